Background: an optimization exercise with open tools, aiming at small area. Do not read the settings as production practice.
Only simulation tests tie the RTL to the original design; equivalence was not proved.
Order is by start time. A run may have started before the one above it ended, and the first run may already hold edits.
Some runs may be left out. An edit can pass the tests and still lose a function that they never use.
Power is estimated from default activity; no workload was simulated.

--- design/flow/config.mk ---
export PLATFORM = sky130hd
export DESIGN_NAME = ADPLL
export DESIGN_NICKNAME = ADPLL
export VERILOG_FILES = /design/flow/design.v
export SDC_FILE = /design/flow/constraint.sdc
export NUM_CORES = 4
export LEC_CHECK = 0
export CAP_MARGIN = 20
export CORE_MARGIN = 2
export CORE_UTILIZATION = 40
export SLEW_MARGIN = 20
export SYNTH_MEMORY_MAX_BITS = 16384
--- design/flow/constraint.sdc ---
create_clock -name core_clock -period 10.0 [get_ports {clk}]
set_input_delay 2.0000 -clock core_clock [delete_from_list [all_inputs] [get_ports {clk}]]
set_output_delay 2.0000 -clock core_clock [all_outputs]
set_load 0.01 [all_outputs]
--- design/flow/design.v ---
`timescale 1ns/100ps
`default_nettype none
module Counter #(
    parameter M = 100
)(
    input wire clk, rst, en,
    output logic [$clog2(M) - 1 : 0] cnt,
    output logic co
);
    assign co = en & (cnt == M - 1);
    always_ff@(posedge clk) begin
        if(rst) cnt <= '0;
        else if(en) begin
            if(cnt < M - 1) cnt <= cnt + 1'b1;
            else cnt <= '0;
        end
    end
endmodule
module CicDownSampler2 (
    input wire clk, rst, eno,
    input wire signed [11:0] in,
    output logic signed [11:0] out
);
    localparam DW = 38;
    logic signed [DW-1:0] i1, i2, i3, candi, d, dly1, c1, dly2, c2, dly3;
    logic signed [11:0] fc3;
    always_ff@(posedge clk) begin
        if(rst) begin
            i1 <= '0; i2 <= '0; i3 <= '0; candi <= '0;
        end
        else begin
            i1 <= i1 + in;
            i2 <= i2 + i1;
            i3 <= i3 + i2;
            candi <= i3;
        end
    end
    wire signed [DW-1:0] c3 = c2 - dly3;
    wire signed [49:0] prod = c3 * 50'sd2147;
    always_ff@(posedge clk) begin
        if(rst) begin
            d <= '0; dly1 <= '0; c1 <= '0; dly2 <= '0; c2 <= '0; dly3 <= '0;
            fc3 <= '0; out <= '0;
        end
        else if(eno) begin
            d <= candi;
            dly1 <= d;
            c1 <= d - dly1;
            dly2 <= c1;
            c2 <= c1 - dly2;
            dly3 <= c2;
            fc3 <= prod[48:37];
            out <= fc3;
        end
    end
endmodule
module FIR_Kaiser_13Taps_LP_0d500_CSDMult_p003813791456755
(
    input [11:0] in,
    output [11:0] out
);
    wire [11:0] shiftSign = (in[11] == 1'b0)? 12'b0 : - 12'b1;
    assign out = + {shiftSign[11:4], in[11:8]} - {shiftSign[11:1], in[11:11]};
endmodule
module FIR_Kaiser_13Taps_LP_0d500_CSDMult_p044784569577449
(
    input [11:0] in,
    output [11:0] out
);
    wire [11:0] shiftSign = (in[11] == 1'b0)? 12'b0 : - 12'b1;
    assign out = ({shiftSign[11:8], in[11:4]} - {shiftSign[11:6], in[11:6]}) - ({shiftSign[11:3], in[11:9]} + {shiftSign[11:1], in[11:11]});
endmodule
module FIR_Kaiser_13Taps_LP_0d500_CSDMult_p290749904641556
(
    input [11:0] in,
    output [11:0] out
);
    wire [11:0] shiftSign = (in[11] == 1'b0)? 12'b0 : - 12'b1;
    assign out = ({shiftSign[11:10], in[11:2]} + {shiftSign[11:7], in[11:5]}) + ({shiftSign[11:5], in[11:7]} + {shiftSign[11:3], in[11:9]} - {shiftSign[11:1], in[11:11]});
endmodule
module FIR_Kaiser_13Taps_LP_0d500_CSDMult_p500000000000000
(
    input [11:0] in,
    output [11:0] out
);
    wire [11:0] shiftSign = (in[11] == 1'b0)? 12'b0 : - 12'b1;
    assign out = + {shiftSign[11:11], in[11:1]};
endmodule
module FIR_Kaiser_13Taps_LP_0d500
(
    input Clock,
    input ClkEn,
    input AsyncRst,
    input signed [11:0] In,
    output reg signed [11:0] Out
);
    reg signed [11:0] delay[11:0];
    wire signed [11:0] prod_0p003813791456755;
    wire signed [11:0] prod_0p044784569577449;
    wire signed [11:0] prod_0p290749904641556;
    wire signed [11:0] prod_0p500000000000000;
    FIR_Kaiser_13Taps_LP_0d500_CSDMult_p003813791456755 mult0p003813791456755(In, prod_0p003813791456755);
    FIR_Kaiser_13Taps_LP_0d500_CSDMult_p044784569577449 mult0p044784569577449(In, prod_0p044784569577449);
    FIR_Kaiser_13Taps_LP_0d500_CSDMult_p290749904641556 mult0p290749904641556(In, prod_0p290749904641556);
    FIR_Kaiser_13Taps_LP_0d500_CSDMult_p500000000000000 mult0p500000000000000(In, prod_0p500000000000000);
    always@(posedge Clock or posedge AsyncRst)
    begin
        if(AsyncRst)
        begin
            delay[0] <= 1'b0;
            delay[1] <= 1'b0;
            delay[2] <= 1'b0;
            delay[3] <= 1'b0;
            delay[4] <= 1'b0;
            delay[5] <= 1'b0;
            delay[6] <= 1'b0;
            delay[7] <= 1'b0;
            delay[8] <= 1'b0;
            delay[9] <= 1'b0;
            delay[10] <= 1'b0;
            delay[11] <= 1'b0;
        end
        else if(ClkEn)
        begin
            Out <= delay[0];
            delay[0] <= delay[1] + prod_0p003813791456755;
            delay[1] <= delay[2];
            delay[2] <= delay[3] - prod_0p044784569577449;
            delay[3] <= delay[4];
            delay[4] <= delay[5] + prod_0p290749904641556;
            delay[5] <= delay[6] + prod_0p500000000000000;
            delay[6] <= delay[7] + prod_0p290749904641556;
            delay[7] <= delay[8];
            delay[8] <= delay[9] - prod_0p044784569577449;
            delay[9] <= delay[10];
            delay[10] <= delay[11] + prod_0p003813791456755;
            delay[11] <= 1'b0;
        end
    end
endmodule
module FIR_Kaiser_17Taps_LP_0d500_CSDMult_p001813036673549
(
    input [11:0] in,
    output [11:0] out
);
    wire [11:0] shiftSign = (in[11] == 1'b0)? 12'b0 : - 12'b1;
    assign out = + {shiftSign[11:3], in[11:9]} - {shiftSign[11:1], in[11:11]};
endmodule
module FIR_Kaiser_17Taps_LP_0d500_CSDMult_p015611065194188
(
    input [11:0] in,
    output [11:0] out
);
    wire [11:0] shiftSign = (in[11] == 1'b0)? 12'b0 : - 12'b1;
    assign out = + {shiftSign[11:6], in[11:6]} - {shiftSign[11:1], in[11:11]};
endmodule
module FIR_Kaiser_17Taps_LP_0d500_CSDMult_p066232043062618
(
    input [11:0] in,
    output [11:0] out
);
    wire [11:0] shiftSign = (in[11] == 1'b0)? 12'b0 : - 12'b1;
    assign out = + {shiftSign[11:8], in[11:4]} + {shiftSign[11:4], in[11:8]} - {shiftSign[11:1], in[11:11]};
endmodule
module FIR_Kaiser_17Taps_LP_0d500_CSDMult_p302544388719490
(
    input [11:0] in,
    output [11:0] out
);
    wire [11:0] shiftSign = (in[11] == 1'b0)? 12'b0 : - 12'b1;
    assign out = ({shiftSign[11:10], in[11:2]} + {shiftSign[11:8], in[11:4]}) - ({shiftSign[11:5], in[11:7]} + {shiftSign[11:3], in[11:9]} + {shiftSign[11:1], in[11:11]});
endmodule
module FIR_Kaiser_17Taps_LP_0d500_CSDMult_p500000000000000
(
    input [11:0] in,
    output [11:0] out
);
    wire [11:0] shiftSign = (in[11] == 1'b0)? 12'b0 : - 12'b1;
    assign out = + {shiftSign[11:11], in[11:1]};
endmodule
module FIR_Kaiser_17Taps_LP_0d500
(
    input Clock,
    input ClkEn,
    input AsyncRst,
    input signed [11:0] In,
    output reg signed [11:0] Out
);
    reg signed [11:0] delay[15:0];
    wire signed [11:0] prod_0p001813036673549;
    wire signed [11:0] prod_0p015611065194188;
    wire signed [11:0] prod_0p066232043062618;
    wire signed [11:0] prod_0p302544388719490;
    wire signed [11:0] prod_0p500000000000000;
    FIR_Kaiser_17Taps_LP_0d500_CSDMult_p001813036673549 mult0p001813036673549(In, prod_0p001813036673549);
    FIR_Kaiser_17Taps_LP_0d500_CSDMult_p015611065194188 mult0p015611065194188(In, prod_0p015611065194188);
    FIR_Kaiser_17Taps_LP_0d500_CSDMult_p066232043062618 mult0p066232043062618(In, prod_0p066232043062618);
    FIR_Kaiser_17Taps_LP_0d500_CSDMult_p302544388719490 mult0p302544388719490(In, prod_0p302544388719490);
    FIR_Kaiser_17Taps_LP_0d500_CSDMult_p500000000000000 mult0p500000000000000(In, prod_0p500000000000000);
    always@(posedge Clock or posedge AsyncRst)
    begin
        if(AsyncRst)
        begin
            delay[0] <= 1'b0;
            delay[1] <= 1'b0;
            delay[2] <= 1'b0;
            delay[3] <= 1'b0;
            delay[4] <= 1'b0;
            delay[5] <= 1'b0;
            delay[6] <= 1'b0;
            delay[7] <= 1'b0;
            delay[8] <= 1'b0;
            delay[9] <= 1'b0;
            delay[10] <= 1'b0;
            delay[11] <= 1'b0;
            delay[12] <= 1'b0;
            delay[13] <= 1'b0;
            delay[14] <= 1'b0;
            delay[15] <= 1'b0;
        end
        else if(ClkEn)
        begin
            Out <= delay[0];
            delay[0] <= delay[1] - prod_0p001813036673549;
            delay[1] <= delay[2];
            delay[2] <= delay[3] + prod_0p015611065194188;
            delay[3] <= delay[4];
            delay[4] <= delay[5] - prod_0p066232043062618;
            delay[5] <= delay[6];
            delay[6] <= delay[7] + prod_0p302544388719490;
            delay[7] <= delay[8] + prod_0p500000000000000;
            delay[8] <= delay[9] + prod_0p302544388719490;
            delay[9] <= delay[10];
            delay[10] <= delay[11] - prod_0p066232043062618;
            delay[11] <= delay[12];
            delay[12] <= delay[13] + prod_0p015611065194188;
            delay[13] <= delay[14];
            delay[14] <= delay[15] - prod_0p001813036673549;
            delay[15] <= 1'b0;
        end
    end
endmodule
module FIR_Kaiser_25Taps_LP_0d125_CSDMult_p000157335600574
(
    input [11:0] in,
    output [11:0] out
);
    wire [11:0] shiftSign = (in[11] == 1'b0)? 12'b0 : - 12'b1;
    assign out = 12'b0;
endmodule
module FIR_Kaiser_25Taps_LP_0d125_CSDMult_p000657966241498
(
    input [11:0] in,
    output [11:0] out
);
    wire [11:0] shiftSign = (in[11] == 1'b0)? 12'b0 : - 12'b1;
    assign out = + {shiftSign[11:1], in[11:11]};
endmodule
module FIR_Kaiser_25Taps_LP_0d125_CSDMult_p001348378900551
(
    input [11:0] in,
    output [11:0] out
);
    wire [11:0] shiftSign = (in[11] == 1'b0)? 12'b0 : - 12'b1;
    assign out = + {shiftSign[11:2], in[11:10]};
endmodule
module FIR_Kaiser_25Taps_LP_0d125_CSDMult_p001574013167120
(
    input [11:0] in,
    output [11:0] out
);
    wire [11:0] shiftSign = (in[11] == 1'b0)? 12'b0 : - 12'b1;
    assign out = + {shiftSign[11:3], in[11:9]} - {shiftSign[11:1], in[11:11]};
endmodule
module FIR_Kaiser_25Taps_LP_0d125_CSDMult_p005213441418913
(
    input [11:0] in,
    output [11:0] out
);
    wire [11:0] shiftSign = (in[11] == 1'b0)? 12'b0 : - 12'b1;
    assign out = + {shiftSign[11:4], in[11:8]} + {shiftSign[11:2], in[11:10]};
endmodule
module FIR_Kaiser_25Taps_LP_0d125_CSDMult_p015833736420368
(
    input [11:0] in,
    output [11:0] out
);
    wire [11:0] shiftSign = (in[11] == 1'b0)? 12'b0 : - 12'b1;
    assign out = + {shiftSign[11:6], in[11:6]};
endmodule
module FIR_Kaiser_25Taps_LP_0d125_CSDMult_p032709156492843
(
    input [11:0] in,
    output [11:0] out
);
    wire [11:0] shiftSign = (in[11] == 1'b0)? 12'b0 : - 12'b1;
    assign out = + {shiftSign[11:7], in[11:5]} + {shiftSign[11:2], in[11:10]};
endmodule
module FIR_Kaiser_25Taps_LP_0d125_CSDMult_p054989358624542
(
    input [11:0] in,
    output [11:0] out
);
    wire [11:0] shiftSign = (in[11] == 1'b0)? 12'b0 : - 12'b1;
    assign out = + {shiftSign[11:8], in[11:4]} - {shiftSign[11:5], in[11:7]};
endmodule
module FIR_Kaiser_25Taps_LP_0d125_CSDMult_p079821695477339
(
    input [11:0] in,
    output [11:0] out
);
    wire [11:0] shiftSign = (in[11] == 1'b0)? 12'b0 : - 12'b1;
    assign out = ({shiftSign[11:8], in[11:4]} + {shiftSign[11:6], in[11:6]}) + ({shiftSign[11:3], in[11:9]} - {shiftSign[11:1], in[11:11]});
endmodule
module FIR_Kaiser_25Taps_LP_0d125_CSDMult_p102795614600693
(
    input [11:0] in,
    output [11:0] out
);
    wire [11:0] shiftSign = (in[11] == 1'b0)? 12'b0 : - 12'b1;
    assign out = ({shiftSign[11:9], in[11:3]} - {shiftSign[11:7], in[11:5]}) + ({shiftSign[11:5], in[11:7]} + {shiftSign[11:2], in[11:10]});
endmodule
module FIR_Kaiser_25Taps_LP_0d125_CSDMult_p119098010057580
(
    input [11:0] in,
    output [11:0] out
);
    wire [11:0] shiftSign = (in[11] == 1'b0)? 12'b0 : - 12'b1;
    assign out = ({shiftSign[11:9], in[11:3]} - {shiftSign[11:5], in[11:7]}) + ({shiftSign[11:3], in[11:9]} - {shiftSign[11:1], in[11:11]});
endmodule
module FIR_Kaiser_25Taps_LP_0d125_CSDMult_p125000000000000
(
    input [11:0] in,
    output [11:0] out
);
    wire [11:0] shiftSign = (in[11] == 1'b0)? 12'b0 : - 12'b1;
    assign out = + {shiftSign[11:9], in[11:3]};
endmodule
module FIR_Kaiser_25Taps_LP_0d125
(
    input Clock,
    input ClkEn,
    input AsyncRst,
    input signed [11:0] In,
    output reg signed [11:0] Out
);
    reg signed [11:0] delay[23:0];
    wire signed [11:0] prod_0p000157335600574;
    wire signed [11:0] prod_0p000657966241498;
    wire signed [11:0] prod_0p001348378900551;
    wire signed [11:0] prod_0p001574013167120;
    wire signed [11:0] prod_0p005213441418913;
    wire signed [11:0] prod_0p015833736420368;
    wire signed [11:0] prod_0p032709156492843;
    wire signed [11:0] prod_0p054989358624542;
    wire signed [11:0] prod_0p079821695477339;
    wire signed [11:0] prod_0p102795614600693;
    wire signed [11:0] prod_0p119098010057580;
    wire signed [11:0] prod_0p125000000000000;
    FIR_Kaiser_25Taps_LP_0d125_CSDMult_p000157335600574 mult0p000157335600574(In, prod_0p000157335600574);
    FIR_Kaiser_25Taps_LP_0d125_CSDMult_p000657966241498 mult0p000657966241498(In, prod_0p000657966241498);
    FIR_Kaiser_25Taps_LP_0d125_CSDMult_p001348378900551 mult0p001348378900551(In, prod_0p001348378900551);
    FIR_Kaiser_25Taps_LP_0d125_CSDMult_p001574013167120 mult0p001574013167120(In, prod_0p001574013167120);
    FIR_Kaiser_25Taps_LP_0d125_CSDMult_p005213441418913 mult0p005213441418913(In, prod_0p005213441418913);
    FIR_Kaiser_25Taps_LP_0d125_CSDMult_p015833736420368 mult0p015833736420368(In, prod_0p015833736420368);
    FIR_Kaiser_25Taps_LP_0d125_CSDMult_p032709156492843 mult0p032709156492843(In, prod_0p032709156492843);
    FIR_Kaiser_25Taps_LP_0d125_CSDMult_p054989358624542 mult0p054989358624542(In, prod_0p054989358624542);
    FIR_Kaiser_25Taps_LP_0d125_CSDMult_p079821695477339 mult0p079821695477339(In, prod_0p079821695477339);
    FIR_Kaiser_25Taps_LP_0d125_CSDMult_p102795614600693 mult0p102795614600693(In, prod_0p102795614600693);
    FIR_Kaiser_25Taps_LP_0d125_CSDMult_p119098010057580 mult0p119098010057580(In, prod_0p119098010057580);
    FIR_Kaiser_25Taps_LP_0d125_CSDMult_p125000000000000 mult0p125000000000000(In, prod_0p125000000000000);
    always@(posedge Clock or posedge AsyncRst)
    begin
        if(AsyncRst)
        begin
            Out <= 1'b0;
            delay[0] <= 1'b0;
            delay[1] <= 1'b0;
            delay[2] <= 1'b0;
            delay[3] <= 1'b0;
            delay[4] <= 1'b0;
            delay[5] <= 1'b0;
            delay[6] <= 1'b0;
            delay[7] <= 1'b0;
            delay[8] <= 1'b0;
            delay[9] <= 1'b0;
            delay[10] <= 1'b0;
            delay[11] <= 1'b0;
            delay[12] <= 1'b0;
            delay[13] <= 1'b0;
            delay[14] <= 1'b0;
            delay[15] <= 1'b0;
            delay[16] <= 1'b0;
            delay[17] <= 1'b0;
            delay[18] <= 1'b0;
            delay[19] <= 1'b0;
            delay[20] <= 1'b0;
            delay[21] <= 1'b0;
            delay[22] <= 1'b0;
            delay[23] <= 1'b0;
        end
        else if(ClkEn)
        begin
            Out <= delay[0] - prod_0p000157335600574;
            delay[0] <= delay[1] - prod_0p000657966241498;
            delay[1] <= delay[2] - prod_0p001348378900551;
            delay[2] <= delay[3] - prod_0p001574013167120;
            delay[3] <= delay[4];
            delay[4] <= delay[5] + prod_0p005213441418913;
            delay[5] <= delay[6] + prod_0p015833736420368;
            delay[6] <= delay[7] + prod_0p032709156492843;
            delay[7] <= delay[8] + prod_0p054989358624542;
            delay[8] <= delay[9] + prod_0p079821695477339;
            delay[9] <= delay[10] + prod_0p102795614600693;
            delay[10] <= delay[11] + prod_0p119098010057580;
            delay[11] <= delay[12] + prod_0p125000000000000;
            delay[12] <= delay[13] + prod_0p119098010057580;
            delay[13] <= delay[14] + prod_0p102795614600693;
            delay[14] <= delay[15] + prod_0p079821695477339;
            delay[15] <= delay[16] + prod_0p054989358624542;
            delay[16] <= delay[17] + prod_0p032709156492843;
            delay[17] <= delay[18] + prod_0p015833736420368;
            delay[18] <= delay[19] + prod_0p005213441418913;
            delay[19] <= delay[20];
            delay[20] <= delay[21] - prod_0p001574013167120;
            delay[21] <= delay[22] - prod_0p001348378900551;
            delay[22] <= delay[23] - prod_0p000657966241498;
            delay[23] <=  - prod_0p000157335600574;
        end
    end
endmodule
module OrthDDS (
    input wire clk, rst,
    input wire [31:0] freq,
    output logic signed [11:0] sin, cos
);
    logic [31:0] phaseAcc;
    logic [9:0] phSum;
    always_ff@(posedge clk) begin
        if(rst) phaseAcc <= '0;
        else phaseAcc <= phaseAcc + freq;
    end
    always_ff@(posedge clk) begin
        if(rst) phSum <= '0;
        else phSum <= phaseAcc[31:22];
    end
    wire [1:0] q = phSum[9:8];
    wire [10:0] a, b;            
    QuarterSin0 rom0(phSum[7:0], a);
    QuarterSin1 rom1(~phSum[7:0], b);
    wire signed [11:0] pa = {1'b0, a}, pb = {1'b0, b};
    always_ff@(posedge clk) begin
        if(rst) begin
            sin <= '0;
            cos <= '0;
        end
        else begin
            case(q)
                2'd0: begin sin <= pa;  cos <= pb;  end
                2'd1: begin sin <= pb;  cos <= -pa; end
                2'd2: begin sin <= -pa; cos <= -pb; end
                default: begin sin <= -pb; cos <= pa; end
            endcase
        end
    end
endmodule
module ADPLL #(
    parameter PW=32, DW=12, AW=10
)(
    input wire clk, rst,     
    input wire signed [DW-1:0] in,
    input wire signed [PW-1:0] base_freq,
    output logic signed [DW-1:0] sin, cos,
    output logic signed [PW-1:0] freq
);
    logic signed [DW-1:0] mix, mix_cic, mix_fir1, mix_fir2, mix_fil;
    always_ff@(posedge clk) begin
        mix <= ((2*DW)'(in) * -sin) >>> (DW-1);
    end
    logic en_250k, en_125k, en_62k5;
    Counter #(400) cnt250k(clk, rst, 1'b1, , en_250k);
    Counter #(2) cnt125k(clk, rst, en_250k, , en_125k);
    Counter #(2) cnt62k5(clk, rst, en_125k, , en_62k5);
    CicDownSampler2 cicDs(clk, rst, en_250k, mix, mix_cic);
    FIR_Kaiser_13Taps_LP_0d500 fir1(clk, en_250k, rst, mix_cic, mix_fir1);
    FIR_Kaiser_17Taps_LP_0d500 fir2(clk, en_125k, rst, mix_fir1, mix_fir2);
    FIR_Kaiser_25Taps_LP_0d125 fir3(clk, en_62k5, rst, mix_fir2, mix_fil);
    wire signed [10:0] s = mix_fil[10:0];
    wire signed [24:0] xp_prod = s * 25'sd10737;
    wire signed [17:0] xi_prod = s * 18'sd69;
    wire signed [14:0] xp = xp_prod[24:10];
    wire signed [7:0] xi = xi_prod[17:10];
    logic signed [32:0] xi_acc;
    logic [31:0] pi_out;
    wire signed [33:0] xi_sum = xi_acc + xi;
    always_ff@(posedge clk) begin
        if(rst) xi_acc <= '0;
        else if(en_62k5) begin
            if(xi_sum > 34'sh080000000) xi_acc <= 33'sh080000000;
            else if(xi_sum < -34'sh080000000) xi_acc <= -33'sh080000000;
            else xi_acc <= xi_sum[32:0];
        end
    end
    always_ff@(posedge clk) begin
        if(rst) pi_out <= '0;
        else if(en_62k5) pi_out <= 32'(xp) + xi_acc[31:0];
    end
    always_ff@(posedge clk) begin
        if(rst) freq <= base_freq;
        else freq <= pi_out + base_freq;
    end
    OrthDDS theDds(clk, rst, freq, sin, cos);
endmodule
module QuarterSin0(
    input wire [7:0] a,
    output logic [10:0] y
);
    always_comb begin
        case(a)
            8'd0: y = 11'd0;
            8'd1: y = 11'd13;
            8'd2: y = 11'd25;
            8'd3: y = 11'd38;
            8'd4: y = 11'd50;
            8'd5: y = 11'd63;
            8'd6: y = 11'd75;
            8'd7: y = 11'd88;
            8'd8: y = 11'd100;
            8'd9: y = 11'd113;
            8'd10: y = 11'd126;
            8'd11: y = 11'd138;
            8'd12: y = 11'd151;
            8'd13: y = 11'd163;
            8'd14: y = 11'd176;
            8'd15: y = 11'd188;
            8'd16: y = 11'd201;
            8'd17: y = 11'd213;
            8'd18: y = 11'd226;
            8'd19: y = 11'd238;
            8'd20: y = 11'd251;
            8'd21: y = 11'd263;
            8'd22: y = 11'd275;
            8'd23: y = 11'd288;
            8'd24: y = 11'd300;
            8'd25: y = 11'd313;
            8'd26: y = 11'd325;
            8'd27: y = 11'd338;
            8'd28: y = 11'd350;
            8'd29: y = 11'd362;
            8'd30: y = 11'd375;
            8'd31: y = 11'd387;
            8'd32: y = 11'd399;
            8'd33: y = 11'd412;
            8'd34: y = 11'd424;
            8'd35: y = 11'd436;
            8'd36: y = 11'd449;
            8'd37: y = 11'd461;
            8'd38: y = 11'd473;
            8'd39: y = 11'd485;
            8'd40: y = 11'd497;
            8'd41: y = 11'd510;
            8'd42: y = 11'd522;
            8'd43: y = 11'd534;
            8'd44: y = 11'd546;
            8'd45: y = 11'd558;
            8'd46: y = 11'd570;
            8'd47: y = 11'd582;
            8'd48: y = 11'd594;
            8'd49: y = 11'd606;
            8'd50: y = 11'd618;
            8'd51: y = 11'd630;
            8'd52: y = 11'd642;
            8'd53: y = 11'd654;
            8'd54: y = 11'd666;
            8'd55: y = 11'd678;
            8'd56: y = 11'd690;
            8'd57: y = 11'd701;
            8'd58: y = 11'd713;
            8'd59: y = 11'd725;
            8'd60: y = 11'd737;
            8'd61: y = 11'd748;
            8'd62: y = 11'd760;
            8'd63: y = 11'd772;
            8'd64: y = 11'd783;
            8'd65: y = 11'd795;
            8'd66: y = 11'd807;
            8'd67: y = 11'd818;
            8'd68: y = 11'd830;
            8'd69: y = 11'd841;
            8'd70: y = 11'd852;
            8'd71: y = 11'd864;
            8'd72: y = 11'd875;
            8'd73: y = 11'd887;
            8'd74: y = 11'd898;
            8'd75: y = 11'd909;
            8'd76: y = 11'd920;
            8'd77: y = 11'd932;
            8'd78: y = 11'd943;
            8'd79: y = 11'd954;
            8'd80: y = 11'd965;
            8'd81: y = 11'd976;
            8'd82: y = 11'd987;
            8'd83: y = 11'd998;
            8'd84: y = 11'd1009;
            8'd85: y = 11'd1020;
            8'd86: y = 11'd1031;
            8'd87: y = 11'd1042;
            8'd88: y = 11'd1052;
            8'd89: y = 11'd1063;
            8'd90: y = 11'd1074;
            8'd91: y = 11'd1085;
            8'd92: y = 11'd1095;
            8'd93: y = 11'd1106;
            8'd94: y = 11'd1116;
            8'd95: y = 11'd1127;
            8'd96: y = 11'd1137;
            8'd97: y = 11'd1148;
            8'd98: y = 11'd1158;
            8'd99: y = 11'd1168;
            8'd100: y = 11'd1179;
            8'd101: y = 11'd1189;
            8'd102: y = 11'd1199;
            8'd103: y = 11'd1209;
            8'd104: y = 11'd1219;
            8'd105: y = 11'd1229;
            8'd106: y = 11'd1239;
            8'd107: y = 11'd1249;
            8'd108: y = 11'd1259;
            8'd109: y = 11'd1269;
            8'd110: y = 11'd1279;
            8'd111: y = 11'd1289;
            8'd112: y = 11'd1299;
            8'd113: y = 11'd1308;
            8'd114: y = 11'd1318;
            8'd115: y = 11'd1328;
            8'd116: y = 11'd1337;
            8'd117: y = 11'd1347;
            8'd118: y = 11'd1356;
            8'd119: y = 11'd1365;
            8'd120: y = 11'd1375;
            8'd121: y = 11'd1384;
            8'd122: y = 11'd1393;
            8'd123: y = 11'd1402;
            8'd124: y = 11'd1411;
            8'd125: y = 11'd1421;
            8'd126: y = 11'd1430;
            8'd127: y = 11'd1439;
            8'd128: y = 11'd1447;
            8'd129: y = 11'd1456;
            8'd130: y = 11'd1465;
            8'd131: y = 11'd1474;
            8'd132: y = 11'd1483;
            8'd133: y = 11'd1491;
            8'd134: y = 11'd1500;
            8'd135: y = 11'd1508;
            8'd136: y = 11'd1517;
            8'd137: y = 11'd1525;
            8'd138: y = 11'd1533;
            8'd139: y = 11'd1542;
            8'd140: y = 11'd1550;
            8'd141: y = 11'd1558;
            8'd142: y = 11'd1566;
            8'd143: y = 11'd1574;
            8'd144: y = 11'd1582;
            8'd145: y = 11'd1590;
            8'd146: y = 11'd1598;
            8'd147: y = 11'd1606;
            8'd148: y = 11'd1614;
            8'd149: y = 11'd1621;
            8'd150: y = 11'd1629;
            8'd151: y = 11'd1637;
            8'd152: y = 11'd1644;
            8'd153: y = 11'd1652;
            8'd154: y = 11'd1659;
            8'd155: y = 11'd1666;
            8'd156: y = 11'd1674;
            8'd157: y = 11'd1681;
            8'd158: y = 11'd1688;
            8'd159: y = 11'd1695;
            8'd160: y = 11'd1702;
            8'd161: y = 11'd1709;
            8'd162: y = 11'd1716;
            8'd163: y = 11'd1723;
            8'd164: y = 11'd1729;
            8'd165: y = 11'd1736;
            8'd166: y = 11'd1743;
            8'd167: y = 11'd1749;
            8'd168: y = 11'd1756;
            8'd169: y = 11'd1762;
            8'd170: y = 11'd1769;
            8'd171: y = 11'd1775;
            8'd172: y = 11'd1781;
            8'd173: y = 11'd1787;
            8'd174: y = 11'd1793;
            8'd175: y = 11'd1799;
            8'd176: y = 11'd1805;
            8'd177: y = 11'd1811;
            8'd178: y = 11'd1817;
            8'd179: y = 11'd1823;
            8'd180: y = 11'd1828;
            8'd181: y = 11'd1834;
            8'd182: y = 11'd1840;
            8'd183: y = 11'd1845;
            8'd184: y = 11'd1850;
            8'd185: y = 11'd1856;
            8'd186: y = 11'd1861;
            8'd187: y = 11'd1866;
            8'd188: y = 11'd1871;
            8'd189: y = 11'd1876;
            8'd190: y = 11'd1881;
            8'd191: y = 11'd1886;
            8'd192: y = 11'd1891;
            8'd193: y = 11'd1896;
            8'd194: y = 11'd1901;
            8'd195: y = 11'd1905;
            8'd196: y = 11'd1910;
            8'd197: y = 11'd1914;
            8'd198: y = 11'd1919;
            8'd199: y = 11'd1923;
            8'd200: y = 11'd1927;
            8'd201: y = 11'd1932;
            8'd202: y = 11'd1936;
            8'd203: y = 11'd1940;
            8'd204: y = 11'd1944;
            8'd205: y = 11'd1948;
            8'd206: y = 11'd1951;
            8'd207: y = 11'd1955;
            8'd208: y = 11'd1959;
            8'd209: y = 11'd1962;
            8'd210: y = 11'd1966;
            8'd211: y = 11'd1969;
            8'd212: y = 11'd1973;
            8'd213: y = 11'd1976;
            8'd214: y = 11'd1979;
            8'd215: y = 11'd1983;
            8'd216: y = 11'd1986;
            8'd217: y = 11'd1989;
            8'd218: y = 11'd1992;
            8'd219: y = 11'd1994;
            8'd220: y = 11'd1997;
            8'd221: y = 11'd2000;
            8'd222: y = 11'd2003;
            8'd223: y = 11'd2005;
            8'd224: y = 11'd2008;
            8'd225: y = 11'd2010;
            8'd226: y = 11'd2012;
            8'd227: y = 11'd2015;
            8'd228: y = 11'd2017;
            8'd229: y = 11'd2019;
            8'd230: y = 11'd2021;
            8'd231: y = 11'd2023;
            8'd232: y = 11'd2025;
            8'd233: y = 11'd2027;
            8'd234: y = 11'd2028;
            8'd235: y = 11'd2030;
            8'd236: y = 11'd2032;
            8'd237: y = 11'd2033;
            8'd238: y = 11'd2035;
            8'd239: y = 11'd2036;
            8'd240: y = 11'd2037;
            8'd241: y = 11'd2038;
            8'd242: y = 11'd2039;
            8'd243: y = 11'd2040;
            8'd244: y = 11'd2041;
            8'd245: y = 11'd2042;
            8'd246: y = 11'd2043;
            8'd247: y = 11'd2044;
            8'd248: y = 11'd2045;
            8'd249: y = 11'd2045;
            8'd250: y = 11'd2046;
            8'd251: y = 11'd2046;
            8'd252: y = 11'd2046;
            8'd253: y = 11'd2047;
            8'd254: y = 11'd2047;
            8'd255: y = 11'd2047;
        endcase
    end
endmodule
module QuarterSin1(
    input wire [7:0] a,
    output logic [10:0] y
);
    always_comb begin
        case(a)
            8'd0: y = 11'd13;
            8'd1: y = 11'd25;
            8'd2: y = 11'd38;
            8'd3: y = 11'd50;
            8'd4: y = 11'd63;
            8'd5: y = 11'd75;
            8'd6: y = 11'd88;
            8'd7: y = 11'd100;
            8'd8: y = 11'd113;
            8'd9: y = 11'd126;
            8'd10: y = 11'd138;
            8'd11: y = 11'd151;
            8'd12: y = 11'd163;
            8'd13: y = 11'd176;
            8'd14: y = 11'd188;
            8'd15: y = 11'd201;
            8'd16: y = 11'd213;
            8'd17: y = 11'd226;
            8'd18: y = 11'd238;
            8'd19: y = 11'd251;
            8'd20: y = 11'd263;
            8'd21: y = 11'd275;
            8'd22: y = 11'd288;
            8'd23: y = 11'd300;
            8'd24: y = 11'd313;
            8'd25: y = 11'd325;
            8'd26: y = 11'd338;
            8'd27: y = 11'd350;
            8'd28: y = 11'd362;
            8'd29: y = 11'd375;
            8'd30: y = 11'd387;
            8'd31: y = 11'd399;
            8'd32: y = 11'd412;
            8'd33: y = 11'd424;
            8'd34: y = 11'd436;
            8'd35: y = 11'd449;
            8'd36: y = 11'd461;
            8'd37: y = 11'd473;
            8'd38: y = 11'd485;
            8'd39: y = 11'd497;
            8'd40: y = 11'd510;
            8'd41: y = 11'd522;
            8'd42: y = 11'd534;
            8'd43: y = 11'd546;
            8'd44: y = 11'd558;
            8'd45: y = 11'd570;
            8'd46: y = 11'd582;
            8'd47: y = 11'd594;
            8'd48: y = 11'd606;
            8'd49: y = 11'd618;
            8'd50: y = 11'd630;
            8'd51: y = 11'd642;
            8'd52: y = 11'd654;
            8'd53: y = 11'd666;
            8'd54: y = 11'd678;
            8'd55: y = 11'd690;
            8'd56: y = 11'd701;
            8'd57: y = 11'd713;
            8'd58: y = 11'd725;
            8'd59: y = 11'd737;
            8'd60: y = 11'd748;
            8'd61: y = 11'd760;
            8'd62: y = 11'd772;
            8'd63: y = 11'd783;
            8'd64: y = 11'd795;
            8'd65: y = 11'd807;
            8'd66: y = 11'd818;
            8'd67: y = 11'd830;
            8'd68: y = 11'd841;
            8'd69: y = 11'd852;
            8'd70: y = 11'd864;
            8'd71: y = 11'd875;
            8'd72: y = 11'd887;
            8'd73: y = 11'd898;
            8'd74: y = 11'd909;
            8'd75: y = 11'd920;
            8'd76: y = 11'd932;
            8'd77: y = 11'd943;
            8'd78: y = 11'd954;
            8'd79: y = 11'd965;
            8'd80: y = 11'd976;
            8'd81: y = 11'd987;
            8'd82: y = 11'd998;
            8'd83: y = 11'd1009;
            8'd84: y = 11'd1020;
            8'd85: y = 11'd1031;
            8'd86: y = 11'd1042;
            8'd87: y = 11'd1052;
            8'd88: y = 11'd1063;
            8'd89: y = 11'd1074;
            8'd90: y = 11'd1085;
            8'd91: y = 11'd1095;
            8'd92: y = 11'd1106;
            8'd93: y = 11'd1116;
            8'd94: y = 11'd1127;
            8'd95: y = 11'd1137;
            8'd96: y = 11'd1148;
            8'd97: y = 11'd1158;
            8'd98: y = 11'd1168;
            8'd99: y = 11'd1179;
            8'd100: y = 11'd1189;
            8'd101: y = 11'd1199;
            8'd102: y = 11'd1209;
            8'd103: y = 11'd1219;
            8'd104: y = 11'd1229;
            8'd105: y = 11'd1239;
            8'd106: y = 11'd1249;
            8'd107: y = 11'd1259;
            8'd108: y = 11'd1269;
            8'd109: y = 11'd1279;
            8'd110: y = 11'd1289;
            8'd111: y = 11'd1299;
            8'd112: y = 11'd1308;
            8'd113: y = 11'd1318;
            8'd114: y = 11'd1328;
            8'd115: y = 11'd1337;
            8'd116: y = 11'd1347;
            8'd117: y = 11'd1356;
            8'd118: y = 11'd1365;
            8'd119: y = 11'd1375;
            8'd120: y = 11'd1384;
            8'd121: y = 11'd1393;
            8'd122: y = 11'd1402;
            8'd123: y = 11'd1411;
            8'd124: y = 11'd1421;
            8'd125: y = 11'd1430;
            8'd126: y = 11'd1439;
            8'd127: y = 11'd1447;
            8'd128: y = 11'd1456;
            8'd129: y = 11'd1465;
            8'd130: y = 11'd1474;
            8'd131: y = 11'd1483;
            8'd132: y = 11'd1491;
            8'd133: y = 11'd1500;
            8'd134: y = 11'd1508;
            8'd135: y = 11'd1517;
            8'd136: y = 11'd1525;
            8'd137: y = 11'd1533;
            8'd138: y = 11'd1542;
            8'd139: y = 11'd1550;
            8'd140: y = 11'd1558;
            8'd141: y = 11'd1566;
            8'd142: y = 11'd1574;
            8'd143: y = 11'd1582;
            8'd144: y = 11'd1590;
            8'd145: y = 11'd1598;
            8'd146: y = 11'd1606;
            8'd147: y = 11'd1614;
            8'd148: y = 11'd1621;
            8'd149: y = 11'd1629;
            8'd150: y = 11'd1637;
            8'd151: y = 11'd1644;
            8'd152: y = 11'd1652;
            8'd153: y = 11'd1659;
            8'd154: y = 11'd1666;
            8'd155: y = 11'd1674;
            8'd156: y = 11'd1681;
            8'd157: y = 11'd1688;
            8'd158: y = 11'd1695;
            8'd159: y = 11'd1702;
            8'd160: y = 11'd1709;
            8'd161: y = 11'd1716;
            8'd162: y = 11'd1723;
            8'd163: y = 11'd1729;
            8'd164: y = 11'd1736;
            8'd165: y = 11'd1743;
            8'd166: y = 11'd1749;
            8'd167: y = 11'd1756;
            8'd168: y = 11'd1762;
            8'd169: y = 11'd1769;
            8'd170: y = 11'd1775;
            8'd171: y = 11'd1781;
            8'd172: y = 11'd1787;
            8'd173: y = 11'd1793;
            8'd174: y = 11'd1799;
            8'd175: y = 11'd1805;
            8'd176: y = 11'd1811;
            8'd177: y = 11'd1817;
            8'd178: y = 11'd1823;
            8'd179: y = 11'd1828;
            8'd180: y = 11'd1834;
            8'd181: y = 11'd1840;
            8'd182: y = 11'd1845;
            8'd183: y = 11'd1850;
            8'd184: y = 11'd1856;
            8'd185: y = 11'd1861;
            8'd186: y = 11'd1866;
            8'd187: y = 11'd1871;
            8'd188: y = 11'd1876;
            8'd189: y = 11'd1881;
            8'd190: y = 11'd1886;
            8'd191: y = 11'd1891;
            8'd192: y = 11'd1896;
            8'd193: y = 11'd1901;
            8'd194: y = 11'd1905;
            8'd195: y = 11'd1910;
            8'd196: y = 11'd1914;
            8'd197: y = 11'd1919;
            8'd198: y = 11'd1923;
            8'd199: y = 11'd1927;
            8'd200: y = 11'd1932;
            8'd201: y = 11'd1936;
            8'd202: y = 11'd1940;
            8'd203: y = 11'd1944;
            8'd204: y = 11'd1948;
            8'd205: y = 11'd1951;
            8'd206: y = 11'd1955;
            8'd207: y = 11'd1959;
            8'd208: y = 11'd1962;
            8'd209: y = 11'd1966;
            8'd210: y = 11'd1969;
            8'd211: y = 11'd1973;
            8'd212: y = 11'd1976;
            8'd213: y = 11'd1979;
            8'd214: y = 11'd1983;
            8'd215: y = 11'd1986;
            8'd216: y = 11'd1989;
            8'd217: y = 11'd1992;
            8'd218: y = 11'd1994;
            8'd219: y = 11'd1997;
            8'd220: y = 11'd2000;
            8'd221: y = 11'd2003;
            8'd222: y = 11'd2005;
            8'd223: y = 11'd2008;
            8'd224: y = 11'd2010;
            8'd225: y = 11'd2012;
            8'd226: y = 11'd2015;
            8'd227: y = 11'd2017;
            8'd228: y = 11'd2019;
            8'd229: y = 11'd2021;
            8'd230: y = 11'd2023;
            8'd231: y = 11'd2025;
            8'd232: y = 11'd2027;
            8'd233: y = 11'd2028;
            8'd234: y = 11'd2030;
            8'd235: y = 11'd2032;
            8'd236: y = 11'd2033;
            8'd237: y = 11'd2035;
            8'd238: y = 11'd2036;
            8'd239: y = 11'd2037;
            8'd240: y = 11'd2038;
            8'd241: y = 11'd2039;
            8'd242: y = 11'd2040;
            8'd243: y = 11'd2041;
            8'd244: y = 11'd2042;
            8'd245: y = 11'd2043;
            8'd246: y = 11'd2044;
            8'd247: y = 11'd2045;
            8'd248: y = 11'd2045;
            8'd249: y = 11'd2046;
            8'd250: y = 11'd2046;
            8'd251: y = 11'd2046;
            8'd252: y = 11'd2047;
            8'd253: y = 11'd2047;
            8'd254: y = 11'd2047;
            8'd255: y = 11'd2047;
        endcase
    end
endmodule
--- design/flow/run.sh ---
#!/bin/bash
# synth_recipe.tcl (not shown) runs the flow's synth.tcl, then flattens the netlist and writes it again
# the make line also repeats each setting of config.mk as NAME=value (left out here)
make -C /OpenROAD-flow-scripts/flow DESIGN_CONFIG=/design/flow/config.mk WORK_HOME=/design/flow/orfs CLKGATE_MAP_FILE= SYNTH_SCRIPT=/design/flow/synth_recipe.tcl finish
==> out/qor.csv, run 1 <==
stage,metric,value,unit
worst_setup_path,timing.rr.start,fir3.Out[7],
pwr,finalPower,0.0296,W
sta,fmax,112,MHz
logic_synthesis,synth_cell_types,99,
die,ioPinCount,102,
sta,slew_violations,0,
cells_and_area,fill_cells,22768,
job,maxCapViolCount,0,
drt,vias,72998,
cells_and_area,top_register,fir3.delay,
logic_synthesis,ys_warn_count,13,
worst_setup_path,worst-setup-path-type,register to register,
pwr,peakVddDrop,0.00252,V
cells_and_area,area.growth.synth_to_final,9.54,%
worst_setup_path,worstPathRequired,10710,ps
outcome,status,no timing/DRC/antenna violations,
hold_path,holdPathEnd,cicDs.dly2[21],
worst_setup_path,end_kind,register,
pwr,p_leak,48.7,nW
worst_setup_path,cp_slowest_stage_delay,630,ps
logic_synthesis,synth_ff_type,dfxtp_1,
sta,relSlewSlack,26.0,%
clock_tree,clk-insertion-delay-late,820,ps
clock_tree,cts-root-buf,clkbuf_16,
worst_setup_path,reg2reg_to,pi_out[29],
sta,final.setup.tns,0,ps
logic_synthesis,syn_nets,12545,
cells_and_area,reg_top3,"fir3.delay x240, fir2.delay x165, fir1.delay x117",
drt,drt_pre_antenna_iters,5,
worst_setup_path,crit_cells,31,
sta,skew,75.1,ps
drt,wl_per_cell,15.9,um
hold_path,min_path_type,register to register,
sta,worstMarginPinSlew,1110,ps
die,core,232000,um^2
drt,drcViolationCount,0,
clock_tree,clk_pin_slew,60,ps
worst_setup_path,worstSetupStartpointType,register,
cells_and_area,postLayoutCoreUtil,43.9,%
clock_tree,htreeDepth,4,
clock_tree,cts_buffers,144,
clock_tree,cts_tree,done,
grt,grt_pass1_wl,372000,um
drt,drt-initial-drc-count,3869,
logic_synthesis,synth_edf_count,20,
logic_synthesis,netlist_area,93000,um^2
place,pre_cts_slack,1230,ps
cells_and_area,final_cell_mix,"1645 x nand2_1, 1195 x ha_1, 1066 x inv_1",
drt,vias_per_cell,5.22,
grt,grt-ovfl-total,0,
hold_path,min_from,cicDs.c1[21],
worst_setup_path,r2r_cells,31,
place,place_hpwl,164000,um
cells_and_area,largest_reg_flops,240,
drt,wirelength,223000,um
worst_setup_path,critPathArrivalTime,9600,ps
place,gp_congestion,0.893,
logic_synthesis,yosysSeqAreaShare,27.9,%
worst_setup_path,crit_fanout,18,
sta,hold_viol,0,
clock_tree,holdBufCountCts,0,
grt,grt_usage,18.7,%
clock_tree,cts_resized,0,
logic_synthesis,synthArstFlopShare,46.3,%
clock_tree,clock_path_buffers,3,
clock_tree,cts_sinks,1152,
die,dieArea,236000,um^2
place,io_buffers,101,
worst_setup_path,critPathBufInv,6,
sta,rsz0062_at_grt,no,
worst_setup_path,startpoint,fir3.Out[7],
sta,fin_crit,8890,ps
logic_synthesis,synth_cells,10899,
logic_synthesis,ys_seq_elements,1152,
sta,setup_slack,1110,ps
sta,finalSetupViolations,0,
die,rows,177,
worst_setup_path,cp_slowest_cell,o41ai_1,
worst_setup_path,regToRegSetupSlack,1110,ps
hold_path,hold_path_depth,2,
cells_and_area,nets,12465,
drt,detail-route-antenna-nets,0,
logic_synthesis,synth_area_per_cell,8.54,um^2
worst_setup_path,critPathTopFamily,compound AO/OA/AOI/OAI gates,
sta,fin_crit_sh,88.9,%
clock_tree,post_cts_buffers,0,
grt,grt_start_max_net_pins,237,
die,initial_utilization,40.1,%
cells_and_area,drive_gt1_share,4.84,%
pwr,power_density,291,nW/um^2
grt,grt_pass1_vias,73795,
cells_and_area,mostFrequentLayoutCell,nand2_1,
die,die_h,486,um
grt,antenna_found_initial,2,
die,chipWidth,486,um
routing by layer:
layer / share of wire [%] / up-vias / wire length [um] / track usage (%)
li1: - / 36860 / - / -
met1: 48 / 34603 / 107000 / 25.5
met2: 46 / 1178 / 102000 / 31.1
met3: 3.5 / 357 / 7760 / 2.21
met4: 2.5 / 0 / 5530 / 5.51
met5: 0 / - / 0 / 0
stage by stage:
step | cells | cell area (um^2) | hold WS [ps]
CTS | 13980 | 102000 | 412
global route | 13981 | 102000 | 440
detailed placement | 13716 | 97000 | 425
global placement | 13716 | 97000 | 421
finish | 13982 | 102000 | 421
floorplan | 10899 | 93000 | 417
cell families after synthesis:
| family | Yosys count | synth area share [%] |
|---|---|---|
| compound gates | 2785 | 18.3 |
| xor+xnor | 776 | 7.32 |
| fa+ha+maj | 1600 | 24.8 |
| buf+inv | 1487 | 6.06 |
| flops | 1152 | 27.9 |
| mux | 130 | 1.69 |
| simple gates | 2969 | 14.0 |
power by group:
| part | internal (W) | total [W] | switching, W |
|---|---|---|---|
| Clock | 0.00311 | 0.00534 | 0.00222 |
| Combinational | 0.00826 | 0.0186 | 0.0104 |
| Sequential | 0.00534 | 0.00564 | 0.000296 |
| Total | 0.0167 | 0.0296 | 0.0129 |
how the worst max path moves through the flow:
stage / endpoint / slack, ps
final: pi_out[29] / 1110
after global routing: pi_out[29] / 330
after CTS: pi_out[29] / 1120
after detailed placement: pi_out[29] / 1230
after global placement: pi_out[29] / 1220
after floorplan: pi_out[29] / 1820
worst register-to-register path: cells and delay by family, from the launching register on:
kind	cells	cell delay (ps)
AOI/OAI and AO/OA	12	3330
and+or+nand+nor	5	950
buffers and inverters	6	810
DFF	1	360
xor gates and xnor gates	1	180
adders and majority gates	7	3160
Yosys cell counts (123+ instances only):
cell / number / area share [%]
xor2_1: 215 / 2.0
ha_1: 1195 / 16
a21o_1: 241 / 1.9
o21ai_0: 717 / 3.9
dfrtp_1: 533 / 14
nor2_1: 511 / 2.1
clkbuf_1: 362 / 1.5
o21bai_1: 233 / 1.9
a21oi_1: 973 / 5.2
inv_1: 1066 / 4.3
nor3_1: 123 / 0.66
dfxtp_1: 599 / 13
nand2_1: 1646 / 6.6
fa_1: 405 / 8.7
xnor2_1: 560 / 5.3
area by class of cell:
| class | instances | area, um^2 | share of cell area (%) |
|---|---|---|---|
| clock inverter | 61 | 808 | 0.793 |
| tap | 3043 | 3810 | 3.74 |
| clock buffer | 203 | 4080 | 4.00 |
| antenna | 2 | 5.00 | 0.00491 |
| inverter | 1072 | 4030 | 3.96 |
| sequential | 1152 | 25900 | 25.5 |
| timing repair buffer | 189 | 1710 | 1.68 |
| multi-input combinational | 8260 | 61500 | 60.4 |
==> run 2, diff against run 1 <==
--- a/design/flow/design.v
+++ b/design/flow/design.v
@@ -1,431 +1,245 @@
 `timescale 1ns/100ps
 `default_nettype none
-module Counter #(
-    parameter M = 100
-)(
-    input wire clk, rst, en,
-    output logic [$clog2(M) - 1 : 0] cnt,
-    output logic co
-);
-    assign co = en & (cnt == M - 1);
+module WordRing #(parameter W = 12, L = 6, PB = 3)(
+    input wire clk, clr, arm, shiftp,
+    input wire [W-1:0] term,
+    output wire [W-1:0] head,
+    output logic [PB-1:0] phase,
+    output wire run
+);
+    logic [W-1:0] r [L];
+    logic pending, started;
+    assign head = r[0];
+    assign run = started | (pending & (phase == '0));
+    wire last = (phase == PB'(L - 1));
+    wire [W-1:0] base = shiftp ? (last ? '0 : r[1]) : r[0];
+    wire [W-1:0] tail = clr ? '0 : run ? base + term : r[0];
+    always_ff@(posedge clk) begin
+        for(int j = 0; j < L - 1; j++) r[j] <= r[j+1];
+        r[L-1] <= tail;
+        phase <= (clr | last) ? '0 : phase + 1'b1;
+    end
     always_ff@(posedge clk) begin
-        if(rst) cnt <= '0;
-        else if(en) begin
-            if(cnt < M - 1) cnt <= cnt + 1'b1;
-            else cnt <= '0;
+        if(clr) begin
+            pending <= 1'b0;
+            started <= 1'b0;
+        end
+        else begin
+            if(arm) pending <= 1'b1;
+            else if(run & last) pending <= 1'b0;
+            if(run) started <= ~last;
         end
     end
 endmodule
 module CicDownSampler2 (
-    input wire clk, rst, eno,
+    input wire clk, rst, init,
+    input wire [3:0] hi,
+    input wire [5:0] lo,
     input wire signed [11:0] in,
-    output logic signed [11:0] out
+    output logic [10:0] f
 );
     localparam DW = 38;
-    logic signed [DW-1:0] i1, i2, i3, candi, d, dly1, c1, dly2, c2, dly3;
-    logic signed [11:0] fc3;
+    logic signed [DW-1:0] i1, i2, i3;
     always_ff@(posedge clk) begin
         if(rst) begin
-            i1 <= '0; i2 <= '0; i3 <= '0; candi <= '0;
+            i1 <= '0; i2 <= '0; i3 <= '0;
         end
         else begin
             i1 <= i1 + in;
             i2 <= i2 + i1;
             i3 <= i3 + i2;
-            candi <= i3;
         end
     end
-    wire signed [DW-1:0] c3 = c2 - dly3;
-    wire signed [49:0] prod = c3 * 50'sd2147;
+    logic [39:0] dr, q1, q2, q3;
+    wire load = (hi == 4'd9) && (lo == 6'd38);
+    wire b0 = (hi == 4'd7) && (lo == 6'd39);
+    wire qact = !init && (b0 || (hi == 4'd8 && lo <= 6'd36));
+    wire b37 = (hi == 4'd8) && (lo == 6'd36);
+    wire mact = !init && ((hi == 4'd8 && lo >= 6'd37) || (hi == 4'd9 && lo <= 6'd7));
+    logic dprev, ct, c1, c2, c3, cv, vsign;
+    wire d = dr[0];
+    wire d1 = b0 ? 1'b0 : dprev;
+    wire t = d ^ d1 ^ ct;
+    wire ct_n = (d & d1) | (d & ct) | (d1 & ct);
+    wire nt = ~t;
+    wire n1 = q2[0] ^ nt ^ c1;
+    wire c1_n = (q2[0] & nt) | (q2[0] & c1) | (nt & c1);
+    wire n2 = q3[0] ^ t ^ c2;
+    wire c2_n = (q3[0] & t) | (q3[0] & c2) | (t & c2);
+    wire n3 = ~d ^ c3;
+    wire c3_n = ~d & c3;
+    wire vb = d ^ q1[0] ^ cv;
+    wire cv_n = (d & q1[0]) | (d & cv) | (q1[0] & cv);
     always_ff@(posedge clk) begin
-        if(rst) begin
-            d <= '0; dly1 <= '0; c1 <= '0; dly2 <= '0; c2 <= '0; dly3 <= '0;
-            fc3 <= '0; out <= '0;
+        dprev <= d;
+        if(qact) begin
+            ct <= ct_n; c1 <= c1_n; c2 <= c2_n; c3 <= c3_n; cv <= cv_n;
         end
-        else if(eno) begin
-            d <= candi;
-            dly1 <= d;
-            c1 <= d - dly1;
-            dly2 <= c1;
-            c2 <= c1 - dly2;
-            dly3 <= c2;
-            fc3 <= prod[48:37];
-            out <= fc3;
+        else begin
+            ct <= 1'b0; c1 <= 1'b1; c2 <= 1'b0; c3 <= 1'b1; cv <= 1'b0;
         end
+        if(b37) vsign <= vb;
+    end
+    always_ff@(posedge clk) begin
+        if(load) dr <= {2'b00, i3};
+        else dr <= {dr[0], dr[39:1]};
+        q1 <= {init ? 1'b0 : qact ? n1 : q1[0], q1[39:1]};
+        q2 <= {init ? 1'b0 : qact ? n2 : q2[0], q2[39:1]};
+        q3 <= {init ? 1'b0 : qact ? n3 : q3[0], q3[39:1]};
+    end
+    wire vs = qact ? vb : mact ? vsign : 1'b0;
+    logic [10:0] vd;
+    logic [2:0] pc;
+    wire [3:0] psum = vs + vd[0] + vd[4] + vd[5] + vd[10] + pc;
+    always_ff@(posedge clk) begin
+        vd <= {vd[9:0], vs};
+        pc <= (qact | mact) ? psum[3:1] : 3'd0;
+    end
+    wire fsh = mact;
+    always_ff@(posedge clk) begin
+        if(rst) f <= '0;
+        else if(fsh) f <= {psum[0], f[10:1]};
     end
-endmodule
-module FIR_Kaiser_13Taps_LP_0d500_CSDMult_p003813791456755
-(
-    input [11:0] in,
-    output [11:0] out
-);
-    wire [11:0] shiftSign = (in[11] == 1'b0)? 12'b0 : - 12'b1;
-    assign out = + {shiftSign[11:4], in[11:8]} - {shiftSign[11:1], in[11:11]};
-endmodule
-module FIR_Kaiser_13Taps_LP_0d500_CSDMult_p044784569577449
-(
-    input [11:0] in,
-    output [11:0] out
-);
-    wire [11:0] shiftSign = (in[11] == 1'b0)? 12'b0 : - 12'b1;
-    assign out = ({shiftSign[11:8], in[11:4]} - {shiftSign[11:6], in[11:6]}) - ({shiftSign[11:3], in[11:9]} + {shiftSign[11:1], in[11:11]});
-endmodule
-module FIR_Kaiser_13Taps_LP_0d500_CSDMult_p290749904641556
-(
-    input [11:0] in,
-    output [11:0] out
-);
-    wire [11:0] shiftSign = (in[11] == 1'b0)? 12'b0 : - 12'b1;
-    assign out = ({shiftSign[11:10], in[11:2]} + {shiftSign[11:7], in[11:5]}) + ({shiftSign[11:5], in[11:7]} + {shiftSign[11:3], in[11:9]} - {shiftSign[11:1], in[11:11]});
-endmodule
-module FIR_Kaiser_13Taps_LP_0d500_CSDMult_p500000000000000
-(
-    input [11:0] in,
-    output [11:0] out
-);
-    wire [11:0] shiftSign = (in[11] == 1'b0)? 12'b0 : - 12'b1;
-    assign out = + {shiftSign[11:11], in[11:1]};
 endmodule
 module FIR_Kaiser_13Taps_LP_0d500
 (
-    input Clock,
-    input ClkEn,
-    input AsyncRst,
-    input signed [11:0] In,
-    output reg signed [11:0] Out
-);
-    reg signed [11:0] delay[11:0];
-    wire signed [11:0] prod_0p003813791456755;
-    wire signed [11:0] prod_0p044784569577449;
-    wire signed [11:0] prod_0p290749904641556;
-    wire signed [11:0] prod_0p500000000000000;
-    FIR_Kaiser_13Taps_LP_0d500_CSDMult_p003813791456755 mult0p003813791456755(In, prod_0p003813791456755);
-    FIR_Kaiser_13Taps_LP_0d500_CSDMult_p044784569577449 mult0p044784569577449(In, prod_0p044784569577449);
-    FIR_Kaiser_13Taps_LP_0d500_CSDMult_p290749904641556 mult0p290749904641556(In, prod_0p290749904641556);
-    FIR_Kaiser_13Taps_LP_0d500_CSDMult_p500000000000000 mult0p500000000000000(In, prod_0p500000000000000);
-    always@(posedge Clock or posedge AsyncRst)
-    begin
-        if(AsyncRst)
-        begin
-            delay[0] <= 1'b0;
-            delay[1] <= 1'b0;
-            delay[2] <= 1'b0;
-            delay[3] <= 1'b0;
-            delay[4] <= 1'b0;
-            delay[5] <= 1'b0;
-            delay[6] <= 1'b0;
-            delay[7] <= 1'b0;
-            delay[8] <= 1'b0;
-            delay[9] <= 1'b0;
-            delay[10] <= 1'b0;
-            delay[11] <= 1'b0;
-        end
-        else if(ClkEn)
-        begin
-            Out <= delay[0];
-            delay[0] <= delay[1] + prod_0p003813791456755;
-            delay[1] <= delay[2];
-            delay[2] <= delay[3] - prod_0p044784569577449;
-            delay[3] <= delay[4];
-            delay[4] <= delay[5] + prod_0p290749904641556;
-            delay[5] <= delay[6] + prod_0p500000000000000;
-            delay[6] <= delay[7] + prod_0p290749904641556;
-            delay[7] <= delay[8];
-            delay[8] <= delay[9] - prod_0p044784569577449;
-            delay[9] <= delay[10];
-            delay[10] <= delay[11] + prod_0p003813791456755;
-            delay[11] <= 1'b0;
+    input wire Clock,
+    input wire Clr,
+    input wire Arm,
+    input wire Odd,
+    input wire [10:0] In,          
+    output logic [10:0] Out        
+);
+    wire [11:0] in = {In, 1'b0};
+    wire [11:0] shiftSign = (in[11] == 1'b0)? 12'b0 : - 12'b1;
+    wire [11:0] p0038 = + {shiftSign[11:4], in[11:8]} - {shiftSign[11:1], in[11:11]};
+    wire [11:0] p0448 = ({shiftSign[11:8], in[11:4]} - {shiftSign[11:6], in[11:6]}) - ({shiftSign[11:3], in[11:9]} + {shiftSign[11:1], in[11:11]});
+    wire [11:0] p29 = ({shiftSign[11:10], in[11:2]} + {shiftSign[11:7], in[11:5]}) + ({shiftSign[11:5], in[11:7]} + {shiftSign[11:3], in[11:9]} - {shiftSign[11:1], in[11:11]});
+    wire [11:0] p5 = + {shiftSign[11:11], in[11:1]};
+    wire [11:0] head;
+    wire [2:0] phase;
+    wire run;
+    logic [11:0] p;
+    logic neg;
+    always_comb begin
+        neg = 1'b0;
+        p = '0;
+        if(Odd) begin
+            if(phase == 3'd2) p = p5;
+        end
+        else begin
+            case(phase)
+                3'd0, 3'd5: p = p0038;
+                3'd1, 3'd4: begin p = p0448; neg = 1'b1; end
+                3'd2, 3'd3: p = p29;
+                default: p = '0;
+            endcase
         end
     end
-endmodule
-module FIR_Kaiser_17Taps_LP_0d500_CSDMult_p001813036673549
-(
-    input [11:0] in,
-    output [11:0] out
-);
-    wire [11:0] shiftSign = (in[11] == 1'b0)? 12'b0 : - 12'b1;
-    assign out = + {shiftSign[11:3], in[11:9]} - {shiftSign[11:1], in[11:11]};
-endmodule
-module FIR_Kaiser_17Taps_LP_0d500_CSDMult_p015611065194188
-(
-    input [11:0] in,
-    output [11:0] out
-);
-    wire [11:0] shiftSign = (in[11] == 1'b0)? 12'b0 : - 12'b1;
-    assign out = + {shiftSign[11:6], in[11:6]} - {shiftSign[11:1], in[11:11]};
-endmodule
-module FIR_Kaiser_17Taps_LP_0d500_CSDMult_p066232043062618
-(
-    input [11:0] in,
-    output [11:0] out
-);
-    wire [11:0] shiftSign = (in[11] == 1'b0)? 12'b0 : - 12'b1;
-    assign out = + {shiftSign[11:8], in[11:4]} + {shiftSign[11:4], in[11:8]} - {shiftSign[11:1], in[11:11]};
-endmodule
-module FIR_Kaiser_17Taps_LP_0d500_CSDMult_p302544388719490
-(
-    input [11:0] in,
-    output [11:0] out
-);
-    wire [11:0] shiftSign = (in[11] == 1'b0)? 12'b0 : - 12'b1;
-    assign out = ({shiftSign[11:10], in[11:2]} + {shiftSign[11:8], in[11:4]}) - ({shiftSign[11:5], in[11:7]} + {shiftSign[11:3], in[11:9]} + {shiftSign[11:1], in[11:11]});
-endmodule
-module FIR_Kaiser_17Taps_LP_0d500_CSDMult_p500000000000000
-(
-    input [11:0] in,
-    output [11:0] out
-);
-    wire [11:0] shiftSign = (in[11] == 1'b0)? 12'b0 : - 12'b1;
-    assign out = + {shiftSign[11:11], in[11:1]};
+    wire [11:0] term = neg ? -p : p;
+    WordRing #(12, 6, 3) ring(Clock, Clr, Arm, Odd, term, head, phase, run);
+    always_ff@(posedge Clock) begin
+        if(Clr) Out <= '0;
+        else if(run && Odd && phase == 3'd0) Out <= head[11:1];
+    end
 endmodule
 module FIR_Kaiser_17Taps_LP_0d500
 (
-    input Clock,
-    input ClkEn,
-    input AsyncRst,
-    input signed [11:0] In,
-    output reg signed [11:0] Out
-);
-    reg signed [11:0] delay[15:0];
-    wire signed [11:0] prod_0p001813036673549;
-    wire signed [11:0] prod_0p015611065194188;
-    wire signed [11:0] prod_0p066232043062618;
-    wire signed [11:0] prod_0p302544388719490;
-    wire signed [11:0] prod_0p500000000000000;
-    FIR_Kaiser_17Taps_LP_0d500_CSDMult_p001813036673549 mult0p001813036673549(In, prod_0p001813036673549);
-    FIR_Kaiser_17Taps_LP_0d500_CSDMult_p015611065194188 mult0p015611065194188(In, prod_0p015611065194188);
-    FIR_Kaiser_17Taps_LP_0d500_CSDMult_p066232043062618 mult0p066232043062618(In, prod_0p066232043062618);
-    FIR_Kaiser_17Taps_LP_0d500_CSDMult_p302544388719490 mult0p302544388719490(In, prod_0p302544388719490);
-    FIR_Kaiser_17Taps_LP_0d500_CSDMult_p500000000000000 mult0p500000000000000(In, prod_0p500000000000000);
-    always@(posedge Clock or posedge AsyncRst)
-    begin
-        if(AsyncRst)
-        begin
-            delay[0] <= 1'b0;
-            delay[1] <= 1'b0;
-            delay[2] <= 1'b0;
-            delay[3] <= 1'b0;
-            delay[4] <= 1'b0;
-            delay[5] <= 1'b0;
-            delay[6] <= 1'b0;
-            delay[7] <= 1'b0;
-            delay[8] <= 1'b0;
-            delay[9] <= 1'b0;
-            delay[10] <= 1'b0;
-            delay[11] <= 1'b0;
-            delay[12] <= 1'b0;
-            delay[13] <= 1'b0;
-            delay[14] <= 1'b0;
-            delay[15] <= 1'b0;
-        end
-        else if(ClkEn)
-        begin
-            Out <= delay[0];
-            delay[0] <= delay[1] - prod_0p001813036673549;
-            delay[1] <= delay[2];
-            delay[2] <= delay[3] + prod_0p015611065194188;
-            delay[3] <= delay[4];
-            delay[4] <= delay[5] - prod_0p066232043062618;
-            delay[5] <= delay[6];
-            delay[6] <= delay[7] + prod_0p302544388719490;
-            delay[7] <= delay[8] + prod_0p500000000000000;
-            delay[8] <= delay[9] + prod_0p302544388719490;
-            delay[9] <= delay[10];
-            delay[10] <= delay[11] - prod_0p066232043062618;
-            delay[11] <= delay[12];
-            delay[12] <= delay[13] + prod_0p015611065194188;
-            delay[13] <= delay[14];
-            delay[14] <= delay[15] - prod_0p001813036673549;
-            delay[15] <= 1'b0;
+    input wire Clock,
+    input wire Clr,
+    input wire Arm,
+    input wire Odd,
+    input wire [10:0] In,          
+    output logic [8:0] Out         
+);
+    wire [11:0] in = {In, 1'b0};
+    wire [11:0] shiftSign = (in[11] == 1'b0)? 12'b0 : - 12'b1;
+    wire [11:0] p0018 = + {shiftSign[11:3], in[11:9]} - {shiftSign[11:1], in[11:11]};
+    wire [11:0] p0156 = + {shiftSign[11:6], in[11:6]} - {shiftSign[11:1], in[11:11]};
+    wire [11:0] p066 = + {shiftSign[11:8], in[11:4]} + {shiftSign[11:4], in[11:8]} - {shiftSign[11:1], in[11:11]};
+    wire [11:0] p30 = ({shiftSign[11:10], in[11:2]} + {shiftSign[11:8], in[11:4]}) - ({shiftSign[11:5], in[11:7]} + {shiftSign[11:3], in[11:9]} + {shiftSign[11:1], in[11:11]});
+    wire [11:0] p5 = + {shiftSign[11:11], in[11:1]};
+    wire [11:0] head;
+    wire [2:0] phase;
+    wire run;
+    logic [11:0] p;
+    logic neg;
+    always_comb begin
+        neg = 1'b0;
+        p = '0;
+        if(Odd) begin
+            if(phase == 3'd3) p = p5;
+        end
+        else begin
+            case(phase)
+                3'd0, 3'd7: begin p = p0018; neg = 1'b1; end
+                3'd1, 3'd6: p = p0156;
+                3'd2, 3'd5: begin p = p066; neg = 1'b1; end
+                default: p = p30;
+            endcase
         end
     end
-endmodule
-module FIR_Kaiser_25Taps_LP_0d125_CSDMult_p000157335600574
-(
-    input [11:0] in,
-    output [11:0] out
-);
-    wire [11:0] shiftSign = (in[11] == 1'b0)? 12'b0 : - 12'b1;
-    assign out = 12'b0;
-endmodule
-module FIR_Kaiser_25Taps_LP_0d125_CSDMult_p000657966241498
-(
-    input [11:0] in,
-    output [11:0] out
-);
-    wire [11:0] shiftSign = (in[11] == 1'b0)? 12'b0 : - 12'b1;
-    assign out = + {shiftSign[11:1], in[11:11]};
-endmodule
-module FIR_Kaiser_25Taps_LP_0d125_CSDMult_p001348378900551
-(
-    input [11:0] in,
-    output [11:0] out
-);
-    wire [11:0] shiftSign = (in[11] == 1'b0)? 12'b0 : - 12'b1;
-    assign out = + {shiftSign[11:2], in[11:10]};
-endmodule
-module FIR_Kaiser_25Taps_LP_0d125_CSDMult_p001574013167120
-(
-    input [11:0] in,
-    output [11:0] out
-);
-    wire [11:0] shiftSign = (in[11] == 1'b0)? 12'b0 : - 12'b1;
-    assign out = + {shiftSign[11:3], in[11:9]} - {shiftSign[11:1], in[11:11]};
-endmodule
-module FIR_Kaiser_25Taps_LP_0d125_CSDMult_p005213441418913
-(
-    input [11:0] in,
-    output [11:0] out
-);
-    wire [11:0] shiftSign = (in[11] == 1'b0)? 12'b0 : - 12'b1;
-    assign out = + {shiftSign[11:4], in[11:8]} + {shiftSign[11:2], in[11:10]};
-endmodule
-module FIR_Kaiser_25Taps_LP_0d125_CSDMult_p015833736420368
-(
-    input [11:0] in,
-    output [11:0] out
-);
-    wire [11:0] shiftSign = (in[11] == 1'b0)? 12'b0 : - 12'b1;
-    assign out = + {shiftSign[11:6], in[11:6]};
-endmodule
-module FIR_Kaiser_25Taps_LP_0d125_CSDMult_p032709156492843
-(
-    input [11:0] in,
-    output [11:0] out
-);
-    wire [11:0] shiftSign = (in[11] == 1'b0)? 12'b0 : - 12'b1;
-    assign out = + {shiftSign[11:7], in[11:5]} + {shiftSign[11:2], in[11:10]};
-endmodule
-module FIR_Kaiser_25Taps_LP_0d125_CSDMult_p054989358624542
-(
-    input [11:0] in,
-    output [11:0] out
-);
-    wire [11:0] shiftSign = (in[11] == 1'b0)? 12'b0 : - 12'b1;
-    assign out = + {shiftSign[11:8], in[11:4]} - {shiftSign[11:5], in[11:7]};
-endmodule
-module FIR_Kaiser_25Taps_LP_0d125_CSDMult_p079821695477339
-(
-    input [11:0] in,
-    output [11:0] out
-);
-    wire [11:0] shiftSign = (in[11] == 1'b0)? 12'b0 : - 12'b1;
-    assign out = ({shiftSign[11:8], in[11:4]} + {shiftSign[11:6], in[11:6]}) + ({shiftSign[11:3], in[11:9]} - {shiftSign[11:1], in[11:11]});
-endmodule
-module FIR_Kaiser_25Taps_LP_0d125_CSDMult_p102795614600693
-(
-    input [11:0] in,
-    output [11:0] out
-);
-    wire [11:0] shiftSign = (in[11] == 1'b0)? 12'b0 : - 12'b1;
-    assign out = ({shiftSign[11:9], in[11:3]} - {shiftSign[11:7], in[11:5]}) + ({shiftSign[11:5], in[11:7]} + {shiftSign[11:2], in[11:10]});
-endmodule
-module FIR_Kaiser_25Taps_LP_0d125_CSDMult_p119098010057580
-(
-    input [11:0] in,
-    output [11:0] out
-);
-    wire [11:0] shiftSign = (in[11] == 1'b0)? 12'b0 : - 12'b1;
-    assign out = ({shiftSign[11:9], in[11:3]} - {shiftSign[11:5], in[11:7]}) + ({shiftSign[11:3], in[11:9]} - {shiftSign[11:1], in[11:11]});
-endmodule
-module FIR_Kaiser_25Taps_LP_0d125_CSDMult_p125000000000000
-(
-    input [11:0] in,
-    output [11:0] out
-);
-    wire [11:0] shiftSign = (in[11] == 1'b0)? 12'b0 : - 12'b1;
-    assign out = + {shiftSign[11:9], in[11:3]};
+    wire [11:0] term = neg ? -p : p;
+    WordRing #(12, 8, 3) ring(Clock, Clr, Arm, Odd, term, head, phase, run);
+    always_ff@(posedge Clock) begin
+        if(Clr) Out <= '0;
+        else if(run && Odd && phase == 3'd0) Out <= head[11:3];
+    end
 endmodule
 module FIR_Kaiser_25Taps_LP_0d125
 (
-    input Clock,
-    input ClkEn,
-    input AsyncRst,
-    input signed [11:0] In,
-    output reg signed [11:0] Out
-);
-    reg signed [11:0] delay[23:0];
-    wire signed [11:0] prod_0p000157335600574;
-    wire signed [11:0] prod_0p000657966241498;
-    wire signed [11:0] prod_0p001348378900551;
-    wire signed [11:0] prod_0p001574013167120;
-    wire signed [11:0] prod_0p005213441418913;
-    wire signed [11:0] prod_0p015833736420368;
-    wire signed [11:0] prod_0p032709156492843;
-    wire signed [11:0] prod_0p054989358624542;
-    wire signed [11:0] prod_0p079821695477339;
-    wire signed [11:0] prod_0p102795614600693;
-    wire signed [11:0] prod_0p119098010057580;
-    wire signed [11:0] prod_0p125000000000000;
-    FIR_Kaiser_25Taps_LP_0d125_CSDMult_p000157335600574 mult0p000157335600574(In, prod_0p000157335600574);
-    FIR_Kaiser_25Taps_LP_0d125_CSDMult_p000657966241498 mult0p000657966241498(In, prod_0p000657966241498);
-    FIR_Kaiser_25Taps_LP_0d125_CSDMult_p001348378900551 mult0p001348378900551(In, prod_0p001348378900551);
-    FIR_Kaiser_25Taps_LP_0d125_CSDMult_p001574013167120 mult0p001574013167120(In, prod_0p001574013167120);
-    FIR_Kaiser_25Taps_LP_0d125_CSDMult_p005213441418913 mult0p005213441418913(In, prod_0p005213441418913);
-    FIR_Kaiser_25Taps_LP_0d125_CSDMult_p015833736420368 mult0p015833736420368(In, prod_0p015833736420368);
-    FIR_Kaiser_25Taps_LP_0d125_CSDMult_p032709156492843 mult0p032709156492843(In, prod_0p032709156492843);
-    FIR_Kaiser_25Taps_LP_0d125_CSDMult_p054989358624542 mult0p054989358624542(In, prod_0p054989358624542);
-    FIR_Kaiser_25Taps_LP_0d125_CSDMult_p079821695477339 mult0p079821695477339(In, prod_0p079821695477339);
-    FIR_Kaiser_25Taps_LP_0d125_CSDMult_p102795614600693 mult0p102795614600693(In, prod_0p102795614600693);
-    FIR_Kaiser_25Taps_LP_0d125_CSDMult_p119098010057580 mult0p119098010057580(In, prod_0p119098010057580);
-    FIR_Kaiser_25Taps_LP_0d125_CSDMult_p125000000000000 mult0p125000000000000(In, prod_0p125000000000000);
-    always@(posedge Clock or posedge AsyncRst)
-    begin
-        if(AsyncRst)
-        begin
-            Out <= 1'b0;
-            delay[0] <= 1'b0;
-            delay[1] <= 1'b0;
-            delay[2] <= 1'b0;
-            delay[3] <= 1'b0;
-            delay[4] <= 1'b0;
-            delay[5] <= 1'b0;
-            delay[6] <= 1'b0;
-            delay[7] <= 1'b0;
-            delay[8] <= 1'b0;
-            delay[9] <= 1'b0;
-            delay[10] <= 1'b0;
-            delay[11] <= 1'b0;
-            delay[12] <= 1'b0;
-            delay[13] <= 1'b0;
-            delay[14] <= 1'b0;
-            delay[15] <= 1'b0;
-            delay[16] <= 1'b0;
-            delay[17] <= 1'b0;
-            delay[18] <= 1'b0;
-            delay[19] <= 1'b0;
-            delay[20] <= 1'b0;
-            delay[21] <= 1'b0;
-            delay[22] <= 1'b0;
-            delay[23] <= 1'b0;
-        end
-        else if(ClkEn)
-        begin
-            Out <= delay[0] - prod_0p000157335600574;
-            delay[0] <= delay[1] - prod_0p000657966241498;
-            delay[1] <= delay[2] - prod_0p001348378900551;
-            delay[2] <= delay[3] - prod_0p001574013167120;
-            delay[3] <= delay[4];
-            delay[4] <= delay[5] + prod_0p005213441418913;
-            delay[5] <= delay[6] + prod_0p015833736420368;
-            delay[6] <= delay[7] + prod_0p032709156492843;
-            delay[7] <= delay[8] + prod_0p054989358624542;
-            delay[8] <= delay[9] + prod_0p079821695477339;
-            delay[9] <= delay[10] + prod_0p102795614600693;
-            delay[10] <= delay[11] + prod_0p119098010057580;
-            delay[11] <= delay[12] + prod_0p125000000000000;
-            delay[12] <= delay[13] + prod_0p119098010057580;
-            delay[13] <= delay[14] + prod_0p102795614600693;
-            delay[14] <= delay[15] + prod_0p079821695477339;
-            delay[15] <= delay[16] + prod_0p054989358624542;
-            delay[16] <= delay[17] + prod_0p032709156492843;
-            delay[17] <= delay[18] + prod_0p015833736420368;
-            delay[18] <= delay[19] + prod_0p005213441418913;
-            delay[19] <= delay[20];
-            delay[20] <= delay[21] - prod_0p001574013167120;
-            delay[21] <= delay[22] - prod_0p001348378900551;
-            delay[22] <= delay[23] - prod_0p000657966241498;
-            delay[23] <=  - prod_0p000157335600574;
+    input wire Clock,
+    input wire Clr,
+    input wire Arm,
+    input wire [8:0] In,           
+    output logic [10:0] Out,       
+    output logic [10:0] Prev       
+);
+    wire [11:0] in = {In, 3'b0};
+    wire [11:0] shiftSign = (in[11] == 1'b0)? 12'b0 : - 12'b1;
+    wire [11:0] p00066 = + {shiftSign[11:1], in[11:11]};
+    wire [11:0] p0013 = + {shiftSign[11:2], in[11:10]};
+    wire [11:0] p0016 = + {shiftSign[11:3], in[11:9]} - {shiftSign[11:1], in[11:11]};
+    wire [11:0] p0052 = + {shiftSign[11:4], in[11:8]} + {shiftSign[11:2], in[11:10]};
+    wire [11:0] p0158 = + {shiftSign[11:6], in[11:6]};
+    wire [11:0] p0327 = + {shiftSign[11:7], in[11:5]} + {shiftSign[11:2], in[11:10]};
+    wire [11:0] p055 = + {shiftSign[11:8], in[11:4]} - {shiftSign[11:5], in[11:7]};
+    wire [11:0] p0798 = ({shiftSign[11:8], in[11:4]} + {shiftSign[11:6], in[11:6]}) + ({shiftSign[11:3], in[11:9]} - {shiftSign[11:1], in[11:11]});
+    wire [11:0] p1028 = ({shiftSign[11:9], in[11:3]} - {shiftSign[11:7], in[11:5]}) + ({shiftSign[11:5], in[11:7]} + {shiftSign[11:2], in[11:10]});
+    wire [11:0] p119 = ({shiftSign[11:9], in[11:3]} - {shiftSign[11:5], in[11:7]}) + ({shiftSign[11:3], in[11:9]} - {shiftSign[11:1], in[11:11]});
+    wire [11:0] p125 = + {shiftSign[11:9], in[11:3]};
+    wire [10:0] head;
+    wire [4:0] phase;
+    wire run;
+    logic [11:0] p;
+    logic neg;
+    always_comb begin
+        neg = 1'b0;
+        case(phase)
+            5'd0, 5'd22: begin p = p00066; neg = 1'b1; end
+            5'd1, 5'd21: begin p = p0013; neg = 1'b1; end
+            5'd2, 5'd20: begin p = p0016; neg = 1'b1; end
+            5'd4, 5'd18: p = p0052;
+            5'd5, 5'd17: p = p0158;
+            5'd6, 5'd16: p = p0327;
+            5'd7, 5'd15: p = p055;
+            5'd8, 5'd14: p = p0798;
+            5'd9, 5'd13: p = p1028;
+            5'd10, 5'd12: p = p119;
+            5'd11: p = p125;
+            default: p = '0;
+        endcase
+    end
+    wire [10:0] term = neg ? -p[10:0] : p[10:0];
+    WordRing #(11, 23, 5) ring(Clock, Clr, Arm, 1'b1, term, head, phase, run);
+    always_ff@(posedge Clock) begin
+        if(Clr) begin
+            Out <= '0;
+            Prev <= '0;
+        end
+        else if(run && phase == 5'd0) begin
+            Out <= head;
+            Prev <= Out;
         end
     end
 endmodule
@@ -473,41 +287,60 @@
     output logic signed [DW-1:0] sin, cos,
     output logic signed [PW-1:0] freq
 );
-    logic signed [DW-1:0] mix, mix_cic, mix_fir1, mix_fir2, mix_fil;
+    logic signed [DW-1:0] mix;
     always_ff@(posedge clk) begin
         mix <= ((2*DW)'(in) * -sin) >>> (DW-1);
     end
-    logic en_250k, en_125k, en_62k5;
-    Counter #(400) cnt250k(clk, rst, 1'b1, , en_250k);
-    Counter #(2) cnt125k(clk, rst, en_250k, , en_125k);
-    Counter #(2) cnt62k5(clk, rst, en_125k, , en_62k5);
-    CicDownSampler2 cicDs(clk, rst, en_250k, mix, mix_cic);
-    FIR_Kaiser_13Taps_LP_0d500 fir1(clk, en_250k, rst, mix_cic, mix_fir1);
-    FIR_Kaiser_17Taps_LP_0d500 fir2(clk, en_125k, rst, mix_fir1, mix_fir2);
-    FIR_Kaiser_25Taps_LP_0d125 fir3(clk, en_62k5, rst, mix_fir2, mix_fil);
-    wire signed [10:0] s = mix_fil[10:0];
+    logic [5:0] lo;
+    logic [3:0] hi;
+    logic c125, c62, init;
+    wire strobe = (hi == 4'd9) && (lo == 6'd39);
+    wire en_62k5 = strobe & c125 & c62;
+    always_ff@(posedge clk) begin
+        if(rst) begin
+            lo <= '0; hi <= '0; c125 <= 1'b0; c62 <= 1'b0; init <= 1'b1;
+        end
+        else begin
+            lo <= (lo == 6'd39) ? 6'd0 : lo + 1'b1;
+            if(lo == 6'd39) hi <= (hi == 4'd9) ? 4'd0 : hi + 1'b1;
+            if(strobe) begin
+                c125 <= ~c125;
+                if(c125) c62 <= ~c62;
+                init <= 1'b0;
+            end
+        end
+    end
+    wire [10:0] cic_f, y1, y3, y3_prev;
+    wire [8:0] y2;
+    CicDownSampler2 cicDs(clk, rst, init, hi, lo, mix, cic_f);
+    wire arm3 = !init && !c125 && !c62 && (hi == 4'd0) && (lo == 6'd1);
+    wire arm2 = !init && !c125 && (hi == 4'd1) && (lo == 6'd20);
+    wire arm1 = !init && (hi == 4'd2) && (lo == 6'd20);
+    FIR_Kaiser_25Taps_LP_0d125 fir3(clk, init, arm3, y2, y3, y3_prev);
+    FIR_Kaiser_17Taps_LP_0d500 fir2(clk, init, arm2, c62, y1, y2);
+    FIR_Kaiser_13Taps_LP_0d500 fir1(clk, init, arm1, c125, cic_f, y1);
+    logic signed [10:0] s;
+    logic signed [32:0] x_acc;
     wire signed [24:0] xp_prod = s * 25'sd10737;
     wire signed [17:0] xi_prod = s * 18'sd69;
     wire signed [14:0] xp = xp_prod[24:10];
     wire signed [7:0] xi = xi_prod[17:10];
-    logic signed [32:0] xi_acc;
-    logic [31:0] pi_out;
-    wire signed [33:0] xi_sum = xi_acc + xi;
+    wire signed [33:0] xi_sum = x_acc + xi;
     always_ff@(posedge clk) begin
-        if(rst) xi_acc <= '0;
+        if(rst) begin
+            s <= '0;
+            x_acc <= '0;
+        end
         else if(en_62k5) begin
-            if(xi_sum > 34'sh080000000) xi_acc <= 33'sh080000000;
-            else if(xi_sum < -34'sh080000000) xi_acc <= -33'sh080000000;
-            else xi_acc <= xi_sum[32:0];
+            s <= y3_prev;
+            if(xi_sum > 34'sh080000000) x_acc <= 33'sh080000000;
+            else if(xi_sum < -34'sh080000000) x_acc <= -33'sh080000000;
+            else x_acc <= xi_sum[32:0];
         end
     end
     always_ff@(posedge clk) begin
-        if(rst) pi_out <= '0;
-        else if(en_62k5) pi_out <= 32'(xp) + xi_acc[31:0];
-    end
-    always_ff@(posedge clk) begin
         if(rst) freq <= base_freq;
-        else freq <= pi_out + base_freq;
+        else freq <= base_freq + 32'(xp) + x_acc[31:0];
     end
     OrthDDS theDds(clk, rst, freq, sin, cos);
 endmodule
==> run 2 against run 1 <==
Against the previous run:
- still clean
- register-to-register slack lost 250 ps
- setup slack lost 250 ps
- non-clock buffer count shrank 26
- die area shrank 37%
- final cell count shrank 40%
- critical endpoint is now freq[31]
==> out/qor.csv, run 2 <==
stage,metric,value,unit,change
cells_and_area,postLayoutCoreUtil,44.6,%,+0.62 points
drt,vias_per_cell,5.24,,+0.32%
sta,fin_crit,9140,ps,+246 ps
drt,drcViolationCount,0,,unchanged
logic_synthesis,synthArstFlopShare,0,%,-46 points
drt,wl_per_cell,16.4,um,+3.0%
cells_and_area,reg_top3,"fir3.ring.r x253, fir2.ring.r x96, fir1.ring.r x72",,
logic_synthesis,yosysSeqAreaShare,33.1,%,+5.2 points
sta,fin_crit_sh,91.4,%,+2.5 points
sta,slew_violations,0,,unchanged
logic_synthesis,syn_nets,7371,,-41%
sta,hold_viol,0,,unchanged
clock_tree,cts_resized,0,,unchanged
worst_setup_path,critPathArrivalTime,9800,ps,+200 ps
worst_setup_path,worstPathRequired,10660,ps,-50 ps
cells_and_area,nets,7373,,-41%
place,io_buffers,101,,unchanged
logic_synthesis,synthTopCellsByArea,"dfxtp_1 33%, ha_1 13%, fa_1 11%, nand2_1 3.9%, a21oi_1 3.9%",,
logic_synthesis,yosys-top-cells-count,"963 x dfxtp_1, 610 x nand2_1, 585 x ha_1",,
clock_tree,htreeDepth,3,,-1
cells_and_area,largest_reg_flops,253,,+5.4%
logic_synthesis,synthAdderAreaFrac,23.1,%,-1.7 points
logic_synthesis,synth_top_area_cell,dfxtp_1,,
grt,grt_start_max_net_pins,186,,-22%
logic_synthesis,ys_warn_count,14,,+1
logic_synthesis,synth_simple_gate_area_share,14.0,%,about the same
place,place_hpwl,102000,um,-37%
logic_synthesis,synth_cell_types,101,,+2.0%
cells_and_area,ff_latch_area,19300,um^2,-26%
cells_and_area,top_register,fir3.ring.r,,
grt,grt_usage,18.5,%,-0.20 points
drt,drt-initial-drc-count,2961,,-23%
worst_setup_path,cp_slowest_stage_delay,560,ps,-70 ps
logic_synthesis,synth_ff_type,dfxtp_1,,
sta,finalSetupViolations,0,,unchanged
die,chipWidth,386,um,-21%
place,gp_congestion,0.921,,+3.1%
sta,fmax,109,MHz,-2.7%
cells_and_area,multiInputGateArea,35900,um^2,-42%
worst_setup_path,cp_slowest_cell,fa_1,,
hold_path,min_path_type,register to register,,
clock_tree,holdBufCountCts,0,,unchanged
drt,detail-route-antenna-nets,0,,unchanged
die,initial_utilization,40.2,%,+0.088 points
grt,grt_pass1_vias,43250,,-41%
logic_synthesis,synth_top_family_by_area,adder cells,,
clock_tree,cts_buffers,98,,-32%
logic_synthesis,synth_edf_count,1,,-95%
worst_setup_path,end_kind,register,,
worst_setup_path,worst-setup-path-type,register to register,,
die,rows,140,,-21%
logic_synthesis,synth_xor_area_share,5.88,%,-1.4 points
logic_synthesis,synth_area_per_cell,9.08,um^2,+6.3%
sta,final.setup.tns,0,ps,unchanged
die,dieArea,149000,um^2,-37%
worst_setup_path,crit_fanout,17,,-1
worst_setup_path,worstSetupStartpointType,register,,
sta,skew,70.3,ps,-4.78 ps
logic_synthesis,netlist_area,58400,um^2,-37%
drt,wirelength,138000,um,-38%
worst_setup_path,crit_path_frequent_cell,inv_1,,
clock_tree,cts_tree,done,,
clock_tree,cts-root-buf,clkbuf_16,,
die,core,145000,um^2,-37%
logic_synthesis,yosysTopAreaCellShare,33.0,%,+17 points
cells_and_area,drive_gt1_share,6.06,%,+1.2 points
sta,holdWs,264,ps,-156 ps
logic_synthesis,synthMostInstantiatedCell,dfxtp_1,,
logic_synthesis,synthMuxAreaShare,2.20,%,+0.51 points
cells_and_area,fill_cells,14093,,-38%
drt,drt_pre_antenna_iters,6,,+1
cells_and_area,instances_no_fill,8431,,-40%
clock_tree,cts_sinks,964,,-16%
clock_tree,clk-insertion-delay-late,740,ps,-80 ps
drt,vias,44160,,-40%
grt,grt_pass1_wl,227000,um,-39%
die,ioPinCount,102,,unchanged
logic_synthesis,synth_cells,6433,,-41%
clock_tree,post_cts_buffers,0,,unchanged
place,dp_cells,8252,,-40%
grt,antenna_found_initial,9,,+7
die,die_h,386,um,-21%
outcome,status,no timing/DRC/antenna violations,,
cells_and_area,mostFrequentLayoutCell,dfxtp_1,,
job,maxCapViolCount,0,,unchanged
logic_synthesis,synth-compound-area-share,16.2,%,-2.1 points
grt,grt-ovfl-total,0,,unchanged
sta,rsz0062_at_grt,no,,
sta,worstMarginPinSlew,1110,ps,+6.32 ps
cells_and_area,area.growth.synth_to_final,10.9,%,
logic_synthesis,ys_seq_elements,964,,-16%
clock_tree,clock_path_buffers,3,,unchanged
cells_and_area,final_cell_mix,"959 x dfxtp_1, 610 x nand2_1, 585 x ha_1",,
sta,relSlewSlack,25.4,%,-0.59 points
clock_tree,clk_pin_slew,70,ps,about the same
-- run 2: area by class of cell --
| class | count | share of cell area, % |
|---|---|---|
| antenna | 1 | 0.00387 |
| clock buffer | 130 | 4.27 |
| clock inverter | 48 | 1.07 |
| inverter | 577 | 3.35 |
| multi-input combinational | 4631 | 55.4 |
| sequential | 964 | 29.8 |
| tap | 1917 | 3.71 |
| timing repair buffer | 163 | 2.31 |
-- run 2: logic make-up (layout without fill, tap and decap cells) --
group,count (synthesis),count (layout)
and+or+nand+nor,1782,1782
buffers and inverters,838,918
muxes,107,107
AOI/OAI and AO/OA,1458,1458
other,0,1
DFF,964,964
adders and majority gates,892,892
xor gates and xnor gates,392,392
-- run 2: critical path: cells and delay by family, from the launching register on --
family	cells	cell delay (ps)
and+or+nand+nor	3	540
buffers and inverters	7	810
muxes	1	250
xor gates and xnor gates	3	460
DFF	1	550
adders and majority gates	8	3540
AOI/OAI and AO/OA	12	2930
-- run 2: per-layer routing --
layer | GRT usage, % | part of all wire [%] | vias to the layer above | wire length [um]
li1 | - | - | 21870 | -
met1 | 25.4 | 47 | 21128 | 65200
met2 | 30.3 | 46 | 931 | 63200
met3 | 3.17 | 5.0 | 217 | 6940
met4 | 4.44 | 2.0 | 14 | 2700
met5 | 0 | 0.067 | - | 92
-- run 2: stage by stage --
stage / setup WS (ps) / cell area (um^2)
6_report: 862 / 64700
5_1_grt: 341 / 64700
4_1_cts: 849 / 64700
3_5_place_dp: 861 / 61200
3_3_place_gp: 901 / 61200
2_1_floorplan: 1080 / 58400
-- run 2: final timing paths --
kind,start,end,slack (ps),cells past startpoint
setup / recovery,s[7],freq[31],860,34
hold / removal,cicDs.q2[2],cicDs.q2[1],260,0
setup reg to reg,s[7],freq[31],860,34
hold reg to reg,cicDs.q2[2],cicDs.q2[1],260,0
Power of run 2 is not shown: the default activity estimate is doubtful for this run.
==> run 3, diff against run 2 <==
--- a/design/flow/design.v
+++ b/design/flow/design.v
@@ -1,7 +1,33 @@
 `timescale 1ns/100ps
 `default_nettype none
+module Rca #(parameter W = 8)(
+    input wire [W-1:0] a, b,
+    input wire ci,
+    output wire [W-1:0] s,
+    output wire co
+);
+    wire [W:0] c;
+    assign c[0] = ci;
+    for(genvar i = 0; i < W; i++) begin : g
+        assign c[i+1] = (a[i] & b[i]) | (c[i] & (a[i] ^ b[i]));
+    end
+    assign s = a ^ b ^ c[W-1:0];
+    assign co = c[W];
+endmodule
+module Csel #(parameter W = 32, K = 16)(
+    input wire [W-1:0] a, b,
+    input wire ci,
+    output wire [W-1:0] s
+);
+    wire cl, c0, c1;
+    wire [W-K-1:0] h0, h1;
+    Rca #(K) lo(a[K-1:0], b[K-1:0], ci, s[K-1:0], cl);
+    Rca #(W-K) hi0(a[W-1:K], b[W-1:K], 1'b0, h0, c0);
+    Rca #(W-K) hi1(a[W-1:K], b[W-1:K], 1'b1, h1, c1);
+    assign s[W-1:K] = cl ? h1 : h0;
+endmodule
 module WordRing #(parameter W = 12, L = 6, PB = 3)(
-    input wire clk, clr, arm, shiftp,
+    input wire clk, clr, arm, shiftp, neg,
     input wire [W-1:0] term,
     output wire [W-1:0] head,
     output logic [PB-1:0] phase,
@@ -13,7 +39,10 @@
     assign run = started | (pending & (phase == '0));
     wire last = (phase == PB'(L - 1));
     wire [W-1:0] base = shiftp ? (last ? '0 : r[1]) : r[0];
-    wire [W-1:0] tail = clr ? '0 : run ? base + term : r[0];
+    wire [W-1:0] sum;
+    wire co;
+    Rca #(W) add(base, term ^ {W{neg}}, neg, sum, co);
+    wire [W-1:0] tail = clr ? '0 : run ? sum : r[0];
     always_ff@(posedge clk) begin
         for(int j = 0; j < L - 1; j++) r[j] <= r[j+1];
         r[L-1] <= tail;
@@ -40,14 +69,18 @@
 );
     localparam DW = 38;
     logic signed [DW-1:0] i1, i2, i3;
+    wire [DW-1:0] i1n, i2n, i3n;
+    Csel #(DW, 19) a1(i1, DW'(in), 1'b0, i1n);
+    Csel #(DW, 19) a2(i2, i1, 1'b0, i2n);
+    Csel #(DW, 19) a3(i3, i2, 1'b0, i3n);
     always_ff@(posedge clk) begin
         if(rst) begin
             i1 <= '0; i2 <= '0; i3 <= '0;
         end
         else begin
-            i1 <= i1 + in;
-            i2 <= i2 + i1;
-            i3 <= i3 + i2;
+            i1 <= i1n;
+            i2 <= i2n;
+            i3 <= i3n;
         end
     end
     logic [39:0] dr, q1, q2, q3;
@@ -136,8 +169,7 @@
             endcase
         end
     end
-    wire [11:0] term = neg ? -p : p;
-    WordRing #(12, 6, 3) ring(Clock, Clr, Arm, Odd, term, head, phase, run);
+    WordRing #(12, 6, 3) ring(Clock, Clr, Arm, Odd, neg, p, head, phase, run);
     always_ff@(posedge Clock) begin
         if(Clr) Out <= '0;
         else if(run && Odd && phase == 3'd0) Out <= head[11:1];
@@ -179,8 +211,7 @@
             endcase
         end
     end
-    wire [11:0] term = neg ? -p : p;
-    WordRing #(12, 8, 3) ring(Clock, Clr, Arm, Odd, term, head, phase, run);
+    WordRing #(12, 8, 3) ring(Clock, Clr, Arm, Odd, neg, p, head, phase, run);
     always_ff@(posedge Clock) begin
         if(Clr) Out <= '0;
         else if(run && Odd && phase == 3'd0) Out <= head[11:3];
@@ -230,8 +261,7 @@
             default: p = '0;
         endcase
     end
-    wire [10:0] term = neg ? -p[10:0] : p[10:0];
-    WordRing #(11, 23, 5) ring(Clock, Clr, Arm, 1'b1, term, head, phase, run);
+    WordRing #(11, 23, 5) ring(Clock, Clr, Arm, 1'b1, neg, p[10:0], head, phase, run);
     always_ff@(posedge Clock) begin
         if(Clr) begin
             Out <= '0;
@@ -249,10 +279,12 @@
     output logic signed [11:0] sin, cos
 );
     logic [31:0] phaseAcc;
+    wire [31:0] phaseNext;
+    Csel #(32, 16) acc(phaseAcc, freq, 1'b0, phaseNext);
     logic [9:0] phSum;
     always_ff@(posedge clk) begin
         if(rst) phaseAcc <= '0;
-        else phaseAcc <= phaseAcc + freq;
+        else phaseAcc <= phaseNext;
     end
     always_ff@(posedge clk) begin
         if(rst) phSum <= '0;
@@ -325,7 +357,8 @@
     wire signed [17:0] xi_prod = s * 18'sd69;
     wire signed [14:0] xp = xp_prod[24:10];
     wire signed [7:0] xi = xi_prod[17:10];
-    wire signed [33:0] xi_sum = x_acc + xi;
+    wire signed [33:0] xi_sum;
+    Csel #(34, 17) xadd(34'(x_acc), 34'(xi), 1'b0, xi_sum);
     always_ff@(posedge clk) begin
         if(rst) begin
             s <= '0;
@@ -338,9 +371,14 @@
             else x_acc <= xi_sum[32:0];
         end
     end
+    wire [31:0] fa = base_freq, fb = 32'(xp), fc = x_acc[31:0];
+    wire [31:0] fs = fa ^ fb ^ fc;
+    wire [31:0] fcy = (fa & fb) | (fa & fc) | (fb & fc);
+    wire [31:0] freq_next;
+    Csel #(32, 16) fadd(fs, {fcy[30:0], 1'b0}, 1'b0, freq_next);
     always_ff@(posedge clk) begin
         if(rst) freq <= base_freq;
-        else freq <= base_freq + 32'(xp) + x_acc[31:0];
+        else freq <= freq_next;
     end
     OrthDDS theDds(clk, rst, freq, sin, cos);
 endmodule
==> run 3 against run 2 <==
Against the previous run:
- the layout now fails its checks (negative setup slack)
- synthesized area decreased by 6.1%
- clock-buffer cell count decreased by 8
- core utilization increased by 2.3 points
==> out/qor.csv, run 3 <==
stage,metric,value,unit,change
outcome,status,"complete, but fails checks",,
outcome,so.violations,negative setup slack,,
clock_tree,cts_tree,done,,
clock_tree,clk_pin_slew,60,ps,about the same
worst_setup_path,cp_slowest_cell,fa_2,,
grt,antenna_found_initial,4,,-5
die,rows,135,,-3.6%
cells_and_area,nets,6793,,-7.9%
logic_synthesis,synth_cells,5682,,-12%
sta,setup_slack,-1860,ps,-2720 ps
worst_setup_path,crit_path_frequent_cell,fa_2,,
drt,vias,39726,,-10%
hold_path,min_path_type,register to register,,
cells_and_area,mostFrequentLayoutCell,dfxtp_1,,
logic_synthesis,ys_seq_elements,964,,unchanged
clock_tree,htreeDepth,3,,unchanged
logic_synthesis,synth_edf_count,1,,unchanged
logic_synthesis,synthTopCellsByArea,"dfxtp_1 35%, fa_1 16%, ha_1 10%, inv_1 4.2%, nand2_1 3.3%",,
sta,finalSetupViolations,49,,+49
worst_setup_path,end_kind,register,,
die,chipWidth,374,um,-3.1%
drt,wirelength,134000,um,-3.2%
sta,fin_crit_sh,119,%,+27 points
worst_setup_path,cp_slowest_stage_delay,580,ps,+20 ps
drt,drt-initial-drc-count,2811,,-5.1%
sta,fmax,84.3,MHz,-23%
sta,hold_viol,0,,unchanged
logic_synthesis,yosysSeqAreaShare,35.2,%,+2.1 points
drt,wl_per_cell,17.3,um,+5.7%
cells_and_area,diodes,0,,-1
drt,drcViolationCount,0,,unchanged
logic_synthesis,synthMostInstantiatedCell,dfxtp_1,,
clock_tree,cts_buffers,99,,+1.0%
worst_setup_path,worst-setup-path-type,register to register,,
logic_synthesis,synth_top_area_cell,dfxtp_1,,
worst_setup_path,critPathTopFamily,adder cells,,
grt,grt_pass1_vias,39947,,-7.6%
place,gp_congestion,0.902,,-2.0%
cells_and_area,instances_no_fill,7723,,-8.4%
grt,grt-ovfl-total,0,,unchanged
worst_setup_path,critPathBufInv,4,,-3
drt,drt_pre_antenna_iters,6,,unchanged
logic_synthesis,syn_nets,6619,,-10%
worst_setup_path,worstPathRequired,10610,ps,-50 ps
cells_and_area,fill_cells,12809,,-9.1%
cells_and_area,reg_top3,"fir3.ring.r x253, fir2.ring.r x96, fir1.ring.r x72",,
logic_synthesis,synth_area_per_cell,9.65,um^2,+6.3%
die,core,136000,um^2,-6.5%
grt,grt_pass1_wl,217000,um,-4.2%
drt,vias_per_cell,5.14,,-1.8%
logic_synthesis,synth_ff_type,dfxtp_1,,
cells_and_area,drive_gt1_share,12.6,%,+6.5 points
logic_synthesis,yosys-top-cells-count,"963 x dfxtp_1, 613 x inv_1, 479 x nand2_1",,
die,initial_utilization,40.4,%,+0.17 points
grt,grt_start_max_net_pins,157,,-16%
logic_synthesis,netlist_area,54800,um^2,-6.1%
cells_and_area,largest_reg_flops,253,,unchanged
cells_and_area,top_register,fir3.ring.r,,
place,io_buffers,101,,unchanged
worst_setup_path,crit_fanout,2,,-15
die,die_h,374,um,-3.1%
sta,worstMarginPinSlew,987,ps,-128 ps
job,maxCapViolCount,0,,unchanged
place,place_hpwl,97400,um,-4.9%
die,dieArea,140000,um^2,-6.0%
worst_setup_path,worstSetupStartpointType,register,,
place,dp_cells,7480,,-9.4%
die,ioPinCount,102,,unchanged
clock_tree,cts-root-buf,clkbuf_16,,
cells_and_area,final_cell_mix,"946 x dfxtp_1, 600 x inv_1, 477 x nand2_1",,
sta,slew_violations,0,,unchanged
logic_synthesis,synthArstFlopShare,0,%,unchanged
sta,rsz0062_at_grt,yes,,
clock_tree,holdBufCountCts,0,,unchanged
clock_tree,clk-insertion-delay-late,750,ps,about the same
sta,skew,73.7,ps,+3.48 ps
sta,holdWs,277,ps,+12.9 ps
clock_tree,clock_path_buffers,3,,unchanged
drt,detail-route-antenna-nets,0,,unchanged
sta,relSlewSlack,33.8,%,+8.4 points
logic_synthesis,synth_cell_types,88,,-13%
grt,grt_usage,19.1,%,+0.57 points
worst_setup_path,critPathArrivalTime,12470,ps,+2670 ps
sta,fin_crit,11860,ps,+2720 ps
cells_and_area,area.growth.synth_to_final,16.1,%,
clock_tree,cts_sinks,964,,unchanged
logic_synthesis,ys_warn_count,14,,unchanged
logic_synthesis,yosysTopAreaCellShare,35.2,%,+2.1 points
## run 3: changes by cell type after synthesis, moves of 45 or more
cell	before	now
inv_1	568	613
xnor2_1	240	158
a21oi_1	453	294
fa_1	307	433
ha_1	585	458
a21o_1	143	74
o21ai_0	307	223
nand2_1	610	479
nor2_1	535	376
xor2_1	152	95
nor2b_1	93	149
## run 3: worst reg2reg max path, delay by kind of cell (launching register included)
family | cells | cell delay, ps
buffers and inverters | 4 | 290
AOI/OAI and AO/OA | 9 | 1530
and+or+nand+nor | 4 | 790
xor gates and xnor gates | 5 | 720
DFF | 1 | 330
adders and majority gates | 22 | 8090
## run 3: routing by layer
metal | vias to the layer above | share of wire [%] | GRT usage [%] | routed length (um)
met4 | 0 | 2.4 | 5.10 | 3220
met5 | - | 0 | 0 | 0
li1 | 19294 | - | - | -
met3 | 216 | 4.6 | 2.50 | 6220
met1 | 19216 | 47 | 26.5 | 62300
met2 | 1000 | 46 | 31.3 | 62100
## run 3: cells by family after synthesis
logic type | count (synthesis) | share of synthesized area [%]
adder cells (fa/ha/maj) | 891 | 26.3
flip-flops | 964 | 35.2
XOR/XNOR | 254 | 4.08
multiplexers | 140 | 2.93
AND/OR/NAND/NOR | 1491 | 12.8
buffers and inverters | 883 | 6.14
AO/OA/AOI/OAI | 1059 | 12.6
## run 3: final timing paths
kind                 from      endpoint  slack, ps  cells past startpoint
max reg2reg          s[4]      freq[31]      -1860                     44
min          cicDs.q2[38]  cicDs.q2[37]        280                      0
min reg2reg  cicDs.q2[38]  cicDs.q2[37]        280                      0
max                  s[4]      freq[31]      -1860                     44
## run 3: cell type report
cell class	instances	area, um^2	area share [%]
well taps	1781	2230	3.50
clock buffers	122	2670	4.20
inverters	622	2330	3.67
clock inverters	65	958	1.51
multi-input cells	3835	33100	52.0
repair buffers	334	3030	4.75
flip-flops and latches	964	19300	30.4
## run 3: per-stage QoR
stage	util [%]	cell area [um^2]	setup WS, ps	TNS [ps]
3_3_place_gp	43.3	58900	-1870	-60420
5_1_grt	46.9	63700	-2260	-69960
4_1_cts	46.6	63300	-1850	-62750
6_report	46.9	63700	-1860	-51510
3_5_place_dp	43.3	58900	-1940	-62710
2_1_floorplan	-	55200	-1470	-34220
## run 3: timing repair
action                                  CTS  global route
endpoints found under the setup margin   56            56
pin swaps                               124            83
resized for setup                       105            62
setup buffers                            34            19
cloned                                    5             1
Power of run 3 is not shown: the default activity estimate is doubtful for this run.
==> run 4, diff against run 3 <==
--- a/design/flow/design.v
+++ b/design/flow/design.v
@@ -320,8 +320,10 @@
     output logic signed [PW-1:0] freq
 );
     logic signed [DW-1:0] mix;
+    wire [DW-1:0] mix_n;
+    MixMul mul(in, sin, mix_n);
     always_ff@(posedge clk) begin
-        mix <= ((2*DW)'(in) * -sin) >>> (DW-1);
+        mix <= mix_n;
     end
     logic [5:0] lo;
     logic [3:0] hi;
@@ -351,21 +353,23 @@
     FIR_Kaiser_25Taps_LP_0d125 fir3(clk, init, arm3, y2, y3, y3_prev);
     FIR_Kaiser_17Taps_LP_0d500 fir2(clk, init, arm2, c62, y1, y2);
     FIR_Kaiser_13Taps_LP_0d500 fir1(clk, init, arm1, c125, cic_f, y1);
-    logic signed [10:0] s;
+    logic signed [14:0] xp;
+    logic signed [7:0] xi;
     logic signed [32:0] x_acc;
-    wire signed [24:0] xp_prod = s * 25'sd10737;
-    wire signed [17:0] xi_prod = s * 18'sd69;
-    wire signed [14:0] xp = xp_prod[24:10];
-    wire signed [7:0] xi = xi_prod[17:10];
+    wire signed [10:0] y3s = y3_prev;
+    wire signed [24:0] xp_prod = y3s * 25'sd10737;
+    wire signed [17:0] xi_prod = y3s * 18'sd69;
     wire signed [33:0] xi_sum;
     Csel #(34, 17) xadd(34'(x_acc), 34'(xi), 1'b0, xi_sum);
     always_ff@(posedge clk) begin
         if(rst) begin
-            s <= '0;
+            xp <= '0;
+            xi <= '0;
             x_acc <= '0;
         end
         else if(en_62k5) begin
-            s <= y3_prev;
+            xp <= xp_prod[24:10];
+            xi <= xi_prod[17:10];
             if(xi_sum > 34'sh080000000) x_acc <= 33'sh080000000;
             else if(xi_sum < -34'sh080000000) x_acc <= -33'sh080000000;
             else x_acc <= xi_sum[32:0];
@@ -382,6 +386,282 @@
     end
     OrthDDS theDds(clk, rst, freq, sin, cos);
 endmodule
+module MixMul(
+    input wire [11:0] a, b,
+    output wire [11:0] y
+);
+    wire t1 = (a[1] & ~b[10]) ^ (a[2] & ~b[9]);
+    wire t2 = (a[1] & ~b[10]) & (a[2] & ~b[9]);
+    wire t3 = (a[0] & ~b[8]) ^ (a[1] & ~b[7]);
+    wire t4 = (a[0] & ~b[8]) & (a[1] & ~b[7]);
+    wire t5 = (a[0] & ~b[9]) ^ (a[1] & ~b[8]) ^ (a[2] & ~b[7]);
+    wire t6 = ((a[0] & ~b[9]) & (a[1] & ~b[8])) | ((a[0] & ~b[9]) & (a[2] & ~b[7])) | ((a[1] & ~b[8]) & (a[2] & ~b[7]));
+    wire t7 = (a[3] & ~b[6]) ^ (a[4] & ~b[5]);
+    wire t8 = (a[3] & ~b[6]) & (a[4] & ~b[5]);
+    wire t9 = (a[0] & ~b[10]) ^ (a[1] & ~b[9]) ^ (a[2] & ~b[8]);
+    wire t10 = ((a[0] & ~b[10]) & (a[1] & ~b[9])) | ((a[0] & ~b[10]) & (a[2] & ~b[8])) | ((a[1] & ~b[9]) & (a[2] & ~b[8]));
+    wire t11 = (a[3] & ~b[7]) ^ (a[4] & ~b[6]) ^ (a[5] & ~b[5]);
+    wire t12 = ((a[3] & ~b[7]) & (a[4] & ~b[6])) | ((a[3] & ~b[7]) & (a[5] & ~b[5])) | ((a[4] & ~b[6]) & (a[5] & ~b[5]));
+    wire t13 = (a[6] & ~b[4]) ^ (a[7] & ~b[3]);
+    wire t14 = (a[6] & ~b[4]) & (a[7] & ~b[3]);
+    wire t15 = (a[3] & ~b[8]) ^ (a[4] & ~b[7]) ^ (a[5] & ~b[6]);
+    wire t16 = ((a[3] & ~b[8]) & (a[4] & ~b[7])) | ((a[3] & ~b[8]) & (a[5] & ~b[6])) | ((a[4] & ~b[7]) & (a[5] & ~b[6]));
+    wire t17 = (a[6] & ~b[5]) ^ (a[7] & ~b[4]) ^ (a[8] & ~b[3]);
+    wire t18 = ((a[6] & ~b[5]) & (a[7] & ~b[4])) | ((a[6] & ~b[5]) & (a[8] & ~b[3])) | ((a[7] & ~b[4]) & (a[8] & ~b[3]));
+    wire t19 = (a[9] & ~b[2]) ^ (a[10] & ~b[1]) ^ ~(a[11] & ~b[0]);
+    wire t20 = ((a[9] & ~b[2]) & (a[10] & ~b[1])) | ((a[9] & ~b[2]) & ~(a[11] & ~b[0])) | ((a[10] & ~b[1]) & ~(a[11] & ~b[0]));
+    wire t21 = ~(a[0] & ~b[11]) ^ ~a[11];
+    wire t22 = ~(a[0] & ~b[11]) & ~a[11];
+    wire t23 = (a[2] & ~b[10]) ^ (a[3] & ~b[9]) ^ (a[4] & ~b[8]);
+    wire t24 = ((a[2] & ~b[10]) & (a[3] & ~b[9])) | ((a[2] & ~b[10]) & (a[4] & ~b[8])) | ((a[3] & ~b[9]) & (a[4] & ~b[8]));
+    wire t25 = (a[5] & ~b[7]) ^ (a[6] & ~b[6]) ^ (a[7] & ~b[5]);
+    wire t26 = ((a[5] & ~b[7]) & (a[6] & ~b[6])) | ((a[5] & ~b[7]) & (a[7] & ~b[5])) | ((a[6] & ~b[6]) & (a[7] & ~b[5]));
+    wire t27 = (a[8] & ~b[4]) ^ (a[9] & ~b[3]) ^ (a[10] & ~b[2]);
+    wire t28 = ((a[8] & ~b[4]) & (a[9] & ~b[3])) | ((a[8] & ~b[4]) & (a[10] & ~b[2])) | ((a[9] & ~b[3]) & (a[10] & ~b[2]));
+    wire t29 = ~(a[11] & ~b[1]) ^ ~(a[1] & ~b[11]);
+    wire t30 = ~(a[11] & ~b[1]) & ~(a[1] & ~b[11]);
+    wire t31 = (a[3] & ~b[10]) ^ (a[4] & ~b[9]) ^ (a[5] & ~b[8]);
+    wire t32 = ((a[3] & ~b[10]) & (a[4] & ~b[9])) | ((a[3] & ~b[10]) & (a[5] & ~b[8])) | ((a[4] & ~b[9]) & (a[5] & ~b[8]));
+    wire t33 = (a[6] & ~b[7]) ^ (a[7] & ~b[6]) ^ (a[8] & ~b[5]);
+    wire t34 = ((a[6] & ~b[7]) & (a[7] & ~b[6])) | ((a[6] & ~b[7]) & (a[8] & ~b[5])) | ((a[7] & ~b[6]) & (a[8] & ~b[5]));
+    wire t35 = (a[9] & ~b[4]) ^ (a[10] & ~b[3]);
+    wire t36 = (a[9] & ~b[4]) & (a[10] & ~b[3]);
+    wire t37 = (a[4] & ~b[10]) ^ (a[5] & ~b[9]) ^ (a[6] & ~b[8]);
+    wire t38 = ((a[4] & ~b[10]) & (a[5] & ~b[9])) | ((a[4] & ~b[10]) & (a[6] & ~b[8])) | ((a[5] & ~b[9]) & (a[6] & ~b[8]));
+    wire t39 = (a[7] & ~b[7]) ^ (a[8] & ~b[6]);
+    wire t40 = (a[7] & ~b[7]) & (a[8] & ~b[6]);
+    wire t41 = (a[5] & ~b[10]) ^ (a[6] & ~b[9]);
+    wire t42 = (a[5] & ~b[10]) & (a[6] & ~b[9]);
+    wire t43 = (a[0] & ~b[5]) ^ (a[1] & ~b[4]);
+    wire t44 = (a[0] & ~b[5]) & (a[1] & ~b[4]);
+    wire t45 = (a[0] & ~b[6]) ^ (a[1] & ~b[5]) ^ (a[2] & ~b[4]);
+    wire t46 = ((a[0] & ~b[6]) & (a[1] & ~b[5])) | ((a[0] & ~b[6]) & (a[2] & ~b[4])) | ((a[1] & ~b[5]) & (a[2] & ~b[4]));
+    wire t47 = (a[3] & ~b[3]) ^ (a[4] & ~b[2]);
+    wire t48 = (a[3] & ~b[3]) & (a[4] & ~b[2]);
+    wire t49 = (a[0] & ~b[7]) ^ (a[1] & ~b[6]) ^ (a[2] & ~b[5]);
+    wire t50 = ((a[0] & ~b[7]) & (a[1] & ~b[6])) | ((a[0] & ~b[7]) & (a[2] & ~b[5])) | ((a[1] & ~b[6]) & (a[2] & ~b[5]));
+    wire t51 = (a[3] & ~b[4]) ^ (a[4] & ~b[3]) ^ (a[5] & ~b[2]);
+    wire t52 = ((a[3] & ~b[4]) & (a[4] & ~b[3])) | ((a[3] & ~b[4]) & (a[5] & ~b[2])) | ((a[4] & ~b[3]) & (a[5] & ~b[2]));
+    wire t53 = (a[6] & ~b[1]) ^ (a[7] & ~b[0]);
+    wire t54 = (a[6] & ~b[1]) & (a[7] & ~b[0]);
+    wire t55 = (a[2] & ~b[6]) ^ (a[3] & ~b[5]) ^ (a[4] & ~b[4]);
+    wire t56 = ((a[2] & ~b[6]) & (a[3] & ~b[5])) | ((a[2] & ~b[6]) & (a[4] & ~b[4])) | ((a[3] & ~b[5]) & (a[4] & ~b[4]));
+    wire t57 = (a[5] & ~b[3]) ^ (a[6] & ~b[2]) ^ (a[7] & ~b[1]);
+    wire t58 = ((a[5] & ~b[3]) & (a[6] & ~b[2])) | ((a[5] & ~b[3]) & (a[7] & ~b[1])) | ((a[6] & ~b[2]) & (a[7] & ~b[1]));
+    wire t59 = (a[8] & ~b[0]) ^ a[8] ^ t3;
+    wire t60 = ((a[8] & ~b[0]) & a[8]) | ((a[8] & ~b[0]) & t3) | (a[8] & t3);
+    wire t61 = (a[5] & ~b[4]) ^ (a[6] & ~b[3]) ^ (a[7] & ~b[2]);
+    wire t62 = ((a[5] & ~b[4]) & (a[6] & ~b[3])) | ((a[5] & ~b[4]) & (a[7] & ~b[2])) | ((a[6] & ~b[3]) & (a[7] & ~b[2]));
+    wire t63 = (a[8] & ~b[1]) ^ (a[9] & ~b[0]) ^ a[9];
+    wire t64 = ((a[8] & ~b[1]) & (a[9] & ~b[0])) | ((a[8] & ~b[1]) & a[9]) | ((a[9] & ~b[0]) & a[9]);
+    wire t65 = t4 ^ t5 ^ t7;
+    wire t66 = (t4 & t5) | (t4 & t7) | (t5 & t7);
+    wire t67 = (a[8] & ~b[2]) ^ (a[9] & ~b[1]) ^ (a[10] & ~b[0]);
+    wire t68 = ((a[8] & ~b[2]) & (a[9] & ~b[1])) | ((a[8] & ~b[2]) & (a[10] & ~b[0])) | ((a[9] & ~b[1]) & (a[10] & ~b[0]));
+    wire t69 = a[10] ^ t6 ^ t8;
+    wire t70 = (a[10] & t6) | (a[10] & t8) | (t6 & t8);
+    wire t71 = t9 ^ t11 ^ t13;
+    wire t72 = (t9 & t11) | (t9 & t13) | (t11 & t13);
+    wire t73 = 1'b1 ^ t1 ^ t10;
+    wire t74 = (1'b1 & t1) | (1'b1 & t10) | (t1 & t10);
+    wire t75 = t12 ^ t14 ^ t15;
+    wire t76 = (t12 & t14) | (t12 & t15) | (t14 & t15);
+    wire t77 = t17 ^ t19 ^ t21;
+    wire t78 = (t17 & t19) | (t17 & t21) | (t19 & t21);
+    wire t79 = t2 ^ t16 ^ t18;
+    wire t80 = (t2 & t16) | (t2 & t18) | (t16 & t18);
+    wire t81 = t20 ^ t22 ^ t23;
+    wire t82 = (t20 & t22) | (t20 & t23) | (t22 & t23);
+    wire t83 = t25 ^ t27 ^ t29;
+    wire t84 = (t25 & t27) | (t25 & t29) | (t27 & t29);
+    wire t85 = ~(a[11] & ~b[2]) ^ ~(a[2] & ~b[11]) ^ t24;
+    wire t86 = (~(a[11] & ~b[2]) & ~(a[2] & ~b[11])) | (~(a[11] & ~b[2]) & t24) | (~(a[2] & ~b[11]) & t24);
+    wire t87 = t26 ^ t28 ^ t30;
+    wire t88 = (t26 & t28) | (t26 & t30) | (t28 & t30);
+    wire t89 = t31 ^ t33 ^ t35;
+    wire t90 = (t31 & t33) | (t31 & t35) | (t33 & t35);
+    wire t91 = (a[9] & ~b[5]) ^ (a[10] & ~b[4]) ^ ~(a[11] & ~b[3]);
+    wire t92 = ((a[9] & ~b[5]) & (a[10] & ~b[4])) | ((a[9] & ~b[5]) & ~(a[11] & ~b[3])) | ((a[10] & ~b[4]) & ~(a[11] & ~b[3]));
+    wire t93 = ~(a[3] & ~b[11]) ^ t32 ^ t34;
+    wire t94 = (~(a[3] & ~b[11]) & t32) | (~(a[3] & ~b[11]) & t34) | (t32 & t34);
+    wire t95 = t36 ^ t37 ^ t39;
+    wire t96 = (t36 & t37) | (t36 & t39) | (t37 & t39);
+    wire t97 = (a[7] & ~b[8]) ^ (a[8] & ~b[7]) ^ (a[9] & ~b[6]);
+    wire t98 = ((a[7] & ~b[8]) & (a[8] & ~b[7])) | ((a[7] & ~b[8]) & (a[9] & ~b[6])) | ((a[8] & ~b[7]) & (a[9] & ~b[6]));
+    wire t99 = (a[10] & ~b[5]) ^ ~(a[11] & ~b[4]) ^ ~(a[4] & ~b[11]);
+    wire t100 = ((a[10] & ~b[5]) & ~(a[11] & ~b[4])) | ((a[10] & ~b[5]) & ~(a[4] & ~b[11])) | (~(a[11] & ~b[4]) & ~(a[4] & ~b[11]));
+    wire t101 = t38 ^ t40 ^ t41;
+    wire t102 = (t38 & t40) | (t38 & t41) | (t40 & t41);
+    wire t103 = (a[6] & ~b[10]) ^ (a[7] & ~b[9]) ^ (a[8] & ~b[8]);
+    wire t104 = ((a[6] & ~b[10]) & (a[7] & ~b[9])) | ((a[6] & ~b[10]) & (a[8] & ~b[8])) | ((a[7] & ~b[9]) & (a[8] & ~b[8]));
+    wire t105 = (a[9] & ~b[7]) ^ (a[10] & ~b[6]) ^ ~(a[11] & ~b[5]);
+    wire t106 = ((a[9] & ~b[7]) & (a[10] & ~b[6])) | ((a[9] & ~b[7]) & ~(a[11] & ~b[5])) | ((a[10] & ~b[6]) & ~(a[11] & ~b[5]));
+    wire t107 = ~(a[5] & ~b[11]) ^ t42;
+    wire t108 = ~(a[5] & ~b[11]) & t42;
+    wire t109 = (a[7] & ~b[10]) ^ (a[8] & ~b[9]) ^ (a[9] & ~b[8]);
+    wire t110 = ((a[7] & ~b[10]) & (a[8] & ~b[9])) | ((a[7] & ~b[10]) & (a[9] & ~b[8])) | ((a[8] & ~b[9]) & (a[9] & ~b[8]));
+    wire t111 = (a[10] & ~b[7]) ^ ~(a[11] & ~b[6]);
+    wire t112 = (a[10] & ~b[7]) & ~(a[11] & ~b[6]);
+    wire t113 = (a[8] & ~b[10]) ^ (a[9] & ~b[9]);
+    wire t114 = (a[8] & ~b[10]) & (a[9] & ~b[9]);
+    wire t115 = (a[0] & ~b[3]) ^ (a[1] & ~b[2]);
+    wire t116 = (a[0] & ~b[3]) & (a[1] & ~b[2]);
+    wire t117 = (a[0] & ~b[4]) ^ (a[1] & ~b[3]) ^ (a[2] & ~b[2]);
+    wire t118 = ((a[0] & ~b[4]) & (a[1] & ~b[3])) | ((a[0] & ~b[4]) & (a[2] & ~b[2])) | ((a[1] & ~b[3]) & (a[2] & ~b[2]));
+    wire t119 = (a[3] & ~b[1]) ^ (a[4] & ~b[0]);
+    wire t120 = (a[3] & ~b[1]) & (a[4] & ~b[0]);
+    wire t121 = (a[2] & ~b[3]) ^ (a[3] & ~b[2]) ^ (a[4] & ~b[1]);
+    wire t122 = ((a[2] & ~b[3]) & (a[3] & ~b[2])) | ((a[2] & ~b[3]) & (a[4] & ~b[1])) | ((a[3] & ~b[2]) & (a[4] & ~b[1]));
+    wire t123 = (a[5] & ~b[0]) ^ a[5] ^ t43;
+    wire t124 = ((a[5] & ~b[0]) & a[5]) | ((a[5] & ~b[0]) & t43) | (a[5] & t43);
+    wire t125 = (a[5] & ~b[1]) ^ (a[6] & ~b[0]) ^ a[6];
+    wire t126 = ((a[5] & ~b[1]) & (a[6] & ~b[0])) | ((a[5] & ~b[1]) & a[6]) | ((a[6] & ~b[0]) & a[6]);
+    wire t127 = t44 ^ t45 ^ t47;
+    wire t128 = (t44 & t45) | (t44 & t47) | (t45 & t47);
+    wire t129 = a[7] ^ t46 ^ t48;
+    wire t130 = (a[7] & t46) | (a[7] & t48) | (t46 & t48);
+    wire t131 = t49 ^ t51 ^ t53;
+    wire t132 = (t49 & t51) | (t49 & t53) | (t51 & t53);
+    wire t133 = t50 ^ t52 ^ t54;
+    wire t134 = (t50 & t52) | (t50 & t54) | (t52 & t54);
+    wire t135 = t55 ^ t57 ^ t59;
+    wire t136 = (t55 & t57) | (t55 & t59) | (t57 & t59);
+    wire t137 = t56 ^ t58 ^ t60;
+    wire t138 = (t56 & t58) | (t56 & t60) | (t58 & t60);
+    wire t139 = t61 ^ t63 ^ t65;
+    wire t140 = (t61 & t63) | (t61 & t65) | (t63 & t65);
+    wire t141 = t62 ^ t64 ^ t66;
+    wire t142 = (t62 & t64) | (t62 & t66) | (t64 & t66);
+    wire t143 = t67 ^ t69 ^ t71;
+    wire t144 = (t67 & t69) | (t67 & t71) | (t69 & t71);
+    wire t145 = t68 ^ t70 ^ t72;
+    wire t146 = (t68 & t70) | (t68 & t72) | (t70 & t72);
+    wire t147 = t73 ^ t75 ^ t77;
+    wire t148 = (t73 & t75) | (t73 & t77) | (t75 & t77);
+    wire t149 = t74 ^ t76 ^ t78;
+    wire t150 = (t74 & t76) | (t74 & t78) | (t76 & t78);
+    wire t151 = t79 ^ t81 ^ t83;
+    wire t152 = (t79 & t81) | (t79 & t83) | (t81 & t83);
+    wire t153 = t80 ^ t82 ^ t84;
+    wire t154 = (t80 & t82) | (t80 & t84) | (t82 & t84);
+    wire t155 = t85 ^ t87 ^ t89;
+    wire t156 = (t85 & t87) | (t85 & t89) | (t87 & t89);
+    wire t157 = t86 ^ t88 ^ t90;
+    wire t158 = (t86 & t88) | (t86 & t90) | (t88 & t90);
+    wire t159 = t91 ^ t93 ^ t95;
+    wire t160 = (t91 & t93) | (t91 & t95) | (t93 & t95);
+    wire t161 = t92 ^ t94 ^ t96;
+    wire t162 = (t92 & t94) | (t92 & t96) | (t94 & t96);
+    wire t163 = t97 ^ t99 ^ t101;
+    wire t164 = (t97 & t99) | (t97 & t101) | (t99 & t101);
+    wire t165 = t98 ^ t100 ^ t102;
+    wire t166 = (t98 & t100) | (t98 & t102) | (t100 & t102);
+    wire t167 = t103 ^ t105 ^ t107;
+    wire t168 = (t103 & t105) | (t103 & t107) | (t105 & t107);
+    wire t169 = ~(a[6] & ~b[11]) ^ t104 ^ t106;
+    wire t170 = (~(a[6] & ~b[11]) & t104) | (~(a[6] & ~b[11]) & t106) | (t104 & t106);
+    wire t171 = t108 ^ t109 ^ t111;
+    wire t172 = (t108 & t109) | (t108 & t111) | (t109 & t111);
+    wire t173 = (a[10] & ~b[8]) ^ ~(a[11] & ~b[7]) ^ ~(a[7] & ~b[11]);
+    wire t174 = ((a[10] & ~b[8]) & ~(a[11] & ~b[7])) | ((a[10] & ~b[8]) & ~(a[7] & ~b[11])) | (~(a[11] & ~b[7]) & ~(a[7] & ~b[11]));
+    wire t175 = t110 ^ t112 ^ t113;
+    wire t176 = (t110 & t112) | (t110 & t113) | (t112 & t113);
+    wire t177 = (a[9] & ~b[10]) ^ (a[10] & ~b[9]) ^ ~(a[11] & ~b[8]);
+    wire t178 = ((a[9] & ~b[10]) & (a[10] & ~b[9])) | ((a[9] & ~b[10]) & ~(a[11] & ~b[8])) | ((a[10] & ~b[9]) & ~(a[11] & ~b[8]));
+    wire t179 = ~(a[8] & ~b[11]) ^ t114;
+    wire t180 = ~(a[8] & ~b[11]) & t114;
+    wire t181 = (a[10] & ~b[10]) ^ ~(a[11] & ~b[9]);
+    wire t182 = (a[10] & ~b[10]) & ~(a[11] & ~b[9]);
+    wire t183 = (a[0] & ~b[2]) ^ (a[1] & ~b[1]);
+    wire t184 = (a[0] & ~b[2]) & (a[1] & ~b[1]);
+    wire t185 = (a[2] & ~b[1]) ^ (a[3] & ~b[0]) ^ a[3];
+    wire t186 = ((a[2] & ~b[1]) & (a[3] & ~b[0])) | ((a[2] & ~b[1]) & a[3]) | ((a[3] & ~b[0]) & a[3]);
+    wire t187 = a[4] ^ t116 ^ t117;
+    wire t188 = (a[4] & t116) | (a[4] & t117) | (t116 & t117);
+    wire t189 = t118 ^ t120 ^ t121;
+    wire t190 = (t118 & t120) | (t118 & t121) | (t120 & t121);
+    wire t191 = t122 ^ t124 ^ t125;
+    wire t192 = (t122 & t124) | (t122 & t125) | (t124 & t125);
+    wire t193 = t126 ^ t128 ^ t129;
+    wire t194 = (t126 & t128) | (t126 & t129) | (t128 & t129);
+    wire t195 = t130 ^ t132 ^ t133;
+    wire t196 = (t130 & t132) | (t130 & t133) | (t132 & t133);
+    wire t197 = t134 ^ t136 ^ t137;
+    wire t198 = (t134 & t136) | (t134 & t137) | (t136 & t137);
+    wire t199 = t138 ^ t140 ^ t141;
+    wire t200 = (t138 & t140) | (t138 & t141) | (t140 & t141);
+    wire t201 = t142 ^ t144 ^ t145;
+    wire t202 = (t142 & t144) | (t142 & t145) | (t144 & t145);
+    wire t203 = t146 ^ t148 ^ t149;
+    wire t204 = (t146 & t148) | (t146 & t149) | (t148 & t149);
+    wire t205 = t150 ^ t152 ^ t153;
+    wire t206 = (t150 & t152) | (t150 & t153) | (t152 & t153);
+    wire t207 = t154 ^ t156 ^ t157;
+    wire t208 = (t154 & t156) | (t154 & t157) | (t156 & t157);
+    wire t209 = t158 ^ t160 ^ t161;
+    wire t210 = (t158 & t160) | (t158 & t161) | (t160 & t161);
+    wire t211 = t162 ^ t164 ^ t165;
+    wire t212 = (t162 & t164) | (t162 & t165) | (t164 & t165);
+    wire t213 = t166 ^ t168 ^ t169;
+    wire t214 = (t166 & t168) | (t166 & t169) | (t168 & t169);
+    wire t215 = t170 ^ t172 ^ t173;
+    wire t216 = (t170 & t172) | (t170 & t173) | (t172 & t173);
+    wire t217 = t174 ^ t176 ^ t177;
+    wire t218 = (t174 & t176) | (t174 & t177) | (t176 & t177);
+    wire t219 = ~(a[9] & ~b[11]) ^ t178 ^ t180;
+    wire t220 = (~(a[9] & ~b[11]) & t178) | (~(a[9] & ~b[11]) & t180) | (t178 & t180);
+    wire t221 = ~(a[11] & ~b[10]) ^ ~(a[10] & ~b[11]);
+    wire t222 = ~(a[11] & ~b[10]) & ~(a[10] & ~b[11]);
+    wire t223 = (a[0] & ~b[1]) ^ (a[1] & ~b[0]);
+    wire t224 = (a[0] & ~b[1]) & (a[1] & ~b[0]);
+    wire t225 = (a[2] & ~b[0]) ^ a[2] ^ t183;
+    wire t226 = ((a[2] & ~b[0]) & a[2]) | ((a[2] & ~b[0]) & t183) | (a[2] & t183);
+    wire t227 = t115 ^ t184 ^ t185;
+    wire t228 = (t115 & t184) | (t115 & t185) | (t184 & t185);
+    wire t229 = t119 ^ t186 ^ t187;
+    wire t230 = (t119 & t186) | (t119 & t187) | (t186 & t187);
+    wire t231 = t123 ^ t188 ^ t189;
+    wire t232 = (t123 & t188) | (t123 & t189) | (t188 & t189);
+    wire t233 = t127 ^ t190 ^ t191;
+    wire t234 = (t127 & t190) | (t127 & t191) | (t190 & t191);
+    wire t235 = t131 ^ t192 ^ t193;
+    wire t236 = (t131 & t192) | (t131 & t193) | (t192 & t193);
+    wire t237 = t135 ^ t194 ^ t195;
+    wire t238 = (t135 & t194) | (t135 & t195) | (t194 & t195);
+    wire t239 = t139 ^ t196 ^ t197;
+    wire t240 = (t139 & t196) | (t139 & t197) | (t196 & t197);
+    wire t241 = t143 ^ t198 ^ t199;
+    wire t242 = (t143 & t198) | (t143 & t199) | (t198 & t199);
+    wire t243 = t147 ^ t200 ^ t201;
+    wire t244 = (t147 & t200) | (t147 & t201) | (t200 & t201);
+    wire t245 = t151 ^ t202 ^ t203;
+    wire t246 = (t151 & t202) | (t151 & t203) | (t202 & t203);
+    wire t247 = t155 ^ t204 ^ t205;
+    wire t248 = (t155 & t204) | (t155 & t205) | (t204 & t205);
+    wire t249 = t159 ^ t206 ^ t207;
+    wire t250 = (t159 & t206) | (t159 & t207) | (t206 & t207);
+    wire t251 = t163 ^ t208 ^ t209;
+    wire t252 = (t163 & t208) | (t163 & t209) | (t208 & t209);
+    wire t253 = t167 ^ t210 ^ t211;
+    wire t254 = (t167 & t210) | (t167 & t211) | (t210 & t211);
+    wire t255 = t171 ^ t212 ^ t213;
+    wire t256 = (t171 & t212) | (t171 & t213) | (t212 & t213);
+    wire t257 = t175 ^ t214 ^ t215;
+    wire t258 = (t175 & t214) | (t175 & t215) | (t214 & t215);
+    wire t259 = t179 ^ t216 ^ t217;
+    wire t260 = (t179 & t216) | (t179 & t217) | (t216 & t217);
+    wire t261 = t181 ^ t218 ^ t219;
+    wire t262 = (t181 & t218) | (t181 & t219) | (t218 & t219);
+    wire t263 = t182 ^ t220 ^ t221;
+    wire t264 = (t182 & t220) | (t182 & t221) | (t220 & t221);
+    wire t265 = (a[11] & ~b[11]) ^ t222;
+    wire t266 = (a[11] & ~b[11]) & t222;
+    wire [22:0] ra = {t264, t262, t260, t258, t256, t254, t252, t250, t248, t246, t244, t242, t240, t238, t236, t234, t232, t230, t228, t226, t224, a[1], (a[0] & ~b[0])};
+    wire [22:0] rb = {t265, t263, t261, t259, t257, t255, t253, t251, t249, t247, t245, t243, t241, t239, t237, t235, t233, t231, t229, t227, t225, t223, a[0]};
+    wire [22:0] sum;
+    Csel #(23, 12) fin(ra, rb, 1'b0, sum);
+    assign y = sum[22:11];
+endmodule
 module QuarterSin0(
     input wire [7:0] a,
     output logic [10:0] y
==> run 4 against run 3 <==
Against the previous run:
- the run now finishes clean
- highest routed layer unchanged
- via count shrank 6.7%
- flip-flop and latch count grew 12
- largest cell class unchanged
- clock skew shrank 41 ps
- synthesized area shrank 3.2%
- wire length shrank 9.2%
==> out/qor.csv, run 4 <==
stage,metric,value,unit,change
worst_setup_path,startpoint,base_freq[0],,
worst_setup_path,end_kind,register,,
sta,hold_viol,0,,unchanged
place,io_buffers,101,,unchanged
pwr,peakVddDrop,0.000565,V,
worst_setup_path,timing.rr.start,x_acc[0],,
worst_setup_path,worstSetupStartpointType,input port,,
cells_and_area,postLayoutCellArea,59600,um^2,-6.4%
logic_synthesis,yosysSeqAreaShare,36.8,%,+1.6 points
cells_and_area,area.growth.synth_to_final,12.3,%,
worst_setup_path,crit_fanout,2,,unchanged
clock_tree,holdBufCountCts,0,,unchanged
sta,skew,33.2,ps,-40.6 ps
worst_setup_path,cp_slowest_cell,fa_2,,
sta,fin_crit,9690,ps,-2170 ps
logic_synthesis,synth_area_per_cell,9.95,um^2,+3.1%
logic_synthesis,synthArstFlopShare,0,%,unchanged
logic_synthesis,synth_ff_type,dfxtp_1,,
drt,wirelength,122000,um,-9.2%
place,gp_congestion,0.925,,+2.5%
clock_tree,cts_sinks,976,,+1.2%
worst_setup_path,cp_slowest_stage_delay,420,ps,-160 ps
logic_synthesis,synth_cells,5337,,-6.1%
grt,grt-ovfl-total,0,,unchanged
hold_path,min_path_type,register to register,,
hold_path,min_from,fir3.ring.r[21][7],,
logic_synthesis,synthMostInstantiatedCell,dfxtp_1,,
die,die_h,368,um,-1.6%
sta,finalSetupViolations,0,,-100%
die,initial_utilization,40.3,%,about the same
die,rows,133,,-1.5%
job,maxCapViolCount,0,,unchanged
cells_and_area,top_register,fir3.ring.r,,
die,ioPinCount,102,,unchanged
pwr,power_density,265,nW/um^2,
logic_synthesis,synthTopCellsByArea,"dfxtp_1 37%, fa_1 15%, ha_1 11%, inv_1 3.2%, nor2_1 2.9%",,
cells_and_area,instances_no_fill,7237,,-6.3%
grt,grt_start_max_net_pins,113,,-28%
clock_tree,cts-root-buf,clkbuf_16,,
logic_synthesis,synth_cell_types,115,,+31%
cells_and_area,mostFrequentLayoutCell,dfxtp_1,,
place,post_dp_cell_area,56100,um^2,-4.7%
grt,grt_pass1_wl,199000,um,-8.3%
sta,slew_violations,0,,unchanged
worst_setup_path,critPathArrivalTime,10270,ps,-2200 ps
logic_synthesis,synth_top_area_cell,dfxtp_1,,
clock_tree,clock_path_buffers,3,,unchanged
die,dieArea,136000,um^2,-3.1%
logic_synthesis,ys_seq_elements,976,,+1.2%
logic_synthesis,yosys-top-cells-count,"975 x dfxtp_1, 454 x inv_1, 446 x ha_1",,
clock_tree,htreeDepth,3,,unchanged
place,place_hpwl,88200,um,-9.4%
die,chipWidth,368,um,-1.6%
sta,fmax,103,MHz,+22%
drt,drt_pre_antenna_iters,8,,+2
logic_synthesis,synth_edf_count,1,,unchanged
cells_and_area,reg_top3,"fir3.ring.r x253, fir2.ring.r x96, fir1.ring.r x72",,
drt,vias_per_cell,5.12,,-0.49%
worst_setup_path,worst-setup-path-type,input port to register,,
sta,worstMarginPinSlew,1120,ps,+131 ps
drt,vias,37045,,-6.7%
grt,antenna_found_initial,0,,-4
clock_tree,clk_pin_slew,60,ps,about the same
logic_synthesis,netlist_area,53100,um^2,-3.2%
worst_setup_path,crit_path_frequent_cell,fa_2,,
drt,drt-initial-drc-count,2705,,-3.8%
logic_synthesis,yosysTopAreaCellShare,36.8,%,+1.6 points
drt,detail-route-antenna-nets,0,,unchanged
die,core,132000,um^2,-3.1%
clock_tree,cts_tree,done,,
pwr,finalPower,0.0158,W,
sta,fin_crit_sh,96.9,%,-22 points
clock_tree,clk-insertion-delay-late,700,ps,-50 ps
clock_tree,cts_buffers,99,,unchanged
logic_synthesis,syn_nets,6218,,-6.1%
worst_setup_path,worstPathRequired,10580,ps,-30 ps
cells_and_area,fill_cells,12467,,-2.7%
sta,relSlewSlack,25.5,%,-8.4 points
place,dp_cells,7044,,-5.8%
pwr,p_leak,25.1,nW,
grt,grt_pass1_vias,36578,,-8.4%
sta,holdWs,303,ps,+26.1 ps
drt,drcViolationCount,0,,unchanged
grt,grt_usage,18.0,%,-1.1 points
cells_and_area,largest_reg_flops,253,,unchanged
cells_and_area,final_cell_mix,"971 x dfxtp_1, 452 x inv_1, 445 x ha_1",,
logic_synthesis,ys_warn_count,14,,unchanged
cells_and_area,drive_gt1_share,9.54,%,-3.0 points
outcome,status,no timing/DRC/antenna violations,,
place,pre_cts_slack,-934,ps,+1000 ps
drt,wl_per_cell,16.8,um,-3.1%
sta,setup_slack,311,ps,+2170 ps
cells_and_area,nets,6285,,-7.5%
run 4: cells by family (layout without fill, tap and decap cells):
| logic type | after synthesis | in the layout | synth area share [%] |
|---|---|---|---|
| compound gates | 1040 | 1040 | 12.7 |
| xor+xnor | 255 | 255 | 4.21 |
| fa+ha+maj | 835 | 835 | 25.2 |
| buf+inv | 708 | 852 | 5.48 |
| flops | 976 | 976 | 36.8 |
| mux | 125 | 125 | 2.72 |
| other cells | 0 | 1 | 0 |
| simple gates | 1398 | 1398 | 12.9 |
run 4: critical path, delay by kind of cell:
family	cells	cell delay, ps
fa+ha+maj	17	5530
compound gates	7	1390
simple gates	2	160
xor+xnor	3	510
buf+inv	5	630
run 4: report_power, final:
part           switching (W)  internal [W]  total [W]
combinational        0.00402       0.00342    0.00745
sequential          0.000371       0.00433    0.00470
clock                0.00154       0.00212    0.00366
run 4: cell type report:
type                       instances  area (um^2)  share of cell area [%]
clock buffer                     138         2840                    4.77
clock inverter                    40          418                   0.701
timing repair buffer             210         1850                    3.11
multi-input combinational       3653        31000                    52.0
inverter                         464         1740                    2.92
sequential                       976        19600                    32.8
tap                             1755         2200                    3.68
antenna                            1         2.50                 0.00420
run 4: metal layers:
| metal | global-route usage (%) | part of all wire, % | up-vias |
|---|---|---|---|
| met2 | 28.2 | 44 | 944 |
| met5 | 0 | 0 | - |
| met1 | 25.8 | 48 | 17844 |
| met3 | 2.85 | 5.5 | 175 |
| met4 | 4.82 | 2.5 | 0 |
| li1 | - | - | 18082 |
run 4: worst paths after layout:
kind,to,slack (ps),cells past startpoint
setup / recovery,freq[31],310,34
hold / removal,fir3.ring.r[20][7],300,0
setup reg to reg,x_acc[4],400,31
hold reg to reg,fir3.ring.r[20][7],300,0
run 4: timing repair:
action                                  4_1_cts  5_1_grt
buffers inserted                              5        9
gates resized for setup                      32       31
endpoints found under the setup margin       43       42
pin swaps                                    36       61
run 4: metrics by stage:
step	util, %	TNS [ps]
2_1_floorplan	-	-73.9
3_3_place_gp	42.6	-10890
3_5_place_dp	42.6	-13030
4_1_cts	45.2	0
5_1_grt	45.3	-24.1
6_report	45.3	0
==> run 5, diff against run 4 <==
--- a/design/flow/design.v
+++ b/design/flow/design.v
@@ -26,11 +26,12 @@
     Rca #(W-K) hi1(a[W-1:K], b[W-1:K], 1'b1, h1, c1);
     assign s[W-1:K] = cl ? h1 : h0;
 endmodule
-module WordRing #(parameter W = 12, L = 6, PB = 3)(
+module WordRing #(parameter W = 12, L = 6, PB = 3, NP = 1, QB = 1)(
     input wire clk, clr, arm, shiftp, neg,
     input wire [W-1:0] term,
     output wire [W-1:0] head,
     output logic [PB-1:0] phase,
+    output logic [QB-1:0] pass,
     output wire run
 );
     logic [W-1:0] r [L];
@@ -38,7 +39,8 @@
     assign head = r[0];
     assign run = started | (pending & (phase == '0));
     wire last = (phase == PB'(L - 1));
-    wire [W-1:0] base = shiftp ? (last ? '0 : r[1]) : r[0];
+    wire lastpass = (pass == QB'(NP - 1));
+    wire [W-1:0] base = (shiftp && pass == '0) ? (last ? '0 : r[1]) : r[0];
     wire [W-1:0] sum;
     wire co;
     Rca #(W) add(base, term ^ {W{neg}}, neg, sum, co);
@@ -52,11 +54,15 @@
         if(clr) begin
             pending <= 1'b0;
             started <= 1'b0;
+            pass <= '0;
         end
         else begin
             if(arm) pending <= 1'b1;
-            else if(run & last) pending <= 1'b0;
-            if(run) started <= ~last;
+            else if(run & last & lastpass) pending <= 1'b0;
+            if(run) begin
+                started <= ~(last & lastpass);
+                if(last) pass <= lastpass ? '0 : pass + 1'b1;
+            end
         end
     end
 endmodule
@@ -68,23 +74,31 @@
     output logic [10:0] f
 );
     localparam DW = 38;
-    logic signed [DW-1:0] i1, i2, i3;
-    wire [DW-1:0] i1n, i2n, i3n;
-    Csel #(DW, 19) a1(i1, DW'(in), 1'b0, i1n);
-    Csel #(DW, 19) a2(i2, i1, 1'b0, i2n);
-    Csel #(DW, 19) a3(i3, i2, 1'b0, i3n);
+    logic [18:0] l1, l2, l3, h1, h2, h3;
+    logic c1r, c2r, c3r, xs;
+    wire [18:0] l1n, l2n, l3n, h1n, h2n, h3n;
+    wire c1n, c2n, c3n, u1, u2, u3;
+    Rca #(19) al1(l1, 19'(in), 1'b0, l1n, c1n);
+    Rca #(19) ah1(h1, {19{xs}}, c1r, h1n, u1);
+    Rca #(19) al2(l2, l1, 1'b0, l2n, c2n);
+    Rca #(19) ah2(h2, h1, c2r, h2n, u2);
+    Rca #(19) al3(l3, l2, 1'b0, l3n, c3n);
+    Rca #(19) ah3(h3, h2, c3r, h3n, u3);
     always_ff@(posedge clk) begin
         if(rst) begin
-            i1 <= '0; i2 <= '0; i3 <= '0;
+            l1 <= '0; l2 <= '0; l3 <= '0; h1 <= '0; h2 <= '0; h3 <= '0;
+            c1r <= 1'b0; c2r <= 1'b0; c3r <= 1'b0; xs <= 1'b0;
         end
         else begin
-            i1 <= i1n;
-            i2 <= i2n;
-            i3 <= i3n;
+            l1 <= l1n; l2 <= l2n; l3 <= l3n;
+            h1 <= h1n; h2 <= h2n; h3 <= h3n;
+            c1r <= c1n; c2r <= c2n; c3r <= c3n;
+            xs <= in[11];
         end
     end
     logic [39:0] dr, q1, q2, q3;
     wire load = (hi == 4'd9) && (lo == 6'd38);
+    wire loadh = (hi == 4'd9) && (lo == 6'd39);
     wire b0 = (hi == 4'd7) && (lo == 6'd39);
     wire qact = !init && (b0 || (hi == 4'd8 && lo <= 6'd36));
     wire b37 = (hi == 4'd8) && (lo == 6'd36);
@@ -114,7 +128,8 @@
         if(b37) vsign <= vb;
     end
     always_ff@(posedge clk) begin
-        if(load) dr <= {2'b00, i3};
+        if(load) dr <= {dr[0], dr[39:20], l3};
+        else if(loadh) dr <= {dr[0], dr[39], dr[38], h3, dr[18:1]};
         else dr <= {dr[0], dr[39:1]};
         q1 <= {init ? 1'b0 : qact ? n1 : q1[0], q1[39:1]};
         q2 <= {init ? 1'b0 : qact ? n2 : q2[0], q2[39:1]};
@@ -140,39 +155,65 @@
     input wire Clr,
     input wire Arm,
     input wire Odd,
-    input wire [10:0] In,          
+    input wire [11:0] Term,        
+    output wire Run,
+    output logic En,
+    output logic [3:0] Sh,
+    output logic Ng,
     output logic [10:0] Out        
 );
-    wire [11:0] in = {In, 1'b0};
-    wire [11:0] shiftSign = (in[11] == 1'b0)? 12'b0 : - 12'b1;
-    wire [11:0] p0038 = + {shiftSign[11:4], in[11:8]} - {shiftSign[11:1], in[11:11]};
-    wire [11:0] p0448 = ({shiftSign[11:8], in[11:4]} - {shiftSign[11:6], in[11:6]}) - ({shiftSign[11:3], in[11:9]} + {shiftSign[11:1], in[11:11]});
-    wire [11:0] p29 = ({shiftSign[11:10], in[11:2]} + {shiftSign[11:7], in[11:5]}) + ({shiftSign[11:5], in[11:7]} + {shiftSign[11:3], in[11:9]} - {shiftSign[11:1], in[11:11]});
-    wire [11:0] p5 = + {shiftSign[11:11], in[11:1]};
     wire [11:0] head;
     wire [2:0] phase;
-    wire run;
-    logic [11:0] p;
-    logic neg;
+    wire [2:0] pass;
+    logic en, ng;
+    logic [3:0] sh;
     always_comb begin
-        neg = 1'b0;
-        p = '0;
+        en = 1'b0; sh = 4'd0; ng = 1'b0;
         if(Odd) begin
-            if(phase == 3'd2) p = p5;
+            case({pass, phase})
+                {3'd0, 3'd2}: begin en = 1'b1; sh = 4'd1; ng = 1'b0; end
+                default: ;
+            endcase
         end
         else begin
-            case(phase)
-                3'd0, 3'd5: p = p0038;
-                3'd1, 3'd4: begin p = p0448; neg = 1'b1; end
-                3'd2, 3'd3: p = p29;
-                default: p = '0;
+            case({pass, phase})
+                {3'd0, 3'd0}: begin en = 1'b1; sh = 4'd8; ng = 1'b0; end
+                {3'd1, 3'd0}: begin en = 1'b1; sh = 4'd11; ng = 1'b1; end
+                {3'd0, 3'd1}: begin en = 1'b1; sh = 4'd4; ng = 1'b1; end
+                {3'd1, 3'd1}: begin en = 1'b1; sh = 4'd6; ng = 1'b0; end
+                {3'd2, 3'd1}: begin en = 1'b1; sh = 4'd9; ng = 1'b0; end
+                {3'd3, 3'd1}: begin en = 1'b1; sh = 4'd11; ng = 1'b0; end
+                {3'd0, 3'd2}: begin en = 1'b1; sh = 4'd2; ng = 1'b0; end
+                {3'd1, 3'd2}: begin en = 1'b1; sh = 4'd5; ng = 1'b0; end
+                {3'd2, 3'd2}: begin en = 1'b1; sh = 4'd7; ng = 1'b0; end
+                {3'd3, 3'd2}: begin en = 1'b1; sh = 4'd9; ng = 1'b0; end
+                {3'd4, 3'd2}: begin en = 1'b1; sh = 4'd11; ng = 1'b1; end
+                {3'd0, 3'd3}: begin en = 1'b1; sh = 4'd2; ng = 1'b0; end
+                {3'd1, 3'd3}: begin en = 1'b1; sh = 4'd5; ng = 1'b0; end
+                {3'd2, 3'd3}: begin en = 1'b1; sh = 4'd7; ng = 1'b0; end
+                {3'd3, 3'd3}: begin en = 1'b1; sh = 4'd9; ng = 1'b0; end
+                {3'd4, 3'd3}: begin en = 1'b1; sh = 4'd11; ng = 1'b1; end
+                {3'd0, 3'd4}: begin en = 1'b1; sh = 4'd4; ng = 1'b1; end
+                {3'd1, 3'd4}: begin en = 1'b1; sh = 4'd6; ng = 1'b0; end
+                {3'd2, 3'd4}: begin en = 1'b1; sh = 4'd9; ng = 1'b0; end
+                {3'd3, 3'd4}: begin en = 1'b1; sh = 4'd11; ng = 1'b0; end
+                {3'd0, 3'd5}: begin en = 1'b1; sh = 4'd8; ng = 1'b0; end
+                {3'd1, 3'd5}: begin en = 1'b1; sh = 4'd11; ng = 1'b1; end
+                default: ;
             endcase
         end
     end
-    WordRing #(12, 6, 3) ring(Clock, Clr, Arm, Odd, neg, p, head, phase, run);
+    assign En = Run & en;
+    assign Sh = Run ? sh : 4'd0;
+    assign Ng = Run & en & ng;
+    WordRing #(12, 6, 3, 5, 3) ring(Clock, Clr, Arm, Odd, Ng, Term, head, phase, pass, Run);
     always_ff@(posedge Clock) begin
-        if(Clr) Out <= '0;
-        else if(run && Odd && phase == 3'd0) Out <= head[11:1];
+        if(Clr) begin
+            Out <= '0;
+        end
+        else if(Run && Odd && pass == 3'd0 && phase == 3'd0) begin
+            Out <= head[11:1];
+        end
     end
 endmodule
 module FIR_Kaiser_17Taps_LP_0d500
@@ -181,40 +222,67 @@
     input wire Clr,
     input wire Arm,
     input wire Odd,
-    input wire [10:0] In,          
+    input wire [11:0] Term,        
+    output wire Run,
+    output logic En,
+    output logic [3:0] Sh,
+    output logic Ng,
     output logic [8:0] Out         
 );
-    wire [11:0] in = {In, 1'b0};
-    wire [11:0] shiftSign = (in[11] == 1'b0)? 12'b0 : - 12'b1;
-    wire [11:0] p0018 = + {shiftSign[11:3], in[11:9]} - {shiftSign[11:1], in[11:11]};
-    wire [11:0] p0156 = + {shiftSign[11:6], in[11:6]} - {shiftSign[11:1], in[11:11]};
-    wire [11:0] p066 = + {shiftSign[11:8], in[11:4]} + {shiftSign[11:4], in[11:8]} - {shiftSign[11:1], in[11:11]};
-    wire [11:0] p30 = ({shiftSign[11:10], in[11:2]} + {shiftSign[11:8], in[11:4]}) - ({shiftSign[11:5], in[11:7]} + {shiftSign[11:3], in[11:9]} + {shiftSign[11:1], in[11:11]});
-    wire [11:0] p5 = + {shiftSign[11:11], in[11:1]};
     wire [11:0] head;
     wire [2:0] phase;
-    wire run;
-    logic [11:0] p;
-    logic neg;
+    wire [2:0] pass;
+    logic en, ng;
+    logic [3:0] sh;
     always_comb begin
-        neg = 1'b0;
-        p = '0;
+        en = 1'b0; sh = 4'd0; ng = 1'b0;
         if(Odd) begin
-            if(phase == 3'd3) p = p5;
+            case({pass, phase})
+                {3'd0, 3'd3}: begin en = 1'b1; sh = 4'd1; ng = 1'b0; end
+                default: ;
+            endcase
         end
         else begin
-            case(phase)
-                3'd0, 3'd7: begin p = p0018; neg = 1'b1; end
-                3'd1, 3'd6: p = p0156;
-                3'd2, 3'd5: begin p = p066; neg = 1'b1; end
-                default: p = p30;
+            case({pass, phase})
+                {3'd0, 3'd0}: begin en = 1'b1; sh = 4'd9; ng = 1'b1; end
+                {3'd1, 3'd0}: begin en = 1'b1; sh = 4'd11; ng = 1'b0; end
+                {3'd0, 3'd1}: begin en = 1'b1; sh = 4'd6; ng = 1'b0; end
+                {3'd1, 3'd1}: begin en = 1'b1; sh = 4'd11; ng = 1'b1; end
+                {3'd0, 3'd2}: begin en = 1'b1; sh = 4'd4; ng = 1'b1; end
+                {3'd1, 3'd2}: begin en = 1'b1; sh = 4'd8; ng = 1'b1; end
+                {3'd2, 3'd2}: begin en = 1'b1; sh = 4'd11; ng = 1'b0; end
+                {3'd0, 3'd3}: begin en = 1'b1; sh = 4'd2; ng = 1'b0; end
+                {3'd1, 3'd3}: begin en = 1'b1; sh = 4'd4; ng = 1'b0; end
+                {3'd2, 3'd3}: begin en = 1'b1; sh = 4'd7; ng = 1'b1; end
+                {3'd3, 3'd3}: begin en = 1'b1; sh = 4'd9; ng = 1'b1; end
+                {3'd4, 3'd3}: begin en = 1'b1; sh = 4'd11; ng = 1'b1; end
+                {3'd0, 3'd4}: begin en = 1'b1; sh = 4'd2; ng = 1'b0; end
+                {3'd1, 3'd4}: begin en = 1'b1; sh = 4'd4; ng = 1'b0; end
+                {3'd2, 3'd4}: begin en = 1'b1; sh = 4'd7; ng = 1'b1; end
+                {3'd3, 3'd4}: begin en = 1'b1; sh = 4'd9; ng = 1'b1; end
+                {3'd4, 3'd4}: begin en = 1'b1; sh = 4'd11; ng = 1'b1; end
+                {3'd0, 3'd5}: begin en = 1'b1; sh = 4'd4; ng = 1'b1; end
+                {3'd1, 3'd5}: begin en = 1'b1; sh = 4'd8; ng = 1'b1; end
+                {3'd2, 3'd5}: begin en = 1'b1; sh = 4'd11; ng = 1'b0; end
+                {3'd0, 3'd6}: begin en = 1'b1; sh = 4'd6; ng = 1'b0; end
+                {3'd1, 3'd6}: begin en = 1'b1; sh = 4'd11; ng = 1'b1; end
+                {3'd0, 3'd7}: begin en = 1'b1; sh = 4'd9; ng = 1'b1; end
+                {3'd1, 3'd7}: begin en = 1'b1; sh = 4'd11; ng = 1'b0; end
+                default: ;
             endcase
         end
     end
-    WordRing #(12, 8, 3) ring(Clock, Clr, Arm, Odd, neg, p, head, phase, run);
+    assign En = Run & en;
+    assign Sh = Run ? sh : 4'd0;
+    assign Ng = Run & en & ng;
+    WordRing #(12, 8, 3, 5, 3) ring(Clock, Clr, Arm, Odd, Ng, Term, head, phase, pass, Run);
     always_ff@(posedge Clock) begin
-        if(Clr) Out <= '0;
-        else if(run && Odd && phase == 3'd0) Out <= head[11:3];
+        if(Clr) begin
+            Out <= '0;
+        end
+        else if(Run && Odd && pass == 3'd0 && phase == 3'd0) begin
+            Out <= head[11:3];
+        end
     end
 endmodule
 module FIR_Kaiser_25Taps_LP_0d125
@@ -222,52 +290,82 @@
     input wire Clock,
     input wire Clr,
     input wire Arm,
-    input wire [8:0] In,           
+    input wire [10:0] Term,        
+    output wire Run,
+    output logic En,
+    output logic [3:0] Sh,
+    output logic Ng,
     output logic [10:0] Out,       
     output logic [10:0] Prev       
 );
-    wire [11:0] in = {In, 3'b0};
-    wire [11:0] shiftSign = (in[11] == 1'b0)? 12'b0 : - 12'b1;
-    wire [11:0] p00066 = + {shiftSign[11:1], in[11:11]};
-    wire [11:0] p0013 = + {shiftSign[11:2], in[11:10]};
-    wire [11:0] p0016 = + {shiftSign[11:3], in[11:9]} - {shiftSign[11:1], in[11:11]};
-    wire [11:0] p0052 = + {shiftSign[11:4], in[11:8]} + {shiftSign[11:2], in[11:10]};
-    wire [11:0] p0158 = + {shiftSign[11:6], in[11:6]};
-    wire [11:0] p0327 = + {shiftSign[11:7], in[11:5]} + {shiftSign[11:2], in[11:10]};
-    wire [11:0] p055 = + {shiftSign[11:8], in[11:4]} - {shiftSign[11:5], in[11:7]};
-    wire [11:0] p0798 = ({shiftSign[11:8], in[11:4]} + {shiftSign[11:6], in[11:6]}) + ({shiftSign[11:3], in[11:9]} - {shiftSign[11:1], in[11:11]});
-    wire [11:0] p1028 = ({shiftSign[11:9], in[11:3]} - {shiftSign[11:7], in[11:5]}) + ({shiftSign[11:5], in[11:7]} + {shiftSign[11:2], in[11:10]});
-    wire [11:0] p119 = ({shiftSign[11:9], in[11:3]} - {shiftSign[11:5], in[11:7]}) + ({shiftSign[11:3], in[11:9]} - {shiftSign[11:1], in[11:11]});
-    wire [11:0] p125 = + {shiftSign[11:9], in[11:3]};
     wire [10:0] head;
     wire [4:0] phase;
-    wire run;
-    logic [11:0] p;
-    logic neg;
+    wire [1:0] pass;
+    logic en, ng;
+    logic [3:0] sh;
     always_comb begin
-        neg = 1'b0;
-        case(phase)
-            5'd0, 5'd22: begin p = p00066; neg = 1'b1; end
-            5'd1, 5'd21: begin p = p0013; neg = 1'b1; end
-            5'd2, 5'd20: begin p = p0016; neg = 1'b1; end
-            5'd4, 5'd18: p = p0052;
-            5'd5, 5'd17: p = p0158;
-            5'd6, 5'd16: p = p0327;
-            5'd7, 5'd15: p = p055;
-            5'd8, 5'd14: p = p0798;
-            5'd9, 5'd13: p = p1028;
-            5'd10, 5'd12: p = p119;
-            5'd11: p = p125;
-            default: p = '0;
+        en = 1'b0; sh = 4'd0; ng = 1'b0;
+        case({pass, phase})
+            {2'd0, 5'd0}: begin en = 1'b1; sh = 4'd11; ng = 1'b1; end
+            {2'd0, 5'd1}: begin en = 1'b1; sh = 4'd10; ng = 1'b1; end
+            {2'd0, 5'd2}: begin en = 1'b1; sh = 4'd9; ng = 1'b1; end
+            {2'd1, 5'd2}: begin en = 1'b1; sh = 4'd11; ng = 1'b0; end
+            {2'd0, 5'd4}: begin en = 1'b1; sh = 4'd8; ng = 1'b0; end
+            {2'd1, 5'd4}: begin en = 1'b1; sh = 4'd10; ng = 1'b0; end
+            {2'd0, 5'd5}: begin en = 1'b1; sh = 4'd6; ng = 1'b0; end
+            {2'd0, 5'd6}: begin en = 1'b1; sh = 4'd5; ng = 1'b0; end
+            {2'd1, 5'd6}: begin en = 1'b1; sh = 4'd10; ng = 1'b0; end
+            {2'd0, 5'd7}: begin en = 1'b1; sh = 4'd4; ng = 1'b0; end
+            {2'd1, 5'd7}: begin en = 1'b1; sh = 4'd7; ng = 1'b1; end
+            {2'd0, 5'd8}: begin en = 1'b1; sh = 4'd4; ng = 1'b0; end
+            {2'd1, 5'd8}: begin en = 1'b1; sh = 4'd6; ng = 1'b0; end
+            {2'd2, 5'd8}: begin en = 1'b1; sh = 4'd9; ng = 1'b0; end
+            {2'd3, 5'd8}: begin en = 1'b1; sh = 4'd11; ng = 1'b1; end
+            {2'd0, 5'd9}: begin en = 1'b1; sh = 4'd3; ng = 1'b0; end
+            {2'd1, 5'd9}: begin en = 1'b1; sh = 4'd5; ng = 1'b1; end
+            {2'd2, 5'd9}: begin en = 1'b1; sh = 4'd7; ng = 1'b0; end
+            {2'd3, 5'd9}: begin en = 1'b1; sh = 4'd10; ng = 1'b0; end
+            {2'd0, 5'd10}: begin en = 1'b1; sh = 4'd3; ng = 1'b0; end
+            {2'd1, 5'd10}: begin en = 1'b1; sh = 4'd7; ng = 1'b1; end
+            {2'd2, 5'd10}: begin en = 1'b1; sh = 4'd9; ng = 1'b0; end
+            {2'd3, 5'd10}: begin en = 1'b1; sh = 4'd11; ng = 1'b1; end
+            {2'd0, 5'd11}: begin en = 1'b1; sh = 4'd3; ng = 1'b0; end
+            {2'd0, 5'd12}: begin en = 1'b1; sh = 4'd3; ng = 1'b0; end
+            {2'd1, 5'd12}: begin en = 1'b1; sh = 4'd7; ng = 1'b1; end
+            {2'd2, 5'd12}: begin en = 1'b1; sh = 4'd9; ng = 1'b0; end
+            {2'd3, 5'd12}: begin en = 1'b1; sh = 4'd11; ng = 1'b1; end
+            {2'd0, 5'd13}: begin en = 1'b1; sh = 4'd3; ng = 1'b0; end
+            {2'd1, 5'd13}: begin en = 1'b1; sh = 4'd5; ng = 1'b1; end
+            {2'd2, 5'd13}: begin en = 1'b1; sh = 4'd7; ng = 1'b0; end
+            {2'd3, 5'd13}: begin en = 1'b1; sh = 4'd10; ng = 1'b0; end
+            {2'd0, 5'd14}: begin en = 1'b1; sh = 4'd4; ng = 1'b0; end
+            {2'd1, 5'd14}: begin en = 1'b1; sh = 4'd6; ng = 1'b0; end
+            {2'd2, 5'd14}: begin en = 1'b1; sh = 4'd9; ng = 1'b0; end
+            {2'd3, 5'd14}: begin en = 1'b1; sh = 4'd11; ng = 1'b1; end
+            {2'd0, 5'd15}: begin en = 1'b1; sh = 4'd4; ng = 1'b0; end
+            {2'd1, 5'd15}: begin en = 1'b1; sh = 4'd7; ng = 1'b1; end
+            {2'd0, 5'd16}: begin en = 1'b1; sh = 4'd5; ng = 1'b0; end
+            {2'd1, 5'd16}: begin en = 1'b1; sh = 4'd10; ng = 1'b0; end
+            {2'd0, 5'd17}: begin en = 1'b1; sh = 4'd6; ng = 1'b0; end
+            {2'd0, 5'd18}: begin en = 1'b1; sh = 4'd8; ng = 1'b0; end
+            {2'd1, 5'd18}: begin en = 1'b1; sh = 4'd10; ng = 1'b0; end
+            {2'd0, 5'd20}: begin en = 1'b1; sh = 4'd9; ng = 1'b1; end
+            {2'd1, 5'd20}: begin en = 1'b1; sh = 4'd11; ng = 1'b0; end
+            {2'd0, 5'd21}: begin en = 1'b1; sh = 4'd10; ng = 1'b1; end
+            {2'd0, 5'd22}: begin en = 1'b1; sh = 4'd11; ng = 1'b1; end
+            default: ;
         endcase
     end
-    WordRing #(11, 23, 5) ring(Clock, Clr, Arm, 1'b1, neg, p[10:0], head, phase, run);
+    assign En = Run & en;
+    assign Sh = Run ? sh : 4'd0;
+    assign Ng = Run & en & ng;
+    WordRing #(11, 23, 5, 4, 2) ring(Clock, Clr, Arm, 1'b1, Ng, Term, head, phase, pass, Run);
     always_ff@(posedge Clock) begin
         if(Clr) begin
             Out <= '0;
             Prev <= '0;
         end
-        else if(run && phase == 5'd0) begin
+        else if(Run &&  pass == 2'd0 && phase == 5'd0) begin
             Out <= head;
             Prev <= Out;
         end
@@ -348,19 +446,25 @@
     wire [8:0] y2;
     CicDownSampler2 cicDs(clk, rst, init, hi, lo, mix, cic_f);
     wire arm3 = !init && !c125 && !c62 && (hi == 4'd0) && (lo == 6'd1);
-    wire arm2 = !init && !c125 && (hi == 4'd1) && (lo == 6'd20);
-    wire arm1 = !init && (hi == 4'd2) && (lo == 6'd20);
-    FIR_Kaiser_25Taps_LP_0d125 fir3(clk, init, arm3, y2, y3, y3_prev);
-    FIR_Kaiser_17Taps_LP_0d500 fir2(clk, init, arm2, c62, y1, y2);
-    FIR_Kaiser_13Taps_LP_0d500 fir1(clk, init, arm1, c125, cic_f, y1);
+    wire arm2 = !init && !c125 && (hi == 4'd3) && (lo == 6'd0);
+    wire arm1 = !init && (hi == 4'd4) && (lo == 6'd10);
+    wire run1, run2, run3, en1, en2, en3, ng1, ng2, ng3;
+    wire [3:0] sh1, sh2, sh3;
+    wire [11:0] xsel = ({12{run1}} & {cic_f, 1'b0}) | ({12{run2}} & {y1, 1'b0})
+                     | ({12{run3}} & {y2, 3'b000});
+    wire signed [11:0] xs = xsel;
+    wire [3:0] sh = sh1 | sh2 | sh3;
+    wire [11:0] term = (en1 | en2 | en3) ? 12'(xs >>> sh) : 12'd0;
+    FIR_Kaiser_25Taps_LP_0d125 fir3(clk, init, arm3, term[10:0], run3, en3, sh3, ng3, y3, y3_prev);
+    FIR_Kaiser_17Taps_LP_0d500 fir2(clk, init, arm2, c62, term, run2, en2, sh2, ng2, y2);
+    FIR_Kaiser_13Taps_LP_0d500 fir1(clk, init, arm1, c125, term, run1, en1, sh1, ng1, y1);
     logic signed [14:0] xp;
     logic signed [7:0] xi;
     logic signed [32:0] x_acc;
     wire signed [10:0] y3s = y3_prev;
     wire signed [24:0] xp_prod = y3s * 25'sd10737;
     wire signed [17:0] xi_prod = y3s * 18'sd69;
-    wire signed [33:0] xi_sum;
-    Csel #(34, 17) xadd(34'(x_acc), 34'(xi), 1'b0, xi_sum);
+    wire signed [33:0] xi_sum = x_acc + xi;
     always_ff@(posedge clk) begin
         if(rst) begin
             xp <= '0;
@@ -375,14 +479,9 @@
             else x_acc <= xi_sum[32:0];
         end
     end
-    wire [31:0] fa = base_freq, fb = 32'(xp), fc = x_acc[31:0];
-    wire [31:0] fs = fa ^ fb ^ fc;
-    wire [31:0] fcy = (fa & fb) | (fa & fc) | (fb & fc);
-    wire [31:0] freq_next;
-    Csel #(32, 16) fadd(fs, {fcy[30:0], 1'b0}, 1'b0, freq_next);
     always_ff@(posedge clk) begin
         if(rst) freq <= base_freq;
-        else freq <= freq_next;
+        else freq <= base_freq + 32'(xp) + x_acc[31:0];
     end
     OrthDDS theDds(clk, rst, freq, sin, cos);
 endmodule
==> run 5 against run 4 <==
Against the previous run:
- still clean
- combinational power is 13% lower
- setup slack gained 270 ps
- wire length shrank 9.2%
- global-route usage decreased by 0.48 points
- flip-flop and latch count is 11 higher
- critical path type is now register to register
- critical endpoint is now theDds.phaseAcc[31]
==> out/qor.csv, run 5 <==
stage,metric,value,unit,change
grt,met1_usage,24.7,%,-1.1 points
clock_tree,htreeDepth,3,,unchanged
logic_synthesis,synth_edf_count,1,,unchanged
sta,fmax,106,MHz,+2.8%
worst_setup_path,crit_cells,30,,-12%
cells_and_area,final_cell_mix,"983 x dfxtp_1, 370 x nand2_1, 340 x fa_1",,
worst_setup_path,crit_fanout,3,,+1
logic_synthesis,synth_top_area_cell,dfxtp_1,,
pwr,p_leak,23.5,nW,-6.6%
sta,worstMarginPinSlew,970,ps,-148 ps
pwr,clock_power_share,25.9,%,+2.7 points
clock_tree,cts_buffers,100,,+1.0%
worst_setup_path,critPathArrivalTime,9950,ps,-320 ps
die,ioPinCount,102,,unchanged
sta,finalSetupViolations,0,,unchanged
cells_and_area,reg_top3,"fir3.ring.r x253, fir2.ring.r x96, fir1.ring.r x72",,
worst_setup_path,cp_slowest_cell,fa_1,,
logic_synthesis,ys_seq_elements,987,,+1.1%
pwr,internal_power,0.00969,W,-1.9%
worst_setup_path,worstSetupStartpointType,register,,
drt,drcViolationCount,0,,unchanged
cells_and_area,mostFrequentLayoutCell,dfxtp_1,,
worst_setup_path,reg2reg_to,theDds.phaseAcc[31],,
logic_synthesis,yosysSeqAreaShare,40.0,%,+3.1 points
die,initial_utilization,40.2,%,-0.17 points
logic_synthesis,yosys-top-cells-count,"986 x dfxtp_1, 370 x nand2_1, 340 x fa_1",,
worst_setup_path,critPathBufInv,1,,-4
place,pre_cts_slack,217,ps,+1150 ps
sta,final.setup.tns,0,ps,unchanged
logic_synthesis,synthTopCellsByArea,"dfxtp_1 40%, fa_1 14%, ha_1 7.9%, nor2b_1 3.1%, a21oi_1 2.9%",,
grt,top_usage_layer,met2,,
drt,wl_per_cell,16.5,um,-1.5%
drt,detail-route-antenna-nets,0,,unchanged
sta,setup_slack,578,ps,+267 ps
clock_tree,cts-root-buf,clkbuf_16,,
worst_setup_path,critPathTopFamily,adder cells,,
pwr,swShare,36.0,%,-1.5 points
place,io_buffers,101,,unchanged
drt,vias,34505,,-6.9%
grt,grt_usage,17.6,%,-0.48 points
grt,grt_start_max_net_pins,91,,-19%
cells_and_area,area.growth.synth_to_final,12.1,%,
cells_and_area,diodes,0,,-1
pwr,p_seq_share,31.5,%,+1.8 points
die,dieArea,127000,um^2,-6.8%
cells_and_area,top_register,fir3.ring.r,,
pwr,power.switching,0.00546,W,-8.0%
worst_setup_path,end_kind,register,,
die,chipWidth,356,um,-3.4%
worst_setup_path,crit_path_frequent_cell,fa_1,,
worst_setup_path,worst-setup-path-type,register to register,,
hold_path,holdPathEnd,cicDs.q3[5],,
worst_setup_path,r2r_cells,30,,-3.2%
job,maxCapViolCount,0,,unchanged
cells_and_area,drive_gt1_share,6.33,%,-3.2 points
logic_synthesis,synth_area_per_cell,9.96,um^2,about the same
grt,grt-ovfl-total,0,,unchanged
sta,rsz0062_at_grt,no,,
worst_setup_path,worstPathRequired,10530,ps,-50 ps
worst_setup_path,timing.rr.start,freq[0],,
logic_synthesis,yosysTopAreaCellShare,39.9,%,+3.1 points
drt,wirelength,110000,um,-9.2%
clock_tree,cts_tree,done,,
outcome,status,no timing/DRC/antenna violations,,
place,gp_congestion,0.896,,-3.1%
hold_path,min_from,cicDs.q3[6],,
cells_and_area,nets,5656,,-10%
pwr,peakVddDrop,0.000660,V,+17%
sta,hold_viol,0,,unchanged
logic_synthesis,netlist_area,49500,um^2,-6.8%
sta,skew,26.2,ps,-7.00 ps
place,place_hpwl,77800,um,-12%
sta,slew_violations,0,,unchanged
grt,met2_usage,27.3,%,-0.90 points
logic_synthesis,synthMostInstantiatedCell,dfxtp_1,,
drt,vias_per_cell,5.17,,+0.97%
drt,drt_pre_antenna_iters,9,,+1
clock_tree,clk-insertion-delay-late,690,ps,about the same
clock_tree,clock_path_buffers,3,,unchanged
grt,grt_pass1_wl,182000,um,-8.7%
logic_synthesis,ys_warn_count,14,,unchanged
die,rows,129,,-3.0%
clock_tree,holdBufCountCts,0,,unchanged
grt,grtUsageMet3,2.93,%,+0.085 points
worst_setup_path,cp_slowest_stage_delay,450,ps,+30 ps
grt,grt_pass1_vias,33575,,-8.2%
worst_setup_path,regToRegSetupSlack,580,ps,+180 ps
die,core,123000,um^2,-6.4%
sta,fin_crit,9420,ps,-267 ps
clock_tree,cts_sinks,987,,+1.1%
pwr,power_density,273,nW/um^2,+3.0%
logic_synthesis,synth_cells,4969,,-6.9%
sta,fin_crit_sh,94.2,%,-2.7 points
clock_tree,clk_pin_slew,60,ps,about the same
drt,drt-initial-drc-count,2375,,-12%
logic_synthesis,synth_ff_type,dfxtp_1,,
logic_synthesis,synth_cell_types,95,,-17%
cells_and_area,largest_reg_flops,253,,unchanged
logic_synthesis,synthArstFlopShare,0,%,unchanged
hold_path,hold_path_depth,0,,unchanged
die,die_h,356,um,-3.4%
grt,antenna_found_initial,2,,+2
logic_synthesis,syn_nets,5668,,-8.8%
pwr,p_comb_share,42.6,%,-4.5 points
sta,relSlewSlack,35.3,%,+9.8 points
hold_path,min_path_type,register to register,,
## run 5: worst max path at each step
stage | from | endpoint | slack [ps]
3_3_place_gp | freq[0] | theDds.phaseAcc[31] | 260
5_1_grt | freq[0] | theDds.phaseAcc[31] | 20
6_report | freq[0] | theDds.phaseAcc[31] | 580
3_5_place_dp | freq[0] | theDds.phaseAcc[31] | 220
4_1_cts | freq[0] | theDds.phaseAcc[31] | 220
2_1_floorplan | freq[0] | theDds.phaseAcc[31] | 560
## run 5: area by class of cell
type                    count  area (um^2)
multi-input cells        3370        27400
flip-flops and latches    987        19800
well taps                1637         2050
repair buffers            148         1370
clock inverters            42          682
fillers                 11596        67700
clock buffers             142         2860
inverters                 350         1310
## run 5: logic make-up (layout without fill, tap and decap cells)
kind of cell	count (synthesis)	after routing	share of synthesized area, %
AOI/OAI and AO/OA	1011	1011	13.1
muxes	155	155	3.63
adders and majority gates	653	653	21.7
and+or+nand+nor	1361	1361	13.6
buffers and inverters	612	682	4.74
xor gates and xnor gates	190	190	3.36
DFF	987	987	40.0
## run 5: what timing repair did
action | in CTS | in global routing
buffers inserted | 0 | 0
resized for setup | 0 | 4
endpoints found under the setup margin | 0 | 2
## run 5: metrics by stage
stage / cell area, um^2 / hold WS, ps / utilization [%] / std cells / total power, W
after CTS: 55400 / 318 / 45.0 / 6676 / 0.0154
final: 55500 / 315 / 45.0 / 6676 / 0.0151
after global placement: 51900 / 310 / 42.1 / 6492 / 0.0112
after floorplan: 49500 / 310 / - / 4969 / 0.00980
after detailed placement: 51900 / 312 / 42.1 / 6492 / 0.0113
after global routing: 55500 / 325 / 45.0 / 6676 / 0.0166
## run 5: power groups by stage
stage               Clock (W)  Combinational, W  Sequential [W]
CTS                   0.00405           0.00655         0.00477
detailed placement          0           0.00647         0.00485
global placement            0           0.00640         0.00485
finish                0.00392           0.00646         0.00477
global route          0.00421           0.00758         0.00482
floorplan                   0           0.00510         0.00470
## run 5: per-layer routing
layer	vias to the layer above	wire length, um
met5	-	0
met2	864	49000
met1	16627	52000
li1	16801	-
met3	213	6190
met4	0	3230
==> run 6, diff against run 5 <==
--- a/design/flow/design.v
+++ b/design/flow/design.v
@@ -295,6 +295,7 @@
     output logic En,
     output logic [3:0] Sh,
     output logic Ng,
+    input wire Shr,                
     output logic [10:0] Out,       
     output logic [10:0] Prev       
 );
@@ -369,6 +370,9 @@
             Out <= head;
             Prev <= Out;
         end
+        else if(Shr) begin
+            Prev <= {Prev[10], Prev[10:1]};
+        end
     end
 endmodule
 module OrthDDS (
@@ -455,33 +459,80 @@
     wire signed [11:0] xs = xsel;
     wire [3:0] sh = sh1 | sh2 | sh3;
     wire [11:0] term = (en1 | en2 | en3) ? 12'(xs >>> sh) : 12'd0;
-    FIR_Kaiser_25Taps_LP_0d125 fir3(clk, init, arm3, term[10:0], run3, en3, sh3, ng3, y3, y3_prev);
+    FIR_Kaiser_25Taps_LP_0d125 fir3(clk, init, arm3, term[10:0], run3, en3, sh3, ng3, pr, y3, y3_prev);
     FIR_Kaiser_17Taps_LP_0d500 fir2(clk, init, arm2, c62, term, run2, en2, sh2, ng2, y2);
     FIR_Kaiser_13Taps_LP_0d500 fir1(clk, init, arm1, c125, term, run1, en1, sh1, ng1, y1);
-    logic signed [14:0] xp;
-    logic signed [7:0] xi;
-    logic signed [32:0] x_acc;
-    wire signed [10:0] y3s = y3_prev;
-    wire signed [24:0] xp_prod = y3s * 25'sd10737;
-    wire signed [17:0] xi_prod = y3s * 18'sd69;
-    wire signed [33:0] xi_sum = x_acc + xi;
+    logic pr;
+    logic [5:0] j;
     always_ff@(posedge clk) begin
-        if(rst) begin
-            xp <= '0;
-            xi <= '0;
-            x_acc <= '0;
-        end
-        else if(en_62k5) begin
-            xp <= xp_prod[24:10];
-            xi <= xi_prod[17:10];
-            if(xi_sum > 34'sh080000000) x_acc <= 33'sh080000000;
-            else if(xi_sum < -34'sh080000000) x_acc <= -33'sh080000000;
-            else x_acc <= xi_sum[32:0];
+        if(init) begin
+            pr <= 1'b0;
+            j <= '0;
+        end
+        else if(c125 && c62 && hi == 4'd8 && lo == 6'd37) begin
+            pr <= 1'b1;
+            j <= '0;
+        end
+        else if(pr) begin
+            j <= j + 1'b1;
+            if(j == 6'd42) pr <= 1'b0;
+        end
+    end
+    wire st = pr & y3_prev[0];
+    logic [12:0] dl;
+    logic [2:0] mc;
+    logic [1:0] nc;
+    wire [3:0] msum = dl[12] + dl[10] + dl[8] + !dl[3] + st + mc;
+    wire [2:0] nsum = dl[5] + dl[1] + st + nc;
+    always_ff@(posedge clk) begin
+        dl <= {dl[11:0], st};
+        mc <= pr ? msum[3:1] : 3'd1;
+        nc <= pr ? nsum[2:1] : 2'd0;
+    end
+    logic [39:0] xr;
+    logic [31:0] psh;
+    logic [31:0] p;
+    logic pc, xc, nzr, s31, ovp, ovn;
+    wire upd = pr && j >= 6'd10;
+    wire xh = xr[0];
+    wire pb = msum[0] ^ xh ^ pc;
+    wire xb = nsum[0] ^ xh ^ xc;
+    wire clampw = (ovp | ovn) && ((hi == 4'd0 && lo >= 6'd8) || (hi == 4'd1 && lo == 6'd0));
+    wire cbit = (lo == 6'd39) || (ovn && lo == 6'd0);
+    always_ff@(posedge clk) begin
+        xr <= {init ? 1'b0 : upd ? xb : clampw ? cbit : xh, xr[39:1]};
+        psh <= {pb, psh[31:1]};
+        if(upd) begin
+            pc <= (msum[0] & xh) | (msum[0] & pc) | (xh & pc);
+            xc <= (nsum[0] & xh) | (nsum[0] & xc) | (xh & xc);
+        end
+        else begin
+            pc <= 1'b0;
+            xc <= 1'b0;
+        end
+        if(upd && j <= 6'd40) nzr <= nzr | xb;
+        else if(!pr) nzr <= 1'b0;
+        if(j == 6'd41) s31 <= xb;
+        if(init) begin
+            ovp <= 1'b0;
+            ovn <= 1'b0;
         end
+        else if(pr && j == 6'd42) begin
+            ovp <= !xb & s31 & nzr;
+            ovn <= xb & !s31;
+        end
+        else if(hi == 4'd1 && lo == 6'd1) begin
+            ovp <= 1'b0;
+            ovn <= 1'b0;
+        end
+    end
+    always_ff@(posedge clk) begin
+        if(rst) p <= '0;
+        else if(en_62k5) p <= {pb, psh[31:1]};
     end
     always_ff@(posedge clk) begin
         if(rst) freq <= base_freq;
-        else freq <= base_freq + 32'(xp) + x_acc[31:0];
+        else freq <= base_freq + p;
     end
     OrthDDS theDds(clk, rst, freq, sin, cos);
 endmodule
==> run 6 against run 5 <==
Against the previous run:
- still clean
- die area fell by 6.0%
- core utilization grew 0.34 points
- fmax down 0.30%
- clock skew up 9.1 ps
- sequential share of layout area is 5.0 points higher
- combinational power is 3.7% higher
- global-route usage barely moved
- power grew 5.6%
- setup slack lost 29 ps
- synthesized area decreased by 6.1%
- critical endpoint unchanged
==> out/qor.csv, run 6 <==
stage,metric,value,unit,change
cells_and_area,reg_top3,"fir3.ring.r x253, fir2.ring.r x96, fir1.ring.r x72",,
drt,detail-route-antenna-nets,0,,unchanged
worst_setup_path,critPathTopFamily,adder cells,,
sta,final.setup.tns,0,ps,unchanged
cells_and_area,largest_reg_flops,253,,unchanged
worst_setup_path,worstPathRequired,10520,ps,about the same
logic_synthesis,synthTopCellsByArea,"dfxtp_1 46%, fa_1 12%, ha_1 4.8%, nor2b_1 3.2%, a21oi_1 2.9%",,
logic_synthesis,yosysSeqAreaShare,45.9,%,+6.0 points
die,core,116000,um^2,-6.0%
drt,wirelength,104000,um,-5.7%
hold_path,hold_path_depth,0,,unchanged
logic_synthesis,synthMostInstantiatedCell,dfxtp_1,,
logic_synthesis,synth_ff_type,dfxtp_1,,
worst_setup_path,crit_cells,30,,unchanged
sta,worstMarginPinSlew,1050,ps,+76.0 ps
sta,fin_crit,9450,ps,+28.6 ps
sta,skew,35.2,ps,+9.05 ps
cells_and_area,top_register,fir3.ring.r,,
clock_tree,holdBufCountCts,0,,unchanged
cells_and_area,diodes,0,,unchanged
logic_synthesis,synth_edf_count,3,,+2
pwr,power_density,305,nW/um^2,+12%
die,rows,125,,-3.1%
die,chipWidth,345,um,-3.0%
worst_setup_path,crit_fanout,4,,+1
sta,slew_violations,0,,unchanged
worst_setup_path,worstSetupStartpointType,register,,
worst_setup_path,cp_slowest_stage_delay,440,ps,about the same
sta,hold_viol,0,,unchanged
clock_tree,cts_resized,0,,unchanged
logic_synthesis,synth_cells,4575,,-7.9%
grt,grt-ovfl-total,0,,unchanged
clock_tree,clk-insertion-delay-late,690,ps,about the same
drt,vias,31643,,-8.3%
clock_tree,post_cts_buffers,0,,unchanged
pwr,peakVddDrop,0.000511,V,-23%
logic_synthesis,synth_top_area_cell,dfxtp_1,,
worst_setup_path,critPathBufInv,2,,+1
clock_tree,clk_pin_slew,60,ps,about the same
logic_synthesis,ys_seq_elements,1065,,+7.9%
place,post_dp_cell_area,48700,um^2,-6.2%
clock_tree,cts_tree,done,,
die,die_h,345,um,-3.0%
cells_and_area,postLayoutCellArea,52500,um^2,-5.3%
grt,grt_usage,17.6,%,about the same
place,gp_congestion,0.916,,+2.3%
grt,grt_start_max_net_pins,113,,+24%
cells_and_area,area.growth.synth_to_final,13.0,%,
worst_setup_path,critPathArrivalTime,9970,ps,+20 ps
cells_and_area,mostFrequentLayoutCell,dfxtp_1,,
drt,drt-initial-drc-count,2400,,+1.1%
sta,finalSetupViolations,0,,unchanged
drt,drcViolationCount,0,,unchanged
logic_synthesis,ys_warn_count,14,,unchanged
logic_synthesis,netlist_area,46500,um^2,-6.1%
clock_tree,clock_path_buffers,3,,unchanged
worst_setup_path,crit_path_frequent_cell,fa_1,,
cells_and_area,nets,5063,,-10%
die,ioPinCount,102,,unchanged
sta,fmax,106,MHz,-0.30%
drt,drt_pre_antenna_iters,6,,-3
place,place_hpwl,70900,um,-8.9%
logic_synthesis,synth_cell_types,98,,+3.2%
sta,relSlewSlack,30.3,%,-5.0 points
hold_path,min_path_type,register to register,,
worst_setup_path,end_kind,register,,
pwr,p_leak,21.2,nW,-9.8%
clock_tree,cts-root-buf,clkbuf_16,,
drt,wl_per_cell,16.8,um,+1.9%
logic_synthesis,syn_nets,5071,,-11%
logic_synthesis,synth_area_per_cell,10.2,um^2,+2.0%
worst_setup_path,r2r_cells,30,,unchanged
pwr,finalPower,0.0160,W,+5.6%
die,initial_utilization,40.2,%,about the same
logic_synthesis,yosys-top-cells-count,"1062 x dfxtp_1, 335 x nand2_1, 315 x nor2_1",,
grt,grt_pass1_wl,169000,um,-7.0%
clock_tree,cts_buffers,105,,+5.0%
grt,antenna_found_initial,1,,-1
place,io_buffers,101,,unchanged
logic_synthesis,yosysTopAreaCellShare,45.7,%,+5.9 points
worst_setup_path,cp_slowest_cell,fa_1,,
die,dieArea,119000,um^2,-6.0%
sta,holdWs,300,ps,-14.5 ps
logic_synthesis,synthArstFlopShare,0,%,unchanged
cells_and_area,drive_gt1_share,7.60,%,+1.3 points
clock_tree,cts_sinks,1065,,+7.9%
sta,fin_crit_sh,94.5,%,+0.29 points
job,maxCapViolCount,0,,unchanged
clock_tree,htreeDepth,3,,unchanged
cells_and_area,final_cell_mix,"1057 x dfxtp_1, 335 x nand2_1, 315 x nor2_1",,
outcome,status,no timing/DRC/antenna violations,,
worst_setup_path,worst-setup-path-type,register to register,,
grt,grt_pass1_vias,30882,,-8.0%
drt,vias_per_cell,5.12,,-0.92%
## run 6: changes by cell type in the layout (fill, tap and decap cells not counted), sizes merged, moves of 11 or more
cell    before   now
inv        348   300
xor2        73    43
fa         340   273
dfxtp      986  1062
a31oi       56    36
xnor2      117    74
a221oi       6    21
nor2       331   316
mux2i       84    73
nand2      372   335
o21ai      236   210
ha         313   177
a21o        56    37
## run 6: final timing paths
path	start	end	slack, ps
min reg2reg	cicDs.q2[39]	cicDs.q2[38]	300
min	cicDs.q2[39]	cicDs.q2[38]	300
max	freq[0]	theDds.phaseAcc[31]	550
max reg2reg	freq[0]	theDds.phaseAcc[31]	550
## run 6: logic make-up (layout without fill, tap and decap cells)
kind of cell	count (synthesis)	count (layout)	share of synthesized area, %
buf+inv	563	643	4.81
flops	1065	1065	45.9
fa+ha+maj	450	450	16.5
compound gates	928	928	12.8
simple gates	1306	1306	13.9
mux	146	146	3.76
xor+xnor	117	117	2.21
## run 6: metrics by stage
step | instances | utilization [%] | setup slack, ps
2_1_floorplan | 4575 | - | 712
3_3_place_gp | 5984 | 42.1 | 348
3_5_place_dp | 5984 | 42.1 | 403
4_1_cts | 6179 | 45.4 | 333
5_1_grt | 6179 | 45.4 | -19.2
6_report | 6179 | 45.4 | 549
## run 6: area by class of cell
type	count	area [um^2]
Clock buffer	140	2930
Clock inverter	55	878
Fill cell	10796	63200
Inverter	297	1110
Multi-Input combinational cell	2947	22900
Sequential cell	1065	21400
Tap cell	1524	1910
Timing Repair Buffer	151	1390
## run 6: where the power goes
part	leakage (nW)	internal (W)	total [W]	switching, W
combinational	10.7	0.00301	0.00670	0.00369
sequential	8.65	0.00469	0.00507	0.000381
clock	1.84	0.00253	0.00422	0.00170
## run 6: routing by layer
layer | vias up | routed length (um) | GRT usage (%)
met4 | 0 | 2270 | 5.01
met2 | 903 | 46500 | 27.6
met1 | 15146 | 49600 | 25.0
met3 | 150 | 5770 | 2.72
li1 | 15444 | - | -
met5 | - | 0 | 0
==> run 7, diff against run 6 <==
--- a/design/flow/config.mk
+++ b/design/flow/config.mk
@@ -7,6 +7,8 @@
 export LEC_CHECK = 0
 export CAP_MARGIN = 20
 export CORE_MARGIN = 2
-export CORE_UTILIZATION = 40
+export CORE_UTILIZATION = 65
+export CTS_BUF_LIST = sky130_fd_sc_hd__clkbuf_4 sky130_fd_sc_hd__clkbuf_8
+export PLACE_DENSITY = 0.75
 export SLEW_MARGIN = 20
 export SYNTH_MEMORY_MAX_BITS = 16384
==> run 7 against run 6 <==
Against the previous run:
- still clean on timing, DRC and antenna
- critical path depth down 1
- synthesized area unchanged
- combinational power down 2%
- final cell count down 8.1%
- cell area down 2.0%
- clock skew up 16 ps
- worst hold slack worse by 2.4 ps
- wire length down 3.5%
- flip-flop and latch count unchanged
- global-route usage up 9.9 points
- power down 3.3%
- clock power down 9.7%
==> out/qor.csv, run 7 <==
stage,metric,value,unit,change
outcome,status,no timing/DRC/antenna violations,,
drt,detail-route-antenna-nets,0,,unchanged
sta,rsz0062_at_grt,no,,
die,chipWidth,271,um,-21%
logic_synthesis,synthTopCellsByArea,"dfxtp_1 46%, fa_1 12%, ha_1 4.8%, nor2b_1 3.2%, a21oi_1 2.9%",,
grt,grt-ovfl-total,0,,unchanged
pwr,power.switching,0.00565,W,-2.1%
logic_synthesis,yosys-top-cells-count,"1062 x dfxtp_1, 335 x nand2_1, 315 x nor2_1",,
cells_and_area,drive_gt1_share,9.40,%,+1.8 points
place,gp_congestion,0.994,,+8.5%
logic_synthesis,synth_cells,4575,,unchanged
grt,grt_pass1_vias,31406,,+1.7%
sta,fin_crit_sh,95.0,%,+0.46 points
sta,worstMarginPinSlew,1280,ps,+234 ps
pwr,peakVddDrop,0.000693,V,+36%
cells_and_area,instances_no_fill,5679,,-8.1%
grt,grt_usage,27.5,%,+9.9 points
worst_setup_path,crit_fanout,3,,-1
clock_tree,cts_sinks,1065,,unchanged
pwr,p_seq_share,32.8,%,+1.1 points
pwr,p_comb_share,42.6,%,+0.7 points
worst_setup_path,critPathArrivalTime,10170,ps,+200 ps
die,rows,98,,-22%
place,io_buffers,101,,unchanged
worst_setup_path,cp_slowest_stage_delay,450,ps,about the same
logic_synthesis,netlist_area,46500,um^2,unchanged
grt,antenna_found_initial,3,,+2
grt,grt_pass1_wl,165000,um,-2.6%
cells_and_area,final_cell_mix,"1057 x dfxtp_1, 335 x nand2_1, 315 x nor2_1",,
die,ioPinCount,102,,unchanged
clock_tree,htreeDepth,4,,+1
cells_and_area,fill_cells,5115,,-53%
cells_and_area,mostFrequentLayoutCell,dfxtp_1,,
clock_tree,cts_tree,done,,
clock_tree,holdBufCountCts,0,,unchanged
sta,hold_viol,0,,unchanged
worst_setup_path,end_kind,register,,
worst_setup_path,cp_slowest_cell,fa_1,,
drt,drcViolationCount,0,,unchanged
clock_tree,cts-root-buf,clkbuf_8,,
cells_and_area,largest_reg_flops,253,,unchanged
logic_synthesis,synthMostInstantiatedCell,dfxtp_1,,
logic_synthesis,ys_warn_count,14,,unchanged
logic_synthesis,synth_ff_type,dfxtp_1,,
worst_setup_path,worstPathRequired,10670,ps,+150 ps
logic_synthesis,synth_area_per_cell,10.2,um^2,unchanged
sta,final.setup.tns,0,ps,unchanged
die,initial_utilization,65.3,%,+25 points
logic_synthesis,yosysSeqAreaShare,45.9,%,unchanged
drt,drt_pre_antenna_iters,8,,+2
die,dieArea,73600,um^2,-38%
logic_synthesis,synthArstFlopShare,0,%,unchanged
job,maxCapViolCount,0,,unchanged
cells_and_area,nets,5101,,+0.75%
clock_tree,cts_buffers,158,,+50%
logic_synthesis,synth_cell_types,98,,unchanged
drt,wirelength,100000,um,-3.5%
logic_synthesis,ys_seq_elements,1065,,unchanged
logic_synthesis,syn_nets,5071,,unchanged
worst_setup_path,worstSetupStartpointType,register,,
sta,fin_crit,9500,ps,+46.3 ps
clock_tree,clk_pin_slew,60,ps,about the same
pwr,internal_power,0.00981,W,-4.0%
clock_tree,clock_path_buffers,3,,unchanged
logic_synthesis,synth_top_area_cell,dfxtp_1,,
worst_setup_path,crit_path_frequent_cell,fa_1,,
pwr,power_density,300,nW/um^2,-1.3%
drt,wl_per_cell,17.7,um,+5.0%
pwr,p_leak,21.1,nW,-0.13%
sta,slew_violations,0,,unchanged
pwr,clock_power_share,24.6,%,-1.8 points
drt,vias,32298,,+2.1%
die,core,71100,um^2,-39%
grt,grt_start_max_net_pins,226,,+100%
die,die_h,271,um,-21%
cells_and_area,reg_top3,"fir3.ring.r x253, fir2.ring.r x96, fir1.ring.r x72",,
cells_and_area,area.growth.synth_to_final,10.7,%,
drt,drt-initial-drc-count,2910,,+21%
sta,skew,51.0,ps,+15.7 ps
drt,vias_per_cell,5.69,,+11%
hold_path,min_path_type,register to register,,
logic_synthesis,yosysTopAreaCellShare,45.7,%,unchanged
worst_setup_path,worst-setup-path-type,register to register,,
sta,fmax,105,MHz,-0.49%
place,dp_cells,5395,,-9.8%
cells_and_area,top_register,fir3.ring.r,,
pwr,swShare,36.5,%,+0.46 points
clock_tree,clk-insertion-delay-late,820,ps,+130 ps
sta,finalSetupViolations,0,,unchanged
sta,relSlewSlack,13.8,%,-17 points
logic_synthesis,synth_edf_count,3,,unchanged
place,place_hpwl,67000,um,-5.5%
run 7: metal layers:
metal  global-route usage, %  vias to the layer above  share of wire [%]
met5                       0                        -              0.027
met1                    39.3                    15495                 46
met4                    9.07                        4                2.5
met2                    42.2                     1064                 45
met3                    5.48                      213                6.8
li1                        -                    15522                  -
run 7: logic make-up (layout without fill, tap and decap cells):
logic type | after synthesis | count (layout) | synth area share [%]
adders and majority gates | 450 | 450 | 16.5
and+or+nand+nor | 1306 | 1306 | 13.9
muxes | 146 | 146 | 3.76
buffers and inverters | 563 | 713 | 4.81
xor gates and xnor gates | 117 | 117 | 2.21
DFF | 1065 | 1065 | 45.9
other | 0 | 4 | 0
AOI/OAI and AO/OA | 928 | 928 | 12.8
run 7: layout make-up:
| cell class | count | area (um^2) | share of cell area, % |
|---|---|---|---|
| repair buffers | 136 | 1290 | 2.52 |
| diodes | 4 | 10.0 | 0.0195 |
| flip-flops and latches | 1065 | 21400 | 41.5 |
| clock buffers | 242 | 3040 | 5.91 |
| clock inverters | 38 | 497 | 0.965 |
| multi-input cells | 2947 | 22900 | 44.6 |
| well taps | 950 | 1190 | 2.31 |
| inverters | 297 | 1110 | 2.17 |
run 7: power by group through the flow:
stage               Clock (W)  Combinational, W  Sequential (W)
floorplan                   0           0.00514         0.00502
CTS                   0.00390           0.00663         0.00507
global route          0.00407           0.00769         0.00512
global placement            0           0.00637         0.00515
detailed placement          0           0.00654         0.00516
finish                0.00381           0.00658         0.00507
run 7: what timing repair did:
| action | in CTS | in global routing |
|---|---|---|
| endpoints found under the setup margin | 0 | 2 |
| buffers inserted | 0 | 0 |
| gates resized for setup | 0 | 3 |
run 7: path summary, 6_finish.rpt:
kind / startpoint / endpoint / slack, ps / depth (start not counted)
max: freq[0] / theDds.phaseAcc[31] / 500 / 29
min: fir3.ring.r[4][1] / fir3.ring.r[3][1] / 300 / 0
max reg2reg: freq[0] / theDds.phaseAcc[31] / 500 / 29
min reg2reg: fir3.ring.r[4][1] / fir3.ring.r[3][1] / 300 / 0
run 7: critical path, delay by kind of cell, from the launching register on:
| family | cells | cell delay, ps |
|---|---|---|
| adders and majority gates | 17 | 6820 |
| AOI/OAI and AO/OA | 8 | 1820 |
| DFF | 1 | 310 |
| and+or+nand+nor | 2 | 190 |
| xor gates and xnor gates | 1 | 160 |
| buffers and inverters | 1 | 80 |
run 7: metrics by stage:
stage / hold slack, ps / worst slack (ps) / utilization (%) / total power (W) / instance area, um^2
2_1_floorplan: 310 / 712 / - / 0.0102 / 46500
3_3_place_gp: 310 / 349 / 67.3 / 0.0115 / 47900
3_5_place_dp: 312 / 253 / 67.3 / 0.0117 / 47900
4_1_cts: 296 / 230 / 72.3 / 0.0156 / 51400
5_1_grt: 300 / 4.25 / 72.3 / 0.0169 / 51400
6_report: 298 / 503 / 72.3 / 0.0155 / 51500
==> run 8, diff against run 7 <==
--- a/design/flow/design.v
+++ b/design/flow/design.v
@@ -27,8 +27,9 @@
     assign s[W-1:K] = cl ? h1 : h0;
 endmodule
 module WordRing #(parameter W = 12, L = 6, PB = 3, NP = 1, QB = 1)(
-    input wire clk, clr, arm, shiftp, neg,
-    input wire [W-1:0] term,
+    input wire clk, clr, arm, shiftp,
+    input wire [W-1:0] sum,        
+    output wire [W-1:0] base,
     output wire [W-1:0] head,
     output logic [PB-1:0] phase,
     output logic [QB-1:0] pass,
@@ -40,10 +41,7 @@
     assign run = started | (pending & (phase == '0));
     wire last = (phase == PB'(L - 1));
     wire lastpass = (pass == QB'(NP - 1));
-    wire [W-1:0] base = (shiftp && pass == '0) ? (last ? '0 : r[1]) : r[0];
-    wire [W-1:0] sum;
-    wire co;
-    Rca #(W) add(base, term ^ {W{neg}}, neg, sum, co);
+    assign base = (shiftp && pass == '0) ? (last ? '0 : r[1]) : r[0];
     wire [W-1:0] tail = clr ? '0 : run ? sum : r[0];
     always_ff@(posedge clk) begin
         for(int j = 0; j < L - 1; j++) r[j] <= r[j+1];
@@ -155,7 +153,8 @@
     input wire Clr,
     input wire Arm,
     input wire Odd,
-    input wire [11:0] Term,        
+    input wire [11:0] Sum,         
+    output wire [11:0] Base,       
     output wire Run,
     output logic En,
     output logic [3:0] Sh,
@@ -206,7 +205,7 @@
     assign En = Run & en;
     assign Sh = Run ? sh : 4'd0;
     assign Ng = Run & en & ng;
-    WordRing #(12, 6, 3, 5, 3) ring(Clock, Clr, Arm, Odd, Ng, Term, head, phase, pass, Run);
+    WordRing #(12, 6, 3, 5, 3) ring(Clock, Clr, Arm, Odd, Sum, Base, head, phase, pass, Run);
     always_ff@(posedge Clock) begin
         if(Clr) begin
             Out <= '0;
@@ -222,7 +221,8 @@
     input wire Clr,
     input wire Arm,
     input wire Odd,
-    input wire [11:0] Term,        
+    input wire [11:0] Sum,         
+    output wire [11:0] Base,       
     output wire Run,
     output logic En,
     output logic [3:0] Sh,
@@ -275,7 +275,7 @@
     assign En = Run & en;
     assign Sh = Run ? sh : 4'd0;
     assign Ng = Run & en & ng;
-    WordRing #(12, 8, 3, 5, 3) ring(Clock, Clr, Arm, Odd, Ng, Term, head, phase, pass, Run);
+    WordRing #(12, 8, 3, 5, 3) ring(Clock, Clr, Arm, Odd, Sum, Base, head, phase, pass, Run);
     always_ff@(posedge Clock) begin
         if(Clr) begin
             Out <= '0;
@@ -290,7 +290,10 @@
     input wire Clock,
     input wire Clr,
     input wire Arm,
-    input wire [10:0] Term,        
+    input wire [8:0] In,           
+    input wire [10:0] Sum,         
+    output wire [10:0] Base,       
+    output wire [8:0] Head,        
     output wire Run,
     output logic En,
     output logic [3:0] Sh,
@@ -299,75 +302,106 @@
     output logic [10:0] Out,       
     output logic [10:0] Prev       
 );
-    wire [10:0] head;
-    wire [4:0] phase;
-    wire [1:0] pass;
+    logic [8:0] r [23];
+    logic [4:0] phase;
+    logic [2:0] pass;
+    logic pending, started;
+    logic [10:0] acc;
     logic en, ng;
     logic [3:0] sh;
     always_comb begin
         en = 1'b0; sh = 4'd0; ng = 1'b0;
         case({pass, phase})
-            {2'd0, 5'd0}: begin en = 1'b1; sh = 4'd11; ng = 1'b1; end
-            {2'd0, 5'd1}: begin en = 1'b1; sh = 4'd10; ng = 1'b1; end
-            {2'd0, 5'd2}: begin en = 1'b1; sh = 4'd9; ng = 1'b1; end
-            {2'd1, 5'd2}: begin en = 1'b1; sh = 4'd11; ng = 1'b0; end
-            {2'd0, 5'd4}: begin en = 1'b1; sh = 4'd8; ng = 1'b0; end
-            {2'd1, 5'd4}: begin en = 1'b1; sh = 4'd10; ng = 1'b0; end
-            {2'd0, 5'd5}: begin en = 1'b1; sh = 4'd6; ng = 1'b0; end
-            {2'd0, 5'd6}: begin en = 1'b1; sh = 4'd5; ng = 1'b0; end
-            {2'd1, 5'd6}: begin en = 1'b1; sh = 4'd10; ng = 1'b0; end
-            {2'd0, 5'd7}: begin en = 1'b1; sh = 4'd4; ng = 1'b0; end
-            {2'd1, 5'd7}: begin en = 1'b1; sh = 4'd7; ng = 1'b1; end
-            {2'd0, 5'd8}: begin en = 1'b1; sh = 4'd4; ng = 1'b0; end
-            {2'd1, 5'd8}: begin en = 1'b1; sh = 4'd6; ng = 1'b0; end
-            {2'd2, 5'd8}: begin en = 1'b1; sh = 4'd9; ng = 1'b0; end
-            {2'd3, 5'd8}: begin en = 1'b1; sh = 4'd11; ng = 1'b1; end
-            {2'd0, 5'd9}: begin en = 1'b1; sh = 4'd3; ng = 1'b0; end
-            {2'd1, 5'd9}: begin en = 1'b1; sh = 4'd5; ng = 1'b1; end
-            {2'd2, 5'd9}: begin en = 1'b1; sh = 4'd7; ng = 1'b0; end
-            {2'd3, 5'd9}: begin en = 1'b1; sh = 4'd10; ng = 1'b0; end
-            {2'd0, 5'd10}: begin en = 1'b1; sh = 4'd3; ng = 1'b0; end
-            {2'd1, 5'd10}: begin en = 1'b1; sh = 4'd7; ng = 1'b1; end
-            {2'd2, 5'd10}: begin en = 1'b1; sh = 4'd9; ng = 1'b0; end
-            {2'd3, 5'd10}: begin en = 1'b1; sh = 4'd11; ng = 1'b1; end
-            {2'd0, 5'd11}: begin en = 1'b1; sh = 4'd3; ng = 1'b0; end
-            {2'd0, 5'd12}: begin en = 1'b1; sh = 4'd3; ng = 1'b0; end
-            {2'd1, 5'd12}: begin en = 1'b1; sh = 4'd7; ng = 1'b1; end
-            {2'd2, 5'd12}: begin en = 1'b1; sh = 4'd9; ng = 1'b0; end
-            {2'd3, 5'd12}: begin en = 1'b1; sh = 4'd11; ng = 1'b1; end
-            {2'd0, 5'd13}: begin en = 1'b1; sh = 4'd3; ng = 1'b0; end
-            {2'd1, 5'd13}: begin en = 1'b1; sh = 4'd5; ng = 1'b1; end
-            {2'd2, 5'd13}: begin en = 1'b1; sh = 4'd7; ng = 1'b0; end
-            {2'd3, 5'd13}: begin en = 1'b1; sh = 4'd10; ng = 1'b0; end
-            {2'd0, 5'd14}: begin en = 1'b1; sh = 4'd4; ng = 1'b0; end
-            {2'd1, 5'd14}: begin en = 1'b1; sh = 4'd6; ng = 1'b0; end
-            {2'd2, 5'd14}: begin en = 1'b1; sh = 4'd9; ng = 1'b0; end
-            {2'd3, 5'd14}: begin en = 1'b1; sh = 4'd11; ng = 1'b1; end
-            {2'd0, 5'd15}: begin en = 1'b1; sh = 4'd4; ng = 1'b0; end
-            {2'd1, 5'd15}: begin en = 1'b1; sh = 4'd7; ng = 1'b1; end
-            {2'd0, 5'd16}: begin en = 1'b1; sh = 4'd5; ng = 1'b0; end
-            {2'd1, 5'd16}: begin en = 1'b1; sh = 4'd10; ng = 1'b0; end
-            {2'd0, 5'd17}: begin en = 1'b1; sh = 4'd6; ng = 1'b0; end
-            {2'd0, 5'd18}: begin en = 1'b1; sh = 4'd8; ng = 1'b0; end
-            {2'd1, 5'd18}: begin en = 1'b1; sh = 4'd10; ng = 1'b0; end
-            {2'd0, 5'd20}: begin en = 1'b1; sh = 4'd9; ng = 1'b1; end
-            {2'd1, 5'd20}: begin en = 1'b1; sh = 4'd11; ng = 1'b0; end
-            {2'd0, 5'd21}: begin en = 1'b1; sh = 4'd10; ng = 1'b1; end
-            {2'd0, 5'd22}: begin en = 1'b1; sh = 4'd11; ng = 1'b1; end
+            {3'd0, 5'd0}: begin en = 1'b1; sh = 4'd11; ng = 1'b1; end
+            {3'd0, 5'd1}: begin en = 1'b1; sh = 4'd10; ng = 1'b1; end
+            {3'd0, 5'd2}: begin en = 1'b1; sh = 4'd9; ng = 1'b1; end
+            {3'd1, 5'd2}: begin en = 1'b1; sh = 4'd11; ng = 1'b0; end
+            {3'd0, 5'd4}: begin en = 1'b1; sh = 4'd8; ng = 1'b0; end
+            {3'd1, 5'd4}: begin en = 1'b1; sh = 4'd10; ng = 1'b0; end
+            {3'd0, 5'd5}: begin en = 1'b1; sh = 4'd6; ng = 1'b0; end
+            {3'd0, 5'd6}: begin en = 1'b1; sh = 4'd5; ng = 1'b0; end
+            {3'd1, 5'd6}: begin en = 1'b1; sh = 4'd10; ng = 1'b0; end
+            {3'd0, 5'd7}: begin en = 1'b1; sh = 4'd4; ng = 1'b0; end
+            {3'd1, 5'd7}: begin en = 1'b1; sh = 4'd7; ng = 1'b1; end
+            {3'd0, 5'd8}: begin en = 1'b1; sh = 4'd4; ng = 1'b0; end
+            {3'd1, 5'd8}: begin en = 1'b1; sh = 4'd6; ng = 1'b0; end
+            {3'd2, 5'd8}: begin en = 1'b1; sh = 4'd9; ng = 1'b0; end
+            {3'd3, 5'd8}: begin en = 1'b1; sh = 4'd11; ng = 1'b1; end
+            {3'd0, 5'd9}: begin en = 1'b1; sh = 4'd3; ng = 1'b0; end
+            {3'd1, 5'd9}: begin en = 1'b1; sh = 4'd5; ng = 1'b1; end
+            {3'd2, 5'd9}: begin en = 1'b1; sh = 4'd7; ng = 1'b0; end
+            {3'd3, 5'd9}: begin en = 1'b1; sh = 4'd10; ng = 1'b0; end
+            {3'd0, 5'd10}: begin en = 1'b1; sh = 4'd3; ng = 1'b0; end
+            {3'd1, 5'd10}: begin en = 1'b1; sh = 4'd7; ng = 1'b1; end
+            {3'd2, 5'd10}: begin en = 1'b1; sh = 4'd9; ng = 1'b0; end
+            {3'd3, 5'd10}: begin en = 1'b1; sh = 4'd11; ng = 1'b1; end
+            {3'd0, 5'd11}: begin en = 1'b1; sh = 4'd3; ng = 1'b0; end
+            {3'd0, 5'd12}: begin en = 1'b1; sh = 4'd3; ng = 1'b0; end
+            {3'd1, 5'd12}: begin en = 1'b1; sh = 4'd7; ng = 1'b1; end
+            {3'd2, 5'd12}: begin en = 1'b1; sh = 4'd9; ng = 1'b0; end
+            {3'd3, 5'd12}: begin en = 1'b1; sh = 4'd11; ng = 1'b1; end
+            {3'd0, 5'd13}: begin en = 1'b1; sh = 4'd3; ng = 1'b0; end
+            {3'd1, 5'd13}: begin en = 1'b1; sh = 4'd5; ng = 1'b1; end
+            {3'd2, 5'd13}: begin en = 1'b1; sh = 4'd7; ng = 1'b0; end
+            {3'd3, 5'd13}: begin en = 1'b1; sh = 4'd10; ng = 1'b0; end
+            {3'd0, 5'd14}: begin en = 1'b1; sh = 4'd4; ng = 1'b0; end
+            {3'd1, 5'd14}: begin en = 1'b1; sh = 4'd6; ng = 1'b0; end
+            {3'd2, 5'd14}: begin en = 1'b1; sh = 4'd9; ng = 1'b0; end
+            {3'd3, 5'd14}: begin en = 1'b1; sh = 4'd11; ng = 1'b1; end
+            {3'd0, 5'd15}: begin en = 1'b1; sh = 4'd4; ng = 1'b0; end
+            {3'd1, 5'd15}: begin en = 1'b1; sh = 4'd7; ng = 1'b1; end
+            {3'd0, 5'd16}: begin en = 1'b1; sh = 4'd5; ng = 1'b0; end
+            {3'd1, 5'd16}: begin en = 1'b1; sh = 4'd10; ng = 1'b0; end
+            {3'd0, 5'd17}: begin en = 1'b1; sh = 4'd6; ng = 1'b0; end
+            {3'd0, 5'd18}: begin en = 1'b1; sh = 4'd8; ng = 1'b0; end
+            {3'd1, 5'd18}: begin en = 1'b1; sh = 4'd10; ng = 1'b0; end
+            {3'd0, 5'd20}: begin en = 1'b1; sh = 4'd9; ng = 1'b1; end
+            {3'd1, 5'd20}: begin en = 1'b1; sh = 4'd11; ng = 1'b0; end
+            {3'd0, 5'd21}: begin en = 1'b1; sh = 4'd10; ng = 1'b1; end
+            {3'd0, 5'd22}: begin en = 1'b1; sh = 4'd11; ng = 1'b1; end
             default: ;
         endcase
     end
+    assign Run = started | (pending & (phase == 5'd0));
+    wire last = (phase == 5'd22);
+    wire lastpass = (pass == 3'd4);
+    assign Head = r[0];
+    assign Base = acc;
     assign En = Run & en;
     assign Sh = Run ? sh : 4'd0;
     assign Ng = Run & en & ng;
-    WordRing #(11, 23, 5, 4, 2) ring(Clock, Clr, Arm, 1'b1, Ng, Term, head, phase, pass, Run);
+    wire [8:0] tail = Clr ? 9'd0 : (Run & lastpass) ? (last ? In : r[1]) : r[0];
+    always_ff@(posedge Clock) begin
+        for(int j = 0; j < 22; j++) r[j] <= r[j+1];
+        r[22] <= tail;
+        phase <= (Clr | last) ? 5'd0 : phase + 1'b1;
+    end
+    always_ff@(posedge Clock) begin
+        if(Clr) begin
+            pending <= 1'b0;
+            started <= 1'b0;
+            pass <= 3'd0;
+        end
+        else begin
+            if(Arm) pending <= 1'b1;
+            else if(Run & last & lastpass) pending <= 1'b0;
+            if(Run) begin
+                started <= ~(last & lastpass);
+                if(last) pass <= lastpass ? 3'd0 : pass + 1'b1;
+            end
+        end
+    end
+    always_ff@(posedge Clock) begin
+        if(Arm) acc <= 11'd0;
+        else if(Run && !lastpass) acc <= Sum;
+    end
     always_ff@(posedge Clock) begin
         if(Clr) begin
             Out <= '0;
             Prev <= '0;
         end
-        else if(Run &&  pass == 2'd0 && phase == 5'd0) begin
-            Out <= head;
+        else if(Run && lastpass && phase == 5'd0) begin
+            Out <= acc;
             Prev <= Out;
         end
         else if(Shr) begin
@@ -450,18 +484,26 @@
     wire [8:0] y2;
     CicDownSampler2 cicDs(clk, rst, init, hi, lo, mix, cic_f);
     wire arm3 = !init && !c125 && !c62 && (hi == 4'd0) && (lo == 6'd1);
-    wire arm2 = !init && !c125 && (hi == 4'd3) && (lo == 6'd0);
-    wire arm1 = !init && (hi == 4'd4) && (lo == 6'd10);
+    wire arm2 = !init && !c125 && (hi == 4'd3) && (lo == 6'd30);
+    wire arm1 = !init && (hi == 4'd5) && (lo == 6'd0);
     wire run1, run2, run3, en1, en2, en3, ng1, ng2, ng3;
     wire [3:0] sh1, sh2, sh3;
     wire [11:0] xsel = ({12{run1}} & {cic_f, 1'b0}) | ({12{run2}} & {y1, 1'b0})
-                     | ({12{run3}} & {y2, 3'b000});
+                     | ({12{run3}} & {head3, 3'b000});
     wire signed [11:0] xs = xsel;
     wire [3:0] sh = sh1 | sh2 | sh3;
     wire [11:0] term = (en1 | en2 | en3) ? 12'(xs >>> sh) : 12'd0;
-    FIR_Kaiser_25Taps_LP_0d125 fir3(clk, init, arm3, term[10:0], run3, en3, sh3, ng3, pr, y3, y3_prev);
-    FIR_Kaiser_17Taps_LP_0d500 fir2(clk, init, arm2, c62, term, run2, en2, sh2, ng2, y2);
-    FIR_Kaiser_13Taps_LP_0d500 fir1(clk, init, arm1, c125, term, run1, en1, sh1, ng1, y1);
+    wire [11:0] base1, base2;
+    wire [10:0] base3;
+    wire [8:0] head3;
+    wire [11:0] bsel = ({12{run1}} & base1) | ({12{run2}} & base2) | ({12{run3}} & {1'b0, base3});
+    wire ng = ng1 | ng2 | ng3;
+    wire [11:0] rsum;
+    wire rco;
+    Rca #(12) radd(bsel, term ^ {12{ng}}, ng, rsum, rco);
+    FIR_Kaiser_25Taps_LP_0d125 fir3(clk, init, arm3, y2, rsum[10:0], base3, head3, run3, en3, sh3, ng3, pr, y3, y3_prev);
+    FIR_Kaiser_17Taps_LP_0d500 fir2(clk, init, arm2, c62, rsum, base2, run2, en2, sh2, ng2, y2);
+    FIR_Kaiser_13Taps_LP_0d500 fir1(clk, init, arm1, c125, rsum, base1, run1, en1, sh1, ng1, y1);
     logic pr;
     logic [5:0] j;
     always_ff@(posedge clk) begin
@@ -814,531 +856,673 @@
 endmodule
 module QuarterSin0(
     input wire [7:0] a,
-    output logic [10:0] y
+    output wire [10:0] y
 );
+    logic [10:0] c;
+    logic [5:0] f;
+    always_comb begin
+        case(a[7:2])
+            6'd0: c = 11'd0;
+            6'd1: c = 11'd50;
+            6'd2: c = 11'd100;
+            6'd3: c = 11'd151;
+            6'd4: c = 11'd201;
+            6'd5: c = 11'd251;
+            6'd6: c = 11'd300;
+            6'd7: c = 11'd350;
+            6'd8: c = 11'd399;
+            6'd9: c = 11'd449;
+            6'd10: c = 11'd497;
+            6'd11: c = 11'd546;
+            6'd12: c = 11'd594;
+            6'd13: c = 11'd642;
+            6'd14: c = 11'd690;
+            6'd15: c = 11'd737;
+            6'd16: c = 11'd783;
+            6'd17: c = 11'd830;
+            6'd18: c = 11'd875;
+            6'd19: c = 11'd920;
+            6'd20: c = 11'd965;
+            6'd21: c = 11'd1009;
+            6'd22: c = 11'd1052;
+            6'd23: c = 11'd1095;
+            6'd24: c = 11'd1137;
+            6'd25: c = 11'd1179;
+            6'd26: c = 11'd1219;
+            6'd27: c = 11'd1259;
+            6'd28: c = 11'd1299;
+            6'd29: c = 11'd1337;
+            6'd30: c = 11'd1375;
+            6'd31: c = 11'd1411;
+            6'd32: c = 11'd1447;
+            6'd33: c = 11'd1483;
+            6'd34: c = 11'd1517;
+            6'd35: c = 11'd1550;
+            6'd36: c = 11'd1582;
+            6'd37: c = 11'd1614;
+            6'd38: c = 11'd1644;
+            6'd39: c = 11'd1674;
+            6'd40: c = 11'd1702;
+            6'd41: c = 11'd1729;
+            6'd42: c = 11'd1756;
+            6'd43: c = 11'd1781;
+            6'd44: c = 11'd1805;
+            6'd45: c = 11'd1828;
+            6'd46: c = 11'd1850;
+            6'd47: c = 11'd1871;
+            6'd48: c = 11'd1891;
+            6'd49: c = 11'd1910;
+            6'd50: c = 11'd1927;
+            6'd51: c = 11'd1944;
+            6'd52: c = 11'd1959;
+            6'd53: c = 11'd1973;
+            6'd54: c = 11'd1986;
+            6'd55: c = 11'd1997;
+            6'd56: c = 11'd2008;
+            6'd57: c = 11'd2017;
+            6'd58: c = 11'd2025;
+            6'd59: c = 11'd2032;
+            6'd60: c = 11'd2037;
+            6'd61: c = 11'd2041;
+            6'd62: c = 11'd2045;
+            6'd63: c = 11'd2046;
+        endcase
+    end
     always_comb begin
         case(a)
-            8'd0: y = 11'd0;
-            8'd1: y = 11'd13;
-            8'd2: y = 11'd25;
-            8'd3: y = 11'd38;
-            8'd4: y = 11'd50;
-            8'd5: y = 11'd63;
-            8'd6: y = 11'd75;
-            8'd7: y = 11'd88;
-            8'd8: y = 11'd100;
-            8'd9: y = 11'd113;
-            8'd10: y = 11'd126;
-            8'd11: y = 11'd138;
-            8'd12: y = 11'd151;
-            8'd13: y = 11'd163;
-            8'd14: y = 11'd176;
-            8'd15: y = 11'd188;
-            8'd16: y = 11'd201;
-            8'd17: y = 11'd213;
-            8'd18: y = 11'd226;
-            8'd19: y = 11'd238;
-            8'd20: y = 11'd251;
-            8'd21: y = 11'd263;
-            8'd22: y = 11'd275;
-            8'd23: y = 11'd288;
-            8'd24: y = 11'd300;
-            8'd25: y = 11'd313;
-            8'd26: y = 11'd325;
-            8'd27: y = 11'd338;
-            8'd28: y = 11'd350;
-            8'd29: y = 11'd362;
-            8'd30: y = 11'd375;
-            8'd31: y = 11'd387;
-            8'd32: y = 11'd399;
-            8'd33: y = 11'd412;
-            8'd34: y = 11'd424;
-            8'd35: y = 11'd436;
-            8'd36: y = 11'd449;
-            8'd37: y = 11'd461;
-            8'd38: y = 11'd473;
-            8'd39: y = 11'd485;
-            8'd40: y = 11'd497;
-            8'd41: y = 11'd510;
-            8'd42: y = 11'd522;
-            8'd43: y = 11'd534;
-            8'd44: y = 11'd546;
-            8'd45: y = 11'd558;
-            8'd46: y = 11'd570;
-            8'd47: y = 11'd582;
-            8'd48: y = 11'd594;
-            8'd49: y = 11'd606;
-            8'd50: y = 11'd618;
-            8'd51: y = 11'd630;
-            8'd52: y = 11'd642;
-            8'd53: y = 11'd654;
-            8'd54: y = 11'd666;
-            8'd55: y = 11'd678;
-            8'd56: y = 11'd690;
-            8'd57: y = 11'd701;
-            8'd58: y = 11'd713;
-            8'd59: y = 11'd725;
-            8'd60: y = 11'd737;
-            8'd61: y = 11'd748;
-            8'd62: y = 11'd760;
-            8'd63: y = 11'd772;
-            8'd64: y = 11'd783;
-            8'd65: y = 11'd795;
-            8'd66: y = 11'd807;
-            8'd67: y = 11'd818;
-            8'd68: y = 11'd830;
-            8'd69: y = 11'd841;
-            8'd70: y = 11'd852;
-            8'd71: y = 11'd864;
-            8'd72: y = 11'd875;
-            8'd73: y = 11'd887;
-            8'd74: y = 11'd898;
-            8'd75: y = 11'd909;
-            8'd76: y = 11'd920;
-            8'd77: y = 11'd932;
-            8'd78: y = 11'd943;
-            8'd79: y = 11'd954;
-            8'd80: y = 11'd965;
-            8'd81: y = 11'd976;
-            8'd82: y = 11'd987;
-            8'd83: y = 11'd998;
-            8'd84: y = 11'd1009;
-            8'd85: y = 11'd1020;
-            8'd86: y = 11'd1031;
-            8'd87: y = 11'd1042;
-            8'd88: y = 11'd1052;
-            8'd89: y = 11'd1063;
-            8'd90: y = 11'd1074;
-            8'd91: y = 11'd1085;
-            8'd92: y = 11'd1095;
-            8'd93: y = 11'd1106;
-            8'd94: y = 11'd1116;
-            8'd95: y = 11'd1127;
-            8'd96: y = 11'd1137;
-            8'd97: y = 11'd1148;
-            8'd98: y = 11'd1158;
-            8'd99: y = 11'd1168;
-            8'd100: y = 11'd1179;
-            8'd101: y = 11'd1189;
-            8'd102: y = 11'd1199;
-            8'd103: y = 11'd1209;
-            8'd104: y = 11'd1219;
-            8'd105: y = 11'd1229;
-            8'd106: y = 11'd1239;
-            8'd107: y = 11'd1249;
-            8'd108: y = 11'd1259;
-            8'd109: y = 11'd1269;
-            8'd110: y = 11'd1279;
-            8'd111: y = 11'd1289;
-            8'd112: y = 11'd1299;
-            8'd113: y = 11'd1308;
-            8'd114: y = 11'd1318;
-            8'd115: y = 11'd1328;
-            8'd116: y = 11'd1337;
-            8'd117: y = 11'd1347;
-            8'd118: y = 11'd1356;
-            8'd119: y = 11'd1365;
-            8'd120: y = 11'd1375;
-            8'd121: y = 11'd1384;
-            8'd122: y = 11'd1393;
-            8'd123: y = 11'd1402;
-            8'd124: y = 11'd1411;
-            8'd125: y = 11'd1421;
-            8'd126: y = 11'd1430;
-            8'd127: y = 11'd1439;
-            8'd128: y = 11'd1447;
-            8'd129: y = 11'd1456;
-            8'd130: y = 11'd1465;
-            8'd131: y = 11'd1474;
-            8'd132: y = 11'd1483;
-            8'd133: y = 11'd1491;
-            8'd134: y = 11'd1500;
-            8'd135: y = 11'd1508;
-            8'd136: y = 11'd1517;
-            8'd137: y = 11'd1525;
-            8'd138: y = 11'd1533;
-            8'd139: y = 11'd1542;
-            8'd140: y = 11'd1550;
-            8'd141: y = 11'd1558;
-            8'd142: y = 11'd1566;
-            8'd143: y = 11'd1574;
-            8'd144: y = 11'd1582;
-            8'd145: y = 11'd1590;
-            8'd146: y = 11'd1598;
-            8'd147: y = 11'd1606;
-            8'd148: y = 11'd1614;
-            8'd149: y = 11'd1621;
-            8'd150: y = 11'd1629;
-            8'd151: y = 11'd1637;
-            8'd152: y = 11'd1644;
-            8'd153: y = 11'd1652;
-            8'd154: y = 11'd1659;
-            8'd155: y = 11'd1666;
-            8'd156: y = 11'd1674;
-            8'd157: y = 11'd1681;
-            8'd158: y = 11'd1688;
-            8'd159: y = 11'd1695;
-            8'd160: y = 11'd1702;
-            8'd161: y = 11'd1709;
-            8'd162: y = 11'd1716;
-            8'd163: y = 11'd1723;
-            8'd164: y = 11'd1729;
-            8'd165: y = 11'd1736;
-            8'd166: y = 11'd1743;
-            8'd167: y = 11'd1749;
-            8'd168: y = 11'd1756;
-            8'd169: y = 11'd1762;
-            8'd170: y = 11'd1769;
-            8'd171: y = 11'd1775;
-            8'd172: y = 11'd1781;
-            8'd173: y = 11'd1787;
-            8'd174: y = 11'd1793;
-            8'd175: y = 11'd1799;
-            8'd176: y = 11'd1805;
-            8'd177: y = 11'd1811;
-            8'd178: y = 11'd1817;
-            8'd179: y = 11'd1823;
-            8'd180: y = 11'd1828;
-            8'd181: y = 11'd1834;
-            8'd182: y = 11'd1840;
-            8'd183: y = 11'd1845;
-            8'd184: y = 11'd1850;
-            8'd185: y = 11'd1856;
-            8'd186: y = 11'd1861;
-            8'd187: y = 11'd1866;
-            8'd188: y = 11'd1871;
-            8'd189: y = 11'd1876;
-            8'd190: y = 11'd1881;
-            8'd191: y = 11'd1886;
-            8'd192: y = 11'd1891;
-            8'd193: y = 11'd1896;
-            8'd194: y = 11'd1901;
-            8'd195: y = 11'd1905;
-            8'd196: y = 11'd1910;
-            8'd197: y = 11'd1914;
-            8'd198: y = 11'd1919;
-            8'd199: y = 11'd1923;
-            8'd200: y = 11'd1927;
-            8'd201: y = 11'd1932;
-            8'd202: y = 11'd1936;
-            8'd203: y = 11'd1940;
-            8'd204: y = 11'd1944;
-            8'd205: y = 11'd1948;
-            8'd206: y = 11'd1951;
-            8'd207: y = 11'd1955;
-            8'd208: y = 11'd1959;
-            8'd209: y = 11'd1962;
-            8'd210: y = 11'd1966;
-            8'd211: y = 11'd1969;
-            8'd212: y = 11'd1973;
-            8'd213: y = 11'd1976;
-            8'd214: y = 11'd1979;
-            8'd215: y = 11'd1983;
-            8'd216: y = 11'd1986;
-            8'd217: y = 11'd1989;
-            8'd218: y = 11'd1992;
-            8'd219: y = 11'd1994;
-            8'd220: y = 11'd1997;
-            8'd221: y = 11'd2000;
-            8'd222: y = 11'd2003;
-            8'd223: y = 11'd2005;
-            8'd224: y = 11'd2008;
-            8'd225: y = 11'd2010;
-            8'd226: y = 11'd2012;
-            8'd227: y = 11'd2015;
-            8'd228: y = 11'd2017;
-            8'd229: y = 11'd2019;
-            8'd230: y = 11'd2021;
-            8'd231: y = 11'd2023;
-            8'd232: y = 11'd2025;
-            8'd233: y = 11'd2027;
-            8'd234: y = 11'd2028;
-            8'd235: y = 11'd2030;
-            8'd236: y = 11'd2032;
-            8'd237: y = 11'd2033;
-            8'd238: y = 11'd2035;
-            8'd239: y = 11'd2036;
-            8'd240: y = 11'd2037;
-            8'd241: y = 11'd2038;
-            8'd242: y = 11'd2039;
-            8'd243: y = 11'd2040;
-            8'd244: y = 11'd2041;
-            8'd245: y = 11'd2042;
-            8'd246: y = 11'd2043;
-            8'd247: y = 11'd2044;
-            8'd248: y = 11'd2045;
-            8'd249: y = 11'd2045;
-            8'd250: y = 11'd2046;
-            8'd251: y = 11'd2046;
-            8'd252: y = 11'd2046;
-            8'd253: y = 11'd2047;
-            8'd254: y = 11'd2047;
-            8'd255: y = 11'd2047;
+            8'd0: f = 6'd0;
+            8'd1: f = 6'd13;
+            8'd2: f = 6'd25;
+            8'd3: f = 6'd38;
+            8'd4: f = 6'd0;
+            8'd5: f = 6'd13;
+            8'd6: f = 6'd25;
+            8'd7: f = 6'd38;
+            8'd8: f = 6'd0;
+            8'd9: f = 6'd13;
+            8'd10: f = 6'd26;
+            8'd11: f = 6'd38;
+            8'd12: f = 6'd0;
+            8'd13: f = 6'd12;
+            8'd14: f = 6'd25;
+            8'd15: f = 6'd37;
+            8'd16: f = 6'd0;
+            8'd17: f = 6'd12;
+            8'd18: f = 6'd25;
+            8'd19: f = 6'd37;
+            8'd20: f = 6'd0;
+            8'd21: f = 6'd12;
+            8'd22: f = 6'd24;
+            8'd23: f = 6'd37;
+            8'd24: f = 6'd0;
+            8'd25: f = 6'd13;
+            8'd26: f = 6'd25;
+            8'd27: f = 6'd38;
+            8'd28: f = 6'd0;
+            8'd29: f = 6'd12;
+            8'd30: f = 6'd25;
+            8'd31: f = 6'd37;
+            8'd32: f = 6'd0;
+            8'd33: f = 6'd13;
+            8'd34: f = 6'd25;
+            8'd35: f = 6'd37;
+            8'd36: f = 6'd0;
+            8'd37: f = 6'd12;
+            8'd38: f = 6'd24;
+            8'd39: f = 6'd36;
+            8'd40: f = 6'd0;
+            8'd41: f = 6'd13;
+            8'd42: f = 6'd25;
+            8'd43: f = 6'd37;
+            8'd44: f = 6'd0;
+            8'd45: f = 6'd12;
+            8'd46: f = 6'd24;
+            8'd47: f = 6'd36;
+            8'd48: f = 6'd0;
+            8'd49: f = 6'd12;
+            8'd50: f = 6'd24;
+            8'd51: f = 6'd36;
+            8'd52: f = 6'd0;
+            8'd53: f = 6'd12;
+            8'd54: f = 6'd24;
+            8'd55: f = 6'd36;
+            8'd56: f = 6'd0;
+            8'd57: f = 6'd11;
+            8'd58: f = 6'd23;
+            8'd59: f = 6'd35;
+            8'd60: f = 6'd0;
+            8'd61: f = 6'd11;
+            8'd62: f = 6'd23;
+            8'd63: f = 6'd35;
+            8'd64: f = 6'd0;
+            8'd65: f = 6'd12;
+            8'd66: f = 6'd24;
+            8'd67: f = 6'd35;
+            8'd68: f = 6'd0;
+            8'd69: f = 6'd11;
+            8'd70: f = 6'd22;
+            8'd71: f = 6'd34;
+            8'd72: f = 6'd0;
+            8'd73: f = 6'd12;
+            8'd74: f = 6'd23;
+            8'd75: f = 6'd34;
+            8'd76: f = 6'd0;
+            8'd77: f = 6'd12;
+            8'd78: f = 6'd23;
+            8'd79: f = 6'd34;
+            8'd80: f = 6'd0;
+            8'd81: f = 6'd11;
+            8'd82: f = 6'd22;
+            8'd83: f = 6'd33;
+            8'd84: f = 6'd0;
+            8'd85: f = 6'd11;
+            8'd86: f = 6'd22;
+            8'd87: f = 6'd33;
+            8'd88: f = 6'd0;
+            8'd89: f = 6'd11;
+            8'd90: f = 6'd22;
+            8'd91: f = 6'd33;
+            8'd92: f = 6'd0;
+            8'd93: f = 6'd11;
+            8'd94: f = 6'd21;
+            8'd95: f = 6'd32;
+            8'd96: f = 6'd0;
+            8'd97: f = 6'd11;
+            8'd98: f = 6'd21;
+            8'd99: f = 6'd31;
+            8'd100: f = 6'd0;
+            8'd101: f = 6'd10;
+            8'd102: f = 6'd20;
+            8'd103: f = 6'd30;
+            8'd104: f = 6'd0;
+            8'd105: f = 6'd10;
+            8'd106: f = 6'd20;
+            8'd107: f = 6'd30;
+            8'd108: f = 6'd0;
+            8'd109: f = 6'd10;
+            8'd110: f = 6'd20;
+            8'd111: f = 6'd30;
+            8'd112: f = 6'd0;
+            8'd113: f = 6'd9;
+            8'd114: f = 6'd19;
+            8'd115: f = 6'd29;
+            8'd116: f = 6'd0;
+            8'd117: f = 6'd10;
+            8'd118: f = 6'd19;
+            8'd119: f = 6'd28;
+            8'd120: f = 6'd0;
+            8'd121: f = 6'd9;
+            8'd122: f = 6'd18;
+            8'd123: f = 6'd27;
+            8'd124: f = 6'd0;
+            8'd125: f = 6'd10;
+            8'd126: f = 6'd19;
+            8'd127: f = 6'd28;
+            8'd128: f = 6'd0;
+            8'd129: f = 6'd9;
+            8'd130: f = 6'd18;
+            8'd131: f = 6'd27;
+            8'd132: f = 6'd0;
+            8'd133: f = 6'd8;
+            8'd134: f = 6'd17;
+            8'd135: f = 6'd25;
+            8'd136: f = 6'd0;
+            8'd137: f = 6'd8;
+            8'd138: f = 6'd16;
+            8'd139: f = 6'd25;
+            8'd140: f = 6'd0;
+            8'd141: f = 6'd8;
+            8'd142: f = 6'd16;
+            8'd143: f = 6'd24;
+            8'd144: f = 6'd0;
+            8'd145: f = 6'd8;
+            8'd146: f = 6'd16;
+            8'd147: f = 6'd24;
+            8'd148: f = 6'd0;
+            8'd149: f = 6'd7;
+            8'd150: f = 6'd15;
+            8'd151: f = 6'd23;
+            8'd152: f = 6'd0;
+            8'd153: f = 6'd8;
+            8'd154: f = 6'd15;
+            8'd155: f = 6'd22;
+            8'd156: f = 6'd0;
+            8'd157: f = 6'd7;
+            8'd158: f = 6'd14;
+            8'd159: f = 6'd21;
+            8'd160: f = 6'd0;
+            8'd161: f = 6'd7;
+            8'd162: f = 6'd14;
+            8'd163: f = 6'd21;
+            8'd164: f = 6'd0;
+            8'd165: f = 6'd7;
+            8'd166: f = 6'd14;
+            8'd167: f = 6'd20;
+            8'd168: f = 6'd0;
+            8'd169: f = 6'd6;
+            8'd170: f = 6'd13;
+            8'd171: f = 6'd19;
+            8'd172: f = 6'd0;
+            8'd173: f = 6'd6;
+            8'd174: f = 6'd12;
+            8'd175: f = 6'd18;
+            8'd176: f = 6'd0;
+            8'd177: f = 6'd6;
+            8'd178: f = 6'd12;
+            8'd179: f = 6'd18;
+            8'd180: f = 6'd0;
+            8'd181: f = 6'd6;
+            8'd182: f = 6'd12;
+            8'd183: f = 6'd17;
+            8'd184: f = 6'd0;
+            8'd185: f = 6'd6;
+            8'd186: f = 6'd11;
+            8'd187: f = 6'd16;
+            8'd188: f = 6'd0;
+            8'd189: f = 6'd5;
+            8'd190: f = 6'd10;
+            8'd191: f = 6'd15;
+            8'd192: f = 6'd0;
+            8'd193: f = 6'd5;
+            8'd194: f = 6'd10;
+            8'd195: f = 6'd14;
+            8'd196: f = 6'd0;
+            8'd197: f = 6'd4;
+            8'd198: f = 6'd9;
+            8'd199: f = 6'd13;
+            8'd200: f = 6'd0;
+            8'd201: f = 6'd5;
+            8'd202: f = 6'd9;
+            8'd203: f = 6'd13;
+            8'd204: f = 6'd0;
+            8'd205: f = 6'd4;
+            8'd206: f = 6'd7;
+            8'd207: f = 6'd11;
+            8'd208: f = 6'd0;
+            8'd209: f = 6'd3;
+            8'd210: f = 6'd7;
+            8'd211: f = 6'd10;
+            8'd212: f = 6'd0;
+            8'd213: f = 6'd3;
+            8'd214: f = 6'd6;
+            8'd215: f = 6'd10;
+            8'd216: f = 6'd0;
+            8'd217: f = 6'd3;
+            8'd218: f = 6'd6;
+            8'd219: f = 6'd8;
+            8'd220: f = 6'd0;
+            8'd221: f = 6'd3;
+            8'd222: f = 6'd6;
+            8'd223: f = 6'd8;
+            8'd224: f = 6'd0;
+            8'd225: f = 6'd2;
+            8'd226: f = 6'd4;
+            8'd227: f = 6'd7;
+            8'd228: f = 6'd0;
+            8'd229: f = 6'd2;
+            8'd230: f = 6'd4;
+            8'd231: f = 6'd6;
+            8'd232: f = 6'd0;
+            8'd233: f = 6'd2;
+            8'd234: f = 6'd3;
+            8'd235: f = 6'd5;
+            8'd236: f = 6'd0;
+            8'd237: f = 6'd1;
+            8'd238: f = 6'd3;
+            8'd239: f = 6'd4;
+            8'd240: f = 6'd0;
+            8'd241: f = 6'd1;
+            8'd242: f = 6'd2;
+            8'd243: f = 6'd3;
+            8'd244: f = 6'd0;
+            8'd245: f = 6'd1;
+            8'd246: f = 6'd2;
+            8'd247: f = 6'd3;
+            8'd248: f = 6'd0;
+            8'd249: f = 6'd0;
+            8'd250: f = 6'd1;
+            8'd251: f = 6'd1;
+            8'd252: f = 6'd0;
+            8'd253: f = 6'd1;
+            8'd254: f = 6'd1;
+            8'd255: f = 6'd1;
         endcase
     end
+    assign y = c + f;
 endmodule
 module QuarterSin1(
     input wire [7:0] a,
-    output logic [10:0] y
+    output wire [10:0] y
 );
+    logic [10:0] c;
+    logic [5:0] f;
+    always_comb begin
+        case(a[7:2])
+            6'd0: c = 11'd13;
+            6'd1: c = 11'd63;
+            6'd2: c = 11'd113;
+            6'd3: c = 11'd163;
+            6'd4: c = 11'd213;
+            6'd5: c = 11'd263;
+            6'd6: c = 11'd313;
+            6'd7: c = 11'd362;
+            6'd8: c = 11'd412;
+            6'd9: c = 11'd461;
+            6'd10: c = 11'd510;
+            6'd11: c = 11'd558;
+            6'd12: c = 11'd606;
+            6'd13: c = 11'd654;
+            6'd14: c = 11'd701;
+            6'd15: c = 11'd748;
+            6'd16: c = 11'd795;
+            6'd17: c = 11'd841;
+            6'd18: c = 11'd887;
+            6'd19: c = 11'd932;
+            6'd20: c = 11'd976;
+            6'd21: c = 11'd1020;
+            6'd22: c = 11'd1063;
+            6'd23: c = 11'd1106;
+            6'd24: c = 11'd1148;
+            6'd25: c = 11'd1189;
+            6'd26: c = 11'd1229;
+            6'd27: c = 11'd1269;
+            6'd28: c = 11'd1308;
+            6'd29: c = 11'd1347;
+            6'd30: c = 11'd1384;
+            6'd31: c = 11'd1421;
+            6'd32: c = 11'd1456;
+            6'd33: c = 11'd1491;
+            6'd34: c = 11'd1525;
+            6'd35: c = 11'd1558;
+            6'd36: c = 11'd1590;
+            6'd37: c = 11'd1621;
+            6'd38: c = 11'd1652;
+            6'd39: c = 11'd1681;
+            6'd40: c = 11'd1709;
+            6'd41: c = 11'd1736;
+            6'd42: c = 11'd1762;
+            6'd43: c = 11'd1787;
+            6'd44: c = 11'd1811;
+            6'd45: c = 11'd1834;
+            6'd46: c = 11'd1856;
+            6'd47: c = 11'd1876;
+            6'd48: c = 11'd1896;
+            6'd49: c = 11'd1914;
+            6'd50: c = 11'd1932;
+            6'd51: c = 11'd1948;
+            6'd52: c = 11'd1962;
+            6'd53: c = 11'd1976;
+            6'd54: c = 11'd1989;
+            6'd55: c = 11'd2000;
+            6'd56: c = 11'd2010;
+            6'd57: c = 11'd2019;
+            6'd58: c = 11'd2027;
+            6'd59: c = 11'd2033;
+            6'd60: c = 11'd2038;
+            6'd61: c = 11'd2042;
+            6'd62: c = 11'd2045;
+            6'd63: c = 11'd2047;
+        endcase
+    end
     always_comb begin
         case(a)
-            8'd0: y = 11'd13;
-            8'd1: y = 11'd25;
-            8'd2: y = 11'd38;
-            8'd3: y = 11'd50;
-            8'd4: y = 11'd63;
-            8'd5: y = 11'd75;
-            8'd6: y = 11'd88;
-            8'd7: y = 11'd100;
-            8'd8: y = 11'd113;
-            8'd9: y = 11'd126;
-            8'd10: y = 11'd138;
-            8'd11: y = 11'd151;
-            8'd12: y = 11'd163;
-            8'd13: y = 11'd176;
-            8'd14: y = 11'd188;
-            8'd15: y = 11'd201;
-            8'd16: y = 11'd213;
-            8'd17: y = 11'd226;
-            8'd18: y = 11'd238;
-            8'd19: y = 11'd251;
-            8'd20: y = 11'd263;
-            8'd21: y = 11'd275;
-            8'd22: y = 11'd288;
-            8'd23: y = 11'd300;
-            8'd24: y = 11'd313;
-            8'd25: y = 11'd325;
-            8'd26: y = 11'd338;
-            8'd27: y = 11'd350;
-            8'd28: y = 11'd362;
-            8'd29: y = 11'd375;
-            8'd30: y = 11'd387;
-            8'd31: y = 11'd399;
-            8'd32: y = 11'd412;
-            8'd33: y = 11'd424;
-            8'd34: y = 11'd436;
-            8'd35: y = 11'd449;
-            8'd36: y = 11'd461;
-            8'd37: y = 11'd473;
-            8'd38: y = 11'd485;
-            8'd39: y = 11'd497;
-            8'd40: y = 11'd510;
-            8'd41: y = 11'd522;
-            8'd42: y = 11'd534;
-            8'd43: y = 11'd546;
-            8'd44: y = 11'd558;
-            8'd45: y = 11'd570;
-            8'd46: y = 11'd582;
-            8'd47: y = 11'd594;
-            8'd48: y = 11'd606;
-            8'd49: y = 11'd618;
-            8'd50: y = 11'd630;
-            8'd51: y = 11'd642;
-            8'd52: y = 11'd654;
-            8'd53: y = 11'd666;
-            8'd54: y = 11'd678;
-            8'd55: y = 11'd690;
-            8'd56: y = 11'd701;
-            8'd57: y = 11'd713;
-            8'd58: y = 11'd725;
-            8'd59: y = 11'd737;
-            8'd60: y = 11'd748;
-            8'd61: y = 11'd760;
-            8'd62: y = 11'd772;
-            8'd63: y = 11'd783;
-            8'd64: y = 11'd795;
-            8'd65: y = 11'd807;
-            8'd66: y = 11'd818;
-            8'd67: y = 11'd830;
-            8'd68: y = 11'd841;
-            8'd69: y = 11'd852;
-            8'd70: y = 11'd864;
-            8'd71: y = 11'd875;
-            8'd72: y = 11'd887;
-            8'd73: y = 11'd898;
-            8'd74: y = 11'd909;
-            8'd75: y = 11'd920;
-            8'd76: y = 11'd932;
-            8'd77: y = 11'd943;
-            8'd78: y = 11'd954;
-            8'd79: y = 11'd965;
-            8'd80: y = 11'd976;
-            8'd81: y = 11'd987;
-            8'd82: y = 11'd998;
-            8'd83: y = 11'd1009;
-            8'd84: y = 11'd1020;
-            8'd85: y = 11'd1031;
-            8'd86: y = 11'd1042;
-            8'd87: y = 11'd1052;
-            8'd88: y = 11'd1063;
-            8'd89: y = 11'd1074;
-            8'd90: y = 11'd1085;
-            8'd91: y = 11'd1095;
-            8'd92: y = 11'd1106;
-            8'd93: y = 11'd1116;
-            8'd94: y = 11'd1127;
-            8'd95: y = 11'd1137;
-            8'd96: y = 11'd1148;
-            8'd97: y = 11'd1158;
-            8'd98: y = 11'd1168;
-            8'd99: y = 11'd1179;
-            8'd100: y = 11'd1189;
-            8'd101: y = 11'd1199;
-            8'd102: y = 11'd1209;
-            8'd103: y = 11'd1219;
-            8'd104: y = 11'd1229;
-            8'd105: y = 11'd1239;
-            8'd106: y = 11'd1249;
-            8'd107: y = 11'd1259;
-            8'd108: y = 11'd1269;
-            8'd109: y = 11'd1279;
-            8'd110: y = 11'd1289;
-            8'd111: y = 11'd1299;
-            8'd112: y = 11'd1308;
-            8'd113: y = 11'd1318;
-            8'd114: y = 11'd1328;
-            8'd115: y = 11'd1337;
-            8'd116: y = 11'd1347;
-            8'd117: y = 11'd1356;
-            8'd118: y = 11'd1365;
-            8'd119: y = 11'd1375;
-            8'd120: y = 11'd1384;
-            8'd121: y = 11'd1393;
-            8'd122: y = 11'd1402;
-            8'd123: y = 11'd1411;
-            8'd124: y = 11'd1421;
-            8'd125: y = 11'd1430;
-            8'd126: y = 11'd1439;
-            8'd127: y = 11'd1447;
-            8'd128: y = 11'd1456;
-            8'd129: y = 11'd1465;
-            8'd130: y = 11'd1474;
-            8'd131: y = 11'd1483;
-            8'd132: y = 11'd1491;
-            8'd133: y = 11'd1500;
-            8'd134: y = 11'd1508;
-            8'd135: y = 11'd1517;
-            8'd136: y = 11'd1525;
-            8'd137: y = 11'd1533;
-            8'd138: y = 11'd1542;
-            8'd139: y = 11'd1550;
-            8'd140: y = 11'd1558;
-            8'd141: y = 11'd1566;
-            8'd142: y = 11'd1574;
-            8'd143: y = 11'd1582;
-            8'd144: y = 11'd1590;
-            8'd145: y = 11'd1598;
-            8'd146: y = 11'd1606;
-            8'd147: y = 11'd1614;
-            8'd148: y = 11'd1621;
-            8'd149: y = 11'd1629;
-            8'd150: y = 11'd1637;
-            8'd151: y = 11'd1644;
-            8'd152: y = 11'd1652;
-            8'd153: y = 11'd1659;
-            8'd154: y = 11'd1666;
-            8'd155: y = 11'd1674;
-            8'd156: y = 11'd1681;
-            8'd157: y = 11'd1688;
-            8'd158: y = 11'd1695;
-            8'd159: y = 11'd1702;
-            8'd160: y = 11'd1709;
-            8'd161: y = 11'd1716;
-            8'd162: y = 11'd1723;
-            8'd163: y = 11'd1729;
-            8'd164: y = 11'd1736;
-            8'd165: y = 11'd1743;
-            8'd166: y = 11'd1749;
-            8'd167: y = 11'd1756;
-            8'd168: y = 11'd1762;
-            8'd169: y = 11'd1769;
-            8'd170: y = 11'd1775;
-            8'd171: y = 11'd1781;
-            8'd172: y = 11'd1787;
-            8'd173: y = 11'd1793;
-            8'd174: y = 11'd1799;
-            8'd175: y = 11'd1805;
-            8'd176: y = 11'd1811;
-            8'd177: y = 11'd1817;
-            8'd178: y = 11'd1823;
-            8'd179: y = 11'd1828;
-            8'd180: y = 11'd1834;
-            8'd181: y = 11'd1840;
-            8'd182: y = 11'd1845;
-            8'd183: y = 11'd1850;
-            8'd184: y = 11'd1856;
-            8'd185: y = 11'd1861;
-            8'd186: y = 11'd1866;
-            8'd187: y = 11'd1871;
-            8'd188: y = 11'd1876;
-            8'd189: y = 11'd1881;
-            8'd190: y = 11'd1886;
-            8'd191: y = 11'd1891;
-            8'd192: y = 11'd1896;
-            8'd193: y = 11'd1901;
-            8'd194: y = 11'd1905;
-            8'd195: y = 11'd1910;
-            8'd196: y = 11'd1914;
-            8'd197: y = 11'd1919;
-            8'd198: y = 11'd1923;
-            8'd199: y = 11'd1927;
-            8'd200: y = 11'd1932;
-            8'd201: y = 11'd1936;
-            8'd202: y = 11'd1940;
-            8'd203: y = 11'd1944;
-            8'd204: y = 11'd1948;
-            8'd205: y = 11'd1951;
-            8'd206: y = 11'd1955;
-            8'd207: y = 11'd1959;
-            8'd208: y = 11'd1962;
-            8'd209: y = 11'd1966;
-            8'd210: y = 11'd1969;
-            8'd211: y = 11'd1973;
-            8'd212: y = 11'd1976;
-            8'd213: y = 11'd1979;
-            8'd214: y = 11'd1983;
-            8'd215: y = 11'd1986;
-            8'd216: y = 11'd1989;
-            8'd217: y = 11'd1992;
-            8'd218: y = 11'd1994;
-            8'd219: y = 11'd1997;
-            8'd220: y = 11'd2000;
-            8'd221: y = 11'd2003;
-            8'd222: y = 11'd2005;
-            8'd223: y = 11'd2008;
-            8'd224: y = 11'd2010;
-            8'd225: y = 11'd2012;
-            8'd226: y = 11'd2015;
-            8'd227: y = 11'd2017;
-            8'd228: y = 11'd2019;
-            8'd229: y = 11'd2021;
-            8'd230: y = 11'd2023;
-            8'd231: y = 11'd2025;
-            8'd232: y = 11'd2027;
-            8'd233: y = 11'd2028;
-            8'd234: y = 11'd2030;
-            8'd235: y = 11'd2032;
-            8'd236: y = 11'd2033;
-            8'd237: y = 11'd2035;
-            8'd238: y = 11'd2036;
-            8'd239: y = 11'd2037;
-            8'd240: y = 11'd2038;
-            8'd241: y = 11'd2039;
-            8'd242: y = 11'd2040;
-            8'd243: y = 11'd2041;
-            8'd244: y = 11'd2042;
-            8'd245: y = 11'd2043;
-            8'd246: y = 11'd2044;
-            8'd247: y = 11'd2045;
-            8'd248: y = 11'd2045;
-            8'd249: y = 11'd2046;
-            8'd250: y = 11'd2046;
-            8'd251: y = 11'd2046;
-            8'd252: y = 11'd2047;
-            8'd253: y = 11'd2047;
-            8'd254: y = 11'd2047;
-            8'd255: y = 11'd2047;
+            8'd0: f = 6'd0;
+            8'd1: f = 6'd12;
+            8'd2: f = 6'd25;
+            8'd3: f = 6'd37;
+            8'd4: f = 6'd0;
+            8'd5: f = 6'd12;
+            8'd6: f = 6'd25;
+            8'd7: f = 6'd37;
+            8'd8: f = 6'd0;
+            8'd9: f = 6'd13;
+            8'd10: f = 6'd25;
+            8'd11: f = 6'd38;
+            8'd12: f = 6'd0;
+            8'd13: f = 6'd13;
+            8'd14: f = 6'd25;
+            8'd15: f = 6'd38;
+            8'd16: f = 6'd0;
+            8'd17: f = 6'd13;
+            8'd18: f = 6'd25;
+            8'd19: f = 6'd38;
+            8'd20: f = 6'd0;
+            8'd21: f = 6'd12;
+            8'd22: f = 6'd25;
+            8'd23: f = 6'd37;
+            8'd24: f = 6'd0;
+            8'd25: f = 6'd12;
+            8'd26: f = 6'd25;
+            8'd27: f = 6'd37;
+            8'd28: f = 6'd0;
+            8'd29: f = 6'd13;
+            8'd30: f = 6'd25;
+            8'd31: f = 6'd37;
+            8'd32: f = 6'd0;
+            8'd33: f = 6'd12;
+            8'd34: f = 6'd24;
+            8'd35: f = 6'd37;
+            8'd36: f = 6'd0;
+            8'd37: f = 6'd12;
+            8'd38: f = 6'd24;
+            8'd39: f = 6'd36;
+            8'd40: f = 6'd0;
+            8'd41: f = 6'd12;
+            8'd42: f = 6'd24;
+            8'd43: f = 6'd36;
+            8'd44: f = 6'd0;
+            8'd45: f = 6'd12;
+            8'd46: f = 6'd24;
+            8'd47: f = 6'd36;
+            8'd48: f = 6'd0;
+            8'd49: f = 6'd12;
+            8'd50: f = 6'd24;
+            8'd51: f = 6'd36;
+            8'd52: f = 6'd0;
+            8'd53: f = 6'd12;
+            8'd54: f = 6'd24;
+            8'd55: f = 6'd36;
+            8'd56: f = 6'd0;
+            8'd57: f = 6'd12;
+            8'd58: f = 6'd24;
+            8'd59: f = 6'd36;
+            8'd60: f = 6'd0;
+            8'd61: f = 6'd12;
+            8'd62: f = 6'd24;
+            8'd63: f = 6'd35;
+            8'd64: f = 6'd0;
+            8'd65: f = 6'd12;
+            8'd66: f = 6'd23;
+            8'd67: f = 6'd35;
+            8'd68: f = 6'd0;
+            8'd69: f = 6'd11;
+            8'd70: f = 6'd23;
+            8'd71: f = 6'd34;
+            8'd72: f = 6'd0;
+            8'd73: f = 6'd11;
+            8'd74: f = 6'd22;
+            8'd75: f = 6'd33;
+            8'd76: f = 6'd0;
+            8'd77: f = 6'd11;
+            8'd78: f = 6'd22;
+            8'd79: f = 6'd33;
+            8'd80: f = 6'd0;
+            8'd81: f = 6'd11;
+            8'd82: f = 6'd22;
+            8'd83: f = 6'd33;
+            8'd84: f = 6'd0;
+            8'd85: f = 6'd11;
+            8'd86: f = 6'd22;
+            8'd87: f = 6'd32;
+            8'd88: f = 6'd0;
+            8'd89: f = 6'd11;
+            8'd90: f = 6'd22;
+            8'd91: f = 6'd32;
+            8'd92: f = 6'd0;
+            8'd93: f = 6'd10;
+            8'd94: f = 6'd21;
+            8'd95: f = 6'd31;
+            8'd96: f = 6'd0;
+            8'd97: f = 6'd10;
+            8'd98: f = 6'd20;
+            8'd99: f = 6'd31;
+            8'd100: f = 6'd0;
+            8'd101: f = 6'd10;
+            8'd102: f = 6'd20;
+            8'd103: f = 6'd30;
+            8'd104: f = 6'd0;
+            8'd105: f = 6'd10;
+            8'd106: f = 6'd20;
+            8'd107: f = 6'd30;
+            8'd108: f = 6'd0;
+            8'd109: f = 6'd10;
+            8'd110: f = 6'd20;
+            8'd111: f = 6'd30;
+            8'd112: f = 6'd0;
+            8'd113: f = 6'd10;
+            8'd114: f = 6'd20;
+            8'd115: f = 6'd29;
+            8'd116: f = 6'd0;
+            8'd117: f = 6'd9;
+            8'd118: f = 6'd18;
+            8'd119: f = 6'd28;
+            8'd120: f = 6'd0;
+            8'd121: f = 6'd9;
+            8'd122: f = 6'd18;
+            8'd123: f = 6'd27;
+            8'd124: f = 6'd0;
+            8'd125: f = 6'd9;
+            8'd126: f = 6'd18;
+            8'd127: f = 6'd26;
+            8'd128: f = 6'd0;
+            8'd129: f = 6'd9;
+            8'd130: f = 6'd18;
+            8'd131: f = 6'd27;
+            8'd132: f = 6'd0;
+            8'd133: f = 6'd9;
+            8'd134: f = 6'd17;
+            8'd135: f = 6'd26;
+            8'd136: f = 6'd0;
+            8'd137: f = 6'd8;
+            8'd138: f = 6'd17;
+            8'd139: f = 6'd25;
+            8'd140: f = 6'd0;
+            8'd141: f = 6'd8;
+            8'd142: f = 6'd16;
+            8'd143: f = 6'd24;
+            8'd144: f = 6'd0;
+            8'd145: f = 6'd8;
+            8'd146: f = 6'd16;
+            8'd147: f = 6'd24;
+            8'd148: f = 6'd0;
+            8'd149: f = 6'd8;
+            8'd150: f = 6'd16;
+            8'd151: f = 6'd23;
+            8'd152: f = 6'd0;
+            8'd153: f = 6'd7;
+            8'd154: f = 6'd14;
+            8'd155: f = 6'd22;
+            8'd156: f = 6'd0;
+            8'd157: f = 6'd7;
+            8'd158: f = 6'd14;
+            8'd159: f = 6'd21;
+            8'd160: f = 6'd0;
+            8'd161: f = 6'd7;
+            8'd162: f = 6'd14;
+            8'd163: f = 6'd20;
+            8'd164: f = 6'd0;
+            8'd165: f = 6'd7;
+            8'd166: f = 6'd13;
+            8'd167: f = 6'd20;
+            8'd168: f = 6'd0;
+            8'd169: f = 6'd7;
+            8'd170: f = 6'd13;
+            8'd171: f = 6'd19;
+            8'd172: f = 6'd0;
+            8'd173: f = 6'd6;
+            8'd174: f = 6'd12;
+            8'd175: f = 6'd18;
+            8'd176: f = 6'd0;
+            8'd177: f = 6'd6;
+            8'd178: f = 6'd12;
+            8'd179: f = 6'd17;
+            8'd180: f = 6'd0;
+            8'd181: f = 6'd6;
+            8'd182: f = 6'd11;
+            8'd183: f = 6'd16;
+            8'd184: f = 6'd0;
+            8'd185: f = 6'd5;
+            8'd186: f = 6'd10;
+            8'd187: f = 6'd15;
+            8'd188: f = 6'd0;
+            8'd189: f = 6'd5;
+            8'd190: f = 6'd10;
+            8'd191: f = 6'd15;
+            8'd192: f = 6'd0;
+            8'd193: f = 6'd5;
+            8'd194: f = 6'd9;
+            8'd195: f = 6'd14;
+            8'd196: f = 6'd0;
+            8'd197: f = 6'd5;
+            8'd198: f = 6'd9;
+            8'd199: f = 6'd13;
+            8'd200: f = 6'd0;
+            8'd201: f = 6'd4;
+            8'd202: f = 6'd8;
+            8'd203: f = 6'd12;
+            8'd204: f = 6'd0;
+            8'd205: f = 6'd3;
+            8'd206: f = 6'd7;
+            8'd207: f = 6'd11;
+            8'd208: f = 6'd0;
+            8'd209: f = 6'd4;
+            8'd210: f = 6'd7;
+            8'd211: f = 6'd11;
+            8'd212: f = 6'd0;
+            8'd213: f = 6'd3;
+            8'd214: f = 6'd7;
+            8'd215: f = 6'd10;
+            8'd216: f = 6'd0;
+            8'd217: f = 6'd3;
+            8'd218: f = 6'd5;
+            8'd219: f = 6'd8;
+            8'd220: f = 6'd0;
+            8'd221: f = 6'd3;
+            8'd222: f = 6'd5;
+            8'd223: f = 6'd8;
+            8'd224: f = 6'd0;
+            8'd225: f = 6'd2;
+            8'd226: f = 6'd5;
+            8'd227: f = 6'd7;
+            8'd228: f = 6'd0;
+            8'd229: f = 6'd2;
+            8'd230: f = 6'd4;
+            8'd231: f = 6'd6;
+            8'd232: f = 6'd0;
+            8'd233: f = 6'd1;
+            8'd234: f = 6'd3;
+            8'd235: f = 6'd5;
+            8'd236: f = 6'd0;
+            8'd237: f = 6'd2;
+            8'd238: f = 6'd3;
+            8'd239: f = 6'd4;
+            8'd240: f = 6'd0;
+            8'd241: f = 6'd1;
+            8'd242: f = 6'd2;
+            8'd243: f = 6'd3;
+            8'd244: f = 6'd0;
+            8'd245: f = 6'd1;
+            8'd246: f = 6'd2;
+            8'd247: f = 6'd3;
+            8'd248: f = 6'd0;
+            8'd249: f = 6'd1;
+            8'd250: f = 6'd1;
+            8'd251: f = 6'd1;
+            8'd252: f = 6'd0;
+            8'd253: f = 6'd0;
+            8'd254: f = 6'd0;
+            8'd255: f = 6'd0;
         endcase
     end
+    assign y = c + f;
 endmodule
==> design/flow/config.mk (replaced) <==
export PLATFORM = sky130hd
export DESIGN_NAME = ADPLL
export DESIGN_NICKNAME = ADPLL
export VERILOG_FILES = /design/flow/design.v
export SDC_FILE = /design/flow/constraint.sdc
export NUM_CORES = 4
export LEC_CHECK = 0
export CAP_MARGIN = 20
export CORE_MARGIN = 2
export CORE_UTILIZATION = 40
export SLEW_MARGIN = 20
export SYNTH_MEMORY_MAX_BITS = 16384
==> run 8 against run 7 <==
Against the previous run:
- sequential share of layout area is 0.24 points lower
- fmax grew 0.22%
- clock-buffer cell count is 108 lower
- wire length shrank 6.8%
- non-clock buffer count unchanged
- die area is 55% higher
- worst hold slack improved by 6.5 ps
- global-route usage down 11 points
- synthesized cell count decreased by 4.0%
- clock power increased by 3%
- power fell by 0.40%
==> out/qor.csv, run 8 <==
stage,metric,value,unit,change
grt,top_usage_layer,met2,,
die,chipWidth,338,um,+25%
cells_and_area,fill_cells,10329,,+100%
worst_setup_path,crit_path_frequent_cell,fa_1,,
logic_synthesis,yosysTopAreaCellShare,46.4,%,+0.64 points
logic_synthesis,yosysSeqAreaShare,46.6,%,+0.65 points
place,post_dp_cell_area,46800,um^2,-2.2%
hold_path,min_path_type,register to register,,
logic_synthesis,synth_area_per_cell,10.2,um^2,about the same
clock_tree,clock_path_buffers,3,,unchanged
grt,met1_usage,23.4,%,-16 points
logic_synthesis,yosys-top-cells-count,"1034 x dfxtp_1, 359 x nand2_1, 338 x nor2_1",,
logic_synthesis,synth_cell_types,94,,-4.1%
cells_and_area,nets,4882,,-4.3%
logic_synthesis,synth_ff_type,dfxtp_1,,
clock_tree,cts_tree,done,,
sta,final.setup.tns,0,ps,unchanged
cells_and_area,reg_top3,"fir3.r x207, fir2.ring.r x96, fir1.ring.r x72",,
drt,detail-route-antenna-nets,0,,unchanged
grt,grt_start_max_net_pins,125,,-45%
sta,holdWs,304,ps,+6.50 ps
cells_and_area,area.growth.synth_to_final,12.9,%,
drt,vias_per_cell,4.99,,-12%
pwr,peakVddDrop,0.000586,V,-15%
logic_synthesis,synthTopCellsByArea,"dfxtp_1 46%, fa_1 11%, ha_1 5.2%, nor2b_1 3.2%, a21oi_1 3.2%",,
worst_setup_path,worstSetupStartpointType,register,,
drt,drt-initial-drc-count,1958,,-33%
cells_and_area,largest_reg_flops,207,,-18%
sta,fin_crit_sh,94.8,%,-0.20 points
cells_and_area,final_cell_mix,"1031 x dfxtp_1, 358 x nand2_1, 338 x nor2_1",,
grt,grtUsageMet3,2.32,%,-3.2 points
grt,grt_pass1_vias,29344,,-6.6%
clock_tree,holdBufCountCts,0,,unchanged
clock_tree,clk-insertion-delay-late,710,ps,-110 ps
sta,slew_violations,0,,unchanged
drt,drcViolationCount,0,,unchanged
cells_and_area,top_register,fir3.r,,
sta,skew,58.7,ps,+7.71 ps
hold_path,holdPathEnd,fir3.r[7][8],,
grt,antenna_found_initial,1,,-2
sta,relSlewSlack,30.9,%,+17 points
cells_and_area,instances_no_fill,5965,,+5.0%
die,dieArea,114000,um^2,+55%
logic_synthesis,netlist_area,44600,um^2,-4.0%
die,die_h,338,um,+25%
pwr,p_leak,20.6,nW,-2.8%
cells_and_area,drive_gt1_share,6.66,%,-2.7 points
worst_setup_path,r2r_cells,28,,-3.4%
clock_tree,cts_sinks,1037,,-2.6%
logic_synthesis,synth_edf_count,3,,unchanged
sta,fmax,106,MHz,+0.22%
cells_and_area,postLayoutCellArea,50400,um^2,-2.1%
worst_setup_path,cp_slowest_stage_delay,610,ps,+160 ps
sta,rsz0062_at_grt,no,,
clock_tree,cts-root-buf,clkbuf_16,,
clock_tree,htreeDepth,3,,-1
pwr,power_density,306,nW/um^2,+1.7%
worst_setup_path,critPathArrivalTime,9990,ps,-180 ps
sta,hold_viol,0,,unchanged
drt,wirelength,93700,um,-6.8%
logic_synthesis,syn_nets,4880,,-3.8%
logic_synthesis,synth_top_area_cell,dfxtp_1,,
clock_tree,clk_pin_slew,70,ps,about the same
logic_synthesis,ys_warn_count,13,,-1
die,rows,122,,+24%
outcome,status,no timing/DRC/antenna violations,,
worst_setup_path,end_kind,register,,
sta,fin_crit,9480,ps,-20.5 ps
drt,drt_pre_antenna_iters,5,,-3
grt,met2_usage,26.8,%,-15 points
worst_setup_path,crit_fanout,3,,unchanged
clock_tree,cts_resized,0,,unchanged
worst_setup_path,timing.rr.start,freq[0],,
hold_path,min_from,fir3.r[8][8],,
cells_and_area,mostFrequentLayoutCell,dfxtp_1,,
logic_synthesis,synthArstFlopShare,0,%,unchanged
logic_synthesis,synthMostInstantiatedCell,dfxtp_1,,
die,initial_utilization,40.3,%,-25 points
worst_setup_path,regToRegSetupSlack,520,ps,+20 ps
drt,wl_per_cell,15.7,um,-11%
worst_setup_path,worstPathRequired,10520,ps,-150 ps
logic_synthesis,ys_seq_elements,1037,,-2.6%
grt,grt-ovfl-total,0,,unchanged
place,gp_congestion,0.882,,-11%
job,maxCapViolCount,0,,unchanged
place,dp_cells,5780,,+7.1%
grt,grt_pass1_wl,156000,um,-5.5%
drt,vias,29778,,-7.8%
clock_tree,post_cts_buffers,0,,unchanged
logic_synthesis,synth_cells,4393,,-4.0%
place,place_hpwl,63400,um,-5.4%
clock_tree,cts_buffers,101,,-36%
hold_path,hold_path_depth,0,,unchanged
worst_setup_path,reg2reg_to,theDds.phaseAcc[30],,
die,ioPinCount,102,,unchanged
sta,finalSetupViolations,0,,unchanged
die,core,111000,um^2,+56%
worst_setup_path,worst-setup-path-type,register to register,,
place,io_buffers,101,,unchanged
worst_setup_path,cp_slowest_cell,o41ai_1,,
sta,worstMarginPinSlew,1040,ps,-244 ps
grt,grt_usage,16.6,%,-11 points
==> run 8: worst max-delay path by stage <==
stage / startpoint / endpoint / slack [ps] / cells after the start
after global placement: freq[0] / theDds.phaseAcc[31] / 430 / 29
after detailed placement: freq[0] / theDds.phaseAcc[31] / 450 / 29
after CTS: freq[0] / theDds.phaseAcc[31] / 350 / 29
after global routing: freq[0] / theDds.phaseAcc[30] / 3 / 28
after floorplan: freq[0] / theDds.phaseAcc[31] / 900 / 29
final: freq[0] / theDds.phaseAcc[30] / 520 / 28
==> run 8: report_power, final <==
group / total, W / switching (W) / internal (W) / leakage (nW)
logic: 0.00654 / 0.00354 / 0.00300 / 10.4
clock network: 0.00393 / 0.00163 / 0.00230 / 1.71
registers: 0.00492 / 0.000340 / 0.00458 / 8.42
==> run 8: through the flow <==
stage	setup slack (ps)	total power (W)	utilization, %
floorplan	899	0.0101	-
global placement	427	0.0115	42.3
detailed placement	455	0.0116	42.3
CTS	355	0.0156	45.5
global route	2.80	0.0169	45.5
finish	524	0.0154	45.5
==> run 8: routing by layer <==
layer	vias up	wire, um
li1	14757	-
met1	14279	44800
met2	610	43000
met3	132	3990
met4	0	1880
met5	-	0
==> run 8: kinds of logic after synthesis <==
group           count (synthesis)  share of synthesized area (%)
compound gates                853                           12.0
xor+xnor                      117                           2.30
fa+ha+maj                     441                           16.7
buf+inv                       517                           4.49
flops                        1037                           46.6
mux                           163                           4.18
simple gates                 1265                           13.7
==> run 8: critical path: cells and delay by family, from the launching register on <==
family	cells	cell delay [ps]
flip-flops	1	320
AND/OR/NAND/NOR	4	640
adder cells (fa/ha/maj)	17	6850
AO/OA/AOI/OAI	6	1440
buffers and inverters	1	80
==> run 8: final cells by class <==
| type | count | area, um^2 | share of cell area (%) |
|---|---|---|---|
| Clock inverter | 50 | 756 | 1.50 |
| Antenna cell | 1 | 2.50 | 0.00497 |
| Clock buffer | 134 | 2790 | 5.54 |
| Tap cell | 1488 | 1860 | 3.69 |
| Inverter | 280 | 1050 | 2.09 |
| Multi-Input combinational cell | 2839 | 21900 | 43.4 |
| Timing Repair Buffer | 136 | 1280 | 2.54 |
| Sequential cell | 1037 | 20800 | 41.3 |
==> run 9, diff against run 8 <==
--- a/design/flow/config.mk
+++ b/design/flow/config.mk
@@ -7,6 +7,10 @@
 export LEC_CHECK = 0
 export CAP_MARGIN = 20
 export CORE_MARGIN = 2
-export CORE_UTILIZATION = 40
+export CORE_UTILIZATION = 65
+export CTS_BUF_LIST = sky130_fd_sc_hd__clkbuf_8
+export CTS_CLUSTER_DIAMETER = 50
+export CTS_CLUSTER_SIZE = 20
+export PLACE_DENSITY = 0.75
 export SLEW_MARGIN = 20
 export SYNTH_MEMORY_MAX_BITS = 16384
==> run 9 against run 8 <==
Against the previous run:
- wire length shrank 5.3%
- non-clock buffer count is 5 higher
- worst hold slack lost 1.8 ps
- synthesized area unchanged
- power fell by 7.3%
- critical path type unchanged
- fmax rose by 0.32%
- clock power decreased by 33%
- still clean on timing, DRC and antenna
- setup slack better by 30 ps
- combinational power grew 3%
- largest power group unchanged
- largest cell class unchanged
- sequential share of layout area rose by 1.9 points
==> out/qor.csv, run 9 <==
stage,metric,value,unit,change
die,dieArea,70800,um^2,-38%
drt,vias,30050,,+0.91%
worst_setup_path,regToRegSetupSlack,550,ps,+30 ps
place,place_hpwl,60300,um,-4.9%
pwr,p_leak,19.9,nW,-3.2%
sta,worstMarginPinSlew,969,ps,-67.6 ps
die,rows,96,,-21%
worst_setup_path,timing.rr.start,freq[0],,
logic_synthesis,synth_ff_type,dfxtp_1,,
cells_and_area,multiInputGateArea,21900,um^2,+0.13%
worst_setup_path,startpoint,freq[0],,
grt,grt-ovfl-total,0,,unchanged
logic_synthesis,synth_edf_count,3,,unchanged
drt,drt-initial-drc-count,2320,,+18%
worst_setup_path,cp_slowest_cell,o41ai_2,,
worst_setup_path,cp_slowest_stage_delay,460,ps,-150 ps
cells_and_area,final_cell_mix,"1031 x dfxtp_1, 358 x nand2_1, 338 x nor2_1",,
drt,vias_per_cell,5.64,,+13%
place,io_buffers,101,,unchanged
logic_synthesis,synthArstFlopShare,0,%,unchanged
job,maxCapViolCount,0,,unchanged
clock_tree,cts_tree,done,,
logic_synthesis,syn_nets,4880,,unchanged
worst_setup_path,reg2reg_to,theDds.phaseAcc[30],,
cells_and_area,mostFrequentLayoutCell,dfxtp_1,,
die,core,68200,um^2,-38%
hold_path,min_path_type,register to register,,
cells_and_area,fill_cells,5170,,-50%
worst_setup_path,crit_path_frequent_cell,fa_1,,
pwr,power_density,296,nW/um^2,-3.0%
grt,grt_pass1_wl,147000,um,-5.7%
grt,grt_start_max_net_pins,109,,-13%
worst_setup_path,crit_end,theDds.phaseAcc[30],,
clock_tree,htreeDepth,3,,unchanged
sta,final.setup.tns,0,ps,unchanged
cells_and_area,area.growth.synth_to_final,8.01,%,
logic_synthesis,netlist_area,44600,um^2,unchanged
logic_synthesis,yosys-top-cells-count,"1034 x dfxtp_1, 359 x nand2_1, 338 x nor2_1",,
logic_synthesis,synth_cells,4393,,unchanged
cells_and_area,top_register,fir3.r,,
sta,relSlewSlack,35.4,%,+4.5 points
logic_synthesis,yosysSeqAreaShare,46.6,%,unchanged
logic_synthesis,synthMostInstantiatedCell,dfxtp_1,,
worst_setup_path,worstSetupStartpointType,register,,
cells_and_area,drive_gt1_share,6.48,%,-0.18 points
worst_setup_path,end_kind,register,,
sta,hold_viol,0,,unchanged
clock_tree,cts-root-buf,clkbuf_8,,
worst_setup_path,worstPathRequired,10570,ps,+50 ps
drt,wirelength,88700,um,-5.3%
worst_setup_path,critPathArrivalTime,10010,ps,+20 ps
clock_tree,clock_path_buffers,3,,unchanged
cells_and_area,reg_top3,"fir3.r x207, fir2.ring.r x96, fir1.ring.r x72",,
sta,slew_violations,0,,unchanged
logic_synthesis,synthTopCellsByArea,"dfxtp_1 46%, fa_1 11%, ha_1 5.2%, nor2b_1 3.2%, a21oi_1 3.2%",,
sta,fin_crit,9450,ps,-29.8 ps
drt,drt_pre_antenna_iters,5,,unchanged
pwr,peakVddDrop,0.000540,V,-7.9%
worst_setup_path,crit_fanout,3,,unchanged
worst_setup_path,r2r_cells,29,,+3.6%
die,chipWidth,266,um,-21%
clock_tree,clk-insertion-delay-late,750,ps,+40 ps
drt,drcViolationCount,0,,unchanged
grt,antenna_found_initial,2,,+1
sta,fin_crit_sh,94.5,%,-0.30 points
clock_tree,cts_buffers,87,,-14%
logic_synthesis,yosysTopAreaCellShare,46.4,%,unchanged
sta,rsz0062_at_grt,no,,
place,pre_cts_slack,318,ps,-137 ps
drt,detail-route-antenna-nets,0,,unchanged
outcome,status,no timing/DRC/antenna violations,,
sta,skew,56.8,ps,-1.86 ps
clock_tree,clk_pin_slew,100,ps,+30 ps
logic_synthesis,ys_warn_count,13,,unchanged
worst_setup_path,worst-setup-path-type,register to register,,
cells_and_area,largest_reg_flops,207,,unchanged
die,initial_utilization,65.4,%,+25 points
die,die_h,266,um,-21%
die,ioPinCount,102,,unchanged
grt,grt_usage,25.3,%,+8.7 points
logic_synthesis,synth_area_per_cell,10.2,um^2,unchanged
logic_synthesis,synth_cell_types,94,,unchanged
logic_synthesis,synth_top_area_cell,dfxtp_1,,
place,gp_congestion,0.889,,+0.76%
clock_tree,cts_sinks,1037,,unchanged
cells_and_area,nets,4873,,-0.18%
sta,fmax,106,MHz,+0.32%
drt,wl_per_cell,16.6,um,+6.0%
cells_and_area,ff_latch_area,20800,um^2,unchanged
sta,finalSetupViolations,0,,unchanged
sta,setup_slack,553,ps,+29.8 ps
grt,grt_pass1_vias,29326,,-0.061%
logic_synthesis,ys_seq_elements,1037,,unchanged
-- run 9: cell counts after synthesis --
Identical to the previous run, type by type.
-- run 9: worst min-delay path by stage --
stage | start | to | slack, ps | depth (start not counted)
2_1_floorplan | cicDs.dr[38] | cicDs.dr[37] | 310 | 0
3_3_place_gp | fir3.r[12][6] | fir3.r[11][6] | 310 | 0
3_5_place_dp | fir3.r[17][0] | fir3.r[16][0] | 310 | 0
4_1_cts | cicDs.q2[2] | cicDs.q2[1] | 300 | 0
5_1_grt | cicDs.q2[2] | cicDs.q2[1] | 310 | 0
6_report | fir2.ring.r[4][0] | fir2.ring.r[3][0] | 300 | 0
-- run 9: cell type report --
| cell class | instances | share of cell area, % |
|---|---|---|
| antenna | 3 | 0.0156 |
| clock buffer | 92 | 2.63 |
| clock inverter | 57 | 1.60 |
| inverter | 280 | 2.18 |
| multi-input combinational | 2839 | 45.4 |
| sequential | 1037 | 43.2 |
| tap | 882 | 2.29 |
| timing repair buffer | 141 | 2.74 |
-- run 9: worst max-delay path, delay by kind of cell, from the launching register on --
family / cells / cell delay [ps]
adders and majority gates: 17 / 6850
DFF: 1 / 320
and+or+nand+nor: 4 / 660
buffers and inverters: 2 / 230
AOI/OAI and AO/OA: 6 / 1200
-- run 9: logic make-up after synthesis --
kind of cell / Yosys count / synth area share, %
simple gates: 1265 / 13.7
xor+xnor: 117 / 2.30
mux: 163 / 4.18
flops: 1037 / 46.6
buf+inv: 517 / 4.49
compound gates: 853 / 12.0
fa+ha+maj: 441 / 16.7
-- run 9: metrics by stage --
stage | cells | utilization (%) | cell area (um^2) | hold WS, ps | power [W]
2_1_floorplan | 4393 | - | 44600 | 310 | 0.0101
3_3_place_gp | 5179 | 67.6 | 46100 | 310 | 0.0115
3_5_place_dp | 5179 | 67.6 | 46100 | 312 | 0.0117
4_1_cts | 5328 | 70.6 | 48100 | 300 | 0.0144
5_1_grt | 5330 | 70.6 | 48200 | 312 | 0.0156
6_report | 5331 | 70.6 | 48200 | 303 | 0.0143
-- run 9: timing repair --
action                                  in CTS  in global routing
resized for setup                            0                  6
hold buffers                                 0                  0
endpoints found under the setup margin       0                  2
setup buffers                                0                  0
-- run 9: where the power goes --
| group | total (W) | internal, W | switching (W) |
|---|---|---|---|
| registers | 0.00492 | 0.00457 | 0.000343 |
| logic | 0.00673 | 0.00306 | 0.00366 |
| clock network | 0.00264 | 0.00112 | 0.00152 |
-- run 9: layer usage --
layer | up-vias | track usage (%) | share of wire, %
li1 | 14727 | - | -
met1 | 14358 | 34.3 | 45
met2 | 769 | 41.8 | 47
met3 | 196 | 3.66 | 5.0
met4 | 0 | 8.96 | 2.9
met5 | - | 0 | 0
==> run 10, diff against run 9 <==
--- a/design/flow/config.mk
+++ b/design/flow/config.mk
@@ -8,9 +8,9 @@
 export CAP_MARGIN = 20
 export CORE_MARGIN = 2
 export CORE_UTILIZATION = 65
-export CTS_BUF_LIST = sky130_fd_sc_hd__clkbuf_8
-export CTS_CLUSTER_DIAMETER = 50
-export CTS_CLUSTER_SIZE = 20
+export CTS_BUF_LIST = sky130_fd_sc_hd__clkbuf_16
+export CTS_CLUSTER_DIAMETER = 60
+export CTS_CLUSTER_SIZE = 30
 export PLACE_DENSITY = 0.75
 export SLEW_MARGIN = 20
 export SYNTH_MEMORY_MAX_BITS = 16384
==> run 10 against run 9 <==
Against the previous run:
- global-route usage is 0.063 points higher
- cell area increased by 0.30%
- highest routed layer unchanged
- critical path type unchanged
- sequential share of layout area is 0.13 points lower
- synthesized cell count is the same
- clock power grew 7%
==> out/qor.csv, run 10 <==
stage,metric,value,unit,change
outcome,status,no timing/DRC/antenna violations,,
sta,finalSetupViolations,0,,unchanged
drt,wl_per_cell,16.9,um,+1.3%
logic_synthesis,synth_cells,4393,,unchanged
die,core,68200,um^2,unchanged
worst_setup_path,critPathArrivalTime,10070,ps,+60 ps
logic_synthesis,netlist_area,44600,um^2,unchanged
sta,fin_crit,9560,ps,+111 ps
die,initial_utilization,65.4,%,unchanged
cells_and_area,reg_top3,"fir3.r x207, fir2.ring.r x96, fir1.ring.r x72",,
logic_synthesis,synthMuxAreaShare,4.18,%,unchanged
grt,grt-ovfl-total,0,,unchanged
place,dp_cells,5179,,unchanged
worst_setup_path,worstPathRequired,10510,ps,-60 ps
place,gp_congestion,0.889,,unchanged
grt,top_usage_layer,met2,,
cells_and_area,top_register,fir3.r,,
clock_tree,cts_buffers,59,,-32%
worst_setup_path,cp_slowest_cell,o41ai_2,,
cells_and_area,fill_cells,5107,,-1.2%
grt,grt_start_max_net_pins,109,,unchanged
pwr,finalPower,0.0145,W,+1.4%
worst_setup_path,worst-setup-path-type,register to register,,
logic_synthesis,synth_xor_area_share,2.30,%,unchanged
pwr,peakVddDrop,0.000540,V,about the same
logic_synthesis,synth-compound-area-share,12.0,%,unchanged
hold_path,min_from,xr[16],,
cells_and_area,largest_reg_flops,207,,unchanged
place,pre_cts_slack,318,ps,unchanged
clock_tree,clk-insertion-delay-late,670,ps,-80 ps
drt,detail-route-antenna-nets,0,,unchanged
worst_setup_path,regToRegSetupSlack,440,ps,-110 ps
sta,skew,29.2,ps,-27.6 ps
logic_synthesis,syn_nets,4880,,unchanged
die,ioPinCount,102,,unchanged
drt,drt_pre_antenna_iters,6,,+1
logic_synthesis,synthAdderAreaFrac,16.7,%,unchanged
logic_synthesis,ys_warn_count,13,,unchanged
grt,antenna_found_initial,0,,-2
clock_tree,clock_path_buffers,3,,unchanged
sta,worstMarginPinSlew,1000,ps,+35.0 ps
logic_synthesis,synth_ff_type,dfxtp_1,,
sta,slew_violations,0,,unchanged
cells_and_area,drive_gt1_share,5.46,%,-1.0 points
worst_setup_path,end_kind,register,,
clock_tree,holdBufCountCts,0,,unchanged
sta,fmax,105,MHz,-1.2%
worst_setup_path,r2r_cells,29,,unchanged
logic_synthesis,yosysTopAreaCellShare,46.4,%,unchanged
grt,met1_usage,34.6,%,+0.31 points
drt,wirelength,89100,um,+0.36%
sta,fin_crit_sh,95.6,%,+1.1 points
worst_setup_path,cp_slowest_stage_delay,480,ps,+20 ps
sta,hold_viol,0,,unchanged
grt,grt_pass1_wl,147000,um,+0.51%
clock_tree,cts_tree,done,,
cells_and_area,diodes,0,,-3
place,place_hpwl,60300,um,unchanged
logic_synthesis,ys_seq_elements,1037,,unchanged
sta,relSlewSlack,32.2,%,-3.2 points
cells_and_area,area.growth.synth_to_final,8.34,%,
grt,grt_usage,25.4,%,+0.063 points
worst_setup_path,crit_path_frequent_cell,fa_1,,
cells_and_area,mostFrequentLayoutCell,dfxtp_1,,
hold_path,holdPathEnd,xr[15],,
worst_setup_path,reg2reg_to,theDds.phaseAcc[30],,
grt,grtUsageMet3,2.87,%,-0.79 points
hold_path,hold_path_depth,0,,unchanged
sta,setup_slack,442,ps,-111 ps
clock_tree,cts_resized,0,,unchanged
logic_synthesis,synthTopCellsByArea,"dfxtp_1 46%, fa_1 11%, ha_1 5.2%, nor2b_1 3.2%, a21oi_1 3.2%",,
worst_setup_path,worstSetupStartpointType,register,,
grt,met2_usage,42.7,%,+0.94 points
worst_setup_path,timing.rr.start,freq[0],,
drt,drt-initial-drc-count,2372,,+2.2%
logic_synthesis,synthArstFlopShare,0,%,unchanged
die,die_h,266,um,unchanged
die,chipWidth,266,um,unchanged
logic_synthesis,synth_edf_count,3,,unchanged
drt,drcViolationCount,0,,unchanged
logic_synthesis,synth_simple_gate_area_share,13.7,%,unchanged
die,rows,96,,unchanged
clock_tree,htreeDepth,2,,-1
clock_tree,cts-root-buf,clkbuf_16,,
grt,grt_pass1_vias,29242,,-0.29%
logic_synthesis,synth_top_family_by_area,adder cells,,
cells_and_area,nets,4845,,-0.57%
pwr,power_density,300,nW/um^2,+1.1%
logic_synthesis,synthMostInstantiatedCell,dfxtp_1,,
worst_setup_path,crit_fanout,3,,unchanged
place,io_buffers,101,,unchanged
die,dieArea,70800,um^2,unchanged
clock_tree,clk_pin_slew,100,ps,about the same
logic_synthesis,synth_top_area_cell,dfxtp_1,,
pwr,p_leak,19.9,nW,+0.11%
job,maxCapViolCount,0,,unchanged
logic_synthesis,synth_area_per_cell,10.2,um^2,unchanged
clock_tree,cts_sinks,1037,,unchanged
logic_synthesis,yosys-top-cells-count,"1034 x dfxtp_1, 359 x nand2_1, 338 x nor2_1",,
hold_path,min_path_type,register to register,,
drt,vias,29820,,-0.77%
cells_and_area,instances_no_fill,5281,,-0.94%
drt,vias_per_cell,5.65,,+0.17%
logic_synthesis,synth_cell_types,94,,unchanged
logic_synthesis,yosysSeqAreaShare,46.6,%,unchanged
cells_and_area,final_cell_mix,"1031 x dfxtp_1, 358 x nand2_1, 338 x nor2_1",,
clock_tree,post_cts_buffers,0,,unchanged
## run 10: worst max-delay path: cells and delay by family (launching register included)
| kind | cells | cell delay, ps |
|---|---|---|
| AO/OA/AOI/OAI | 6 | 1290 |
| flip-flops | 1 | 320 |
| adder cells (fa/ha/maj) | 17 | 6850 |
| buffers and inverters | 2 | 250 |
| AND/OR/NAND/NOR | 4 | 660 |
## run 10: worst max-delay path by stage
| stage | slack, ps | startpoint | endpoint |
|---|---|---|---|
| floorplan | 900 | freq[0] | theDds.phaseAcc[31] |
| global placement | 400 | freq[0] | theDds.phaseAcc[30] |
| detailed placement | 320 | freq[0] | theDds.phaseAcc[30] |
| CTS | 230 | freq[0] | theDds.phaseAcc[30] |
| global route | -70 | freq[0] | theDds.phaseAcc[31] |
| finish | 440 | freq[0] | theDds.phaseAcc[30] |
## run 10: final cells by class
type | count | area, um^2 | area share, %
sequential | 1037 | 20800 | 43.0
timing repair buffer | 141 | 1320 | 2.73
tap | 882 | 1100 | 2.28
multi-input combinational | 2839 | 21900 | 45.2
inverter | 280 | 1050 | 2.17
clock inverter | 42 | 702 | 1.45
clock buffer | 60 | 1500 | 3.11
## run 10: routing by layer
| layer | wire length [um] | up-vias |
|---|---|---|
| met3 | 4470 | 175 |
| met5 | 0 | - |
| li1 | - | 14655 |
| met4 | 2380 | 0 |
| met2 | 42400 | 782 |
| met1 | 39800 | 14208 |
## run 10: stage by stage
stage | util (%) | TNS, ps | instance area [um^2] | hold slack (ps)
after global placement | 67.6 | 0 | 46100 | 310
after floorplan | - | 0 | 44600 | 310
after detailed placement | 67.6 | 0 | 46100 | 312
after CTS | 70.8 | 0 | 48300 | 312
final | 70.8 | 0 | 48300 | 321
after global routing | 70.8 | -119 | 48300 | 319
## run 10: logic make-up (layout without fill, tap and decap cells)
group | count (synthesis) | in the layout
AND/OR/NAND/NOR | 1265 | 1265
AO/OA/AOI/OAI | 853 | 853
XOR/XNOR | 117 | 117
flip-flops | 1037 | 1037
multiplexers | 163 | 163
adder cells (fa/ha/maj) | 441 | 441
buffers and inverters | 517 | 523
## run 10: report_power, final
group          total [W]  switching [W]  internal (W)
logic            0.00674        0.00367       0.00307
clock network    0.00283        0.00156       0.00127
registers        0.00492       0.000345       0.00457
total             0.0145        0.00557       0.00891
==> run 11, diff against run 10 <==
--- a/design/flow/design.v
+++ b/design/flow/design.v
@@ -73,6 +73,9 @@
 );
     localparam DW = 38;
     logic [18:0] l1, l2, l3, h1, h2, h3;
+    logic [39:0] dr, q1, q2;
+    wire load = (hi == 4'd9) && (lo == 6'd38);
+    wire loadh = (hi == 4'd9) && (lo == 6'd39);
     logic c1r, c2r, c3r, xs;
     wire [18:0] l1n, l2n, l3n, h1n, h2n, h3n;
     wire c1n, c2n, c3n, u1, u2, u3;
@@ -80,8 +83,8 @@
     Rca #(19) ah1(h1, {19{xs}}, c1r, h1n, u1);
     Rca #(19) al2(l2, l1, 1'b0, l2n, c2n);
     Rca #(19) ah2(h2, h1, c2r, h2n, u2);
-    Rca #(19) al3(l3, l2, 1'b0, l3n, c3n);
-    Rca #(19) ah3(h3, h2, c3r, h3n, u3);
+    Rca #(19) al3(load ? 19'd0 : l3, l2, 1'b0, l3n, c3n);
+    Rca #(19) ah3(loadh ? 19'd0 : h3, h2, c3r, h3n, u3);
     always_ff@(posedge clk) begin
         if(rst) begin
             l1 <= '0; l2 <= '0; l3 <= '0; h1 <= '0; h2 <= '0; h3 <= '0;
@@ -94,34 +97,25 @@
             xs <= in[11];
         end
     end
-    logic [39:0] dr, q1, q2, q3;
-    wire load = (hi == 4'd9) && (lo == 6'd38);
-    wire loadh = (hi == 4'd9) && (lo == 6'd39);
     wire b0 = (hi == 4'd7) && (lo == 6'd39);
     wire qact = !init && (b0 || (hi == 4'd8 && lo <= 6'd36));
     wire b37 = (hi == 4'd8) && (lo == 6'd36);
     wire mact = !init && ((hi == 4'd8 && lo >= 6'd37) || (hi == 4'd9 && lo <= 6'd7));
-    logic dprev, ct, c1, c2, c3, cv, vsign;
+    logic dprev, c1, cv, vsign;
     wire d = dr[0];
-    wire d1 = b0 ? 1'b0 : dprev;
-    wire t = d ^ d1 ^ ct;
-    wire ct_n = (d & d1) | (d & ct) | (d1 & ct);
-    wire nt = ~t;
+    wire d1 = b0 ? 1'b0 : dprev;      
+    wire nt = ~d1;
     wire n1 = q2[0] ^ nt ^ c1;
     wire c1_n = (q2[0] & nt) | (q2[0] & c1) | (nt & c1);
-    wire n2 = q3[0] ^ t ^ c2;
-    wire c2_n = (q3[0] & t) | (q3[0] & c2) | (t & c2);
-    wire n3 = ~d ^ c3;
-    wire c3_n = ~d & c3;
     wire vb = d ^ q1[0] ^ cv;
     wire cv_n = (d & q1[0]) | (d & cv) | (q1[0] & cv);
     always_ff@(posedge clk) begin
         dprev <= d;
         if(qact) begin
-            ct <= ct_n; c1 <= c1_n; c2 <= c2_n; c3 <= c3_n; cv <= cv_n;
+            c1 <= c1_n; cv <= cv_n;
         end
         else begin
-            ct <= 1'b0; c1 <= 1'b1; c2 <= 1'b0; c3 <= 1'b1; cv <= 1'b0;
+            c1 <= 1'b1; cv <= 1'b0;
         end
         if(b37) vsign <= vb;
     end
@@ -130,8 +124,7 @@
         else if(loadh) dr <= {dr[0], dr[39], dr[38], h3, dr[18:1]};
         else dr <= {dr[0], dr[39:1]};
         q1 <= {init ? 1'b0 : qact ? n1 : q1[0], q1[39:1]};
-        q2 <= {init ? 1'b0 : qact ? n2 : q2[0], q2[39:1]};
-        q3 <= {init ? 1'b0 : qact ? n3 : q3[0], q3[39:1]};
+        q2 <= {init ? 1'b0 : qact ? d : q2[0], q2[39:1]};
     end
     wire vs = qact ? vb : mact ? vsign : 1'b0;
     logic [10:0] vd;
@@ -426,25 +419,32 @@
         if(rst) phSum <= '0;
         else phSum <= phaseAcc[31:22];
     end
-    wire [1:0] q = phSum[9:8];
     wire [10:0] a, b;            
-    QuarterSin0 rom0(phSum[7:0], a);
+    QuarterSin0 rom0(~phSum[7:0], a);
     QuarterSin1 rom1(~phSum[7:0], b);
-    wire signed [11:0] pa = {1'b0, a}, pb = {1'b0, b};
+    logic [10:0] ra, rb;
+    logic [1:0] q;
     always_ff@(posedge clk) begin
         if(rst) begin
-            sin <= '0;
-            cos <= '0;
+            ra <= '0;
+            rb <= '0;
+            q <= '0;
         end
         else begin
-            case(q)
-                2'd0: begin sin <= pa;  cos <= pb;  end
-                2'd1: begin sin <= pb;  cos <= -pa; end
-                2'd2: begin sin <= -pa; cos <= -pb; end
-                default: begin sin <= -pb; cos <= pa; end
-            endcase
+            ra <= a;
+            rb <= b;
+            q <= phSum[9:8];
         end
     end
+    wire signed [11:0] pa = {1'b0, ra}, pb = {1'b0, rb};
+    always_comb begin
+        case(q)
+            2'd0: begin sin = pa;  cos = pb;  end
+            2'd1: begin sin = pb;  cos = -pa; end
+            2'd2: begin sin = -pa; cos = -pb; end
+            default: begin sin = -pb; cos = pa; end
+        endcase
+    end
 endmodule
 module ADPLL #(
     parameter PW=32, DW=12, AW=10
@@ -862,330 +862,330 @@
     logic [5:0] f;
     always_comb begin
         case(a[7:2])
-            6'd0: c = 11'd0;
-            6'd1: c = 11'd50;
-            6'd2: c = 11'd100;
-            6'd3: c = 11'd151;
-            6'd4: c = 11'd201;
-            6'd5: c = 11'd251;
-            6'd6: c = 11'd300;
-            6'd7: c = 11'd350;
-            6'd8: c = 11'd399;
-            6'd9: c = 11'd449;
-            6'd10: c = 11'd497;
-            6'd11: c = 11'd546;
-            6'd12: c = 11'd594;
-            6'd13: c = 11'd642;
-            6'd14: c = 11'd690;
-            6'd15: c = 11'd737;
-            6'd16: c = 11'd783;
-            6'd17: c = 11'd830;
-            6'd18: c = 11'd875;
-            6'd19: c = 11'd920;
-            6'd20: c = 11'd965;
-            6'd21: c = 11'd1009;
-            6'd22: c = 11'd1052;
-            6'd23: c = 11'd1095;
-            6'd24: c = 11'd1137;
-            6'd25: c = 11'd1179;
-            6'd26: c = 11'd1219;
-            6'd27: c = 11'd1259;
-            6'd28: c = 11'd1299;
-            6'd29: c = 11'd1337;
-            6'd30: c = 11'd1375;
-            6'd31: c = 11'd1411;
-            6'd32: c = 11'd1447;
-            6'd33: c = 11'd1483;
-            6'd34: c = 11'd1517;
-            6'd35: c = 11'd1550;
-            6'd36: c = 11'd1582;
-            6'd37: c = 11'd1614;
-            6'd38: c = 11'd1644;
-            6'd39: c = 11'd1674;
-            6'd40: c = 11'd1702;
-            6'd41: c = 11'd1729;
-            6'd42: c = 11'd1756;
-            6'd43: c = 11'd1781;
-            6'd44: c = 11'd1805;
-            6'd45: c = 11'd1828;
-            6'd46: c = 11'd1850;
-            6'd47: c = 11'd1871;
-            6'd48: c = 11'd1891;
-            6'd49: c = 11'd1910;
-            6'd50: c = 11'd1927;
-            6'd51: c = 11'd1944;
-            6'd52: c = 11'd1959;
-            6'd53: c = 11'd1973;
-            6'd54: c = 11'd1986;
-            6'd55: c = 11'd1997;
-            6'd56: c = 11'd2008;
-            6'd57: c = 11'd2017;
-            6'd58: c = 11'd2025;
-            6'd59: c = 11'd2032;
-            6'd60: c = 11'd2037;
-            6'd61: c = 11'd2041;
-            6'd62: c = 11'd2045;
-            6'd63: c = 11'd2046;
+            6'd0: c = 11'd2046;
+            6'd1: c = 11'd2045;
+            6'd2: c = 11'd2041;
+            6'd3: c = 11'd2037;
+            6'd4: c = 11'd2032;
+            6'd5: c = 11'd2025;
+            6'd6: c = 11'd2017;
+            6'd7: c = 11'd2008;
+            6'd8: c = 11'd1997;
+            6'd9: c = 11'd1986;
+            6'd10: c = 11'd1973;
+            6'd11: c = 11'd1959;
+            6'd12: c = 11'd1944;
+            6'd13: c = 11'd1927;
+            6'd14: c = 11'd1910;
+            6'd15: c = 11'd1891;
+            6'd16: c = 11'd1871;
+            6'd17: c = 11'd1850;
+            6'd18: c = 11'd1828;
+            6'd19: c = 11'd1805;
+            6'd20: c = 11'd1781;
+            6'd21: c = 11'd1756;
+            6'd22: c = 11'd1729;
+            6'd23: c = 11'd1702;
+            6'd24: c = 11'd1674;
+            6'd25: c = 11'd1644;
+            6'd26: c = 11'd1614;
+            6'd27: c = 11'd1582;
+            6'd28: c = 11'd1550;
+            6'd29: c = 11'd1517;
+            6'd30: c = 11'd1483;
+            6'd31: c = 11'd1447;
+            6'd32: c = 11'd1411;
+            6'd33: c = 11'd1375;
+            6'd34: c = 11'd1337;
+            6'd35: c = 11'd1299;
+            6'd36: c = 11'd1259;
+            6'd37: c = 11'd1219;
+            6'd38: c = 11'd1179;
+            6'd39: c = 11'd1137;
+            6'd40: c = 11'd1095;
+            6'd41: c = 11'd1052;
+            6'd42: c = 11'd1009;
+            6'd43: c = 11'd965;
+            6'd44: c = 11'd920;
+            6'd45: c = 11'd875;
+            6'd46: c = 11'd830;
+            6'd47: c = 11'd783;
+            6'd48: c = 11'd737;
+            6'd49: c = 11'd690;
+            6'd50: c = 11'd642;
+            6'd51: c = 11'd594;
+            6'd52: c = 11'd546;
+            6'd53: c = 11'd497;
+            6'd54: c = 11'd449;
+            6'd55: c = 11'd399;
+            6'd56: c = 11'd350;
+            6'd57: c = 11'd300;
+            6'd58: c = 11'd251;
+            6'd59: c = 11'd201;
+            6'd60: c = 11'd151;
+            6'd61: c = 11'd100;
+            6'd62: c = 11'd50;
+            6'd63: c = 11'd0;
         endcase
     end
     always_comb begin
         case(a)
-            8'd0: f = 6'd0;
-            8'd1: f = 6'd13;
-            8'd2: f = 6'd25;
-            8'd3: f = 6'd38;
-            8'd4: f = 6'd0;
-            8'd5: f = 6'd13;
-            8'd6: f = 6'd25;
-            8'd7: f = 6'd38;
-            8'd8: f = 6'd0;
-            8'd9: f = 6'd13;
-            8'd10: f = 6'd26;
-            8'd11: f = 6'd38;
-            8'd12: f = 6'd0;
-            8'd13: f = 6'd12;
-            8'd14: f = 6'd25;
-            8'd15: f = 6'd37;
-            8'd16: f = 6'd0;
-            8'd17: f = 6'd12;
-            8'd18: f = 6'd25;
-            8'd19: f = 6'd37;
-            8'd20: f = 6'd0;
-            8'd21: f = 6'd12;
-            8'd22: f = 6'd24;
-            8'd23: f = 6'd37;
-            8'd24: f = 6'd0;
-            8'd25: f = 6'd13;
-            8'd26: f = 6'd25;
-            8'd27: f = 6'd38;
-            8'd28: f = 6'd0;
-            8'd29: f = 6'd12;
-            8'd30: f = 6'd25;
-            8'd31: f = 6'd37;
-            8'd32: f = 6'd0;
-            8'd33: f = 6'd13;
-            8'd34: f = 6'd25;
-            8'd35: f = 6'd37;
-            8'd36: f = 6'd0;
-            8'd37: f = 6'd12;
-            8'd38: f = 6'd24;
-            8'd39: f = 6'd36;
-            8'd40: f = 6'd0;
-            8'd41: f = 6'd13;
-            8'd42: f = 6'd25;
-            8'd43: f = 6'd37;
-            8'd44: f = 6'd0;
-            8'd45: f = 6'd12;
-            8'd46: f = 6'd24;
-            8'd47: f = 6'd36;
-            8'd48: f = 6'd0;
-            8'd49: f = 6'd12;
-            8'd50: f = 6'd24;
-            8'd51: f = 6'd36;
-            8'd52: f = 6'd0;
-            8'd53: f = 6'd12;
-            8'd54: f = 6'd24;
-            8'd55: f = 6'd36;
-            8'd56: f = 6'd0;
-            8'd57: f = 6'd11;
-            8'd58: f = 6'd23;
-            8'd59: f = 6'd35;
-            8'd60: f = 6'd0;
-            8'd61: f = 6'd11;
-            8'd62: f = 6'd23;
-            8'd63: f = 6'd35;
-            8'd64: f = 6'd0;
-            8'd65: f = 6'd12;
-            8'd66: f = 6'd24;
-            8'd67: f = 6'd35;
-            8'd68: f = 6'd0;
+            8'd0: f = 6'd1;
+            8'd1: f = 6'd1;
+            8'd2: f = 6'd1;
+            8'd3: f = 6'd0;
+            8'd4: f = 6'd1;
+            8'd5: f = 6'd1;
+            8'd6: f = 6'd0;
+            8'd7: f = 6'd0;
+            8'd8: f = 6'd3;
+            8'd9: f = 6'd2;
+            8'd10: f = 6'd1;
+            8'd11: f = 6'd0;
+            8'd12: f = 6'd3;
+            8'd13: f = 6'd2;
+            8'd14: f = 6'd1;
+            8'd15: f = 6'd0;
+            8'd16: f = 6'd4;
+            8'd17: f = 6'd3;
+            8'd18: f = 6'd1;
+            8'd19: f = 6'd0;
+            8'd20: f = 6'd5;
+            8'd21: f = 6'd3;
+            8'd22: f = 6'd2;
+            8'd23: f = 6'd0;
+            8'd24: f = 6'd6;
+            8'd25: f = 6'd4;
+            8'd26: f = 6'd2;
+            8'd27: f = 6'd0;
+            8'd28: f = 6'd7;
+            8'd29: f = 6'd4;
+            8'd30: f = 6'd2;
+            8'd31: f = 6'd0;
+            8'd32: f = 6'd8;
+            8'd33: f = 6'd6;
+            8'd34: f = 6'd3;
+            8'd35: f = 6'd0;
+            8'd36: f = 6'd8;
+            8'd37: f = 6'd6;
+            8'd38: f = 6'd3;
+            8'd39: f = 6'd0;
+            8'd40: f = 6'd10;
+            8'd41: f = 6'd6;
+            8'd42: f = 6'd3;
+            8'd43: f = 6'd0;
+            8'd44: f = 6'd10;
+            8'd45: f = 6'd7;
+            8'd46: f = 6'd3;
+            8'd47: f = 6'd0;
+            8'd48: f = 6'd11;
+            8'd49: f = 6'd7;
+            8'd50: f = 6'd4;
+            8'd51: f = 6'd0;
+            8'd52: f = 6'd13;
+            8'd53: f = 6'd9;
+            8'd54: f = 6'd5;
+            8'd55: f = 6'd0;
+            8'd56: f = 6'd13;
+            8'd57: f = 6'd9;
+            8'd58: f = 6'd4;
+            8'd59: f = 6'd0;
+            8'd60: f = 6'd14;
+            8'd61: f = 6'd10;
+            8'd62: f = 6'd5;
+            8'd63: f = 6'd0;
+            8'd64: f = 6'd15;
+            8'd65: f = 6'd10;
+            8'd66: f = 6'd5;
+            8'd67: f = 6'd0;
+            8'd68: f = 6'd16;
             8'd69: f = 6'd11;
-            8'd70: f = 6'd22;
-            8'd71: f = 6'd34;
-            8'd72: f = 6'd0;
+            8'd70: f = 6'd6;
+            8'd71: f = 6'd0;
+            8'd72: f = 6'd17;
             8'd73: f = 6'd12;
-            8'd74: f = 6'd23;
-            8'd75: f = 6'd34;
-            8'd76: f = 6'd0;
+            8'd74: f = 6'd6;
+            8'd75: f = 6'd0;
+            8'd76: f = 6'd18;
             8'd77: f = 6'd12;
-            8'd78: f = 6'd23;
-            8'd79: f = 6'd34;
-            8'd80: f = 6'd0;
-            8'd81: f = 6'd11;
-            8'd82: f = 6'd22;
-            8'd83: f = 6'd33;
-            8'd84: f = 6'd0;
-            8'd85: f = 6'd11;
-            8'd86: f = 6'd22;
-            8'd87: f = 6'd33;
-            8'd88: f = 6'd0;
-            8'd89: f = 6'd11;
-            8'd90: f = 6'd22;
-            8'd91: f = 6'd33;
-            8'd92: f = 6'd0;
-            8'd93: f = 6'd11;
-            8'd94: f = 6'd21;
-            8'd95: f = 6'd32;
-            8'd96: f = 6'd0;
-            8'd97: f = 6'd11;
-            8'd98: f = 6'd21;
-            8'd99: f = 6'd31;
-            8'd100: f = 6'd0;
-            8'd101: f = 6'd10;
-            8'd102: f = 6'd20;
-            8'd103: f = 6'd30;
-            8'd104: f = 6'd0;
-            8'd105: f = 6'd10;
-            8'd106: f = 6'd20;
-            8'd107: f = 6'd30;
-            8'd108: f = 6'd0;
-            8'd109: f = 6'd10;
-            8'd110: f = 6'd20;
-            8'd111: f = 6'd30;
-            8'd112: f = 6'd0;
-            8'd113: f = 6'd9;
-            8'd114: f = 6'd19;
-            8'd115: f = 6'd29;
-            8'd116: f = 6'd0;
-            8'd117: f = 6'd10;
-            8'd118: f = 6'd19;
-            8'd119: f = 6'd28;
-            8'd120: f = 6'd0;
-            8'd121: f = 6'd9;
-            8'd122: f = 6'd18;
-            8'd123: f = 6'd27;
-            8'd124: f = 6'd0;
-            8'd125: f = 6'd10;
-            8'd126: f = 6'd19;
-            8'd127: f = 6'd28;
-            8'd128: f = 6'd0;
-            8'd129: f = 6'd9;
-            8'd130: f = 6'd18;
-            8'd131: f = 6'd27;
-            8'd132: f = 6'd0;
-            8'd133: f = 6'd8;
-            8'd134: f = 6'd17;
-            8'd135: f = 6'd25;
-            8'd136: f = 6'd0;
-            8'd137: f = 6'd8;
-            8'd138: f = 6'd16;
-            8'd139: f = 6'd25;
-            8'd140: f = 6'd0;
-            8'd141: f = 6'd8;
-            8'd142: f = 6'd16;
-            8'd143: f = 6'd24;
-            8'd144: f = 6'd0;
-            8'd145: f = 6'd8;
-            8'd146: f = 6'd16;
-            8'd147: f = 6'd24;
-            8'd148: f = 6'd0;
-            8'd149: f = 6'd7;
-            8'd150: f = 6'd15;
-            8'd151: f = 6'd23;
-            8'd152: f = 6'd0;
-            8'd153: f = 6'd8;
-            8'd154: f = 6'd15;
-            8'd155: f = 6'd22;
-            8'd156: f = 6'd0;
-            8'd157: f = 6'd7;
-            8'd158: f = 6'd14;
-            8'd159: f = 6'd21;
-            8'd160: f = 6'd0;
-            8'd161: f = 6'd7;
-            8'd162: f = 6'd14;
-            8'd163: f = 6'd21;
-            8'd164: f = 6'd0;
-            8'd165: f = 6'd7;
-            8'd166: f = 6'd14;
-            8'd167: f = 6'd20;
-            8'd168: f = 6'd0;
-            8'd169: f = 6'd6;
-            8'd170: f = 6'd13;
-            8'd171: f = 6'd19;
-            8'd172: f = 6'd0;
-            8'd173: f = 6'd6;
-            8'd174: f = 6'd12;
-            8'd175: f = 6'd18;
-            8'd176: f = 6'd0;
-            8'd177: f = 6'd6;
+            8'd78: f = 6'd6;
+            8'd79: f = 6'd0;
+            8'd80: f = 6'd18;
+            8'd81: f = 6'd12;
+            8'd82: f = 6'd6;
+            8'd83: f = 6'd0;
+            8'd84: f = 6'd19;
+            8'd85: f = 6'd13;
+            8'd86: f = 6'd6;
+            8'd87: f = 6'd0;
+            8'd88: f = 6'd20;
+            8'd89: f = 6'd14;
+            8'd90: f = 6'd7;
+            8'd91: f = 6'd0;
+            8'd92: f = 6'd21;
+            8'd93: f = 6'd14;
+            8'd94: f = 6'd7;
+            8'd95: f = 6'd0;
+            8'd96: f = 6'd21;
+            8'd97: f = 6'd14;
+            8'd98: f = 6'd7;
+            8'd99: f = 6'd0;
+            8'd100: f = 6'd22;
+            8'd101: f = 6'd15;
+            8'd102: f = 6'd8;
+            8'd103: f = 6'd0;
+            8'd104: f = 6'd23;
+            8'd105: f = 6'd15;
+            8'd106: f = 6'd7;
+            8'd107: f = 6'd0;
+            8'd108: f = 6'd24;
+            8'd109: f = 6'd16;
+            8'd110: f = 6'd8;
+            8'd111: f = 6'd0;
+            8'd112: f = 6'd24;
+            8'd113: f = 6'd16;
+            8'd114: f = 6'd8;
+            8'd115: f = 6'd0;
+            8'd116: f = 6'd25;
+            8'd117: f = 6'd16;
+            8'd118: f = 6'd8;
+            8'd119: f = 6'd0;
+            8'd120: f = 6'd25;
+            8'd121: f = 6'd17;
+            8'd122: f = 6'd8;
+            8'd123: f = 6'd0;
+            8'd124: f = 6'd27;
+            8'd125: f = 6'd18;
+            8'd126: f = 6'd9;
+            8'd127: f = 6'd0;
+            8'd128: f = 6'd28;
+            8'd129: f = 6'd19;
+            8'd130: f = 6'd10;
+            8'd131: f = 6'd0;
+            8'd132: f = 6'd27;
+            8'd133: f = 6'd18;
+            8'd134: f = 6'd9;
+            8'd135: f = 6'd0;
+            8'd136: f = 6'd28;
+            8'd137: f = 6'd19;
+            8'd138: f = 6'd10;
+            8'd139: f = 6'd0;
+            8'd140: f = 6'd29;
+            8'd141: f = 6'd19;
+            8'd142: f = 6'd9;
+            8'd143: f = 6'd0;
+            8'd144: f = 6'd30;
+            8'd145: f = 6'd20;
+            8'd146: f = 6'd10;
+            8'd147: f = 6'd0;
+            8'd148: f = 6'd30;
+            8'd149: f = 6'd20;
+            8'd150: f = 6'd10;
+            8'd151: f = 6'd0;
+            8'd152: f = 6'd30;
+            8'd153: f = 6'd20;
+            8'd154: f = 6'd10;
+            8'd155: f = 6'd0;
+            8'd156: f = 6'd31;
+            8'd157: f = 6'd21;
+            8'd158: f = 6'd11;
+            8'd159: f = 6'd0;
+            8'd160: f = 6'd32;
+            8'd161: f = 6'd21;
+            8'd162: f = 6'd11;
+            8'd163: f = 6'd0;
+            8'd164: f = 6'd33;
+            8'd165: f = 6'd22;
+            8'd166: f = 6'd11;
+            8'd167: f = 6'd0;
+            8'd168: f = 6'd33;
+            8'd169: f = 6'd22;
+            8'd170: f = 6'd11;
+            8'd171: f = 6'd0;
+            8'd172: f = 6'd33;
+            8'd173: f = 6'd22;
+            8'd174: f = 6'd11;
+            8'd175: f = 6'd0;
+            8'd176: f = 6'd34;
+            8'd177: f = 6'd23;
             8'd178: f = 6'd12;
-            8'd179: f = 6'd18;
-            8'd180: f = 6'd0;
-            8'd181: f = 6'd6;
+            8'd179: f = 6'd0;
+            8'd180: f = 6'd34;
+            8'd181: f = 6'd23;
             8'd182: f = 6'd12;
-            8'd183: f = 6'd17;
-            8'd184: f = 6'd0;
-            8'd185: f = 6'd6;
+            8'd183: f = 6'd0;
+            8'd184: f = 6'd34;
+            8'd185: f = 6'd22;
             8'd186: f = 6'd11;
-            8'd187: f = 6'd16;
-            8'd188: f = 6'd0;
-            8'd189: f = 6'd5;
-            8'd190: f = 6'd10;
-            8'd191: f = 6'd15;
-            8'd192: f = 6'd0;
-            8'd193: f = 6'd5;
-            8'd194: f = 6'd10;
-            8'd195: f = 6'd14;
-            8'd196: f = 6'd0;
-            8'd197: f = 6'd4;
-            8'd198: f = 6'd9;
-            8'd199: f = 6'd13;
-            8'd200: f = 6'd0;
-            8'd201: f = 6'd5;
-            8'd202: f = 6'd9;
-            8'd203: f = 6'd13;
-            8'd204: f = 6'd0;
-            8'd205: f = 6'd4;
-            8'd206: f = 6'd7;
-            8'd207: f = 6'd11;
-            8'd208: f = 6'd0;
-            8'd209: f = 6'd3;
-            8'd210: f = 6'd7;
-            8'd211: f = 6'd10;
-            8'd212: f = 6'd0;
-            8'd213: f = 6'd3;
-            8'd214: f = 6'd6;
-            8'd215: f = 6'd10;
-            8'd216: f = 6'd0;
-            8'd217: f = 6'd3;
-            8'd218: f = 6'd6;
-            8'd219: f = 6'd8;
-            8'd220: f = 6'd0;
-            8'd221: f = 6'd3;
-            8'd222: f = 6'd6;
-            8'd223: f = 6'd8;
-            8'd224: f = 6'd0;
-            8'd225: f = 6'd2;
-            8'd226: f = 6'd4;
-            8'd227: f = 6'd7;
-            8'd228: f = 6'd0;
-            8'd229: f = 6'd2;
-            8'd230: f = 6'd4;
-            8'd231: f = 6'd6;
-            8'd232: f = 6'd0;
-            8'd233: f = 6'd2;
-            8'd234: f = 6'd3;
-            8'd235: f = 6'd5;
-            8'd236: f = 6'd0;
-            8'd237: f = 6'd1;
-            8'd238: f = 6'd3;
-            8'd239: f = 6'd4;
-            8'd240: f = 6'd0;
-            8'd241: f = 6'd1;
-            8'd242: f = 6'd2;
-            8'd243: f = 6'd3;
-            8'd244: f = 6'd0;
-            8'd245: f = 6'd1;
-            8'd246: f = 6'd2;
-            8'd247: f = 6'd3;
-            8'd248: f = 6'd0;
-            8'd249: f = 6'd0;
-            8'd250: f = 6'd1;
-            8'd251: f = 6'd1;
-            8'd252: f = 6'd0;
-            8'd253: f = 6'd1;
-            8'd254: f = 6'd1;
-            8'd255: f = 6'd1;
+            8'd187: f = 6'd0;
+            8'd188: f = 6'd35;
+            8'd189: f = 6'd24;
+            8'd190: f = 6'd12;
+            8'd191: f = 6'd0;
+            8'd192: f = 6'd35;
+            8'd193: f = 6'd23;
+            8'd194: f = 6'd11;
+            8'd195: f = 6'd0;
+            8'd196: f = 6'd35;
+            8'd197: f = 6'd23;
+            8'd198: f = 6'd11;
+            8'd199: f = 6'd0;
+            8'd200: f = 6'd36;
+            8'd201: f = 6'd24;
+            8'd202: f = 6'd12;
+            8'd203: f = 6'd0;
+            8'd204: f = 6'd36;
+            8'd205: f = 6'd24;
+            8'd206: f = 6'd12;
+            8'd207: f = 6'd0;
+            8'd208: f = 6'd36;
+            8'd209: f = 6'd24;
+            8'd210: f = 6'd12;
+            8'd211: f = 6'd0;
+            8'd212: f = 6'd37;
+            8'd213: f = 6'd25;
+            8'd214: f = 6'd13;
+            8'd215: f = 6'd0;
+            8'd216: f = 6'd36;
+            8'd217: f = 6'd24;
+            8'd218: f = 6'd12;
+            8'd219: f = 6'd0;
+            8'd220: f = 6'd37;
+            8'd221: f = 6'd25;
+            8'd222: f = 6'd13;
+            8'd223: f = 6'd0;
+            8'd224: f = 6'd37;
+            8'd225: f = 6'd25;
+            8'd226: f = 6'd12;
+            8'd227: f = 6'd0;
+            8'd228: f = 6'd38;
+            8'd229: f = 6'd25;
+            8'd230: f = 6'd13;
+            8'd231: f = 6'd0;
+            8'd232: f = 6'd37;
+            8'd233: f = 6'd24;
+            8'd234: f = 6'd12;
+            8'd235: f = 6'd0;
+            8'd236: f = 6'd37;
+            8'd237: f = 6'd25;
+            8'd238: f = 6'd12;
+            8'd239: f = 6'd0;
+            8'd240: f = 6'd37;
+            8'd241: f = 6'd25;
+            8'd242: f = 6'd12;
+            8'd243: f = 6'd0;
+            8'd244: f = 6'd38;
+            8'd245: f = 6'd26;
+            8'd246: f = 6'd13;
+            8'd247: f = 6'd0;
+            8'd248: f = 6'd38;
+            8'd249: f = 6'd25;
+            8'd250: f = 6'd13;
+            8'd251: f = 6'd0;
+            8'd252: f = 6'd38;
+            8'd253: f = 6'd25;
+            8'd254: f = 6'd13;
+            8'd255: f = 6'd0;
         endcase
     end
     assign y = c + f;
==> run 11 against run 10 <==
Against the previous run:
- register-to-register slack better by 30 ps
- final cell count down 2.7%
- fmax up 0.30%
- wire length down 1.6%
- clock skew up 21 ps
- synthesized cell count down 2.8%
- clock-buffer cell count down 10
- clock power down 15%
- cell area down 4.8%
- worst hold slack worse by 3.2 ps
- critical path type unchanged
- largest power group unchanged
==> out/qor.csv, run 11 <==
stage,metric,value,unit,change
drt,vias_per_cell,5.62,,-0.52%
sta,fin_crit_sh,95.3,%,-0.29 points
grt,antenna_found_initial,0,,unchanged
die,ioPinCount,102,,unchanged
worst_setup_path,regToRegSetupSlack,470,ps,+30 ps
worst_setup_path,worstPathRequired,10460,ps,-50 ps
sta,relSlewSlack,19.2,%,-13 points
place,dp_cells,5057,,-2.4%
sta,skew,50.5,ps,+21.3 ps
grt,grt-ovfl-total,0,,unchanged
grt,grt_pass1_wl,145000,um,-1.5%
pwr,power_density,316,nW/um^2,+5.3%
place,pre_cts_slack,122,ps,-196 ps
die,rows,93,,-3.1%
clock_tree,htreeDepth,2,,unchanged
drt,vias,28879,,-3.2%
logic_synthesis,ys_warn_count,13,,unchanged
logic_synthesis,synth_edf_count,3,,unchanged
sta,worstMarginPinSlew,1200,ps,+200 ps
outcome,status,no timing/DRC/antenna violations,,
pwr,clock_power_share,16.6,%,-2.9 points
worst_setup_path,worst-setup-path-type,register to register,,
logic_synthesis,synth_cells,4268,,-2.8%
drt,drt-initial-drc-count,2408,,+1.5%
sta,final.setup.tns,0,ps,unchanged
clock_tree,cts_sinks,977,,-5.8%
drt,drt_pre_antenna_iters,6,,unchanged
cells_and_area,drive_gt1_share,5.41,%,-0.043 points
clock_tree,clk-insertion-delay-late,640,ps,-30 ps
sta,slew_violations,0,,unchanged
pwr,peakVddDrop,0.00107,V,+97%
worst_setup_path,cp_slowest_cell,fa_1,,
die,initial_utilization,65.9,%,+0.53 points
worst_setup_path,end_kind,register,,
pwr,p_comb_share,51.4,%,+4.9 points
clock_tree,clock_path_buffers,3,,unchanged
cells_and_area,diodes,0,,unchanged
cells_and_area,mostFrequentLayoutCell,dfxtp_1,,
logic_synthesis,yosys-top-cells-count,"974 x dfxtp_1, 408 x nand2_1, 356 x nor2_1",,
pwr,internal_power,0.00883,W,-0.93%
cells_and_area,largest_reg_flops,207,,unchanged
clock_tree,cts-root-buf,clkbuf_16,,
pwr,p_leak,19.1,nW,-4.1%
sta,fmax,105,MHz,+0.30%
grt,grt_start_max_net_pins,115,,+5.5%
worst_setup_path,crit_path_frequent_cell,fa_1,,
sta,setup_slack,471,ps,+28.9 ps
drt,wirelength,87600,um,-1.6%
cells_and_area,reg_top3,"fir3.r x207, fir2.ring.r x96, fir1.ring.r x72",,
logic_synthesis,synthMostInstantiatedCell,dfxtp_1,,
drt,wl_per_cell,17.0,um,+1.1%
job,maxCapViolCount,0,,unchanged
sta,finalSetupViolations,0,,unchanged
place,gp_congestion,0.947,,+6.5%
logic_synthesis,synth_top_area_cell,dfxtp_1,,
die,chipWidth,260,um,-2.3%
cells_and_area,area.growth.synth_to_final,8.08,%,
clock_tree,cts_buffers,50,,-15%
place,io_buffers,101,,unchanged
pwr,swShare,39.2,%,+0.72 points
cells_and_area,top_register,fir3.r,,
clock_tree,cts_tree,done,,
grt,grt_pass1_vias,28214,,-3.5%
clock_tree,clk_pin_slew,110,ps,about the same
cells_and_area,nets,4730,,-2.4%
die,dieArea,67600,um^2,-4.5%
worst_setup_path,cp_slowest_stage_delay,430,ps,-50 ps
pwr,finalPower,0.0145,W,+0.24%
drt,detail-route-antenna-nets,0,,unchanged
hold_path,min_path_type,register to register,,
worst_setup_path,critPathArrivalTime,9990,ps,-80 ps
drt,drcViolationCount,0,,unchanged
logic_synthesis,synthTopCellsByArea,"dfxtp_1 46%, fa_1 12%, ha_1 5.1%, nand2_1 3.6%, a21oi_1 3.2%",,
logic_synthesis,yosysTopAreaCellShare,45.8,%,-0.59 points
sta,rsz0062_at_grt,no,,
die,die_h,260,um,-2.3%
sta,fin_crit,9530,ps,-28.9 ps
worst_setup_path,crit_fanout,2,,-1
cells_and_area,instances_no_fill,5141,,-2.7%
cells_and_area,final_cell_mix,"967 x dfxtp_1, 406 x nand2_1, 356 x nor2_1",,
grt,grt_usage,26.3,%,+0.93 points
logic_synthesis,synth_ff_type,dfxtp_1,,
worst_setup_path,worstSetupStartpointType,register,,
logic_synthesis,ys_seq_elements,977,,-5.8%
pwr,power.switching,0.00569,W,+2.1%
logic_synthesis,netlist_area,42600,um^2,-4.6%
logic_synthesis,yosysSeqAreaShare,46.0,%,-0.59 points
place,place_hpwl,61700,um,+2.3%
logic_synthesis,syn_nets,4743,,-2.8%
die,core,64600,um^2,-5.3%
sta,hold_viol,0,,unchanged
logic_synthesis,synthArstFlopShare,0,%,unchanged
pwr,p_seq_share,32.0,%,-2.0 points
logic_synthesis,synth_cell_types,94,,unchanged
logic_synthesis,synth_area_per_cell,9.98,um^2,-1.8%
==> run 11: cell count changes in the layout (fill, tap and decap cells not counted), moves of 18 or more <==
| cell | change |
|---|---|
| o21ai_0 | -27 |
| mux2i_1 | -20 |
| nor2b_1 | -36 |
| a211oi_1 | -31 |
| nor2_1 | +18 |
| nand2_1 | +48 |
| dfxtp_1 | -64 |
| and2_1 | +68 |
| nand2b_1 | -45 |
==> run 11: worst paths after layout <==
check	startpoint	to	cells after the start
min	cicDs.q1[39]	cicDs.q1[38]	0
max reg2reg	freq[0]	theDds.phaseAcc[31]	31
max	freq[0]	theDds.phaseAcc[31]	31
min reg2reg	cicDs.q1[39]	cicDs.q1[38]	0
==> run 11: cells by family after synthesis <==
| group | after synthesis | synth area share, % |
|---|---|---|
| xor gates and xnor gates | 131 | 2.69 |
| buffers and inverters | 511 | 4.55 |
| and+or+nand+nor | 1303 | 14.6 |
| muxes | 137 | 3.59 |
| AOI/OAI and AO/OA | 780 | 11.5 |
| adders and majority gates | 429 | 17.1 |
| DFF | 977 | 46.0 |
==> run 11: repair_timing <==
action                     CTS  global route
buffers inserted             0             1
setup endpoints to repair    0             4
hold buffers                 0             0
resized for setup            0             8
==> run 11: worst max-delay path: cells and delay by family (launching register included) <==
kind / cells / cell delay (ps)
adder cells (fa/ha/maj): 17 / 6400
AO/OA/AOI/OAI: 7 / 1800
buffers and inverters: 2 / 120
flip-flops: 1 / 330
XOR/XNOR: 2 / 310
AND/OR/NAND/NOR: 3 / 370
==> run 11: area by class of cell <==
type	instances	area, um^2
fillers	4847	18600
clock buffers	50	1250
well taps	855	1070
clock inverters	33	498
inverters	290	1090
multi-input cells	2780	21100
repair buffers	156	1430
flip-flops and latches	977	19600
==> run 11: through the flow <==
| step | utilization [%] | area, um^2 | hold WS, ps |
|---|---|---|---|
| 6_report | 71.3 | 46000 | 317 |
| 5_1_grt | 71.3 | 46000 | 308 |
| 4_1_cts | 71.2 | 46000 | 318 |
| 3_5_place_dp | 68.5 | 44200 | 312 |
| 3_3_place_gp | 68.5 | 44200 | 310 |
| 2_1_floorplan | - | 42600 | 310 |
==> run 11: power by group through the flow <==
| stage | Clock, W | Sequential [W] | Combinational, W |
|---|---|---|---|
| 2_1_floorplan | 0 | 0.00466 | 0.00576 |
| 3_3_place_gp | 0 | 0.00473 | 0.00719 |
| 3_5_place_dp | 0 | 0.00474 | 0.00747 |
| 4_1_cts | 0.00246 | 0.00465 | 0.00756 |
| 5_1_grt | 0.00261 | 0.00470 | 0.00871 |
| 6_report | 0.00240 | 0.00465 | 0.00747 |
==> run 11: layer usage <==
metal	track usage (%)	routed length, um	part of all wire [%]
met1	37.2	39900	45
met2	42.4	40300	46
met3	3.60	4940	5.6
met4	8.08	2530	2.9
met5	0	0	0
==> run 12, diff against run 11 <==
==> design/flow/flow/run.sh (new file) <==
#!/bin/bash
# The standard layout, with the port buffers made of the platform's smallest
# buffer (sky130_fd_sc_hd__buf_1) instead of the cell buffer_ports picks by
# default. Every input and output port still gets its buffer.
set -o pipefail
cp standard.sh standard.sh.txt
export BUFFER_PORTS_ARGS="-buffer_cell sky130_fd_sc_hd__buf_1"
bash standard.sh > standard.log 2>&1
==> design/flow/standard.sh (new file) <==
#!/bin/bash
# synth_recipe.tcl (not shown) runs the flow's synth.tcl, then flattens the netlist and writes it again
# the make line also repeats each setting of config.mk as NAME=value (left out here)
make -C /OpenROAD-flow-scripts/flow DESIGN_CONFIG=/design/flow/config.mk WORK_HOME=/design/flow/orfs CLKGATE_MAP_FILE= SYNTH_SCRIPT=/design/flow/synth_recipe.tcl "${@:-finish}"
removed: design/flow/run.sh
==> run 12 against run 11 <==
Against the previous run:
- still clean
- sequential share of layout area up 0.63 points
- combinational power down 2%
- power down 1.0%
- die area unchanged
- clock skew down 13 ps
- non-clock buffer count down 2
- largest power group unchanged
==> out/qor.csv, run 12 <==
stage,metric,value,unit,change
worst_setup_path,worst-setup-path-type,register to register,,
pwr,finalPower,0.0144,W,-1.0%
grt,grt-ovfl-total,0,,unchanged
cells_and_area,fill_cells,4903,,+1.2%
grt,grt_pass1_wl,144000,um,-0.67%
clock_tree,cts_sinks,977,,unchanged
clock_tree,holdBufCountCts,0,,unchanged
cells_and_area,reg_top3,"fir3.r x207, fir2.ring.r x96, fir1.ring.r x72",,
die,ioPinCount,102,,unchanged
cells_and_area,largest_reg_flops,207,,unchanged
logic_synthesis,synth_top_area_cell,dfxtp_1,,
worst_setup_path,worstPathRequired,10460,ps,about the same
worst_setup_path,critPathArrivalTime,10040,ps,+50 ps
logic_synthesis,yosys-top-cells-count,"974 x dfxtp_1, 408 x nand2_1, 356 x nor2_1",,
cells_and_area,postLayoutCoreUtil,70.2,%,-1.0 points
sta,worstMarginPinSlew,1110,ps,-98.2 ps
drt,vias_per_cell,5.61,,-0.11%
clock_tree,htreeDepth,2,,unchanged
worst_setup_path,end_kind,register,,
pwr,peakVddDrop,0.000904,V,-15%
cells_and_area,top_register,fir3.r,,
outcome,status,no timing/DRC/antenna violations,,
sta,finalSetupViolations,0,,unchanged
logic_synthesis,netlist_area,42600,um^2,unchanged
clock_tree,clk-insertion-delay-late,640,ps,about the same
worst_setup_path,r2r_cells,31,,unchanged
place,gp_congestion,0.953,,+0.68%
logic_synthesis,synth_cell_types,94,,unchanged
sta,fin_crit,9590,ps,+56.5 ps
job,maxCapViolCount,0,,unchanged
logic_synthesis,synthTopCellsByArea,"dfxtp_1 46%, fa_1 12%, ha_1 5.1%, nand2_1 3.6%, a21oi_1 3.2%",,
die,core,64600,um^2,unchanged
pwr,p_leak,18.8,nW,-1.4%
drt,drt_pre_antenna_iters,6,,unchanged
logic_synthesis,synth_ff_type,dfxtp_1,,
cells_and_area,area.growth.synth_to_final,6.50,%,
grt,grt_usage,26.3,%,-0.055 points
clock_tree,clk_pin_slew,110,ps,about the same
logic_synthesis,synth_edf_count,3,,unchanged
worst_setup_path,crit_end,theDds.phaseAcc[31],,
sta,holdWs,319,ps,+1.71 ps
worst_setup_path,worstSetupStartpointType,register,,
drt,drt-initial-drc-count,2653,,+10%
die,die_h,260,um,unchanged
place,io_buffers,101,,unchanged
logic_synthesis,synth_cells,4268,,unchanged
cells_and_area,diodes,0,,unchanged
cells_and_area,postLayoutCellArea,45300,um^2,-1.5%
sta,rsz0062_at_grt,yes,,
grt,grt_pass1_vias,28198,,-0.057%
drt,wirelength,86800,um,-0.97%
drt,vias,28831,,-0.17%
worst_setup_path,cp_slowest_cell,fa_1,,
grt,antenna_found_initial,0,,unchanged
sta,relSlewSlack,26.0,%,+6.8 points
logic_synthesis,ys_seq_elements,977,,unchanged
drt,detail-route-antenna-nets,0,,unchanged
cells_and_area,drive_gt1_share,5.32,%,-0.090 points
logic_synthesis,synthArstFlopShare,0,%,unchanged
logic_synthesis,syn_nets,4743,,unchanged
logic_synthesis,yosysSeqAreaShare,46.0,%,unchanged
logic_synthesis,yosysTopAreaCellShare,45.8,%,unchanged
sta,hold_viol,0,,unchanged
clock_tree,cts_buffers,50,,unchanged
worst_setup_path,regToRegSetupSlack,410,ps,-60 ps
sta,slew_violations,0,,unchanged
place,post_dp_cell_area,43600,um^2,-1.4%
sta,fmax,104,MHz,-0.59%
worst_setup_path,startpoint,freq[0],,
worst_setup_path,timing.rr.start,freq[0],,
place,place_hpwl,60900,um,-1.2%
clock_tree,cts_tree,done,,
drt,drcViolationCount,0,,unchanged
die,chipWidth,260,um,unchanged
clock_tree,clock_path_buffers,3,,unchanged
worst_setup_path,crit_path_frequent_cell,fa_1,,
logic_synthesis,synth_area_per_cell,9.98,um^2,unchanged
drt,wl_per_cell,16.9,um,-0.91%
die,dieArea,67600,um^2,unchanged
sta,skew,37.2,ps,-13.3 ps
worst_setup_path,cp_slowest_stage_delay,440,ps,about the same
sta,fin_crit_sh,95.9,%,+0.56 points
cells_and_area,final_cell_mix,"967 x dfxtp_1, 406 x nand2_1, 356 x nor2_1",,
logic_synthesis,ys_warn_count,13,,unchanged
grt,grt_start_max_net_pins,99,,-14%
die,rows,93,,unchanged
pwr,power_density,317,nW/um^2,+0.47%
die,initial_utilization,65.9,%,unchanged
logic_synthesis,synthMostInstantiatedCell,dfxtp_1,,
clock_tree,post_cts_buffers,0,,unchanged
worst_setup_path,crit_fanout,2,,unchanged
clock_tree,cts-root-buf,clkbuf_16,,
worst_setup_path,reg2reg_to,theDds.phaseAcc[31],,
cells_and_area,nets,4728,,-0.042%
hold_path,min_path_type,register to register,,
cells_and_area,mostFrequentLayoutCell,dfxtp_1,,
run 12: cell counts after synthesis:
Identical to the previous run, type by type.
run 12: repair_timing:
action | CTS | global route
resized for setup | 1 | 6
setup endpoints to repair | 1 | 4
pin swaps | 0 | 0
gates cloned | 0 | 0
run 12: worst min-delay path by stage:
stage | start | end | slack [ps] | cells past startpoint
3_3_place_gp | xr[1] | xr[0] | 310 | 0
3_5_place_dp | cicDs.q1[13] | cicDs.q1[12] | 310 | 0
5_1_grt | cicDs.q2[22] | cicDs.q2[21] | 310 | 0
2_1_floorplan | cicDs.dr[38] | cicDs.dr[37] | 310 | 0
4_1_cts | psh[23] | psh[22] | 310 | 0
6_report | psh[23] | psh[22] | 320 | 0
run 12: cell type report:
cell class	count	area, um^2	share of cell area [%]
Multi-Input combinational cell	2780	21100	46.5
Tap cell	855	1070	2.36
Clock inverter	31	454	1.00
Timing Repair Buffer	154	781	1.72
Inverter	290	1090	2.40
Sequential cell	977	19600	43.2
Clock buffer	51	1280	2.81
run 12: worst max-delay path: cells and delay by family, from the launching register on:
family          cells  cell delay [ps]
fa+ha+maj          17             6500
compound gates      7             1750
simple gates        3              370
xor+xnor            2              330
flops               1              320
buf+inv             2              120
run 12: cell families (layout without fill, tap and decap cells):
family,count (synthesis),in the layout,synth area share [%]
xor gates and xnor gates,131,131,2.69
AOI/OAI and AO/OA,780,780,11.5
muxes,137,137,3.59
buffers and inverters,511,526,4.55
DFF,977,977,46.0
and+or+nand+nor,1303,1303,14.6
adders and majority gates,429,429,17.1
run 12: stage by stage:
step                cells  worst slack (ps)  TNS [ps]
floorplan            4268               380         0
global placement     5056               221         0
detailed placement   5056              46.5         0
CTS                  5138              60.0         0
global route         5138             -71.2     -93.3
finish               5138               414         0
run 12: report_power, final:
| group | internal [W] | total (W) | switching (W) | leakage [nW] |
|---|---|---|---|---|
| Clock | 0.00106 | 0.00239 | 0.00133 | 0.835 |
| Sequential | 0.00437 | 0.00464 | 0.000278 | 7.94 |
| Combinational | 0.00334 | 0.00734 | 0.00400 | 10.1 |
| Total | 0.00876 | 0.0144 | 0.00562 | 18.8 |
run 12: routing by layer:
| layer | vias to the layer above | share of wire, % | global-route usage [%] |
|---|---|---|---|
| li1 | 14124 | - | - |
| met1 | 13775 | 45 | 36.5 |
| met2 | 759 | 47 | 42.7 |
| met3 | 173 | 5.1 | 3.72 |
| met4 | 0 | 3.1 | 8.33 |
| met5 | - | 0 | 0 |
==> run 13, diff against run 12 <==
--- a/design/flow/design.v
+++ b/design/flow/design.v
@@ -69,6 +69,8 @@
     input wire [3:0] hi,
     input wire [5:0] lo,
     input wire signed [11:0] in,
+    input wire [12:0] dl,          
+    output wire vs,                
     output logic [10:0] f
 );
     localparam DW = 38;
@@ -97,10 +99,10 @@
             xs <= in[11];
         end
     end
-    wire b0 = (hi == 4'd7) && (lo == 6'd39);
-    wire qact = !init && (b0 || (hi == 4'd8 && lo <= 6'd36));
-    wire b37 = (hi == 4'd8) && (lo == 6'd36);
-    wire mact = !init && ((hi == 4'd8 && lo >= 6'd37) || (hi == 4'd9 && lo <= 6'd7));
+    wire b0 = (hi == 4'd6) && (lo == 6'd39);
+    wire qact = !init && (b0 || (hi == 4'd7 && lo <= 6'd36));
+    wire b37 = (hi == 4'd7) && (lo == 6'd36);
+    wire mact = !init && ((hi == 4'd7 && lo >= 6'd37) || (hi == 4'd8 && lo <= 6'd7));
     logic dprev, c1, cv, vsign;
     wire d = dr[0];
     wire d1 = b0 ? 1'b0 : dprev;      
@@ -126,12 +128,10 @@
         q1 <= {init ? 1'b0 : qact ? n1 : q1[0], q1[39:1]};
         q2 <= {init ? 1'b0 : qact ? d : q2[0], q2[39:1]};
     end
-    wire vs = qact ? vb : mact ? vsign : 1'b0;
-    logic [10:0] vd;
+    assign vs = qact ? vb : mact ? vsign : 1'b0;
     logic [2:0] pc;
-    wire [3:0] psum = vs + vd[0] + vd[4] + vd[5] + vd[10] + pc;
+    wire [3:0] psum = vs + dl[0] + dl[4] + dl[5] + dl[10] + pc;
     always_ff@(posedge clk) begin
-        vd <= {vd[9:0], vs};
         pc <= (qact | mact) ? psum[3:1] : 3'd0;
     end
     wire fsh = mact;
@@ -292,7 +292,6 @@
     output logic [3:0] Sh,
     output logic Ng,
     input wire Shr,                
-    output logic [10:0] Out,       
     output logic [10:0] Prev       
 );
     logic [8:0] r [23];
@@ -385,17 +384,15 @@
         end
     end
     always_ff@(posedge Clock) begin
-        if(Arm) acc <= 11'd0;
+        if(Clr | Arm) acc <= 11'd0;
         else if(Run && !lastpass) acc <= Sum;
     end
     always_ff@(posedge Clock) begin
         if(Clr) begin
-            Out <= '0;
             Prev <= '0;
         end
-        else if(Run && lastpass && phase == 5'd0) begin
-            Out <= acc;
-            Prev <= Out;
+        else if(Arm) begin
+            Prev <= acc;
         end
         else if(Shr) begin
             Prev <= {Prev[10], Prev[10:1]};
@@ -480,9 +477,11 @@
             end
         end
     end
-    wire [10:0] cic_f, y1, y3, y3_prev;
+    wire [10:0] cic_f, y1, y3_prev;
     wire [8:0] y2;
-    CicDownSampler2 cicDs(clk, rst, init, hi, lo, mix, cic_f);
+    logic [12:0] dl;
+    wire cvs;
+    CicDownSampler2 cicDs(clk, rst, init, hi, lo, mix, dl, cvs, cic_f);
     wire arm3 = !init && !c125 && !c62 && (hi == 4'd0) && (lo == 6'd1);
     wire arm2 = !init && !c125 && (hi == 4'd3) && (lo == 6'd30);
     wire arm1 = !init && (hi == 4'd5) && (lo == 6'd0);
@@ -501,33 +500,24 @@
     wire [11:0] rsum;
     wire rco;
     Rca #(12) radd(bsel, term ^ {12{ng}}, ng, rsum, rco);
-    FIR_Kaiser_25Taps_LP_0d125 fir3(clk, init, arm3, y2, rsum[10:0], base3, head3, run3, en3, sh3, ng3, pr, y3, y3_prev);
+    FIR_Kaiser_25Taps_LP_0d125 fir3(clk, init, arm3, y2, rsum[10:0], base3, head3, run3, en3, sh3, ng3, pr, y3_prev);
     FIR_Kaiser_17Taps_LP_0d500 fir2(clk, init, arm2, c62, rsum, base2, run2, en2, sh2, ng2, y2);
     FIR_Kaiser_13Taps_LP_0d500 fir1(clk, init, arm1, c125, rsum, base1, run1, en1, sh1, ng1, y1);
     logic pr;
-    logic [5:0] j;
+    wire j42 = (hi == 4'd0) && (lo == 6'd0);
+    wire j41 = (hi == 4'd9) && (lo == 6'd39);
     always_ff@(posedge clk) begin
-        if(init) begin
-            pr <= 1'b0;
-            j <= '0;
-        end
-        else if(c125 && c62 && hi == 4'd8 && lo == 6'd37) begin
-            pr <= 1'b1;
-            j <= '0;
-        end
-        else if(pr) begin
-            j <= j + 1'b1;
-            if(j == 6'd42) pr <= 1'b0;
-        end
+        if(init) pr <= 1'b0;
+        else if(c125 && c62 && hi == 4'd8 && lo == 6'd37) pr <= 1'b1;
+        else if(j42) pr <= 1'b0;
     end
     wire st = pr & y3_prev[0];
-    logic [12:0] dl;
     logic [2:0] mc;
     logic [1:0] nc;
     wire [3:0] msum = dl[12] + dl[10] + dl[8] + !dl[3] + st + mc;
     wire [2:0] nsum = dl[5] + dl[1] + st + nc;
     always_ff@(posedge clk) begin
-        dl <= {dl[11:0], st};
+        dl <= {dl[11:0], st | cvs};
         mc <= pr ? msum[3:1] : 3'd1;
         nc <= pr ? nsum[2:1] : 2'd0;
     end
@@ -535,7 +525,7 @@
     logic [31:0] psh;
     logic [31:0] p;
     logic pc, xc, nzr, s31, ovp, ovn;
-    wire upd = pr && j >= 6'd10;
+    wire upd = pr && ((hi == 4'd9 && lo >= 6'd8) || j42);
     wire xh = xr[0];
     wire pb = msum[0] ^ xh ^ pc;
     wire xb = nsum[0] ^ xh ^ xc;
@@ -552,14 +542,14 @@
             pc <= 1'b0;
             xc <= 1'b0;
         end
-        if(upd && j <= 6'd40) nzr <= nzr | xb;
+        if(upd && !j41 && !j42) nzr <= nzr | xb;
         else if(!pr) nzr <= 1'b0;
-        if(j == 6'd41) s31 <= xb;
+        if(j41) s31 <= xb;
         if(init) begin
             ovp <= 1'b0;
             ovn <= 1'b0;
         end
-        else if(pr && j == 6'd42) begin
+        else if(pr && j42) begin
             ovp <= !xb & s31 & nzr;
             ovn <= xb & !s31;
         end
==> design/flow/run.sh (new file) <==
#!/bin/bash
# synth_recipe.tcl (not shown) runs the flow's synth.tcl, then flattens the netlist and writes it again
# the make line also repeats each setting of config.mk as NAME=value (left out here)
make -C /OpenROAD-flow-scripts/flow DESIGN_CONFIG=/design/flow/config.mk WORK_HOME=/design/flow/orfs CLKGATE_MAP_FILE= SYNTH_SCRIPT=/design/flow/synth_recipe.tcl finish
removed: design/flow/flow/run.sh
removed: design/flow/standard.sh
==> run 13 against run 12 <==
Against the previous run:
- largest cell class unchanged
- highest routed layer is now met5
- critical path depth unchanged
- flip-flop and latch count decreased by 28
- critical path type unchanged
- combinational power decreased by 0.7%
- register-to-register slack improved by 120 ps
==> out/qor.csv, run 13 <==
stage,metric,value,unit,change
outcome,status,no timing/DRC/antenna violations,,
worst_setup_path,worstPathRequired,10490,ps,+30 ps
clock_tree,clk_pin_slew,100,ps,about the same
cells_and_area,drive_gt1_share,5.51,%,+0.18 points
clock_tree,cts_tree,done,,
grt,antenna_found_initial,7,,+7
worst_setup_path,reg2reg_to,theDds.phaseAcc[31],,
cells_and_area,final_cell_mix,"940 x dfxtp_1, 401 x nand2_1, 318 x nor2_1",,
place,place_hpwl,63000,um,+3.4%
sta,hold_viol,0,,unchanged
pwr,p_leak,19.0,nW,+0.98%
worst_setup_path,cp_slowest_stage_delay,470,ps,+30 ps
sta,fin_crit_sh,94.6,%,-1.2 points
drt,wirelength,90900,um,+4.8%
pwr,peakVddDrop,0.000750,V,-17%
cells_and_area,largest_reg_flops,207,,unchanged
die,die_h,258,um,-0.73%
clock_tree,cts_buffers,50,,unchanged
cells_and_area,area.growth.synth_to_final,8.28,%,
place,gp_congestion,0.940,,-1.4%
worst_setup_path,cp_slowest_cell,fa_1,,
clock_tree,cts_resized,0,,-1
sta,skew,24.0,ps,-13.2 ps
drt,detail-route-antenna-nets,0,,unchanged
worst_setup_path,crit_fanout,3,,+1
cells_and_area,top_register,fir3.r,,
die,ioPinCount,102,,unchanged
pwr,power_density,314,nW/um^2,-0.81%
hold_path,min_from,fir2.ring.r[2][9],,
die,rows,93,,unchanged
worst_setup_path,critPathArrivalTime,9960,ps,-80 ps
logic_synthesis,synth_ff_type,dfxtp_1,,
logic_synthesis,synthArstFlopShare,0,%,unchanged
sta,fin_crit,9460,ps,-122 ps
hold_path,hold_path_depth,0,,unchanged
logic_synthesis,yosys-top-cells-count,"946 x dfxtp_1, 401 x nand2_1, 318 x nor2_1",,
place,dp_cells,4982,,-1.5%
sta,relSlewSlack,30.7,%,+4.7 points
clock_tree,cts-root-buf,clkbuf_16,,
cells_and_area,reg_top3,"fir3.r x207, fir2.ring.r x96, fir1.ring.r x72",,
grt,grt_pass1_vias,27951,,-0.88%
logic_synthesis,yosysTopAreaCellShare,45.1,%,-0.65 points
worst_setup_path,crit_path_frequent_cell,fa_1,,
logic_synthesis,ys_seq_elements,949,,-2.9%
sta,fmax,106,MHz,+1.3%
drt,drt_pre_antenna_iters,5,,-1
clock_tree,clock_path_buffers,3,,unchanged
grt,grt_usage,27.6,%,+1.3 points
worst_setup_path,worstSetupStartpointType,register,,
grt,grt-ovfl-total,0,,unchanged
cells_and_area,diodes,0,,unchanged
worst_setup_path,r2r_cells,31,,unchanged
clock_tree,post_cts_buffers,0,,unchanged
cells_and_area,instances_no_fill,5068,,-1.4%
clock_tree,clk-insertion-delay-late,640,ps,about the same
drt,drcViolationCount,0,,unchanged
cells_and_area,mostFrequentLayoutCell,dfxtp_1,,
sta,slew_violations,0,,unchanged
cells_and_area,nets,4651,,-1.6%
logic_synthesis,synth_cell_types,85,,-9.6%
grt,grt_start_max_net_pins,136,,+37%
sta,finalSetupViolations,0,,unchanged
logic_synthesis,syn_nets,4673,,-1.5%
drt,wl_per_cell,17.9,um,+6.2%
logic_synthesis,ys_warn_count,13,,unchanged
drt,vias_per_cell,5.67,,+0.96%
clock_tree,holdBufCountCts,0,,unchanged
logic_synthesis,yosysSeqAreaShare,45.4,%,-0.65 points
worst_setup_path,regToRegSetupSlack,540,ps,+120 ps
worst_setup_path,worst-setup-path-type,register to register,,
place,io_buffers,101,,unchanged
logic_synthesis,synth_edf_count,3,,unchanged
worst_setup_path,end_kind,register,,
sta,final.setup.tns,0,ps,unchanged
grt,grt_pass1_wl,149000,um,+3.4%
clock_tree,cts_sinks,949,,-2.9%
die,core,64100,um^2,-0.72%
cells_and_area,fill_cells,4791,,-2.3%
logic_synthesis,synthMostInstantiatedCell,dfxtp_1,,
clock_tree,htreeDepth,2,,unchanged
die,chipWidth,258,um,-0.73%
worst_setup_path,timing.rr.start,freq[0],,
logic_synthesis,synthTopCellsByArea,"dfxtp_1 45%, fa_1 12%, ha_1 5.1%, nand2_1 3.6%, a21oi_1 3.1%",,
logic_synthesis,synth_top_area_cell,dfxtp_1,,
drt,drt-initial-drc-count,2537,,-4.4%
hold_path,holdPathEnd,fir2.ring.r[1][9],,
hold_path,min_path_type,register to register,,
logic_synthesis,synth_area_per_cell,9.98,um^2,about the same
die,initial_utilization,65.4,%,-0.50 points
sta,worstMarginPinSlew,1040,ps,-66.1 ps
sta,rsz0062_at_grt,no,,
logic_synthesis,netlist_area,41900,um^2,-1.5%
logic_synthesis,synth_cells,4201,,-1.6%
drt,vias,28711,,-0.42%
die,dieArea,66600,um^2,-1.5%
job,maxCapViolCount,0,,unchanged
-- run 13: cell count changes in the layout (fill, tap and decap cells not counted), sizes merged, moves of 11 or more --
cell	delta
clkdlybuf4s50	+100
buf	-99
nor2	-37
dfxtp	-28
nor3	-20
and3	+15
nor2b	+15
o21ai	-15
and2	-14
a21oi	-11
xor2	-11
-- run 13: cell families after synthesis --
group                      count (synthesis)  share of synthesized area (%)
AOI/OAI and AO/OA                        792                           12.2
xor gates and xnor gates                 123                           2.57
adders and majority gates                426                           17.3
buffers and inverters                    526                           4.81
DFF                                      949                           45.4
muxes                                    134                           3.53
and+or+nand+nor                         1251                           14.3
-- run 13: power by group --
group	switching [W]	internal [W]	leakage [nW]
clock	0.00135	0.00113	0.893
sequential	0.000270	0.00425	7.71
combinational	0.00397	0.00332	10.4
-- run 13: how the worst max path moves through the flow --
stage / start / end / slack (ps) / depth (start not counted)
2_1_floorplan: freq[0] / theDds.phaseAcc[31] / 860 / 31
5_1_grt: freq[0] / theDds.phaseAcc[31] / 40 / 31
4_1_cts: freq[0] / theDds.phaseAcc[31] / 390 / 31
3_5_place_dp: freq[0] / theDds.phaseAcc[31] / 350 / 31
3_3_place_gp: freq[0] / theDds.phaseAcc[31] / 530 / 31
6_report: freq[0] / theDds.phaseAcc[31] / 540 / 31
-- run 13: per-layer routing --
metal	share of wire (%)	global-route usage, %
met5	0.076	0
met4	2.8	7.72
met3	7.1	5.65
met2	45	43.1
met1	45	39.2
-- run 13: cell type report --
type / count / area [um^2] / area share (%)
Clock buffer: 53 / 1330 / 2.92
Clock inverter: 33 / 543 / 1.20
Inverter: 298 / 1120 / 2.46
Multi-Input combinational cell: 2726 / 20900 / 46.0
Sequential cell: 949 / 19000 / 41.9
Tap cell: 855 / 1070 / 2.36
Timing Repair Buffer: 154 / 1410 / 3.11
-- run 13: through the flow --
stage | hold slack [ps] | total power [W] | utilization (%) | area, um^2 | setup WS (ps)
floorplan | 310 | 0.0100 | - | 41900 | 857
global placement | 310 | 0.0116 | 67.9 | 43500 | 535
detailed placement | 312 | 0.0119 | 67.9 | 43500 | 347
CTS | 324 | 0.0144 | 70.8 | 45400 | 387
global route | 327 | 0.0157 | 70.8 | 45400 | 35.3
finish | 325 | 0.0143 | 70.8 | 45400 | 536
-- run 13: worst max-delay path, delay by kind of cell, from the launching register on --
kind / cells / cell delay [ps]
flip-flops: 1 / 320
adder cells (fa/ha/maj): 17 / 6770
AND/OR/NAND/NOR: 4 / 600
buffers and inverters: 2 / 130
XOR/XNOR: 2 / 350
AO/OA/AOI/OAI: 6 / 1180
==> run 14, diff against run 13 <==
==> design/flow/flow/run.sh (new file) <==
#!/bin/bash
# The standard layout, with the port buffers made of the platform's smallest
# buffer (sky130_fd_sc_hd__buf_1) instead of the cell buffer_ports picks by
# default. Every input and output port still gets its buffer.
set -o pipefail
cp standard.sh standard.sh.txt
export BUFFER_PORTS_ARGS="-buffer_cell sky130_fd_sc_hd__buf_1"
bash standard.sh > standard.log 2>&1
==> design/flow/standard.sh (new file) <==
#!/bin/bash
# synth_recipe.tcl (not shown) runs the flow's synth.tcl, then flattens the netlist and writes it again
# the make line also repeats each setting of config.mk as NAME=value (left out here)
make -C /OpenROAD-flow-scripts/flow DESIGN_CONFIG=/design/flow/config.mk WORK_HOME=/design/flow/orfs CLKGATE_MAP_FILE= SYNTH_SCRIPT=/design/flow/synth_recipe.tcl "${@:-finish}"
removed: design/flow/run.sh
==> run 14 against run 13 <==
Against the previous run:
- setup slack worse by 5.1 ps
- first-iteration DRC count is 4.3% higher
- sequential share of layout area grew 0.53 points
- global-route usage decreased by 0.16 points
- clock-buffer cell count fell by 2
- sequential power about the same
- wire length fell by 0.15%
- clock power barely moved
- worst hold slack worse by 22 ps
- combinational power down 1%
- die area unchanged
- largest power group unchanged
==> out/qor.csv, run 14 <==
stage,metric,value,unit,change
clock_tree,cts_buffers,51,,+2.0%
worst_setup_path,end_kind,register,,
grt,grtUsageMet3,5.52,%,-0.14 points
pwr,power.switching,0.00564,W,+0.84%
pwr,p_leak,18.8,nW,-1.1%
clock_tree,cts-root-buf,clkbuf_16,,
place,gp_congestion,0.944,,+0.52%
job,maxCapViolCount,0,,unchanged
cells_and_area,postLayoutCoreUtil,70.0,%,-0.89 points
grt,met2_usage,43.8,%,+0.72 points
worst_setup_path,critPathTopFamily,adder cells,,
cells_and_area,drive_gt1_share,5.66,%,+0.16 points
logic_synthesis,synth_cell_types,85,,unchanged
grt,grt_pass1_vias,27965,,+0.050%
worst_setup_path,worstSetupStartpointType,register,,
drt,wl_per_cell,17.9,um,-0.34%
cells_and_area,reg_top3,"fir3.r x207, fir2.ring.r x96, fir1.ring.r x72",,
logic_synthesis,synth_edf_count,3,,unchanged
die,chipWidth,258,um,unchanged
cells_and_area,final_cell_mix,"940 x dfxtp_1, 401 x nand2_1, 318 x nor2_1",,
logic_synthesis,synthTopCellsByArea,"dfxtp_1 45%, fa_1 12%, ha_1 5.1%, nand2_1 3.6%, a21oi_1 3.1%",,
clock_tree,cts_tree,done,,
pwr,p_comb_share,50.7,%,-0.3 points
die,die_h,258,um,unchanged
logic_synthesis,synthMostInstantiatedCell,dfxtp_1,,
clock_tree,clock_path_buffers,3,,unchanged
sta,fin_crit_sh,94.7,%,about the same
sta,rsz0062_at_grt,no,,
worst_setup_path,critPathArrivalTime,9950,ps,about the same
drt,drcViolationCount,0,,unchanged
grt,met1_usage,38.0,%,-1.2 points
die,initial_utilization,65.4,%,unchanged
drt,vias_per_cell,5.72,,+0.95%
logic_synthesis,yosys-top-cells-count,"946 x dfxtp_1, 401 x nand2_1, 318 x nor2_1",,
sta,relSlewSlack,28.1,%,-2.6 points
drt,wirelength,90800,um,-0.15%
pwr,power_density,316,nW/um^2,+0.54%
die,core,64100,um^2,unchanged
clock_tree,clk-insertion-delay-late,640,ps,about the same
grt,grt_pass1_wl,148000,um,-0.65%
pwr,clock_power_share,17.5,%,about the same
logic_synthesis,yosysTopAreaCellShare,45.1,%,unchanged
logic_synthesis,ys_seq_elements,949,,unchanged
clock_tree,clk_pin_slew,90,ps,about the same
worst_setup_path,crit_path_frequent_cell,fa_1,,
cells_and_area,area.growth.synth_to_final,6.92,%,
grt,grt-ovfl-total,0,,unchanged
logic_synthesis,synth_ff_type,dfxtp_1,,
cells_and_area,top_register,fir3.r,,
worst_setup_path,critPathBufInv,2,,unchanged
logic_synthesis,synth_cells,4201,,unchanged
worst_setup_path,crit_fanout,3,,unchanged
outcome,status,no timing/DRC/antenna violations,,
sta,slew_violations,0,,unchanged
grt,antenna_found_initial,7,,unchanged
hold_path,min_path_type,register to register,,
pwr,swShare,39.8,%,+0.61 points
sta,fin_crit,9470,ps,+5.15 ps
sta,hold_viol,0,,unchanged
drt,drt_pre_antenna_iters,6,,+1
clock_tree,cts_sinks,949,,unchanged
place,place_hpwl,63500,um,+0.75%
logic_synthesis,netlist_area,41900,um^2,unchanged
logic_synthesis,yosysSeqAreaShare,45.4,%,unchanged
drt,detail-route-antenna-nets,0,,unchanged
cells_and_area,fill_cells,4993,,+4.2%
pwr,internal_power,0.00854,W,-1.7%
sta,fmax,106,MHz,about the same
sta,finalSetupViolations,0,,unchanged
die,dieArea,66600,um^2,unchanged
grt,top_usage_layer,met2,,
cells_and_area,largest_reg_flops,207,,unchanged
logic_synthesis,ys_warn_count,13,,unchanged
pwr,peakVddDrop,0.000696,V,-7.3%
logic_synthesis,synthArstFlopShare,0,%,unchanged
logic_synthesis,synth_area_per_cell,9.98,um^2,unchanged
logic_synthesis,synth_top_area_cell,dfxtp_1,,
die,ioPinCount,102,,unchanged
clock_tree,htreeDepth,2,,unchanged
die,rows,93,,unchanged
cells_and_area,nets,4658,,+0.15%
drt,drt-initial-drc-count,2646,,+4.3%
place,io_buffers,101,,unchanged
worst_setup_path,worst-setup-path-type,register to register,,
worst_setup_path,regToRegSetupSlack,530,ps,about the same
worst_setup_path,worstPathRequired,10480,ps,about the same
worst_setup_path,cp_slowest_cell,fa_1,,
logic_synthesis,syn_nets,4673,,unchanged
grt,grt_usage,27.4,%,-0.16 points
grt,grt_start_max_net_pins,223,,+64%
sta,worstMarginPinSlew,1080,ps,+38.3 ps
worst_setup_path,cp_slowest_stage_delay,460,ps,about the same
pwr,p_seq_share,31.8,%,+0.2 points
sta,final.setup.tns,0,ps,unchanged
cells_and_area,mostFrequentLayoutCell,dfxtp_1,,
sta,skew,39.8,ps,+15.8 ps
drt,vias,29041,,+1.1%
[run 14: cell count changes in the layout (fill, tap and decap cells not counted), sizes merged]
| cell | change |
|---|---|
| inv | +1 |
| diode | +2 |
| buf | +105 |
| clkbuf | -1 |
| clkinv | +5 |
| clkinvlp | -2 |
| clkdlybuf4s50 | -100 |
[run 14: through the flow]
stage / cell area [um^2] / total power [W] / std cells / hold slack, ps / setup slack (ps)
floorplan: 41900 / 0.0100 / 4201 / 310 / 857
global placement: 43000 / 0.0115 / 4987 / 310 / 515
detailed placement: 43000 / 0.0118 / 4987 / 312 / 318
CTS: 44800 / 0.0143 / 5075 / 301 / 328
global route: 44800 / 0.0156 / 5077 / 301 / 57.9
finish: 44800 / 0.0142 / 5078 / 303 / 531
[run 14: final timing paths]
kind	from	endpoint	depth (start not counted)
worst max register to register	freq[0]	theDds.phaseAcc[31]	31
worst min-delay path	cicDs.q1[29]	cicDs.q1[28]	0
worst min register to register	cicDs.q1[29]	cicDs.q1[28]	0
worst max-delay path	freq[0]	theDds.phaseAcc[31]	31
[run 14: cell type report]
type	instances	area (um^2)	share of cell area [%]
tap	855	1070	2.39
clock inverter	37	594	1.33
multi-input combinational	2726	20900	46.6
antenna	2	5.00	0.0112
clock buffer	51	1280	2.85
sequential	949	19000	42.4
timing repair buffer	160	838	1.87
inverter	298	1120	2.49
[run 14: logic make-up after synthesis]
kind of cell	after synthesis	share of synthesized area, %
mux	134	3.53
compound gates	792	12.2
xor+xnor	123	2.57
flops	949	45.4
fa+ha+maj	426	17.3
simple gates	1251	14.3
buf+inv	526	4.81
[run 14: power by group through the flow]
| stage | sequential (W) | clock, W | combinational (W) |
|---|---|---|---|
| 4_1_cts | 0.00451 | 0.00254 | 0.00722 |
| 3_3_place_gp | 0.00459 | 0 | 0.00692 |
| 3_5_place_dp | 0.00459 | 0 | 0.00717 |
| 5_1_grt | 0.00456 | 0.00268 | 0.00832 |
| 2_1_floorplan | 0.00453 | 0 | 0.00546 |
| 6_report | 0.00451 | 0.00248 | 0.00719 |
[run 14: what timing repair did]
action,CTS,global route
setup endpoints to repair,0,1
buffers inserted,0,1
hold buffers,0,0
gates resized for setup,0,2
[run 14: routing by layer]
layer | up-vias | part of all wire (%)
li1 | 13979 | -
met1 | 13881 | 43
met2 | 990 | 46
met3 | 179 | 7.7
met4 | 12 | 2.7
met5 | - | 0.079
==> run 15, diff against run 14 <==
--- a/design/flow/config.mk
+++ b/design/flow/config.mk
@@ -5,6 +5,7 @@
 export SDC_FILE = /design/flow/constraint.sdc
 export NUM_CORES = 4
 export LEC_CHECK = 0
+export ABC_AREA = 1
 export CAP_MARGIN = 20
 export CORE_MARGIN = 2
 export CORE_UTILIZATION = 65
==> run 15 against run 14 <==
Against the previous run:
- non-clock buffer count is 26 lower
- sequential share of layout area grew 0.57 points
- first-iteration DRC count up 8.5%
- final cell count is 10% higher
- fmax rose by 0.90%
- cell area is 1.4% lower
- synthesized area decreased by 1.1%
- synthesized cell count rose by 11%
- via count increased by 6.5%
- clock-buffer cell count shrank 1
==> out/qor.csv, run 15 <==
stage,metric,value,unit,change
logic_synthesis,syn_nets,5155,,+10%
sta,final.setup.tns,0,ps,unchanged
clock_tree,cts_tree,done,,
drt,drcViolationCount,0,,unchanged
cells_and_area,reg_top3,"fir3.r x207, fir2.ring.r x96, fir1.ring.r x72",,
cells_and_area,mostFrequentLayoutCell,dfxtp_1,,
clock_tree,cts_resized,0,,unchanged
worst_setup_path,crit_path_frequent_cell,fa_1,,
die,die_h,257,um,-0.53%
worst_setup_path,critPathArrivalTime,9910,ps,-40 ps
grt,grt_pass1_vias,30273,,+8.3%
worst_setup_path,cp_slowest_cell,fa_1,,
sta,slew_violations,0,,unchanged
logic_synthesis,synth_area_per_cell,8.86,um^2,-11%
drt,drt_pre_antenna_iters,7,,+1
clock_tree,cts_buffers,49,,-3.9%
grt,grt_usage,29.8,%,+2.4 points
pwr,peakVddDrop,0.000624,V,-10%
job,maxCapViolCount,0,,unchanged
cells_and_area,top_register,fir3.r,,
logic_synthesis,synthMostInstantiatedCell,dfxtp_1,,
grt,grt_start_max_net_pins,72,,-68%
logic_synthesis,yosysSeqAreaShare,45.9,%,+0.49 points
sta,hold_viol,0,,unchanged
clock_tree,clock_path_buffers,3,,unchanged
cells_and_area,postLayoutCellArea,44200,um^2,-1.4%
cells_and_area,ff_latch_area,19000,um^2,about the same
grt,grt-ovfl-total,0,,unchanged
place,place_hpwl,70400,um,+11%
drt,wl_per_cell,17.4,um,-2.4%
logic_synthesis,synth_ff_type,dfxtp_1,,
worst_setup_path,cp_slowest_stage_delay,480,ps,+20 ps
drt,vias_per_cell,5.54,,-3.2%
die,core,63100,um^2,-1.6%
sta,finalSetupViolations,0,,unchanged
cells_and_area,fill_cells,4967,,-0.52%
logic_synthesis,synth_cell_types,73,,-14%
hold_path,min_path_type,register to register,,
sta,worstMarginPinSlew,1120,ps,+39.9 ps
cells_and_area,drive_gt1_share,4.85,%,-0.81 points
worst_setup_path,end_kind,register,,
die,rows,92,,-1.1%
clock_tree,post_cts_buffers,0,,unchanged
logic_synthesis,synthTopCellsByArea,"dfxtp_1 46%, fa_1 12%, inv_1 6.4%, nand2_1 5.7%, nor2_1 5.5%",,
sta,fin_crit_sh,93.8,%,-0.84 points
drt,vias,30938,,+6.5%
drt,detail-route-antenna-nets,0,,unchanged
drt,wirelength,97500,um,+7.4%
logic_synthesis,synth_top_area_cell,dfxtp_1,,
sta,rsz0062_at_grt,no,,
sta,skew,29.3,ps,-10.5 ps
place,post_dp_cell_area,42500,um^2,-1.0%
logic_synthesis,yosysTopAreaCellShare,45.6,%,+0.49 points
outcome,status,no timing/DRC/antenna violations,,
cells_and_area,final_cell_mix,"946 x dfxtp_1, 710 x inv_1, 624 x nand2_1",,
place,io_buffers,101,,unchanged
worst_setup_path,crit_fanout,3,,unchanged
grt,antenna_found_initial,1,,-6
die,dieArea,65900,um^2,-1.1%
sta,fin_crit,9380,ps,-84.4 ps
clock_tree,clk_pin_slew,100,ps,about the same
logic_synthesis,netlist_area,41500,um^2,-1.1%
clock_tree,cts-root-buf,clkbuf_16,,
logic_synthesis,ys_seq_elements,949,,unchanged
cells_and_area,multiInputGateArea,19000,um^2,-9.0%
clock_tree,clk-insertion-delay-late,640,ps,about the same
cells_and_area,diodes,0,,-2
cells_and_area,largest_reg_flops,207,,unchanged
pwr,power_density,312,nW/um^2,-1.2%
grt,grt_pass1_wl,158000,um,+7.0%
logic_synthesis,synth_cells,4683,,+11%
worst_setup_path,worstPathRequired,10520,ps,+40 ps
clock_tree,cts_sinks,949,,unchanged
sta,relSlewSlack,23.6,%,-4.6 points
clock_tree,htreeDepth,2,,unchanged
die,chipWidth,257,um,-0.53%
logic_synthesis,yosys-top-cells-count,"946 x dfxtp_1, 709 x inv_1, 625 x nand2_1",,
worst_setup_path,worstSetupStartpointType,register,,
worst_setup_path,worst-setup-path-type,register to register,,
logic_synthesis,synthArstFlopShare,0,%,unchanged
logic_synthesis,synth_edf_count,3,,unchanged
die,initial_utilization,65.8,%,+0.37 points
pwr,p_leak,19.8,nW,+5.6%
clock_tree,holdBufCountCts,0,,unchanged
cells_and_area,area.growth.synth_to_final,6.61,%,
cells_and_area,nets,5185,,+11%
drt,drt-initial-drc-count,2872,,+8.5%
die,ioPinCount,102,,unchanged
logic_synthesis,ys_warn_count,13,,unchanged
sta,fmax,107,MHz,+0.90%
place,gp_congestion,1.00,,+5.9%
==> run 15: per-layer routing <==
layer,vias to the layer above,routed length (um),global-route usage (%)
met2,1205,46300,49.7
li1,14905,-,-
met1,14541,40500,39.3
met5,-,0,0
met3,287,6790,4.58
met4,0,3930,11.5
==> run 15: area by class of cell <==
type | instances | share of cell area (%)
Clock buffer | 50 | 2.83
Clock inverter | 31 | 1.07
Inverter | 736 | 6.28
Multi-Input combinational cell | 2843 | 43.0
Sequential cell | 949 | 43.0
Tap cell | 846 | 2.39
Timing Repair Buffer | 134 | 1.43
==> run 15: worst max-delay path, delay by kind of cell (launching register included) <==
kind	cells	cell delay, ps
adders and majority gates	17	6840
AOI/OAI and AO/OA	4	440
DFF	1	320
buffers and inverters	3	220
and+or+nand+nor	21	1460
==> run 15: stage by stage <==
| stage | setup slack (ps) | power, W | instances | hold WS (ps) | utilization [%] |
|---|---|---|---|---|---|
| after CTS | 563 | 0.0139 | 5589 | 319 | 70.1 |
| after floorplan | 930 | 0.00989 | 4683 | 310 | - |
| final | 616 | 0.0138 | 5589 | 319 | 70.1 |
| after detailed placement | 582 | 0.0116 | 5508 | 312 | 67.4 |
| after global placement | 800 | 0.0113 | 5508 | 310 | 67.4 |
| after global routing | 27.1 | 0.0153 | 5589 | 322 | 70.1 |
==> run 15: kinds of logic (layout without fill, tap and decap cells) <==
| kind of cell | after synthesis | in the layout | share of synthesized area [%] |
|---|---|---|---|
| simple gates | 1496 | 1496 | 15.0 |
| flops | 949 | 949 | 45.9 |
| buf+inv | 891 | 951 | 8.33 |
| compound gates | 861 | 861 | 12.1 |
| fa+ha+maj | 426 | 426 | 17.4 |
| xor+xnor | 58 | 58 | 1.22 |
| mux | 2 | 2 | 0.0513 |
==> run 15: power breakdown <==
group	total (W)	switching (W)	internal, W
Combinational	0.00695	0.00404	0.00291
Clock	0.00237	0.00133	0.00104
Sequential	0.00450	0.000254	0.00425
Total	0.0138	0.00562	0.00820
==> run 15: path summary, 6_finish.rpt <==
path	from	to	slack, ps	cells past startpoint
hold reg to reg	fir2.ring.r[6][7]	fir2.ring.r[5][7]	320	0
setup reg to reg	freq[0]	theDds.phaseAcc[31]	620	45
hold / removal	fir2.ring.r[6][7]	fir2.ring.r[5][7]	320	0
setup / recovery	freq[0]	theDds.phaseAcc[31]	620	45
==> run 16, diff against run 15 <==
==> design/flow/run.sh (new file) <==
#!/bin/bash
# synth_recipe.tcl (not shown) runs the flow's synth.tcl, then flattens the netlist and writes it again
# the make line also repeats each setting of config.mk as NAME=value (left out here)
make -C /OpenROAD-flow-scripts/flow DESIGN_CONFIG=/design/flow/config.mk WORK_HOME=/design/flow/orfs CLKGATE_MAP_FILE= SYNTH_SCRIPT=/design/flow/synth_recipe.tcl finish
removed: design/flow/flow/run.sh
removed: design/flow/standard.sh
==> run 16 against run 15 <==
Against the previous run:
- die area did not move
- largest power group unchanged
- non-clock buffer count rose by 3
- first-iteration DRC count rose by 3.9%
- worst hold slack lost 0.98 ps
==> out/qor.csv, run 16 <==
stage,metric,value,unit,change
grt,grt_pass1_wl,163000,um,+2.7%
worst_setup_path,worstPathRequired,10520,ps,about the same
sta,final.setup.tns,0,ps,unchanged
logic_synthesis,yosysTopAreaCellShare,45.6,%,unchanged
drt,vias,30994,,+0.18%
place,io_buffers,101,,unchanged
clock_tree,holdBufCountCts,0,,unchanged
pwr,p_seq_share,32.6,%,about the same
worst_setup_path,crit_path_frequent_cell,fa_1,,
pwr,p_leak,20.1,nW,+1.2%
drt,vias_per_cell,5.54,,+0.15%
drt,drt_pre_antenna_iters,6,,-1
die,rows,92,,unchanged
sta,relSlewSlack,22.3,%,-1.2 points
logic_synthesis,synthArstFlopShare,0,%,unchanged
worst_setup_path,worstSetupStartpointType,register,,
hold_path,min_path_type,register to register,,
grt,grtUsageMet3,4.05,%,-0.52 points
outcome,status,no timing/DRC/antenna violations,,
worst_setup_path,end_kind,register,,
logic_synthesis,synth_ff_type,dfxtp_1,,
job,maxCapViolCount,0,,unchanged
clock_tree,clock_path_buffers,3,,unchanged
sta,slew_violations,0,,unchanged
pwr,internal_power,0.00817,W,-0.32%
cells_and_area,top_register,fir3.r,,
hold_path,hold_path_depth,0,,unchanged
logic_synthesis,synthMostInstantiatedCell,dfxtp_1,,
die,core,63100,um^2,unchanged
logic_synthesis,ys_warn_count,13,,unchanged
cells_and_area,reg_top3,"fir3.r x207, fir2.ring.r x96, fir1.ring.r x72",,
sta,hold_viol,0,,unchanged
clock_tree,cts_sinks,949,,unchanged
grt,grt_start_max_net_pins,108,,+50%
die,chipWidth,257,um,unchanged
clock_tree,cts-root-buf,clkbuf_16,,
drt,detail-route-antenna-nets,0,,unchanged
logic_synthesis,syn_nets,5155,,unchanged
cells_and_area,ff_latch_area,19000,um^2,unchanged
drt,wirelength,101000,um,+3.3%
logic_synthesis,ys_seq_elements,949,,unchanged
cells_and_area,nets,5186,,+0.019%
clock_tree,cts_buffers,47,,-4.1%
cells_and_area,diodes,0,,unchanged
die,ioPinCount,102,,unchanged
drt,drt-initial-drc-count,2984,,+3.9%
drt,wl_per_cell,18.0,um,+3.3%
pwr,peakVddDrop,0.000595,V,-4.7%
worst_setup_path,cp_slowest_stage_delay,470,ps,about the same
logic_synthesis,synth_edf_count,3,,unchanged
sta,skew,32.2,ps,+2.86 ps
pwr,power.switching,0.00562,W,about the same
cells_and_area,largest_reg_flops,207,,unchanged
grt,grt_pass1_vias,30571,,+0.98%
cells_and_area,area.growth.synth_to_final,7.97,%,
cells_and_area,mostFrequentLayoutCell,dfxtp_1,,
pwr,p_comb_share,50.9,%,+0.6 points
worst_setup_path,regToRegSetupSlack,640,ps,+20 ps
grt,met1_usage,41.2,%,+1.9 points
logic_synthesis,yosysSeqAreaShare,45.9,%,unchanged
drt,drcViolationCount,0,,unchanged
hold_path,holdPathEnd,fir1.ring.r[3][2],,
cells_and_area,fill_cells,4893,,-1.5%
logic_synthesis,yosys-top-cells-count,"946 x dfxtp_1, 709 x inv_1, 625 x nand2_1",,
cells_and_area,multiInputGateArea,19000,um^2,unchanged
logic_synthesis,netlist_area,41500,um^2,unchanged
pwr,swShare,40.8,%,+0.087 points
logic_synthesis,synthTopCellsByArea,"dfxtp_1 46%, fa_1 12%, inv_1 6.4%, nand2_1 5.7%, nor2_1 5.5%",,
grt,met2_usage,51.4,%,+1.7 points
clock_tree,cts_tree,done,,
worst_setup_path,crit_fanout,3,,unchanged
logic_synthesis,synth_cells,4683,,unchanged
sta,fin_crit,9360,ps,-20.0 ps
die,die_h,257,um,unchanged
grt,grt_usage,30.7,%,+0.91 points
clock_tree,post_cts_buffers,0,,unchanged
place,gp_congestion,0.989,,-1.1%
clock_tree,clk-insertion-delay-late,650,ps,about the same
sta,worstMarginPinSlew,1140,ps,+18.2 ps
logic_synthesis,synth_top_area_cell,dfxtp_1,,
grt,antenna_found_initial,5,,+4
logic_synthesis,synth_area_per_cell,8.86,um^2,unchanged
pwr,clock_power_share,16.5,%,-0.7 points
logic_synthesis,synth_cell_types,73,,unchanged
grt,grt-ovfl-total,0,,unchanged
die,initial_utilization,65.8,%,unchanged
worst_setup_path,worst-setup-path-type,register to register,,
cells_and_area,drive_gt1_share,4.83,%,-0.023 points
worst_setup_path,critPathArrivalTime,9880,ps,-30 ps
grt,top_usage_layer,met2,,
worst_setup_path,reg2reg_to,theDds.phaseAcc[31],,
sta,finalSetupViolations,0,,unchanged
worst_setup_path,timing.rr.start,freq[0],,
sta,rsz0062_at_grt,no,,
clock_tree,htreeDepth,2,,unchanged
hold_path,min_from,fir1.ring.r[4][2],,
worst_setup_path,r2r_cells,45,,unchanged
sta,fin_crit_sh,93.6,%,-0.20 points
pwr,power_density,308,nW/um^2,-1.4%
pwr,finalPower,0.0138,W,-0.17%
sta,fmax,107,MHz,+0.21%
place,place_hpwl,72100,um,+2.5%
clock_tree,clk_pin_slew,100,ps,about the same
die,dieArea,65900,um^2,unchanged
cells_and_area,final_cell_mix,"946 x dfxtp_1, 711 x inv_1, 624 x nand2_1",,
worst_setup_path,cp_slowest_cell,fa_1,,
==> run 16: stage by stage <==
step	area [um^2]	hold WS (ps)	setup WS [ps]	cells	utilization, %
floorplan	41500	310	930	4683	-
global placement	43200	310	754	5510	68.4
detailed placement	43200	312	525	5510	68.4
CTS	44800	323	491	5590	71.0
global route	44800	328	61.9	5591	71.0
finish	44800	318	636	5591	71.0
==> run 16: per-layer routing <==
metal	wire (um)	up-vias
met3	6880	268
met5	7	-
met2	48000	1181
li1	-	14904
met1	42300	14639
met4	3530	2
==> run 16: worst max-delay path: cells and delay by family, from the launching register on <==
| family | cells | cell delay (ps) |
|---|---|---|
| and+or+nand+nor | 21 | 1490 |
| adders and majority gates | 17 | 6770 |
| AOI/OAI and AO/OA | 4 | 460 |
| buffers and inverters | 3 | 220 |
| DFF | 1 | 320 |
==> run 16: kinds of logic after synthesis <==
kind of cell	after synthesis	share of synthesized area [%]
buffers and inverters	891	8.33
multiplexers	2	0.0513
AND/OR/NAND/NOR	1496	15.0
AO/OA/AOI/OAI	861	12.1
XOR/XNOR	58	1.22
adder cells (fa/ha/maj)	426	17.4
flip-flops	949	45.9
==> run 16: cell type report <==
class / count / area share [%]
repair buffers: 137 / 2.87
clock buffers: 48 / 2.68
inverters: 736 / 6.20
multi-input cells: 2843 / 42.5
clock inverters: 32 / 0.961
flip-flops and latches: 949 / 42.5
well taps: 846 / 2.36
==> run 16: how the worst max path moves through the flow <==
stage / start / end / slack [ps] / cells past startpoint
final: freq[0] / theDds.phaseAcc[31] / 640 / 45
after global routing: freq[0] / theDds.phaseAcc[31] / 60 / 45
after CTS: freq[0] / theDds.phaseAcc[31] / 490 / 45
after detailed placement: freq[0] / theDds.phaseAcc[31] / 530 / 45
after global placement: freq[0] / theDds.phaseAcc[31] / 750 / 45
after floorplan: hi[0] / cicDs.l3[18] / 930 / 33
==> run 16: power groups by stage <==
stage | Combinational, W | Clock [W] | Sequential (W)
2_1_floorplan | 0.00536 | 0 | 0.00453
3_3_place_gp | 0.00680 | 0 | 0.00458
3_5_place_dp | 0.00704 | 0 | 0.00459
4_1_cts | 0.00710 | 0.00232 | 0.00450
5_1_grt | 0.00824 | 0.00245 | 0.00455
6_report | 0.00702 | 0.00228 | 0.00450
==> run 16: what timing repair did <==
| action | 4_1_cts | 5_1_grt |
|---|---|---|
| setup endpoints to repair | 0 | 1 |
| resized for setup | 0 | 1 |
| hold endpoints to repair | 0 | 0 |
==> run 17, diff against run 16 <==
==> design/flow/flow/run.sh (new file) <==
#!/bin/bash
# The standard layout, with the port buffers made of the platform's smallest
# buffer (sky130_fd_sc_hd__buf_1) instead of the cell buffer_ports picks by
# default. Every input and output port still gets its buffer.
set -o pipefail
cp standard.sh standard.sh.txt
export BUFFER_PORTS_ARGS="-buffer_cell sky130_fd_sc_hd__buf_1"
bash standard.sh > standard.log 2>&1
==> design/flow/standard.sh (new file) <==
#!/bin/bash
# synth_recipe.tcl (not shown) runs the flow's synth.tcl, then flattens the netlist and writes it again
# the make line also repeats each setting of config.mk as NAME=value (left out here)
make -C /OpenROAD-flow-scripts/flow DESIGN_CONFIG=/design/flow/config.mk WORK_HOME=/design/flow/orfs CLKGATE_MAP_FILE= SYNTH_SCRIPT=/design/flow/synth_recipe.tcl "${@:-finish}"
--- a/design/flow/config.mk
+++ b/design/flow/config.mk
@@ -8,10 +8,10 @@
 export ABC_AREA = 1
 export CAP_MARGIN = 20
 export CORE_MARGIN = 2
-export CORE_UTILIZATION = 65
+export CORE_UTILIZATION = 75
 export CTS_BUF_LIST = sky130_fd_sc_hd__clkbuf_16
 export CTS_CLUSTER_DIAMETER = 60
 export CTS_CLUSTER_SIZE = 30
-export PLACE_DENSITY = 0.75
+export PLACE_DENSITY = 0.85
 export SLEW_MARGIN = 20
 export SYNTH_MEMORY_MAX_BITS = 16384
removed: design/flow/run.sh
==> run 17 against run 16 <==
Against the previous run:
- fmax is 3.1% lower
- still clean on timing, DRC and antenna
- flip-flop and latch count stayed put
- first-iteration DRC count is 34% higher
- clock skew is 23 ps higher
- via count is 6.6% higher
- largest power group unchanged
- non-clock buffer count is 6 lower
- sequential power hardly changed
- wire length is 13% higher
- setup slack worse by 300 ps
- core utilization is 8.9 points higher
==> out/qor.csv, run 17 <==
stage,metric,value,unit,change
logic_synthesis,synth_cell_types,73,,unchanged
cells_and_area,final_cell_mix,"944 x dfxtp_1, 708 x inv_1, 624 x nand2_1",,
cells_and_area,fill_cells,3342,,-32%
sta,fin_crit_sh,96.7,%,+3.0 points
worst_setup_path,end_kind,register,,
place,gp_congestion,0.994,,+0.56%
grt,grt_pass1_wl,179000,um,+9.9%
clock_tree,cts_buffers,46,,-2.1%
clock_tree,cts-root-buf,clkbuf_16,,
drt,vias,33045,,+6.6%
cells_and_area,area.growth.synth_to_final,5.74,%,
sta,skew,55.4,ps,+23.2 ps
sta,hold_viol,0,,unchanged
logic_synthesis,synth_xor_area_share,1.22,%,unchanged
drt,detail-route-antenna-nets,0,,unchanged
pwr,peakVddDrop,0.000709,V,+19%
sta,relSlewSlack,36.1,%,+14 points
cells_and_area,largest_reg_flops,207,,unchanged
logic_synthesis,synth_area_per_cell,8.86,um^2,unchanged
grt,grt_start_max_net_pins,89,,-18%
hold_path,min_path_type,register to register,,
grt,grt_pass1_vias,33111,,+8.3%
worst_setup_path,cp_slowest_stage_delay,460,ps,about the same
die,die_h,239,um,-6.8%
drt,wirelength,114000,um,+13%
clock_tree,cts_tree,done,,
sta,fin_crit,9670,ps,+301 ps
cells_and_area,reg_top3,"fir3.r x207, fir2.ring.r x96, fir1.ring.r x72",,
cells_and_area,top_register,fir3.r,,
clock_tree,htreeDepth,2,,unchanged
worst_setup_path,crit_fanout,5,,+2
logic_synthesis,synthMuxAreaShare,0.0513,%,unchanged
logic_synthesis,yosys-top-cells-count,"946 x dfxtp_1, 709 x inv_1, 625 x nand2_1",,
grt,antenna_found_initial,2,,-3
logic_synthesis,synthAdderAreaFrac,17.4,%,unchanged
logic_synthesis,yosysSeqAreaShare,45.9,%,unchanged
cells_and_area,mostFrequentLayoutCell,dfxtp_1,,
worst_setup_path,cp_slowest_cell,fa_1,,
sta,final.setup.tns,0,ps,unchanged
pwr,power_density,326,nW/um^2,+5.8%
place,pre_cts_slack,539,ps,+13.9 ps
clock_tree,clk_pin_slew,120,ps,+20 ps
sta,setup_slack,335,ps,-301 ps
logic_synthesis,ys_seq_elements,949,,unchanged
logic_synthesis,synth_top_family_by_area,adder cells,,
drt,wl_per_cell,21.0,um,+17%
logic_synthesis,ys_warn_count,13,,unchanged
logic_synthesis,synth_cells,4683,,unchanged
drt,drt_pre_antenna_iters,11,,+5
clock_tree,clk-insertion-delay-late,640,ps,about the same
outcome,status,no timing/DRC/antenna violations,,
logic_synthesis,synth-compound-area-share,12.1,%,unchanged
place,place_hpwl,77100,um,+6.8%
pwr,p_leak,19.7,nW,-1.6%
logic_synthesis,netlist_area,41500,um^2,unchanged
logic_synthesis,synth_top_area_cell,dfxtp_1,,
job,maxCapViolCount,0,,unchanged
sta,fmax,103,MHz,-3.1%
place,io_buffers,101,,unchanged
sta,worstMarginPinSlew,957,ps,-179 ps
die,rows,86,,-6.5%
logic_synthesis,synth_simple_gate_area_share,15.0,%,unchanged
clock_tree,cts_sinks,949,,unchanged
cells_and_area,nets,5179,,-0.13%
place,post_dp_cell_area,42300,um^2,-1.9%
drt,drcViolationCount,0,,unchanged
drt,vias_per_cell,6.08,,+9.7%
grt,grt-ovfl-total,0,,unchanged
worst_setup_path,crit_path_frequent_cell,fa_1,,
worst_setup_path,worstSetupStartpointType,register,,
clock_tree,holdBufCountCts,0,,unchanged
cells_and_area,postLayoutCellArea,43900,um^2,-2.1%
drt,drt-initial-drc-count,4007,,+34%
die,chipWidth,239,um,-6.8%
sta,finalSetupViolations,0,,unchanged
die,ioPinCount,102,,unchanged
worst_setup_path,worstPathRequired,10570,ps,+50 ps
cells_and_area,drive_gt1_share,4.67,%,-0.15 points
grt,grt_usage,40.3,%,+9.6 points
logic_synthesis,synthTopCellsByArea,"dfxtp_1 46%, fa_1 12%, inv_1 6.4%, nand2_1 5.7%, nor2_1 5.5%",,
logic_synthesis,synthArstFlopShare,0,%,unchanged
die,initial_utilization,75.6,%,+9.8 points
logic_synthesis,syn_nets,5155,,unchanged
cells_and_area,diodes,0,,unchanged
worst_setup_path,worst-setup-path-type,register to register,,
logic_synthesis,synthMostInstantiatedCell,dfxtp_1,,
logic_synthesis,synth_ff_type,dfxtp_1,,
clock_tree,clock_path_buffers,3,,unchanged
die,dieArea,57200,um^2,-13%
die,core,54900,um^2,-13%
logic_synthesis,synth_edf_count,3,,unchanged
logic_synthesis,yosysTopAreaCellShare,45.6,%,unchanged
sta,slew_violations,0,,unchanged
worst_setup_path,critPathArrivalTime,10230,ps,+350 ps
## run 17: cell counts after synthesis
Identical to the previous run, type by type.
## run 17: layout make-up
type	count	area, um^2	share of cell area [%]
Tap cell	704	881	2.01
Clock buffer	46	1150	2.62
Sequential cell	949	19000	43.4
Inverter	736	2780	6.33
Timing Repair Buffer	131	608	1.39
Clock inverter	25	397	0.904
Multi-Input combinational cell	2843	19000	43.4
## run 17: final timing paths
path	start	to	slack (ps)	cells after the start
max	hi[0]	cicDs.l3[18]	330	32
max reg2reg	hi[0]	cicDs.l3[18]	330	32
min reg2reg	fir3.r[17][1]	fir3.r[16][1]	320	0
min	fir3.r[17][1]	fir3.r[16][1]	320	0
## run 17: worst max-delay path, delay by kind of cell (launching register included)
family,cells,cell delay [ps]
buf+inv,8,790
fa+ha+maj,19,7520
flops,1,380
simple gates,5,900
## run 17: cells by family (layout without fill, tap and decap cells)
group,Yosys count,count (layout)
simple gates,1496,1496
flops,949,949
buf+inv,891,938
compound gates,861,861
fa+ha+maj,426,426
xor+xnor,58,58
mux,2,2
## run 17: per-stage QoR
step                      total power [W]  utilization (%)  hold WS (ps)  cells
after detailed placement           0.0118             77.1           312   5363
final                              0.0143             80.0           318   5434
after floorplan                   0.00989                -           310   4683
after global routing               0.0156             80.0           326   5434
after CTS                          0.0143             79.9           319   5434
after global placement             0.0114             77.1           310   5363
## run 17: report_power, final
part | total [W] | switching (W) | internal (W)
clock network | 0.00227 | 0.00133 | 0.000941
logic | 0.00750 | 0.00450 | 0.00300
registers | 0.00453 | 0.000278 | 0.00425
## run 17: timing repair
item / in CTS / in global routing
resized for setup: 0 / 3
setup buffers: 0 / 0
endpoints found under the setup margin: 0 / 3
## run 17: routing by layer
layer  track usage, %  wire length, um  up-vias
met4             25.4             8550        4
met3             8.33            10700      657
met1             48.5            41500    15382
met2             66.6            53300     2111
met5                0               27        -
li1                 -                -    14891
==> run 18, diff against run 17 <==
--- a/design/flow/config.mk
+++ b/design/flow/config.mk
@@ -8,10 +8,11 @@
 export ABC_AREA = 1
 export CAP_MARGIN = 20
 export CORE_MARGIN = 2
-export CORE_UTILIZATION = 75
+export CORE_UTILIZATION = 65
 export CTS_BUF_LIST = sky130_fd_sc_hd__clkbuf_16
 export CTS_CLUSTER_DIAMETER = 60
 export CTS_CLUSTER_SIZE = 30
-export PLACE_DENSITY = 0.85
+export GPL_TIMING_DRIVEN = 0
+export PLACE_DENSITY = 0.75
 export SLEW_MARGIN = 20
 export SYNTH_MEMORY_MAX_BITS = 16384
==> run 18 against run 17 <==
Against the previous run:
- first-iteration DRC count shrank 23%
- wire length decreased by 2.5%
- clock-buffer cell count increased by 2
- clock skew fell by 6.9 ps
- setup slack better by 130 ps
- via count is 2.2% lower
- power is 1.9% lower
- worst hold slack better by 4.7 ps
- fmax is 1.4% higher
- critical path type unchanged
- largest cell class unchanged
- largest power group unchanged
==> out/qor.csv, run 18 <==
stage,metric,value,unit,change
sta,slew_violations,0,,unchanged
worst_setup_path,critPathArrivalTime,10050,ps,-180 ps
sta,setup_slack,469,ps,+134 ps
logic_synthesis,synth_simple_gate_area_share,15.0,%,unchanged
logic_synthesis,synth_edf_count,3,,unchanged
sta,fin_crit_sh,95.3,%,-1.3 points
logic_synthesis,synth_ff_type,dfxtp_1,,
die,chipWidth,257,um,+7.3%
pwr,finalPower,0.0140,W,-1.9%
sta,skew,48.5,ps,-6.89 ps
cells_and_area,drive_gt1_share,4.85,%,+0.18 points
logic_synthesis,syn_nets,5155,,unchanged
cells_and_area,largest_reg_flops,207,,unchanged
grt,grt_pass1_wl,176000,um,-1.9%
logic_synthesis,synthMostInstantiatedCell,dfxtp_1,,
drt,drt_pre_antenna_iters,7,,-4
logic_synthesis,synthAdderAreaFrac,17.4,%,unchanged
cells_and_area,postLayoutCoreUtil,70.9,%,-9.1 points
clock_tree,cts_sinks,949,,unchanged
drt,drcViolationCount,0,,unchanged
logic_synthesis,ys_warn_count,13,,unchanged
clock_tree,cts-root-buf,clkbuf_16,,
cells_and_area,top_register,fir3.r,,
drt,vias,32332,,-2.2%
hold_path,min_path_type,register to register,,
clock_tree,holdBufCountCts,0,,unchanged
sta,finalSetupViolations,0,,unchanged
grt,grt_start_max_net_pins,31,,-65%
logic_synthesis,synthTopCellsByArea,"dfxtp_1 46%, fa_1 12%, inv_1 6.4%, nand2_1 5.7%, nor2_1 5.5%",,
place,dp_cells,5626,,+4.9%
die,dieArea,65900,um^2,+15%
logic_synthesis,yosysTopAreaCellShare,45.6,%,unchanged
pwr,peakVddDrop,0.000516,V,-27%
worst_setup_path,worst-setup-path-type,register to register,,
place,gp_congestion,1.03,,+3.5%
logic_synthesis,synth_top_area_cell,dfxtp_1,,
worst_setup_path,end_kind,register,,
logic_synthesis,synth-compound-area-share,12.1,%,unchanged
die,core,63100,um^2,+15%
worst_setup_path,crit_fanout,19,,+14
logic_synthesis,synthMuxAreaShare,0.0513,%,unchanged
cells_and_area,mostFrequentLayoutCell,dfxtp_1,,
logic_synthesis,synth_area_per_cell,8.86,um^2,unchanged
logic_synthesis,synth_cells,4683,,unchanged
sta,relSlewSlack,30.6,%,-5.5 points
cells_and_area,nets,5310,,+2.5%
clock_tree,htreeDepth,2,,unchanged
pwr,p_leak,20.0,nW,+1.2%
job,maxCapViolCount,0,,unchanged
clock_tree,clk_pin_slew,110,ps,about the same
clock_tree,cts_tree,done,,
cells_and_area,area.growth.synth_to_final,7.76,%,
grt,antenna_found_initial,4,,+2
die,initial_utilization,65.8,%,-9.8 points
logic_synthesis,yosysSeqAreaShare,45.9,%,unchanged
drt,wl_per_cell,19.5,um,-7.2%
place,place_hpwl,82400,um,+6.9%
pwr,power_density,314,nW/um^2,-3.7%
logic_synthesis,netlist_area,41500,um^2,unchanged
grt,grt_pass1_vias,32025,,-3.3%
outcome,status,no timing/DRC/antenna violations,,
worst_setup_path,worstSetupStartpointType,register,,
drt,detail-route-antenna-nets,0,,unchanged
die,ioPinCount,102,,unchanged
place,io_buffers,97,,-4.0%
grt,grt-ovfl-total,0,,unchanged
logic_synthesis,ys_seq_elements,949,,unchanged
worst_setup_path,worstPathRequired,10520,ps,-50 ps
logic_synthesis,synthArstFlopShare,0,%,unchanged
logic_synthesis,yosys-top-cells-count,"946 x dfxtp_1, 709 x inv_1, 625 x nand2_1",,
grt,grt_usage,33.9,%,-6.5 points
place,pre_cts_slack,-398,ps,-937 ps
drt,wirelength,111000,um,-2.5%
sta,fin_crit,9530,ps,-134 ps
cells_and_area,reg_top3,"fir3.r x207, fir2.ring.r x96, fir1.ring.r x72",,
clock_tree,cts_buffers,48,,+4.3%
cells_and_area,instances_no_fill,5711,,+5.1%
sta,fmax,105,MHz,+1.4%
sta,holdWs,323,ps,+4.67 ps
drt,vias_per_cell,5.66,,-6.9%
logic_synthesis,synth_cell_types,73,,unchanged
drt,drt-initial-drc-count,3093,,-23%
clock_tree,clock_path_buffers,3,,unchanged
logic_synthesis,synth_xor_area_share,1.22,%,unchanged
sta,worstMarginPinSlew,1040,ps,+83.8 ps
clock_tree,clk-insertion-delay-late,660,ps,+20 ps
logic_synthesis,synth_top_family_by_area,adder cells,,
sta,hold_viol,0,,unchanged
die,die_h,257,um,+7.3%
die,rows,92,,+7.0%
cells_and_area,final_cell_mix,"944 x dfxtp_1, 710 x inv_1, 625 x nand2_1",,
==> run 18: critical path, stage by stage, from the launching register on <==
cell,delay [ps]
dfxtp_1,660
inv_1,190
fa_1,180
inv_1,50
fa_1,450
fa_1,470
fa_1,490
fa_1,500
fa_1,480
fa_1,470
fa_1,470
fa_1,480
fa_1,500
fa_1,470
fa_1,470
fa_1,460
fa_1,470
fa_1,470
fa_1,460
fa_1,470
fa_1,470
o21ai_0,200
a21oi_1,60
==> run 18: layout make-up <==
cell class	count	area, um^2
timing repair buffer	107	452
clock inverter	28	472
sequential	949	19000
multi-input combinational	2843	19000
clock buffer	48	1200
fill	4786	18400
antenna	1	2.50
tap	846	1060
buffer	153	676
inverter	736	2790
==> run 18: what timing repair did <==
action,in CTS,in global routing
setup endpoints to repair,3,7
pin swaps,1,2
cloned,0,0
setup buffers,2,8
resized for setup,1,19
==> run 18: cell families (layout without fill, tap and decap cells) <==
kind of cell             after synthesis  in the layout
other                                  0              1
buffers and inverters                891           1072
flip-flops                           949            949
adder cells (fa/ha/maj)              426            426
AND/OR/NAND/NOR                     1496           1496
multiplexers                           2              2
AO/OA/AOI/OAI                        861            861
XOR/XNOR                              58             58
==> run 18: metal layers <==
layer  vias to the layer above  wire length [um]  track usage (%)
li1                      15178                 -                -
met1                     15249             44700             43.4
met2                      1511             52200             56.3
met3                       392              8490             5.02
met4                         2              5910             16.5
met5                         -                 8                0
==> run 18: worst paths after layout <==
path	endpoint	start	depth (start not counted)	slack, ps
hold reg to reg	fir1.ring.r[2][9]	fir1.ring.r[3][9]	0	320
hold / removal	fir1.ring.r[2][9]	fir1.ring.r[3][9]	0	320
setup reg to reg	cicDs.h1[18]	cicDs.xs	22	470
setup / recovery	cicDs.h1[18]	cicDs.xs	22	470
==> run 18: per-stage QoR <==
step	setup TNS [ps]	cell area, um^2
after global placement	-174	42900
after floorplan	0	41500
after detailed placement	-587	42900
after CTS	0	44600
after global routing	-35.9	44700
final	0	44700
==> run 18: where the power goes <==
group,total (W),internal (W),leakage [nW],switching [W]
combinational,0.00717,0.00290,11.5,0.00427
sequential,0.00452,0.00425,7.71,0.000274
clock,0.00234,0.000990,0.804,0.00135
total,0.0140,0.00813,20.0,0.00590
==> run 19, diff against run 18 <==
--- a/design/flow/design.v
+++ b/design/flow/design.v
@@ -26,12 +26,13 @@
     Rca #(W-K) hi1(a[W-1:K], b[W-1:K], 1'b1, h1, c1);
     assign s[W-1:K] = cl ? h1 : h0;
 endmodule
-module WordRing #(parameter W = 12, L = 6, PB = 3, NP = 1, QB = 1)(
+module WordRing #(parameter W = 12, L = 6, PB = 3, NP = 1, QB = 1, XP = 0)(
     input wire clk, clr, arm, shiftp,
+    input wire [PB-1:0] xphase,    
     input wire [W-1:0] sum,        
     output wire [W-1:0] base,
     output wire [W-1:0] head,
-    output logic [PB-1:0] phase,
+    output wire [PB-1:0] phase,
     output logic [QB-1:0] pass,
     output wire run
 );
@@ -42,11 +43,13 @@
     wire last = (phase == PB'(L - 1));
     wire lastpass = (pass == QB'(NP - 1));
     assign base = (shiftp && pass == '0) ? (last ? '0 : r[1]) : r[0];
-    wire [W-1:0] tail = clr ? '0 : run ? sum : r[0];
+    wire [W-1:0] tail = (clr | run) ? sum : r[0];
+    logic [PB-1:0] ph;
+    assign phase = XP ? xphase : ph;
     always_ff@(posedge clk) begin
         for(int j = 0; j < L - 1; j++) r[j] <= r[j+1];
         r[L-1] <= tail;
-        phase <= (clr | last) ? '0 : phase + 1'b1;
+        ph <= (clr | last) ? '0 : ph + 1'b1;
     end
     always_ff@(posedge clk) begin
         if(clr) begin
@@ -198,7 +201,7 @@
     assign En = Run & en;
     assign Sh = Run ? sh : 4'd0;
     assign Ng = Run & en & ng;
-    WordRing #(12, 6, 3, 5, 3) ring(Clock, Clr, Arm, Odd, Sum, Base, head, phase, pass, Run);
+    WordRing #(12, 6, 3, 5, 3, 0) ring(Clock, Clr, Arm, Odd, 3'd0, Sum, Base, head, phase, pass, Run);
     always_ff@(posedge Clock) begin
         if(Clr) begin
             Out <= '0;
@@ -214,6 +217,7 @@
     input wire Clr,
     input wire Arm,
     input wire Odd,
+    input wire [5:0] Lo,
     input wire [11:0] Sum,         
     output wire [11:0] Base,       
     output wire Run,
@@ -268,7 +272,7 @@
     assign En = Run & en;
     assign Sh = Run ? sh : 4'd0;
     assign Ng = Run & en & ng;
-    WordRing #(12, 8, 3, 5, 3) ring(Clock, Clr, Arm, Odd, Sum, Base, head, phase, pass, Run);
+    WordRing #(12, 8, 3, 5, 3, 1) ring(Clock, Clr, Arm, Odd, Lo[2:0], Sum, Base, head, phase, pass, Run);
     always_ff@(posedge Clock) begin
         if(Clr) begin
             Out <= '0;
@@ -501,7 +505,7 @@
     wire rco;
     Rca #(12) radd(bsel, term ^ {12{ng}}, ng, rsum, rco);
     FIR_Kaiser_25Taps_LP_0d125 fir3(clk, init, arm3, y2, rsum[10:0], base3, head3, run3, en3, sh3, ng3, pr, y3_prev);
-    FIR_Kaiser_17Taps_LP_0d500 fir2(clk, init, arm2, c62, rsum, base2, run2, en2, sh2, ng2, y2);
+    FIR_Kaiser_17Taps_LP_0d500 fir2(clk, init, arm2, c62, lo, rsum, base2, run2, en2, sh2, ng2, y2);
     FIR_Kaiser_13Taps_LP_0d500 fir1(clk, init, arm1, c125, rsum, base1, run1, en1, sh1, ng1, y1);
     logic pr;
     wire j42 = (hi == 4'd0) && (lo == 6'd0);
--- a/design/flow/config.mk
+++ b/design/flow/config.mk
@@ -8,11 +8,10 @@
 export ABC_AREA = 1
 export CAP_MARGIN = 20
 export CORE_MARGIN = 2
-export CORE_UTILIZATION = 65
+export CORE_UTILIZATION = 75
 export CTS_BUF_LIST = sky130_fd_sc_hd__clkbuf_16
 export CTS_CLUSTER_DIAMETER = 60
 export CTS_CLUSTER_SIZE = 30
-export GPL_TIMING_DRIVEN = 0
-export PLACE_DENSITY = 0.75
+export PLACE_DENSITY = 0.85
 export SLEW_MARGIN = 20
 export SYNTH_MEMORY_MAX_BITS = 16384
==> run 19 against run 18 <==
Against the previous run:
- sequential share of layout area is 0.96 points higher
- critical path depth is 9 higher
- via count is 3.4% higher
- flip-flop and latch count is 3 lower
- non-clock buffer count is 119 lower
- setup slack worse by 120 ps
- die area is 14% lower
- clock skew is 14 ps lower
==> out/qor.csv, run 19 <==
stage,metric,value,unit,change
outcome,status,no timing/DRC/antenna violations,,
pwr,power_density,345,nW/um^2,+9.9%
drt,detail-route-antenna-nets,0,,unchanged
clock_tree,cts_buffers,47,,-2.1%
place,post_dp_cell_area,41900,um^2,-2.4%
clock_tree,htreeDepth,2,,unchanged
grt,antenna_found_initial,2,,-2
worst_setup_path,cp_slowest_stage_delay,460,ps,-200 ps
drt,drcViolationCount,0,,unchanged
logic_synthesis,yosysSeqAreaShare,46.3,%,+0.45 points
job,maxCapViolCount,0,,unchanged
pwr,power.switching,0.00672,W,+14%
pwr,peakVddDrop,0.000593,V,+15%
place,dp_cells,5322,,-5.4%
sta,final.setup.tns,0,ps,unchanged
logic_synthesis,synth_ff_type,dfxtp_1,,
pwr,p_seq_share,30.0,%,-2.2 points
worst_setup_path,worstPathRequired,10470,ps,-50 ps
logic_synthesis,synth_cells,4637,,-0.98%
cells_and_area,area.growth.synth_to_final,6.39,%,
clock_tree,cts-root-buf,clkbuf_16,,
sta,skew,34.1,ps,-14.4 ps
sta,finalSetupViolations,0,,unchanged
cells_and_area,reg_top3,"fir3.r x207, fir2.ring.r x96, fir1.ring.r x72",,
logic_synthesis,syn_nets,5105,,-0.97%
pwr,p_comb_share,54.8,%,+3.7 points
cells_and_area,largest_reg_flops,207,,unchanged
sta,relSlewSlack,18.9,%,-12 points
die,ioPinCount,102,,unchanged
sta,worstMarginPinSlew,1190,ps,+145 ps
clock_tree,clk-insertion-delay-late,630,ps,-30 ps
pwr,p_leak,19.4,nW,-2.9%
drt,drt_pre_antenna_iters,9,,+2
worst_setup_path,critPathArrivalTime,10120,ps,+70 ps
sta,hold_viol,0,,unchanged
logic_synthesis,yosys-top-cells-count,"943 x dfxtp_1, 702 x inv_1, 642 x nand2_1",,
place,pre_cts_slack,101,ps,+499 ps
sta,setup_slack,347,ps,-122 ps
cells_and_area,nets,5146,,-3.1%
die,core,53900,um^2,-15%
grt,grt_pass1_wl,179000,um,+1.9%
logic_synthesis,ys_warn_count,13,,unchanged
logic_synthesis,yosysTopAreaCellShare,46.1,%,+0.44 points
die,rows,85,,-7.6%
grt,grt-ovfl-total,0,,unchanged
die,chipWidth,238,um,-7.4%
logic_synthesis,netlist_area,41000,um^2,-1.3%
logic_synthesis,synthTopCellsByArea,"dfxtp_1 46%, fa_1 12%, inv_1 6.4%, nand2_1 5.9%, nor2_1 5.6%",,
worst_setup_path,end_kind,register,,
cells_and_area,mostFrequentLayoutCell,dfxtp_1,,
hold_path,min_path_type,register to register,,
place,place_hpwl,73200,um,-11%
worst_setup_path,critPathBufInv,6,,+4
clock_tree,clock_path_buffers,3,,unchanged
cells_and_area,top_register,fir3.r,,
cells_and_area,instances_no_fill,5403,,-5.4%
drt,vias_per_cell,6.19,,+9.3%
sta,fin_crit_sh,96.5,%,+1.2 points
worst_setup_path,crit_path_frequent_cell,fa_1,,
grt,grt_pass1_vias,33512,,+4.6%
pwr,internal_power,0.00831,W,+2.2%
place,gp_congestion,0.987,,-4.0%
sta,rsz0062_at_grt,no,,
die,initial_utilization,76.0,%,+10 points
grt,grt_start_max_net_pins,104,,+240%
logic_synthesis,synth_cell_types,70,,-4.1%
clock_tree,cts_tree,done,,
die,dieArea,56500,um^2,-14%
logic_synthesis,synth_edf_count,3,,unchanged
pwr,clock_power_share,15.2,%,-1.5 points
logic_synthesis,synth_top_area_cell,dfxtp_1,,
clock_tree,cts_sinks,946,,-0.32%
clock_tree,clk_pin_slew,110,ps,about the same
worst_setup_path,critPathTopFamily,adder cells,,
drt,wirelength,113000,um,+1.5%
logic_synthesis,synthArstFlopShare,0,%,unchanged
sta,slew_violations,0,,unchanged
logic_synthesis,synthMostInstantiatedCell,dfxtp_1,,
logic_synthesis,synth_area_per_cell,8.84,um^2,-0.30%
drt,drt-initial-drc-count,4502,,+46%
cells_and_area,postLayoutCoreUtil,80.8,%,+9.9 points
cells_and_area,postLayoutCellArea,43600,um^2,-2.5%
clock_tree,holdBufCountCts,0,,unchanged
worst_setup_path,cp_slowest_cell,fa_1,,
sta,fmax,104,MHz,-1.3%
worst_setup_path,worstSetupStartpointType,register,,
drt,vias,33443,,+3.4%
pwr,swShare,44.7,%,+2.7 points
logic_synthesis,ys_seq_elements,946,,-0.32%
worst_setup_path,crit_fanout,22,,+3
cells_and_area,final_cell_mix,"942 x dfxtp_1, 702 x inv_1, 641 x nand2_1",,
die,die_h,238,um,-7.4%
worst_setup_path,worst-setup-path-type,register to register,,
drt,wl_per_cell,20.9,um,+7.2%
cells_and_area,drive_gt1_share,4.27,%,-0.58 points
grt,grt_usage,40.1,%,+6.2 points
place,io_buffers,101,,+4.1%
sta,fin_crit,9650,ps,+122 ps
[run 19: cell types whose count changed after synthesis, sizes merged, moves of 11 or more]
cell,delta
a21oi,-30
buf,-21
nand3,-15
inv,-11
clkbuf,+15
nor3,+11
[run 19: per-layer routing]
metal / track usage, % / share of wire (%) / vias up
met3: 8.76 / 10 / 751
met4: 23.3 / 7.2 / 0
met1: 49.9 / 36 / 15591
li1: - / - / 14760
met5: 0 / 0 / -
met2: 64.7 / 46 / 2341
[run 19: power groups by stage]
stage	combinational (W)	sequential [W]	clock, W
2_1_floorplan	0.00534	0.00452	0
3_3_place_gp	0.00679	0.00456	0
3_5_place_dp	0.00750	0.00457	0
4_1_cts	0.00807	0.00450	0.00229
5_1_grt	0.00904	0.00454	0.00241
6_report	0.00823	0.00451	0.00229
[run 19: area by class of cell]
class	count	area [um^2]
well taps	696	871
repair buffers	141	691
diodes	3	7.51
clock inverters	28	422
flip-flops and latches	946	19000
fillers	3156	10300
clock buffers	47	1180
inverters	729	2740
multi-input cells	2813	18700
[run 19: through the flow]
stage | hold slack [ps] | total power (W)
floorplan | 310 | 0.00986
global placement | 310 | 0.0113
detailed placement | 312 | 0.0121
CTS | 330 | 0.0149
global route | 330 | 0.0160
finish | 323 | 0.0150
[run 19: path summary, 6_finish.rpt]
| path | start | to | slack (ps) | cells past startpoint |
|---|---|---|---|---|
| setup / recovery | lo[3] | cicDs.h3[18] | 350 | 31 |
| hold reg to reg | fir1.ring.r[3][1] | fir1.ring.r[2][1] | 320 | 0 |
| hold / removal | fir1.ring.r[3][1] | fir1.ring.r[2][1] | 320 | 0 |
| setup reg to reg | lo[3] | cicDs.h3[18] | 350 | 31 |
[run 19: cells by family (layout without fill, tap and decap cells)]
group           Yosys count  count (layout)  synth area share (%)
simple gates           1489            1489                  14.7
flops                   946             946                  46.3
buf+inv                 878             945                  8.16
compound gates          839             839                  12.0
fa+ha+maj               422             422                  17.5
xor+xnor                 61              61                  1.30
mux                       2               2                0.0519
other cells               0               3                     0
[run 19: timing repair]
item                                    4_1_cts  5_1_grt
endpoints found under the setup margin        2        4
cloned                                        0        0
pin swaps                                     0        2
resized for setup                             2       13
setup buffers                                 0        1
==> run 20, diff against run 19 <==
--- a/design/flow/config.mk
+++ b/design/flow/config.mk
@@ -8,10 +8,10 @@
 export ABC_AREA = 1
 export CAP_MARGIN = 20
 export CORE_MARGIN = 2
-export CORE_UTILIZATION = 75
+export CORE_UTILIZATION = 65
 export CTS_BUF_LIST = sky130_fd_sc_hd__clkbuf_16
 export CTS_CLUSTER_DIAMETER = 60
 export CTS_CLUSTER_SIZE = 30
-export PLACE_DENSITY = 0.85
+export PLACE_DENSITY = 0.75
 export SLEW_MARGIN = 20
 export SYNTH_MEMORY_MAX_BITS = 16384
==> run 20 against run 19 <==
Against the previous run:
- global-route usage decreased by 11 points
- clock skew increased by 19 ps
- power decreased by 6.7%
- critical path depth increased by 2
- largest cell class unchanged
==> out/qor.csv, run 20 <==
stage,metric,value,unit,change
sta,worstMarginPinSlew,952,ps,-233 ps
job,maxCapViolCount,0,,unchanged
grt,grt_pass1_vias,29547,,-12%
die,dieArea,65100,um^2,+15%
cells_and_area,area.growth.synth_to_final,6.70,%,
place,dp_cells,5475,,+2.9%
worst_setup_path,crit_path_frequent_cell,fa_1,,
worst_setup_path,worst-setup-path-type,register to register,,
clock_tree,htreeDepth,2,,unchanged
sta,skew,53.1,ps,+19.1 ps
cells_and_area,top_register,fir3.r,,
clock_tree,clock_path_buffers,3,,unchanged
drt,vias_per_cell,5.52,,-11%
die,ioPinCount,102,,unchanged
logic_synthesis,synth_top_area_cell,dfxtp_1,,
drt,wl_per_cell,17.0,um,-19%
cells_and_area,mostFrequentLayoutCell,dfxtp_1,,
pwr,power_density,321,nW/um^2,-7.0%
clock_tree,clk-insertion-delay-late,640,ps,about the same
die,rows,92,,+8.2%
logic_synthesis,ys_warn_count,13,,unchanged
die,chipWidth,255,um,+7.3%
worst_setup_path,worstPathRequired,10500,ps,+30 ps
drt,detail-route-antenna-nets,0,,unchanged
sta,relSlewSlack,34.9,%,+16 points
clock_tree,clk_pin_slew,110,ps,about the same
cells_and_area,drive_gt1_share,4.06,%,-0.21 points
logic_synthesis,yosys-top-cells-count,"943 x dfxtp_1, 702 x inv_1, 642 x nand2_1",,
worst_setup_path,end_kind,register,,
grt,grtUsageMet3,4.08,%,-4.7 points
worst_setup_path,cp_slowest_stage_delay,450,ps,about the same
place,place_hpwl,67400,um,-8.0%
logic_synthesis,syn_nets,5105,,unchanged
logic_synthesis,synth_ff_type,dfxtp_1,,
die,initial_utilization,65.3,%,-11 points
worst_setup_path,crit_fanout,6,,-73%
cells_and_area,largest_reg_flops,207,,unchanged
logic_synthesis,synth_cells,4637,,unchanged
logic_synthesis,synthArstFlopShare,0,%,unchanged
logic_synthesis,netlist_area,41000,um^2,unchanged
pwr,peakVddDrop,0.000507,V,-15%
sta,hold_viol,0,,unchanged
clock_tree,cts_sinks,946,,unchanged
logic_synthesis,yosysTopAreaCellShare,46.1,%,unchanged
grt,grt_pass1_wl,152000,um,-15%
clock_tree,cts-root-buf,clkbuf_16,,
drt,vias,30609,,-8.5%
grt,top_usage_layer,met2,,
cells_and_area,reg_top3,"fir3.r x207, fir2.ring.r x96, fir1.ring.r x72",,
logic_synthesis,synth_area_per_cell,8.84,um^2,unchanged
sta,finalSetupViolations,0,,unchanged
pwr,finalPower,0.0140,W,-6.7%
clock_tree,cts_tree,done,,
outcome,status,no timing/DRC/antenna violations,,
pwr,p_leak,19.4,nW,-0.20%
place,gp_congestion,0.970,,-1.7%
worst_setup_path,worstSetupStartpointType,register,,
logic_synthesis,yosysSeqAreaShare,46.3,%,unchanged
sta,fin_crit_sh,93.7,%,-2.8 points
drt,drt-initial-drc-count,2883,,-36%
place,io_buffers,101,,unchanged
grt,grt_usage,29.3,%,-11 points
sta,fmax,107,MHz,+3.0%
grt,grt_start_max_net_pins,74,,-29%
worst_setup_path,cp_slowest_cell,fa_1,,
cells_and_area,final_cell_mix,"942 x dfxtp_1, 701 x inv_1, 641 x nand2_1",,
cells_and_area,instances_no_fill,5550,,+2.7%
grt,antenna_found_initial,1,,-1
logic_synthesis,synth_edf_count,3,,unchanged
cells_and_area,fill_cells,4880,,+55%
cells_and_area,nets,5147,,+0.019%
grt,met2_usage,47.3,%,-17 points
clock_tree,cts_buffers,48,,+2.1%
grt,grt-ovfl-total,0,,unchanged
drt,drt_pre_antenna_iters,8,,-1
logic_synthesis,synth_cell_types,70,,unchanged
logic_synthesis,ys_seq_elements,946,,unchanged
drt,wirelength,94400,um,-16%
worst_setup_path,critPathBufInv,7,,+1
sta,final.setup.tns,0,ps,unchanged
hold_path,min_path_type,register to register,,
logic_synthesis,synthTopCellsByArea,"dfxtp_1 46%, fa_1 12%, inv_1 6.4%, nand2_1 5.9%, nor2_1 5.6%",,
sta,fin_crit,9370,ps,-284 ps
die,die_h,255,um,+7.3%
grt,met1_usage,40.6,%,-9.3 points
die,core,62700,um^2,+16%
worst_setup_path,critPathArrivalTime,9870,ps,-250 ps
drt,drcViolationCount,0,,unchanged
worst_setup_path,critPathTopFamily,adder cells,,
sta,slew_violations,0,,unchanged
logic_synthesis,synthMostInstantiatedCell,dfxtp_1,,
## run 20: kinds of logic after synthesis
group                    count (synthesis)  share of synthesized area, %
AND/OR/NAND/NOR                       1489                          14.7
buffers and inverters                  878                          8.16
adder cells (fa/ha/maj)                422                          17.5
XOR/XNOR                                61                          1.30
flip-flops                             946                          46.3
AO/OA/AOI/OAI                          839                          12.0
multiplexers                             2                        0.0519
## run 20: path summary, 6_finish.rpt
path,from,to,slack [ps],depth (start not counted)
worst max register to register,lo[3],cicDs.h3[18],630,33
worst min register to register,psh[30],psh[29],310,0
worst max-delay path,lo[3],cicDs.h3[18],630,33
worst min-delay path,psh[30],psh[29],310,0
## run 20: power by group
group          leakage, nW  switching (W)  internal [W]
sequential            7.69       0.000250       0.00424
clock                0.747        0.00128      0.000939
combinational         10.9        0.00435       0.00296
## run 20: stage by stage
stage          hold WS (ps)  util, %  area (um^2)  setup WS, ps
5_1_grt                 314     69.7        43700         -11.8
3_5_place_dp            312     67.1        42100           297
2_1_floorplan           310        -        41000           843
6_report                306     69.7        43700           630
4_1_cts                 306     69.6        43700           135
3_3_place_gp            310     67.1        42100           431
## run 20: cell type report
class | instances | area [um^2] | share of cell area (%)
inverter | 729 | 2740 | 6.26
antenna | 1 | 2.50 | 0.00572
timing repair buffer | 141 | 687 | 1.57
sequential | 946 | 19000 | 43.4
clock buffer | 48 | 1200 | 2.75
clock inverter | 26 | 360 | 0.824
multi-input combinational | 2813 | 18700 | 42.8
tap | 846 | 1060 | 2.42
## run 20: repair_timing
action / 4_1_cts / 5_1_grt
gates resized for setup: 0 / 12
setup buffers: 0 / 0
hold buffers: 0 / 0
endpoints found under the hold margin: 0 / 0
setup endpoints to repair: 0 / 3
## run 20: worst register-to-register path, delay by kind of cell, from the launching register on
family,cells,cell delay (ps)
adders and majority gates,18,7210
DFF,1,350
and+or+nand+nor,6,730
buffers and inverters,7,640
xor gates and xnor gates,2,340
## run 20: per-layer routing
layer | vias to the layer above | wire, um | part of all wire [%]
li1 | 14751 | - | -
met1 | 14464 | 41500 | 44
met2 | 1146 | 43300 | 46
met3 | 248 | 6400 | 6.8
met4 | 0 | 3240 | 3.4
met5 | - | 0 | 0

[static timing again, ports no longer ideal]
The flow's constraints put no driver on any port. The routed layouts listed below were extracted and timed again, unchanged, in two steps.
Step 1: set_driving_cell puts a clkbuf_16 on clk and a buf_2 on each other input, an assumption about the parent block.
Step 2 moves the port delays by t, midway between the first and last clock arrival at a register: inputs arrive t later, outputs are due t later. That takes back most of the time a late clock gives input paths.
Three values: no drivers, after step 1, after step 2; two values: the first two.
| run | t, ns | setup slack, ns | hold WS [ns] | worst register clock-pin slew, ns |
|---|---|---|---|---|
| run 1 | 0.879 | 1.107 / 1.107 / 1.107 | 0.421 / 0.421 / 0.421 | 0.07 / 0.07 |
| run 2 | 0.778 | 0.862 / 0.862 / 0.862 | 0.264 / 0.264 / 0.264 | 0.07 / 0.07 |
| run 3 | 0.793 | -1.859 / -1.859 / -1.859 | 0.277 / 0.277 / 0.277 | 0.07 / 0.07 |
| run 4 | 0.745 | 0.311 / 0.354 / -0.391 | 0.303 / 0.303 / 0.303 | 0.07 / 0.07 |
| run 5 | 0.744 | 0.578 / 0.578 / 0.578 | 0.315 / 0.315 / 0.315 | 0.07 / 0.07 |
| run 6 | 0.736 | 0.549 / 0.549 / 0.549 | 0.300 / 0.300 / 0.300 | 0.08 / 0.08 |
| run 7 | 0.849 | 0.503 / 0.503 / 0.503 | 0.298 / 0.298 / 0.298 | 0.07 / 0.07 |
| run 8 | 0.736 | 0.524 / 0.524 / 0.524 | 0.304 / 0.304 / 0.304 | 0.07 / 0.07 |
| run 9 | 0.785 | 0.553 / 0.553 / 0.553 | 0.303 / 0.303 / 0.303 | 0.11 / 0.11 |
| run 10 | 0.726 | 0.442 / 0.442 / 0.442 | 0.321 / 0.321 / 0.321 | 0.10 / 0.10 |
| run 11 | 0.668 | 0.471 / 0.471 / 0.471 | 0.317 / 0.317 / 0.317 | 0.11 / 0.11 |
| run 12 | 0.679 | 0.414 / 0.415 / 0.415 | 0.319 / 0.319 / 0.319 | 0.11 / 0.11 |
| run 13 | 0.685 | 0.536 / 0.536 / 0.536 | 0.325 / 0.325 / 0.325 | 0.11 / 0.11 |
| run 14 | 0.697 | 0.531 / 0.531 / 0.531 | 0.303 / 0.303 / 0.303 | 0.11 / 0.11 |
| run 15 | 0.697 | 0.616 / 0.616 / 0.616 | 0.319 / 0.319 / 0.319 | 0.11 / 0.11 |
| run 16 | 0.703 | 0.636 / 0.636 / 0.636 | 0.318 / 0.318 / 0.318 | 0.11 / 0.11 |
| run 17 | 0.683 | 0.335 / 0.335 / 0.335 | 0.318 / 0.318 / 0.318 | 0.12 / 0.12 |
| run 18 | 0.699 | 0.469 / 0.469 / 0.469 | 0.323 / 0.323 / 0.323 | 0.11 / 0.11 |
| run 19 | 0.677 | 0.347 / 0.347 / 0.347 | 0.323 / 0.323 / 0.323 | 0.12 / 0.12 |
| run 20 | 0.673 | 0.630 / 0.630 / 0.630 | 0.306 / 0.306 / 0.306 | 0.11 / 0.11 |
Met with ideal ports but missed after step 2: setup timing in run 4. The setup slack of run 4, which loses most, moves by +0.043 ns with the drivers and by -0.702 ns with both steps.
